What follows belongs to an exercise in optimizing a design on an open flow for small area; a production flow would make more cautious choices. At most, simulation tests tie the RTL to the original design; equivalence was not proved. Order is by start time. A run may have started before the one above it ended, and the first run may already hold edits. Not every run is shown, and edits may drop behaviour that the tests do not exercise. Only the layout flow was run in runs 1, 4, 5, 12, 23, 32, 33, 35 and 36; the RTL was not checked for function there. The clock port is modelled as an ideal driver; clocking choices that lean on that would not hold on a real chip. Power is estimated from default activity; no workload was simulated.

**run.sh**
```bash
#!/bin/bash
# synth_recipe.tcl (not shown) runs the flow's synth.tcl, then flattens the netlist and writes it again
# the make line also repeats each setting of config.mk as NAME=value (left out here)
make -C /OpenROAD-flow-scripts/flow DESIGN_CONFIG=/design/flow/config.mk WORK_HOME=/design/flow/orfs CLKGATE_MAP_FILE= SYNTH_SCRIPT=/design/flow/synth_recipe.tcl finish
```
**config.mk**
```make
export PLATFORM = sky130hd
export DESIGN_NAME = mch_codec
export DESIGN_NICKNAME = mch_codec
export VERILOG_FILES = /design/flow/design.v
export SDC_FILE = /design/flow/constraint.sdc
export NUM_CORES = 4
export LEC_CHECK = 0
export CAP_MARGIN = 20
export CORE_MARGIN = 2
export CORE_UTILIZATION = 40
export SLEW_MARGIN = 20
```
**constraint.sdc**
```tcl
create_clock -name core_clock -period 10.0 [get_ports {clk}]
set_input_delay 2.0000 -clock core_clock [delete_from_list [all_inputs] [get_ports {clk}]]
set_output_delay 2.0000 -clock core_clock [all_outputs]
set_load 0.01 [all_outputs]
```
**design.v**
```verilog
module debounce(
    input rst,clk,
    input btnr,
    output reg key
    );
reg [15:0] cnt;  
reg pls_1k0,pls_1k1;
reg btn0,btn1;
reg [4:0] btn_cnt;  
always@(negedge rst, posedge clk)
begin
    if (rst == 0)
        begin
            btn0 <= 0;  btn1 <= 0;  btn_cnt <= 0;   key <= 0;         
        end
    else if (pls_1k0 & ~pls_1k1)
        begin
            btn0 <= btnr;   btn1 <= btn0;
            if (btn0 ^ btn1)
                btn_cnt <= 0;
            else if (btn_cnt < 30)
                btn_cnt <= btn_cnt + 1;
            if (btn_cnt == 29)
                key <= btn1;
        end
end
always@(negedge rst, posedge clk)
begin
    if (rst == 0)
        begin
            cnt <= 60000;   pls_1k0 <= 0; pls_1k1 <= 0;
        end
    else 
        begin
            pls_1k1 <= pls_1k0;
            if (cnt < 49)    
                cnt <= cnt + 1;
            else
                begin
                    cnt <= 0;
                    pls_1k0 <= ~pls_1k0;    
                end   
        end         
end    
endmodule
module hex2ascii
(
    input 	rst,  
    input 	clk,   
    input 	[15:0] sw,
    output 	reg [7:0] pd0,pd1,pd2,pd3
);
wire [3:0] nb0,nb1,nb2,nb3;
assign nb0 = sw[15:12];
assign nb1 = sw[11:08];
assign nb2 = sw[07:04];
assign nb3 = sw[03:00];
always@(negedge rst, posedge clk)
begin
	if (rst == 0)    
		begin
			pd0 <= 8'hff;	pd1 <= 8'hff;	pd2 <= 8'hff;	pd3 <= 8'hff;
		end
	else
		begin
			if (nb0 < 10)	
				pd0 <= {4'h3, nb0};
			else
				begin
					pd0[7:4] <= 4'h4; 
					pd0[3:0] <= (nb0 - 9);
				end
			if (nb1 < 10)	
				pd1 <= {4'h3, nb1};
			else	
				begin
					pd1[7:4] <= 4'h4; 
					pd1[3:0] <= (nb1 - 9);
				end
			if (nb2 < 10)	
				pd2 <= {4'h3, nb2};
			else
				begin
					pd2[7:4] <= 4'h4; 
					pd2[3:0] <= (nb2 - 9);
				end
			if (nb3 < 10)	
				pd3 <= {4'h3, nb3};
			else			
				begin
					pd3[7:4] <= 4'h4; 
					pd3[3:0] <= (nb3 - 9);
				end
		end
end
endmodule
module ascii2hex
(
    input 	rst,  
    input 	clk,   
    input 	[7:0] pd0,pd1,pd2,pd3,
    output 	[15:0] rpd
);
reg [3:0] nb0,nb1,nb2,nb3;
assign rpd = {nb0,nb1,nb2,nb3};
always@(negedge rst, posedge clk)
begin
	if (rst == 0)    
		begin
			nb0 <= 0;	nb1 <= 0;	nb2 <= 0;	nb3 <= 0;
		end
	else
		begin
			if ((pd0[7:4] == 3) & (pd0[3:0] < 10))
				nb0 <= pd0[3:0];
			else if ((pd0[7:4] == 4) & (pd0[3:0] > 0) & (pd0[3:0] < 7))
				nb0 <= pd0[3:0] + 9;
			if ((pd1[7:4] == 3) & (pd1[3:0] < 10))
				nb1 <= pd1[3:0];
			else if ((pd1[7:4] == 4) & (pd1[3:0] > 0) & (pd1[3:0] < 7))
				nb1 <= pd1[3:0] + 9;
			if ((pd2[7:4] == 3) & (pd2[3:0] < 10))
				nb2 <= pd2[3:0];
			else if ((pd2[7:4] == 4) & (pd2[3:0] > 0) & (pd2[3:0] < 7))
				nb2 <= pd2[3:0] + 9;
			if ((pd3[7:4] == 3) & (pd3[3:0] < 10))
				nb3 <= pd3[3:0];
			else if ((pd3[7:4] == 4) & (pd3[3:0] > 0) & (pd3[3:0] < 7))
				nb3 <= pd3[3:0] + 9;
		end
end
endmodule
module mch_enc_ctl
(
    input   rst,
    input   clk,
    input   start,
    output	reg [1:0] stm,
    output	pls1m,pls2m,
    output  reg [6:0] q80
);
reg st0,st1;    
reg [4:0] q25;
reg [1:0] q4;
assign pls1m = q4[1];
assign pls2m = q4[0];
always@(negedge rst, posedge clk)
begin
    if (rst == 0)
        stm <= 3;
    else if (st0 & ~st1)
    	stm <= 0;
    else if ((q25 == 24) & (q4 == 3))
    	if (q80 == 11)
    		stm <= 1;
    	else if (q80 == 67)
    		stm <= 2;
    	else if (q80 == 79)
    		stm <= 3;
end
always@(negedge rst, posedge clk)
begin
    if (rst == 0)
    	begin
	        q25 <= 31;	q4 <= 3;   q80 <= 127;   
	  	end
    else if (st0 & ~st1)
    	begin
            q25 <= 0; 	q4 <= 0;   q80 <= 0;   
     	end
   	else if (q25 < 24)
   		q25 <= q25 + 1;
  	else if (q4 < 3)
  		begin
  			q25 <= 0;	
  			q4 <= q4 + 1;
  		end
  	else if (q80 < 80)
    	begin
  			q25 <= 0;	q4 <= 0;
  			q80 <= q80 + 1;
	  	end
	else
    	begin
	        q25 <= 31;	q4 <= 3;   q80 <= 127;   
	  	end
end
always@(negedge rst, posedge clk)
begin
    if (rst == 0)
        begin
            st0 <= 0;    st1 <= 0;
        end
    else
        begin
            st0 <= start;   st1 <= st0;
        end
end
endmodule
module mch_enc_p2s(
    input   rst,
    input   clk,
    input   pls_1m,
    input   start,   
    input   [7:0] pd,
    output  reg sdo
    );
reg pl0,pl1;     
reg	st0;
reg [7:0] pdi;
reg [3:0] cnt;
reg sd;
always@(negedge rst, posedge clk)
begin
    if (rst == 0)
        sdo <= 0;
    else
       if (cnt < 8)
           sdo <= sd ^ ~pl1;
       else
           sdo <= 1;
end
always@(negedge rst, posedge clk)
begin
    if (rst == 0)
    	begin
	        sd <= 0;   st0 <= 0;	cnt <= 15;
        end   
    else if (pl1 & ~pl0)
    	begin
    		st0 <= start;
	        sd <= pdi[7];
        	if (st0)
            	cnt <= 0;
            else if (cnt < 7)
           		cnt <= cnt + 1;
          	else
            	cnt <= 15;
      	end
end
always@(negedge rst, posedge clk)
begin
    if (rst == 0)
        pdi <= 0;   
    else if (pl0 & ~pl1)
        if (start)
            pdi <= pd;  
        else 
            pdi <= {pdi[6:0],1'b0};
end
always@(negedge rst, posedge clk)
begin
    if (rst == 0)
        begin
            pl0 <= 0;   pl1 <= 0;   
        end
    else
        begin
            pl0 <= pls_1m;  pl1 <= pl0;
        end
end
endmodule
module mch_tx
(
    input   rst,
    input   clk,
    input   start,
    input   [7:0] pd0,pd1,pd2,pd3,
    output  reg txsd
);
wire [7:0] d_sync,length;
reg [7:0] pd_sel;
wire [1:0] stm;
wire [6:0] q80;
wire pls1m,pls2m;
reg pl0,pl1;	 
wire sdo;
reg p2s_start;
assign d_sync = 8'hcc;
assign length = 8'd04;
always@(negedge rst, posedge clk)
begin
	if (rst == 0)
		pd_sel <= 8'hff;
	else
		case (q80)
		7'd10 :		pd_sel <= d_sync ;
		7'd18 :		pd_sel <= length ;
		7'd26 :		pd_sel <= pd0    ;
		7'd34 :		pd_sel <= pd1    ;
		7'd42 :		pd_sel <= pd2    ;
		7'd50 :		pd_sel <= pd3    ;
		7'd58 :		pd_sel <= d_sync ;
		7'd66 :		pd_sel <= 8'hff ;
		endcase
end
always@(negedge rst, posedge clk)
begin
	if (rst == 0)
		p2s_start <= 0;
	else
		case (q80)
		7'd11 :		p2s_start <= 1;
		7'd19 :		p2s_start <= 1;
		7'd27 :		p2s_start <= 1;
		7'd35 :		p2s_start <= 1;
		7'd43 :		p2s_start <= 1;
		7'd51 :		p2s_start <= 1;
		7'd59 :		p2s_start <= 1;
		default :	p2s_start <= 0;
		endcase
end
always@(negedge rst, posedge clk)
begin
	if (rst == 0)
		begin
			pl0 <= 1;	pl1 <= 1;
			txsd <= 1;
		end
	else
		begin
			pl0 <= pls2m;	pl1 <= pl0;
			if (pl0 & ~pl1)
				case (stm)
				2'd0	:	txsd <= q80[1];		 
				2'd1	:	txsd <= sdo;		 
				2'd2	: 	txsd <= ~q80[1];
				default	:	txsd <= 1;
				endcase
		end
end
mch_enc_p2s u_mch_enc_p2s
(
.rst        (rst        ),
.clk        (clk        ),
.pls_1m    	(pls1m     	),
.start      (p2s_start  ),
.pd         (pd_sel     ),
.sdo        (sdo        )
);
mch_enc_ctl u_mch_enc_ctl
(
.rst        (rst        ),
.clk        (clk        ),
.start  	(start  	),
.pls1m     	(pls1m     	),
.pls2m     	(pls2m     	),
.stm     	(stm     	),
.q80    	(q80    	)
);
endmodule
module mch_rx_ctl
(
    input   rst,
    input   clk,
    input   rxsd,
    output	reg rcv_sd,sy_ok,pls1m,pls2m
);
reg rd0,rd1;
reg rxing;	 
reg [5:0] cnt;
reg pl0,pl1;
reg syok;
reg [7:0] acnt;
reg [4:0] sy_cnt;
always@(negedge rst, posedge clk)
begin
	if (rst == 0)
		sy_ok <= 0;
	else if (pl0 & ~pl1)
		sy_ok <= syok;
end
always@(negedge rst, posedge clk)
begin
	if (rst == 0)
		rcv_sd <= 0;
	else if (syok == 0)
		rcv_sd <= 0;
	else if (pl0 & ~pl1)
		rcv_sd <= rd0 ^ pls1m;
end
always@(negedge rst, posedge clk)
begin
	if (rst == 0)
		syok <= 0;
	else if (rxing == 0)
		syok <= 0;
	else if (pl1 & ~pl0)
		if (acnt >= 136)
			syok <= 0;
		else if (sy_cnt == 24)
			syok <= 1;
		else
			syok <= 0;
end
always@(negedge rst, posedge clk)
begin
	if (rst == 0)
		sy_cnt <= 0;
	else if (rxing == 0)
		sy_cnt <= 0;
	else if (pl0 & ~pl1)
		if (sy_cnt < 4)
			if (rd0 == 0)
				sy_cnt <= sy_cnt + 1;
			else
				sy_cnt <= 31;
		else if (sy_cnt < 8)
			if (rd0 == 1)
				sy_cnt <= sy_cnt + 1;
			else
				sy_cnt <= 31;
		else if (sy_cnt < 12)
			if (rd0 == 0)
				sy_cnt <= sy_cnt + 1;
			else
				sy_cnt <= 31;
		else if (sy_cnt < 16)
			if (rd0 == 1)
				sy_cnt <= sy_cnt + 1;
			else
				sy_cnt <= 31;
		else if (sy_cnt < 20)
			if (rd0 == 0)
				sy_cnt <= sy_cnt + 1;
			else
				sy_cnt <= 31;
		else if (sy_cnt < 24)
			if (rd0 == 1)
				sy_cnt <= sy_cnt + 1;
			else
				sy_cnt <= 31;
end
always@(negedge rst, posedge clk)
begin
	if (rst == 0)
		pls1m <= 1;
	else if (rxing == 0)
		pls1m <= 1;
	else if (pl1 & ~pl0)
		pls1m <= ~acnt[0];
end
always@(negedge rst, posedge clk)
begin
	if (rst == 0)
		acnt <= 0;
	else if (rxing == 0)
		acnt <= 0;
	else if (pl0 & ~pl1)
		if (acnt < 170)
			acnt <= acnt + 1;
end
always@(negedge rst, posedge clk)
begin
	if (rst == 0)
		begin
			pl0 <= 1;	pl1 <= 1;	pls2m <= 1;
		end
	else
		begin
			pl1 <= pl0;	pls2m <= pl0;
			if (cnt < 25)
				pl0 <= 0;
			else 
				pl0 <= 1;   
		end
end
always@(negedge rst, posedge clk)
begin
	if (rst == 0)
		begin
			rxing <= 0;	cnt <= 63;
		end
	else
		if ((rxing == 0) & (rd1 & ~rd0))
			begin
				rxing <= 1;	cnt <= 0;
			end
		else if (rxing == 1)
			begin
				if (rd0 ^ rd1)
					cnt <= 0;
				else if (cnt < 49)
					cnt <= cnt + 1;
				else
					cnt <= 0;
				if (acnt == 170)
					rxing <= 0;
			end
		else
			cnt <= 63;
end
always@(negedge rst, posedge clk)
begin
	if (rst == 0)
		begin
			rd0 <= 1;	rd1 <= 1;
		end
	else
		begin
			rd0 <= rxsd;	rd1 <= rd0;
		end
end
endmodule
module mch_rx_s2p
(
    input   rst,
    input   clk,
    input   pls1m,
    input   sy_ok,
    input   rcv_sd,
    output	reg done,
    output  reg [7:0] length,pd0,pd1,pd2,pd3
);
reg sy0,sy1;	
reg pl0,pl1;	 
reg [2:0] bcnt,bycnt;
reg [7:0] tpd,pd;	
reg flag;	
reg [7:0] ilen,d0,d1,d2,d3;	
always@(negedge rst, posedge clk)
begin
	if (rst == 0)
		done <= 0;
	else if (pl0 & ~pl1)		
		begin
			if (bycnt == 7)
				if ((bcnt == 4) | (bcnt == 5))
					done <= ~flag;
				else
					done <= 0;
		end
end
always@(negedge rst, posedge clk)
begin
	if (rst == 0)
		begin
			length <= 0;	pd0 <= 0;	pd1 <= 0;	pd2 <= 0;	pd3 <= 0;
		end
	else if (pl0 & ~pl1)		
		begin
			if (bcnt == 2)
				if (bycnt == 7)
					if (flag == 0)
						begin
							length <= ilen;
							pd0	<= d0;
							pd1 <= d1;
							pd2 <= d2;
							pd3 <= d3;		
						end
		end
end
always@(negedge rst, posedge clk)
begin
	if (rst == 0)
		begin
			flag <= 0;	ilen <= 0;	d0 <= 0;	d1 <= 0;	d2 <= 0;	d3 <= 0;
		end
	else if (pl0 & ~pl1)		
		begin
			if (bcnt == 3)
				if (bycnt == 1)
					if (pd == 8'hcc)
						flag <= 0;
					else
						flag <= 1;
				else if (bycnt == 2)	ilen <= pd;
				else if (bycnt == 3)	d0 <= pd;
				else if (bycnt == 4)	d1 <= pd;
				else if (bycnt == 5)	d2 <= pd;
				else if (bycnt == 6)	d3 <= pd;			
		end
end
always@(negedge rst, posedge clk)
begin
	if (rst == 0)
		begin
			tpd <= 0;	pd <= 0;
		end
	else if (pl0 & ~pl1)		
		begin
			tpd <= {tpd[6:0],rcv_sd};
			if (bcnt == 7)
				pd <= {tpd[6:0],rcv_sd};
		end
end
always@(negedge rst, posedge clk)
begin
	if (rst == 0)
		begin
			bcnt <= 7;	bycnt <= 7;
		end
	else if (sy0 & ~sy1)		
		begin
			bcnt <= 0;	bycnt <= 0;		
		end
	else if (pl1 & ~pl0)
		if (bcnt < 7)
			bcnt <= bcnt + 1;
		else if (bycnt < 7)
			begin
				bcnt <= 0;	bycnt <= bycnt + 1;
			end
end
always@(negedge rst, posedge clk)
begin
	if (rst == 0)
		begin
			sy0 <= 1;	sy1 <= 1;
			pl0 <= 1;	pl1 <= 1;
		end
	else
		begin
			sy0 <= sy_ok;	sy1 <= sy0;	
			pl0 <= pls1m;	pl1 <= pl0;				
		end
end
endmodule
module mch_rx
(
    input   rst,
    input   clk,
    input   rxsd,
    output	rcv_done,
    output  [7:0] length,pd0,pd1,pd2,pd3
);
reg pl0,pl1;
wire pls1m,pls2m;
wire sy_ok,rcv_sd;
reg dsy_ok,drcv_sd;
mch_rx_s2p u_mch_rx_s2p
(
.rst		(rst		),
.clk		(clk		),
.pls1m		(pls1m		),
.sy_ok		(dsy_ok		),
.rcv_sd		(drcv_sd	),
.done		(rcv_done	),
.length		(length		),
.pd0		(pd0		),
.pd1		(pd1		),
.pd2		(pd2		),
.pd3		(pd3		)
);
always@(negedge rst, posedge clk)
begin
	if (rst == 0)
		begin
			dsy_ok <= 0;	drcv_sd <= 0;
		end
	else if (pl1 & ~pl0)
		begin
			dsy_ok <= sy_ok;	drcv_sd <= rcv_sd;
		end
end
always@(negedge rst, posedge clk)
begin
	if (rst == 0)
		begin
			pl0 <= 1;	pl1 <= 1;
		end
	else
		begin
			pl1 <= pl0;	pl0 <= pls2m;
		end
end
mch_rx_ctl u_mch_rx_ctl
(
.rst		(rst		),
.clk		(clk		),
.rxsd		(rxsd		),
.pls1m		(pls1m		),
.pls2m		(pls2m		),
.rcv_sd		(rcv_sd		),
.sy_ok		(sy_ok		)
);
endmodule
module mch_codec
(
    input 	btnl,  
    input 	clk,   
    input 	btnr,  
    input 	btnd,  
    input 	[15:0] sw,
    input	rxsd,
    output  txsd,
    output	[6:0] seg,
    output  dp,
    output	[3:0] an,
    output 	reg [15:0] led
);
wire 	rst;
wire 	key;
wire 	start;
reg 	k0,k1,lsel;
wire   [7:0] pd0,pd1,pd2,pd3;
wire 	rcv_done;
wire 	[7:0]	rlength,rpd0,rpd1,rpd2,rpd3;
wire 	[15:0]	rpd;
assign seg = 7'b1111111;	 
assign dp = 0;	 
assign an = {lsel,~lsel,~lsel,lsel};
always@(negedge rst, posedge clk)
begin
	if (rst == 0)
		led <= 0;	
	else if (lsel == 0)
		led <= sw;
	else
		led <= rpd;
end
always@(negedge rst, posedge clk)
begin
	if (rst == 0)
		begin
			lsel <= 0;	k0 <= 0;	k1 <= 0;
		end
	else 
		begin
			k0 <= key;	k1 <= k0;
			if (k0 & ~k1)
				lsel <= ~lsel;
		end
end
ascii2hex u_ascii2hex
(
.rst		(rst		),
.clk		(clk		),
.pd0		(rpd0		),
.pd1		(rpd1		),
.pd2		(rpd2		),
.pd3		(rpd3		),
.rpd		(rpd		)
);
mch_rx u_mch_rx
(
.rst		(rst		),
.clk		(clk		),
.rxsd    	(rxsd    	),
.rcv_done	(rcv_done	),
.length		(rlength	),
.pd0		(rpd0		),
.pd1		(rpd1		),
.pd2		(rpd2		),
.pd3		(rpd3		)
);
hex2ascii u_hex2ascii
(
.rst		(rst		),
.clk		(clk		),
.sw	    	(sw	    	),
.pd0		(pd0		),
.pd1		(pd1		),
.pd2		(pd2		),
.pd3		(pd3		)
);
mch_tx u_mch_tx
(
.rst        (rst        ),
.clk        (clk        ),
.start  	(start  	),
.pd0     	(pd0     	),
.pd1     	(pd1     	),
.pd2     	(pd2     	),
.pd3     	(pd3     	),
.txsd    	(txsd    	)
);
debounce u_debounce0
(
.rst        (rst        ),
.clk        (clk        ),
.btnr  		(btnr  		),
.key  		(start  	)
);
debounce u_debounce1
(
.rst        (rst        ),
.clk        (clk        ),
.btnr  		(btnd  		),
.key  		(key	  	)
);
assign rst = ~btnl;
endmodule
```
==> flow_summary.ini, run 1 <==
[logic_synthesis]
syn_area_per_cell_um2 = 12.08
yosysSeqAreaShare_pct = 57.59
synth-seq-cells = 280
synthFlopType = dfrtp_1
synthArstFlopShare_pct = 100.0
syn_area_um2 = 12370
synth-edff-count = 0
syn_inst = 1024
yosysWarningCount = 10
yosysUniqueCellTypes = 78

[timing]
finalCritPeriodShare_pct = 42.43
setup_slack_ns = 5.757
setup_viol = 0
slew-limit-headroom_pct = 33.81
max_freq_ghz = 0.2357
finalMaxSlewViolations = 0
hold_viol_final = 0
setup_tns_ns = 0
rsz0062_at_grt = no
clock_skew_ns = 0.01889
fin_crit_ns = 4.243
hold-worst-slack_ns = 0.3630
tightest_slew_ns = 0.9928

[power]
power_density_nw_per_um2 = 200.4
ir_drop_uv = 115.1
p_leak_nw = 6.265
power_mw = 2.888

[cts]
cts_hold_buf = 0
tritoncts = done
clk_latency_ns = 0.50
htree_levels = 2
post_cts_buffers = 0
clockBufferDepth = 3
clk_pin_slew_ns = 0.06
numCtsBuffers = 34
cts_root_buf = clkbuf_16
cts_resized = 0
cts.sinks = 280

[critical_path]
critical_path.max_stage_delay_ns = 0.99
startpoint_type = flip-flop
cp_cell_sequence = inv_1 > clkdlybuf4s50_1
cp.arrival_ns = 2.24
path_buf_inv = 2
required_ns = 8.00
end_kind = output port
path_class = reg2out
r2r_setup_slack_ns = 7.73
crit_path_top_delay_cell = dfrtp_1
crit_family = flip-flops
path_max_fanout = 27

[route]
via_count = 7586
via_per_inst = 5.021
dr.pass1.iters = 5
avgRoutedWirePerCell_um = 14.76
drt_wl_total_um = 22300
initialDrtViolationCount = 358
route.antenna.remaining_nets = 0
drc = 0

[floorplan]
core_area_um2 = 30510
die-area_um2 = 32340
initial_core_util_pct = 40.53
die_w_um = 179.8
io_pins = 50
rows = 64
fp.dieH_um = 179.8

[place]
place_inst = 1450
gp_congestion = 0.7798
dp_hpwl_um = 14450
detailedPlace.worstSlack_ns = 5.999
postPlaceCellArea_um2 = 13190
portBuffers = 41

[global_route]
grt_max_degree = 169
grt_usage_pct = 14.07
grt_pass1_wl_um = 38290
grt_pass1_vias = 7668
antenna_found_initial = 0
grt-ovfl-total = 0

[layout]
drive_gt1_share_pct = 24.13
fin_area_um2 = 14410
fin_util_pct = 47.24
mostFrequentLayoutCell = dfrtp_1
area_growth_pct = 16.54
layout.nets = 1151
antenna_cells = 0
final_cell_mix = 188 x dfrtp_1, 98 x mux2_2, 92 x dfstp_2, 74 x nand2_1, 55 x inv_1
layout.cells.non_filler = 1511

[run_status]
status = no timing/DRC/antenna violations

[min_path]
min-delay-path-class = reg2reg

[run]
cap_violations = 0
==> metal layers <==
layer	GRT usage (%)	share of wire (%)
met3	2.654	3.4
met4	4.390	2.2
met5	0	0
met1	19.36	48
met2	22.61	46
==> cell usage after synthesis (8+ instances only) <==
cell	number	share of area (%)
ha_1	40	4.0
nor2_1	53	1.6
inv_1	56	1.7
nand4_1	10	0.51
nor3b_1	9	0.55
nand2b_1	16	0.81
buf_4	11	0.67
nand2_1	74	2.2
o21ai_0	48	1.9
xor2_1	11	0.78
a31oi_1	8	0.40
clkbuf_1	19	0.58
nand3_1	33	1.3
mux2i_1	19	1.5
o211ai_1	9	0.55
xnor2_1	24	1.7
mux2_2	98	8.9
nor3_1	14	0.57
a21oi_1	43	1.7
dfrtp_1	188	38
o21a_1	9	0.55
nor2b_1	12	0.61
dfstp_2	92	20
==> where the power goes <==
part           total (mW)  switching (mW)  internal (mW)  leakage (nW)
registers            1.30          0.0758           1.23          3.48
logic               0.259           0.142          0.117          2.19
clock network        1.32           0.464          0.861         0.597
total                2.89           0.682           2.21          6.26
==> final timing paths <==
kind | start | to | depth (start not counted)
worst max-delay path | lsel | an[2] | 2
worst min-delay path | u_mch_rx.u_mch_rx_s2p.sy0 | u_mch_rx.u_mch_rx_s2p.sy1 | 0
worst max register to register | u_mch_rx.u_mch_rx_s2p.pl0 | u_mch_rx.u_mch_rx_s2p.pd0[5] | 5
worst min register to register | u_mch_rx.u_mch_rx_s2p.sy0 | u_mch_rx.u_mch_rx_s2p.sy1 | 0
max in group asynchronous | btnl | u_debounce1.cnt[7] | 3
min in group asynchronous | btnl | u_ascii2hex.nb2[0] | 2
==> logic make-up after synthesis <==
| logic type | synth area share [%] |
|---|---|
| DFF | 57.59 |
| and+or+nand+nor | 12.45 |
| AOI/OAI and AO/OA | 9.208 |
| muxes | 10.67 |
| buffers and inverters | 3.491 |
| adders and majority gates | 4.047 |
| xor gates and xnor gates | 2.479 |
| other | 0.06073 |
==> state kept, by name, indices dropped and copies added, names as in the netlist, 7 cells and up <==
register	flops
u_mch_rx.u_mch_rx_s2p.pd2	8
u_mch_rx.u_mch_rx_ctl.acnt	8
u_mch_tx.pd_sel	7
u_mch_rx.u_mch_rx_s2p.d1	8
u_mch_tx.u_mch_enc_ctl.q80	7
u_mch_rx.u_mch_rx_s2p.pd3	8
u_debounce0.cnt	16
u_debounce1.cnt	16
u_mch_rx.u_mch_rx_s2p.tpd	7
u_mch_rx.u_mch_rx_s2p.d0	8
u_hex2ascii.pd0	7
u_mch_rx.u_mch_rx_s2p.pd1	8
u_mch_tx.u_mch_enc_p2s.pdi	8
u_mch_rx.u_mch_rx_s2p.pd0	8
u_mch_rx.u_mch_rx_s2p.d3	8
u_mch_rx.u_mch_rx_s2p.pd	8
led	16
u_mch_rx.u_mch_rx_s2p.d2	8
==> worst reg2reg max path, delay by kind of cell (launching register included) <==
| family | cells | cell delay [ns] |
|---|---|---|
| and+or+nand+nor | 3 | 0.78 |
| muxes | 1 | 0.41 |
| DFF | 1 | 0.54 |
| buffers and inverters | 1 | 0.41 |
==> cell type report <==
class | count | area, µm²
Clock buffer | 47 | 970.9
Clock inverter | 14 | 254.0
Fill cell | 2740 | 16100
Inverter | 56 | 217.7
Multi-Input combinational cell | 675 | 4913
Sequential cell | 280 | 7122
Tap cell | 396 | 495.5
Timing Repair Buffer | 43 | 437.9
==> run 2: changes to the inputs <==
==> design.v (replaced) <==
module debounce(
    input  btnl,
    input  clk,
    input  stb,      
    input  ph2,      
    input  btn,
    output fire
    );
reg       btn0, btn1, key, rose;
reg [4:0] btn_cnt;
assign fire = rose & ph2;
always @(posedge clk or posedge btnl)
begin
    if (btnl)
        begin
            btn0 <= 0;  btn1 <= 0;  btn_cnt <= 0;  key <= 0;  rose <= 0;
        end
    else if (stb)
        begin
            btn0 <= btn;  btn1 <= btn0;
            if (btn0 ^ btn1)
                btn_cnt <= 0;
            else if (btn_cnt < 30)
                btn_cnt <= btn_cnt + 1;
            rose <= (btn_cnt == 29) & btn1 & ~key;
            if (btn_cnt == 29)
                key <= btn1;
        end
end
endmodule
module mch_codec
(
    input   btnl,  
    input   clk,   
    input   btnr,  
    input   btnd,  
    input   [15:0] sw,
    input   rxsd,
    output  reg txsd,
    output  [6:0] seg,
    output  dp,
    output  [3:0] an,
    output  reg [15:0] led
);
assign seg = 7'b1111111;
assign dp  = 1'b0;
reg [6:0] pre;
wire stb = (pre == 7'd0);
wire ph2 = (pre == 7'd2);
always @(posedge clk or posedge btnl)
    if (btnl)
        pre <= 7'd99;
    else if (pre == 7'd99)
        pre <= 7'd0;
    else
        pre <= pre + 7'd1;
wire start, lsel_tg;
debounce u_debounce0 (.btnl(btnl), .clk(clk), .stb(stb), .ph2(ph2), .btn(btnr), .fire(start));
debounce u_debounce1 (.btnl(btnl), .clk(clk), .stb(stb), .ph2(ph2), .btn(btnd), .fire(lsel_tg));
reg lsel;
assign an = {lsel, ~lsel, ~lsel, lsel};
always @(posedge clk or posedge btnl)
    if (btnl)
        lsel <= 1'b0;
    else if (lsel_tg)
        lsel <= ~lsel;
reg [4:0] q25;
reg [1:0] q4;
reg [6:0] q80;
always @(posedge clk or posedge btnl)
    if (btnl)
        begin q25 <= 31;  q4 <= 3;  q80 <= 127; end
    else if (start)
        begin q25 <= 0;   q4 <= 0;  q80 <= 0;   end
    else if (q25 < 24)
        q25 <= q25 + 1'b1;
    else if (q4 < 3)
        begin q25 <= 0;  q4 <= q4 + 1'b1; end
    else if (q80 < 80)
        begin q25 <= 0;  q4 <= 0;  q80 <= q80 + 1'b1; end
    else
        begin q25 <= 31;  q4 <= 3;  q80 <= 127; end
reg [3:0] nib;
reg       sbit;
wire      lt   = (nib < 10);
wire [3:0] low = lt ? nib : nib + 4'd7;
wire      cap  = (q4 == 3) & (q25 == 23) & (q80[2:0] == 3'd2) &
                 (q80[6:3] >= 4'd3) & (q80[6:3] <= 4'd7);
always @(posedge clk)
    if (cap)
        begin
            sbit <= low[0];
            case (q80[5:3])
            3'd3: nib <= sw[15:12];
            3'd4: nib <= sw[11:8];
            3'd5: nib <= sw[7:4];
            3'd6: nib <= sw[3:0];
            default: ;
            endcase
        end
wire [2:0] j = {~q80[2], q80[1:0]};      
reg        cbit;
always @*
    case (j)
    3'd0: cbit = 1'b0;
    3'd1: cbit = ~lt;
    3'd2: cbit = lt;
    3'd3: cbit = lt;
    3'd4: cbit = low[3];
    3'd5: cbit = low[2];
    3'd6: cbit = low[1];
    default: cbit = sbit;
    endcase
reg bbit;
always @*
    if (q80 < 20)       bbit = ~q80[1];           
    else if (q80 < 28)  bbit = (j == 3'd5);       
    else if (q80 < 60)  bbit = cbit;              
    else                bbit = ~q80[1];           
wire sdo = bbit ^ ~q4[1];
reg tpl0, tpl1;
always @(posedge clk or posedge btnl)
    if (btnl)
        begin tpl0 <= 1; tpl1 <= 1; txsd <= 1; end
    else
        begin
            tpl0 <= q4[0];  tpl1 <= tpl0;
            if (tpl0 & ~tpl1)
                begin
                    if (q80 < 12)       txsd <= q80[1];
                    else if (q80 < 68)  txsd <= sdo;
                    else if (q80 < 80)  txsd <= ~q80[1];
                    else                txsd <= 1'b1;
                end
        end
reg       rd0, rd1, rxing;
reg [5:0] cnt;
reg       pl0, pl1;
reg [7:0] acnt;
reg [4:0] sy_cnt;
reg       syok, sy_ok, rcv_sd, pls1m;
wire rR = pl0 & ~pl1;
wire rF = pl1 & ~pl0;
always @(posedge clk or posedge btnl)
    if (btnl)
        begin rd0 <= 1;  rd1 <= 1; end
    else
        begin rd0 <= rxsd;  rd1 <= rd0; end
always @(posedge clk or posedge btnl)
    if (btnl)
        begin rxing <= 0;  cnt <= 63; end
    else if (~rxing & rd1 & ~rd0)
        begin rxing <= 1;  cnt <= 0; end
    else if (rxing)
        begin
            if (rd0 ^ rd1)      cnt <= 0;
            else if (cnt < 49)  cnt <= cnt + 1'b1;
            else                cnt <= 0;
            if (acnt == 170)    rxing <= 0;
        end
    else
        cnt <= 63;
always @(posedge clk or posedge btnl)
    if (btnl)
        begin pl0 <= 1;  pl1 <= 1; end
    else
        begin pl0 <= (cnt >= 25);  pl1 <= pl0; end
always @(posedge clk or posedge btnl)
    if (btnl)
        acnt <= 0;
    else if (~rxing)
        acnt <= 0;
    else if (rR & (acnt < 170))
        acnt <= acnt + 1'b1;
always @(posedge clk or posedge btnl)
    if (btnl)
        pls1m <= 1;
    else if (~rxing)
        pls1m <= 1;
    else if (rF)
        pls1m <= ~acnt[0];
always @(posedge clk or posedge btnl)
    if (btnl)
        syok <= 0;
    else if (~rxing)
        syok <= 0;
    else if (rF)
        syok <= (acnt < 136) & (sy_cnt == 24);
always @(posedge clk or posedge btnl)
    if (btnl)
        sy_ok <= 0;
    else if (rR)
        sy_ok <= syok;
always @(posedge clk or posedge btnl)
    if (btnl)
        rcv_sd <= 0;
    else if (~syok)
        rcv_sd <= 0;
    else if (rR)
        rcv_sd <= rd0 ^ pls1m;
always @(posedge clk or posedge btnl)
    if (btnl)
        sy_cnt <= 0;
    else if (~rxing)
        sy_cnt <= 0;
    else if (rR & (sy_cnt < 24))
        begin
            if (rd0 == sy_cnt[2])
                sy_cnt <= sy_cnt + 1'b1;
            else
                sy_cnt <= 31;
        end
reg rpl0, rpl1, dsy_ok, drcv_sd;
reg sy0, sy1, spl0, spl1;
reg [2:0] bcnt, bycnt;
always @(posedge clk or posedge btnl)
    if (btnl)
        begin rpl0 <= 1;  rpl1 <= 1;  dsy_ok <= 0;  drcv_sd <= 0; end
    else
        begin
            rpl0 <= pl1;  rpl1 <= rpl0;
            if (rpl1 & ~rpl0)
                begin dsy_ok <= sy_ok;  drcv_sd <= rcv_sd; end
        end
always @(posedge clk or posedge btnl)
    if (btnl)
        begin sy0 <= 1;  sy1 <= 1;  spl0 <= 1;  spl1 <= 1; end
    else
        begin sy0 <= dsy_ok;  sy1 <= sy0;  spl0 <= pls1m;  spl1 <= spl0; end
wire sE1 = spl0 & ~spl1;
wire sE2 = spl1 & ~spl0;
always @(posedge clk or posedge btnl)
    if (btnl)
        begin bcnt <= 7;  bycnt <= 7; end
    else if (sy0 & ~sy1)
        begin bcnt <= 0;  bycnt <= 0; end
    else if (sE2)
        begin
            if (bcnt < 7)
                bcnt <= bcnt + 1'b1;
            else if (bycnt < 7)
                begin bcnt <= 0;  bycnt <= bycnt + 1'b1; end
        end
reg [6:0] tpd;
reg       flag;
reg [3:0] d0, d1, d2, d3;
reg [3:0] v;
reg       cm;
reg [3:0] nb0, nb1, nb2, nb3;
wire [7:0] rbyte = {tpd, drcv_sd};
wire       dig   = (rbyte[7:4] == 4'h3) & (rbyte[3:0] < 10);
wire       alp   = (rbyte[7:4] == 4'h4) & (rbyte[3:0] > 0) & (rbyte[3:0] < 7);
wire       rvld  = dig | alp;
wire [3:0] rdec  = dig ? rbyte[3:0] : rbyte[3:0] + 4'd9;
wire       bend  = sE1 & (bcnt == 7);
always @(posedge clk)
    begin
        if (sE1)
            tpd <= {tpd[5:0], drcv_sd};
        if (bend & (bycnt == 0))
            flag <= (rbyte != 8'hcc);
        if (bend & (bycnt == 2)) begin d0 <= rdec;  v[0] <= rvld; end
        if (bend & (bycnt == 3)) begin d1 <= rdec;  v[1] <= rvld; end
        if (bend & (bycnt == 4)) begin d2 <= rdec;  v[2] <= rvld; end
        if (bend & (bycnt == 5)) begin d3 <= rdec;  v[3] <= rvld; end
    end
always @(posedge clk or posedge btnl)
    if (btnl)
        cm <= 0;
    else
        cm <= sE1 & (bcnt == 2) & (bycnt == 7) & ~flag;
always @(posedge clk or posedge btnl)
    if (btnl)
        begin nb0 <= 0;  nb1 <= 0;  nb2 <= 0;  nb3 <= 0; end
    else if (cm)
        begin
            if (v[0]) nb0 <= d0;
            if (v[1]) nb1 <= d1;
            if (v[2]) nb2 <= d2;
            if (v[3]) nb3 <= d3;
        end
always @(posedge clk or posedge btnl)
    if (btnl)
        led <= 0;
    else if (lsel == 0)
        led <= sw;
    else
        led <= {nb0, nb1, nb2, nb3};
endmodule
==> run 2 against run 1 <==
Compared with the run above: still clean on timing, DRC and antenna; clock power shrank 54%; worst setup slack gained 0.23 ns; count of clock-buffer cells in the layout shrank 22; cell count shrank 40%; total power shrank 47%; combinational power shrank 37%; critical path depth shrank 1; maximum frequency grew 5.8%; critical endpoint is now an[3]; largest cell class unchanged.
==> flow_summary.ini, run 2 <==
[min_path]
min-delay-path-class = reg2reg
min_to = tpl1
holdPathStages = 0
min_from = tpl0

[logic_synthesis]
synth-simple-area-share_pct = 14.56
yosysUniqueCellTypes = 61
synthArstFlopShare_pct = 78.15
synth_top_area_share_pct = 25.96
synthXorXnorAreaFrac_pct = 3.437
yosysSeqAreaShare_pct = 56.05
synth_mux_area_share_pct = 6.524
syn_area_um2 = 7134
synth-edff-count = 33
syn_area_per_cell_um2 = 11.47
synthTopCellsByCount = 74 x dfrtp_1, 52 x nand2_1, 44 x dfstp_2
synth_top_family_by_area = simple AND/OR/NAND/NOR gates
yosysWarningCount = 2
synthAdderAreaFrac_pct = 5.787
synth-compound-area-share_pct = 9.909
syn_inst = 622
synthFlopType = dfrtp_1
synth_area_leaders = dfrtp_1 26%, dfstp_2 16%, edfxtp_1 14%
yosysTopAreaCell = dfrtp_1
synth.most_common_cell = dfrtp_1
synth-seq-cells = 151

[route]
routedLengthMet1_um = 6328
top_layer = met4
route.antenna.remaining_nets = 0
dr.pass1.iters = 4
via_count = 4688
via_per_inst = 5.197
wl_met2_um = 6286
initialDrtViolationCount = 272
drc = 0
avgRoutedWirePerCell_um = 14.79
drt_wl_total_um = 13340
dr_wl_met3_um = 521

[layout]
area_growth_pct = 16.12
regMostFlops = led
fin_area_um2 = 8284
antenna_cells = 0
reg.largest.list = led (16), acnt (8)
drive_gt1_share_pct = 18.32
mostFrequentLayoutCell = dfrtp_1
nFillCells = 1545
layout.nets = 718
largest_register_ffs = 16
layout.cells.non_filler = 902
regArea_um2 = 3999
final_cell_mix = 74 x dfrtp_1, 52 x nand2_1, 44 x dfstp_2, 43 x nor2_1, 41 x clkdlybuf4s50_1
multi_input_area_um2 = 2899

[timing]
finalMaxSlewViolations = 0
finalCritPeriodShare_pct = 40.11
rsz0062_at_grt = no
hold_viol_final = 0
tightest_slew_ns = 0.9229
setup_tns_ns = 0
setup_viol = 0
slew-limit-headroom_pct = 38.47
setup_slack_ns = 5.989
max_freq_ghz = 0.2493
clock_skew_ns = 0.004432
fin_crit_ns = 4.011

[critical_path]
critical_path.max_stage_delay_ns = 0.91
path_buf_inv = 1
crit_path_top_delay_cell = dfrtp_1
r2r_cells = 4
crit_start = lsel
crit_family = flip-flops
rr_endpoint = d2[2]
startpoint_type = flip-flop
cp_cell_sequence = clkdlybuf4s50_1
r2r_start = spl0
path_max_fanout = 20
required_ns = 8.00
path_class = reg2out
r2r_setup_slack_ns = 7.75
cp.arrival_ns = 2.01
end_kind = output port

[global_route]
grt_pass1_vias = 4503
grt_max_degree = 76
grt_usage_pct = 15.25
grt-ovfl-total = 0
antenna_found_initial = 0
grt_pass1_wl_um = 22410

[cts]
cts_resized = 0
clk_latency_ns = 0.42
numCtsBuffers = 17
clk_pin_slew_ns = 0.06
cts.sinks = 151
clockBufferDepth = 2
post_cts_buffers = 0
tritoncts = done
cts_root_buf = clkbuf_16
cts_hold_buf = 0
htree_levels = 4

[power]
power_density_nw_per_um2 = 184.0
ir_drop_uv = 126.6
power_mw = 1.524
p_leak_nw = 3.471

[place]
gp_congestion = 0.8176
postPlaceCellArea_um2 = 7716
dp_hpwl_um = 9439
portBuffers = 41
detailedPlace.worstSlack_ns = 6.155
place_inst = 870

[floorplan]
die_w_um = 137.6
rows = 48
die-area_um2 = 18920
io_pins = 50
fp.dieH_um = 137.6
initial_core_util_pct = 41.10
core_area_um2 = 17360

[run]
cap_violations = 0

[run_status]
status = no timing/DRC/antenna violations
==> run 2: how the worst max path moves through the flow <==
stage                         end  depth (start not counted)  slack [ns]
after global routing        an[2]                          2        5.88
after detailed placement  led[14]                          3        6.16
after CTS                   an[3]                          1        5.97
final                       an[3]                          1        5.99
after global placement    led[14]                          3        6.19
after floorplan           acnt[0]                          1        4.94
==> run 2: cell type report <==
class / count / area share (%)
Clock buffer: 25 / 6.374
Clock inverter: 7 / 0.4833
Inverter: 31 / 1.435
Multi-Input combinational cell: 421 / 34.99
Sequential cell: 151 / 48.27
Tap cell: 225 / 3.398
Timing Repair Buffer: 42 / 5.045
==> run 2: cell families after synthesis <==
kind of cell / Yosys count
and+or+nand+nor: 201
muxes: 42
other: 2
DFF: 151
adders and majority gates: 33
AOI/OAI and AO/OA: 109
buffers and inverters: 56
xor gates and xnor gates: 28
==> run 2: metrics by stage <==
step / hold slack, ns / utilization, %
floorplan: 0.3510 / -
finish: 0.3649 / 47.73
global placement: 0.3537 / 44.46
global route: 0.3729 / 47.73
detailed placement: 0.3582 / 44.46
CTS: 0.3664 / 47.73
==> run 2: metal layers <==
metal / global-route usage (%) / vias to the layer above
li1: - / 2279
met5: 0 / -
met1: 20.31 / 2303
met3: 4.341 / 18
met2: 23.99 / 88
met4: 5.155 / 0
==> run 2: report_power, final <==
part | internal, mW | switching [mW]
logic | 0.0737 | 0.0889
registers | 0.706 | 0.0531
clock network | 0.364 | 0.238
total | 1.14 | 0.380
==> run 3: changes to the inputs <==
--- a/config.mk
+++ b/config.mk
@@ -9,3 +9,6 @@
 export CORE_MARGIN = 2
 export CORE_UTILIZATION = 40
+export CTS_BUF_LIST = sky130_fd_sc_hd__clkbuf_4
+export CTS_CLUSTER_DIAMETER = 100
+export CTS_CLUSTER_SIZE = 30
 export SLEW_MARGIN = 20
==> run 3 against run 2 <==
Compared with the run above: via count is essentially flat; critical path type unchanged; sequential share of layout area grew 1.8 points; largest cell class unchanged; die area is the same; maximum frequency shrank 3.6%; combinational power is essentially flat; critical path depth is the same; area after synthesis is the same; cell count grew 0.11%; sequential power is essentially flat; global-route usage shrank 0.17 points.
==> flow_summary.ini, run 3 <==
[layout]
regMostFlops = led
layout.nets = 718
final_cell_mix = 74 x dfrtp_1, 52 x nand2_1, 44 x dfstp_2, 43 x nor2_1, 41 x clkdlybuf4s50_1
nFillCells = 1571
mostFrequentLayoutCell = dfrtp_1
area_growth_pct = 11.86
drive_gt1_share_pct = 18.32
largest_register_ffs = 16
reg.largest.list = led (16), acnt (8)

[logic_synthesis]
synth.most_common_cell = dfrtp_1
syn_area_um2 = 7134
synthArstFlopShare_pct = 78.15
synthFlopType = dfrtp_1
yosysWarningCount = 2
syn_area_per_cell_um2 = 11.47
yosysUniqueCellTypes = 61
synth_area_leaders = dfrtp_1 26%, dfstp_2 16%, edfxtp_1 14%
yosysTopAreaCell = dfrtp_1
synth-seq-cells = 151
synth-edff-count = 33
syn_inst = 622
synthTopCellsByCount = 74 x dfrtp_1, 52 x nand2_1, 44 x dfstp_2
yosysSeqAreaShare_pct = 56.05
synth_top_area_share_pct = 25.96

[route]
drc = 0
via_per_inst = 5.193
initialDrtViolationCount = 302
avgRoutedWirePerCell_um = 14.68
route.antenna.remaining_nets = 0
via_count = 4689
drt_wl_total_um = 13260
dr.pass1.iters = 7

[cts]
clk_latency_ns = 0.53
cts.sinks = 151
tritoncts = done
cts_resized = 0
htree_levels = 4
cts_hold_buf = 0
clk_pin_slew_ns = 0.12
post_cts_buffers = 0
clockBufferDepth = 2
numCtsBuffers = 17
cts_root_buf = clkbuf_4

[timing]
setup_tns_ns = 0
hold_viol_final = 0
slew-limit-headroom_pct = 38.47
rsz0062_at_grt = no
finalCritPeriodShare_pct = 41.60
fin_crit_ns = 4.160
setup_viol = 0
clock_skew_ns = 0.009071
max_freq_ghz = 0.2404
finalMaxSlewViolations = 0
tightest_slew_ns = 0.9229

[place]
gp_congestion = 0.8176
dp_hpwl_um = 9439
portBuffers = 41

[critical_path]
path_max_fanout = 20
path_class = reg2out
crit_path_top_delay_cell = dfrtp_1
path_buf_inv = 1
required_ns = 8.00
cp.arrival_ns = 2.16
r2r_cells = 4
crit_cells = 1
crit_family = flip-flops
critical_path.max_stage_delay_ns = 0.94
end_kind = output port
cp_cell_sequence = clkdlybuf4s50_1
startpoint_type = flip-flop

[global_route]
grt_max_degree = 76
grt_pass1_vias = 4492
grt-ovfl-total = 0
grt_pass1_wl_um = 22270
antenna_found_initial = 1
grt_usage_pct = 15.08

[power]
p_leak_nw = 3.337
ir_drop_uv = 84.24
p_int_mw = 0.9301
combPwrFrac_pct = 12.8
seq_power_share_pct = 59.5
power_mw = 1.274
p_sw_share_pct = 26.98
power_density_nw_per_um2 = 159.6
p_sw_mw = 0.3436
p_clk_share_pct = 27.7

[min_path]
holdPathStages = 0
min-delay-path-class = reg2reg

[run_status]
status = no timing/DRC/antenna violations

[floorplan]
fp.dieH_um = 137.6
core_area_um2 = 17360
die_w_um = 137.6
io_pins = 50
initial_core_util_pct = 41.10
die-area_um2 = 18920
rows = 48

[run]
cap_violations = 0
-- run 3: final cells by class --
| type | count | area (µm²) | share of cell area (%) |
|---|---|---|---|
| well taps | 225 | 281.5 | 3.528 |
| flip-flops and latches | 151 | 3999 | 50.11 |
| clock inverters | 12 | 111.4 | 1.395 |
| inverters | 31 | 118.9 | 1.489 |
| diodes | 1 | 2.502 | 0.03136 |
| clock buffers | 20 | 150.1 | 1.881 |
| multi-input cells | 421 | 2899 | 36.33 |
| repair buffers | 42 | 417.9 | 5.237 |
-- run 3: final timing paths --
check,slack [ns],from,to
setup / recovery,5.84,lsel,an[3]
hold / removal,0.37,rpl0,rpl1
setup reg to reg,7.75,spl0,d2[2]
hold reg to reg,0.37,rpl0,rpl1
max in group asynchronous,6.85,btnl,nb2[1]
min in group asynchronous,1.85,btnl,sy_cnt[3]
-- run 3: kinds of logic after synthesis --
family,count (synthesis),share of synthesized area (%)
AND/OR/NAND/NOR,201,14.56
adder cells (fa/ha/maj),33,5.787
AO/OA/AOI/OAI,109,9.909
other,2,0.1053
flip-flops,151,56.05
multiplexers,42,6.524
buffers and inverters,56,3.630
XOR/XNOR,28,3.437
-- run 3: power by group through the flow --
stage	registers, mW	clock network (mW)	logic (mW)
detailed placement	0.769	0	0.166
global route	0.768	0.399	0.189
floorplan	0.752	0	0.124
global placement	0.765	0	0.159
finish	0.758	0.353	0.163
CTS	0.758	0.369	0.166
-- run 3: stage by stage --
stage	worst slack [ns]	area [µm²]	cells	hold slack [ns]	util (%)
floorplan	4.944	7157	628	0.3510	-
global placement	6.194	7716	870	0.3537	44.46
detailed placement	6.155	7716	870	0.3582	44.46
CTS	5.800	7978	902	0.3750	45.96
global route	5.690	7980	903	0.3819	45.98
finish	5.840	7980	903	0.3732	45.98
-- run 3: worst register-to-register path: stages (launching register included) --
cell and delay (ns):
dfstp_2 0.56, nor2b_1 0.67, and2_1 0.27, nand2_1 0.08, nor2_1 0.34
-- run 3: per-layer routing --
layer / up-vias / GRT usage, % / wire, µm
met5: - / 0 / 0
met4: 0 / 5.956 / 155
met3: 11 / 3.458 / 381
met2: 78 / 23.88 / 6408
met1: 2320 / 20.13 / 6312
li1: 2280 / - / -
==> run 4: changes to the inputs <==
--- a/design.v
+++ b/design.v
@@ -45,17 +45,18 @@
 assign seg = 7'b1111111;
 assign dp  = 1'b0;
-reg [6:0] pre;
-wire stb = (pre == 7'd0);
-wire ph2 = (pre == 7'd2);
-always @(posedge clk or posedge btnl)
-    if (btnl)
-        pre <= 7'd99;
-    else if (pre == 7'd99)
-        pre <= 7'd0;
-    else
-        pre <= pre + 7'd1;
+reg [4:0] q25p;
+reg [1:0] q4p;
+wire p99 = (q4p == 2'd3) & (q25p == 5'd24);
+wire stb = (q4p == 2'd3) & (q25p == 5'd22);
+always @(posedge clk or posedge btnl)
+    if (btnl)
+        begin q25p <= 5'd21;  q4p <= 2'd3; end
+    else if (q25p == 5'd24)
+        begin q25p <= 5'd0;  q4p <= q4p + 2'd1; end
+    else
+        q25p <= q25p + 5'd1;
 wire start, lsel_tg;
-debounce u_debounce0 (.btnl(btnl), .clk(clk), .stb(stb), .ph2(ph2), .btn(btnr), .fire(start));
-debounce u_debounce1 (.btnl(btnl), .clk(clk), .stb(stb), .ph2(ph2), .btn(btnd), .fire(lsel_tg));
+debounce u_debounce0 (.btnl(btnl), .clk(clk), .stb(stb), .ph2(p99), .btn(btnr), .fire(start));
+debounce u_debounce1 (.btnl(btnl), .clk(clk), .stb(stb), .ph2(p99), .btn(btnd), .fire(lsel_tg));
 reg lsel;
 assign an = {lsel, ~lsel, ~lsel, lsel};
@@ -65,25 +66,17 @@
     else if (lsel_tg)
         lsel <= ~lsel;
-reg [4:0] q25;
-reg [1:0] q4;
-reg [6:0] q80;
-always @(posedge clk or posedge btnl)
-    if (btnl)
-        begin q25 <= 31;  q4 <= 3;  q80 <= 127; end
+reg [6:0] q80;       
+always @(posedge clk or posedge btnl)
+    if (btnl)
+        q80 <= 127;
     else if (start)
-        begin q25 <= 0;   q4 <= 0;  q80 <= 0;   end
-    else if (q25 < 24)
-        q25 <= q25 + 1'b1;
-    else if (q4 < 3)
-        begin q25 <= 0;  q4 <= q4 + 1'b1; end
-    else if (q80 < 80)
-        begin q25 <= 0;  q4 <= 0;  q80 <= q80 + 1'b1; end
-    else
-        begin q25 <= 31;  q4 <= 3;  q80 <= 127; end
+        q80 <= 0;
+    else if (p99)
+        q80 <= (q80 < 80) ? q80 + 1'b1 : 7'd127;
 reg [3:0] nib;
 reg       sbit;
 wire      lt   = (nib < 10);
 wire [3:0] low = lt ? nib : nib + 4'd7;
-wire      cap  = (q4 == 3) & (q25 == 23) & (q80[2:0] == 3'd2) &
+wire      cap  = (q4p == 3) & (q25p == 23) & (q80[2:0] == 3'd2) &
                  (q80[6:3] >= 4'd3) & (q80[6:3] <= 4'd7);
 always @(posedge clk)
@@ -118,19 +111,14 @@
     else if (q80 < 60)  bbit = cbit;              
     else                bbit = ~q80[1];           
-wire sdo = bbit ^ ~q4[1];
-reg tpl0, tpl1;
-always @(posedge clk or posedge btnl)
-    if (btnl)
-        begin tpl0 <= 1; tpl1 <= 1; txsd <= 1; end
-    else
-        begin
-            tpl0 <= q4[0];  tpl1 <= tpl0;
-            if (tpl0 & ~tpl1)
-                begin
-                    if (q80 < 12)       txsd <= q80[1];
-                    else if (q80 < 68)  txsd <= sdo;
-                    else if (q80 < 80)  txsd <= ~q80[1];
-                    else                txsd <= 1'b1;
-                end
+wire sdo = bbit ^ ~q4p[1];
+always @(posedge clk or posedge btnl)
+    if (btnl)
+        txsd <= 1;
+    else if ((q25p == 5'd1) & q4p[0])
+        begin
+            if (q80 < 12)       txsd <= q80[1];
+            else if (q80 < 68)  txsd <= sdo;
+            else if (q80 < 80)  txsd <= ~q80[1];
+            else                txsd <= 1'b1;
         end
 reg       rd0, rd1, rxing;
@@ -139,5 +127,5 @@
 reg [7:0] acnt;
 reg [4:0] sy_cnt;
-reg       syok, sy_ok, rcv_sd, pls1m;
+reg       syok, rcv_sd, pls1m;
 wire rR = pl0 & ~pl1;
 wire rF = pl1 & ~pl0;
@@ -187,9 +175,4 @@
     else if (rF)
         syok <= (acnt < 136) & (sy_cnt == 24);
-always @(posedge clk or posedge btnl)
-    if (btnl)
-        sy_ok <= 0;
-    else if (rR)
-        sy_ok <= syok;
 always @(posedge clk or posedge btnl)
     if (btnl)
@@ -211,27 +194,22 @@
                 sy_cnt <= 31;
         end
-reg rpl0, rpl1, dsy_ok, drcv_sd;
-reg sy0, sy1, spl0, spl1;
+reg drcv_sd, spl0, spl1;
 reg [2:0] bcnt, bycnt;
 always @(posedge clk or posedge btnl)
     if (btnl)
-        begin rpl0 <= 1;  rpl1 <= 1;  dsy_ok <= 0;  drcv_sd <= 0; end
-    else
-        begin
-            rpl0 <= pl1;  rpl1 <= rpl0;
-            if (rpl1 & ~rpl0)
-                begin dsy_ok <= sy_ok;  drcv_sd <= rcv_sd; end
-        end
-always @(posedge clk or posedge btnl)
-    if (btnl)
-        begin sy0 <= 1;  sy1 <= 1;  spl0 <= 1;  spl1 <= 1; end
-    else
-        begin sy0 <= dsy_ok;  sy1 <= sy0;  spl0 <= pls1m;  spl1 <= spl0; end
-wire sE1 = spl0 & ~spl1;
-wire sE2 = spl1 & ~spl0;
+        begin spl0 <= 1;  spl1 <= 1;  drcv_sd <= 0; end
+    else
+        begin
+            spl0 <= pls1m;  spl1 <= spl0;
+            if (spl0 ^ spl1)
+                drcv_sd <= rcv_sd;
+        end
+wire sE1  = spl0 & ~spl1;
+wire sE2  = spl1 & ~spl0;
+wire sync = (spl0 ^ spl1) & syok & (acnt == 8'd25);
 always @(posedge clk or posedge btnl)
     if (btnl)
         begin bcnt <= 7;  bycnt <= 7; end
-    else if (sy0 & ~sy1)
+    else if (sync)
         begin bcnt <= 0;  bycnt <= 0; end
     else if (sE2)
==> run 4 against run 3 <==
Compared with the run above: clock power is 9.6% lower; synthesized cell count is 7.7% lower; hold slack better by 0.014 ns; critical path type unchanged; critical endpoint unchanged; highest routed layer unchanged.
==> flow_summary.ini, run 4 <==
[run_status]
status = no timing/DRC/antenna violations

[route]
via_count = 4235
drc = 0
avgRoutedWirePerCell_um = 14.04
initialDrtViolationCount = 249
via_per_inst = 5.012
route.antenna.remaining_nets = 0
drt_wl_total_um = 11870
dr.pass1.iters = 4

[layout]
area_growth_pct = 12.39
fin_area_um2 = 7425
antenna_cells = 0
nFillCells = 1521
multi_input_area_um2 = 2760
final_cell_mix = 71 x dfrtp_1, 53 x nand2_1, 45 x nor2_1, 42 x mux2_2, 41 x clkdlybuf4s50_1
drive_gt1_share_pct = 18.12
layout.cells.non_filler = 845
layout.nets = 673
regArea_um2 = 3608
largest_register_ffs = 16
regMostFlops = led
mostFrequentLayoutCell = dfrtp_1
reg.largest.list = led (16), acnt (8)

[logic_synthesis]
synth-compound-area-share_pct = 9.792
synth.most_common_cell = dfrtp_1
syn_area_um2 = 6606
yosysTopAreaCell = dfrtp_1
yosysWarningCount = 2
yosysSeqAreaShare_pct = 54.62
syn_area_per_cell_um2 = 11.51
yosysUniqueCellTypes = 63
synthTopCellsByCount = 71 x dfrtp_1, 53 x nand2_1, 45 x nor2_1
synth-seq-cells = 136
synthXorXnorAreaFrac_pct = 3.977
synth-simple-area-share_pct = 12.52
synth_mux_area_share_pct = 8.220
synthFlopType = dfrtp_1
synth_area_leaders = dfrtp_1 27%, edfxtp_1 15%, dfstp_2 13%
synth_top_area_share_pct = 26.89
synth-edff-count = 33
synthArstFlopShare_pct = 75.74
synthAdderAreaFrac_pct = 6.818
synth_top_family_by_area = simple AND/OR/NAND/NOR gates
syn_inst = 574

[min_path]
holdPathStages = 0
min_from = pls1m
min-delay-path-class = reg2reg
min_to = spl0

[place]
dp_hpwl_um = 8465
postPlaceCellArea_um2 = 7179
gp_congestion = 0.7856
detailedPlace.worstSlack_ns = 6.323
portBuffers = 41
place_inst = 813

[critical_path]
crit_family = flip-flops
path_class = reg2out
r2r_start = q80[1]
r2r_cells = 8
required_ns = 8.00
cp.arrival_ns = 2.10
cp_cell_sequence = clkdlybuf4s50_1
path_max_fanout = 20
path_buf_inv = 1
critical_path.max_stage_delay_ns = 0.89
end_kind = output port
rr_endpoint = txsd
r2r_setup_slack_ns = 7.94
startpoint_type = flip-flop
crit_path_top_delay_cell = dfrtp_1

[cts]
cts_hold_buf = 0
htree_levels = 4
clk_latency_ns = 0.54
clk_pin_slew_ns = 0.11
clockBufferDepth = 2
numCtsBuffers = 17
cts.sinks = 136
post_cts_buffers = 0
cts_resized = 0
tritoncts = done
cts_root_buf = clkbuf_4

[timing]
finalMaxSlewViolations = 0
slew-limit-headroom_pct = 45.47
tightest_slew_ns = 0.8180
setup_tns_ns = 0
fin_crit_ns = 4.104
finalCritPeriodShare_pct = 41.04
hold_viol_final = 0
setup_viol = 0
max_freq_ghz = 0.2437
rsz0062_at_grt = no
setup_slack_ns = 5.896
clock_skew_ns = 0.01646

[floorplan]
rows = 46
fp.dieH_um = 132.5
initial_core_util_pct = 41.29
io_pins = 50
core_area_um2 = 16000
die_w_um = 132.5
die-area_um2 = 17560

[global_route]
grt-ovfl-total = 0
grt_pass1_wl_um = 20430
grt_pass1_vias = 4277
grt_max_degree = 59
grt_usage_pct = 14.36
antenna_found_initial = 0

[power]
power_density_nw_per_um2 = 162.9
p_leak_nw = 3.065
ir_drop_uv = 57.46

[run]
cap_violations = 0
==> run 4: changes by cell type in the layout (fill, tap and decap cells not counted), sizes merged, moves of 5 or more <==
cell and change:
dfstp -12, nor2b -5, and3 -8, a21oi -6
nand3 -12, o22ai +6, mux2 +6
==> run 4: area by class of cell <==
cell class | instances | share of cell area, %
clock buffers | 18 | 1.820
flip-flops and latches | 136 | 48.60
clock inverters | 14 | 1.483
well taps | 216 | 3.640
repair buffers | 42 | 5.629
multi-input cells | 387 | 37.18
inverters | 32 | 1.652
==> run 4: worst max path at each step <==
stage / from / end / slack (ns) / cells past startpoint
floorplan: btnl / acnt[0] / 5.35 / 1
CTS: lsel / an[3] / 5.81 / 1
global placement: btnl / led[9] / 6.36 / 3
detailed placement: btnl / led[5] / 6.32 / 3
finish: lsel / an[3] / 5.90 / 1
global route: lsel / an[3] / 5.72 / 1
==> run 4: routing by layer <==
metal / track usage (%) / up-vias / wire length, µm
met4: 4.480 / 0 / 123
met1: 18.41 / 2050 / 5644
met3: 4.751 / 13 / 446
li1: - / 2096 / -
met2: 23.11 / 76 / 5650
met5: 0 / - / 0
==> run 4: logic make-up after synthesis <==
| kind of cell | Yosys count |
|---|---|
| other cells | 2 |
| buf+inv | 57 |
| mux | 49 |
| xor+xnor | 30 |
| compound gates | 99 |
| fa+ha+maj | 36 |
| flops | 136 |
| simple gates | 165 |
==> run 4: where the power goes <==
part	internal, mW	switching (mW)
clock	0.123	0.196
combinational	0.0862	0.101
sequential	0.646	0.0573
total	0.855	0.355
==> run 4: metrics by stage <==
step	util [%]	hold WS [ns]	power, mW
floorplan	-	0.3533	0.8403
global placement	44.87	0.3669	0.8944
detailed placement	44.87	0.3652	0.9028
CTS	46.40	0.3913	1.230
global route	46.40	0.3929	1.288
finish	46.40	0.3876	1.210
==> run 5: changes to the inputs <==
--- a/config.mk
+++ b/config.mk
@@ -6,9 +6,10 @@
 export NUM_CORES = 4
 export LEC_CHECK = 0
+export ABC_AREA = 1
 export CAP_MARGIN = 20
 export CORE_MARGIN = 2
 export CORE_UTILIZATION = 40
-export CTS_BUF_LIST = sky130_fd_sc_hd__clkbuf_4
-export CTS_CLUSTER_DIAMETER = 100
-export CTS_CLUSTER_SIZE = 30
+export CTS_BUF_LIST = sky130_fd_sc_hd__clkbuf_8
+export CTS_CLUSTER_DIAMETER = 60
+export CTS_CLUSTER_SIZE = 20
 export SLEW_MARGIN = 20
==> run 5 against run 4 <==
Compared with the run above: flip-flop and latch count unchanged; die area is 1.2% higher; maximum frequency fell by 1.5%; sequential share of layout area shrank 1.8 points; cell count grew 16%; non-clock buffer count is the same; final area up 3.9%; critical endpoint is now an[2]; largest power group unchanged.
==> flow_summary.ini, run 5 <==
[floorplan]
die-area_um2 = 17770
core_area_um2 = 16470
initial_core_util_pct = 40.61
die_w_um = 133.3
fp.dieH_um = 133.3
io_pins = 50
rows = 47

[layout]
largest_register_ffs = 16
drive_gt1_share_pct = 14.72
layout.nets = 805
area_growth_pct = 15.34
antenna_cells = 0
regMostFlops = led
mostFrequentLayoutCell = nand2_1
reg.largest.list = led (16), acnt (8)
final_cell_mix = 146 x nand2_1, 93 x inv_1, 71 x dfrtp_1, 48 x nor2_1, 41 x clkdlybuf4s50_1

[route]
route.antenna.remaining_nets = 0
initialDrtViolationCount = 277
drc = 0
drt_wl_total_um = 12420
dr.pass1.iters = 5
via_per_inst = 4.808
avgRoutedWirePerCell_um = 12.66
via_count = 4717

[global_route]
grt_pass1_vias = 4681
antenna_found_initial = 0
grt_max_degree = 59
grt-ovfl-total = 0
grt_usage_pct = 14.98
grt_pass1_wl_um = 21440

[logic_synthesis]
synth.most_common_cell = nand2_1
synth-seq-cells = 136
syn_area_per_cell_um2 = 9.538
yosysSeqAreaShare_pct = 53.97
syn_area_um2 = 6686
yosysUniqueCellTypes = 44
yosysWarningCount = 2
synthTopCellsByCount = 146 x nand2_1, 94 x inv_1, 71 x dfrtp_1
yosysTopAreaCell = dfrtp_1
synth_area_leaders = dfrtp_1 27%, edfxtp_1 15%, dfstp_2 13%
synth_top_area_share_pct = 26.57
syn_inst = 701
synthFlopType = dfrtp_1
synth-edff-count = 33
synthArstFlopShare_pct = 75.74

[power]
power_mw = 1.363
p_leak_nw = 3.472
ir_drop_uv = 98.11
power_density_nw_per_um2 = 176.7

[timing]
fin_crit_ns = 4.166
finalCritPeriodShare_pct = 41.66
finalMaxSlewViolations = 0
tightest_slew_ns = 0.7463
setup_tns_ns = 0
max_freq_ghz = 0.2400
hold_viol_final = 0
clock_skew_ns = 0.01139
setup_viol = 0
slew-limit-headroom_pct = 49.86
rsz0062_at_grt = no

[critical_path]
startpoint_type = flip-flop
cp.arrival_ns = 2.17
crit_start = lsel
required_ns = 8.00
path_max_fanout = 25
path_class = reg2out
r2r_start = q4p[0]
end_kind = output port

[run]
cap_violations = 0

[place]
gp_congestion = 0.8241
dp_hpwl_um = 9097
portBuffers = 41

[cts]
numCtsBuffers = 17
cts_resized = 0
cts_hold_buf = 0
tritoncts = done
cts_root_buf = clkbuf_8
clk_latency_ns = 0.43
htree_levels = 4
cts.sinks = 136
clk_pin_slew_ns = 0.08
post_cts_buffers = 0
clockBufferDepth = 2

[min_path]
min-delay-path-class = reg2reg
min_from = pl0

[run_status]
status = no timing/DRC/antenna violations
-- run 5: cell types whose count changed after synthesis, moves of 10 or more --
cell     delta
xnor2_1    -12
o21ai_0    +18
mux2_2     -23
nand3_1    +12
inv_1      +62
inv_2      +10
nand2_1    +93
nor3_1     +17
-- run 5: final cells by class --
cell class	instances	area (µm²)
well taps	220	275.3
repair buffers	42	417.9
clock buffers	17	234.0
multi-input cells	447	2585
fillers	1541	8753
inverters	104	392.9
flip-flops and latches	136	3608
clock inverters	15	198.9
-- run 5: metal layers --
layer	vias up	wire length, µm	global-route usage (%)
met5	-	0	0
met4	0	172	6.265
met3	15	384	3.539
met2	88	6094	24.91
met1	2247	5767	18.82
li1	2367	-	-
-- run 5: final timing paths --
kind	end	slack, ns	depth (start not counted)
worst max-delay path	an[2]	5.83	2
worst min-delay path	pl1	0.38	0
worst max register to register	u_debounce0.btn_cnt[4]	7.81	9
worst min register to register	pl1	0.38	0
max in group asynchronous	u_debounce0.rose	6.86	3
min in group asynchronous	u_debounce1.btn0	1.98	2
-- run 5: logic make-up after synthesis --
family	Yosys count	share of synthesized area, %
AO/OA/AOI/OAI	93	7.859
XOR/XNOR	16	2.096
adder cells (fa/ha/maj)	36	6.736
buffers and inverters	124	7.710
flip-flops	136	53.97
multiplexers	19	3.200
other	2	0.1123
AND/OR/NAND/NOR	275	18.32
-- run 5: metrics by stage --
stage	setup WS (ns)	cell area, µm²	hold slack (ns)	cells	util [%]
6_report	5.834	7712	0.3757	981	46.84
5_1_grt	5.650	7712	0.3859	981	46.84
4_1_cts	5.806	7712	0.3789	981	46.84
3_5_place_dp	6.301	7279	0.3669	949	44.21
3_3_place_gp	6.331	7279	0.3649	949	44.21
2_1_floorplan	5.349	6709	0.3601	707	-
-- run 5: worst max-delay path, stage by stage, from the launching register on --
cell	delay, ns
dfrtp_1	0.77
inv_1	0.39
clkdlybuf4s50_1	0.58
-- run 5: where the power goes --
part / switching, mW / internal, mW / leakage, nW / total [mW]
clock: 0.221 / 0.273 / 0.213 / 0.494
combinational: 0.118 / 0.0702 / 1.69 / 0.188
sequential: 0.0379 / 0.643 / 1.57 / 0.681
total: 0.377 / 0.986 / 3.47 / 1.36
==> run 6: changes to the inputs <==
--- a/design.v
+++ b/design.v
@@ -9,4 +9,5 @@
 reg       btn0, btn1, key, rose;
 reg [4:0] btn_cnt;
+localparam [4:0] C29 = 5'd24, C30 = 5'd16;
 assign fire = rose & ph2;
 always @(posedge clk or posedge btnl)
@@ -21,8 +22,8 @@
             if (btn0 ^ btn1)
                 btn_cnt <= 0;
-            else if (btn_cnt < 30)
-                btn_cnt <= btn_cnt + 1;
-            rose <= (btn_cnt == 29) & btn1 & ~key;
-            if (btn_cnt == 29)
+            else if (btn_cnt != C30)
+                btn_cnt <= {btn_cnt[3:0], ~(btn_cnt[4] ^ btn_cnt[2])};
+            rose <= (btn_cnt == C29) & btn1 & ~key;
+            if (btn_cnt == C29)
                 key <= btn1;
         end
@@ -47,13 +48,14 @@
 reg [4:0] q25p;
 reg [1:0] q4p;
-wire p99 = (q4p == 2'd3) & (q25p == 5'd24);
-wire stb = (q4p == 2'd3) & (q25p == 5'd22);
-always @(posedge clk or posedge btnl)
-    if (btnl)
-        begin q25p <= 5'd21;  q4p <= 2'd3; end
-    else if (q25p == 5'd24)
-        begin q25p <= 5'd0;  q4p <= q4p + 2'd1; end
-    else
-        q25p <= q25p + 5'd1;
+localparam [4:0] L0 = 5'd0, L1 = 5'd1, L21 = 5'd22, L22 = 5'd13, L23 = 5'd26, L24 = 5'd20;
+wire p99 = (q4p == 2'd3) & (q25p == L24);
+wire stb = (q4p == 2'd3) & (q25p == L22);
+always @(posedge clk or posedge btnl)
+    if (btnl)
+        begin q25p <= L21;  q4p <= 2'd3; end
+    else if (q25p == L24)
+        begin q25p <= L0;  q4p <= q4p + 2'd1; end
+    else
+        q25p <= {q25p[3:0], ~(q25p[4] ^ q25p[2])};
 wire start, lsel_tg;
 debounce u_debounce0 (.btnl(btnl), .clk(clk), .stb(stb), .ph2(p99), .btn(btnr), .fire(start));
@@ -78,5 +80,5 @@
 wire      lt   = (nib < 10);
 wire [3:0] low = lt ? nib : nib + 4'd7;
-wire      cap  = (q4p == 3) & (q25p == 23) & (q80[2:0] == 3'd2) &
+wire      cap  = (q4p == 3) & (q25p == L23) & (q80[2:0] == 3'd2) &
                  (q80[6:3] >= 4'd3) & (q80[6:3] <= 4'd7);
 always @(posedge clk)
@@ -115,5 +117,5 @@
     if (btnl)
         txsd <= 1;
-    else if ((q25p == 5'd1) & q4p[0])
+    else if ((q25p == L1) & q4p[0])
         begin
             if (q80 < 12)       txsd <= q80[1];
@@ -123,8 +125,9 @@
         end
 reg       rd0, rd1, rxing;
-reg [5:0] cnt;
+reg       chi;
+reg [4:0] clo;
 reg       pl0, pl1;
 reg [7:0] acnt;
-reg [4:0] sy_cnt;
+reg       fail;        
 reg       syok, rcv_sd, pls1m;
 wire rR = pl0 & ~pl1;
@@ -137,21 +140,24 @@
 always @(posedge clk or posedge btnl)
     if (btnl)
-        begin rxing <= 0;  cnt <= 63; end
+        begin rxing <= 0;  chi <= 1;  clo <= L0; end
     else if (~rxing & rd1 & ~rd0)
-        begin rxing <= 1;  cnt <= 0; end
+        begin rxing <= 1;  chi <= 0;  clo <= L0; end
     else if (rxing)
         begin
-            if (rd0 ^ rd1)      cnt <= 0;
-            else if (cnt < 49)  cnt <= cnt + 1'b1;
-            else                cnt <= 0;
+            if (rd0 ^ rd1)
+                begin chi <= 0;  clo <= L0; end
+            else if (clo != L24)
+                clo <= {clo[3:0], ~(clo[4] ^ clo[2])};
+            else
+                begin chi <= ~chi;  clo <= L0; end
             if (acnt == 170)    rxing <= 0;
         end
     else
-        cnt <= 63;
+        begin chi <= 1;  clo <= L0; end
 always @(posedge clk or posedge btnl)
     if (btnl)
         begin pl0 <= 1;  pl1 <= 1; end
     else
-        begin pl0 <= (cnt >= 25);  pl1 <= pl0; end
+        begin pl0 <= chi;  pl1 <= pl0; end
 always @(posedge clk or posedge btnl)
     if (btnl)
@@ -174,5 +180,5 @@
         syok <= 0;
     else if (rF)
-        syok <= (acnt < 136) & (sy_cnt == 24);
+        syok <= (acnt < 136) & (acnt >= 24) & ~fail;
 always @(posedge clk or posedge btnl)
     if (btnl)
@@ -184,14 +190,9 @@
 always @(posedge clk or posedge btnl)
     if (btnl)
-        sy_cnt <= 0;
-    else if (~rxing)
-        sy_cnt <= 0;
-    else if (rR & (sy_cnt < 24))
-        begin
-            if (rd0 == sy_cnt[2])
-                sy_cnt <= sy_cnt + 1'b1;
-            else
-                sy_cnt <= 31;
-        end
+        fail <= 0;
+    else if (~rxing)
+        fail <= 0;
+    else if (rR & (acnt < 24) & (rd0 != acnt[2]))
+        fail <= 1;
 reg drcv_sd, spl0, spl1;
 reg [2:0] bcnt, bycnt;
--- a/config.mk
+++ b/config.mk
@@ -6,10 +6,7 @@
 export NUM_CORES = 4
 export LEC_CHECK = 0
-export ABC_AREA = 1
 export CAP_MARGIN = 20
 export CORE_MARGIN = 2
 export CORE_UTILIZATION = 40
 export CTS_BUF_LIST = sky130_fd_sc_hd__clkbuf_8
-export CTS_CLUSTER_DIAMETER = 60
-export CTS_CLUSTER_SIZE = 20
 export SLEW_MARGIN = 20
==> run 6 against run 5 <==
Compared with the run above: global-route usage decreased by 0.16 points; clock power is about 10% lower; via count is 15% lower; synthesized cell count is 24% lower; cell count down 21%; wire length down 9.5%; worst setup slack better by 0.035 ns; flip-flop and latch count shrank 4; critical endpoint is now an[1]; largest cell class unchanged.
==> flow_summary.ini, run 6 <==
[layout]
reg.largest.list = led (16), acnt (8)
fin_util_pct = 46.65
layout.nets = 614
antenna_cells = 0
drive_gt1_share_pct = 16.44
largest_register_ffs = 16
final_cell_mix = 72 x dfrtp_1, 62 x nand2_1, 41 x clkdlybuf4s50_1, 33 x edfxtp_1, 32 x mux2_2
mostFrequentLayoutCell = dfrtp_1
regMostFlops = led
area_growth_pct = 14.50
fin_area_um2 = 7066

[min_path]
min-delay-path-class = reg2reg
holdPathStages = 0

[cts]
cts_root_buf = clkbuf_8
clk_pin_slew_ns = 0.08
tritoncts = done
clk_latency_ns = 0.44
numCtsBuffers = 17
clockBufferDepth = 2
post_cts_buffers = 0
htree_levels = 4
cts_resized = 0
cts_hold_buf = 0
cts.sinks = 132

[critical_path]
path_class = reg2out
cp.arrival_ns = 2.13
end_kind = output port
r2r_cells = 7
startpoint_type = flip-flop
path_max_fanout = 24
required_ns = 8.00

[timing]
clock_skew_ns = 0.009425
setup_slack_ns = 5.869
rsz0062_at_grt = no
slew-limit-headroom_pct = 38.87
fin_crit_ns = 4.131
max_freq_ghz = 0.2421
setup_tns_ns = 0
setup_viol = 0
finalMaxSlewViolations = 0
hold_viol_final = 0
finalCritPeriodShare_pct = 41.31
tightest_slew_ns = 0.9170

[floorplan]
io_pins = 50
core_area_um2 = 15150
die_w_um = 128.2
rows = 45
fp.dieH_um = 128.2
die-area_um2 = 16440
initial_core_util_pct = 40.74

[route]
via_per_inst = 5.193
drc = 0
drt_wl_total_um = 11240
avgRoutedWirePerCell_um = 14.56
dr.pass1.iters = 4
route.antenna.remaining_nets = 0
initialDrtViolationCount = 290
via_count = 4009

[logic_synthesis]
syn_area_per_cell_um2 = 11.51
synth-seq-cells = 132
synthArstFlopShare_pct = 75.00
yosysUniqueCellTypes = 63
synthFlopType = dfrtp_1
synth_top_area_share_pct = 29.20
synth.most_common_cell = dfrtp_1
synth_area_leaders = dfrtp_1 29%, edfxtp_1 16%, dfstp_2 11%
synthTopCellsByCount = 72 x dfrtp_1, 62 x nand2_1, 33 x edfxtp_1
synth-edff-count = 33
yosysTopAreaCell = dfrtp_1
yosysSeqAreaShare_pct = 56.75
syn_area_um2 = 6171
yosysWarningCount = 2
syn_inst = 536

[place]
gp_congestion = 0.7771
postPlaceCellArea_um2 = 6668
portBuffers = 41
detailedPlace.worstSlack_ns = 6.316
dp_hpwl_um = 7888

[power]
ir_drop_uv = 86.34
p_leak_nw = 2.958
power_density_nw_per_um2 = 177.5

[global_route]
grt_max_degree = 54
grt_usage_pct = 14.82
grt-ovfl-total = 0
grt_pass1_wl_um = 19330
antenna_found_initial = 0
grt_pass1_vias = 3965

[run]
cap_violations = 0

[run_status]
status = no timing/DRC/antenna violations
==> run 6: cell count changes in the layout (fill, tap and decap cells not counted), sizes merged, moves of 14 or more <==
cell,previous run,this run
nor3,23,5
nor2,52,26
ha,36,22
nand2,151,62
inv,108,32
o21ai,41,20
==> run 6: cell type report <==
type,count,area [µm²]
inverter,25,96.34
clock buffer,18,247.7
sequential,132,3502
clock inverter,14,150.1
fill,1369,8080
timing repair buffer,42,417.9
tap,188,235.2
multi-input combinational,353,2416
==> run 6: metal layers <==
layer	routed length (µm)	part of all wire (%)	GRT usage (%)	vias up
li1	-	-	-	1962
met1	5421	48	19.85	1945
met2	5196	46	23.09	84
met3	445	4.0	4.007	18
met4	178	1.6	5.559	0
met5	0	0	0	-
==> run 6: path summary, 6_finish.rpt <==
| kind | startpoint | to | slack [ns] |
|---|---|---|---|
| max | lsel | an[1] | 5.87 |
| min | pl0 | pl1 | 0.37 |
| max reg2reg | q80[1] | txsd | 7.86 |
| min reg2reg | pl0 | pl1 | 0.37 |
| max in group asynchronous | btnl | rcv_sd | 6.92 |
| min in group asynchronous | btnl | acnt[1] | 1.99 |
==> run 6: cells by family after synthesis <==
| logic type | after synthesis | share of synthesized area [%] |
|---|---|---|
| simple gates | 179 | 14.98 |
| fa+ha+maj | 22 | 4.461 |
| flops | 132 | 56.75 |
| compound gates | 83 | 9.124 |
| buf+inv | 57 | 4.461 |
| mux | 39 | 6.975 |
| xor+xnor | 22 | 3.123 |
| other cells | 2 | 0.1217 |
==> run 6: worst max-delay path, cell delays in order (launching register included) <==
cell             delay [ns]
dfrtp_1                0.95
inv_1                  0.21
clkdlybuf4s50_1        0.54
==> run 6: metrics by stage <==
stage	hold WS [ns]	total power [mW]	std cells
6_report	0.3722	1.254	772
3_5_place_dp	0.3615	0.8235	740
3_3_place_gp	0.3596	0.8147	740
2_1_floorplan	0.3556	0.7671	542
4_1_cts	0.3735	1.275	772
5_1_grt	0.3770	1.327	772
==> run 6: where the power goes <==
group | total (mW) | internal [mW] | switching (mW) | leakage [nW]
combinational | 0.152 | 0.0671 | 0.0849 | 1.23
sequential | 0.658 | 0.617 | 0.0411 | 1.52
clock | 0.444 | 0.231 | 0.213 | 0.206
total | 1.25 | 0.916 | 0.339 | 2.96
==> run 7: changes to the inputs <==
==> flow/run.sh (new file) <==
#!/bin/bash
# Standard ORFS layout with two changes: ports are buffered with the
# smallest buffer, and CTS inserts no dummy loads.
set -euo pipefail
export BUFFER_PORTS_ARGS="-buffer_cell sky130_fd_sc_hd__buf_1"
export CTS_ARGS="-sink_clustering_enable -repair_clock_nets -buf_list sky130_fd_sc_hd__clkbuf_8 -dont_use_dummy_load"
bash standard.sh > standard_flow.log 2>&1
==> standard.sh (new file) <==
#!/bin/bash
# synth_recipe.tcl (not shown) runs the flow's synth.tcl, then flattens the netlist and writes it again
# the make line also repeats each setting of config.mk as NAME=value (left out here)
make -C /OpenROAD-flow-scripts/flow DESIGN_CONFIG=/design/flow/config.mk WORK_HOME=/design/flow/orfs CLKGATE_MAP_FILE= SYNTH_SCRIPT=/design/flow/synth_recipe.tcl "${@:-finish}"
removed: run.sh
==> run 7 against run 6 <==
Compared with the run above: worst setup slack gained 0.44 ns; count of clock-buffer cells in the layout decreased by 1; die area stayed put; maximum frequency rose by 12%; synthesized cell count unchanged; cell count fell by 1.9%; core utilization fell by 2.8 points; critical endpoint unchanged; sequential share of layout area grew 3.1 points.
==> flow_summary.ini, run 7 <==
[run_status]
status = no timing/DRC/antenna violations

[logic_synthesis]
synthFlopType = dfrtp_1
yosysUniqueCellTypes = 63
synthTopCellsByCount = 72 x dfrtp_1, 62 x nand2_1, 33 x edfxtp_1
synth.most_common_cell = dfrtp_1
synth_area_leaders = dfrtp_1 29%, edfxtp_1 16%, dfstp_2 11%
synth_top_area_share_pct = 29.20
syn_inst = 536
synth-seq-cells = 132
synth-edff-count = 33
yosysWarningCount = 2
syn_area_um2 = 6171
yosysSeqAreaShare_pct = 56.75
synthArstFlopShare_pct = 75.00
syn_area_per_cell_um2 = 11.51
yosysTopAreaCell = dfrtp_1

[floorplan]
die-area_um2 = 16440
core_area_um2 = 15150
fp.dieH_um = 128.2
die_w_um = 128.2
io_pins = 50
rows = 45
initial_core_util_pct = 40.74

[route]
drt_wl_total_um = 10960
avgRoutedWirePerCell_um = 14.47
initialDrtViolationCount = 290
via_per_inst = 5.207
dr.pass1.iters = 4
route.antenna.remaining_nets = 0
drc = 0
via_count = 3942

[power]
power_density_nw_per_um2 = 167.8
ir_drop_uv = 69.84
p_leak_nw = 2.763

[global_route]
grt_max_degree = 86
grt_pass1_wl_um = 18490
grt-ovfl-total = 0
grt_pass1_vias = 3901
grt_usage_pct = 14.19
antenna_found_initial = 0

[place]
detailedPlace.worstSlack_ns = 6.692
dp_hpwl_um = 7624
postPlaceCellArea_um2 = 6411
portBuffers = 41
gp_congestion = 0.8307

[critical_path]
path_buf_inv = 2
path_class = reg2out
end_kind = output port
crit_family = flip-flops
cp_cell_sequence = inv_1 > buf_1
crit_path_top_delay_cell = dfrtp_1
required_ns = 8.00
startpoint_type = flip-flop
cp.arrival_ns = 1.69
critical_path.max_stage_delay_ns = 0.89
path_max_fanout = 24

[layout]
area_growth_pct = 7.745
largest_register_ffs = 16
final_cell_mix = 72 x dfrtp_1, 62 x nand2_1, 41 x buf_1, 33 x edfxtp_1, 32 x mux2_2
layout.nets = 614
nFillCells = 1427
regMostFlops = led
reg.largest.list = led (16), acnt (8)
drive_gt1_share_pct = 14.41
mostFrequentLayoutCell = dfrtp_1
antenna_cells = 0
fin_area_um2 = 6649

[cts]
cts_resized = 0
cts.sinks = 132
htree_levels = 4
cts_hold_buf = 0
numCtsBuffers = 17
tritoncts = done
post_cts_buffers = 0
clockBufferDepth = 2
cts_root_buf = clkbuf_8
clk_pin_slew_ns = 0.07
clk_latency_ns = 0.44

[timing]
finalCritPeriodShare_pct = 36.91
setup_slack_ns = 6.309
tightest_slew_ns = 0.8333
max_freq_ghz = 0.2709
hold_viol_final = 0
clock_skew_ns = 0.02321
finalMaxSlewViolations = 0
setup_viol = 0
rsz0062_at_grt = no
fin_crit_ns = 3.691
slew-limit-headroom_pct = 44.45
setup_tns_ns = 0

[min_path]
min-delay-path-class = reg2reg

[run]
cap_violations = 0
==> run 7: where the power goes <==
group	switching [mW]	internal [mW]
registers	0.0412	0.618
logic	0.0840	0.0576
clock network	0.166	0.149
total	0.291	0.825
==> run 7: final timing paths <==
check,start,endpoint,slack [ns],cells after the start
worst max-delay path,lsel,an[1],6.31,2
worst min-delay path,pl0,pl1,0.37,0
worst max register to register,q4p[0],u_debounce1.key,7.85,5
worst min register to register,pl0,pl1,0.37,0
max in group asynchronous,btnl,led[13],7.53,3
min in group asynchronous,btnl,acnt[0],1.48,2
==> run 7: cells by family after synthesis <==
logic type	synth area share [%]
flops	56.75
xor+xnor	3.123
fa+ha+maj	4.461
mux	6.975
buf+inv	4.461
simple gates	14.98
other cells	0.1217
compound gates	9.124
==> run 7: routing by layer <==
metal / routed length (µm) / vias up / track usage, %
met3: 468 / 13 / 4.007
met2: 5122 / 88 / 22.06
met5: 0 / - / 0
met4: 129 / 0 / 5.688
met1: 5236 / 1908 / 18.79
li1: - / 1933 / -
==> run 7: cell type report <==
type	count	area [µm²]	share of cell area [%]
multi-input cells	353	2416	36.34
repair buffers	42	165.2	2.484
well taps	188	235.2	3.538
clock buffers	17	234.0	3.519
inverters	25	96.34	1.449
flip-flops and latches	132	3502	52.67
==> run 7: worst register-to-register path, stage by stage, from the launching register on <==
cell	delay (ns)
dfstp_2	0.56
ha_1	0.19
and2_1	0.18
and4b_1	0.58
nand3_1	0.21
mux2_2	0.31
==> run 7: through the flow <==
step / total power, mW / instances / hold slack, ns / util [%]
after floorplan: 0.7671 / 542 / 0.3556 / -
after global placement: 0.8080 / 740 / 0.3598 / 42.33
after detailed placement: 0.8141 / 740 / 0.3604 / 42.33
after CTS: 1.136 / 757 / 0.3686 / 43.87
after global routing: 1.184 / 757 / 0.3742 / 43.90
final: 1.116 / 757 / 0.3674 / 43.90
==> run 8: changes to the inputs <==
--- a/design.v
+++ b/design.v
@@ -130,5 +130,4 @@
 reg [7:0] acnt;
 reg       fail;        
-reg       syok, rcv_sd, pls1m;
 wire rR = pl0 & ~pl1;
 wire rF = pl1 & ~pl0;
@@ -169,25 +168,4 @@
 always @(posedge clk or posedge btnl)
     if (btnl)
-        pls1m <= 1;
-    else if (~rxing)
-        pls1m <= 1;
-    else if (rF)
-        pls1m <= ~acnt[0];
-always @(posedge clk or posedge btnl)
-    if (btnl)
-        syok <= 0;
-    else if (~rxing)
-        syok <= 0;
-    else if (rF)
-        syok <= (acnt < 136) & (acnt >= 24) & ~fail;
-always @(posedge clk or posedge btnl)
-    if (btnl)
-        rcv_sd <= 0;
-    else if (~syok)
-        rcv_sd <= 0;
-    else if (rR)
-        rcv_sd <= rd0 ^ pls1m;
-always @(posedge clk or posedge btnl)
-    if (btnl)
         fail <= 0;
     else if (~rxing)
@@ -195,58 +173,33 @@
     else if (rR & (acnt < 24) & (rd0 != acnt[2]))
         fail <= 1;
-reg drcv_sd, spl0, spl1;
-reg [2:0] bcnt, bycnt;
-always @(posedge clk or posedge btnl)
-    if (btnl)
-        begin spl0 <= 1;  spl1 <= 1;  drcv_sd <= 0; end
-    else
-        begin
-            spl0 <= pls1m;  spl1 <= spl0;
-            if (spl0 ^ spl1)
-                drcv_sd <= rcv_sd;
-        end
-wire sE1  = spl0 & ~spl1;
-wire sE2  = spl1 & ~spl0;
-wire sync = (spl0 ^ spl1) & syok & (acnt == 8'd25);
-always @(posedge clk or posedge btnl)
-    if (btnl)
-        begin bcnt <= 7;  bycnt <= 7; end
-    else if (sync)
-        begin bcnt <= 0;  bycnt <= 0; end
-    else if (sE2)
-        begin
-            if (bcnt < 7)
-                bcnt <= bcnt + 1'b1;
-            else if (bycnt < 7)
-                begin bcnt <= 0;  bycnt <= bycnt + 1'b1; end
-        end
-reg [6:0] tpd;
+reg [7:0] tpd;
 reg       flag;
 reg [3:0] d0, d1, d2, d3;
 reg [3:0] v;
-reg       cm;
+reg       x0, x1, cm;
 reg [3:0] nb0, nb1, nb2, nb3;
-wire [7:0] rbyte = {tpd, drcv_sd};
-wire       dig   = (rbyte[7:4] == 4'h3) & (rbyte[3:0] < 10);
-wire       alp   = (rbyte[7:4] == 4'h4) & (rbyte[3:0] > 0) & (rbyte[3:0] < 7);
+wire       dig   = (tpd[7:4] == 4'h3) & (tpd[3:0] < 10);
+wire       alp   = (tpd[7:4] == 4'h4) & (tpd[3:0] > 0) & (tpd[3:0] < 7);
 wire       rvld  = dig | alp;
-wire [3:0] rdec  = dig ? rbyte[3:0] : rbyte[3:0] + 4'd9;
-wire       bend  = sE1 & (bcnt == 7);
+wire [3:0] rdec  = dig ? tpd[3:0] : tpd[3:0] + 4'd9;
 always @(posedge clk)
-    begin
-        if (sE1)
-            tpd <= {tpd[5:0], drcv_sd};
-        if (bend & (bycnt == 0))
-            flag <= (rbyte != 8'hcc);
-        if (bend & (bycnt == 2)) begin d0 <= rdec;  v[0] <= rvld; end
-        if (bend & (bycnt == 3)) begin d1 <= rdec;  v[1] <= rvld; end
-        if (bend & (bycnt == 4)) begin d2 <= rdec;  v[2] <= rvld; end
-        if (bend & (bycnt == 5)) begin d3 <= rdec;  v[3] <= rvld; end
-    end
-always @(posedge clk or posedge btnl)
-    if (btnl)
-        cm <= 0;
-    else
-        cm <= sE1 & (bcnt == 2) & (bycnt == 7) & ~flag;
+    if (rR)
+        begin
+            if (~acnt[0])
+                tpd <= {tpd[6:0], ~rd0};
+            if (acnt == 8'd39)  flag <= (tpd != 8'hcc);
+            if (acnt == 8'd71)  begin d0 <= rdec;  v[0] <= rvld; end
+            if (acnt == 8'd87)  begin d1 <= rdec;  v[1] <= rvld; end
+            if (acnt == 8'd103) begin d2 <= rdec;  v[2] <= rvld; end
+            if (acnt == 8'd119) begin d3 <= rdec;  v[3] <= rvld; end
+        end
+always @(posedge clk or posedge btnl)
+    if (btnl)
+        begin x0 <= 1;  x1 <= 1;  cm <= 0; end
+    else
+        begin
+            x0 <= pl1;  x1 <= x0;
+            cm <= x1 & ~x0 & (acnt == 8'd142) & ~fail & ~flag;
+        end
 always @(posedge clk or posedge btnl)
     if (btnl)
==> run.sh (new file) <==
#!/bin/bash
# synth_recipe.tcl (not shown) runs the flow's synth.tcl, then flattens the netlist and writes it again
# the make line also repeats each setting of config.mk as NAME=value (left out here)
make -C /OpenROAD-flow-scripts/flow DESIGN_CONFIG=/design/flow/config.mk WORK_HOME=/design/flow/orfs CLKGATE_MAP_FILE= SYNTH_SCRIPT=/design/flow/synth_recipe.tcl finish
removed: flow/run.sh
removed: standard.sh
==> run 8 against run 7 <==
Compared with the run above: largest cell class unchanged; total power is 7.8% lower; via count is 8.9% lower; area after synthesis is 9.5% lower; sequential share of layout area is 2.2 points lower.
==> flow_summary.ini, run 8 <==
[route]
dr.pass1.iters = 4
drt_wl_total_um = 10390
via_count = 3590
via_per_inst = 5.085
route.antenna.remaining_nets = 0
avgRoutedWirePerCell_um = 14.72
initialDrtViolationCount = 254
drc = 0

[logic_synthesis]
syn_area_um2 = 5582
yosysUniqueCellTypes = 62
syn_area_per_cell_um2 = 11.65
synth.most_common_cell = dfrtp_1
yosysSeqAreaShare_pct = 58.64
yosysTopAreaCell = dfrtp_1
synth_top_area_share_pct = 30.93
synthTopCellsByCount = 69 x dfrtp_1, 54 x nand2_1, 37 x mux2_2
yosysWarningCount = 2
synthArstFlopShare_pct = 72.36
syn_inst = 479
synth_area_leaders = dfrtp_1 31%, edfxtp_1 18%, dfstp_2 9.4%
synth-seq-cells = 123
synth-edff-count = 34
synthFlopType = dfrtp_1

[layout]
reg.largest.list = led (16), acnt (8), tpd (8)
mostFrequentLayoutCell = dfrtp_1
drive_gt1_share_pct = 17.68
final_cell_mix = 69 x dfrtp_1, 54 x nand2_1, 41 x clkdlybuf4s50_1, 37 x mux2_2, 34 x edfxtp_1
regMostFlops = led
layout.nets = 545
area_growth_pct = 16.12
largest_register_ffs = 16
antenna_cells = 0

[min_path]
holdPathStages = 0
min_from = x0
min_to = x1
min-delay-path-class = reg2reg

[cts]
htree_levels = 4
post_cts_buffers = 0
numCtsBuffers = 17
clockBufferDepth = 2
clk_latency_ns = 0.44
cts_resized = 0
tritoncts = done
clk_pin_slew_ns = 0.07
cts_root_buf = clkbuf_8
cts_hold_buf = 0
cts.sinks = 123

[timing]
setup_tns_ns = 0
finalCritPeriodShare_pct = 37.44
hold_viol_final = 0
fin_crit_ns = 3.744
tightest_slew_ns = 0.7591
setup_viol = 0
slew-limit-headroom_pct = 49.01
rsz0062_at_grt = no
finalMaxSlewViolations = 0
max_freq_ghz = 0.2671
clock_skew_ns = 0.01044

[critical_path]
critical_path.max_stage_delay_ns = 0.53
cp_cell_sequence = buf_4 > inv_1 > clkdlybuf4s50_1
end_kind = output port
required_ns = 8.00
r2r_cells = 7
r2r_start = q80[1]
path_max_fanout = 16
path_class = reg2out
rr_endpoint = txsd
cp.arrival_ns = 1.74
crit_family = buffers and inverters
crit_path_top_delay_cell = clkdlybuf4s50_1
path_buf_inv = 3
r2r_setup_slack_ns = 7.60
startpoint_type = flip-flop

[global_route]
grt_pass1_wl_um = 17260
antenna_found_initial = 0
grt_pass1_vias = 3444
grt-ovfl-total = 0
grt_usage_pct = 15.04
grt_max_degree = 58

[power]
power_mw = 1.029
power_density_nw_per_um2 = 158.8
p_leak_nw = 2.661
ir_drop_uv = 84.25

[place]
dp_hpwl_um = 7234
gp_congestion = 0.8420
portBuffers = 41

[floorplan]
initial_core_util_pct = 40.53
core_area_um2 = 13770
rows = 43
io_pins = 50
die-area_um2 = 14910
die_w_um = 122.1
fp.dieH_um = 122.1

[run_status]
status = no timing/DRC/antenna violations

[run]
cap_violations = 0
[run 8: cell count changes in the layout (fill, tap and decap cells not counted), moves of 6 or more]
cell             before  now
buf_1                41    0
ha_1                 22   10
and2_1               13    7
clkdlybuf4s50_1       0   41
dfstp_2              27   20
o21ai_1               2    9
o21ai_0              18   12
nand2_1              62   54
nor2b_1               9    2
nor2_1               26   32
inv_1                24   17
[run 8: how the worst max path moves through the flow]
stage / start / end / slack (ns) / cells after the start
5_1_grt: lsel / an[2] / 6.17 / 3
3_3_place_gp: btnl / nb0[2] / 6.44 / 3
4_1_cts: lsel / an[1] / 6.21 / 3
3_5_place_dp: btnl / led[13] / 6.41 / 3
6_report: lsel / an[1] / 6.26 / 3
2_1_floorplan: btnl / acnt[0] / 5.73 / 1
[run 8: final cells by class]
type	instances	area [µm²]
sequential	123	3273
clock inverter	14	160.2
timing repair buffer	43	425.4
tap	180	225.2
clock buffer	17	234.0
inverter	16	61.31
fill	1263	7292
multi-input combinational	313	2102
[run 8: layer usage]
| metal | track usage, % | wire (µm) | vias up |
|---|---|---|---|
| li1 | - | - | 1761 |
| met1 | 19.81 | 4897 | 1737 |
| met2 | 23.22 | 4826 | 78 |
| met3 | 4.682 | 504 | 14 |
| met4 | 5.963 | 161 | 0 |
| met5 | 0 | 0 | - |
[run 8: per-stage QoR]
step	worst slack, ns	std cells	utilization (%)	hold slack, ns	area, µm²
floorplan	5.726	485	-	0.3506	5604
global placement	6.440	675	44.20	0.3538	6087
detailed placement	6.410	675	44.20	0.3536	6087
CTS	6.207	706	47.06	0.3622	6481
global route	6.174	706	47.06	0.3748	6481
finish	6.256	706	47.06	0.3584	6481
[run 8: kinds of logic (layout without fill, tap and decap cells)]
group / count (synthesis) / after routing / share of synthesized area, %
xor gates and xnor gates: 18 / 18 / 2.824
other: 2 / 8 / 0.1345
buffers and inverters: 49 / 90 / 4.102
and+or+nand+nor: 163 / 163 / 15.20
muxes: 42 / 42 / 8.406
adders and majority gates: 10 / 10 / 2.242
DFF: 123 / 123 / 58.64
AOI/OAI and AO/OA: 72 / 72 / 8.451
[run 8: power breakdown]
part	internal [mW]	switching [mW]
Sequential	0.528	0.0119
Clock	0.242	0.193
Combinational	0.0273	0.0273
==> run 9: changes to the inputs <==
==> flow/run.sh (new file) <==
#!/bin/bash
# Standard ORFS layout with two changes: ports are buffered with the
# smallest buffer, and CTS inserts no dummy loads.
set -euo pipefail
export BUFFER_PORTS_ARGS="-buffer_cell sky130_fd_sc_hd__buf_1"
export CTS_ARGS="-sink_clustering_enable -repair_clock_nets -buf_list sky130_fd_sc_hd__clkbuf_8 -dont_use_dummy_load"
bash standard.sh > standard_flow.log 2>&1
==> standard.sh (new file) <==
#!/bin/bash
# synth_recipe.tcl (not shown) runs the flow's synth.tcl, then flattens the netlist and writes it again
# the make line also repeats each setting of config.mk as NAME=value (left out here)
make -C /OpenROAD-flow-scripts/flow DESIGN_CONFIG=/design/flow/config.mk WORK_HOME=/design/flow/orfs CLKGATE_MAP_FILE= SYNTH_SCRIPT=/design/flow/synth_recipe.tcl "${@:-finish}"
removed: run.sh
==> run 9 against run 8 <==
Compared with the run above: still clean; die area did not move; wire length fell by 0.27%; clock power fell by about 30%; critical path depth did not move; first-iteration DRC count rose by 11%; core utilization fell by 3.0 points; combinational power fell by 17%; synthesized cell count did not move; area after synthesis did not move; clock skew rose by 0.013 ns; total power fell by 14%.
==> flow_summary.ini, run 9 <==
[min_path]
min_from = pl1
holdPathStages = 0
min-delay-path-class = reg2reg
min_to = x0

[cts]
cts_resized = 0
cts_hold_buf = 0
cts_root_buf = clkbuf_8
post_cts_buffers = 0
clk_latency_ns = 0.43
cts.sinks = 123
tritoncts = done
clockBufferDepth = 2
numCtsBuffers = 17
htree_levels = 4
clk_pin_slew_ns = 0.06

[route]
avgRoutedWirePerCell_um = 14.97
via_count = 3590
initialDrtViolationCount = 281
via_per_inst = 5.188
drt_wl_total_um = 10360
route.antenna.remaining_nets = 0
drc = 0
dr.pass1.iters = 4

[critical_path]
required_ns = 8.00
rr_endpoint = txsd
startpoint_type = flip-flop
r2r_cells = 7
path_class = reg2out
end_kind = output port
path_max_fanout = 16
r2r_setup_slack_ns = 7.58
cp.arrival_ns = 1.36
r2r_start = q80[1]

[floorplan]
die_w_um = 122.1
die-area_um2 = 14910
fp.dieH_um = 122.1
io_pins = 50
initial_core_util_pct = 40.53
core_area_um2 = 13770
rows = 43

[timing]
rsz0062_at_grt = no
finalCritPeriodShare_pct = 33.61
finalMaxSlewViolations = 0
tightest_slew_ns = 0.7299
setup_viol = 0
clock_skew_ns = 0.02376
setup_tns_ns = 0
max_freq_ghz = 0.2975
hold_viol_final = 0
slew-limit-headroom_pct = 51.28
fin_crit_ns = 3.361

[logic_synthesis]
syn_area_per_cell_um2 = 11.65
synthArstFlopShare_pct = 72.36
synth-edff-count = 34
yosysSeqAreaShare_pct = 58.64
synthTopCellsByCount = 69 x dfrtp_1, 54 x nand2_1, 37 x mux2_2
synth-seq-cells = 123
yosysWarningCount = 2
synth_area_leaders = dfrtp_1 31%, edfxtp_1 18%, dfstp_2 9.4%
yosysTopAreaCell = dfrtp_1
yosysUniqueCellTypes = 62
syn_area_um2 = 5582
synth.most_common_cell = dfrtp_1
synthFlopType = dfrtp_1
synth_top_area_share_pct = 30.93
syn_inst = 479

[global_route]
grt_max_degree = 49
grt-ovfl-total = 0
antenna_found_initial = 0
grt_pass1_wl_um = 16850
grt_usage_pct = 14.68
grt_pass1_vias = 3385

[power]
p_leak_nw = 2.471
ir_drop_uv = 77.54
power_density_nw_per_um2 = 146.8

[layout]
layout.nets = 545
drive_gt1_share_pct = 16.02
regMostFlops = led
final_cell_mix = 69 x dfrtp_1, 54 x nand2_1, 41 x buf_1, 37 x mux2_2, 34 x edfxtp_1
multi_input_area_um2 = 2102
area_growth_pct = 8.653
regArea_um2 = 3273
antenna_cells = 0
fin_util_pct = 44.03
reg.largest.list = led (16), acnt (8), tpd (8)
nFillCells = 1367
mostFrequentLayoutCell = dfrtp_1
largest_register_ffs = 16

[run]
cap_violations = 0

[place]
dp_hpwl_um = 7369
gp_congestion = 0.7904
portBuffers = 41

[run_status]
status = no timing/DRC/antenna violations
==> run 9: cell counts after synthesis <==
No cell type changed its count.
==> run 9: critical path, stage by stage (launching register included) <==
cell	delay, ns
dfrtp_1	0.45
buf_4	0.28
inv_1	0.08
buf_1	0.13
==> run 9: kinds of logic (layout without fill, tap and decap cells) <==
group,count (synthesis),count (layout),synth area share [%]
flops,123,123,58.64
simple gates,163,163,15.20
compound gates,72,72,8.451
buf+inv,49,76,4.102
mux,42,42,8.406
fa+ha+maj,10,10,2.242
xor+xnor,18,18,2.824
other cells,2,8,0.1345
==> run 9: worst max-delay path by stage <==
stage / startpoint / cells after the start / to / slack, ns
after floorplan: btnl / 1 / acnt[0] / 5.73
after global placement: btnl / 3 / nb0[2] / 6.78
after detailed placement: btnl / 3 / led[13] / 6.75
after CTS: lsel / 3 / an[2] / 6.59
after global routing: lsel / 3 / an[2] / 6.54
final: lsel / 3 / an[2] / 6.64
==> run 9: through the flow <==
step           instances  setup WS, ns  hold WS (ns)  area, µm²  power, mW
4_1_cts              692         6.593        0.3643       6065     0.9051
5_1_grt              692         6.538        0.3726       6065     0.9323
3_5_place_dp         675         6.753        0.3549       5831     0.5960
3_3_place_gp         675         6.781        0.3544       5831     0.5941
6_report             692         6.639        0.3630       6065     0.8900
2_1_floorplan        485         5.726        0.3506       5604     0.5798
==> run 9: power breakdown <==
part	switching, mW	leakage [nW]	internal (mW)	total [mW]
combinational	0.0277	0.935	0.0177	0.0454
clock	0.155	0.122	0.149	0.304
sequential	0.0119	1.41	0.529	0.540
==> run 9: per-layer routing <==
metal	track usage, %	vias to the layer above	wire, µm
li1	-	1735	-
met1	19.50	1763	4894
met2	22.84	80	4862
met3	4.401	12	496
met4	5.388	0	109
met5	0	-	0
==> run 9: final cells by class <==
cell class | count | area share [%]
well taps | 180 | 3.714
multi-input cells | 313 | 34.66
flip-flops and latches | 123 | 53.97
repair buffers | 43 | 2.785
clock buffers | 17 | 3.858
inverters | 16 | 1.011
==> run 10: changes to the inputs <==
==> flow/run.sh (replaced) <==
#!/bin/bash
# Standard ORFS layout with two changes: ports are buffered with the
# smallest buffer, and CTS inserts no dummy loads.
set -euo pipefail
export BUFFER_PORTS_ARGS="-buffer_cell sky130_fd_sc_hd__buf_1"
export CTS_ARGS="-sink_clustering_enable -repair_clock_nets -buf_list sky130_fd_sc_hd__clkbuf_4 -dont_use_dummy_load"
bash standard.sh > standard_flow.log 2>&1
==> run 10 against run 9 <==
Compared with the run above: largest cell class unchanged; worst setup slack lost 0.085 ns; via count shrank 0.19%; critical path depth is the same.
==> flow_summary.ini, run 10 <==
[run_status]
status = no timing/DRC/antenna violations

[cts]
numCtsBuffers = 17
clk_pin_slew_ns = 0.09
cts_root_buf = clkbuf_4
cts_hold_buf = 0
tritoncts = done
cts.sinks = 123
clockBufferDepth = 2
post_cts_buffers = 0
cts_resized = 0
clk_latency_ns = 0.52
htree_levels = 4

[logic_synthesis]
yosysUniqueCellTypes = 62
synth-edff-count = 34
synthTopCellsByCount = 69 x dfrtp_1, 54 x nand2_1, 37 x mux2_2
yosysSeqAreaShare_pct = 58.64
yosysTopAreaCell = dfrtp_1
synthArstFlopShare_pct = 72.36
synth_area_leaders = dfrtp_1 31%, edfxtp_1 18%, dfstp_2 9.4%
synthFlopType = dfrtp_1
synth-seq-cells = 123
synth.most_common_cell = dfrtp_1
syn_area_per_cell_um2 = 11.65
syn_inst = 479
yosysWarningCount = 2
syn_area_um2 = 5582
synth_top_area_share_pct = 30.93

[timing]
slew-limit-headroom_pct = 50.88
setup_tns_ns = 0
clock_skew_ns = 0.03933
setup_slack_ns = 6.554
hold_viol_final = 0
setup_viol = 0
fin_crit_ns = 3.447
finalMaxSlewViolations = 0
finalCritPeriodShare_pct = 34.47
rsz0062_at_grt = no
max_freq_ghz = 0.2901
tightest_slew_ns = 0.7360

[global_route]
grt_pass1_wl_um = 16820
antenna_found_initial = 0
grt-ovfl-total = 0
grt_pass1_vias = 3370
grt_max_degree = 49
grt_usage_pct = 14.73

[power]
p_leak_nw = 2.426
power_density_nw_per_um2 = 135.5
ir_drop_uv = 53.76

[floorplan]
io_pins = 50
die_w_um = 122.1
fp.dieH_um = 122.1
initial_core_util_pct = 40.53
die-area_um2 = 14910
rows = 43
core_area_um2 = 13770

[place]
gp_congestion = 0.7904
dp_hpwl_um = 7369
detailedPlace.worstSlack_ns = 6.753
portBuffers = 41

[critical_path]
startpoint_type = flip-flop
required_ns = 8.00
end_kind = output port
cp.arrival_ns = 1.45
path_class = reg2out
path_max_fanout = 16

[layout]
layout.nets = 545
reg.largest.list = led (16), acnt (8), tpd (8)
area_growth_pct = 6.747
drive_gt1_share_pct = 16.02
regMostFlops = led
largest_register_ffs = 16
final_cell_mix = 69 x dfrtp_1, 54 x nand2_1, 41 x buf_1, 37 x mux2_2, 34 x edfxtp_1
antenna_cells = 0
mostFrequentLayoutCell = dfrtp_1

[route]
route.antenna.remaining_nets = 0
via_count = 3583
initialDrtViolationCount = 262
drc = 0
drt_wl_total_um = 10400
avgRoutedWirePerCell_um = 15.03
dr.pass1.iters = 4
via_per_inst = 5.178

[run]
cap_violations = 0

[min_path]
min-delay-path-class = reg2reg
-- run 10: layout make-up --
type	instances	area (µm²)
sequential	123	3273
multi-input combinational	313	2102
timing repair buffer	43	168.9
clock buffer	17	127.6
fill	1391	7815
tap	180	225.2
inverter	16	61.31
-- run 10: where the power goes --
group          internal (mW)  switching, mW  total (mW)  leakage, nW
Clock                 0.0775          0.145       0.222       0.0782
Combinational         0.0177         0.0276      0.0453        0.935
Sequential             0.528         0.0121       0.540         1.41
Total                  0.623          0.184       0.807         2.43
-- run 10: path summary, 6_finish.rpt --
check / startpoint / to / slack, ns / depth (start not counted)
min in group asynchronous: btnl / led[2] / 1.56 / 2
min: pl1 / x0 / 0.37 / 0
max: lsel / an[2] / 6.55 / 3
max reg2reg: q80[1] / txsd / 7.57 / 7
max in group asynchronous: btnl / acnt[6] / 7.34 / 3
min reg2reg: pl1 / x0 / 0.37 / 0
-- run 10: kinds of logic (layout without fill, tap and decap cells) --
family,after synthesis,in the layout,share of synthesized area (%)
AOI/OAI and AO/OA,72,72,8.451
xor gates and xnor gates,18,18,2.824
adders and majority gates,10,10,2.242
buffers and inverters,49,76,4.102
DFF,123,123,58.64
muxes,42,42,8.406
other,2,8,0.1345
and+or+nand+nor,163,163,15.20
-- run 10: through the flow --
step / util (%) / total power, mW / instance area (µm²) / hold slack [ns] / cells
after floorplan: - / 0.5798 / 5604 / 0.3506 / 485
after global placement: 42.33 / 0.5941 / 5831 / 0.3544 / 675
after detailed placement: 42.33 / 0.5960 / 5831 / 0.3549 / 675
after CTS: 43.26 / 0.8213 / 5958 / 0.3684 / 692
after global routing: 43.26 / 0.8502 / 5958 / 0.3785 / 692
final: 43.26 / 0.8071 / 5958 / 0.3700 / 692
-- run 10: critical path: stages, from the launching register on --
cell,delay [ns]
dfrtp_1,0.46
buf_4,0.28
inv_1,0.08
buf_1,0.13
-- run 10: per-layer routing --
metal | global-route usage [%] | vias up | wire length (µm)
met5 | 0 | - | 0
met4 | 3.879 | 0 | 102
met3 | 5.524 | 8 | 537
met2 | 22.84 | 81 | 4847
met1 | 19.55 | 1748 | 4913
li1 | - | 1746 | -
==> run 11: changes to the inputs <==
--- a/design.v
+++ b/design.v
@@ -139,35 +139,31 @@
 always @(posedge clk or posedge btnl)
     if (btnl)
-        begin rxing <= 0;  chi <= 1;  clo <= L0; end
+        begin rxing <= 0;  chi <= 1; end
     else if (~rxing & rd1 & ~rd0)
-        begin rxing <= 1;  chi <= 0;  clo <= L0; end
+        begin rxing <= 1;  chi <= 0; end
     else if (rxing)
         begin
             if (rd0 ^ rd1)
-                begin chi <= 0;  clo <= L0; end
-            else if (clo != L24)
-                clo <= {clo[3:0], ~(clo[4] ^ clo[2])};
-            else
-                begin chi <= ~chi;  clo <= L0; end
+                chi <= 0;
+            else if (clo == L24)
+                chi <= ~chi;
             if (acnt == 170)    rxing <= 0;
         end
     else
-        begin chi <= 1;  clo <= L0; end
-always @(posedge clk or posedge btnl)
-    if (btnl)
-        begin pl0 <= 1;  pl1 <= 1; end
-    else
-        begin pl0 <= chi;  pl1 <= pl0; end
-always @(posedge clk or posedge btnl)
-    if (btnl)
-        acnt <= 0;
-    else if (~rxing)
+        chi <= 1;
+always @(posedge clk)
+    if (~rxing | (rd0 ^ rd1) | (clo == L24))
+        clo <= L0;
+    else
+        clo <= {clo[3:0], ~(clo[4] ^ clo[2])};
+always @(posedge clk)
+    begin pl0 <= chi;  pl1 <= pl0; end
+always @(posedge clk)
+    if (~rxing)
         acnt <= 0;
     else if (rR & (acnt < 170))
         acnt <= acnt + 1'b1;
-always @(posedge clk or posedge btnl)
-    if (btnl)
-        fail <= 0;
-    else if (~rxing)
+always @(posedge clk)
+    if (~rxing)
         fail <= 0;
     else if (rR & (acnt < 24) & (rd0 != acnt[2]))
==> flow/run.sh (replaced) <==
#!/bin/bash
# Standard ORFS layout with two changes: ports are buffered with the
# smallest buffer, and CTS inserts no dummy loads.
set -euo pipefail
export BUFFER_PORTS_ARGS="-buffer_cell sky130_fd_sc_hd__buf_1"
export CTS_ARGS="-sink_clustering_enable -repair_clock_nets -buf_list {sky130_fd_sc_hd__clkbuf_4 sky130_fd_sc_hd__clkbuf_8} -dont_use_dummy_load"
bash standard.sh > standard_flow.log 2>&1
==> run 11 against run 10 <==
Compared with the run above: critical path type unchanged; die area is 1.2% lower; flip-flop and latch count stayed put; area after synthesis is 1.2% lower; worst setup slack worse by 0.29 ns; sequential power is 0.7% higher; wire length is 4.3% lower; synthesized cell count is 0.63% higher; core utilization is 1.6 points higher; hold slack worse by 0.049 ns; total power is 11% higher.
==> flow_summary.ini, run 11 <==
[power]
ir_drop_uv = 78.84
p_leak_nw = 2.349
power_density_nw_per_um2 = 149.8

[critical_path]
critical_path.endpoint = an[2]
path_buf_inv = 2
r2r_cells = 5
path_class = reg2out
rr_endpoint = u_debounce0.key
required_ns = 8.00
crit_start = lsel
end_kind = output port
crit_path_top_delay_cell = dfrtp_1
critical_path.max_stage_delay_ns = 0.93
r2r_setup_slack_ns = 7.38
cp.arrival_ns = 1.73
cp_cell_sequence = inv_1 > buf_1
r2r_start = q4p[1]
crit_cells = 2
startpoint_type = flip-flop
path_max_fanout = 24
crit_family = flip-flops

[global_route]
grt_max_degree = 74
grt_usage_pct = 15.10
antenna_found_initial = 0
grt_pass1_vias = 3540
grt_pass1_wl_um = 17250
grt-ovfl-total = 0

[logic_synthesis]
syn_area_per_cell_um2 = 11.44
synthTopCellsByCount = 55 x dfrtp_1, 50 x nand2_1, 35 x mux2_2
syn_area_um2 = 5513
synthArstFlopShare_pct = 59.35
synth-seq-cells = 123
synth_top_area_share_pct = 24.97
synthFlopType = dfrtp_1
syn_inst = 482
yosysWarningCount = 2
yosysSeqAreaShare_pct = 57.88
yosysUniqueCellTypes = 57
yosysTopAreaCell = dfrtp_1
synth_area_leaders = dfrtp_1 25%, edfxtp_1 19%, dfstp_2 8.6%
synth-edff-count = 34
synth.most_common_cell = dfrtp_1

[layout]
regArea_um2 = 3191
largest_register_ffs = 16
layout.nets = 548
reg.largest.list = led (16), acnt (8), tpd (8)
fin_util_pct = 44.82
drive_gt1_share_pct = 14.56
area_growth_pct = 8.511
antenna_cells = 0
nFillCells = 1275
final_cell_mix = 55 x dfrtp_1, 50 x nand2_1, 41 x buf_1, 35 x mux2_2, 34 x edfxtp_1
multi_input_area_um2 = 2093
mostFrequentLayoutCell = dfrtp_1
regMostFlops = led

[floorplan]
die-area_um2 = 14740
die_w_um = 121.4
core_area_um2 = 13350
fp.dieH_um = 121.4
io_pins = 50
rows = 42
initial_core_util_pct = 41.30

[timing]
hold_viol_final = 0
rsz0062_at_grt = no
setup_tns_ns = 0
hold-worst-slack_ns = 0.3209
tightest_slew_ns = 0.9378
setup_viol = 0
finalCritPeriodShare_pct = 37.34
fin_crit_ns = 3.734
slew-limit-headroom_pct = 37.29
clock_skew_ns = 0.01553
finalMaxSlewViolations = 0
setup_slack_ns = 6.266
max_freq_ghz = 0.2678

[cts]
clockBufferDepth = 2
cts_resized = 0
cts_hold_buf = 0
cts.sinks = 123
numCtsBuffers = 17
clk_latency_ns = 0.44
htree_levels = 4
post_cts_buffers = 0
cts_root_buf = clkbuf_8
tritoncts = done
clk_pin_slew_ns = 0.06

[route]
route.antenna.remaining_nets = 0
via_count = 3585
drc = 0
drt_wl_total_um = 9956
initialDrtViolationCount = 306
via_per_inst = 5.188
dr.pass1.iters = 5
avgRoutedWirePerCell_um = 14.41

[min_path]
min-delay-path-class = reg2reg

[place]
detailedPlace.worstSlack_ns = 6.661
portBuffers = 41
dp_hpwl_um = 6970
gp_congestion = 0.8350

[run]
cap_violations = 0

[run_status]
status = no timing/DRC/antenna violations
## run 11: changes by cell type after synthesis, moves of 5 or more
| cell | delta |
|---|---|
| dfrtp_1 | -14 |
| dfxtp_1 | +16 |
| inv_1 | +7 |
| mux2i_1 | +6 |
| nor2_1 | -12 |
| nor2b_1 | +5 |
| o21ai_0 | +16 |
| o21ai_1 | -9 |
## run 11: layout make-up
type,instances,share of cell area [%]
flip-flops and latches,123,53.34
multi-input cells,311,34.99
clock buffers,17,3.911
well taps,176,3.681
repair buffers,42,2.698
inverters,22,1.380
## run 11: per-layer routing
layer	global-route usage, %	wire (µm)	vias up
li1	-	-	1760
met1	20.06	4899	1715
met2	22.72	4371	92
met3	4.605	493	18
met4	6.753	191	0
met5	0	0	-
## run 11: how the worst min path moves through the flow
stage | cells after the start | slack, ns | from | endpoint
2_1_floorplan | 0 | 0.30 | pl1 | x0
3_3_place_gp | 0 | 0.31 | pl1 | x0
3_5_place_dp | 0 | 0.32 | pl1 | x0
4_1_cts | 0 | 0.32 | pl1 | x0
5_1_grt | 0 | 0.34 | pl1 | x0
6_report | 0 | 0.32 | pl1 | x0
## run 11: metrics by stage
stage                     instances  instance area [µm²]  power (mW)
after floorplan                 488                 5535      0.5885
after global placement          674                 5748      0.5975
after detailed placement        674                 5748      0.5993
after CTS                       691                 5982      0.9108
after global routing            691                 5982      0.9416
final                           691                 5982      0.8964
## run 11: report_power, final
part           switching [mW]  internal (mW)
clock network           0.158          0.149
registers              0.0140          0.530
logic                  0.0266         0.0189
## run 11: cell families (layout without fill, tap and decap cells)
logic type	after synthesis	count (layout)	synth area share (%)
adders and majority gates	10	10	2.270
buffers and inverters	54	81	4.562
other	2	8	0.1362
muxes	44	44	8.784
AOI/OAI and AO/OA	83	83	9.692
xor gates and xnor gates	16	16	2.542
DFF	123	123	57.88
and+or+nand+nor	150	150	14.14
==> run 12: changes to the inputs <==
--- a/design.v
+++ b/design.v
@@ -7,13 +7,15 @@
     output fire
     );
-reg       btn0, btn1, key, rose;
+reg       btn0, btn1, key;
 reg [4:0] btn_cnt;
-localparam [4:0] C29 = 5'd24, C30 = 5'd16;
-assign fire = rose & ph2;
+localparam [4:0] C0 = 5'd0, C1 = 5'd1, C29 = 5'd24, C30 = 5'd16, CS = 5'd31;
+wire c30 = (btn_cnt == C30);
+wire cs  = (btn_cnt == CS);
+assign fire = ph2 & ~key & ((c30 & btn1) | (cs & ~btn1));
 always @(posedge clk or posedge btnl)
 begin
     if (btnl)
         begin
-            btn0 <= 0;  btn1 <= 0;  btn_cnt <= 0;  key <= 0;  rose <= 0;
+            btn0 <= 0;  btn1 <= 0;  btn_cnt <= C0;
         end
     else if (stb)
@@ -21,12 +23,16 @@
             btn0 <= btn;  btn1 <= btn0;
             if (btn0 ^ btn1)
-                btn_cnt <= 0;
-            else if (btn_cnt != C30)
+                btn_cnt <= (btn_cnt == C29) ? CS : C0;
+            else if (cs)
+                btn_cnt <= C1;
+            else if (~c30)
                 btn_cnt <= {btn_cnt[3:0], ~(btn_cnt[4] ^ btn_cnt[2])};
-            rose <= (btn_cnt == C29) & btn1 & ~key;
-            if (btn_cnt == C29)
-                key <= btn1;
         end
 end
+always @(posedge clk or posedge btnl)
+    if (btnl)
+        key <= 0;
+    else if (ph2 & (c30 | cs))
+        key <= btn1 ^ cs;
 endmodule
 module mch_codec
==> flow/run.sh (replaced) <==
#!/bin/bash
# Standard ORFS layout with two changes: ports are buffered with the
# smallest buffer, and CTS inserts no dummy loads.
set -euo pipefail
export BUFFER_PORTS_ARGS="-buffer_cell sky130_fd_sc_hd__buf_1"
export CTS_ARGS="-sink_clustering_enable -repair_clock_nets -buf_list sky130_fd_sc_hd__clkbuf_8 -dont_use_dummy_load"
bash standard.sh > standard_flow.log 2>&1
==> run 12 against run 11 <==
Compared with the run above: still clean; wire length is 4.0% higher; cell count grew 3.2%; sequential share of layout area is 1.2 points lower; first-iteration DRC count fell by 29%; hold slack worse by 0.00086 ns; clock power is 2% lower; register-to-register slack better by 0.02 ns; critical path type unchanged; largest cell class unchanged.
==> flow_summary.ini, run 12 <==
[run_status]
status = no timing/DRC/antenna violations

[logic_synthesis]
synthArstFlopShare_pct = 58.68
yosysSeqAreaShare_pct = 56.70
syn_area_per_cell_um2 = 11.03
yosysTopAreaCell = dfrtp_1
synth-edff-count = 34
synth_top_area_share_pct = 23.94
synth.most_common_cell = dfrtp_1
synth_area_leaders = dfrtp_1 24%, edfxtp_1 18%, dfstp_2 8.5%
yosysUniqueCellTypes = 64
synthFlopType = dfrtp_1
synthTopCellsByCount = 53 x dfrtp_1, 50 x nand2_1, 34 x edfxtp_1, 34 x nor2_1, 31 x a21oi_1
syn_inst = 502
syn_area_um2 = 5539
synth-seq-cells = 121
yosysWarningCount = 2

[critical_path]
path_max_fanout = 23
r2r_start = q80[4]
crit_path_top_delay_cell = dfrtp_1
r2r_setup_slack_ns = 7.40
rr_endpoint = nib[3]
startpoint_type = flip-flop
cp_cell_sequence = inv_1 > buf_1
required_ns = 8.00
path_class = reg2out
critical_path.max_stage_delay_ns = 0.85
end_kind = output port
critical_path.endpoint = an[2]
r2r_cells = 4
crit_start = lsel
cp.arrival_ns = 1.63

[layout]
regMostFlops = led
layout.nets = 570
final_cell_mix = 53 x dfrtp_1, 50 x nand2_1, 41 x buf_1, 34 x nor2_1, 34 x edfxtp_1
largest_register_ffs = 16
area_growth_pct = 8.697
nFillCells = 1271
mostFrequentLayoutCell = dfrtp_1
drive_gt1_share_pct = 13.22
antenna_cells = 0
reg.largest.list = led (16), acnt (8), tpd (8)
fin_area_um2 = 6021

[floorplan]
fp.dieH_um = 121.7
core_area_um2 = 13400
io_pins = 50
rows = 42
initial_core_util_pct = 41.34
die_w_um = 121.7
die-area_um2 = 14800

[power]
p_sw_mw = 0.2185
p_sw_share_pct = 23.24
power_mw = 0.9403
p_clk_share_pct = 32.1
combPwrFrac_pct = 7.6
seq_power_share_pct = 60.3
p_leak_nw = 2.355
power_density_nw_per_um2 = 156.2
ir_drop_uv = 124.8
p_int_mw = 0.7217

[timing]
fin_crit_ns = 3.627
finalMaxSlewViolations = 0
tightest_slew_ns = 0.8680
clock_skew_ns = 0.01579
finalCritPeriodShare_pct = 36.27
setup_tns_ns = 0
setup_slack_ns = 6.373
setup_viol = 0
rsz0062_at_grt = no
hold-worst-slack_ns = 0.3200
hold_viol_final = 0
slew-limit-headroom_pct = 42.13
max_freq_ghz = 0.2757

[cts]
tritoncts = done
cts_root_buf = clkbuf_8
clk_latency_ns = 0.42
numCtsBuffers = 17
clockBufferDepth = 2
htree_levels = 4
post_cts_buffers = 0
cts.sinks = 121
cts_hold_buf = 0
clk_pin_slew_ns = 0.06
cts_resized = 0

[place]
gp_congestion = 0.8432
dp_hpwl_um = 7519
detailedPlace.worstSlack_ns = 6.755
portBuffers = 41
postPlaceCellArea_um2 = 5787

[route]
initialDrtViolationCount = 217
dr.pass1.iters = 5
route.antenna.remaining_nets = 0
drt_wl_total_um = 10350
via_count = 3737
via_per_inst = 5.241
avgRoutedWirePerCell_um = 14.52
drc = 0

[min_path]
holdPathStages = 0
min-delay-path-class = reg2reg

[global_route]
grt-ovfl-total = 0
grt_max_degree = 72
antenna_found_initial = 0
grt_pass1_vias = 3673
grt_pass1_wl_um = 17570
grt_usage_pct = 15.43

[run]
cap_violations = 0
==> run 12: changes by cell type after synthesis, sizes merged, moves of 4 or more <==
cell   previous run  this run
xnor2             8        13
mux2             35        29
and2              7        13
a31oi             3         8
a21oi            20        31
o21ai            28        18
nor2             20        34
nand3            16        12
xor2              8         3
==> run 12: critical path: cells and delay by family (launching register included) <==
kind	cells	cell delay (ns)
buf+inv	2	0.36
flops	1	0.85
==> run 12: layout make-up <==
cell class | instances | area, µm² | area share, %
Inverter | 21 | 78.83 | 1.309
Clock buffer | 17 | 234.0 | 3.886
Sequential cell | 121 | 3141 | 52.16
Multi-Input combinational cell | 336 | 2186 | 36.31
Tap cell | 176 | 220.2 | 3.658
Timing Repair Buffer | 42 | 161.4 | 2.681
==> run 12: layer usage <==
layer / part of all wire (%) / global-route usage (%) / wire [µm] / vias up
li1: - / - / - / 1843
met1: 44 / 19.05 / 4594 / 1804
met2: 50 / 24.61 / 5152 / 69
met3: 3.8 / 5.103 / 392 / 21
met4: 2.0 / 7.112 / 212 / 0
met5: 0 / 0 / 0 / -
==> run 12: worst min-delay path by stage <==
stage,startpoint,to,slack (ns)
floorplan,pl1,x0,0.30
global placement,pl1,x0,0.31
detailed placement,pl1,x0,0.31
CTS,pl1,x0,0.32
global route,pl1,x0,0.34
finish,pl1,x0,0.32
==> run 12: kinds of logic after synthesis <==
logic type | synth area share [%]
and+or+nand+nor | 15.07
DFF | 56.70
AOI/OAI and AO/OA | 12.09
buffers and inverters | 4.247
muxes | 6.980
xor gates and xnor gates | 2.530
adders and majority gates | 2.259
other | 0.1356
==> run 12: stage by stage <==
step	utilization [%]	instances
after floorplan	-	508
after global placement	43.18	696
after detailed placement	43.18	696
after CTS	44.93	713
after global routing	44.93	713
final	44.93	713
==> run 12: power groups by stage <==
stage                     combinational (mW)  clock (mW)  sequential, mW
after floorplan                       0.0602           0           0.565
after global placement                0.0711           0           0.575
after detailed placement              0.0735           0           0.576
after CTS                             0.0738       0.316           0.567
after global routing                  0.0824       0.339           0.571
final                                 0.0717       0.302           0.567
==> run 13: changes to the inputs <==
--- a/design.v
+++ b/design.v
@@ -7,15 +7,13 @@
     output fire
     );
-reg       btn0, btn1, key;
+reg       btn0, btn1, key, rose;
 reg [4:0] btn_cnt;
-localparam [4:0] C0 = 5'd0, C1 = 5'd1, C29 = 5'd24, C30 = 5'd16, CS = 5'd31;
-wire c30 = (btn_cnt == C30);
-wire cs  = (btn_cnt == CS);
-assign fire = ph2 & ~key & ((c30 & btn1) | (cs & ~btn1));
+localparam [4:0] C29 = 5'd24, C30 = 5'd16;
+assign fire = rose & ph2;
 always @(posedge clk or posedge btnl)
 begin
     if (btnl)
         begin
-            btn0 <= 0;  btn1 <= 0;  btn_cnt <= C0;
+            btn0 <= 0;  btn1 <= 0;  btn_cnt <= 0;  key <= 0;  rose <= 0;
         end
     else if (stb)
@@ -23,16 +21,12 @@
             btn0 <= btn;  btn1 <= btn0;
             if (btn0 ^ btn1)
-                btn_cnt <= (btn_cnt == C29) ? CS : C0;
-            else if (cs)
-                btn_cnt <= C1;
-            else if (~c30)
+                btn_cnt <= 0;
+            else if (btn_cnt != C30)
                 btn_cnt <= {btn_cnt[3:0], ~(btn_cnt[4] ^ btn_cnt[2])};
+            rose <= (btn_cnt == C29) & btn1 & ~key;
+            if (btn_cnt == C29)
+                key <= btn1;
         end
 end
-always @(posedge clk or posedge btnl)
-    if (btnl)
-        key <= 0;
-    else if (ph2 & (c30 | cs))
-        key <= btn1 ^ cs;
 endmodule
 module mch_codec
==> flow/run.sh (replaced) <==
#!/bin/bash
# Standard ORFS layout with two changes: ports are buffered with the
# smallest buffer, and CTS inserts no dummy loads.
set -euo pipefail
export BUFFER_PORTS_ARGS="-buffer_cell sky130_fd_sc_hd__buf_1"
export CTS_ARGS="-sink_clustering_enable -sink_clustering_size 40 -sink_clustering_max_diameter 300 -sink_clustering_levels 1 -buf_list sky130_fd_sc_hd__clkbuf_8 -dont_use_dummy_load -repair_clock_nets"
bash standard.sh > standard_flow.log 2>&1
==> run 13 against run 12 <==
Compared with the run above: total power decreased by 4.7%; wire length decreased by 3.8%; area after synthesis decreased by 0.47%; count of clock-buffer cells in the layout unchanged; flip-flop and latch count increased by 2; die area decreased by 0.46%; worst setup slack got worse by 0.11 ns; synthesized cell count decreased by 4.0%; largest cell class unchanged.
==> flow_summary.ini, run 13 <==
[power]
combPwrFrac_pct = 5.1
p_sw_mw = 0.1990
p_leak_nw = 2.349
p_clk_share_pct = 34.3
seq_power_share_pct = 60.7
power_density_nw_per_um2 = 149.8
ir_drop_uv = 78.84
p_sw_share_pct = 22.20
p_int_mw = 0.6974

[place]
gp_congestion = 0.8350
detailedPlace.worstSlack_ns = 6.661
dp_hpwl_um = 6970
place_inst = 674
portBuffers = 41

[logic_synthesis]
yosysUniqueCellTypes = 57
synth.most_common_cell = dfrtp_1
synthTopCellsByCount = 55 x dfrtp_1, 50 x nand2_1, 35 x mux2_2
synthArstFlopShare_pct = 59.35
synth-seq-cells = 123
yosysSeqAreaShare_pct = 57.88
yosysTopAreaCell = dfrtp_1
synthFlopType = dfrtp_1
synth-edff-count = 34
synthAdderAreaFrac_pct = 2.270
synth_top_family_by_area = simple AND/OR/NAND/NOR gates
synth-compound-area-share_pct = 9.691
syn_area_per_cell_um2 = 11.44
synth-simple-area-share_pct = 14.14
syn_area_um2 = 5513
synth_top_area_share_pct = 24.97
synth_area_leaders = dfrtp_1 25%, edfxtp_1 19%, dfstp_2 8.6%
yosysWarningCount = 2
syn_inst = 482
synth_mux_area_share_pct = 8.783
synthXorXnorAreaFrac_pct = 2.542

[timing]
finalMaxSlewViolations = 0
slew-limit-headroom_pct = 37.29
finalCritPeriodShare_pct = 37.34
rsz0062_at_grt = no
fin_crit_ns = 3.734
max_freq_ghz = 0.2678
hold-worst-slack_ns = 0.3209
tightest_slew_ns = 0.9378
setup_tns_ns = 0
hold_viol_final = 0
clock_skew_ns = 0.01553
setup_viol = 0
setup_slack_ns = 6.266

[cts]
clk_pin_slew_ns = 0.06
post_cts_buffers = 0
cts_hold_buf = 0
cts_root_buf = clkbuf_8
htree_levels = 4
cts.sinks = 123
tritoncts = done
clk_latency_ns = 0.44
cts_resized = 0
clockBufferDepth = 2
numCtsBuffers = 17

[floorplan]
io_pins = 50
initial_core_util_pct = 41.30
fp.dieH_um = 121.4
rows = 42
die-area_um2 = 14740
die_w_um = 121.4
core_area_um2 = 13350

[critical_path]
startpoint_type = flip-flop
path_max_fanout = 24
end_kind = output port
path_class = reg2out
required_ns = 8.00
cp.arrival_ns = 1.73

[route]
drt_wl_total_um = 9956
dr.pass1.iters = 5
via_per_inst = 5.188
drc = 0
via_count = 3585
avgRoutedWirePerCell_um = 14.41
route.antenna.remaining_nets = 0
initialDrtViolationCount = 306

[layout]
final_cell_mix = 55 x dfrtp_1, 50 x nand2_1, 41 x buf_1, 35 x mux2_2, 34 x edfxtp_1
regMostFlops = led
reg.largest.list = led (16), acnt (8), tpd (8)
largest_register_ffs = 16
layout.cells.non_filler = 691
antenna_cells = 0
multi_input_area_um2 = 2093
drive_gt1_share_pct = 14.56
layout.nets = 548
area_growth_pct = 8.511
regArea_um2 = 3191
mostFrequentLayoutCell = dfrtp_1
nFillCells = 1275

[global_route]
use_met3_pct = 4.605
grt_max_degree = 74
grtUsageMet2_pct = 22.72
grt_usage_pct = 15.10
use_met1_pct = 20.06
grt_pass1_wl_um = 17250
grt-ovfl-total = 0
grt_pass1_vias = 3540
grt_busiest_layer = met2
antenna_found_initial = 0

[min_path]
min-delay-path-class = reg2reg

[run_status]
status = no timing/DRC/antenna violations

[run]
cap_violations = 0
## run 13: kinds of logic (layout without fill, tap and decap cells)
| logic type | Yosys count | after routing |
|---|---|---|
| AOI/OAI and AO/OA | 83 | 83 |
| xor gates and xnor gates | 16 | 16 |
| adders and majority gates | 10 | 10 |
| buffers and inverters | 54 | 81 |
| DFF | 123 | 123 |
| muxes | 44 | 44 |
| other | 2 | 8 |
| and+or+nand+nor | 150 | 150 |
## run 13: metal layers
| metal | wire length (µm) | share of wire, % |
|---|---|---|
| met5 | 0 | 0 |
| met4 | 191 | 1.9 |
| met3 | 493 | 5.0 |
| met2 | 4371 | 44 |
| met1 | 4899 | 49 |
## run 13: cell type report
class	instances	share of cell area [%]
clock buffer	17	3.911
tap	176	3.681
sequential	123	53.34
timing repair buffer	42	2.698
multi-input combinational	311	34.99
inverter	22	1.380
## run 13: worst max-delay path, stage by stage (launching register included)
cell	delay [ns]
dfrtp_1	0.93
inv_1	0.19
buf_1	0.18
## run 13: through the flow
stage	power [mW]	cell area (µm²)	util, %
detailed placement	0.5993	5748	43.06
global placement	0.5975	5748	43.06
floorplan	0.5885	5535	-
global route	0.9416	5982	44.82
CTS	0.9108	5982	44.82
finish	0.8964	5982	44.82
## run 13: path summary, 6_finish.rpt
kind | startpoint | endpoint | slack [ns] | cells past startpoint
max in group asynchronous | btnl | rxing | 7.58 | 3
setup / recovery | lsel | an[2] | 6.27 | 2
hold / removal | pl1 | x0 | 0.32 | 0
setup reg to reg | q4p[1] | u_debounce0.key | 7.38 | 5
hold reg to reg | pl1 | x0 | 0.32 | 0
min in group asynchronous | btnl | q25p[3] | 1.83 | 3
## run 13: power by group through the flow
stage | Combinational [mW] | Clock (mW) | Sequential [mW]
finish | 0.0455 | 0.307 | 0.544
global route | 0.0535 | 0.342 | 0.546
CTS | 0.0466 | 0.321 | 0.544
detailed placement | 0.0465 | 0 | 0.553
global placement | 0.0453 | 0 | 0.552
floorplan | 0.0397 | 0 | 0.549
==> run 14: changes to the inputs <==
==> flow/run.sh (replaced) <==
#!/bin/bash
# Standard ORFS layout with two changes: ports are buffered with the
# smallest buffer, and CTS inserts no dummy loads.
set -euo pipefail
export BUFFER_PORTS_ARGS="-buffer_cell sky130_fd_sc_hd__buf_1"
export CTS_ARGS="-sink_clustering_enable -repair_clock_nets -buf_list sky130_fd_sc_hd__clkbuf_8 -dont_use_dummy_load"
bash standard.sh > standard_flow.log 2>&1
==> run 14 against run 13 <==
Compared with the run above: highest routed layer unchanged; maximum frequency stayed put; final area stayed put; combinational power hardly changed; still clean; cell count stayed put; flip-flop and latch count unchanged.
==> flow_summary.ini, run 14 <==
[layout]
regMostFlops = led
reg.largest.list = led (16), acnt (8), tpd (8)
final_cell_mix = 55 x dfrtp_1, 50 x nand2_1, 41 x buf_1, 35 x mux2_2, 34 x edfxtp_1
area_growth_pct = 8.511
antenna_cells = 0
drive_gt1_share_pct = 14.56
mostFrequentLayoutCell = dfrtp_1
fin_util_pct = 44.82
largest_register_ffs = 16
layout.nets = 548
nFillCells = 1275

[critical_path]
r2r_start = q4p[1]
end_kind = output port
rr_endpoint = u_debounce0.key
r2r_cells = 5
path_class = reg2out
startpoint_type = flip-flop
r2r_setup_slack_ns = 7.38
required_ns = 8.00
cp.arrival_ns = 1.73
path_max_fanout = 24

[route]
initialDrtViolationCount = 306
dr.pass1.iters = 5
avgRoutedWirePerCell_um = 14.41
drt_wl_total_um = 9956
via_per_inst = 5.188
route.antenna.remaining_nets = 0
via_count = 3585
dr_wl_met3_um = 493
wl_met2_um = 4371
top_layer = met4
routedLengthMet1_um = 4899
drc = 0

[timing]
setup_slack_ns = 6.266
max_freq_ghz = 0.2678
finalCritPeriodShare_pct = 37.34
setup_tns_ns = 0
finalMaxSlewViolations = 0
hold-worst-slack_ns = 0.3209
setup_viol = 0
hold_viol_final = 0
clock_skew_ns = 0.01553
tightest_slew_ns = 0.9378
fin_crit_ns = 3.734
rsz0062_at_grt = no
slew-limit-headroom_pct = 37.29

[cts]
numCtsBuffers = 17
clockBufferDepth = 2
htree_levels = 4
cts_root_buf = clkbuf_8
cts.sinks = 123
clk_pin_slew_ns = 0.06
cts_resized = 0
cts_hold_buf = 0
tritoncts = done
clk_latency_ns = 0.44
post_cts_buffers = 0

[logic_synthesis]
synthFlopType = dfrtp_1
synth_top_area_share_pct = 24.97
syn_inst = 482
syn_area_per_cell_um2 = 11.44
syn_area_um2 = 5513
yosysTopAreaCell = dfrtp_1
synthTopCellsByCount = 55 x dfrtp_1, 50 x nand2_1, 35 x mux2_2
synthArstFlopShare_pct = 59.35
synth-seq-cells = 123
yosysSeqAreaShare_pct = 57.88
yosysWarningCount = 2
synth_area_leaders = dfrtp_1 25%, edfxtp_1 19%, dfstp_2 8.6%
synth.most_common_cell = dfrtp_1
yosysUniqueCellTypes = 57
synth-edff-count = 34

[power]
p_leak_nw = 2.349
power_mw = 0.8964
power_density_nw_per_um2 = 149.8
ir_drop_uv = 78.84

[floorplan]
io_pins = 50
core_area_um2 = 13350
die_w_um = 121.4
die-area_um2 = 14740
fp.dieH_um = 121.4
initial_core_util_pct = 41.30
rows = 42

[global_route]
grt_usage_pct = 15.10
grt_pass1_wl_um = 17250
grt_max_degree = 74
grt-ovfl-total = 0
antenna_found_initial = 0
grt_pass1_vias = 3540

[place]
gp_congestion = 0.8350
portBuffers = 41
dp_hpwl_um = 6970
detailedPlace.worstSlack_ns = 6.661

[min_path]
min_to = x0
min-delay-path-class = reg2reg
holdPathStages = 0
min_from = pl1

[run_status]
status = no timing/DRC/antenna violations

[run]
cap_violations = 0
-- run 14: cell counts in the layout (fill, tap and decap cells not counted) --
Identical to the previous run, type by type.
-- run 14: how the worst max path moves through the flow --
stage / startpoint / endpoint
global route: lsel / an[2]
floorplan: btnl / cm
detailed placement: lsel / an[2]
global placement: lsel / an[1]
finish: lsel / an[2]
CTS: lsel / an[2]
-- run 14: through the flow --
| step | area [µm²] | cells |
|---|---|---|
| 6_report | 5982 | 691 |
| 5_1_grt | 5982 | 691 |
| 4_1_cts | 5982 | 691 |
| 3_5_place_dp | 5748 | 674 |
| 3_3_place_gp | 5748 | 674 |
| 2_1_floorplan | 5535 | 488 |
-- run 14: metal layers --
metal,vias up,track usage [%]
met2,92,22.72
met3,18,4.605
li1,1760,-
met4,0,6.753
met1,1715,20.06
met5,-,0
-- run 14: cell families (layout without fill, tap and decap cells) --
family	after synthesis	count (layout)	synth area share, %
AOI/OAI and AO/OA	83	83	9.692
xor gates and xnor gates	16	16	2.542
adders and majority gates	10	10	2.270
buffers and inverters	54	81	4.562
DFF	123	123	57.88
muxes	44	44	8.784
other	2	8	0.1362
and+or+nand+nor	150	150	14.14
-- run 14: power by group --
group | leakage, nW | internal, mW | switching [mW]
logic | 0.880 | 0.0189 | 0.0266
clock network | 0.122 | 0.149 | 0.158
registers | 1.35 | 0.530 | 0.0140
-- run 14: area by class of cell --
cell class              instances  area (µm²)  share of cell area, %
inverters                      22       82.58                  1.380
multi-input cells             311        2093                  34.99
flip-flops and latches        123        3191                  53.34
clock buffers                  17       234.0                  3.911
well taps                     176       220.2                  3.681
repair buffers                 42       161.4                  2.698
-- run 14: worst max-delay path, stage by stage (launching register included) --
cell and delay [ns]:
dfrtp_1 0.93, inv_1 0.19, buf_1 0.18
==> run 15: changes to the inputs <==
==> flow/run.sh (replaced) <==
#!/bin/bash
# Standard ORFS layout with two changes: ports are buffered with the
# smallest buffer, and CTS inserts no dummy loads.
set -euo pipefail
export BUFFER_PORTS_ARGS="-buffer_cell sky130_fd_sc_hd__buf_1"
export CTS_ARGS="-sink_clustering_enable -repair_clock_nets -buf_list sky130_fd_sc_hd__clkbuf_4 -dont_use_dummy_load"
bash standard.sh > standard_flow.log 2>&1
--- a/config.mk
+++ b/config.mk
@@ -8,5 +8,4 @@
 export CAP_MARGIN = 20
 export CORE_MARGIN = 2
-export CORE_UTILIZATION = 40
-export CTS_BUF_LIST = sky130_fd_sc_hd__clkbuf_8
+export CORE_UTILIZATION = 60
 export SLEW_MARGIN = 20
==> run 15 against run 14 <==
Compared with the run above: area after synthesis unchanged; synthesized cell count did not move; register-to-register slack better by 0.03 ns; sequential share of layout area rose by 1.8 points; worst setup slack better by 0.022 ns; critical endpoint unchanged.
==> flow_summary.ini, run 15 <==
[run_status]
status = no timing/DRC/antenna violations

[timing]
fin_crit_ns = 3.712
slew-limit-headroom_pct = 38.59
max_freq_ghz = 0.2694
clock_skew_ns = 0.03438
hold_viol_final = 0
setup_viol = 0
rsz0062_at_grt = no
finalCritPeriodShare_pct = 37.12
finalMaxSlewViolations = 0
setup_tns_ns = 0
tightest_slew_ns = 0.9184

[logic_synthesis]
synthTopCellsByCount = 55 x dfrtp_1, 50 x nand2_1, 35 x mux2_2
synth-seq-cells = 123
synth_area_leaders = dfrtp_1 25%, edfxtp_1 19%, dfstp_2 8.6%
synth-simple-area-share_pct = 14.14
synthFlopType = dfrtp_1
synth-edff-count = 34
yosysTopAreaCell = dfrtp_1
yosysUniqueCellTypes = 57
synthArstFlopShare_pct = 59.35
synth-compound-area-share_pct = 9.691
syn_area_um2 = 5513
yosysSeqAreaShare_pct = 57.88
syn_inst = 482
synth_mux_area_share_pct = 8.783
synth.most_common_cell = dfrtp_1
yosysWarningCount = 2
synthXorXnorAreaFrac_pct = 2.542
syn_area_per_cell_um2 = 11.44
synth_top_family_by_area = simple AND/OR/NAND/NOR gates
synth_top_area_share_pct = 24.97
synthAdderAreaFrac_pct = 2.270

[route]
drc = 0
avgRoutedWirePerCell_um = 15.23
initialDrtViolationCount = 137
route.antenna.remaining_nets = 0
via_per_inst = 5.750
dr.pass1.iters = 5
drt_wl_total_um = 9489
via_count = 3582

[critical_path]
crit_path_top_delay_cell = dfrtp_1
required_ns = 8.00
critical_path.max_stage_delay_ns = 0.91
crit_family = flip-flops
startpoint_type = flip-flop
end_kind = output port
cp.arrival_ns = 1.71
path_max_fanout = 24
cp_cell_sequence = inv_1 > buf_1
path_buf_inv = 2
path_class = reg2out

[place]
portBuffers = 41
dp_hpwl_um = 6650
gp_congestion = 0.8365

[layout]
mostFrequentLayoutCell = dfrtp_1
multi_input_area_um2 = 2093
regArea_um2 = 3191
nFillCells = 716
final_cell_mix = 55 x dfrtp_1, 50 x nand2_1, 41 x buf_1, 35 x mux2_2, 34 x edfxtp_1
antenna_cells = 0
reg.largest.list = led (16), acnt (8), tpd (8)
drive_gt1_share_pct = 14.56
fin_util_pct = 65.76
layout.nets = 548
area_growth_pct = 5.039
regMostFlops = led
largest_register_ffs = 16

[cts]
tritoncts = done
cts_root_buf = clkbuf_4
clockBufferDepth = 2
cts_hold_buf = 0
htree_levels = 4
clk_pin_slew_ns = 0.07
post_cts_buffers = 0
cts.sinks = 123
cts_resized = 0
numCtsBuffers = 17
clk_latency_ns = 0.49

[global_route]
grt-ovfl-total = 0
grt_pass1_vias = 3310
grt_usage_pct = 20.36
antenna_found_initial = 0
grt_max_degree = 74
grt_pass1_wl_um = 15810

[floorplan]
io_pins = 50
rows = 34
core_area_um2 = 8806
initial_core_util_pct = 62.60
fp.dieH_um = 99.86
die-area_um2 = 9971
die_w_um = 99.86

[power]
ir_drop_uv = 90.61
p_leak_nw = 2.305
power_density_nw_per_um2 = 139.3

[min_path]
min-delay-path-class = reg2reg

[run]
cap_violations = 0
## run 15: cell types whose count changed in the layout (fill, tap and decap cells not counted)
cell,before,now
clkbuf_4,0,17
clkbuf_8,17,0
## run 15: per-stage QoR
stage               setup slack (ns)  instance area [µm²]  hold WS (ns)  total power, mW  instances
finish                         6.288                 5791        0.3212           0.8067        623
floorplan                      6.177                 5535        0.3046           0.5885        488
global placement               6.781                 5663        0.3108           0.5974        606
CTS                            6.237                 5791        0.3312           0.8185        623
detailed placement             6.758                 5663        0.3233           0.5987        606
global route                   6.072                 5791        0.3512           0.8450        623
## run 15: final cells by class
cell class                 instances  share of cell area [%]
inverter                          22                   1.426
sequential                       123                   55.10
multi-input combinational        311                   36.15
tap                              108                   2.334
timing repair buffer              42                   2.787
clock buffer                      17                   2.204
## run 15: path summary, 6_finish.rpt
path	startpoint	to	slack [ns]	cells after the start
worst max-delay path	lsel	an[2]	6.29	2
worst min-delay path	pl1	x0	0.32	0
worst max register to register	q4p[1]	u_debounce0.key	7.41	5
worst min register to register	pl1	x0	0.32	0
max in group asynchronous	btnl	led[13]	7.63	3
min in group asynchronous	btnl	u_debounce1.key	1.78	3
## run 15: power by group
group,internal (mW),switching (mW)
clock network,0.0778,0.141
registers,0.529,0.0139
logic,0.0188,0.0265
total,0.625,0.181
## run 15: routing by layer
| metal | wire length, µm | share of wire [%] | vias to the layer above | global-route usage [%] |
|---|---|---|---|---|
| li1 | - | - | 1763 | - |
| met1 | 4594 | 48 | 1724 | 28.54 |
| met2 | 4397 | 46 | 93 | 31.60 |
| met3 | 465 | 4.9 | 2 | 6.128 |
| met4 | 31 | 0.33 | 0 | 5.058 |
| met5 | 0 | 0 | - | 0 |
## run 15: logic make-up after synthesis
group           count (synthesis)
mux                            44
xor+xnor                       16
flops                         123
buf+inv                        54
other cells                     2
simple gates                  150
fa+ha+maj                      10
compound gates                 83
==> run 16: changes to the inputs <==
==> flow/run.sh (replaced) <==
#!/bin/bash
# Standard ORFS layout with these changes: ports are buffered with the
# smallest buffer, CTS inserts no dummy loads, tie cells are not split per load.
set -euo pipefail
export BUFFER_PORTS_ARGS="-buffer_cell sky130_fd_sc_hd__buf_1"
export CTS_ARGS="-sink_clustering_enable -repair_clock_nets -buf_list sky130_fd_sc_hd__clkbuf_8 -dont_use_dummy_load"
export SKIP_REPAIR_TIE_FANOUT=1
bash standard.sh > standard_flow.log 2>&1
--- a/config.mk
+++ b/config.mk
@@ -8,4 +8,4 @@
 export CAP_MARGIN = 20
 export CORE_MARGIN = 2
-export CORE_UTILIZATION = 60
+export CORE_UTILIZATION = 40
 export SLEW_MARGIN = 20
==> run 16 against run 15 <==
Compared with the run above: total power grew 11%; flip-flop and latch count did not move; die area is 48% higher.
==> flow_summary.ini, run 16 <==
[run_status]
status = no timing/DRC/antenna violations

[floorplan]
die-area_um2 = 14740
core_area_um2 = 13350
io_pins = 50
fp.dieH_um = 121.4
rows = 42
die_w_um = 121.4
initial_core_util_pct = 41.30

[global_route]
grt-ovfl-total = 0
grt_max_degree = 74
grt_pass1_vias = 3398
grt_usage_pct = 14.68
antenna_found_initial = 0
grt_pass1_wl_um = 16810

[timing]
hold-worst-slack_ns = 0.3303
finalMaxSlewViolations = 0
setup_tns_ns = 0
fin_crit_ns = 3.696
finalCritPeriodShare_pct = 36.96
setup_slack_ns = 6.304
hold_viol_final = 0
tightest_slew_ns = 0.9276
max_freq_ghz = 0.2705
rsz0062_at_grt = no
clock_skew_ns = 0.02304
setup_viol = 0
slew-limit-headroom_pct = 38.16

[layout]
regMostFlops = led
area_growth_pct = 8.307
largest_register_ffs = 16
layout.nets = 543
layout.cells.non_filler = 686
mostFrequentLayoutCell = dfrtp_1
final_cell_mix = 55 x dfrtp_1, 50 x nand2_1, 41 x buf_1, 35 x mux2_2, 34 x edfxtp_1
nFillCells = 1269
reg.largest.list = led (16), acnt (8), tpd (8)
fin_util_pct = 44.73
fin_area_um2 = 5971
drive_gt1_share_pct = 14.90
antenna_cells = 0

[route]
drt_wl_total_um = 9748
avgRoutedWirePerCell_um = 14.21
route.antenna.remaining_nets = 0
dr.pass1.iters = 5
drc = 0
via_count = 3517
via_per_inst = 5.127
initialDrtViolationCount = 299

[critical_path]
r2r_start = q80[4]
crit_cells = 2
path_buf_inv = 2
cp_cell_sequence = inv_1 > buf_1
crit_path_top_delay_cell = dfrtp_1
path_max_fanout = 24
startpoint_type = flip-flop
crit_start = lsel
path_class = reg2out
required_ns = 8.00
end_kind = output port
r2r_cells = 3
rr_endpoint = nib[2]
cp.arrival_ns = 1.70
crit_family = flip-flops
r2r_setup_slack_ns = 7.77
critical_path.max_stage_delay_ns = 0.91
critical_path.endpoint = an[1]

[cts]
tritoncts = done
htree_levels = 4
clockBufferDepth = 2
cts_hold_buf = 0
clk_latency_ns = 0.43
clk_pin_slew_ns = 0.06
cts_resized = 0
cts.sinks = 123
post_cts_buffers = 0
cts_root_buf = clkbuf_8
numCtsBuffers = 17

[logic_synthesis]
yosysWarningCount = 2
yosysSeqAreaShare_pct = 57.88
synthTopCellsByCount = 55 x dfrtp_1, 50 x nand2_1, 35 x mux2_2
syn_area_um2 = 5513
syn_area_per_cell_um2 = 11.44
synthFlopType = dfrtp_1
synth_top_area_share_pct = 24.97
synthArstFlopShare_pct = 59.35
synth.most_common_cell = dfrtp_1
syn_inst = 482
synth-edff-count = 34
yosysUniqueCellTypes = 57
yosysTopAreaCell = dfrtp_1
synth-seq-cells = 123
synth_area_leaders = dfrtp_1 25%, edfxtp_1 19%, dfstp_2 8.6%

[power]
p_leak_nw = 2.335
combPwrFrac_pct = 5.2
power_density_nw_per_um2 = 149.7
p_sw_mw = 0.1962
power_mw = 0.8937
p_sw_share_pct = 21.96
seq_power_share_pct = 60.9
p_int_mw = 0.6975
p_clk_share_pct = 34.0
ir_drop_uv = 65.96

[run]
cap_violations = 0

[place]
dp_hpwl_um = 6860
postPlaceCellArea_um2 = 5725
portBuffers = 41
detailedPlace.worstSlack_ns = 6.685
place_inst = 668
gp_congestion = 0.8406

[min_path]
min-delay-path-class = reg2reg
## run 16: worst min path at each step
stage	start	to	slack (ns)	cells after the start
3_5_place_dp	pl1	x0	0.32	0
6_report	pl1	x0	0.33	0
2_1_floorplan	pl1	x0	0.30	0
3_3_place_gp	pl1	x0	0.31	0
5_1_grt	pl1	x0	0.34	0
4_1_cts	pl1	x0	0.33	0
## run 16: final cells by class
| class | instances | area [µm²] | share of cell area (%) |
|---|---|---|---|
| sequential | 123 | 3191 | 53.44 |
| multi-input combinational | 305 | 2071 | 34.68 |
| clock buffer | 17 | 234.0 | 3.919 |
| tap | 176 | 220.2 | 3.688 |
| timing repair buffer | 43 | 172.7 | 2.892 |
| inverter | 22 | 82.58 | 1.383 |
## run 16: power groups by stage
| stage | sequential (mW) | clock, mW | combinational (mW) |
|---|---|---|---|
| final | 0.544 | 0.304 | 0.0462 |
| after global routing | 0.545 | 0.341 | 0.0540 |
| after CTS | 0.543 | 0.318 | 0.0475 |
| after detailed placement | 0.553 | 0 | 0.0475 |
| after global placement | 0.552 | 0 | 0.0454 |
| after floorplan | 0.549 | 0 | 0.0397 |
## run 16: per-layer routing
| metal | share of wire, % | routed length [µm] | GRT usage, % |
|---|---|---|---|
| met5 | 0 | 0 | 0 |
| met4 | 1.5 | 145 | 6.034 |
| met3 | 3.5 | 339 | 4.088 |
| met2 | 45 | 4423 | 22.12 |
| met1 | 50 | 4841 | 19.96 |
## run 16: logic make-up (layout without fill, tap and decap cells)
kind of cell	Yosys count	in the layout	share of synthesized area (%)
other	2	2	0.1362
AND/OR/NAND/NOR	150	150	14.14
AO/OA/AOI/OAI	83	83	9.692
XOR/XNOR	16	16	2.542
buffers and inverters	54	82	4.562
flip-flops	123	123	57.88
adder cells (fa/ha/maj)	10	10	2.270
multiplexers	44	44	8.784
## run 16: worst register-to-register path: cells and delay by family (launching register included)
kind	cells	cell delay [ns]
AND/OR/NAND/NOR	2	1.00
flip-flops	1	0.73
AO/OA/AOI/OAI	1	0.12
==> run 17: changes to the inputs <==
==> flow/run.sh (replaced) <==
#!/bin/bash
# Standard ORFS layout with these changes: ports are buffered with the
# smallest buffer, CTS inserts no dummy loads, tie cells are not split per load.
set -euo pipefail
export BUFFER_PORTS_ARGS="-buffer_cell sky130_fd_sc_hd__buf_1"
export CTS_ARGS="-sink_clustering_enable -repair_clock_nets -buf_list sky130_fd_sc_hd__clkbuf_4 -dont_use_dummy_load"
export SKIP_REPAIR_TIE_FANOUT=1
bash standard.sh > standard_flow.log 2>&1
--- a/config.mk
+++ b/config.mk
@@ -8,4 +8,4 @@
 export CAP_MARGIN = 20
 export CORE_MARGIN = 2
-export CORE_UTILIZATION = 40
+export CORE_UTILIZATION = 75
 export SLEW_MARGIN = 20
==> run 17 against run 16 <==
Compared with the run above: first-iteration DRC count decreased by 40%; sequential power about the same; worst setup slack got worse by 0.045 ns; register-to-register slack got worse by 0.17 ns; die area decreased by 45%; final area decreased by 3.4%; sequential share of layout area increased by 1.9 points; count of clock-buffer cells in the layout unchanged; core utilization increased by 36 points; maximum frequency decreased by 1.2%; global-route usage increased by 10 points; critical endpoint unchanged; largest cell class unchanged.
==> flow_summary.ini, run 17 <==
[run_status]
status = no timing/DRC/antenna violations

[layout]
largest_register_ffs = 16
reg.largest.list = led (16), acnt (8), tpd (8)
final_cell_mix = 55 x dfrtp_1, 50 x nand2_1, 41 x buf_1, 35 x mux2_2, 34 x edfxtp_1
regArea_um2 = 3191
nFillCells = 447
mostFrequentLayoutCell = dfrtp_1
layout.nets = 543
antenna_cells = 0
area_growth_pct = 4.630
multi_input_area_um2 = 2071
drive_gt1_share_pct = 14.90
regMostFlops = led

[timing]
setup_viol = 0
finalCritPeriodShare_pct = 37.41
max_freq_ghz = 0.2673
setup_tns_ns = 0
fin_crit_ns = 3.741
tightest_slew_ns = 0.8960
finalMaxSlewViolations = 0
rsz0062_at_grt = no
slew-limit-headroom_pct = 40.26
hold_viol_final = 0
clock_skew_ns = 0.04935

[cts]
cts.sinks = 123
htree_levels = 4
tritoncts = done
clk_pin_slew_ns = 0.09
cts_resized = 0
cts_root_buf = clkbuf_4
clockBufferDepth = 2
cts_hold_buf = 0
numCtsBuffers = 17
clk_latency_ns = 0.51
post_cts_buffers = 0

[floorplan]
die-area_um2 = 8052
fp.dieH_um = 89.74
io_pins = 50
initial_core_util_pct = 76.83
die_w_um = 89.74
core_area_um2 = 7176
rows = 31

[logic_synthesis]
synth_top_area_share_pct = 24.97
synth-compound-area-share_pct = 9.691
synthXorXnorAreaFrac_pct = 2.542
yosysWarningCount = 2
synth_top_family_by_area = simple AND/OR/NAND/NOR gates
yosysTopAreaCell = dfrtp_1
synth_area_leaders = dfrtp_1 25%, edfxtp_1 19%, dfstp_2 8.6%
synth.most_common_cell = dfrtp_1
synthArstFlopShare_pct = 59.35
synthTopCellsByCount = 55 x dfrtp_1, 50 x nand2_1, 35 x mux2_2
yosysUniqueCellTypes = 57
synth-seq-cells = 123
syn_area_um2 = 5513
synth-edff-count = 34
synthAdderAreaFrac_pct = 2.270
yosysSeqAreaShare_pct = 57.88
synth-simple-area-share_pct = 14.14
syn_area_per_cell_um2 = 11.44
syn_inst = 482
synthFlopType = dfrtp_1
synth_mux_area_share_pct = 8.783

[critical_path]
required_ns = 8.00
cp.arrival_ns = 1.74
startpoint_type = flip-flop
path_max_fanout = 24
end_kind = output port
crit_start = lsel
r2r_start = q4p[1]
path_class = reg2out

[route]
via_count = 3667
initialDrtViolationCount = 179
via_per_inst = 6.021
avgRoutedWirePerCell_um = 15.63
drc = 0
drt_wl_total_um = 9519
dr.pass1.iters = 5
route.antenna.remaining_nets = 0

[global_route]
grt-ovfl-total = 0
antenna_found_initial = 0
grt_usage_pct = 25.14
grt_pass1_wl_um = 16200
grt_max_degree = 74
grt_pass1_vias = 3553

[power]
combPwrFrac_pct = 5.5
power_mw = 0.8045
power_density_nw_per_um2 = 139.5
p_leak_nw = 2.291
p_int_mw = 0.6250
ir_drop_uv = 98.44
seq_power_share_pct = 67.6
p_sw_mw = 0.1795
p_clk_share_pct = 26.9
p_sw_share_pct = 22.32

[place]
dp_hpwl_um = 6849
gp_congestion = 0.8761
portBuffers = 41

[min_path]
min-delay-path-class = reg2reg
min_from = pl1

[run]
cap_violations = 0
## run 17: cell count changes in the layout (fill, tap and decap cells not counted)
cell / before / now
clkbuf_4: 0 / 17
clkbuf_8: 17 / 0
## run 17: power groups by stage
stage / Combinational, mW / Sequential, mW / Clock [mW]
floorplan: 0.0397 / 0.549 / 0
global placement: 0.0437 / 0.552 / 0
detailed placement: 0.0449 / 0.553 / 0
CTS: 0.0451 / 0.543 / 0.224
global route: 0.0519 / 0.545 / 0.245
finish: 0.0444 / 0.544 / 0.216
## run 17: path summary, 6_finish.rpt
check / to / slack, ns / cells after the start
worst max-delay path: an[1] / 6.26 / 2
worst min-delay path: x0 / 0.31 / 0
worst max register to register: u_debounce1.key / 7.60 / 6
worst min register to register: x0 / 0.31 / 0
max in group asynchronous: led[15] / 7.65 / 3
min in group asynchronous: led[0] / 1.75 / 3
## run 17: worst max-delay path: stages, from the launching register on
cell     delay (ns)
dfrtp_1        0.89
inv_1          0.18
buf_1          0.18
## run 17: cells by family after synthesis
kind of cell             after synthesis
AND/OR/NAND/NOR                      150
flip-flops                           123
AO/OA/AOI/OAI                         83
buffers and inverters                 54
multiplexers                          44
XOR/XNOR                              16
adder cells (fa/ha/maj)               10
other                                  2
## run 17: layout make-up
class / instances / share of cell area, %
repair buffers: 43 / 2.994
multi-input cells: 305 / 35.90
inverters: 22 / 1.432
clock buffers: 17 / 2.213
flip-flops and latches: 123 / 55.31
well taps: 99 / 2.148
## run 17: layer usage
layer  global-route usage [%]  part of all wire, %  up-vias
met5                        0                    0        -
met2                    40.09                   48      124
li1                         -                    -     1759
met4                    7.949                  1.4        0
met1                    34.42                   45     1766
met3                    6.706                  5.4       18
## run 17: per-stage QoR
step | cell area (µm²) | utilization (%) | std cells | worst slack (ns) | hold slack, ns
after floorplan | 5513 | - | 482 | 6.177 | 0.3046
after global placement | 5629 | 78.45 | 591 | 6.807 | 0.3112
after detailed placement | 5629 | 78.45 | 591 | 6.781 | 0.3147
after CTS | 5757 | 80.23 | 608 | 6.228 | 0.3125
after global routing | 5768 | 80.38 | 609 | 6.143 | 0.3204
final | 5768 | 80.38 | 609 | 6.259 | 0.3104
==> run 18: changes to the inputs <==
--- a/config.mk
+++ b/config.mk
@@ -8,4 +8,5 @@
 export CAP_MARGIN = 20
 export CORE_MARGIN = 2
-export CORE_UTILIZATION = 75
+export CORE_UTILIZATION = 60
+export PLACE_DENSITY = 0.8
 export SLEW_MARGIN = 20
==> run 18 against run 17 <==
Compared with the run above: critical path depth is the same; maximum frequency is essentially flat; cell count grew 1.3%; clock power grew 2%; total power grew 0.82%.
==> flow_summary.ini, run 18 <==
[run_status]
status = no timing/DRC/antenna violations

[timing]
hold_viol_final = 0
clock_skew_ns = 0.04783
fin_crit_ns = 3.739
setup_tns_ns = 0
finalCritPeriodShare_pct = 37.39
rsz0062_at_grt = no
setup_viol = 0
hold-worst-slack_ns = 0.3307
finalMaxSlewViolations = 0
max_freq_ghz = 0.2675
tightest_slew_ns = 0.9053
slew-limit-headroom_pct = 39.47

[floorplan]
initial_core_util_pct = 62.60
core_area_um2 = 8806
die-area_um2 = 9971
io_pins = 50
rows = 34
die_w_um = 99.86
fp.dieH_um = 99.86

[logic_synthesis]
synthXorXnorAreaFrac_pct = 2.542
yosysUniqueCellTypes = 57
synth-edff-count = 34
yosysTopAreaCell = dfrtp_1
synth-seq-cells = 123
syn_area_per_cell_um2 = 11.44
synth-compound-area-share_pct = 9.691
synthTopCellsByCount = 55 x dfrtp_1, 50 x nand2_1, 35 x mux2_2
synth-simple-area-share_pct = 14.14
yosysSeqAreaShare_pct = 57.88
synthArstFlopShare_pct = 59.35
syn_inst = 482
synth.most_common_cell = dfrtp_1
synthAdderAreaFrac_pct = 2.270
synthFlopType = dfrtp_1
synth_mux_area_share_pct = 8.783
syn_area_um2 = 5513
synth_top_family_by_area = simple AND/OR/NAND/NOR gates
yosysWarningCount = 2
synth_area_leaders = dfrtp_1 25%, edfxtp_1 19%, dfstp_2 8.6%
synth_top_area_share_pct = 24.97

[layout]
regArea_um2 = 3191
reg.largest.list = led (16), acnt (8), tpd (8)
drive_gt1_share_pct = 14.73
fin_util_pct = 65.50
layout.nets = 542
nFillCells = 698
mostFrequentLayoutCell = dfrtp_1
regMostFlops = led
final_cell_mix = 55 x dfrtp_1, 50 x nand2_1, 41 x buf_1, 35 x mux2_2, 34 x edfxtp_1
antenna_cells = 0
multi_input_area_um2 = 2071
area_growth_pct = 4.630
largest_register_ffs = 16

[place]
dp_hpwl_um = 6774
gp_congestion = 0.8928
portBuffers = 41

[route]
via_count = 3600
avgRoutedWirePerCell_um = 15.62
dr.pass1.iters = 6
drc = 0
via_per_inst = 5.835
drt_wl_total_um = 9638
initialDrtViolationCount = 174
route.antenna.remaining_nets = 0

[cts]
clk_latency_ns = 0.50
cts_root_buf = clkbuf_4
cts_resized = 0
tritoncts = done
clk_pin_slew_ns = 0.08
numCtsBuffers = 17
cts_hold_buf = 0
cts.sinks = 123
clockBufferDepth = 2
htree_levels = 4
post_cts_buffers = 0

[global_route]
grt_max_degree = 74
grt_pass1_vias = 3444
grt-ovfl-total = 0
antenna_found_initial = 0
grt_pass1_wl_um = 16080
grt_usage_pct = 20.66

[run]
cap_violations = 0

[critical_path]
path_buf_inv = 2
path_class = reg2out
crit_family = flip-flops
critical_path.max_stage_delay_ns = 0.92
end_kind = output port
required_ns = 8.00
startpoint_type = flip-flop
crit_path_top_delay_cell = dfrtp_1
path_max_fanout = 24
cp.arrival_ns = 1.74
cp_cell_sequence = inv_1 > buf_1

[power]
power_density_nw_per_um2 = 140.6
p_leak_nw = 2.285
ir_drop_uv = 130.8

[min_path]
min-delay-path-class = reg2reg
## run 18: cell families after synthesis
kind of cell    Yosys count
simple gates            150
xor+xnor                 16
other cells               2
mux                      44
compound gates           83
flops                   123
buf+inv                  54
fa+ha+maj                10
## run 18: cell type report
class,instances,area share (%)
Sequential cell,123,55.31
Multi-Input combinational cell,305,35.90
Timing Repair Buffer,42,2.798
Tap cell,108,2.343
Clock buffer,17,2.213
Inverter,22,1.432
## run 18: report_power, final
part           leakage, nW  internal, mW  switching [mW]
Combinational        0.860        0.0190          0.0276
Sequential            1.35         0.529          0.0145
Clock               0.0782        0.0777           0.143
## run 18: metal layers
| metal | part of all wire (%) | vias up | wire [µm] | global-route usage, % |
|---|---|---|---|---|
| met5 | 0 | - | 0 | 0 |
| met4 | 1.4 | 0 | 131 | 7.165 |
| met3 | 5.7 | 15 | 549 | 5.501 |
| met2 | 47 | 126 | 4563 | 32.17 |
| met1 | 46 | 1696 | 4393 | 28.44 |
| li1 | - | 1763 | - | - |
## run 18: stage by stage
step	cell area, µm²	setup slack, ns	std cells	power (mW)
final	5768	6.261	617	0.8111
after global placement	5640	6.744	600	0.5967
after floorplan	5513	6.177	482	0.5885
after global routing	5768	6.105	617	0.8458
after detailed placement	5640	6.746	600	0.6004
after CTS	5768	6.219	617	0.8188
## run 18: final timing paths
path,endpoint,slack [ns],cells after the start,start
hold reg to reg,x0,0.33,0,pl1
min in group asynchronous,u_debounce1.btn_cnt[2],1.76,3,btnl
setup / recovery,an[2],6.26,2,lsel
max in group asynchronous,led[1],7.63,3,btnl
setup reg to reg,u_debounce1.key,7.45,5,q4p[1]
hold / removal,x0,0.33,0,pl1
==> run 19: changes to the inputs <==
--- a/design.v
+++ b/design.v
@@ -68,23 +68,23 @@
     else if (lsel_tg)
         lsel <= ~lsel;
-reg [6:0] q80;       
-always @(posedge clk or posedge btnl)
-    if (btnl)
-        q80 <= 127;
+reg [6:0] u;
+always @(posedge clk or posedge btnl)
+    if (btnl)
+        u <= 127;
     else if (start)
-        q80 <= 0;
+        u <= 4;
     else if (p99)
-        q80 <= (q80 < 80) ? q80 + 1'b1 : 7'd127;
+        u <= (u < 83) ? u + 1'b1 : 7'd127;
 reg [3:0] nib;
 reg       sbit;
 wire      lt   = (nib < 10);
 wire [3:0] low = lt ? nib : nib + 4'd7;
-wire      cap  = (q4p == 3) & (q25p == L23) & (q80[2:0] == 3'd2) &
-                 (q80[6:3] >= 4'd3) & (q80[6:3] <= 4'd7);
+wire      cap  = (q4p == 3) & (q25p == L23) & (u[2:0] == 3'd6) &
+                 (u[6:3] >= 4'd3) & (u[6:3] <= 4'd7);
 always @(posedge clk)
     if (cap)
         begin
             sbit <= low[0];
-            case (q80[5:3])
+            case (u[5:3])
             3'd3: nib <= sw[15:12];
             3'd4: nib <= sw[11:8];
@@ -94,5 +94,5 @@
             endcase
         end
-wire [2:0] j = {~q80[2], q80[1:0]};      
+wire [2:0] j = u[2:0];
 reg        cbit;
 always @*
@@ -109,8 +109,8 @@
 reg bbit;
 always @*
-    if (q80 < 20)       bbit = ~q80[1];           
-    else if (q80 < 28)  bbit = (j == 3'd5);       
-    else if (q80 < 60)  bbit = cbit;              
-    else                bbit = ~q80[1];           
+    if (u < 24)         bbit = ~u[1];             
+    else if (u < 32)    bbit = (j == 3'd5);       
+    else if (u < 64)    bbit = cbit;              
+    else                bbit = ~u[1];             
 wire sdo = bbit ^ ~q4p[1];
 always @(posedge clk or posedge btnl)
@@ -119,7 +119,7 @@
     else if ((q25p == L1) & q4p[0])
         begin
-            if (q80 < 12)       txsd <= q80[1];
-            else if (q80 < 68)  txsd <= sdo;
-            else if (q80 < 80)  txsd <= ~q80[1];
+            if (u < 16)         txsd <= u[1];
+            else if (u < 72)    txsd <= sdo;
+            else if (u < 84)    txsd <= ~u[1];
             else                txsd <= 1'b1;
         end
@@ -129,5 +129,5 @@
 reg       pl0, pl1;
 reg [7:0] acnt;
-reg       fail;        
+reg       bad;         
 wire rR = pl0 & ~pl1;
 wire rF = pl1 & ~pl0;
@@ -166,9 +166,8 @@
 always @(posedge clk)
     if (~rxing)
-        fail <= 0;
-    else if (rR & (acnt < 24) & (rd0 != acnt[2]))
-        fail <= 1;
+        bad <= 0;
+    else if (rR & (((acnt < 24) & (rd0 != acnt[2])) | ((acnt == 8'd39) & (tpd != 8'hcc))))
+        bad <= 1;
 reg [7:0] tpd;
-reg       flag;
 reg [3:0] d0, d1, d2, d3;
 reg [3:0] v;
@@ -184,5 +183,4 @@
             if (~acnt[0])
                 tpd <= {tpd[6:0], ~rd0};
-            if (acnt == 8'd39)  flag <= (tpd != 8'hcc);
             if (acnt == 8'd71)  begin d0 <= rdec;  v[0] <= rvld; end
             if (acnt == 8'd87)  begin d1 <= rdec;  v[1] <= rvld; end
@@ -196,5 +194,5 @@
         begin
             x0 <= pl1;  x1 <= x0;
-            cm <= x1 & ~x0 & (acnt == 8'd142) & ~fail & ~flag;
+            cm <= x1 & ~x0 & (acnt == 8'd142) & ~bad;
         end
 always @(posedge clk or posedge btnl)
==> flow/run.sh (replaced) <==
#!/bin/bash
# Standard ORFS layout with these changes: ports are buffered with the
# smallest buffer, CTS inserts no dummy loads, tie cells are not split per load.
set -euo pipefail
export BUFFER_PORTS_ARGS="-buffer_cell sky130_fd_sc_hd__buf_1"
export CTS_ARGS="-sink_clustering_enable -repair_clock_nets -root_buf sky130_fd_sc_hd__clkbuf_16 -buf_list sky130_fd_sc_hd__clkbuf_4 -dont_use_dummy_load"
export SKIP_REPAIR_TIE_FANOUT=1
bash standard.sh > standard_flow.log 2>&1
--- a/config.mk
+++ b/config.mk
@@ -8,5 +8,4 @@
 export CAP_MARGIN = 20
 export CORE_MARGIN = 2
-export CORE_UTILIZATION = 60
-export PLACE_DENSITY = 0.8
+export CORE_UTILIZATION = 50
 export SLEW_MARGIN = 20
==> run 19 against run 18 <==
Compared with the run above: still clean on timing, DRC and antenna; synthesized cell count decreased by 3.1%; first-iteration DRC count is 34% higher; global-route usage fell by 3.4 points; count of clock-buffer cells in the layout is the same; worst setup slack gained 0.14 ns; critical path type unchanged.
==> flow_summary.ini, run 19 <==
[global_route]
grt_pass1_wl_um = 15590
grt-ovfl-total = 0
grt_usage_pct = 17.30
grt_max_degree = 74
grt_pass1_vias = 3241
antenna_found_initial = 0

[floorplan]
io_pins = 50
die-area_um2 = 11770
rows = 38
core_area_um2 = 10750
die_w_um = 108.5
fp.dieH_um = 108.5
initial_core_util_pct = 50.82

[layout]
nFillCells = 1006
regMostFlops = led
drive_gt1_share_pct = 15.12
antenna_cells = 0
reg.largest.list = led (16), acnt (8), tpd (8)
final_cell_mix = 55 x dfrtp_1, 51 x nand2_1, 41 x buf_1, 33 x mux2_2, 33 x edfxtp_1
largest_register_ffs = 16
area_growth_pct = 5.935
mostFrequentLayoutCell = dfrtp_1
layout.nets = 529

[route]
route.antenna.remaining_nets = 0
avgRoutedWirePerCell_um = 14.75
drt_wl_total_um = 9381
initialDrtViolationCount = 234
drc = 0
via_count = 3432
dr.pass1.iters = 5
via_per_inst = 5.396

[cts]
clk_latency_ns = 0.36
post_cts_buffers = 0
clockBufferDepth = 2
numCtsBuffers = 17
cts.sinks = 122
htree_levels = 4
cts_hold_buf = 0
cts_root_buf = clkbuf_16
clk_pin_slew_ns = 0.10
tritoncts = done
cts_resized = 0

[power]
p_leak_nw = 2.292
ir_drop_uv = 100.8
power_density_nw_per_um2 = 152.5

[timing]
slew-limit-headroom_pct = 38.79
fin_crit_ns = 3.595
max_freq_ghz = 0.2781
finalMaxSlewViolations = 0
rsz0062_at_grt = no
finalCritPeriodShare_pct = 35.95
setup_tns_ns = 0
hold_viol_final = 0
setup_viol = 0
clock_skew_ns = 0.03555
tightest_slew_ns = 0.9181
setup_slack_ns = 6.405

[critical_path]
end_kind = output port
path_class = reg2out
cp_cell_sequence = inv_1 > buf_1
rr_endpoint = txsd
r2r_setup_slack_ns = 7.77
r2r_cells = 7
cp.arrival_ns = 1.60
crit_path_top_delay_cell = dfrtp_1
path_max_fanout = 24
required_ns = 8.00
startpoint_type = flip-flop
r2r_start = u[1]
critical_path.max_stage_delay_ns = 0.89

[logic_synthesis]
syn_inst = 467
yosysSeqAreaShare_pct = 57.88
yosysWarningCount = 2
syn_area_per_cell_um2 = 11.69
synthTopCellsByCount = 55 x dfrtp_1, 51 x nand2_1, 33 x edfxtp_1, 33 x mux2_2, 21 x inv_1
synth-seq-cells = 122
yosysUniqueCellTypes = 64
syn_area_um2 = 5460
synthArstFlopShare_pct = 59.84
synth.most_common_cell = dfrtp_1
synth_area_leaders = dfrtp_1 25%, edfxtp_1 18%, dfstp_2 8.7%
synth_top_area_share_pct = 25.21
yosysTopAreaCell = dfrtp_1
synth-edff-count = 33
synthFlopType = dfrtp_1

[min_path]
holdPathStages = 0
min_from = pl1
min-delay-path-class = reg2reg
min_to = x0

[run_status]
status = no timing/DRC/antenna violations

[place]
detailedPlace.worstSlack_ns = 6.739
dp_hpwl_um = 6551
portBuffers = 41
gp_congestion = 0.7729

[run]
cap_violations = 0
-- run 19: changes by cell type after synthesis, sizes merged, moves of 5 or more --
cell,change
a21oi,-8
nand3,-8
nand2b,-6
nand4,+6
nor2,-6
and2,+5
-- run 19: critical path, delay by kind of cell, from the launching register on --
kind	cells	cell delay (ns)
DFF	1	0.89
buffers and inverters	2	0.38
-- run 19: how the worst max path moves through the flow --
stage          startpoint  endpoint  slack, ns
2_1_floorplan        btnl        cm       6.18
3_3_place_gp         lsel     an[2]       6.75
3_5_place_dp         lsel     an[2]       6.74
4_1_cts              lsel     an[2]       6.38
5_1_grt              lsel     an[2]       6.27
6_report             lsel     an[2]       6.40
-- run 19: cells by family (layout without fill, tap and decap cells) --
family          Yosys count  count (layout)  synth area share, %
simple gates            142             142                13.91
compound gates           76              76                9.487
flops                   122             122                57.88
other cells               2               2               0.1375
mux                      43              43                8.685
xor+xnor                 20              20                3.208
fa+ha+maj                10              10                2.291
buf+inv                  52              81                4.400
-- run 19: final cells by class --
class / instances / area (µm²) / area share (%)
Tap cell: 140 / 175.2 / 3.028
Inverter: 22 / 82.58 / 1.428
Multi-Input combinational cell: 293 / 2059 / 35.60
Timing Repair Buffer: 42 / 161.4 / 2.790
Sequential cell: 122 / 3161 / 54.64
Clock buffer: 17 / 145.1 / 2.509
-- run 19: routing by layer --
layer | share of wire [%] | wire, µm | global-route usage [%]
met1 | 50 | 4717 | 24.50
met2 | 44 | 4104 | 24.82
met3 | 4.6 | 429 | 5.304
met4 | 1.4 | 129 | 6.960
met5 | 0 | 0 | 0
-- run 19: power by group --
group          total (mW)  internal, mW  switching (mW)
clock network       0.235        0.0927           0.142
registers           0.572         0.546          0.0262
logic              0.0751        0.0319          0.0432
-- run 19: per-stage QoR --
step | instance area [µm²] | hold slack [ns] | cells | utilization (%) | total power, mW
finish | 5784 | 0.3273 | 636 | 53.83 | 0.8820
global route | 5784 | 0.3423 | 636 | 53.83 | 0.9323
CTS | 5784 | 0.3268 | 636 | 53.83 | 0.8957
detailed placement | 5639 | 0.3117 | 619 | 52.48 | 0.6589
global placement | 5639 | 0.3134 | 619 | 52.48 | 0.6573
floorplan | 5460 | 0.3046 | 467 | - | 0.6349
==> run 20: changes to the inputs <==
==> flow/run.sh (replaced) <==
#!/bin/bash
# Layout = the standard ORFS flow (standard.sh), with these changes:
#  - ports are buffered with the smallest buffer (buf_1);
#  - CTS inserts no dummy loads, uses clkbuf_4 under a clkbuf_16 root;
#  - tie cells are not split per load;
#  - after CTS, fix_clk.tcl sizes each clock buffer to the smallest clkbuf
#    that keeps the slew at its loads under CLK_SLEW_TARGET.
# Each tool's output goes to its own log file in this folder.
set -euo pipefail
export BUFFER_PORTS_ARGS="-buffer_cell sky130_fd_sc_hd__buf_1"
export CTS_ARGS="-sink_clustering_enable -repair_clock_nets -root_buf sky130_fd_sc_hd__clkbuf_16 -buf_list sky130_fd_sc_hd__clkbuf_4 -dont_use_dummy_load"
export SKIP_REPAIR_TIE_FANOUT=1
bash standard.sh cts > standard_to_cts.log 2>&1
RES_DIR=orfs/results/sky130hd/mch_codec/base CLK_SLEW_TARGET=0.1 \
  openroad -no_init -exit flow/fix_clk.tcl > fix_clk.log 2>&1
bash standard.sh > standard_finish.log 2>&1
==> flow/fix_clk.tcl (new file) <==
# Resize each clock-tree buffer to the smallest clkbuf whose loads all see a
# slew below the target, leaves first, then re-legalize the placement.
set lib  $::env(FLOW_HOME)/platforms/sky130hd/lib/sky130_fd_sc_hd__tt_025C_1v80.lib
set res  $::env(RES_DIR)
set target $::env(CLK_SLEW_TARGET)
read_liberty $lib
read_db $res/4_cts.odb
read_sdc $res/4_cts.sdc
source $::env(FLOW_HOME)/platforms/sky130hd/setRC.tcl
set_propagated_clock [all_clocks]

set sizes {sky130_fd_sc_hd__clkbuf_1 sky130_fd_sc_hd__clkbuf_2 sky130_fd_sc_hd__clkbuf_4 sky130_fd_sc_hd__clkbuf_8 sky130_fd_sc_hd__clkbuf_16}

proc load_slew {inst} {
  set opin [get_pins -of_objects $inst -filter "direction == output"]
  set net [get_nets -of_objects $opin]
  set mx 0
  foreach p [get_pins -of_objects $net -filter "direction == input"] {
    set s [get_property $p slew_max]
    if {$s > $mx} {set mx $s}
  }
  return $mx
}

proc is_leaf {inst} {
  set opin [get_pins -of_objects $inst -filter "direction == output"]
  set net [get_nets -of_objects $opin]
  foreach p [get_pins -of_objects $net -filter "direction == input"] {
    set c [get_cells -of_objects $p]
    if {[string match "*clkbuf*" [get_property $c ref_name]]} {return 0}
  }
  return 1
}

set bufs [get_cells clkbuf_*]
set leaves {}
set others {}
foreach b $bufs { if {[is_leaf $b]} {lappend leaves $b} else {lappend others $b} }

foreach pass {1 2} {
  foreach b [concat $leaves $others] {
    foreach s $sizes {
      replace_cell $b $s
      estimate_parasitics -placement
      if {[load_slew $b] < $target} break
    }
  }
  detailed_placement
  estimate_parasitics -placement
}
foreach b [concat $leaves $others] {
  puts "[get_full_name $b] [get_property $b ref_name] [load_slew $b]"
}
check_placement
write_db $res/4_cts.odb
==> run 20 against run 19 <==
Compared with the run above: die area did not move; final area rose by 0.17%; critical endpoint unchanged; register-to-register slack barely moved; combinational power rose by 0.7%; area after synthesis did not move; global-route usage rose by 0.077 points; largest cell class unchanged; first-iteration DRC count fell by 7.3%.
==> flow_summary.ini, run 20 <==
[cts]
clk_pin_slew_ns = 0.07
clk_latency_ns = 0.35
cts_resized = 0
clockBufferDepth = 2
tritoncts = done
numCtsBuffers = 17
htree_levels = 4
post_cts_buffers = 0
cts_hold_buf = 0
cts.sinks = 122
cts_root_buf = clkbuf_16

[timing]
slew-limit-headroom_pct = 38.99
rsz0062_at_grt = no
setup_slack_ns = 6.398
fin_crit_ns = 3.602
hold_viol_final = 0
setup_tns_ns = 0
max_freq_ghz = 0.2777
finalMaxSlewViolations = 0
clock_skew_ns = 0.03781
tightest_slew_ns = 0.9151
finalCritPeriodShare_pct = 36.02
setup_viol = 0

[floorplan]
die_w_um = 108.5
io_pins = 50
die-area_um2 = 11770
core_area_um2 = 10750
rows = 38
fp.dieH_um = 108.5
initial_core_util_pct = 50.82

[logic_synthesis]
synth-seq-cells = 122
yosysUniqueCellTypes = 64
synth_top_area_share_pct = 25.21
yosysWarningCount = 2
synthTopCellsByCount = 55 x dfrtp_1, 51 x nand2_1, 33 x edfxtp_1, 33 x mux2_2, 21 x inv_1
syn_area_per_cell_um2 = 11.69
yosysTopAreaCell = dfrtp_1
synth_area_leaders = dfrtp_1 25%, edfxtp_1 18%, dfstp_2 8.7%
synth.most_common_cell = dfrtp_1
synthFlopType = dfrtp_1
synth-edff-count = 33
syn_area_um2 = 5460
syn_inst = 467
synthArstFlopShare_pct = 59.84
yosysSeqAreaShare_pct = 57.88

[global_route]
grt_max_degree = 74
grt-ovfl-total = 0
grt_usage_pct = 17.38
antenna_found_initial = 0
grt_pass1_wl_um = 15620
grt_pass1_vias = 3254

[critical_path]
cp.arrival_ns = 1.60
path_buf_inv = 2
r2r_setup_slack_ns = 7.76
startpoint_type = flip-flop
critical_path.max_stage_delay_ns = 0.90
required_ns = 8.00
cp_cell_sequence = inv_1 > buf_1
path_max_fanout = 24
crit_family = flip-flops
crit_path_top_delay_cell = dfrtp_1
end_kind = output port
path_class = reg2out

[power]
p_clk_share_pct = 27.3
p_int_mw = 0.6769
power_density_nw_per_um2 = 153.7
p_sw_share_pct = 24.02
p_leak_nw = 2.297
combPwrFrac_pct = 8.5
ir_drop_uv = 101.2
seq_power_share_pct = 64.2
p_sw_mw = 0.2140

[route]
route.antenna.remaining_nets = 0
top_layer = met4
drc = 0
via_count = 3464
avgRoutedWirePerCell_um = 14.78
dr.pass1.iters = 4
wl_met2_um = 4127
via_per_inst = 5.447
routedLengthMet1_um = 4724
initialDrtViolationCount = 217
dr_wl_met3_um = 435
drt_wl_total_um = 9401

[layout]
nFillCells = 1005
antenna_cells = 0
mostFrequentLayoutCell = dfrtp_1
layout.nets = 529
final_cell_mix = 55 x dfrtp_1, 51 x nand2_1, 41 x buf_1, 33 x mux2_2, 33 x edfxtp_1
drive_gt1_share_pct = 15.12
area_growth_pct = 6.118
largest_register_ffs = 16
regMostFlops = led
layout.cells.non_filler = 636
reg.largest.list = led (16), acnt (8), tpd (8)

[place]
detailedPlace.worstSlack_ns = 6.739
place_inst = 619
dp_hpwl_um = 6551
gp_congestion = 0.7729
portBuffers = 41

[run_status]
status = no timing/DRC/antenna violations

[min_path]
min-delay-path-class = reg2reg

[run]
cap_violations = 0
run 20: worst paths after layout:
check                      from          endpoint  depth (start not counted)
min reg2reg                 pl1                x0                          0
max reg2reg                u[1]              txsd                          7
max                        lsel             an[2]                          2
min                         pl1                x0                          0
min in group asynchronous  btnl  u_debounce1.btn0                          3
max in group asynchronous  btnl           q25p[3]                          3
run 20: logic make-up after synthesis:
logic type | count (synthesis) | share of synthesized area (%)
other | 2 | 0.1375
muxes | 43 | 8.685
buffers and inverters | 52 | 4.400
and+or+nand+nor | 142 | 13.91
adders and majority gates | 10 | 2.291
AOI/OAI and AO/OA | 76 | 9.487
xor gates and xnor gates | 20 | 3.208
DFF | 122 | 57.88
run 20: power by group through the flow:
| stage | combinational [mW] | sequential [mW] | clock [mW] |
|---|---|---|---|
| after global routing | 0.0869 | 0.576 | 0.277 |
| final | 0.0756 | 0.572 | 0.243 |
| after CTS | 0.0771 | 0.572 | 0.246 |
| after global placement | 0.0756 | 0.582 | 0 |
| after floorplan | 0.0628 | 0.572 | 0 |
| after detailed placement | 0.0768 | 0.582 | 0 |
run 20: layout make-up:
cell class                 count  area (µm²)  area share (%)
sequential                   122        3161           54.55
multi-input combinational    293        2059           35.54
tap                          140       175.2           3.023
timing repair buffer          42       161.4           2.786
clock buffer                  17       155.1           2.678
inverter                      22       82.58           1.425
run 20: metrics by stage:
step | cell area (µm²) | utilization [%] | total power, mW | hold slack, ns
detailed placement | 5639 | 52.48 | 0.6589 | 0.3117
global route | 5794 | 53.92 | 0.9407 | 0.3359
finish | 5794 | 53.92 | 0.8909 | 0.3215
floorplan | 5460 | - | 0.6349 | 0.3046
CTS | 5784 | 53.83 | 0.8957 | 0.3268
global placement | 5639 | 52.48 | 0.6573 | 0.3134
run 20: routing by layer:
| metal | vias up | GRT usage, % |
|---|---|---|
| met2 | 78 | 24.96 |
| met4 | 0 | 6.685 |
| met3 | 12 | 5.666 |
| met5 | - | 0 |
| li1 | 1705 | - |
| met1 | 1669 | 24.50 |
==> run 21: changes to the inputs <==
--- a/design.v
+++ b/design.v
@@ -130,4 +130,6 @@
 reg [7:0] acnt;
 reg       bad;         
+reg  [6:0] tpd;                  
+wire [7:0] rbyte = {tpd, ~rd0};   
 wire rR = pl0 & ~pl1;
 wire rF = pl1 & ~pl0;
@@ -167,24 +169,23 @@
     if (~rxing)
         bad <= 0;
-    else if (rR & (((acnt < 24) & (rd0 != acnt[2])) | ((acnt == 8'd39) & (tpd != 8'hcc))))
+    else if (rR & (((acnt < 24) & (rd0 != acnt[2])) | ((acnt == 8'd38) & (rbyte != 8'hcc))))
         bad <= 1;
-reg [7:0] tpd;
 reg [3:0] d0, d1, d2, d3;
 reg [3:0] v;
 reg       x0, x1, cm;
 reg [3:0] nb0, nb1, nb2, nb3;
-wire       dig   = (tpd[7:4] == 4'h3) & (tpd[3:0] < 10);
-wire       alp   = (tpd[7:4] == 4'h4) & (tpd[3:0] > 0) & (tpd[3:0] < 7);
+wire       dig   = (rbyte[7:4] == 4'h3) & (rbyte[3:0] < 10);
+wire       alp   = (rbyte[7:4] == 4'h4) & (rbyte[3:0] > 0) & (rbyte[3:0] < 7);
 wire       rvld  = dig | alp;
-wire [3:0] rdec  = dig ? tpd[3:0] : tpd[3:0] + 4'd9;
+wire [3:0] rdec  = dig ? rbyte[3:0] : rbyte[3:0] + 4'd9;
 always @(posedge clk)
     if (rR)
         begin
             if (~acnt[0])
-                tpd <= {tpd[6:0], ~rd0};
-            if (acnt == 8'd71)  begin d0 <= rdec;  v[0] <= rvld; end
-            if (acnt == 8'd87)  begin d1 <= rdec;  v[1] <= rvld; end
-            if (acnt == 8'd103) begin d2 <= rdec;  v[2] <= rvld; end
-            if (acnt == 8'd119) begin d3 <= rdec;  v[3] <= rvld; end
+                tpd <= rbyte[6:0];
+            if (acnt == 8'd70)  begin d0 <= rdec;  v[0] <= rvld; end
+            if (acnt == 8'd86)  begin d1 <= rdec;  v[1] <= rvld; end
+            if (acnt == 8'd102) begin d2 <= rdec;  v[2] <= rvld; end
+            if (acnt == 8'd118) begin d3 <= rdec;  v[3] <= rvld; end
         end
 always @(posedge clk or posedge btnl)
==> run 21 against run 20 <==
Compared with the run above: wire length rose by 5.5%; still clean on timing, DRC and antenna; combinational power fell by 29%; via count rose by 3.1%; area after synthesis fell by 0.18%; register-to-register slack got worse by 0.05 ns; clock skew fell by 0.0046 ns; core utilization barely moved; first-iteration DRC count rose by 21%.
==> flow_summary.ini, run 21 <==
[critical_path]
path_buf_inv = 2
path_max_fanout = 24
required_ns = 8.00
cp.arrival_ns = 1.56
crit_path_top_delay_cell = dfrtp_1
critical_path.max_stage_delay_ns = 0.92
path_class = reg2out
startpoint_type = flip-flop
crit_family = flip-flops
cp_cell_sequence = inv_1 > buf_1
end_kind = output port

[cts]
cts_root_buf = clkbuf_16
clk_latency_ns = 0.35
cts.sinks = 121
numCtsBuffers = 17
cts_hold_buf = 0
cts_resized = 0
post_cts_buffers = 0
tritoncts = done
clockBufferDepth = 2
htree_levels = 4
clk_pin_slew_ns = 0.09

[floorplan]
core_area_um2 = 10750
initial_core_util_pct = 50.72
fp.dieH_um = 108.4
rows = 38
die-area_um2 = 11750
io_pins = 50
die_w_um = 108.4

[global_route]
grt_pass1_wl_um = 16180
grt_busiest_layer = met2
grt_usage_pct = 17.93
use_met1_pct = 25.46
use_met3_pct = 5.124
grt-ovfl-total = 0
grtUsageMet2_pct = 26.25
grt_pass1_vias = 3287
grt_max_degree = 74
antenna_found_initial = 0

[timing]
slew-limit-headroom_pct = 30.03
hold_viol_final = 0
rsz0062_at_grt = no
clock_skew_ns = 0.03316
max_freq_ghz = 0.2805
setup_viol = 0
hold-worst-slack_ns = 0.3678
setup_tns_ns = 0
fin_crit_ns = 3.565
finalCritPeriodShare_pct = 35.65
tightest_slew_ns = 1.047
finalMaxSlewViolations = 0

[layout]
area_growth_pct = 6.267
regMostFlops = led
mostFrequentLayoutCell = nand2_1
regArea_um2 = 3131
largest_register_ffs = 16
multi_input_area_um2 = 2081
layout.nets = 535
final_cell_mix = 61 x nand2_1, 55 x dfrtp_1, 41 x buf_1, 32 x edfxtp_1, 31 x mux2_2
reg.largest.list = led (16), acnt (8)
drive_gt1_share_pct = 15.34
nFillCells = 965
antenna_cells = 0

[power]
power_density_nw_per_um2 = 146.2
ir_drop_uv = 78.77
p_leak_nw = 2.277

[logic_synthesis]
synth-seq-cells = 121
synthArstFlopShare_pct = 60.33
synth_top_area_share_pct = 25.25
yosysSeqAreaShare_pct = 57.44
yosysTopAreaCell = dfrtp_1
synth-edff-count = 32
yosysWarningCount = 2
syn_area_per_cell_um2 = 11.55
synth.most_common_cell = nand2_1
syn_inst = 472
yosysUniqueCellTypes = 62
synthTopCellsByCount = 61 x nand2_1, 55 x dfrtp_1, 32 x edfxtp_1
syn_area_um2 = 5450
synthFlopType = dfrtp_1
synth_area_leaders = dfrtp_1 25%, edfxtp_1 18%, dfstp_2 8.7%

[place]
gp_congestion = 0.7886
portBuffers = 41
dp_hpwl_um = 6818

[route]
initialDrtViolationCount = 263
route.antenna.remaining_nets = 0
via_count = 3573
via_per_inst = 5.565
drt_wl_total_um = 9916
drc = 0
avgRoutedWirePerCell_um = 15.45
dr.pass1.iters = 4

[run_status]
status = no timing/DRC/antenna violations

[run]
cap_violations = 0

[min_path]
min-delay-path-class = reg2reg
-- run 21: where the power goes --
part | leakage, nW | switching (mW) | internal (mW) | total, mW
Combinational | 0.862 | 0.0290 | 0.0250 | 0.0540
Sequential | 1.32 | 0.0195 | 0.522 | 0.541
Clock | 0.0933 | 0.148 | 0.104 | 0.252
-- run 21: final cells by class --
class | count | area share [%]
Clock buffer | 17 | 2.787
Inverter | 22 | 1.426
Multi-Input combinational cell | 300 | 35.93
Sequential cell | 121 | 54.05
Tap cell | 140 | 3.024
Timing Repair Buffer | 42 | 2.787
-- run 21: worst register-to-register path, cell delays in order, from the launching register on --
cell      delay, ns
dfstp_2        0.62
inv_1          0.12
ha_1           0.23
or4b_1         0.53
o211ai_1       0.23
nor4_1         0.08
a221oi_2       0.25
o211ai_1       0.13
-- run 21: through the flow --
step | cell area, µm² | setup WS [ns] | utilization, % | std cells | power (mW)
after CTS | 5776 | 6.399 | 53.75 | 642 | 0.8461
after global routing | 5792 | 6.258 | 53.90 | 642 | 0.8891
after floorplan | 5450 | 6.177 | - | 472 | 0.5891
final | 5792 | 6.435 | 53.90 | 642 | 0.8468
after global placement | 5630 | 6.783 | 52.40 | 625 | 0.6050
after detailed placement | 5630 | 6.797 | 52.40 | 625 | 0.6061
-- run 21: logic make-up after synthesis --
kind of cell               count (synthesis)  share of synthesized area (%)
and+or+nand+nor                          154                          15.13
xor gates and xnor gates                  22                          3.535
other                                      2                         0.1378
muxes                                     36                          7.323
AOI/OAI and AO/OA                         76                          9.757
DFF                                      121                          57.44
buffers and inverters                     51                          4.385
adders and majority gates                 10                          2.296
-- run 21: final timing paths --
kind	startpoint	end	slack, ns	cells past startpoint
worst max-delay path	lsel	an[1]	6.44	2
worst min-delay path	pl0	pl1	0.37	0
worst max register to register	u[1]	txsd	7.71	7
worst min register to register	pl0	pl1	0.37	0
max in group asynchronous	btnl	led[0]	7.47	3
min in group asynchronous	btnl	u_debounce1.btn_cnt[2]	1.91	3
-- run 21: per-layer routing --
metal	wire length [µm]	vias to the layer above
li1	-	1722
met1	4893	1753
met2	4431	87
met3	471	11
met4	120	0
met5	0	-
==> run 22: changes to the inputs <==
==> flow/run.sh (replaced) <==
#!/bin/bash
# Layout = the standard ORFS flow (standard.sh), with these changes:
#  - synthesis maps logic with an area-oriented ABC script (flow/area.abc);
#    the synthesis script is otherwise the standard flow's own (synth_recipe.tcl);
#  - ports are buffered with the smallest buffer (buf_1);
#  - CTS inserts no dummy loads, uses clkbuf_4 under a clkbuf_16 root;
#  - tie cells are not split per load;
#  - after CTS, fix_clk.tcl sizes each clock buffer to the smallest clkbuf
#    that keeps the slew at its loads under CLK_SLEW_TARGET.
# Each tool's output goes to its own log file in this folder.
set -euo pipefail
W=$PWD
{ head -n 1 synth_recipe.tcl; cat flow/abc_area.tcl; tail -n +2 synth_recipe.tcl; } > area_synth.tcl
sed "s#SYNTH_SCRIPT=[^ ]*#SYNTH_SCRIPT=$W/area_synth.tcl#" standard.sh > area_standard.sh
grep -q "SYNTH_SCRIPT=$W/area_synth.tcl" area_standard.sh
export AREA_ABC_SCRIPT=$W/flow/area.abc
export BUFFER_PORTS_ARGS="-buffer_cell sky130_fd_sc_hd__buf_1"
export CTS_ARGS="-sink_clustering_enable -repair_clock_nets -root_buf sky130_fd_sc_hd__clkbuf_16 -buf_list sky130_fd_sc_hd__clkbuf_4 -dont_use_dummy_load"
export SKIP_REPAIR_TIE_FANOUT=1
bash area_standard.sh cts > flow_to_cts.log 2>&1
RES_DIR=orfs/results/sky130hd/mch_codec/base CLK_SLEW_TARGET=0.1 \
  openroad -no_init -exit flow/fix_clk.tcl > fix_clk.log 2>&1
bash area_standard.sh > flow_finish.log 2>&1
==> flow/abc_area.tcl (new file) <==
# Map with an area-oriented ABC script instead of ORFS's speed script:
# the design has several ns of slack at the 10 ns clock.  Only the
# combinational mapping changes; flip-flops are mapped before abc runs.
proc abc {args} {
  set i [lsearch -exact $args -script]
  if {$i >= 0} { lset args [expr {$i + 1}] $::env(AREA_ABC_SCRIPT) }
  yosys abc {*}$args
}
==> flow/area.abc (new file) <==
&get -n
&st
&dch
&nf -R 1000 -p
&put
==> run 22 against run 21 <==
Compared with the run above: still clean; global-route usage rose by 0.60 points; largest power group unchanged; count of clock-buffer cells in the layout unchanged; highest routed layer unchanged; cell count shrank 2.5%; synthesized cell count fell by 5.7%; final area down 3.9%; register-to-register slack worse by 0.47 ns; first-iteration DRC count down 30%; non-clock buffer count unchanged.
==> flow_summary.ini, run 22 <==
[logic_synthesis]
synth_area_leaders = dfrtp_1 27%, edfxtp_1 19%, dfstp_2 9.1%
yosysWarningCount = 2
synth_mux_area_share_pct = 7.622
synth-edff-count = 32
synth.most_common_cell = nand2_1
synthFlopType = dfrtp_1
synth_top_family_by_area = simple AND/OR/NAND/NOR gates
synthTopCellsByCount = 77 x nand2_1, 55 x dfrtp_1, 35 x mux2_1
syn_area_per_cell_um2 = 11.62
synth-simple-area-share_pct = 15.39
syn_area_um2 = 5171
syn_inst = 445
synth_top_area_share_pct = 26.62
synthAdderAreaFrac_pct = 2.420
synth-seq-cells = 121
yosysTopAreaCell = dfrtp_1
yosysUniqueCellTypes = 49
synthXorXnorAreaFrac_pct = 2.879
synthArstFlopShare_pct = 60.33
yosysSeqAreaShare_pct = 60.54
synth-compound-area-share_pct = 8.105

[cts]
cts_root_buf = clkbuf_16
htree_levels = 4
clk_pin_slew_ns = 0.09
cts_hold_buf = 0
cts.sinks = 121
post_cts_buffers = 0
clockBufferDepth = 2
clk_latency_ns = 0.35
numCtsBuffers = 17
tritoncts = done
cts_resized = 0

[critical_path]
rr_endpoint = txsd
cp_cell_sequence = clkinv_1 > buf_1
path_max_fanout = 20
crit_path_top_delay_cell = dfrtp_1
critical_path.max_stage_delay_ns = 0.86
r2r_cells = 9
path_class = reg2out
required_ns = 8.00
r2r_start = u[1]
startpoint_type = flip-flop
r2r_setup_slack_ns = 7.24
end_kind = output port
cp.arrival_ns = 1.58

[route]
drt_wl_total_um = 9500
dr.pass1.iters = 4
via_per_inst = 5.420
route.antenna.remaining_nets = 0
dr_wl_met3_um = 497
avgRoutedWirePerCell_um = 15.18
drc = 0
initialDrtViolationCount = 184
top_layer = met4
routedLengthMet1_um = 4593
via_count = 3393
wl_met2_um = 4223

[layout]
regMostFlops = led
regArea_um2 = 3131
reg.largest.list = led (16), acnt (8)
nFillCells = 908
antenna_cells = 0
drive_gt1_share_pct = 7.755
layout.nets = 523
largest_register_ffs = 16
fin_area_um2 = 5568
area_growth_pct = 7.670
final_cell_mix = 77 x nand2_1, 55 x dfrtp_1, 41 x buf_1, 35 x mux2_1, 32 x edfxtp_1
mostFrequentLayoutCell = nand2_1
multi_input_area_um2 = 1897

[timing]
rsz0062_at_grt = no
hold_viol_final = 0
clock_skew_ns = 0.04667
finalMaxSlewViolations = 0
setup_viol = 0
max_freq_ghz = 0.2795
finalCritPeriodShare_pct = 35.78
slew-limit-headroom_pct = 37.98
setup_tns_ns = 0
setup_slack_ns = 6.422
tightest_slew_ns = 0.9303
fin_crit_ns = 3.578

[run]
cap_violations = 0

[power]
p_sw_mw = 0.2185
p_sw_share_pct = 24.54
ir_drop_uv = 115.8
power_density_nw_per_um2 = 159.9
seq_power_share_pct = 64.4
p_leak_nw = 2.267
combPwrFrac_pct = 8.2
p_clk_share_pct = 27.4
p_int_mw = 0.6719

[floorplan]
fp.dieH_um = 105.7
die_w_um = 105.7
initial_core_util_pct = 50.77
io_pins = 50
die-area_um2 = 11170
rows = 37
core_area_um2 = 10180

[place]
portBuffers = 41
detailedPlace.worstSlack_ns = 6.798
gp_congestion = 0.7674
dp_hpwl_um = 6589
postPlaceCellArea_um2 = 5409

[global_route]
grt_usage_pct = 18.53
grt_max_degree = 74
grt_pass1_wl_um = 15970
grt-ovfl-total = 0
antenna_found_initial = 0
grt_pass1_vias = 3216

[min_path]
min_to = x0
min-delay-path-class = reg2reg
holdPathStages = 0
min_from = pl1

[run_status]
status = no timing/DRC/antenna violations
-- run 22: cell count changes in the layout (fill, tap and decap cells not counted), moves of 9 or more --
cell / before / now
mux2_1: 0 / 35
and2_1: 9 / 0
clkinv_1: 0 / 14
nand2_1: 61 / 77
nor2_1: 11 / 24
mux2_2: 31 / 0
inv_1: 21 / 0
-- run 22: power groups by stage --
stage	registers, mW	clock network (mW)	logic (mW)
after global routing	0.578	0.277	0.0856
after global placement	0.581	0	0.0731
after detailed placement	0.583	0	0.0745
after CTS	0.573	0.246	0.0750
after floorplan	0.576	0	0.0535
final	0.573	0.244	0.0732
-- run 22: final cells by class --
cell class,instances,share of cell area (%)
Sequential cell,121,56.22
Multi-Input combinational cell,295,34.07
Tap cell,136,3.056
Timing Repair Buffer,42,2.899
Clock buffer,17,2.742
Inverter,15,1.011
-- run 22: critical path, delay by kind of cell (launching register included) --
family	cells	cell delay (ns)
flip-flops	1	0.86
buffers and inverters	2	0.37
-- run 22: kinds of logic (layout without fill, tap and decap cells) --
group,after synthesis,in the layout
simple gates,168,168
compound gates,63,63
buf+inv,29,74
xor+xnor,17,17
other cells,2,2
fa+ha+maj,10,10
flops,121,121
mux,35,35
-- run 22: metrics by stage --
| step | total power [mW] | util [%] | hold slack (ns) | instances |
|---|---|---|---|---|
| after floorplan | 0.6297 | - | 0.3046 | 445 |
| after global placement | 0.6545 | 53.11 | 0.3103 | 609 |
| after detailed placement | 0.6576 | 53.11 | 0.3154 | 609 |
| after CTS | 0.8947 | 54.53 | 0.3431 | 626 |
| after global routing | 0.9412 | 54.67 | 0.3425 | 626 |
| final | 0.8903 | 54.67 | 0.3331 | 626 |
-- run 22: how the worst max path moves through the flow --
stage / start / end / slack (ns) / cells after the start
after floorplan: lsel / an[2] / 6.83 / 2
after global placement: lsel / an[2] / 6.85 / 2
after detailed placement: lsel / an[1] / 6.80 / 2
after CTS: lsel / an[1] / 6.41 / 2
after global routing: lsel / an[1] / 6.31 / 2
final: lsel / an[1] / 6.42 / 2
-- run 22: per-layer routing --
| metal | vias up | global-route usage (%) |
|---|---|---|
| li1 | 1663 | - |
| met1 | 1623 | 25.62 |
| met2 | 90 | 27.24 |
| met3 | 17 | 6.246 |
| met4 | 0 | 6.861 |
| met5 | - | 0 |
==> run 23: changes to the inputs <==
--- a/design.v
+++ b/design.v
@@ -7,13 +7,15 @@
     output fire
     );
-reg       btn0, btn1, key, rose;
+reg       btn0, btn1, key;
 reg [4:0] btn_cnt;
-localparam [4:0] C29 = 5'd24, C30 = 5'd16;
-assign fire = rose & ph2;
+localparam [4:0] C0 = 5'd0, C1 = 5'd1, C29 = 5'd24, C30 = 5'd16, CS = 5'd31;
+wire c30 = (btn_cnt == C30);
+wire cs  = (btn_cnt == CS);
+assign fire = ph2 & ~key & ((c30 & btn1) | (cs & ~btn1));
 always @(posedge clk or posedge btnl)
 begin
     if (btnl)
         begin
-            btn0 <= 0;  btn1 <= 0;  btn_cnt <= 0;  key <= 0;  rose <= 0;
+            btn0 <= 0;  btn1 <= 0;  btn_cnt <= C0;
         end
     else if (stb)
@@ -21,12 +23,16 @@
             btn0 <= btn;  btn1 <= btn0;
             if (btn0 ^ btn1)
-                btn_cnt <= 0;
-            else if (btn_cnt != C30)
+                btn_cnt <= (btn_cnt == C29) ? CS : C0;
+            else if (cs)
+                btn_cnt <= C1;
+            else if (~c30)
                 btn_cnt <= {btn_cnt[3:0], ~(btn_cnt[4] ^ btn_cnt[2])};
-            rose <= (btn_cnt == C29) & btn1 & ~key;
-            if (btn_cnt == C29)
-                key <= btn1;
         end
 end
+always @(posedge clk or posedge btnl)
+    if (btnl)
+        key <= 0;
+    else if (ph2 & (c30 | cs))
+        key <= btn1 ^ cs;
 endmodule
 module mch_codec
--- a/flow/run.sh
+++ b/flow/run.sh
@@ -1,5 +1,6 @@
 #!/bin/bash
 # Layout = the standard ORFS flow (standard.sh), with these changes:
-#  - synthesis maps logic with an area-oriented ABC script (flow/area.abc);
+#  - synthesis maps logic with an area-oriented ABC script (flow/area.abc,
+#    a 60 s &deepsyn AIG optimization, then area-oriented &nf mapping);
 #    the synthesis script is otherwise the standard flow's own (synth_recipe.tcl);
 #  - ports are buffered with the smallest buffer (buf_1);
==> flow/area.abc (replaced) <==
&get -n
&st
&deepsyn -T 60
&dch
&nf -R 1000 -p
&put
==> run 23 against run 22 <==
Compared with the run above: core utilization grew 1.3 points; sequential power is 6.6% lower; flip-flop and latch count shrank 2; critical path type unchanged; via count fell by 3.2%; clock skew is 0.016 ns lower; worst setup slack improved by 0.45 ns; still clean on timing, DRC and antenna; clock power grew 2%; global-route usage is 1.1 points lower; highest routed layer unchanged; maximum frequency up 14%.
==> flow_summary.ini, run 23 <==
[global_route]
grt_usage_pct = 17.47
grt_max_degree = 72
grt_pass1_vias = 3126
grt_pass1_wl_um = 15170
antenna_found_initial = 0
grt-ovfl-total = 0

[timing]
hold_viol_final = 0
setup_tns_ns = 0
setup_viol = 0
clock_skew_ns = 0.03111
hold-worst-slack_ns = 0.2874
tightest_slew_ns = 0.8759
max_freq_ghz = 0.3197
rsz0062_at_grt = no
fin_crit_ns = 3.128
finalCritPeriodShare_pct = 31.28
slew-limit-headroom_pct = 41.60
setup_slack_ns = 6.872
finalMaxSlewViolations = 0

[floorplan]
rows = 36
initial_core_util_pct = 51.78
die-area_um2 = 11040
die_w_um = 105.1
io_pins = 50
fp.dieH_um = 105.1
core_area_um2 = 9864

[layout]
reg.largest.list = led (16), acnt (8)
drive_gt1_share_pct = 7.933
antenna_cells = 0
mostFrequentLayoutCell = dfrtp_1
regMostFlops = led
largest_register_ffs = 16
final_cell_mix = 53 x dfrtp_1, 41 x buf_1, 40 x nand2_1, 38 x mux2_1, 34 x nor2_1
area_growth_pct = 8.011
nFillCells = 886
layout.nets = 513
regArea_um2 = 3080
multi_input_area_um2 = 1877
fin_area_um2 = 5517

[place]
detailedPlace.worstSlack_ns = 7.093
portBuffers = 41
postPlaceCellArea_um2 = 5349
gp_congestion = 0.8131
dp_hpwl_um = 6305

[critical_path]
path_max_fanout = 18
path_class = reg2out
cp.arrival_ns = 1.13
end_kind = output port
startpoint_type = flip-flop
required_ns = 8.00

[run_status]
status = no timing/DRC/antenna violations

[cts]
clk_latency_ns = 0.34
clockBufferDepth = 2
clk_pin_slew_ns = 0.08
htree_levels = 4
cts_hold_buf = 0
numCtsBuffers = 17
cts_root_buf = clkbuf_16
post_cts_buffers = 0
tritoncts = done
cts_resized = 0
cts.sinks = 119

[route]
dr.pass1.iters = 4
via_per_inst = 5.366
initialDrtViolationCount = 91
drc = 0
route.antenna.remaining_nets = 0
via_count = 3284
drt_wl_total_um = 8863
avgRoutedWirePerCell_um = 14.48

[min_path]
min-delay-path-class = reg2reg

[power]
p_int_mw = 0.6437
power_density_nw_per_um2 = 151.4
p_sw_mw = 0.1914
p_leak_nw = 2.247
p_clk_share_pct = 29.8
seq_power_share_pct = 64.1
combPwrFrac_pct = 6.1
p_sw_share_pct = 22.91
ir_drop_uv = 107.3

[logic_synthesis]
syn_area_um2 = 5107
syn_inst = 433
synth_mux_area_share_pct = 8.378
synth_area_leaders = dfrtp_1 26%, edfxtp_1 19%, dfstp_2 9.3%
synth_top_family_by_area = simple AND/OR/NAND/NOR gates
synth_top_area_share_pct = 25.97
syn_area_per_cell_um2 = 11.80
synthXorXnorAreaFrac_pct = 3.430
yosysSeqAreaShare_pct = 60.31
synth-edff-count = 32
yosysUniqueCellTypes = 44
yosysTopAreaCell = dfrtp_1
synthArstFlopShare_pct = 59.66
synth.most_common_cell = dfrtp_1
synthTopCellsByCount = 53 x dfrtp_1, 40 x nand2_1, 38 x mux2_1
synth-simple-area-share_pct = 13.69
yosysWarningCount = 2
synthAdderAreaFrac_pct = 2.695
synth-compound-area-share_pct = 8.403
synth-seq-cells = 119
synthFlopType = dfrtp_1

[run]
cap_violations = 0
run 23: cell count changes in the layout (fill, tap and decap cells not counted), moves of 4 or more:
cell and delta:
nand4_1 +6, o21ai_0 +4, nand3_1 -8, o22ai_1 +6
a22oi_1 +4, nor2_1 +10, xor2_1 +6, a21oi_1 +8
nand2_1 -37, a22o_1 -7
run 23: logic make-up (layout without fill, tap and decap cells):
| family | count (synthesis) | in the layout |
|---|---|---|
| other | 2 | 2 |
| buffers and inverters | 29 | 75 |
| and+or+nand+nor | 142 | 142 |
| adders and majority gates | 11 | 11 |
| muxes | 38 | 38 |
| xor gates and xnor gates | 20 | 20 |
| DFF | 119 | 119 |
| AOI/OAI and AO/OA | 72 | 72 |
run 23: cell type report:
cell class,count,area share (%)
inverter,15,1.021
clock buffer,17,3.039
multi-input combinational,285,34.02
tap,133,3.017
timing repair buffer,43,3.062
sequential,119,55.84
run 23: final timing paths:
check                       start                     end  slack, ns  cells past startpoint
setup / recovery             lsel                   an[3]       6.87                      2
hold / removal                pl1                      x0       0.29                      0
setup reg to reg           q4p[0]  u_debounce0.btn_cnt[0]       7.20                      7
hold reg to reg               pl1                      x0       0.29                      0
max in group asynchronous    btnl                 led[12]       7.53                      3
min in group asynchronous    btnl        u_debounce1.btn1       1.90                      3
run 23: per-layer routing:
layer | global-route usage [%] | vias up | routed length (µm)
met5 | 0 | - | 0
met4 | 4.286 | 0 | 76
met3 | 5.427 | 7 | 402
met2 | 25.97 | 74 | 3996
met1 | 25.10 | 1574 | 4388
li1 | - | 1629 | -
run 23: critical path, stage by stage (launching register included):
cell and delay (ns):
dfrtp_1 0.35, buf_4 0.25, buf_1 0.18
run 23: metrics by stage:
step | util (%) | std cells | power [mW]
detailed placement | 54.22 | 595 | 0.5963
global placement | 54.22 | 595 | 0.5945
CTS | 55.70 | 612 | 0.8298
finish | 55.92 | 612 | 0.8351
global route | 55.92 | 612 | 0.8769
floorplan | - | 433 | 0.5786
run 23: power by group through the flow:
stage               registers [mW]  logic (mW)  clock network, mW
CTS                          0.535      0.0520              0.243
floorplan                    0.541      0.0375                  0
global placement             0.544      0.0505                  0
finish                       0.535      0.0509              0.249
global route                 0.538      0.0597              0.279
detailed placement           0.545      0.0516                  0
==> run 24: changes to the inputs <==
--- a/design.v
+++ b/design.v
@@ -7,15 +7,13 @@
     output fire
     );
-reg       btn0, btn1, key;
+reg       btn0, btn1, key, rose;
 reg [4:0] btn_cnt;
-localparam [4:0] C0 = 5'd0, C1 = 5'd1, C29 = 5'd24, C30 = 5'd16, CS = 5'd31;
-wire c30 = (btn_cnt == C30);
-wire cs  = (btn_cnt == CS);
-assign fire = ph2 & ~key & ((c30 & btn1) | (cs & ~btn1));
+localparam [4:0] C29 = 5'd24, C30 = 5'd16;
+assign fire = rose & ph2;
 always @(posedge clk or posedge btnl)
 begin
     if (btnl)
         begin
-            btn0 <= 0;  btn1 <= 0;  btn_cnt <= C0;
+            btn0 <= 0;  btn1 <= 0;  btn_cnt <= 0;  key <= 0;  rose <= 0;
         end
     else if (stb)
@@ -23,16 +21,12 @@
             btn0 <= btn;  btn1 <= btn0;
             if (btn0 ^ btn1)
-                btn_cnt <= (btn_cnt == C29) ? CS : C0;
-            else if (cs)
-                btn_cnt <= C1;
-            else if (~c30)
+                btn_cnt <= 0;
+            else if (btn_cnt != C30)
                 btn_cnt <= {btn_cnt[3:0], ~(btn_cnt[4] ^ btn_cnt[2])};
+            rose <= (btn_cnt == C29) & btn1 & ~key;
+            if (btn_cnt == C29)
+                key <= btn1;
         end
 end
-always @(posedge clk or posedge btnl)
-    if (btnl)
-        key <= 0;
-    else if (ph2 & (c30 | cs))
-        key <= btn1 ^ cs;
 endmodule
 module mch_codec
==> run 24 against run 23 <==
Compared with the run above: count of clock-buffer cells in the layout did not move; critical path type unchanged; global-route usage rose by 0.29 points; clock power fell by 5%; hold slack improved by 0.027 ns; cell count fell by 1.6%; synthesized cell count fell by 2.3%; core utilization fell by 0.27 points; total power fell by 1.1%; highest routed layer unchanged; critical path depth rose by 1; worst setup slack got worse by 0.072 ns; sequential power rose by 1%; largest cell class unchanged.
==> flow_summary.ini, run 24 <==
[global_route]
use_met1_pct = 24.38
grt-ovfl-total = 0
grt_pass1_vias = 3146
grtUsageMet2_pct = 26.48
grt_pass1_wl_um = 15280
grt_busiest_layer = met2
antenna_found_initial = 0
grt_usage_pct = 17.76
grt_max_degree = 74
use_met3_pct = 5.677

[logic_synthesis]
syn_area_um2 = 5075
syn_inst = 423
synthArstFlopShare_pct = 60.33
synth_area_leaders = dfrtp_1 27%, edfxtp_1 19%, dfstp_2 9.3%
yosysUniqueCellTypes = 46
yosysWarningCount = 2
yosysTopAreaCell = dfrtp_1
syn_area_per_cell_um2 = 12.00
synthFlopType = dfrtp_1
synthTopCellsByCount = 55 x dfrtp_1, 48 x nand2_1, 36 x nor2_1
synth-edff-count = 32
synth.most_common_cell = dfrtp_1
synth-seq-cells = 121
synth_top_area_share_pct = 27.12
yosysSeqAreaShare_pct = 61.69

[layout]
final_cell_mix = 55 x dfrtp_1, 48 x nand2_1, 41 x buf_1, 36 x nor2_1, 32 x edfxtp_1
mostFrequentLayoutCell = dfrtp_1
regArea_um2 = 3131
largest_register_ffs = 16
fin_area_um2 = 5465
area_growth_pct = 7.692
regMostFlops = led
nFillCells = 886
multi_input_area_um2 = 1802
layout.cells.non_filler = 602
reg.largest.list = led (16), acnt (8)
drive_gt1_share_pct = 8.102
antenna_cells = 0
layout.nets = 502

[power]
power_density_nw_per_um2 = 151.2
p_clk_share_pct = 28.7
seq_power_share_pct = 65.5
p_leak_nw = 2.237
p_sw_mw = 0.1871
p_sw_share_pct = 22.64
ir_drop_uv = 76.98
p_int_mw = 0.6391
combPwrFrac_pct = 5.8

[timing]
setup_tns_ns = 0
slew-limit-headroom_pct = 39.45
tightest_slew_ns = 0.9082
max_freq_ghz = 0.3125
setup_viol = 0
rsz0062_at_grt = no
hold_viol_final = 0
clock_skew_ns = 0.03323
finalMaxSlewViolations = 0
hold-worst-slack_ns = 0.3148
fin_crit_ns = 3.200
finalCritPeriodShare_pct = 32.00

[floorplan]
fp.dieH_um = 104.7
die-area_um2 = 10970
core_area_um2 = 9819
rows = 36
io_pins = 50
die_w_um = 104.7
initial_core_util_pct = 51.68

[min_path]
min_from = pl1
min_to = x0
holdPathStages = 0
min-delay-path-class = reg2reg

[cts]
tritoncts = done
cts_root_buf = clkbuf_16
cts_resized = 0
cts_hold_buf = 0
clk_pin_slew_ns = 0.09
numCtsBuffers = 17
post_cts_buffers = 0
cts.sinks = 121
clockBufferDepth = 2
htree_levels = 4
clk_latency_ns = 0.34

[place]
place_inst = 585
dp_hpwl_um = 6199
postPlaceCellArea_um2 = 5316
gp_congestion = 0.8672
portBuffers = 41

[run]
cap_violations = 0

[critical_path]
path_class = reg2out
crit_family = buffers and inverters
end_kind = output port
required_ns = 8.00
path_max_fanout = 23
startpoint_type = flip-flop
cp.arrival_ns = 1.20
r2r_setup_slack_ns = 7.83
r2r_cells = 9
r2r_start = u[0]
cp_cell_sequence = buf_4 > clkinv_1 > buf_1
crit_path_top_delay_cell = dfrtp_1
rr_endpoint = txsd
crit_cells = 3
path_buf_inv = 3
critical_path.max_stage_delay_ns = 0.33

[route]
avgRoutedWirePerCell_um = 14.75
drc = 0
drt_wl_total_um = 8882
route.antenna.remaining_nets = 0
via_per_inst = 5.254
initialDrtViolationCount = 136
dr.pass1.iters = 4
via_count = 3163

[run_status]
status = no timing/DRC/antenna violations
## run 24: worst reg2reg max path, cell delays in order, from the launching register on
cell,delay (ns)
dfstp_2,0.59
clkinv_1,0.13
ha_1,0.29
nor4b_1,0.30
a31oi_1,0.07
nand4_1,0.10
o21ai_0,0.08
a21oi_1,0.22
a21oi_1,0.11
o31ai_1,0.21
## run 24: final cells by class
cell class                 instances  area share [%]
clock buffer                      17           2.724
inverter                          13          0.8929
multi-input combinational        275           32.97
sequential                       121           57.28
tap                              133           3.045
timing repair buffer              43           3.091
## run 24: metrics by stage
| stage | power [mW] | setup slack, ns | utilization, % |
|---|---|---|---|
| 6_report | 0.8262 | 6.800 | 55.66 |
| 5_1_grt | 0.8731 | 6.678 | 55.66 |
| 4_1_cts | 0.8372 | 6.773 | 55.62 |
| 3_5_place_dp | 0.6005 | 7.069 | 54.14 |
| 3_3_place_gp | 0.5984 | 7.092 | 54.14 |
| 2_1_floorplan | 0.5829 | 6.809 | - |
## run 24: worst max path at each step
stage / startpoint / endpoint
2_1_floorplan: lsel / an[2]
4_1_cts: lsel / an[1]
5_1_grt: lsel / an[1]
6_report: lsel / an[2]
3_5_place_dp: btnl / led[15]
3_3_place_gp: btnl / led[13]
## run 24: cell families (layout without fill, tap and decap cells)
group | Yosys count | in the layout | share of synthesized area (%)
flip-flops | 121 | 121 | 61.69
other | 2 | 2 | 0.1480
multiplexers | 32 | 32 | 7.076
buffers and inverters | 27 | 73 | 2.811
XOR/XNOR | 18 | 18 | 3.106
adder cells (fa/ha/maj) | 10 | 10 | 2.465
AO/OA/AOI/OAI | 66 | 66 | 8.038
AND/OR/NAND/NOR | 147 | 147 | 14.67
## run 24: metal layers
| metal | up-vias | wire length (µm) |
|---|---|---|
| met5 | - | 0 |
| met4 | 0 | 141 |
| met3 | 14 | 471 |
| met2 | 74 | 3998 |
| met1 | 1496 | 4271 |
| li1 | 1579 | - |
## run 24: power groups by stage
stage                     clock [mW]  combinational, mW  sequential (mW)
after floorplan                    0             0.0352            0.548
after global placement             0             0.0477            0.551
after detailed placement           0             0.0491            0.551
after CTS                      0.247             0.0492            0.541
after global routing           0.273             0.0558            0.545
final                          0.237             0.0479            0.542
==> run 25: changes to the inputs <==
--- a/config.mk
+++ b/config.mk
@@ -8,4 +8,4 @@
 export CAP_MARGIN = 20
 export CORE_MARGIN = 2
-export CORE_UTILIZATION = 50
+export CORE_UTILIZATION = 45
 export SLEW_MARGIN = 20
==> run 25 against run 24 <==
Compared with the run above: synthesized cell count stayed put; clock power is 3% higher; still clean on timing, DRC and antenna; area after synthesis unchanged; maximum frequency increased by 7.0%; count of clock-buffer cells in the layout did not move; register-to-register slack worse by 0.04 ns; largest power group unchanged; total power grew 0.59%; combinational power fell by 1%; clock skew up 0.0029 ns.
==> flow_summary.ini, run 25 <==
[run_status]
status = no timing/DRC/antenna violations

[critical_path]
startpoint_type = flip-flop
crit_family = flip-flops
crit_start = txsd
cp.arrival_ns = 0.99
path_max_fanout = 2
required_ns = 8.00
r2r_setup_slack_ns = 7.79
rr_endpoint = u[5]
cp_cell_sequence = buf_1
path_class = reg2out
path_buf_inv = 1
critical_path.max_stage_delay_ns = 0.54
crit_path_top_delay_cell = dfstp_2
r2r_start = q25p[4]
end_kind = output port
r2r_cells = 6

[layout]
multi_input_area_um2 = 1802
layout.nets = 502
largest_register_ffs = 16
regMostFlops = led
antenna_cells = 0
reg.largest.list = led (16), acnt (8)
final_cell_mix = 55 x dfrtp_1, 48 x nand2_1, 41 x buf_1, 36 x nor2_1, 32 x edfxtp_1
nFillCells = 1007
area_growth_pct = 7.988
drive_gt1_share_pct = 8.102
regArea_um2 = 3131
mostFrequentLayoutCell = dfrtp_1

[min_path]
min-delay-path-class = reg2reg
min_from = pl1
min_to = x0
holdPathStages = 0

[logic_synthesis]
synthFlopType = dfrtp_1
synth.most_common_cell = dfrtp_1
synth-seq-cells = 121
synthArstFlopShare_pct = 60.33
syn_area_per_cell_um2 = 12.00
synthTopCellsByCount = 55 x dfrtp_1, 48 x nand2_1, 36 x nor2_1
yosysSeqAreaShare_pct = 61.69
synth_area_leaders = dfrtp_1 27%, edfxtp_1 19%, dfstp_2 9.3%
yosysWarningCount = 2
syn_area_um2 = 5075
synth_top_area_share_pct = 27.12
syn_inst = 423
yosysTopAreaCell = dfrtp_1
yosysUniqueCellTypes = 46
synth-edff-count = 32

[route]
drt_wl_total_um = 9101
route.antenna.remaining_nets = 0
initialDrtViolationCount = 211
dr_wl_met3_um = 455
routedLengthMet1_um = 4373
drc = 0
avgRoutedWirePerCell_um = 14.94
via_count = 3197
wl_met2_um = 4160
top_layer = met4
dr.pass1.iters = 4
via_per_inst = 5.250

[power]
p_leak_nw = 2.239
power_density_nw_per_um2 = 151.6
p_int_mw = 0.6433
ir_drop_uv = 81.19
combPwrFrac_pct = 5.7
p_clk_share_pct = 29.2
p_sw_mw = 0.1878
p_sw_share_pct = 22.59
seq_power_share_pct = 65.1

[place]
detailedPlace.worstSlack_ns = 7.040
dp_hpwl_um = 6407
portBuffers = 41
gp_congestion = 0.7703

[timing]
finalCritPeriodShare_pct = 29.92
max_freq_ghz = 0.3343
slew-limit-headroom_pct = 39.44
hold_viol_final = 0
finalMaxSlewViolations = 0
setup_slack_ns = 7.008
fin_crit_ns = 2.992
setup_viol = 0
rsz0062_at_grt = no
setup_tns_ns = 0
tightest_slew_ns = 0.9084
clock_skew_ns = 0.03614

[global_route]
grt-ovfl-total = 0
grt_pass1_wl_um = 15250
grt_usage_pct = 16.53
grt_max_degree = 74
antenna_found_initial = 0
grt_pass1_vias = 3090

[cts]
htree_levels = 4
clk_latency_ns = 0.35
cts_hold_buf = 0
cts_root_buf = clkbuf_16
tritoncts = done
cts.sinks = 121
numCtsBuffers = 17
post_cts_buffers = 0
cts_resized = 0
clk_pin_slew_ns = 0.09
clockBufferDepth = 2

[floorplan]
io_pins = 50
die-area_um2 = 12140
die_w_um = 110.2
fp.dieH_um = 110.2
rows = 38
initial_core_util_pct = 46.41
core_area_um2 = 10940

[run]
cap_violations = 0
-- run 25: layer usage --
layer / vias to the layer above / GRT usage (%)
met5: - / 0
met2: 80 / 25.90
li1: 1584 / -
met4: 0 / 5.357
met1: 1522 / 22.06
met3: 11 / 5.056
-- run 25: through the flow --
stage	power [mW]	std cells	util, %	hold WS [ns]	instance area [µm²]
detailed placement	0.5998	592	48.70	0.3015	5325
finish	0.8311	609	50.11	0.3024	5480
CTS	0.8371	609	50.02	0.3053	5470
global route	0.8746	609	50.11	0.3119	5480
floorplan	0.5829	423	-	0.2925	5075
global placement	0.5975	592	48.70	0.2984	5325
-- run 25: worst max path at each step --
stage              to  slack [ns]  depth (start not counted)
4_1_cts         an[2]        6.94                          2
5_1_grt         an[1]        6.89                          2
6_report         txsd        7.01                          1
3_3_place_gp   led[4]        7.06                          3
2_1_floorplan   an[2]        6.81                          2
3_5_place_dp   led[4]        7.04                          3
-- run 25: power by group through the flow --
| stage | combinational, mW | sequential [mW] | clock [mW] |
|---|---|---|---|
| 2_1_floorplan | 0.0352 | 0.548 | 0 |
| 5_1_grt | 0.0554 | 0.544 | 0.275 |
| 6_report | 0.0474 | 0.541 | 0.243 |
| 4_1_cts | 0.0489 | 0.541 | 0.247 |
| 3_3_place_gp | 0.0475 | 0.550 | 0 |
| 3_5_place_dp | 0.0486 | 0.551 | 0 |
-- run 25: cell type report --
| cell class | count | area share [%] |
|---|---|---|
| Tap cell | 140 | 3.196 |
| Inverter | 13 | 0.8904 |
| Timing Repair Buffer | 43 | 3.082 |
| Multi-Input combinational cell | 275 | 32.88 |
| Sequential cell | 121 | 57.12 |
| Clock buffer | 17 | 2.831 |
-- run 25: cell families (layout without fill, tap and decap cells) --
kind of cell | after synthesis | in the layout | share of synthesized area [%]
AOI/OAI and AO/OA | 66 | 66 | 8.038
xor gates and xnor gates | 18 | 18 | 3.106
adders and majority gates | 10 | 10 | 2.465
buffers and inverters | 27 | 73 | 2.811
DFF | 121 | 121 | 61.69
muxes | 32 | 32 | 7.076
other | 2 | 2 | 0.1480
and+or+nand+nor | 147 | 147 | 14.67
==> run 26: changes to the inputs <==
--- a/flow/run.sh
+++ b/flow/run.sh
@@ -20,5 +20,5 @@
 export SKIP_REPAIR_TIE_FANOUT=1
 bash area_standard.sh cts > flow_to_cts.log 2>&1
-RES_DIR=orfs/results/sky130hd/mch_codec/base CLK_SLEW_TARGET=0.1 \
+RES_DIR=orfs/results/sky130hd/mch_codec/base CLK_SLEW_TARGET=0.115 \
   openroad -no_init -exit flow/fix_clk.tcl > fix_clk.log 2>&1
 bash area_standard.sh > flow_finish.log 2>&1
--- a/config.mk
+++ b/config.mk
@@ -8,4 +8,4 @@
 export CAP_MARGIN = 20
 export CORE_MARGIN = 2
-export CORE_UTILIZATION = 45
+export CORE_UTILIZATION = 50
 export SLEW_MARGIN = 20
==> run 26 against run 25 <==
Compared with the run above: flip-flop and latch count stayed put; non-clock buffer count stayed put; die area is 9.6% lower; final area is 0.48% lower; global-route usage is 1.2 points higher; highest routed layer unchanged; worst setup slack worse by 0.21 ns; largest cell class unchanged; still clean on timing, DRC and antenna.
==> flow_summary.ini, run 26 <==
[run_status]
status = no timing/DRC/antenna violations

[route]
via_per_inst = 5.249
route.antenna.remaining_nets = 0
dr.pass1.iters = 4
initialDrtViolationCount = 136
via_count = 3160
avgRoutedWirePerCell_um = 14.76
drc = 0
drt_wl_total_um = 8883

[place]
dp_hpwl_um = 6199
gp_congestion = 0.8672
portBuffers = 41
place_inst = 585

[cts]
clk_latency_ns = 0.36
htree_levels = 4
cts_hold_buf = 0
cts_root_buf = clkbuf_16
clk_pin_slew_ns = 0.09
clockBufferDepth = 2
tritoncts = done
cts.sinks = 121
cts_resized = 0
numCtsBuffers = 17
post_cts_buffers = 0

[critical_path]
required_ns = 8.00
r2r_start = u[0]
critical_path.max_stage_delay_ns = 0.33
cp.arrival_ns = 1.20
crit_path_top_delay_cell = dfrtp_1
r2r_cells = 9
crit_start = lsel
path_class = reg2out
rr_endpoint = txsd
critical_path.endpoint = an[2]
cp_cell_sequence = buf_4 > clkinv_1 > buf_1
r2r_setup_slack_ns = 7.83
path_max_fanout = 23
end_kind = output port
startpoint_type = flip-flop

[floorplan]
io_pins = 50
fp.dieH_um = 104.7
die-area_um2 = 10970
core_area_um2 = 9819
rows = 36
die_w_um = 104.7
initial_core_util_pct = 51.68

[layout]
layout.cells.non_filler = 602
final_cell_mix = 55 x dfrtp_1, 48 x nand2_1, 41 x buf_1, 36 x nor2_1, 32 x edfxtp_1
reg.largest.list = led (16), acnt (8)
mostFrequentLayoutCell = dfrtp_1
regMostFlops = led
largest_register_ffs = 16
regArea_um2 = 3131
drive_gt1_share_pct = 8.102
multi_input_area_um2 = 1802
area_growth_pct = 7.470
antenna_cells = 0
nFillCells = 888
layout.nets = 502

[timing]
clock_skew_ns = 0.03503
tightest_slew_ns = 0.9080
setup_tns_ns = 0
slew-limit-headroom_pct = 39.47
max_freq_ghz = 0.3127
finalMaxSlewViolations = 0
fin_crit_ns = 3.198
setup_viol = 0
rsz0062_at_grt = no
finalCritPeriodShare_pct = 31.98
hold_viol_final = 0

[global_route]
grt_pass1_vias = 3146
antenna_found_initial = 0
grt_max_degree = 74
grt-ovfl-total = 0
grt_usage_pct = 17.76
grt_pass1_wl_um = 15280

[logic_synthesis]
yosysUniqueCellTypes = 46
syn_area_per_cell_um2 = 12.00
synth_area_leaders = dfrtp_1 27%, edfxtp_1 19%, dfstp_2 9.3%
synthTopCellsByCount = 55 x dfrtp_1, 48 x nand2_1, 36 x nor2_1
synth-seq-cells = 121
synth_top_area_share_pct = 27.12
synthFlopType = dfrtp_1
yosysTopAreaCell = dfrtp_1
synth.most_common_cell = dfrtp_1
yosysWarningCount = 2
syn_area_um2 = 5075
synthArstFlopShare_pct = 60.33
synth-edff-count = 32
syn_inst = 423
yosysSeqAreaShare_pct = 61.69

[power]
p_leak_nw = 2.233
power_density_nw_per_um2 = 149.9
ir_drop_uv = 76.34

[min_path]
min-delay-path-class = reg2reg

[run]
cap_violations = 0
[run 26: cell counts after synthesis]
Identical to the previous run, type by type.
[run 26: logic make-up (layout without fill, tap and decap cells)]
group | count (synthesis) | in the layout | synth area share, %
and+or+nand+nor | 147 | 147 | 14.67
DFF | 121 | 121 | 61.69
AOI/OAI and AO/OA | 66 | 66 | 8.038
muxes | 32 | 32 | 7.076
buffers and inverters | 27 | 73 | 2.811
xor gates and xnor gates | 18 | 18 | 3.106
adders and majority gates | 10 | 10 | 2.465
other | 2 | 2 | 0.1480
[run 26: area by class of cell]
cell class,instances,share of cell area (%)
Sequential cell,121,57.40
Multi-Input combinational cell,275,33.04
Timing Repair Buffer,43,3.097
Tap cell,133,3.051
Clock buffer,17,2.524
Inverter,13,0.8947
[run 26: per-stage QoR]
step	util, %	worst slack [ns]	instance area, µm²	power, mW	hold WS, ns
floorplan	-	6.809	5075	0.5829	0.2925
global placement	54.14	7.092	5316	0.5984	0.2971
global route	55.54	6.680	5454	0.8643	0.3314
detailed placement	54.14	7.069	5316	0.6005	0.3017
CTS	55.62	6.773	5461	0.8372	0.3164
finish	55.54	6.802	5454	0.8174	0.3148
[run 26: worst min-delay path by stage]
stage                     startpoint  to  slack [ns]  cells past startpoint
after global placement           pl1  x0        0.30                      0
after CTS                        pl1  x0        0.32                      0
final                            pl1  x0        0.31                      0
after global routing             pl1  x0        0.33                      0
after detailed placement         pl1  x0        0.30                      0
after floorplan                  pl1  x0        0.29                      0
[run 26: report_power, final]
| part | total [mW] | internal (mW) | switching, mW |
|---|---|---|---|
| Sequential | 0.542 | 0.522 | 0.0192 |
| Clock | 0.228 | 0.0869 | 0.141 |
| Combinational | 0.0479 | 0.0217 | 0.0262 |
[run 26: per-layer routing]
metal / share of wire, % / GRT usage [%]
met3: 5.3 / 5.677
met4: 1.6 / 6.667
met2: 45 / 26.48
met1: 48 / 24.38
met5: 0 / 0
[run 26: worst max-delay path, delay by kind of cell, from the launching register on]
| kind | cells | cell delay, ns |
|---|---|---|
| buffers and inverters | 3 | 0.52 |
| DFF | 1 | 0.33 |
==> run 27: changes to the inputs <==
--- a/design.v
+++ b/design.v
@@ -15,5 +15,5 @@
     if (btnl)
         begin
-            btn0 <= 0;  btn1 <= 0;  btn_cnt <= 0;  key <= 0;  rose <= 0;
+            btn0 <= 0;  btn1 <= 0;  btn_cnt <= 0;  key <= 0;
         end
     else if (stb)
@@ -24,9 +24,11 @@
             else if (btn_cnt != C30)
                 btn_cnt <= {btn_cnt[3:0], ~(btn_cnt[4] ^ btn_cnt[2])};
-            rose <= (btn_cnt == C29) & btn1 & ~key;
             if (btn_cnt == C29)
                 key <= btn1;
         end
 end
+always @(posedge clk)
+    if (stb)
+        rose <= (btn_cnt == C29) & btn1 & ~key;
 endmodule
 module mch_codec
@@ -164,5 +166,5 @@
     if (~rxing)
         acnt <= 0;
-    else if (rR & (acnt < 170))
+    else if (rR)                 
         acnt <= acnt + 1'b1;
 always @(posedge clk)
--- a/flow/run.sh
+++ b/flow/run.sh
@@ -20,5 +20,5 @@
 export SKIP_REPAIR_TIE_FANOUT=1
 bash area_standard.sh cts > flow_to_cts.log 2>&1
-RES_DIR=orfs/results/sky130hd/mch_codec/base CLK_SLEW_TARGET=0.115 \
+RES_DIR=orfs/results/sky130hd/mch_codec/base CLK_SLEW_TARGET=0.1 \
   openroad -no_init -exit flow/fix_clk.tcl > fix_clk.log 2>&1
 bash area_standard.sh > flow_finish.log 2>&1
==> run 27 against run 26 <==
Compared with the run above: still clean on timing, DRC and antenna; first-iteration DRC count is 8.8% lower; global-route usage is 0.32 points higher; flip-flop and latch count did not move; area after synthesis up 0.25%; core utilization increased by 0.31 points; worst setup slack gained 0.17 ns; count of clock-buffer cells in the layout unchanged; hold slack gained 0.0014 ns; total power is 0.53% lower; clock skew down 0.00090 ns; critical path depth is 1 lower.
==> flow_summary.ini, run 27 <==
[layout]
area_growth_pct = 7.796
regArea_um2 = 3141
reg.largest.list = led (16), acnt (8)
regMostFlops = led
layout.nets = 493
nFillCells = 892
drive_gt1_share_pct = 8.279
largest_register_ffs = 16
fin_util_pct = 55.85
mostFrequentLayoutCell = dfrtp_1
final_cell_mix = 53 x dfrtp_1, 41 x buf_1, 37 x nor2_1, 34 x mux2_1, 34 x edfxtp_1
multi_input_area_um2 = 1800
antenna_cells = 0

[global_route]
grt_usage_pct = 18.08
antenna_found_initial = 0
grt_pass1_vias = 3122
grt_max_degree = 72
grt_pass1_wl_um = 15550
grt-ovfl-total = 0

[place]
portBuffers = 41
gp_congestion = 0.8018
dp_hpwl_um = 6342
detailedPlace.worstSlack_ns = 7.079

[critical_path]
required_ns = 8.00
cp.arrival_ns = 1.03
r2r_setup_slack_ns = 7.54
cp_cell_sequence = clkinv_1 > buf_1
startpoint_type = flip-flop
path_class = reg2out
path_buf_inv = 2
crit_family = flip-flops
rr_endpoint = u_debounce1.key
crit_path_top_delay_cell = dfrtp_1
r2r_cells = 6
end_kind = output port
r2r_start = q4p[1]
crit_cells = 2
critical_path.max_stage_delay_ns = 0.46
path_max_fanout = 7

[route]
avgRoutedWirePerCell_um = 15.16
route.antenna.remaining_nets = 0
dr.pass1.iters = 4
drc = 0
via_count = 3174
via_per_inst = 5.361
initialDrtViolationCount = 124
drt_wl_total_um = 8972

[timing]
setup_slack_ns = 6.969
clock_skew_ns = 0.03412
setup_viol = 0
rsz0062_at_grt = no
max_freq_ghz = 0.3299
finalMaxSlewViolations = 0
hold_viol_final = 0
hold-worst-slack_ns = 0.3162
setup_tns_ns = 0
fin_crit_ns = 3.031
finalCritPeriodShare_pct = 30.31
tightest_slew_ns = 1.027
slew-limit-headroom_pct = 30.88

[power]
power_density_nw_per_um2 = 148.3
power_mw = 0.8131
ir_drop_uv = 74.32
p_leak_nw = 2.164

[logic_synthesis]
synth_area_leaders = dfrtp_1 26%, edfxtp_1 20%, dfstp_2 9.3%
synth_top_area_share_pct = 26.07
synthArstFlopShare_pct = 58.68
syn_area_um2 = 5087
synth-edff-count = 34
yosysWarningCount = 2
syn_inst = 413
synth-seq-cells = 121
synth.most_common_cell = dfrtp_1
yosysUniqueCellTypes = 49
synthFlopType = dfrtp_1
yosysSeqAreaShare_pct = 61.73
synthTopCellsByCount = 53 x dfrtp_1, 37 x nor2_1, 34 x edfxtp_1, 34 x mux2_1, 33 x nand2_1
syn_area_per_cell_um2 = 12.32
yosysTopAreaCell = dfrtp_1

[cts]
clk_latency_ns = 0.34
post_cts_buffers = 0
cts_hold_buf = 0
clockBufferDepth = 2
cts_resized = 0
clk_pin_slew_ns = 0.08
numCtsBuffers = 17
tritoncts = done
htree_levels = 4
cts_root_buf = clkbuf_16
cts.sinks = 121

[min_path]
min-delay-path-class = reg2reg
min_to = x0
min_from = pl1
holdPathStages = 0

[floorplan]
die-area_um2 = 11000
fp.dieH_um = 104.9
io_pins = 50
initial_core_util_pct = 51.81
die_w_um = 104.9
core_area_um2 = 9819
rows = 36

[run_status]
status = no timing/DRC/antenna violations

[run]
cap_violations = 0
==> run 27: cell types whose count changed in the layout (fill, tap and decap cells not counted), moves of 3 or more <==
cell,change
nand2_1,-15
o21ai_0,-6
and3_1,-5
nand3_1,+5
o22ai_1,-4
a221oi_1,+3
mux2_1,+3
nand4_1,-3
nor3b_1,+3
==> run 27: cell type report <==
type	count	share of cell area, %
Multi-Input combinational cell	264	32.83
Sequential cell	121	57.27
Inverter	14	0.9582
Timing Repair Buffer	43	3.080
Tap cell	133	3.034
Clock buffer	17	2.829
==> run 27: kinds of logic after synthesis <==
logic type | count (synthesis) | synth area share [%]
other | 2 | 0.1476
AO/OA/AOI/OAI | 69 | 8.953
XOR/XNOR | 16 | 2.755
adder cells (fa/ha/maj) | 11 | 2.705
AND/OR/NAND/NOR | 131 | 13.11
flip-flops | 121 | 61.73
multiplexers | 35 | 7.723
buffers and inverters | 28 | 2.878
==> run 27: worst max-delay path by stage <==
stage / end / startpoint / slack, ns
after global routing: an[2] / lsel / 6.89
after floorplan: an[2] / lsel / 6.83
final: an[2] / lsel / 6.97
after CTS: an[2] / lsel / 6.88
after global placement: led[14] / btnl / 7.08
after detailed placement: led[13] / btnl / 7.08
==> run 27: power breakdown <==
| part | internal [mW] | switching [mW] |
|---|---|---|
| registers | 0.521 | 0.0104 |
| clock network | 0.0993 | 0.141 |
| logic | 0.0174 | 0.0237 |
| total | 0.638 | 0.176 |
==> run 27: per-stage QoR <==
| stage | cell area [µm²] | instances |
|---|---|---|
| 2_1_floorplan | 5087 | 413 |
| 3_3_place_gp | 5329 | 575 |
| 3_5_place_dp | 5329 | 575 |
| 4_1_cts | 5474 | 592 |
| 5_1_grt | 5484 | 592 |
| 6_report | 5484 | 592 |
==> run 27: routing by layer <==
metal / vias to the layer above / GRT usage, % / wire (µm)
met5: - / 0 / 0
met4: 0 / 6.571 / 87
li1: 1567 / - / -
met1: 1535 / 25.32 / 4511
met2: 64 / 26.67 / 3999
met3: 8 / 5.552 / 374
==> run 28: changes to the inputs <==
--- a/design.v
+++ b/design.v
@@ -15,5 +15,5 @@
     if (btnl)
         begin
-            btn0 <= 0;  btn1 <= 0;  btn_cnt <= 0;  key <= 0;
+            btn0 <= 0;  btn1 <= 0;  btn_cnt <= 0;  key <= 0;  rose <= 0;
         end
     else if (stb)
@@ -24,11 +24,9 @@
             else if (btn_cnt != C30)
                 btn_cnt <= {btn_cnt[3:0], ~(btn_cnt[4] ^ btn_cnt[2])};
+            rose <= (btn_cnt == C29) & btn1 & ~key;
             if (btn_cnt == C29)
                 key <= btn1;
         end
 end
-always @(posedge clk)
-    if (stb)
-        rose <= (btn_cnt == C29) & btn1 & ~key;
 endmodule
 module mch_codec
@@ -166,5 +164,5 @@
     if (~rxing)
         acnt <= 0;
-    else if (rR)                 
+    else if (rR & (acnt < 170))
         acnt <= acnt + 1'b1;
 always @(posedge clk)
--- a/flow/run.sh
+++ b/flow/run.sh
@@ -2,5 +2,5 @@
 # Layout = the standard ORFS flow (standard.sh), with these changes:
 #  - synthesis maps logic with an area-oriented ABC script (flow/area.abc,
-#    a 60 s &deepsyn AIG optimization, then area-oriented &nf mapping);
+#    a 60 s &deepsyn AIG optimization, then area-oriented amap mapping);
 #    the synthesis script is otherwise the standard flow's own (synth_recipe.tcl);
 #  - ports are buffered with the smallest buffer (buf_1);
==> flow/area.abc (replaced) <==
&get -n
&st
&deepsyn -T 60
&put
dch
amap
==> run 28 against run 27 <==
Compared with the run above: synthesized cell count increased by 17%; core utilization about the same; total power is 2.2% higher; non-clock buffer count did not move; area after synthesis shrank 0.61%; via count is 11% higher; still clean on timing, DRC and antenna.
==> flow_summary.ini, run 28 <==
[power]
seq_power_share_pct = 64.4
p_int_mw = 0.6424
p_leak_nw = 2.077
p_sw_share_pct = 22.67
power_density_nw_per_um2 = 152.3
p_clk_share_pct = 29.3
p_sw_mw = 0.1883
combPwrFrac_pct = 6.2
ir_drop_uv = 134.7

[cts]
clockBufferDepth = 2
numCtsBuffers = 17
htree_levels = 4
cts_root_buf = clkbuf_16
clk_pin_slew_ns = 0.08
cts.sinks = 121
cts_hold_buf = 0
clk_latency_ns = 0.34
cts_resized = 0
post_cts_buffers = 0
tritoncts = done

[critical_path]
end_kind = output port
path_max_fanout = 25
path_class = reg2out
startpoint_type = flip-flop
required_ns = 8.00
r2r_cells = 7
r2r_setup_slack_ns = 7.62
cp.arrival_ns = 1.93

[logic_synthesis]
synth-compound-area-share_pct = 14.87
syn_inst = 484
synth-simple-area-share_pct = 13.24
synthTopCellsByCount = 74 x clkinv_1, 72 x nor2_1, 55 x dfrtp_1
synthArstFlopShare_pct = 60.33
synth_top_family_by_area = compound AO/OA/AOI/OAI gates
synthAdderAreaFrac_pct = 2.475
synth_area_leaders = dfrtp_1 27%, edfxtp_1 19%, dfstp_2 9.4%
syn_area_um2 = 5056
yosysSeqAreaShare_pct = 61.92
yosysWarningCount = 2
synth_mux_area_share_pct = 0
synth-edff-count = 32
syn_area_per_cell_um2 = 10.45
synth-seq-cells = 121
yosysUniqueCellTypes = 40
synth.most_common_cell = clkinv_1
synthXorXnorAreaFrac_pct = 0
yosysTopAreaCell = dfrtp_1
synthFlopType = dfrtp_1
synth_top_area_share_pct = 27.22

[global_route]
antenna_found_initial = 0
grt_max_degree = 74
grt-ovfl-total = 0
grt_pass1_wl_um = 15810
grt_usage_pct = 17.95
grt_pass1_vias = 3432

[timing]
setup_viol = 0
clock_skew_ns = 0.02901
fin_crit_ns = 3.930
finalCritPeriodShare_pct = 39.30
setup_tns_ns = 0
hold_viol_final = 0
rsz0062_at_grt = no
max_freq_ghz = 0.2545
tightest_slew_ns = 0.8980
slew-limit-headroom_pct = 40.13
finalMaxSlewViolations = 0

[route]
via_count = 3538
drt_wl_total_um = 9270
dr.pass1.iters = 4
route.antenna.remaining_nets = 0
avgRoutedWirePerCell_um = 13.98
initialDrtViolationCount = 200
drc = 0
via_per_inst = 5.336

[floorplan]
initial_core_util_pct = 51.73
io_pins = 50
die-area_um2 = 10930
core_area_um2 = 9774
die_w_um = 104.6
rows = 36
fp.dieH_um = 104.6

[place]
dp_hpwl_um = 6676
gp_congestion = 0.8492
portBuffers = 41
place_inst = 646

[layout]
antenna_cells = 0
largest_register_ffs = 16
layout.cells.non_filler = 663
reg.largest.list = led (16), acnt (8)
drive_gt1_share_pct = 7.170
mostFrequentLayoutCell = clkinv_1
area_growth_pct = 7.894
nFillCells = 906
final_cell_mix = 73 x clkinv_1, 72 x nor2_1, 55 x dfrtp_1, 41 x buf_1, 32 x edfxtp_1
regMostFlops = led
layout.nets = 563

[run]
cap_violations = 0

[min_path]
min-delay-path-class = reg2reg
holdPathStages = 0

[run_status]
status = no timing/DRC/antenna violations
[run 28: changes by cell type in the layout (fill, tap and decap cells not counted), moves of 6 or more]
cell      before  now
nor3_1         6   12
xnor2_1       13    0
o22ai_1        0   22
nor2_1        37   72
nand2_1       33   27
nor4_1         1    7
mux2_1        34    0
clkinv_1      13   73
o22a_1         0    8
a21oi_1       18   27
[run 28: final timing paths]
path / start / end
max reg2reg: u[3] / nib[0]
max: lsel / an[2]
min reg2reg: pl1 / x0
min in group asynchronous: btnl / u_debounce1.btn0
min: pl1 / x0
max in group asynchronous: btnl / led[1]
[run 28: logic make-up after synthesis]
logic type / Yosys count
buf+inv: 88
compound gates: 113
fa+ha+maj: 10
simple gates: 150
flops: 121
other cells: 2
[run 28: through the flow]
step	area (µm²)	hold WS [ns]	utilization, %	total power [mW]	worst slack, ns
3_3_place_gp	5298	0.3025	54.20	0.5965	6.454
5_1_grt	5455	0.3236	55.81	0.8756	5.871
6_report	5455	0.3151	55.81	0.8307	6.070
2_1_floorplan	5056	0.2974	-	0.5811	6.629
4_1_cts	5443	0.3173	55.68	0.8326	6.038
3_5_place_dp	5298	0.3023	54.20	0.5975	6.411
[run 28: metal layers]
metal	up-vias	track usage [%]	share of wire [%]
li1	1774	-	-
met1	1678	24.18	49
met2	82	27.92	46
met3	4	5.739	4.6
met4	0	5.405	0.50
met5	-	0	0
[run 28: worst max-delay path: stages (launching register included)]
cell      delay, ns
dfrtp_1        0.82
clkinv_1       0.54
buf_1          0.24
[run 28: final cells by class]
| cell class | instances | area, µm² | area share, % |
|---|---|---|---|
| clock buffers | 17 | 157.7 | 2.890 |
| inverters | 74 | 277.8 | 5.092 |
| multi-input cells | 275 | 1554 | 28.49 |
| flip-flops and latches | 121 | 3131 | 57.39 |
| well taps | 133 | 166.4 | 3.050 |
| repair buffers | 43 | 168.9 | 3.096 |
[run 28: power groups by stage]
stage	clock, mW	sequential [mW]	combinational (mW)
after floorplan	0	0.544	0.0374
after global placement	0	0.545	0.0518
after detailed placement	0	0.545	0.0526
after CTS	0.245	0.535	0.0528
after global routing	0.278	0.537	0.0605
final	0.244	0.535	0.0518
==> run 29: changes to the inputs <==
--- a/design.v
+++ b/design.v
@@ -15,5 +15,5 @@
     if (btnl)
         begin
-            btn0 <= 0;  btn1 <= 0;  btn_cnt <= 0;  key <= 0;  rose <= 0;
+            btn0 <= 0;  btn1 <= 0;  btn_cnt <= 0;  key <= 0;
         end
     else if (stb)
@@ -24,9 +24,11 @@
             else if (btn_cnt != C30)
                 btn_cnt <= {btn_cnt[3:0], ~(btn_cnt[4] ^ btn_cnt[2])};
-            rose <= (btn_cnt == C29) & btn1 & ~key;
             if (btn_cnt == C29)
                 key <= btn1;
         end
 end
+always @(posedge clk)
+    if (stb)
+        rose <= (btn_cnt == C29) & btn1 & ~key;
 endmodule
 module mch_codec
@@ -164,5 +166,5 @@
     if (~rxing)
         acnt <= 0;
-    else if (rR & (acnt < 170))
+    else if (rR)                 
         acnt <= acnt + 1'b1;
 always @(posedge clk)
--- a/flow/run.sh
+++ b/flow/run.sh
@@ -17,5 +17,5 @@
 export AREA_ABC_SCRIPT=$W/flow/area.abc
 export BUFFER_PORTS_ARGS="-buffer_cell sky130_fd_sc_hd__buf_1"
-export CTS_ARGS="-sink_clustering_enable -repair_clock_nets -root_buf sky130_fd_sc_hd__clkbuf_16 -buf_list sky130_fd_sc_hd__clkbuf_4 -dont_use_dummy_load"
+export CTS_ARGS="-repair_clock_nets -root_buf sky130_fd_sc_hd__clkbuf_16 -buf_list sky130_fd_sc_hd__clkbuf_4 -dont_use_dummy_load"
 export SKIP_REPAIR_TIE_FANOUT=1
 bash area_standard.sh cts > flow_to_cts.log 2>&1
==> run 29 against run 28 <==
Compared with the run above: cell count decreased by 4.8%; combinational power decreased by 17%; final area about the same; global-route usage increased by 0.19 points; clock skew increased by 0.018 ns; area after synthesis decreased by 0.52%; flip-flop and latch count unchanged.
==> flow_summary.ini, run 29 <==
[run_status]
status = no timing/DRC/antenna violations

[layout]
reg.largest.list = led (16), acnt (8)
mostFrequentLayoutCell = clkinv_1
drive_gt1_share_pct = 8.032
antenna_cells = 0
area_growth_pct = 8.358
largest_register_ffs = 16
layout.nets = 532
final_cell_mix = 57 x clkinv_1, 53 x dfrtp_1, 41 x buf_1, 40 x nor2_1, 34 x edfxtp_1
regMostFlops = led

[route]
dr.pass1.iters = 5
drt_wl_total_um = 9151
drc = 0
route.antenna.remaining_nets = 0
avgRoutedWirePerCell_um = 14.50
initialDrtViolationCount = 115
via_count = 3413
via_per_inst = 5.409

[global_route]
grt-ovfl-total = 0
grt_pass1_vias = 3283
grt_pass1_wl_um = 15630
grt_max_degree = 72
antenna_found_initial = 0
grt_usage_pct = 18.14

[min_path]
holdPathStages = 0
min_from = pl1
min-delay-path-class = reg2reg

[critical_path]
startpoint_type = flip-flop
critical_path.max_stage_delay_ns = 0.70
required_ns = 8.00
crit_path_top_delay_cell = dfrtp_1
crit_cells = 2
path_class = reg2out
path_max_fanout = 20
path_buf_inv = 2
cp.arrival_ns = 1.93
r2r_start = q25p[4]
r2r_cells = 9
end_kind = output port
crit_family = buffers and inverters
cp_cell_sequence = clkinv_1 > buf_1
crit_start = lsel

[cts]
cts_resized = 0
clockBufferDepth = 2
tritoncts = done
cts.sinks = 121
post_cts_buffers = 0
htree_levels = 4
clk_pin_slew_ns = 0.09
clk_latency_ns = 0.35
cts_root_buf = clkbuf_16
cts_hold_buf = 0
numCtsBuffers = 17

[power]
seq_power_share_pct = 64.5
p_leak_nw = 2.061
p_clk_share_pct = 30.3
ir_drop_uv = 71.41
p_sw_share_pct = 22.01
power_mw = 0.8244
combPwrFrac_pct = 5.2
p_int_mw = 0.6430
p_sw_mw = 0.1814
power_density_nw_per_um2 = 151.3

[place]
portBuffers = 41
dp_hpwl_um = 6609
gp_congestion = 0.8073

[logic_synthesis]
yosysWarningCount = 2
yosysSeqAreaShare_pct = 62.44
synth.most_common_cell = clkinv_1
synth-seq-cells = 121
synth_top_area_share_pct = 26.37
synthTopCellsByCount = 58 x clkinv_1, 53 x dfrtp_1, 40 x nor2_1
syn_area_um2 = 5030
yosysUniqueCellTypes = 42
synthFlopType = dfrtp_1
yosysTopAreaCell = dfrtp_1
synth_area_leaders = dfrtp_1 26%, edfxtp_1 20%, dfstp_2 9.4%
syn_inst = 451
syn_area_per_cell_um2 = 11.15
synthArstFlopShare_pct = 58.68
synth-edff-count = 34

[timing]
slew-limit-headroom_pct = 40.74
hold_viol_final = 0
tightest_slew_ns = 0.8888
fin_crit_ns = 3.935
max_freq_ghz = 0.2541
setup_tns_ns = 0
setup_viol = 0
rsz0062_at_grt = no
finalMaxSlewViolations = 0
finalCritPeriodShare_pct = 39.35
clock_skew_ns = 0.04708

[run]
cap_violations = 0

[floorplan]
die_w_um = 104.3
io_pins = 50
fp.dieH_um = 104.3
core_area_um2 = 9774
die-area_um2 = 10880
initial_core_util_pct = 51.46
rows = 36
[run 29: cell count changes after synthesis, moves of 6 or more]
cell,change
nor2_1,-32
o22a_1,+24
clkinv_1,-16
a22o_1,-9
o22ai_1,-8
a21oi_1,-6
[run 29: logic make-up (layout without fill, tap and decap cells)]
kind of cell,count (synthesis),count (layout),share of synthesized area [%]
buf+inv,72,119,6.194
compound gates,122,122,17.11
other cells,2,2,0.1493
fa+ha+maj,11,11,2.736
simple gates,123,123,11.37
flops,121,121,62.44
[run 29: power groups by stage]
stage          combinational, mW  clock (mW)  sequential [mW]
2_1_floorplan             0.0305           0            0.541
3_3_place_gp              0.0429           0            0.541
3_5_place_dp              0.0439           0            0.542
4_1_cts                   0.0440       0.244            0.532
5_1_grt                   0.0505       0.279            0.534
6_report                  0.0431       0.250            0.532
[run 29: per-layer routing]
metal  vias up  track usage [%]  wire (µm)
li1       1718                -          -
met1      1589            24.95       4406
met2        86            26.70       4078
met3        20            5.451        453
met4         0            7.915        212
met5         -                0          0
[run 29: final timing paths]
check | to | slack (ns)
setup / recovery | an[2] | 6.07
hold / removal | x0 | 0.34
setup reg to reg | u[3] | 7.13
hold reg to reg | x0 | 0.34
max in group asynchronous | nb3[3] | 7.50
min in group asynchronous | u_debounce0.btn0 | 1.89
[run 29: worst register-to-register path, cell delays in order (launching register included)]
cell	delay, ns
dfstp_2	0.55
clkinv_1	0.09
nor4_1	0.35
nand2_1	0.19
nor2_1	0.46
clkinv_1	0.27
nor4_1	0.46
clkinv_1	0.16
a22oi_1	0.19
o21a_1	0.13
[run 29: final cells by class]
cell class / instances / area, µm²
clock buffers: 17 / 165.2
fillers: 888 / 4324
inverters: 58 / 217.7
multi-input cells: 258 / 1584
flip-flops and latches: 121 / 3141
well taps: 133 / 166.4
repair buffers: 44 / 176.4
[run 29: per-stage QoR]
step | area (µm²) | util (%) | setup WS (ns) | hold WS, ns | std cells
after global routing | 5450 | 55.76 | 5.887 | 0.3485 | 631
after CTS | 5430 | 55.56 | 5.996 | 0.3449 | 631
after detailed placement | 5285 | 54.07 | 6.404 | 0.3104 | 614
after floorplan | 5030 | - | 6.660 | 0.2974 | 451
after global placement | 5285 | 54.07 | 6.470 | 0.3022 | 614
final | 5450 | 55.76 | 6.065 | 0.3425 | 631
==> run 30: changes to the inputs <==
--- a/flow/run.sh
+++ b/flow/run.sh
@@ -17,5 +17,5 @@
 export AREA_ABC_SCRIPT=$W/flow/area.abc
 export BUFFER_PORTS_ARGS="-buffer_cell sky130_fd_sc_hd__buf_1"
-export CTS_ARGS="-repair_clock_nets -root_buf sky130_fd_sc_hd__clkbuf_16 -buf_list sky130_fd_sc_hd__clkbuf_4 -dont_use_dummy_load"
+export CTS_ARGS="-sink_clustering_enable -sink_clustering_size 25 -sink_clustering_max_diameter 80 -sink_clustering_levels 2 -repair_clock_nets -root_buf sky130_fd_sc_hd__clkbuf_16 -buf_list sky130_fd_sc_hd__clkbuf_4 -dont_use_dummy_load"
 export SKIP_REPAIR_TIE_FANOUT=1
 bash area_standard.sh cts > flow_to_cts.log 2>&1
==> run 30 against run 29 <==
Compared with the run above: hold slack is the same; wire length is the same; critical endpoint unchanged; clock power is essentially flat; critical path type unchanged; sequential share of layout area is the same; largest cell class unchanged; still clean on timing, DRC and antenna; core utilization is the same; die area is the same; via count is the same; cell count is the same.
==> flow_summary.ini, run 30 <==
[run_status]
status = no timing/DRC/antenna violations

[timing]
tightest_slew_ns = 0.8888
max_freq_ghz = 0.2541
fin_crit_ns = 3.935
finalMaxSlewViolations = 0
rsz0062_at_grt = no
slew-limit-headroom_pct = 40.74
setup_viol = 0
finalCritPeriodShare_pct = 39.35
clock_skew_ns = 0.04708
hold_viol_final = 0
setup_tns_ns = 0

[cts]
cts_hold_buf = 0
clk_pin_slew_ns = 0.09
post_cts_buffers = 0
tritoncts = done
cts_resized = 0
clockBufferDepth = 2
cts.sinks = 121
cts_root_buf = clkbuf_16
htree_levels = 4
clk_latency_ns = 0.35
numCtsBuffers = 17

[critical_path]
r2r_cells = 9
startpoint_type = flip-flop
rr_endpoint = u[3]
cp.arrival_ns = 1.93
path_class = reg2out
r2r_start = q25p[4]
required_ns = 8.00
path_max_fanout = 20
end_kind = output port
r2r_setup_slack_ns = 7.13

[power]
p_clk_share_pct = 30.3
p_sw_mw = 0.1814
combPwrFrac_pct = 5.2
power_density_nw_per_um2 = 151.3
p_leak_nw = 2.061
ir_drop_uv = 71.41
power_mw = 0.8244
p_sw_share_pct = 22.01
seq_power_share_pct = 64.5
p_int_mw = 0.6430

[layout]
antenna_cells = 0
regMostFlops = led
layout.nets = 532
reg.largest.list = led (16), acnt (8)
final_cell_mix = 57 x clkinv_1, 53 x dfrtp_1, 41 x buf_1, 40 x nor2_1, 34 x edfxtp_1
largest_register_ffs = 16
area_growth_pct = 8.358
mostFrequentLayoutCell = clkinv_1
layout.cells.non_filler = 631
regArea_um2 = 3141
drive_gt1_share_pct = 8.032
multi_input_area_um2 = 1584
fin_util_pct = 55.76
nFillCells = 888

[logic_synthesis]
yosysTopAreaCell = dfrtp_1
syn_area_per_cell_um2 = 11.15
syn_inst = 451
synth-seq-cells = 121
synthArstFlopShare_pct = 58.68
synthTopCellsByCount = 58 x clkinv_1, 53 x dfrtp_1, 40 x nor2_1
synth_top_area_share_pct = 26.37
synth-edff-count = 34
syn_area_um2 = 5030
yosysSeqAreaShare_pct = 62.44
synthFlopType = dfrtp_1
yosysUniqueCellTypes = 42
synth.most_common_cell = clkinv_1
synth_area_leaders = dfrtp_1 26%, edfxtp_1 20%, dfstp_2 9.4%
yosysWarningCount = 2

[global_route]
grt_pass1_wl_um = 15630
antenna_found_initial = 0
grt_usage_pct = 18.14
grt-ovfl-total = 0
grt_max_degree = 72
grt_pass1_vias = 3283

[place]
dp_hpwl_um = 6609
gp_congestion = 0.8073
portBuffers = 41
place_inst = 614

[floorplan]
fp.dieH_um = 104.3
core_area_um2 = 9774
die-area_um2 = 10880
io_pins = 50
die_w_um = 104.3
rows = 36
initial_core_util_pct = 51.46

[min_path]
min_to = x0
min-delay-path-class = reg2reg
min_from = pl1
holdPathStages = 0

[route]
drt_wl_total_um = 9151
avgRoutedWirePerCell_um = 14.50
dr.pass1.iters = 5
route.antenna.remaining_nets = 0
drc = 0
via_per_inst = 5.409
initialDrtViolationCount = 115
via_count = 3413

[run]
cap_violations = 0
-- run 30: logic make-up (layout without fill, tap and decap cells) --
family,count (synthesis),in the layout,synth area share [%]
other cells,2,2,0.1493
buf+inv,72,119,6.194
simple gates,123,123,11.37
flops,121,121,62.44
fa+ha+maj,11,11,2.736
compound gates,122,122,17.11
-- run 30: worst max-delay path by stage --
stage	startpoint	to	cells after the start
after floorplan	lsel	an[2]	2
after global placement	lsel	an[2]	2
after detailed placement	lsel	an[2]	2
after CTS	lsel	an[2]	2
after global routing	lsel	an[2]	2
final	lsel	an[2]	2
-- run 30: worst max-delay path, cell delays in order, from the launching register on --
cell and delay, ns:
dfrtp_1 0.70, clkinv_1 0.63, buf_1 0.27
-- run 30: through the flow --
stage	worst slack (ns)	area, µm²	hold slack, ns
detailed placement	6.404	5285	0.3104
floorplan	6.660	5030	0.2974
global route	5.887	5450	0.3485
CTS	5.996	5430	0.3449
finish	6.065	5450	0.3425
global placement	6.470	5285	0.3022
-- run 30: power by group through the flow --
stage	Clock, mW	Combinational, mW	Sequential, mW
3_5_place_dp	0	0.0439	0.542
2_1_floorplan	0	0.0305	0.541
6_report	0.250	0.0431	0.532
5_1_grt	0.279	0.0505	0.534
3_3_place_gp	0	0.0429	0.541
4_1_cts	0.244	0.0440	0.532
-- run 30: cell type report --
type | instances | area share (%)
inverters | 58 | 3.994
multi-input cells | 258 | 29.06
flip-flops and latches | 121 | 57.62
repair buffers | 44 | 3.237
well taps | 133 | 3.053
clock buffers | 17 | 3.030
-- run 30: layer usage --
layer  vias up  share of wire [%]  GRT usage [%]
li1       1718                  -              -
met1      1589                 48          24.95
met2        86                 45          26.70
met3        20                5.0          5.451
met4         0                2.3          7.915
met5         -                  0              0
==> run 31: changes to the inputs <==
--- a/flow/run.sh
+++ b/flow/run.sh
@@ -17,5 +17,5 @@
 export AREA_ABC_SCRIPT=$W/flow/area.abc
 export BUFFER_PORTS_ARGS="-buffer_cell sky130_fd_sc_hd__buf_1"
-export CTS_ARGS="-sink_clustering_enable -sink_clustering_size 25 -sink_clustering_max_diameter 80 -sink_clustering_levels 2 -repair_clock_nets -root_buf sky130_fd_sc_hd__clkbuf_16 -buf_list sky130_fd_sc_hd__clkbuf_4 -dont_use_dummy_load"
+export CTS_ARGS="-sink_clustering_enable -repair_clock_nets -root_buf sky130_fd_sc_hd__clkbuf_16 -buf_list sky130_fd_sc_hd__clkbuf_4 -dont_use_dummy_load"
 export SKIP_REPAIR_TIE_FANOUT=1
 bash area_standard.sh cts > flow_to_cts.log 2>&1
==> run 31 against run 30 <==
Compared with the run above: combinational power about the same; count of clock-buffer cells in the layout unchanged; worst setup slack unchanged; area after synthesis unchanged; clock skew unchanged; synthesized cell count unchanged; largest power group unchanged.
==> flow_summary.ini, run 31 <==
[logic_synthesis]
yosysWarningCount = 2
synthFlopType = dfrtp_1
synth_mux_area_share_pct = 0
yosysSeqAreaShare_pct = 62.44
yosysUniqueCellTypes = 42
synthArstFlopShare_pct = 58.68
synth-seq-cells = 121
synthAdderAreaFrac_pct = 2.736
syn_area_per_cell_um2 = 11.15
synth-edff-count = 34
synthTopCellsByCount = 58 x clkinv_1, 53 x dfrtp_1, 40 x nor2_1
synthXorXnorAreaFrac_pct = 0
synth-simple-area-share_pct = 11.37
syn_inst = 451
synth_top_family_by_area = compound AO/OA/AOI/OAI gates
synth-compound-area-share_pct = 17.11
syn_area_um2 = 5030
yosysTopAreaCell = dfrtp_1
synth_area_leaders = dfrtp_1 26%, edfxtp_1 20%, dfstp_2 9.4%
synth_top_area_share_pct = 26.37
synth.most_common_cell = clkinv_1

[cts]
htree_levels = 4
cts_resized = 0
clk_pin_slew_ns = 0.09
numCtsBuffers = 17
cts.sinks = 121
cts_root_buf = clkbuf_16
clockBufferDepth = 2
clk_latency_ns = 0.35
post_cts_buffers = 0
cts_hold_buf = 0
tritoncts = done

[critical_path]
cp_cell_sequence = clkinv_1 > buf_1
required_ns = 8.00
path_class = reg2out
crit_path_top_delay_cell = dfrtp_1
startpoint_type = flip-flop
path_buf_inv = 2
cp.arrival_ns = 1.93
r2r_setup_slack_ns = 7.13
end_kind = output port
crit_family = buffers and inverters
path_max_fanout = 20
critical_path.max_stage_delay_ns = 0.70

[route]
dr.pass1.iters = 5
drc = 0
avgRoutedWirePerCell_um = 14.50
drt_wl_total_um = 9151
route.antenna.remaining_nets = 0
via_per_inst = 5.409
initialDrtViolationCount = 115
via_count = 3413

[timing]
setup_tns_ns = 0
fin_crit_ns = 3.935
clock_skew_ns = 0.04708
setup_viol = 0
hold_viol_final = 0
slew-limit-headroom_pct = 40.74
rsz0062_at_grt = no
finalCritPeriodShare_pct = 39.35
max_freq_ghz = 0.2541
tightest_slew_ns = 0.8888
hold-worst-slack_ns = 0.3425
finalMaxSlewViolations = 0

[floorplan]
io_pins = 50
die_w_um = 104.3
fp.dieH_um = 104.3
core_area_um2 = 9774
rows = 36
initial_core_util_pct = 51.46
die-area_um2 = 10880

[power]
p_leak_nw = 2.061
power_density_nw_per_um2 = 151.3
ir_drop_uv = 71.41

[global_route]
grt_pass1_wl_um = 15630
grt-ovfl-total = 0
grt_pass1_vias = 3283
grt_usage_pct = 18.14
antenna_found_initial = 0
grt_max_degree = 72

[place]
portBuffers = 41
gp_congestion = 0.8073
dp_hpwl_um = 6609

[layout]
layout.nets = 532
mostFrequentLayoutCell = clkinv_1
drive_gt1_share_pct = 8.032
regMostFlops = led
reg.largest.list = led (16), acnt (8)
largest_register_ffs = 16
area_growth_pct = 8.358
final_cell_mix = 57 x clkinv_1, 53 x dfrtp_1, 41 x buf_1, 40 x nor2_1, 34 x edfxtp_1
antenna_cells = 0

[run_status]
status = no timing/DRC/antenna violations

[min_path]
min-delay-path-class = reg2reg

[run]
cap_violations = 0
## run 31: cell counts after synthesis
Identical to the previous run, type by type.
## run 31: per-layer routing
metal | up-vias | global-route usage, % | share of wire [%]
li1 | 1718 | - | -
met1 | 1589 | 24.95 | 48
met2 | 86 | 26.70 | 45
met3 | 20 | 5.451 | 5.0
met4 | 0 | 7.915 | 2.3
met5 | - | 0 | 0
## run 31: cells by family (layout without fill, tap and decap cells)
logic type | count (synthesis) | in the layout
DFF | 121 | 121
and+or+nand+nor | 123 | 123
AOI/OAI and AO/OA | 122 | 122
adders and majority gates | 11 | 11
other | 2 | 2
buffers and inverters | 72 | 119
## run 31: through the flow
stage | utilization, % | power (mW) | std cells | worst slack, ns | cell area, µm²
2_1_floorplan | - | 0.5717 | 451 | 6.660 | 5030
3_3_place_gp | 54.07 | 0.5843 | 614 | 6.470 | 5285
3_5_place_dp | 54.07 | 0.5854 | 614 | 6.404 | 5285
4_1_cts | 55.56 | 0.8194 | 631 | 5.996 | 5430
5_1_grt | 55.76 | 0.8639 | 631 | 5.887 | 5450
6_report | 55.76 | 0.8244 | 631 | 6.065 | 5450
## run 31: worst paths after layout
path | startpoint | to | cells after the start
setup reg to reg | q25p[4] | u[3] | 9
hold reg to reg | pl1 | x0 | 0
max in group asynchronous | btnl | nb3[3] | 3
min in group asynchronous | btnl | u_debounce0.btn0 | 3
setup / recovery | lsel | an[2] | 2
hold / removal | pl1 | x0 | 0
## run 31: cell type report
cell class	instances	area, µm²
fillers	888	4324
flip-flops and latches	121	3141
repair buffers	44	176.4
clock buffers	17	165.2
inverters	58	217.7
well taps	133	166.4
multi-input cells	258	1584
## run 31: power breakdown
| part | internal [mW] | switching (mW) | leakage (nW) |
|---|---|---|---|
| registers | 0.521 | 0.0105 | 1.32 |
| clock network | 0.106 | 0.144 | 0.0954 |
| logic | 0.0161 | 0.0270 | 0.648 |
==> run 32: changes to the inputs <==
--- a/design.v
+++ b/design.v
@@ -82,16 +82,14 @@
 wire      lt   = (nib < 10);
 wire [3:0] low = lt ? nib : nib + 4'd7;
-wire      cap  = (q4p == 3) & (q25p == L23) & (u[2:0] == 3'd6) &
-                 (u[6:3] >= 4'd3) & (u[6:3] <= 4'd7);
+wire      cap  = (q4p == 3) & (q25p == L23) & (u[2:0] == 3'd6);
 always @(posedge clk)
     if (cap)
         begin
             sbit <= low[0];
-            case (u[5:3])
-            3'd3: nib <= sw[15:12];
-            3'd4: nib <= sw[11:8];
-            3'd5: nib <= sw[7:4];
-            3'd6: nib <= sw[3:0];
-            default: ;
+            case (u[4:3])
+            2'd3: nib <= sw[15:12];
+            2'd0: nib <= sw[11:8];
+            2'd1: nib <= sw[7:4];
+            default: nib <= sw[3:0];
             endcase
         end
@@ -180,5 +178,5 @@
 wire       alp   = (rbyte[7:4] == 4'h4) & (rbyte[3:0] > 0) & (rbyte[3:0] < 7);
 wire       rvld  = dig | alp;
-wire [3:0] rdec  = dig ? rbyte[3:0] : rbyte[3:0] + 4'd9;
+wire [3:0] rdec  = rbyte[6] ? rbyte[3:0] + 4'd9 : rbyte[3:0];    
 always @(posedge clk)
     if (rR)
@@ -186,8 +184,11 @@
             if (~acnt[0])
                 tpd <= rbyte[6:0];
-            if (acnt == 8'd70)  begin d0 <= rdec;  v[0] <= rvld; end
-            if (acnt == 8'd86)  begin d1 <= rdec;  v[1] <= rvld; end
-            if (acnt == 8'd102) begin d2 <= rdec;  v[2] <= rvld; end
-            if (acnt == 8'd118) begin d3 <= rdec;  v[3] <= rvld; end
+            if (~acnt[7] & (acnt[3:0] == 4'd6))
+                case (acnt[5:4])
+                2'd0: begin d0 <= rdec;  v[0] <= rvld; end
+                2'd1: begin d1 <= rdec;  v[1] <= rvld; end
+                2'd2: begin d2 <= rdec;  v[2] <= rvld; end
+                2'd3: begin d3 <= rdec;  v[3] <= rvld; end
+                endcase
         end
 always @(posedge clk or posedge btnl)
==> run 32 against run 31 <==
Compared with the run above: area after synthesis decreased by 0.72%; worst setup slack worse by 0.013 ns; die area decreased by 0.69%; first-iteration DRC count is 30% higher; combinational power rose by 8.1%; critical endpoint unchanged; flip-flop and latch count unchanged; sequential share of layout area rose by 0.53 points; count of clock-buffer cells in the layout did not move; register-to-register slack better by 0.56 ns; largest power group unchanged; cell count increased by 3.3%; highest routed layer unchanged.
==> flow_summary.ini, run 32 <==
[route]
via_per_inst = 5.302
dr.pass1.iters = 4
drt_wl_total_um = 9173
route.antenna.remaining_nets = 0
avgRoutedWirePerCell_um = 14.07
drc = 0
via_count = 3457
initialDrtViolationCount = 149

[place]
portBuffers = 41
dp_hpwl_um = 6669
detailedPlace.worstSlack_ns = 6.407
gp_congestion = 0.8952
postPlaceCellArea_um2 = 5241
place_inst = 635

[logic_synthesis]
synth-seq-cells = 121
synthArstFlopShare_pct = 58.68
yosysWarningCount = 2
yosysSeqAreaShare_pct = 62.89
yosysUniqueCellTypes = 38
synthFlopType = dfrtp_1
synth.most_common_cell = clkinv_1
yosysTopAreaCell = dfrtp_1
synth_top_area_share_pct = 26.56
synth-edff-count = 34
synth_area_leaders = dfrtp_1 27%, edfxtp_1 20%, dfstp_2 9.5%
syn_area_um2 = 4994
synthTopCellsByCount = 69 x clkinv_1, 56 x nor2_1, 53 x dfrtp_1
syn_inst = 473
syn_area_per_cell_um2 = 10.56

[floorplan]
die_w_um = 103.9
io_pins = 50
fp.dieH_um = 103.9
die-area_um2 = 10800
rows = 36
initial_core_util_pct = 51.32
core_area_um2 = 9729

[power]
power_mw = 0.8219
power_density_nw_per_um2 = 152.2
ir_drop_uv = 75.88
p_leak_nw = 2.083

[cts]
tritoncts = done
cts.sinks = 121
htree_levels = 4
clk_latency_ns = 0.34
cts_hold_buf = 0
clockBufferDepth = 2
cts_resized = 0
post_cts_buffers = 0
cts_root_buf = clkbuf_16
numCtsBuffers = 17
clk_pin_slew_ns = 0.08

[critical_path]
end_kind = output port
cp.arrival_ns = 1.95
path_class = reg2out
path_max_fanout = 21
startpoint_type = flip-flop
required_ns = 8.00

[layout]
antenna_cells = 0
layout.nets = 553
mostFrequentLayoutCell = clkinv_1
layout.cells.non_filler = 652
reg.largest.list = led (16), acnt (8)
area_growth_pct = 8.143
largest_register_ffs = 16
drive_gt1_share_pct = 7.514
regMostFlops = led
final_cell_mix = 68 x clkinv_1, 56 x nor2_1, 53 x dfrtp_1, 43 x nand2_1, 41 x buf_1
fin_area_um2 = 5400

[timing]
fin_crit_ns = 3.948
clock_skew_ns = 0.04443
hold_viol_final = 0
max_freq_ghz = 0.2533
rsz0062_at_grt = no
slew-limit-headroom_pct = 40.55
setup_viol = 0
finalCritPeriodShare_pct = 39.48
finalMaxSlewViolations = 0
setup_tns_ns = 0
setup_slack_ns = 6.052
tightest_slew_ns = 0.8917

[run_status]
status = no timing/DRC/antenna violations

[run]
cap_violations = 0

[global_route]
grt_pass1_wl_um = 15650
grt_max_degree = 72
grt_usage_pct = 18.17
antenna_found_initial = 0
grt_pass1_vias = 3325
grt-ovfl-total = 0

[min_path]
min-delay-path-class = reg2reg
==> run 32: changes by cell type after synthesis, sizes merged, moves of 10 or more <==
cell / change
a22o: +10
nor2: +16
nand2: +11
o22a: -27
a21oi: +14
clkinv: +11
==> run 32: layout make-up <==
| type | instances | area (µm²) |
|---|---|---|
| Clock buffer | 17 | 158.9 |
| Fill cell | 918 | 4329 |
| Inverter | 69 | 259.0 |
| Multi-Input combinational cell | 269 | 1506 |
| Sequential cell | 121 | 3141 |
| Tap cell | 133 | 166.4 |
| Timing Repair Buffer | 43 | 168.9 |
==> run 32: final timing paths <==
check                      cells after the start                      to  start  slack (ns)
setup reg to reg                               9                    txsd   u[2]        7.69
setup / recovery                               2                   an[2]   lsel        6.05
min in group asynchronous                      3  u_debounce0.btn_cnt[0]   btnl        1.90
hold / removal                                 0                      x0    pl1        0.32
hold reg to reg                                0                      x0    pl1        0.32
max in group asynchronous                      3                 q25p[0]   btnl        7.50
==> run 32: metrics by stage <==
step           hold WS (ns)  utilization [%]
6_report             0.3162            55.50
5_1_grt              0.3307            55.50
4_1_cts              0.3196            55.36
3_5_place_dp         0.3115            53.87
3_3_place_gp         0.3020            53.87
2_1_floorplan        0.2974                -
==> run 32: cells by family after synthesis <==
kind of cell	after synthesis	synth area share (%)
AND/OR/NAND/NOR	142	12.50
AO/OA/AOI/OAI	114	14.63
flip-flops	121	62.89
buffers and inverters	83	7.066
adder cells (fa/ha/maj)	11	2.756
other	2	0.1504
==> run 32: power breakdown <==
part	internal, mW	total [mW]	switching (mW)
clock network	0.102	0.241	0.140
logic	0.0177	0.0466	0.0290
registers	0.521	0.534	0.0130
total	0.640	0.822	0.181
==> run 32: critical path, stage by stage (launching register included) <==
cell,delay [ns]
dfrtp_1,0.72
clkinv_1,0.61
buf_1,0.29
==> run 32: routing by layer <==
layer / GRT usage (%) / vias up / routed length [µm]
li1: - / 1744 / -
met1: 25.40 / 1609 / 4457
met2: 27.30 / 92 / 4126
met3: 4.449 / 12 / 453
met4: 7.625 / 0 / 136
met5: 0 / - / 0
==> run 33: changes to the inputs <==
--- a/flow/run.sh
+++ b/flow/run.sh
@@ -2,5 +2,5 @@
 # Layout = the standard ORFS flow (standard.sh), with these changes:
 #  - synthesis maps logic with an area-oriented ABC script (flow/area.abc,
-#    a 60 s &deepsyn AIG optimization, then area-oriented amap mapping);
+#    a 60 s &deepsyn AIG optimization, then area-oriented &nf mapping);
 #    the synthesis script is otherwise the standard flow's own (synth_recipe.tcl);
 #  - ports are buffered with the smallest buffer (buf_1);
==> flow/area.abc (replaced) <==
&get -n
&st
&deepsyn -T 60
&dch
&nf -R 1000 -p
&put
==> run 33 against run 32 <==
Compared with the run above: final area up 0.44%; via count is 12% lower; wire length fell by 4.5%; sequential share of layout area decreased by 0.25 points; area after synthesis up 0.55%; largest cell class unchanged; cell count fell by 12%; register-to-register slack got worse by 0.20 ns; sequential power is essentially flat; worst setup slack improved by 0.36 ns.
==> flow_summary.ini, run 33 <==
[layout]
antenna_cells = 0
drive_gt1_share_pct = 8.597
nFillCells = 881
area_growth_pct = 8.024
regMostFlops = led
mostFrequentLayoutCell = dfrtp_1
reg.largest.list = led (16), acnt (8)
regArea_um2 = 3141
layout.nets = 476
fin_area_um2 = 5424
largest_register_ffs = 16
multi_input_area_um2 = 1730
final_cell_mix = 53 x dfrtp_1, 41 x buf_1, 38 x mux2_1, 36 x nand2_1, 34 x edfxtp_1

[route]
initialDrtViolationCount = 187
drc = 0
drt_wl_total_um = 8763
dr.pass1.iters = 4
via_count = 3048
avgRoutedWirePerCell_um = 15.24
route.antenna.remaining_nets = 0
via_per_inst = 5.301

[power]
combPwrFrac_pct = 5.3
p_clk_share_pct = 30.2
ir_drop_uv = 96.01
p_sw_share_pct = 22.04
p_int_mw = 0.6425
p_sw_mw = 0.1817
power_density_nw_per_um2 = 152.0
p_leak_nw = 2.172
seq_power_share_pct = 64.5

[timing]
max_freq_ghz = 0.2790
setup_tns_ns = 0
setup_slack_ns = 6.416
hold-worst-slack_ns = 0.3181
tightest_slew_ns = 0.8898
slew-limit-headroom_pct = 40.68
setup_viol = 0
finalCritPeriodShare_pct = 35.84
clock_skew_ns = 0.03604
hold_viol_final = 0
fin_crit_ns = 3.584
finalMaxSlewViolations = 0
rsz0062_at_grt = no

[global_route]
grt_pass1_vias = 2956
antenna_found_initial = 0
grt_usage_pct = 17.22
grt_pass1_wl_um = 14590
grt_max_degree = 72
grt-ovfl-total = 0

[cts]
tritoncts = done
post_cts_buffers = 0
clk_latency_ns = 0.35
clockBufferDepth = 2
clk_pin_slew_ns = 0.09
cts_resized = 0
cts_root_buf = clkbuf_16
cts.sinks = 121
htree_levels = 4
cts_hold_buf = 0
numCtsBuffers = 17

[logic_synthesis]
syn_area_per_cell_um2 = 12.68
synth-edff-count = 34
synth_area_leaders = dfrtp_1 26%, edfxtp_1 20%, dfstp_2 9.4%
synth-seq-cells = 121
yosysWarningCount = 2
synth.most_common_cell = dfrtp_1
synthTopCellsByCount = 53 x dfrtp_1, 38 x mux2_1, 36 x nand2_1
synthFlopType = dfrtp_1
syn_inst = 396
yosysUniqueCellTypes = 41
yosysTopAreaCell = dfrtp_1
syn_area_um2 = 5021
synthArstFlopShare_pct = 58.68
yosysSeqAreaShare_pct = 62.55
synth_top_area_share_pct = 26.41

[critical_path]
critical_path.max_stage_delay_ns = 0.88
path_class = reg2out
required_ns = 8.00
cp.arrival_ns = 1.58
crit_family = flip-flops
end_kind = output port
path_max_fanout = 20
startpoint_type = flip-flop
path_buf_inv = 2
cp_cell_sequence = clkinv_1 > buf_1
crit_path_top_delay_cell = dfrtp_1

[floorplan]
initial_core_util_pct = 51.37
die_w_um = 104.2
core_area_um2 = 9774
die-area_um2 = 10860
fp.dieH_um = 104.2
io_pins = 50
rows = 36

[run]
cap_violations = 0

[place]
gp_congestion = 0.7951
detailedPlace.worstSlack_ns = 6.787
portBuffers = 41
dp_hpwl_um = 6183
postPlaceCellArea_um2 = 5263

[run_status]
status = no timing/DRC/antenna violations

[min_path]
min-delay-path-class = reg2reg
run 33: changes by cell type after synthesis, sizes merged, moves of 5 or more:
cell | before | now
clkinv | 69 | 15
mux2 | 0 | 38
nor2 | 56 | 21
a21oi | 35 | 15
o22ai | 18 | 2
xnor2 | 0 | 13
nor3 | 15 | 3
nand2 | 43 | 36
nor2b | 2 | 9
nand3 | 3 | 9
nor4 | 6 | 0
a211oi | 5 | 0
nor4b | 0 | 5
xor2 | 0 | 5
run 33: worst paths after layout:
check	start	end	slack (ns)	depth (start not counted)
worst min register to register	pl1	x0	0.32	0
min in group asynchronous	btnl	u_debounce1.btn0	1.89	3
worst max-delay path	lsel	an[1]	6.42	2
worst min-delay path	pl1	x0	0.32	0
worst max register to register	pl0	bad	7.49	8
max in group asynchronous	btnl	cm	7.51	3
run 33: metrics by stage:
stage / power, mW / util, % / cells
6_report: 0.8242 / 55.49 / 575
5_1_grt: 0.8633 / 55.49 / 575
4_1_cts: 0.8224 / 55.33 / 575
3_5_place_dp: 0.5861 / 53.84 / 558
3_3_place_gp: 0.5845 / 53.84 / 558
2_1_floorplan: 0.5717 / - / 396
run 33: kinds of logic (layout without fill, tap and decap cells):
family / Yosys count / in the layout / share of synthesized area (%)
flip-flops: 121 / 121 / 62.55
AND/OR/NAND/NOR: 114 / 114 / 11.81
AO/OA/AOI/OAI: 62 / 62 / 7.900
multiplexers: 39 / 39 / 8.722
buffers and inverters: 29 / 75 / 2.990
XOR/XNOR: 18 / 18 / 3.140
adder cells (fa/ha/maj): 11 / 11 / 2.741
other: 2 / 2 / 0.1496
run 33: final cells by class:
cell class / count / share of cell area (%)
inverter: 15 / 1.038
sequential: 121 / 57.90
timing repair buffer: 43 / 3.114
tap: 133 / 3.068
multi-input combinational: 246 / 31.90
clock buffer: 17 / 2.976
run 33: routing by layer:
| layer | vias up | track usage (%) | routed length [µm] |
|---|---|---|---|
| met2 | 70 | 25.00 | 3864 |
| met3 | 15 | 5.138 | 360 |
| met1 | 1464 | 24.48 | 4414 |
| li1 | 1499 | - | - |
| met5 | - | 0 | 0 |
| met4 | 0 | 6.660 | 125 |
run 33: power groups by stage:
stage | combinational [mW] | sequential (mW) | clock [mW]
floorplan | 0.0314 | 0.540 | 0
global placement | 0.0435 | 0.541 | 0
detailed placement | 0.0447 | 0.541 | 0
CTS | 0.0449 | 0.531 | 0.246
global route | 0.0496 | 0.533 | 0.280
finish | 0.0440 | 0.531 | 0.249
run 33: worst register-to-register path, cell delays in order (launching register included):
cell and delay, ns:
dfxtp_1 0.32, nor2b_1 0.39, and2_0 0.30, nand3_1 0.18, nor3b_1 0.68, o21ai_0 0.20
o31ai_1 0.13, a31oi_1 0.12, nor2b_1 0.13
==> run 34: changes to the inputs <==
--- a/design.v
+++ b/design.v
@@ -178,5 +178,5 @@
 wire       alp   = (rbyte[7:4] == 4'h4) & (rbyte[3:0] > 0) & (rbyte[3:0] < 7);
 wire       rvld  = dig | alp;
-wire [3:0] rdec  = rbyte[6] ? rbyte[3:0] + 4'd9 : rbyte[3:0];    
+wire [3:0] rdec  = dig ? rbyte[3:0] : rbyte[3:0] + 4'd9;
 always @(posedge clk)
     if (rR)
--- a/flow/run.sh
+++ b/flow/run.sh
@@ -2,5 +2,5 @@
 # Layout = the standard ORFS flow (standard.sh), with these changes:
 #  - synthesis maps logic with an area-oriented ABC script (flow/area.abc,
-#    a 60 s &deepsyn AIG optimization, then area-oriented &nf mapping);
+#    a 60 s &deepsyn AIG optimization, then area-oriented amap mapping);
 #    the synthesis script is otherwise the standard flow's own (synth_recipe.tcl);
 #  - ports are buffered with the smallest buffer (buf_1);
==> flow/area.abc (replaced) <==
&get -n
&st
&deepsyn -T 60
&put
dch
amap
==> run 34 against run 33 <==
Compared with the run above: core utilization decreased by 0.18 points; final area shrank 0.78%; still clean; critical endpoint unchanged; hold slack better by 0.0041 ns; flip-flop and latch count unchanged; synthesized cell count grew 15%.
==> flow_summary.ini, run 34 <==
[run_status]
status = no timing/DRC/antenna violations

[timing]
finalCritPeriodShare_pct = 39.18
setup_viol = 0
fin_crit_ns = 3.918
finalMaxSlewViolations = 0
hold_viol_final = 0
slew-limit-headroom_pct = 38.30
clock_skew_ns = 0.02636
rsz0062_at_grt = no
tightest_slew_ns = 0.9171
setup_tns_ns = 0
max_freq_ghz = 0.2552

[layout]
drive_gt1_share_pct = 7.769
antenna_cells = 0
largest_register_ffs = 16
layout.nets = 536
final_cell_mix = 54 x clkinv_1, 53 x dfrtp_1, 47 x nor2_1, 44 x nand2_1, 41 x buf_1
reg.largest.list = led (16), acnt (8)
regMostFlops = led
mostFrequentLayoutCell = clkinv_1
area_growth_pct = 8.174

[critical_path]
end_kind = output port
path_class = reg2out
cp_cell_sequence = clkinv_1 > buf_1
cp.arrival_ns = 1.92
crit_family = buffers and inverters
crit_path_top_delay_cell = clkinv_1
path_buf_inv = 2
critical_path.max_stage_delay_ns = 0.67
required_ns = 8.00
path_max_fanout = 26
startpoint_type = flip-flop

[global_route]
grt_pass1_vias = 3317
grt_max_degree = 72
grt_usage_pct = 18.10
grt_pass1_wl_um = 15370
antenna_found_initial = 0
grt-ovfl-total = 0

[route]
via_per_inst = 5.346
via_count = 3395
route.antenna.remaining_nets = 0
dr.pass1.iters = 4
drc = 0
initialDrtViolationCount = 138
avgRoutedWirePerCell_um = 13.98
drt_wl_total_um = 8877

[cts]
tritoncts = done
cts_resized = 0
numCtsBuffers = 17
clk_latency_ns = 0.35
htree_levels = 4
post_cts_buffers = 0
cts_hold_buf = 0
clk_pin_slew_ns = 0.09
cts.sinks = 121
cts_root_buf = clkbuf_16
clockBufferDepth = 2

[floorplan]
die_w_um = 103.7
rows = 36
fp.dieH_um = 103.7
core_area_um2 = 9729
die-area_um2 = 10760
initial_core_util_pct = 51.13
io_pins = 50

[logic_synthesis]
synthTopCellsByCount = 55 x clkinv_1, 53 x dfrtp_1, 47 x nor2_1
synth.most_common_cell = clkinv_1
synth_area_leaders = dfrtp_1 27%, edfxtp_1 21%, dfstp_2 9.5%
yosysTopAreaCell = dfrtp_1
syn_inst = 455
syn_area_per_cell_um2 = 10.93
synthFlopType = dfrtp_1
syn_area_um2 = 4975
synth-seq-cells = 121
yosysSeqAreaShare_pct = 63.13
synth_top_area_share_pct = 26.66
synth-edff-count = 34
synthArstFlopShare_pct = 58.68
yosysUniqueCellTypes = 34
yosysWarningCount = 2

[power]
power_density_nw_per_um2 = 152.6
power_mw = 0.8214
p_leak_nw = 2.068
ir_drop_uv = 81.46

[place]
portBuffers = 41
dp_hpwl_um = 6370
gp_congestion = 0.8684

[min_path]
min-delay-path-class = reg2reg

[run]
cap_violations = 0
## run 34: kinds of logic after synthesis
family          after synthesis  share of synthesized area (%)
compound gates              115                          15.67
fa+ha+maj                    11                          2.767
buf+inv                      69                          6.036
flops                       121                          63.13
other cells                   2                         0.1510
simple gates                137                          12.25
## run 34: worst paths after layout
check                      startpoint  endpoint  slack [ns]  cells past startpoint
min                               pl1        x0        0.32                      0
max in group asynchronous        btnl   led[10]        7.53                      3
min in group asynchronous        btnl     rxing        1.89                      3
max reg2reg                      u[0]      txsd        7.67                     11
max                              lsel     an[1]        6.08                      2
min reg2reg                       pl1        x0        0.32                      0
## run 34: power breakdown
part / internal [mW] / total, mW / switching, mW / leakage [nW]
sequential: 0.521 / 0.532 / 0.0109 / 1.32
combinational: 0.0180 / 0.0455 / 0.0275 / 0.659
clock: 0.101 / 0.244 / 0.143 / 0.0911
total: 0.640 / 0.821 / 0.181 / 2.07
## run 34: layout make-up
class                           instances  area, µm²
Fill cell                             872       4348
Tap cell                              133      166.4
Inverter                               55      206.4
Sequential cell                       121       3141
Multi-Input combinational cell        265       1534
Clock buffer                           17      157.7
Timing Repair Buffer                   44      176.4
## run 34: per-layer routing
layer  share of wire (%)  vias to the layer above  wire (µm)  GRT usage (%)
met5                   0                        -          0              0
met4                 1.7                        0        153          7.239
met3                 5.2                       13        458          6.671
met2                  46                       72       4059          27.91
met1                  47                     1604       4207          23.34
li1                    -                     1706          -              -
## run 34: through the flow
step | cells | hold slack, ns | util (%) | setup slack, ns | area, µm²
5_1_grt | 635 | 0.3337 | 55.31 | 5.947 | 5381
4_1_cts | 635 | 0.3242 | 55.18 | 6.102 | 5369
3_3_place_gp | 618 | 0.3020 | 53.69 | 6.537 | 5224
2_1_floorplan | 455 | 0.2974 | - | 6.672 | 4975
6_report | 635 | 0.3223 | 55.31 | 6.082 | 5381
3_5_place_dp | 618 | 0.3106 | 53.69 | 6.492 | 5224
## run 34: worst register-to-register path, stage by stage (launching register included)
cell and delay (ns):
dfstp_2 0.57, clkinv_1 0.14, ha_1 0.25, clkinv_1 0.07, nor3_1 0.05, a211oi_1 0.19, a31oi_1 0.07, o41ai_1 0.42
o21ai_0 0.14, a21oi_1 0.14, a211oi_1 0.07, o22ai_1 0.14
==> run 35: changes to the inputs <==
--- a/design.v
+++ b/design.v
@@ -77,5 +77,5 @@
         u <= 4;
     else if (p99)
-        u <= (u < 83) ? u + 1'b1 : 7'd127;
+        u <= (u[6] & u[4] & u[1] & u[0]) ? 7'd127 : u + 1'b1;    
 reg [3:0] nib;
 reg       sbit;
@@ -150,5 +150,5 @@
             else if (clo == L24)
                 chi <= ~chi;
-            if (acnt == 170)    rxing <= 0;
+            if (acnt[7] & acnt[5] & acnt[3] & acnt[1])  rxing <= 0;    
         end
     else
@@ -178,5 +178,5 @@
 wire       alp   = (rbyte[7:4] == 4'h4) & (rbyte[3:0] > 0) & (rbyte[3:0] < 7);
 wire       rvld  = dig | alp;
-wire [3:0] rdec  = dig ? rbyte[3:0] : rbyte[3:0] + 4'd9;
+wire [3:0] rdec  = rbyte[6] ? rbyte[3:0] + 4'd9 : rbyte[3:0];    
 always @(posedge clk)
     if (rR)
@@ -198,5 +198,5 @@
         begin
             x0 <= pl1;  x1 <= x0;
-            cm <= x1 & ~x0 & (acnt == 8'd142) & ~bad;
+            cm <= x1 & ~x0 & acnt[7] & ~acnt[4] & acnt[3] & acnt[2] & acnt[1] & ~acnt[0] & ~bad;   
         end
 always @(posedge clk or posedge btnl)
==> run 35 against run 34 <==
Compared with the run above: sequential share of layout area down 0.18 points; synthesized cell count up 1.1%; die area up 0.68%; largest cell class unchanged.
==> flow_summary.ini, run 35 <==
[run_status]
status = no timing/DRC/antenna violations

[floorplan]
initial_core_util_pct = 51.49
die-area_um2 = 10840
io_pins = 50
fp.dieH_um = 104.1
die_w_um = 104.1
rows = 36
core_area_um2 = 9729

[critical_path]
r2r_cells = 12
rr_endpoint = txsd
crit_path_top_delay_cell = dfrtp_1
end_kind = output port
cp.arrival_ns = 1.94
r2r_setup_slack_ns = 7.48
path_max_fanout = 23
path_class = reg2out
r2r_start = u[2]
startpoint_type = flip-flop
required_ns = 8.00
critical_path.max_stage_delay_ns = 0.66
critical_path.endpoint = an[1]
cp_cell_sequence = clkinv_1 > buf_1
crit_start = lsel

[run]
cap_violations = 0

[cts]
tritoncts = done
clockBufferDepth = 2
numCtsBuffers = 17
clk_latency_ns = 0.35
cts_resized = 0
cts.sinks = 121
cts_root_buf = clkbuf_16
post_cts_buffers = 0
cts_hold_buf = 0
clk_pin_slew_ns = 0.09
htree_levels = 4

[logic_synthesis]
synth_area_leaders = dfrtp_1 26%, edfxtp_1 20%, dfstp_2 9.4%
syn_area_per_cell_um2 = 10.89
syn_inst = 460
synth-seq-cells = 121
yosysUniqueCellTypes = 43
yosysWarningCount = 2
synthTopCellsByCount = 66 x clkinv_1, 53 x dfrtp_1, 50 x nor2_1
synth-edff-count = 34
synthArstFlopShare_pct = 58.68
yosysSeqAreaShare_pct = 62.69
synthFlopType = dfrtp_1
yosysTopAreaCell = dfrtp_1
synth_top_area_share_pct = 26.47
synth.most_common_cell = clkinv_1
syn_area_um2 = 5010

[global_route]
grt_pass1_wl_um = 15390
grt_usage_pct = 17.99
grt-ovfl-total = 0
grt_pass1_vias = 3224
antenna_found_initial = 0
grt_max_degree = 72

[timing]
finalMaxSlewViolations = 0
slew-limit-headroom_pct = 42.22
setup_viol = 0
fin_crit_ns = 3.941
hold_viol_final = 0
setup_tns_ns = 0
clock_skew_ns = 0.03520
max_freq_ghz = 0.2538
setup_slack_ns = 6.059
rsz0062_at_grt = no
tightest_slew_ns = 0.8667
finalCritPeriodShare_pct = 39.41

[power]
p_leak_nw = 2.090
power_density_nw_per_um2 = 162.8
ir_drop_uv = 96.49

[route]
initialDrtViolationCount = 129
via_per_inst = 5.274
route.antenna.remaining_nets = 0
dr.pass1.iters = 6
via_count = 3370
avgRoutedWirePerCell_um = 14.05
drc = 0
drt_wl_total_um = 8976

[min_path]
min-delay-path-class = reg2reg

[place]
dp_hpwl_um = 6397
portBuffers = 41
detailedPlace.worstSlack_ns = 6.422
gp_congestion = 0.9288

[layout]
largest_register_ffs = 16
drive_gt1_share_pct = 7.510
mostFrequentLayoutCell = clkinv_1
reg.largest.list = led (16), acnt (8)
area_growth_pct = 7.742
nFillCells = 874
regMostFlops = led
layout.nets = 540
final_cell_mix = 65 x clkinv_1, 53 x dfrtp_1, 50 x nor2_1, 41 x buf_1
fin_util_pct = 55.48
antenna_cells = 0
[run 35: layout make-up]
| cell class | count | area (µm²) | area share [%] |
|---|---|---|---|
| sequential | 121 | 3141 | 58.18 |
| multi-input combinational | 259 | 1528 | 28.30 |
| inverter | 66 | 247.7 | 4.590 |
| timing repair buffer | 43 | 168.9 | 3.129 |
| tap | 133 | 166.4 | 3.083 |
| clock buffer | 17 | 146.4 | 2.712 |
[run 35: per-stage QoR]
| step | power, mW | hold slack [ns] | area (µm²) | std cells |
|---|---|---|---|---|
| 2_1_floorplan | 0.6293 | 0.2974 | 5010 | 460 |
| 6_report | 0.8787 | 0.3179 | 5398 | 639 |
| 4_1_cts | 0.8901 | 0.3191 | 5396 | 639 |
| 3_5_place_dp | 0.6543 | 0.3050 | 5251 | 622 |
| 5_1_grt | 0.9334 | 0.3323 | 5398 | 639 |
| 3_3_place_gp | 0.6513 | 0.3006 | 5251 | 622 |
[run 35: report_power, final]
part | switching [mW] | leakage, nW | internal (mW)
sequential | 0.0221 | 1.32 | 0.542
clock | 0.143 | 0.0876 | 0.0931
combinational | 0.0497 | 0.685 | 0.0289
[run 35: critical path: cells and delay by family, from the launching register on]
family,cells,cell delay (ns)
buf+inv,2,0.94
flops,1,0.66
[run 35: worst min-delay path by stage]
stage | start | to | cells past startpoint
after detailed placement | pl1 | x0 | 0
after CTS | pl1 | x0 | 0
final | pl1 | x0 | 0
after global routing | pl1 | x0 | 0
after floorplan | pl1 | x0 | 0
after global placement | pl1 | x0 | 0
[run 35: cell families after synthesis]
logic type | after synthesis | synth area share [%]
other | 2 | 0.1499
DFF | 121 | 62.69
buffers and inverters | 80 | 6.818
AOI/OAI and AO/OA | 116 | 15.83
adders and majority gates | 11 | 2.747
and+or+nand+nor | 130 | 11.76
[run 35: metal layers]
metal  track usage, %  vias to the layer above  wire length (µm)
met2            27.87                       75              4122
li1                 -                     1724                 -
met3            5.388                       16               390
met5                0                        -                 0
met4            6.371                        0               175
met1            24.23                     1555              4288
==> run 36: changes to the inputs <==
--- a/design.v
+++ b/design.v
@@ -50,11 +50,15 @@
 reg [4:0] q25p;
 reg [1:0] q4p;
+wire q_l1  = ~q25p[4] & ~q25p[2] & ~q25p[1] &  q25p[0];    
+wire q_l22 = ~q25p[4] &  q25p[3] & ~q25p[1] &  q25p[0];    
+wire q_l23 =  q25p[4] &  q25p[3] & ~q25p[2] & ~q25p[0];    
+wire q_l24 =  q25p[4] & ~q25p[3] & ~q25p[1] & ~q25p[0];    
 localparam [4:0] L0 = 5'd0, L1 = 5'd1, L21 = 5'd22, L22 = 5'd13, L23 = 5'd26, L24 = 5'd20;
-wire p99 = (q4p == 2'd3) & (q25p == L24);
-wire stb = (q4p == 2'd3) & (q25p == L22);
+wire p99 = (q4p == 2'd3) & q_l24;
+wire stb = (q4p == 2'd3) & q_l22;
 always @(posedge clk or posedge btnl)
     if (btnl)
         begin q25p <= L21;  q4p <= 2'd3; end
-    else if (q25p == L24)
+    else if (q_l24)
         begin q25p <= L0;  q4p <= q4p + 2'd1; end
     else
@@ -82,5 +86,5 @@
 wire      lt   = (nib < 10);
 wire [3:0] low = lt ? nib : nib + 4'd7;
-wire      cap  = (q4p == 3) & (q25p == L23) & (u[2:0] == 3'd6);
+wire      cap  = (q4p == 3) & q_l23 & (u[2:0] == 3'd6);
 always @(posedge clk)
     if (cap)
@@ -117,5 +121,5 @@
     if (btnl)
         txsd <= 1;
-    else if ((q25p == L1) & q4p[0])
+    else if (q_l1 & q4p[0])
         begin
             if (u < 16)         txsd <= u[1];
@@ -127,4 +131,5 @@
 reg       chi;
 reg [4:0] clo;
+wire      c_l24 = clo[4] & ~clo[3] & ~clo[1] & ~clo[0];    
 reg       pl0, pl1;
 reg [7:0] acnt;
@@ -148,5 +153,5 @@
             if (rd0 ^ rd1)
                 chi <= 0;
-            else if (clo == L24)
+            else if (c_l24)
                 chi <= ~chi;
             if (acnt[7] & acnt[5] & acnt[3] & acnt[1])  rxing <= 0;    
@@ -155,5 +160,5 @@
         chi <= 1;
 always @(posedge clk)
-    if (~rxing | (rd0 ^ rd1) | (clo == L24))
+    if (~rxing | (rd0 ^ rd1) | c_l24)
         clo <= L0;
     else
==> run 36 against run 35 <==
Compared with the run above: core utilization up 0.18 points; die area fell by 0.19%; synthesized cell count grew 5.0%; critical path type unchanged; hold slack got worse by 0.0011 ns; flip-flop and latch count unchanged; maximum frequency increased by 16%.
==> flow_summary.ini, run 36 <==
[run_status]
status = no timing/DRC/antenna violations

[layout]
mostFrequentLayoutCell = clkinv_1
layout.cells.non_filler = 663
area_growth_pct = 8.308
reg.largest.list = led (16), acnt (8)
final_cell_mix = 73 x clkinv_1, 55 x nor2_1, 53 x dfrtp_1, 45 x nand2_1, 41 x buf_1
fin_util_pct = 55.66
layout.nets = 565
antenna_cells = 0
nFillCells = 884
largest_register_ffs = 16
regMostFlops = led
drive_gt1_share_pct = 7.736
multi_input_area_um2 = 1499
regArea_um2 = 3141

[route]
drc = 0
routedLengthMet1_um = 4481
wl_met2_um = 4142
top_layer = met4
drt_wl_total_um = 9224
dr.pass1.iters = 4
dr_wl_met3_um = 447
initialDrtViolationCount = 151
route.antenna.remaining_nets = 0
via_count = 3444
via_per_inst = 5.195
avgRoutedWirePerCell_um = 13.91

[logic_synthesis]
synthFlopType = dfrtp_1
synth_area_leaders = dfrtp_1 27%, edfxtp_1 20%, dfstp_2 9.5%
syn_area_um2 = 5000
syn_inst = 483
synthArstFlopShare_pct = 58.68
syn_area_per_cell_um2 = 10.35
yosysTopAreaCell = dfrtp_1
yosysWarningCount = 2
synth-seq-cells = 121
synth-edff-count = 34
synth_top_area_share_pct = 26.53
synthTopCellsByCount = 74 x clkinv_1, 55 x nor2_1, 53 x dfrtp_1
yosysUniqueCellTypes = 40
yosysSeqAreaShare_pct = 62.81
synth.most_common_cell = clkinv_1

[cts]
clk_latency_ns = 0.35
clk_pin_slew_ns = 0.07
clockBufferDepth = 2
tritoncts = done
htree_levels = 4
post_cts_buffers = 0
cts.sinks = 121
numCtsBuffers = 17
cts_root_buf = clkbuf_16
cts_hold_buf = 0
cts_resized = 0

[floorplan]
rows = 36
initial_core_util_pct = 51.39
die_w_um = 104.0
die-area_um2 = 10820
io_pins = 50
core_area_um2 = 9729
fp.dieH_um = 104.0

[critical_path]
startpoint_type = flip-flop
critical_path.max_stage_delay_ns = 0.47
end_kind = output port
path_class = reg2out
cp.arrival_ns = 1.39
r2r_setup_slack_ns = 7.32
cp_cell_sequence = clkinv_1 > buf_1
crit_path_top_delay_cell = dfrtp_1
required_ns = 8.00
path_max_fanout = 11

[place]
gp_congestion = 0.8691
dp_hpwl_um = 6553
place_inst = 646
portBuffers = 41
detailedPlace.worstSlack_ns = 6.950

[power]
ir_drop_uv = 81.71
power_density_nw_per_um2 = 152.9
p_leak_nw = 2.083

[global_route]
grt-ovfl-total = 0
grt_pass1_vias = 3372
grt_usage_pct = 18.77
grt_pass1_wl_um = 15940
antenna_found_initial = 0
grt_max_degree = 72

[timing]
tightest_slew_ns = 0.9032
rsz0062_at_grt = no
max_freq_ghz = 0.2953
fin_crit_ns = 3.386
slew-limit-headroom_pct = 39.79
finalCritPeriodShare_pct = 33.86
setup_viol = 0
setup_slack_ns = 6.614
hold-worst-slack_ns = 0.3168
setup_tns_ns = 0
hold_viol_final = 0
finalMaxSlewViolations = 0
clock_skew_ns = 0.02556

[min_path]
min-delay-path-class = reg2reg

[run]
cap_violations = 0
[run 36: cell count changes after synthesis, sizes merged, moves of 5 or more]
cell,change
clkinv,+8
a22o,-13
nor3,+6
o22a,-7
a21oi,+8
nand2,+11
nor2,+5
o21ai,+13
[run 36: critical path: cells and delay by family, from the launching register on]
family	cells	cell delay, ns
flops	1	0.47
buf+inv	2	0.58
[run 36: cell type report]
type                       count  share of cell area (%)
sequential                   121                   57.99
multi-input combinational    274                   27.68
inverter                      74                   5.129
timing repair buffer          44                   3.258
tap                          133                   3.073
clock buffer                  17                   2.865
[run 36: worst paths after layout]
| path | startpoint | end | cells past startpoint |
|---|---|---|---|
| worst max-delay path | lsel | an[2] | 2 |
| worst min-delay path | pl1 | x0 | 0 |
| worst max register to register | q25p[4] | u[5] | 10 |
| worst min register to register | pl1 | x0 | 0 |
| max in group asynchronous | btnl | led[1] | 3 |
| min in group asynchronous | btnl | u_debounce1.btn_cnt[1] | 3 |
[run 36: per-stage QoR]
stage                     instance area [µm²]  total power, mW
after global routing                     5415           0.8722
after CTS                                5405           0.8317
after floorplan                          5000           0.5788
final                                    5415           0.8281
after global placement                   5254           0.5921
after detailed placement                 5260           0.5945
[run 36: power by group]
group	internal [mW]	leakage [nW]	switching (mW)	total [mW]
Clock	0.0993	0.0907	0.146	0.245
Combinational	0.0175	0.685	0.0302	0.0476
Sequential	0.523	1.31	0.0123	0.536
[run 36: metal layers]
layer	GRT usage (%)	vias to the layer above
li1	-	1754
met1	24.77	1585
met2	28.81	87
met3	5.827	18
met4	8.108	0
met5	0	-
[run 36: kinds of logic (layout without fill, tap and decap cells)]
group | count (synthesis) | in the layout | synth area share, %
other | 2 | 2 | 0.1502
XOR/XNOR | 1 | 1 | 0.1752
AND/OR/NAND/NOR | 151 | 151 | 13.54
flip-flops | 121 | 121 | 62.81
buffers and inverters | 88 | 135 | 7.433
adder cells (fa/ha/maj) | 12 | 12 | 3.003
AO/OA/AOI/OAI | 108 | 108 | 12.89
==> run 37: changes to the inputs <==
--- a/design.v
+++ b/design.v
@@ -50,15 +50,11 @@
 reg [4:0] q25p;
 reg [1:0] q4p;
-wire q_l1  = ~q25p[4] & ~q25p[2] & ~q25p[1] &  q25p[0];    
-wire q_l22 = ~q25p[4] &  q25p[3] & ~q25p[1] &  q25p[0];    
-wire q_l23 =  q25p[4] &  q25p[3] & ~q25p[2] & ~q25p[0];    
-wire q_l24 =  q25p[4] & ~q25p[3] & ~q25p[1] & ~q25p[0];    
 localparam [4:0] L0 = 5'd0, L1 = 5'd1, L21 = 5'd22, L22 = 5'd13, L23 = 5'd26, L24 = 5'd20;
-wire p99 = (q4p == 2'd3) & q_l24;
-wire stb = (q4p == 2'd3) & q_l22;
+wire p99 = (q4p == 2'd3) & (q25p == L24);
+wire stb = (q4p == 2'd3) & (q25p == L22);
 always @(posedge clk or posedge btnl)
     if (btnl)
         begin q25p <= L21;  q4p <= 2'd3; end
-    else if (q_l24)
+    else if (q25p == L24)
         begin q25p <= L0;  q4p <= q4p + 2'd1; end
     else
@@ -75,16 +71,17 @@
         lsel <= ~lsel;
 reg [6:0] u;
-always @(posedge clk or posedge btnl)
-    if (btnl)
-        u <= 127;
+wire      idle = (u[6:2] == 5'd0);       
+always @(posedge clk or posedge btnl)
+    if (btnl)
+        u <= 0;
     else if (start)
         u <= 4;
-    else if (p99)
-        u <= (u[6] & u[4] & u[1] & u[0]) ? 7'd127 : u + 1'b1;    
+    else if (p99 & ~idle)
+        u <= (u[6] & u[4] & u[1] & u[0]) ? 7'd0 : u + 1'b1;      
 reg [3:0] nib;
 reg       sbit;
 wire      lt   = (nib < 10);
 wire [3:0] low = lt ? nib : nib + 4'd7;
-wire      cap  = (q4p == 3) & q_l23 & (u[2:0] == 3'd6);
+wire      cap  = (q4p == 3) & (q25p == L23) & (u[2:0] == 3'd6);
 always @(posedge clk)
     if (cap)
@@ -121,15 +118,14 @@
     if (btnl)
         txsd <= 1;
-    else if (q_l1 & q4p[0])
-        begin
-            if (u < 16)         txsd <= u[1];
+    else if ((q25p == L1) & q4p[0])
+        begin
+            if (idle)           txsd <= 1'b1;
+            else if (u < 16)    txsd <= u[1];
             else if (u < 72)    txsd <= sdo;
-            else if (u < 84)    txsd <= ~u[1];
-            else                txsd <= 1'b1;
+            else                txsd <= ~u[1];
         end
 reg       rd0, rd1, rxing;
 reg       chi;
 reg [4:0] clo;
-wire      c_l24 = clo[4] & ~clo[3] & ~clo[1] & ~clo[0];    
 reg       pl0, pl1;
 reg [7:0] acnt;
@@ -153,5 +149,5 @@
             if (rd0 ^ rd1)
                 chi <= 0;
-            else if (c_l24)
+            else if (clo == L24)
                 chi <= ~chi;
             if (acnt[7] & acnt[5] & acnt[3] & acnt[1])  rxing <= 0;    
@@ -160,5 +156,5 @@
         chi <= 1;
 always @(posedge clk)
-    if (~rxing | (rd0 ^ rd1) | c_l24)
+    if (~rxing | (rd0 ^ rd1) | (clo == L24))
         clo <= L0;
     else
==> run 37 against run 36 <==
Compared with the run above: clock skew up 0.0010 ns; non-clock buffer count down 1; highest routed layer unchanged; worst setup slack worse by 0.61 ns; count of clock-buffer cells in the layout unchanged; global-route usage down 0.67 points; largest power group unchanged; critical endpoint unchanged; core utilization down 0.48 points; wire length down 4.1%; flip-flop and latch count unchanged.
==> flow_summary.ini, run 37 <==
[route]
drt_wl_total_um = 8849
dr.pass1.iters = 4
initialDrtViolationCount = 82
via_count = 3362
route.antenna.remaining_nets = 0
via_per_inst = 5.328
avgRoutedWirePerCell_um = 14.02
drc = 0

[logic_synthesis]
synthArstFlopShare_pct = 58.68
synth-edff-count = 34
yosysTopAreaCell = dfrtp_1
synth_area_leaders = dfrtp_1 30%, edfxtp_1 21%, dfxtp_1 6.5%
synth-seq-cells = 121
synth-compound-area-share_pct = 15.25
yosysSeqAreaShare_pct = 63.42
synth_top_family_by_area = compound AO/OA/AOI/OAI gates
synth-simple-area-share_pct = 12.31
syn_area_per_cell_um2 = 10.93
yosysUniqueCellTypes = 39
synth.most_common_cell = dfrtp_1
synthAdderAreaFrac_pct = 2.787
synth_mux_area_share_pct = 0
synth_top_area_share_pct = 30.40
yosysWarningCount = 2
synthXorXnorAreaFrac_pct = 0
synthTopCellsByCount = 60 x dfrtp_1, 55 x clkinv_1, 47 x nor2_1
syn_area_um2 = 4938
syn_inst = 452
synthFlopType = dfrtp_1

[layout]
final_cell_mix = 60 x dfrtp_1, 54 x clkinv_1, 47 x nor2_1, 41 x buf_1, 39 x nand2_1
regMostFlops = led
mostFrequentLayoutCell = dfrtp_1
antenna_cells = 0
layout.cells.non_filler = 631
reg.largest.list = led (16), acnt (8)
drive_gt1_share_pct = 6.627
multi_input_area_um2 = 1519
largest_register_ffs = 16
layout.nets = 532
regArea_um2 = 3132
fin_util_pct = 55.18
area_growth_pct = 8.209
nFillCells = 880

[floorplan]
die-area_um2 = 10690
io_pins = 50
initial_core_util_pct = 50.99
core_area_um2 = 9684
fp.dieH_um = 103.4
rows = 36
die_w_um = 103.4

[timing]
finalCritPeriodShare_pct = 39.95
hold-worst-slack_ns = 0.3181
hold_viol_final = 0
clock_skew_ns = 0.02661
rsz0062_at_grt = no
setup_tns_ns = 0
tightest_slew_ns = 0.9051
finalMaxSlewViolations = 0
fin_crit_ns = 3.995
setup_viol = 0
slew-limit-headroom_pct = 39.66
max_freq_ghz = 0.2503

[cts]
htree_levels = 4
clk_pin_slew_ns = 0.08
numCtsBuffers = 17
cts_hold_buf = 0
clockBufferDepth = 2
clk_latency_ns = 0.35
post_cts_buffers = 0
cts_resized = 0
cts.sinks = 121
cts_root_buf = clkbuf_16
tritoncts = done

[min_path]
min_from = pl1
min-delay-path-class = reg2reg
holdPathStages = 0
min_to = x0

[critical_path]
cp_cell_sequence = clkinv_1 > buf_1
path_class = reg2out
crit_start = lsel
r2r_setup_slack_ns = 7.69
required_ns = 8.00
startpoint_type = flip-flop
end_kind = output port
crit_path_top_delay_cell = dfrtp_1
rr_endpoint = txsd
critical_path.max_stage_delay_ns = 0.72
cp.arrival_ns = 2.00
r2r_cells = 9
path_max_fanout = 20
r2r_start = u[1]

[place]
dp_hpwl_um = 6302
portBuffers = 41
place_inst = 614
gp_congestion = 0.7951

[power]
power_density_nw_per_um2 = 152.5
ir_drop_uv = 97.20
p_leak_nw = 2.072

[global_route]
use_met3_pct = 6.452
grt_pass1_wl_um = 14350
grt_pass1_vias = 3008
grt-ovfl-total = 0
grt_max_degree = 72
antenna_found_initial = 0
grt_busiest_layer = met2
use_met1_pct = 24.53
grt_usage_pct = 18.10
grtUsageMet2_pct = 26.35

[run]
cap_violations = 0

[run_status]
status = no timing/DRC/antenna violations
[run 37: cell count changes after synthesis, moves of 7 or more]
cell,previous run,this run
dfrtp_1,53,60
nor2_1,55,47
o21ai_0,30,21
o22a_1,0,9
clkinv_1,74,55
and3_1,1,8
dfstp_2,18,11
a22o_1,0,12
[run 37: power breakdown]
part / total (mW) / switching, mW / internal [mW] / leakage, nW
Combinational: 0.0440 / 0.0273 / 0.0167 / 0.645
Sequential: 0.532 / 0.0111 / 0.521 / 1.34
Clock: 0.239 / 0.142 / 0.0970 / 0.0885
[run 37: metrics by stage]
step,instance area [µm²],setup WS [ns],power [mW]
global placement,5186,6.432,0.5853
floorplan,4938,6.649,0.5731
global route,5344,5.844,0.8572
detailed placement,5186,6.376,0.5873
CTS,5331,5.999,0.8224
finish,5344,6.005,0.8151
[run 37: layout make-up]
type                       count  area share, %
clock buffer                  17          2.833
sequential                   121          58.60
tap                          133          3.114
multi-input combinational    262          28.42
timing repair buffer          43          3.161
inverter                      55          3.863
[run 37: cells by family (layout without fill, tap and decap cells)]
family / Yosys count / in the layout
adder cells (fa/ha/maj): 11 / 11
AO/OA/AOI/OAI: 114 / 114
buffers and inverters: 69 / 115
other: 2 / 2
AND/OR/NAND/NOR: 135 / 135
flip-flops: 121 / 121
[run 37: metal layers]
layer | wire length, µm | part of all wire [%]
met1 | 4268 | 48
met4 | 178 | 2.0
met2 | 3947 | 45
met3 | 455 | 5.1
met5 | 0 | 0
[run 37: worst max-delay path, delay by kind of cell (launching register included)]
family                 cells  cell delay, ns
flip-flops                 1            0.72
buffers and inverters      2            0.94
[run 37: worst max-delay path by stage]
stage / to / slack (ns) / cells after the start
6_report: an[2] / 6.00 / 2
3_5_place_dp: an[1] / 6.38 / 2
3_3_place_gp: an[1] / 6.43 / 2
4_1_cts: an[1] / 6.00 / 2
5_1_grt: an[2] / 5.84 / 2
2_1_floorplan: an[2] / 6.65 / 2
==> run 38: changes to the inputs <==
--- a/config.mk
+++ b/config.mk
@@ -9,3 +9,4 @@
 export CORE_MARGIN = 2
 export CORE_UTILIZATION = 50
+export GPL_TIMING_DRIVEN = 0
 export SLEW_MARGIN = 20
==> run 38 against run 37 <==
Compared with the run above: still clean; flip-flop and latch count unchanged; count of clock-buffer cells in the layout unchanged; hold slack got worse by 0.00093 ns; combinational power increased by 3%; register-to-register slack got worse by 0.30 ns; sequential share of layout area decreased by 0.97 points; total power increased by 0.78%; clock skew increased by 0.0087 ns; maximum frequency decreased by 4.0%; critical endpoint unchanged.
==> flow_summary.ini, run 38 <==
[logic_synthesis]
syn_area_um2 = 4938
syn_area_per_cell_um2 = 10.93
yosysTopAreaCell = dfrtp_1
yosysUniqueCellTypes = 39
synth-edff-count = 34
synthFlopType = dfrtp_1
yosysWarningCount = 2
synth-seq-cells = 121
synth_top_area_share_pct = 30.40
synth_area_leaders = dfrtp_1 30%, edfxtp_1 21%, dfxtp_1 6.5%
syn_inst = 452
synthTopCellsByCount = 60 x dfrtp_1, 55 x clkinv_1, 47 x nor2_1
synth.most_common_cell = dfrtp_1
synthArstFlopShare_pct = 58.68
yosysSeqAreaShare_pct = 63.42

[timing]
finalMaxSlewViolations = 0
max_freq_ghz = 0.2404
rsz0062_at_grt = no
setup_slack_ns = 5.841
tightest_slew_ns = 1.097
setup_viol = 0
clock_skew_ns = 0.03535
fin_crit_ns = 4.159
setup_tns_ns = 0
hold_viol_final = 0
finalCritPeriodShare_pct = 41.59
slew-limit-headroom_pct = 26.20

[layout]
mostFrequentLayoutCell = dfrtp_1
layout.cells.non_filler = 644
antenna_cells = 0
drive_gt1_share_pct = 8.219
nFillCells = 874
fin_util_pct = 56.11
regMostFlops = led
final_cell_mix = 60 x dfrtp_1, 54 x clkinv_1, 47 x nor2_1, 44 x buf_1, 39 x nand2_1
area_growth_pct = 10.03
reg.largest.list = led (16), acnt (8)
largest_register_ffs = 16
layout.nets = 545

[cts]
cts_root_buf = clkbuf_16
htree_levels = 4
cts_resized = 0
clockBufferDepth = 2
clk_latency_ns = 0.35
clk_pin_slew_ns = 0.08
numCtsBuffers = 17
cts.sinks = 121
post_cts_buffers = 0
cts_hold_buf = 0
tritoncts = done

[min_path]
min-delay-path-class = reg2reg

[critical_path]
path_class = reg2out
required_ns = 8.00
startpoint_type = flip-flop
end_kind = output port
path_max_fanout = 20
r2r_setup_slack_ns = 7.39
cp.arrival_ns = 2.16

[route]
top_layer = met4
dr.pass1.iters = 4
drt_wl_total_um = 8941
via_count = 3362
via_per_inst = 5.220
drc = 0
dr_wl_met3_um = 440
wl_met2_um = 4054
initialDrtViolationCount = 96
avgRoutedWirePerCell_um = 13.88
route.antenna.remaining_nets = 0
routedLengthMet1_um = 4332

[floorplan]
io_pins = 50
die-area_um2 = 10690
die_w_um = 103.4
initial_core_util_pct = 50.99
fp.dieH_um = 103.4
rows = 36
core_area_um2 = 9684

[place]
place_inst = 627
portBuffers = 41
gp_congestion = 0.7971
detailedPlace.worstSlack_ns = 6.199
dp_hpwl_um = 6476

[global_route]
grt-ovfl-total = 0
grt_max_degree = 72
grt_pass1_wl_um = 14760
grt_pass1_vias = 3282
antenna_found_initial = 0
grt_usage_pct = 18.22

[run_status]
status = no timing/DRC/antenna violations

[power]
p_leak_nw = 2.125
power_density_nw_per_um2 = 151.2
ir_drop_uv = 85.86
power_mw = 0.8215

[run]
cap_violations = 0
==> run 38: report_power, final <==
group | internal (mW) | leakage [nW] | switching, mW | total, mW
Clock | 0.102 | 0.0928 | 0.142 | 0.244
Combinational | 0.0182 | 0.693 | 0.0272 | 0.0454
Sequential | 0.521 | 1.34 | 0.0110 | 0.532
==> run 38: cell families (layout without fill, tap and decap cells) <==
group	Yosys count	in the layout	synth area share, %
AOI/OAI and AO/OA	114	114	15.25
adders and majority gates	11	11	2.787
DFF	121	121	63.42
and+or+nand+nor	135	135	12.31
other	2	2	0.1521
buffers and inverters	69	128	6.081
==> run 38: final cells by class <==
class	count	area, µm²	share of cell area, %
sequential	121	3132	57.63
multi-input combinational	262	1513	27.84
inverter	55	211.5	3.891
tap	133	166.4	3.062
clock buffer	17	158.9	2.924
timing repair buffer	42	158.9	2.924
buffer	14	93.84	1.727
==> run 38: metrics by stage <==
step | hold WS (ns) | area (µm²)
global route | 0.3284 | 5434
floorplan | 0.2974 | 4938
CTS | 0.3182 | 5420
detailed placement | 0.3060 | 5275
finish | 0.3171 | 5434
global placement | 0.3034 | 5259
==> run 38: layer usage <==
metal	vias to the layer above	GRT usage [%]
met5	-	0
met4	0	7.996
met3	9	5.040
met2	87	28.88
met1	1558	23.57
li1	1708	-
==> run 38: path summary, 6_finish.rpt <==
check / start / endpoint / depth (start not counted)
worst max register to register: q4p[0] / u_debounce0.btn_cnt[0] / 7
worst max-delay path: lsel / an[2] / 3
worst min-delay path: pl1 / x0 / 0
worst min register to register: pl1 / x0 / 0
min in group asynchronous: btnl / rxing / 2
max in group asynchronous: btnl / nb3[1] / 2
==> run 38: worst max-delay path, cell delays in order (launching register included) <==
cell and delay, ns:
dfrtp_1 0.73, clkinv_1 0.65, buf_4 0.32, buf_1 0.12

-- what the ideal ports hide --
Ports are ideal in the flow. The routed layouts listed here were re-timed in OpenROAD.
Step 1 assumes that a clkbuf_16 drives the clock port and a buf_2 every other input.
Step 2, shift: input delay + t, output delay - t, t = (earliest + latest rising clock arrival at the registers) / 2. This alone moves slack from input paths to output paths.
Slacks: no drivers / after step 1 / after step 2; pairs: no drivers / after step 1.
| run | shift t [ns] | slack for setup (ns) | worst setup path at the end | worst register clock-pin slew, ns | worst data-port slew with drivers (ns) |
|---|---|---|---|---|---|
| run 1 | 0.537 | 5.757 / 5.711 / 6.146 | input, reset recovery | 0.06 / 0.06 | 0.04 |
| run 2 | 0.457 | 5.989 / 5.951 / 6.275 | input, reset recovery | 0.06 / 0.06 | 0.04 |
| run 3 | 0.560 | 5.840 / 5.807 / 6.295 | input, reset recovery | 0.12 / 0.12 | 0.04 |
| run 4 | 0.565 | 5.896 / 5.862 / 6.427 | register to output | 0.12 / 0.12 | 0.04 |
| run 5 | 0.465 | 5.834 / 5.794 / 6.259 | register to output | 0.08 / 0.08 | 0.04 |
| run 6 | 0.463 | 5.869 / 5.835 / 6.298 | register to output | 0.08 / 0.08 | 0.04 |
| run 7 | 0.458 | 6.309 / 6.272 / 6.730 | register to output | 0.08 / 0.08 | 0.04 |
| run 8 | 0.472 | 6.256 / 6.224 / 6.508 | input, reset recovery | 0.07 / 0.07 | 0.04 |
| run 9 | 0.446 | 6.639 / 6.604 / 6.836 | input, reset recovery | 0.08 / 0.08 | 0.04 |
| run 10 | 0.520 | 6.553 / 6.523 / 6.831 | input, reset recovery | 0.12 / 0.12 | 0.04 |
| run 11 | 0.459 | 6.266 / 6.231 / 6.690 | register to output | 0.07 / 0.07 | 0.04 |
| run 12 | 0.444 | 6.373 / 6.340 / 6.784 | register to output | 0.07 / 0.07 | 0.03 |
| run 13 | 0.459 | 6.266 / 6.231 / 6.690 | register to output | 0.07 / 0.07 | 0.04 |
| run 14 | 0.459 | 6.266 / 6.231 / 6.690 | register to output | 0.07 / 0.07 | 0.04 |
| run 15 | 0.499 | 6.288 / 6.259 / 6.758 | register to output | 0.11 / 0.11 | 0.04 |
| run 16 | 0.449 | 6.304 / 6.270 / 6.718 | register to output | 0.07 / 0.07 | 0.04 |
| run 17 | 0.511 | 6.259 / 6.231 / 6.742 | register to output | 0.12 / 0.12 | 0.04 |
| run 18 | 0.513 | 6.261 / 6.229 / 6.742 | register to output | 0.12 / 0.12 | 0.04 |
| run 19 | 0.377 | 6.405 / 6.365 / 6.742 | register to output | 0.11 / 0.11 | 0.03 |
| run 20 | 0.370 | 6.398 / 6.358 / 6.729 | register to output | 0.09 / 0.09 | 0.03 |
| run 21 | 0.367 | 6.435 / 6.399 / 6.766 | register to output | 0.09 / 0.09 | 0.04 |
| run 22 | 0.367 | 6.422 / 6.384 / 6.751 | register to output | 0.09 / 0.09 | 0.04 |
| run 23 | 0.359 | 6.872 / 6.837 / 7.181 | input, reset recovery | 0.09 / 0.09 | 0.04 |
| run 24 | 0.363 | 6.800 / 6.765 / 7.128 | register to output | 0.09 / 0.09 | 0.03 |
| run 25 | 0.367 | 7.008 / 6.972 / 7.136 | input, reset recovery | 0.10 / 0.10 | 0.03 |
| run 26 | 0.367 | 6.802 / 6.767 / 7.134 | register to output | 0.11 / 0.11 | 0.03 |
| run 27 | 0.361 | 6.969 / 6.932 / 7.148 | input, reset recovery | 0.09 / 0.09 | 0.05 |
| run 28 | 0.359 | 6.070 / 6.037 / 6.397 | register to output | 0.09 / 0.09 | 0.04 |
| run 29 | 0.360 | 6.065 / 6.029 / 6.388 | register to output | 0.09 / 0.09 | 0.04 |
| run 30 | 0.360 | 6.065 / 6.029 / 6.388 | register to output | 0.09 / 0.09 | 0.04 |
| run 31 | 0.360 | 6.065 / 6.029 / 6.388 | register to output | 0.09 / 0.09 | 0.04 |
| run 32 | 0.350 | 6.052 / 6.018 / 6.368 | register to output | 0.09 / 0.09 | 0.04 |
| run 33 | 0.367 | 6.416 / 6.382 / 6.749 | register to output | 0.09 / 0.09 | 0.03 |
| run 34 | 0.370 | 6.082 / 6.046 / 6.416 | register to output | 0.10 / 0.10 | 0.04 |
| run 35 | 0.364 | 6.059 / 6.022 / 6.387 | register to output | 0.10 / 0.10 | 0.04 |
| run 36 | 0.371 | 6.614 / 6.578 / 6.949 | register to output | 0.10 / 0.10 | 0.04 |
| run 37 | 0.377 | 6.005 / 5.968 / 6.345 | register to output | 0.10 / 0.10 | 0.03 |
| run 38 | 0.370 | 5.841 / 5.802 / 6.172 | register to output | 0.10 / 0.10 | 0.03 |
After both steps every run listed still meets setup and hold. The worst setup slack also covers recovery checks on asynchronous resets.
